Source: an optimization exercise on an open RTL-to-GDS flow (aim: small area and a short achievable clock period). Production flows keep margins and buffers that such runs may drop. At most, simulation tests tie the RTL to the original design; equivalence was not proved. Order is by start time. A run may have started before the one above it ended, and the first run may already hold edits. Some runs may be left out. An edit can pass the tests and still lose a function that they never use. Function not checked in runs 2, 3, 6, 8, 13, 19, 20 and 23: the RTL went through the layout flow alone. No activity file was given, so power comes from the tool's default toggle rates.

<file path="run.sh">
#!/bin/bash
# synth_recipe.tcl (not shown) runs the flow's synth.tcl, then flattens the netlist and writes it again
# the make line also repeats each setting of config.mk as NAME=value (left out here)
make -C /OpenROAD-flow-scripts/flow DESIGN_CONFIG=/design/flow/config.mk WORK_HOME=/design/flow/orfs CLKGATE_MAP_FILE= SYNTH_SCRIPT=/design/flow/synth_recipe.tcl finish
</file>
<file path="config.mk">
export PLATFORM = sky130hd
export DESIGN_NAME = mult8_reg
export DESIGN_NICKNAME = mult8_reg
export VERILOG_FILES = /design/flow/design.v
export SDC_FILE = /design/flow/constraint.sdc
export NUM_CORES = 4
export LEC_CHECK = 0
export CAP_MARGIN = 20
export CORE_MARGIN = 2
export CORE_UTILIZATION = 40
export SLEW_MARGIN = 20
</file>
<file path="constraint.sdc">
create_clock -name core_clock -period 7.0 [get_ports {clk}]
set_input_delay 1.4000 -clock core_clock [delete_from_list [all_inputs] [get_ports {clk}]]
set_output_delay 1.4000 -clock core_clock [all_outputs]
set_load 0.01 [all_outputs]
</file>
<file path="design.v">
`timescale 1ns / 1ps
module half_adder_beh(
    input x, y,
    output reg s, c
    );
    always @(x, y)
    begin
        s = x ^ y;
        if (x & y)
        begin
            c = 1'b1;
        end 
        else
        begin
            c = 1'b0;
        end
    end
endmodule
`timescale 1ns / 1ps
module fa_structural(
    input x, y, cin,
    output s, cout
    );
    wire s1, a0, a1;
    xor X0 (s1, x, y);
    xor X1 (s , s1, cin);
    and A0 (a0, s1, cin);
    and A1 (a1, x, y);
    or O0 (cout, a0, a1);
endmodule
`timescale 1ns / 1ps
module array_multiplier_8bit(
    input [7:0] a, b,
    output [15:0] z
    );
    wire [55:0] s, c;
    half_adder_beh HA0 (.x(a[1] & b[0]), .y(a[0] & b[1]), .s(s[0]), .c(c[0]));
    half_adder_beh HA1 (.x(a[2] & b[0]), .y(a[1] & b[1]), .s(s[1]), .c(c[1]));
    half_adder_beh HA2 (.x(a[3] & b[0]), .y(a[2] & b[1]), .s(s[2]), .c(c[2]));
    half_adder_beh HA3 (.x(a[4] & b[0]), .y(a[3] & b[1]), .s(s[3]), .c(c[3]));
    half_adder_beh HA4 (.x(a[5] & b[0]), .y(a[4] & b[1]), .s(s[4]), .c(c[4]));
    half_adder_beh HA5 (.x(a[6] & b[0]), .y(a[5] & b[1]), .s(s[5]), .c(c[5]));
    half_adder_beh HA6 (.x(a[7] & b[0]), .y(a[6] & b[1]), .s(s[6]), .c(c[6]));
    half_adder_beh HA7 (.x(s[43]), .y(c[42]), .s(s[49]), .c(c[49]));
    fa_structural FA0 (.x(s[1]), .y(a[0] & b[2]), .cin(c[0]), .s(s[7]), .cout(c[7]));
    fa_structural FA1 (.x(s[2]), .y(a[1] & b[2]), .cin(c[1]), .s(s[8]), .cout(c[8]));
    fa_structural FA2 (.x(s[3]), .y(a[2] & b[2]), .cin(c[2]), .s(s[9]), .cout(c[9]));
    fa_structural FA3 (.x(s[4]), .y(a[3] & b[2]), .cin(c[3]), .s(s[10]), .cout(c[10]));
    fa_structural FA4 (.x(s[5]), .y(a[4] & b[2]), .cin(c[4]), .s(s[11]), .cout(c[11]));
    fa_structural FA5 (.x(s[6]), .y(a[5] & b[2]), .cin(c[5]), .s(s[12]), .cout(c[12]));
    fa_structural FA6 (.x(a[7] & b[1]), .y(a[6] & b[2]), .cin(c[6]), .s(s[13]), .cout(c[13]));
    fa_structural FA7 (.x(s[8]), .y(a[0] & b[3]), .cin(c[7]), .s(s[14]), .cout(c[14]));
    fa_structural FA8 (.x(s[9]), .y(a[1] & b[3]), .cin(c[8]), .s(s[15]), .cout(c[15]));
    fa_structural FA9 (.x(s[10]), .y(a[2] & b[3]), .cin(c[9]), .s(s[16]), .cout(c[16]));
    fa_structural FA10 (.x(s[11]), .y(a[3] & b[3]), .cin(c[10]), .s(s[17]), .cout(c[17]));
    fa_structural FA11 (.x(s[12]), .y(a[4] & b[3]), .cin(c[11]), .s(s[18]), .cout(c[18]));
    fa_structural FA12 (.x(s[13]), .y(a[5] & b[3]), .cin(c[12]), .s(s[19]), .cout(c[19]));
    fa_structural FA13 (.x(a[7] & b[2]), .y(a[6] & b[3]), .cin(c[13]), .s(s[20]), .cout(c[20]));
    fa_structural FA14 (.x(s[15]), .y(a[0] & b[4]), .cin(c[14]), .s(s[21]), .cout(c[21]));
    fa_structural FA15 (.x(s[16]), .y(a[1] & b[4]), .cin(c[15]), .s(s[22]), .cout(c[22]));
    fa_structural FA16 (.x(s[17]), .y(a[2] & b[4]), .cin(c[16]), .s(s[23]), .cout(c[23]));
    fa_structural FA17 (.x(s[18]), .y(a[3] & b[4]), .cin(c[17]), .s(s[24]), .cout(c[24]));
    fa_structural FA18 (.x(s[19]), .y(a[4] & b[4]), .cin(c[18]), .s(s[25]), .cout(c[25]));
    fa_structural FA19 (.x(s[20]), .y(a[5] & b[4]), .cin(c[19]), .s(s[26]), .cout(c[26]));
    fa_structural FA20 (.x(a[7] & b[3]), .y(a[6] & b[4]), .cin(c[20]), .s(s[27]), .cout(c[27]));
    fa_structural FA21 (.x(s[22]), .y(a[0] & b[5]), .cin(c[21]), .s(s[28]), .cout(c[28]));
    fa_structural FA22 (.x(s[23]), .y(a[1] & b[5]), .cin(c[22]), .s(s[29]), .cout(c[29]));
    fa_structural FA23 (.x(s[24]), .y(a[2] & b[5]), .cin(c[23]), .s(s[30]), .cout(c[30]));
    fa_structural FA24 (.x(s[25]), .y(a[3] & b[5]), .cin(c[24]), .s(s[31]), .cout(c[31]));
    fa_structural FA25 (.x(s[26]), .y(a[4] & b[5]), .cin(c[25]), .s(s[32]), .cout(c[32]));
    fa_structural FA26 (.x(s[27]), .y(a[5] & b[5]), .cin(c[26]), .s(s[33]), .cout(c[33]));
    fa_structural FA27 (.x(a[7] & b[4]), .y(a[6] & b[5]), .cin(c[27]), .s(s[34]), .cout(c[34]));
    fa_structural FA28 (.x(s[29]), .y(a[0] & b[6]), .cin(c[28]), .s(s[35]), .cout(c[35]));
    fa_structural FA29 (.x(s[30]), .y(a[1] & b[6]), .cin(c[29]), .s(s[36]), .cout(c[36]));
    fa_structural FA30 (.x(s[31]), .y(a[2] & b[6]), .cin(c[30]), .s(s[37]), .cout(c[37]));
    fa_structural FA31 (.x(s[32]), .y(a[3] & b[6]), .cin(c[31]), .s(s[38]), .cout(c[38]));
    fa_structural FA32 (.x(s[33]), .y(a[4] & b[6]), .cin(c[32]), .s(s[39]), .cout(c[39]));
    fa_structural FA33 (.x(s[34]), .y(a[5] & b[6]), .cin(c[33]), .s(s[40]), .cout(c[40]));
    fa_structural FA34 (.x(a[7] & b[5]), .y(a[6] & b[6]), .cin(c[34]), .s(s[41]), .cout(c[41]));
    fa_structural FA35 (.x(s[36]), .y(a[0] & b[7]), .cin(c[35]), .s(s[42]), .cout(c[42]));
    fa_structural FA36 (.x(s[37]), .y(a[1] & b[7]), .cin(c[36]), .s(s[43]), .cout(c[43]));
    fa_structural FA37 (.x(s[38]), .y(a[2] & b[7]), .cin(c[37]), .s(s[44]), .cout(c[44]));
    fa_structural FA38 (.x(s[39]), .y(a[3] & b[7]), .cin(c[38]), .s(s[45]), .cout(c[45]));
    fa_structural FA39 (.x(s[40]), .y(a[4] & b[7]), .cin(c[39]), .s(s[46]), .cout(c[46]));
    fa_structural FA40 (.x(s[41]), .y(a[5] & b[7]), .cin(c[40]), .s(s[47]), .cout(c[47]));
    fa_structural FA41 (.x(a[7] & b[6]), .y(a[6] & b[7]), .cin(c[41]), .s(s[48]), .cout(c[48]));
    fa_structural FA42 (.x(s[44]), .y(c[49]), .cin(c[43]), .s(s[50]), .cout(c[50]));
    fa_structural FA43 (.x(s[45]), .y(c[50]), .cin(c[44]), .s(s[51]), .cout(c[51]));
    fa_structural FA44 (.x(s[46]), .y(c[51]), .cin(c[45]), .s(s[52]), .cout(c[52]));
    fa_structural FA45 (.x(s[47]), .y(c[52]), .cin(c[46]), .s(s[53]), .cout(c[53]));
    fa_structural FA46 (.x(s[48]), .y(c[53]), .cin(c[47]), .s(s[54]), .cout(c[54]));
    fa_structural FA47 (.x(a[7] & b[7]), .y(c[54]), .cin(c[48]), .s(s[55]), .cout(c[55]));
    assign z[0] = a[0] & b[0];
    assign z[1] = s[0];
    assign z[2] = s[7];
    assign z[3] = s[14];
    assign z[4] = s[21];
    assign z[5] = s[28];
    assign z[6] = s[35];
    assign z[7] = s[42];
    assign z[8] = s[49];
    assign z[9] = s[50];
    assign z[10] = s[51];
    assign z[11] = s[52];
    assign z[12] = s[53];
    assign z[13] = s[54];
    assign z[14] = s[55];
    assign z[15] = c[55];
endmodule
`timescale 1ns / 1ps
module mult8_reg(
    input clk,
    input [7:0] a, b,
    output reg [15:0] z
    );
    reg [7:0] a_q, b_q;
    wire [15:0] p;
    array_multiplier_8bit MUL (.a(a_q), .b(b_q), .z(p));
    always @(posedge clk) begin
        a_q <= a;
        b_q <= b;
        z <= p;
    end
endmodule
</file>
==> results of run 1 <==
[layout make-up]
class / instances / area share (%)
clock buffers: 6 / 2.64
flip-flops and latches: 32 / 23.4
inverters: 49 / 6.69
multi-input cells: 120 / 51.6
clock inverters: 1 / 0.182
well taps: 72 / 3.28
repair buffers: 34 / 12.2
[cells by family (layout without fill, tap and decap cells)]
kind of cell	Yosys count	in the layout	synth area share (%)
fa+ha+maj	56	56	47.6
flops	32	32	28.7
buf+inv	49	90	8.24
simple gates	64	64	15.5
[per-layer routing]
layer	global-route usage, %	wire, µm	up-vias
li1	-	-	643
met1	15.6	1290	678
met2	23.9	1640	25
met3	4.02	144	6
met4	3.68	43	0
met5	0	0	-
[cells in the mapped netlist, drive strengths merged]
master and number:
and2 42, dfxtp 32, fa 48, ha 8
inv 49, nand2 22
[flip-flops by register name (all words and copies together), names as in the netlist]
signal,cells
a_q,8
b_q,8
z,16
[worst paths after layout]
kind,start,end,slack [ns]
setup / recovery,b_q[0],z[14],0.36
hold / removal,b_q[0],z[0],0.54
setup reg to reg,b_q[0],z[14],0.36
hold reg to reg,b_q[0],z[0],0.54
[report_power, final]
group | switching, mW | leakage [nW] | internal, mW
combinational | 0.181 | 0.945 | 0.199
clock | 0.0627 | 0.0410 | 0.0674
sequential | 0.0167 | 0.270 | 0.232
[timing repair]
action | 4_1_cts | 5_1_grt
hold endpoints to repair | 0 | 0
hold buffers | 0 | 0
gates resized for setup | 0 | 7
endpoints found under the setup margin | 0 | 1
[worst register-to-register path: cells and delay by family, from the launching register on]
| family | cells | cell delay [ns] |
|---|---|---|
| adders and majority gates | 14 | 5.64 |
| buffers and inverters | 6 | 0.35 |
| DFF | 1 | 0.35 |
| and+or+nand+nor | 1 | 0.17 |
[stage by stage]
stage	instances	util [%]	setup WS, ns	cell area [µm²]	hold WS (ns)
6_report	314	50.5	0.359	2750	0.541
5_1_grt	314	50.5	0.0112	2750	0.576
4_1_cts	314	50.3	0.0388	2730	0.588
3_5_place_dp	307	48.8	0.0679	2660	0.577
3_3_place_gp	307	48.8	0.185	2660	0.567
2_1_floorplan	201	-	0.308	2230	0.508
==> impl_metrics.toml, run 1 <==
[run_status]
status = "timing/DRC/antenna clean"

[layout]
regArea_um2 = 643
syn2layout_area_growth_pct = 23.2
mostFrequentLayoutCell = "inv_1"
final_cell_mix = "49 x inv_1, 43 x fa_1, 42 x and2_1"
fillCellCount = 503
multi_input_area_um2 = 1420
drive_gt1_share_pct = 6.20
diodes = 0
final_nets = 315

[floorplanning]
die-area_um2 = 6190
start_util_pct = 41.0
die_w_um = 78.7
io-pin-count = 33
rows = 27
core_um2 = 5440
die_height_um = 78.7

[pwr]
power.leakage_nw = 1.26
power_density_nw_per_um2 = 276
vdd_ir_drop_max_v = 0.000156
finalPower_mw = 0.759

[timing]
final.setup_skew_ns = 0.00397
rsz0062_at_grt = "no"
slew_headroom_pct = 81.6
tns_ns = 0
max_freq_ghz = 0.151
fin_crit_ns = 6.64
worst_slew_pin_slew_ns = 0.276
finalMaxSlewViolations = 0
post-route-period-util_pct = 94.9
final_hold_viol_count = 0
setup_viol = 0

[detailed_routing]
wl_um = 3120
vias = 1352
routedWlPerCell_um = 9.94
antenna_left = 0
dr.first_iter.drc_count = 19
viasPerCell = 4.31
drc = 0
dr.pass1.iters = 2

[clock_tree]
root_buffer = "clkbuf_8"
h-tree-depth = 2
cts_buffer_depth = 2
clock-sinks = 32
cts_setup_buffers = 0
cts.clk_slew.worst_paths_ns = 0.06
clk_latency_ns = 0.28
cts_tree = "done"
cts_buffers = 5

[worst_setup_path]
crit_path_max_fanout = 8
worst_r2r_path_depth = 21
cp.arrival_ns = 6.80
worst-path-stages = 21
crit_type = "register to register"
worstPathCellList = "and2_1 > ha_1 > inv_1 > fa_1 > inv_1 > fa_1 > fa_2 > fa_1 > fa_1 > inv_1 > fa_1 > inv_1 > ha_1 > inv_1 > fa_2 > fa_2 > fa_2 > fa_2 > fa_1 > inv_1 > fa_1"
cp_slowest_cell = "fa_1"
cp-start-kind = "register"
required_ns = 7.15
cpMostUsedCell = "fa_1"
endpoint_kind = "register"
crit_buf_inv = 6
crit_family = "adder cells"
max_stage_delay_ns = 0.54

[synthesis]
yosys_warnings = 2
syn_area_um2 = 2230
synth_top_cells_by_area = "fa_1 43%, dfxtp_1 29%, and2_1 12%"
yosysTopAreaCellShare_pct = 43.1
avgSynthCellArea_um2 = 11.1
yosysTopAreaCell = "fa_1"
yosysUniqueCellTypes = 6
ys_seq_area_share_pct = 28.7
synthesis.nets = 274
netlist_instances = 201
synth-seq-cells = 32

[min_path]
worst_hold_path_type = "register to register"
min_path_cells = 1

[grt]
grt_pass1_wl_um = 6460
grt_pass1_vias = 1553
grt_max_degree = 10
grtUsageTotal_pct = 13.4
antenna_found_initial = 0
gr-total-overflow = 0

[placement]
gp_congestion = 0.764
io_buffers = 32
hpwlAfterDp_um = 2680

[job]
maxCapViolations = 0
==> inputs of run 2 (changes only) <==
--- a/design.v
+++ b/design.v
@@ -115,10 +115,8 @@
     );
     reg [7:0] a_q, b_q;
-    wire [15:0] p;
-    array_multiplier_8bit MUL (.a(a_q), .b(b_q), .z(p));
     always @(posedge clk) begin
         a_q <= a;
         b_q <= b;
-        z <= p;
+        z <= a_q * b_q;
     end
 endmodule
--- a/config.mk
+++ b/config.mk
@@ -9,3 +9,4 @@
 export CORE_MARGIN = 2
 export CORE_UTILIZATION = 40
+export SETUP_SLACK_MARGIN = 4
 export SLEW_MARGIN = 20
==> run 2 against run 1 <==
Worst hold slack better by 0.016 ns. Total power up 46%. Register-to-register slack better by 2.8 ns. Clock power up 12%. Final cell count up 30%. Wire length up 59%. Setup slack better by 2.8 ns. Synthesized area up 23%. First-iteration DRC count rose to 2.6 times the previous value. Non-clock buffer count up 12. Largest cell class unchanged. Largest power group unchanged. Highest routed layer unchanged.
==> impl_metrics.toml, run 2 <==
[clock_tree]
clk_latency_ns = 0.29
hold_buffers = 0
cts_buffers = 5
root_buffer = "clkbuf_8"
clock-sinks = 32
cts_buffer_depth = 2
h-tree-depth = 2
cts_tree = "done"
cts.clk_slew.worst_paths_ns = 0.07

[timing]
tns_ns = 0
finalMaxSlewViolations = 0
final.setup_skew_ns = 0.00564
slew_headroom_pct = 71.7
setup_viol = 0
max_freq_ghz = 0.261
rsz0062_at_grt = "yes"
final_hold_viol_count = 0
worst_slew_pin_slew_ns = 0.418
fin_crit_ns = 3.83
post-route-period-util_pct = 54.7

[grt]
grt_max_degree = 12
grt_pass1_vias = 1951
gr-total-overflow = 0
antenna_found_initial = 0
grtUsageTotal_pct = 14.7
grt_pass1_wl_um = 8640

[pwr]
power.leakage_nw = 1.69
vdd_ir_drop_max_v = 0.000129
power_density_nw_per_um2 = 310

[synthesis]
synth_edf_count = 0
synth-seq-cells = 32
yosysMostFrequentCell = "inv_1"
yosysTopAreaCellShare_pct = 26.2
syn_area_um2 = 2750
netlist_instances = 275
synthTopCellsByCount = "49 x inv_1, 47 x and2_1, 36 x fa_1, 36 x ha_1, 32 x dfxtp_1"
async_flop_share_pct = 0
yosysTopAreaCell = "fa_1"
synth-main-ff-cell = "dfxtp_1"
avgSynthCellArea_um2 = 9.99
synthesis.nets = 364
synth_top_cells_by_area = "fa_1 26%, dfxtp_1 23%, ha_1 16%"
ys_seq_area_share_pct = 23.3
yosys_warnings = 1
yosysUniqueCellTypes = 29

[worst_setup_path]
worstPathCellList = "and2_4 > fa_1 > inv_1 > fa_1 > inv_1 > fa_1 > inv_1 > fa_1 > inv_2 > ha_4 > and2_4 > a221oi_4 > nand2_1 > buf_4 > xor2_1"
crit_type = "register to register"
cpMostUsedCell = "fa_1"
crit_family = "adder cells"
crit_path_max_fanout = 7
cp_slowest_cell = "fa_1"
max_stage_delay_ns = 0.53
crit_buf_inv = 5
required_ns = 7.18
cp.arrival_ns = 4.01
cp-start-kind = "register"
endpoint_kind = "register"

[layout]
fillCellCount = 599
top_register = "z"
drive_gt1_share_pct = 21.6
largest_register_ffs = 16
final_nets = 417
final_cell_mix = "43 x and2_1, 42 x inv_1, 34 x fa_1"
diodes = 0
syn2layout_area_growth_pct = 30.5
reg.largest.list = "z (16), a_q (8), b_q (8)"
mostFrequentLayoutCell = "and2_1"
fin_cells = 409

[floorplanning]
die_w_um = 86.9
die-area_um2 = 7550
start_util_pct = 40.9
io-pin-count = 33
rows = 30
core_um2 = 6720
die_height_um = 86.9

[job]
maxCapViolations = 0

[placement]
hpwlAfterDp_um = 3920
gp_congestion = 0.860
io_buffers = 32
placed_cells = 387

[detailed_routing]
antenna_left = 0
dr.first_iter.drc_count = 49
vias = 1946
wl_um = 4970
drc = 0
viasPerCell = 4.76
routedWlPerCell_um = 12.2
dr.pass1.iters = 4

[run_status]
status = "timing/DRC/antenna clean"

[min_path]
worst_hold_path_type = "register to register"
## run 2: cell types whose count changed after synthesis, moves of 5 or more
cell     before  now
and2_1       42   47
fa_1         48   36
ha_1          8   36
nor2_1        0    6
xnor2_1       0    7
a21oi_1       0    5
## run 2: metal layers
metal / routed length, µm / global-route usage (%)
met5: 0 / 0
met4: 92 / 5.54
met3: 111 / 2.46
met2: 2460 / 25.0
met1: 2310 / 18.6
## run 2: path summary, 6_finish.rpt
check	endpoint	start	depth (start not counted)	slack (ns)
hold / removal	z[0]	a_q[0]	1	0.56
hold reg to reg	z[0]	a_q[0]	1	0.56
setup reg to reg	z[9]	b_q[4]	15	3.17
setup / recovery	z[9]	b_q[4]	15	3.17
## run 2: logic make-up after synthesis
logic type	count (synthesis)	share of synthesized area [%]
flops	32	23.3
xor+xnor	11	3.51
fa+ha+maj	72	42.6
simple gates	88	17.6
buf+inv	49	6.69
compound gates	23	6.24
## run 2: through the flow
step / util [%] / instance area (µm²) / power [mW] / hold WS [ns] / setup WS (ns)
2_1_floorplan: - / 2830 / 0.703 / 0.500 / 3.36
3_3_place_gp: 48.3 / 3250 / 0.862 / 0.583 / 3.13
3_5_place_dp: 48.3 / 3250 / 0.869 / 0.580 / 3.07
4_1_cts: 52.6 / 3530 / 1.10 / 0.555 / 3.20
5_1_grt: 53.4 / 3590 / 1.21 / 0.571 / 3.06
6_report: 53.4 / 3590 / 1.11 / 0.557 / 3.17
## run 2: layout make-up
type	instances	area, µm²	area share (%)
multi-input combinational	194	2090	58.3
tap	80	100	2.79
inverter	49	184	5.13
sequential	32	682	19.0
clock inverter	3	18.8	0.523
clock buffer	5	68.8	1.92
timing repair buffer	46	440	12.3
## run 2: timing repair
item	4_1_cts	5_1_grt
buffers inserted	11	3
setup endpoints to repair	10	10
resized for setup	35	8
pin swaps	22	4
## run 2: worst register-to-register path: stages (launching register included)
cell,delay [ns]
dfxtp_4,0.37
and2_4,0.17
fa_1,0.53
inv_1,0.05
fa_1,0.47
inv_1,0.05
fa_1,0.47
inv_1,0.05
fa_1,0.48
inv_2,0.04
ha_4,0.22
and2_4,0.15
a221oi_4,0.26
nand2_1,0.13
buf_4,0.16
xor2_1,0.13
## run 2: where the power goes
part,switching (mW),internal [mW],total [mW],leakage (nW)
Combinational,0.327,0.393,0.721,1.37
Sequential,0.0177,0.229,0.246,0.273
Clock,0.0758,0.0692,0.145,0.0479
==> inputs of run 3 (changes only) <==
--- a/config.mk
+++ b/config.mk
@@ -9,4 +9,4 @@
 export CORE_MARGIN = 2
 export CORE_UTILIZATION = 40
-export SETUP_SLACK_MARGIN = 4
+export SETUP_SLACK_MARGIN = 5
 export SLEW_MARGIN = 20
==> run 3 against run 2 <==
Maximum frequency up 0.42%. Sequential share of layout area down 0.11 points. Global-route usage up 0.96 points. Clock skew down 0.0010 ns. Die area unchanged. Critical path type unchanged. Critical endpoint is now z[15].
==> impl_metrics.toml, run 3 <==
[run_status]
status = "timing/DRC/antenna clean"

[timing]
max_freq_ghz = 0.262
slew_headroom_pct = 66.9
setup_viol = 0
rsz0062_at_grt = "yes"
fin_crit_ns = 3.81
final_hold_viol_count = 0
post-route-period-util_pct = 54.5
finalMaxSlewViolations = 0
worst_slew_pin_slew_ns = 0.491
final.setup_skew_ns = 0.00464
tns_ns = 0

[worst_setup_path]
crit_type = "register to register"
required_ns = 7.23
cp.arrival_ns = 4.04
worst_r2r_path_depth = 15
endpoint_kind = "register"
rr_startpoint = "a_q[3]"
crit_path_max_fanout = 6
reg2reg_slack_ns = 3.19
cp-start-kind = "register"
rr_endpoint = "z[15]"

[layout]
top_register = "z"
largest_register_ffs = 16
diodes = 0
final_cell_area_um2 = 3660
final_nets = 425
fillCellCount = 608
regArea_um2 = 692
multi_input_area_um2 = 2140
syn2layout_area_growth_pct = 33.2
reg.largest.list = "z (16), a_q (8), b_q (8)"
final_cell_mix = "39 x and2_1, 39 x inv_1, 33 x fa_1"
drive_gt1_share_pct = 32.6

[grt]
antenna_found_initial = 0
grt_pass1_wl_um = 9160
grt_pass1_vias = 2011
grt_max_degree = 13
grtUsageTotal_pct = 15.6
gr-total-overflow = 0

[floorplanning]
die-area_um2 = 7550
core_um2 = 6720
start_util_pct = 40.9
die_w_um = 86.9
die_height_um = 86.9
io-pin-count = 33
rows = 30

[synthesis]
ys_seq_area_share_pct = 23.3
synth-main-ff-cell = "dfxtp_1"
synth-seq-cells = 32
yosysTopAreaCell = "fa_1"
async_flop_share_pct = 0
synth_edf_count = 0
netlist_instances = 275
syn_area_um2 = 2750
yosys_warnings = 1
yosysMostFrequentCell = "inv_1"
yosysUniqueCellTypes = 29
yosysTopAreaCellShare_pct = 26.2
avgSynthCellArea_um2 = 9.99
synth_top_cells_by_area = "fa_1 26%, dfxtp_1 23%, ha_1 16%"
synthesis.nets = 364
synthTopCellsByCount = "49 x inv_1, 47 x and2_1, 36 x fa_1, 36 x ha_1, 32 x dfxtp_1"

[pwr]
power.leakage_nw = 1.75
power_density_nw_per_um2 = 300
vdd_ir_drop_max_v = 0.000147

[detailed_routing]
routedWlPerCell_um = 13.1
antenna_left = 0
dr.first_iter.drc_count = 41
wl_um = 5450
dr.pass1.iters = 4
vias = 2003
drc = 0
viasPerCell = 4.80

[min_path]
min_path_cells = 1
worst_hold_path_type = "register to register"
worstHoldStart = "b_q[0]"
min_to = "z[0]"

[clock_tree]
cts_buffers = 5
hold_buffers = 0
clk_latency_ns = 0.30
cts_buffer_depth = 2
cts_tree = "done"
cts.clk_slew.worst_paths_ns = 0.08
root_buffer = "clkbuf_8"
clock-sinks = 32
h-tree-depth = 2

[placement]
io_buffers = 32
gp_congestion = 0.783
hpwlAfterDp_um = 4090
place_area_um2 = 3270

[job]
maxCapViolations = 0
[run 3: worst max path at each step]
stage | from | cells after the start | endpoint | slack (ns)
after global placement | b_q[7] | 12 | z[15] | 3.18
after detailed placement | b_q[7] | 12 | z[15] | 3.13
after floorplan | b_q[4] | 15 | z[11] | 3.36
after CTS | a_q[3] | 15 | z[15] | 3.19
after global routing | a_q[3] | 15 | z[15] | 3.02
final | a_q[3] | 15 | z[15] | 3.19
[run 3: critical path, cell delays in order, from the launching register on]
cell and delay [ns]:
dfxtp_4 0.37, and2_4 0.16, fa_1 0.53, inv_1 0.05
fa_1 0.47, inv_1 0.05, fa_1 0.48, inv_1 0.05
fa_1 0.48, inv_2 0.05, ha_4 0.21, and2_4 0.14
a221oi_4 0.26, nand3_2 0.13, and3_1 0.19, a211oi_2 0.13
[run 3: per-layer routing]
layer	share of wire, %	track usage, %	routed length, µm
met1	45	20.6	2450
met4	1.4	4.69	74
met3	2.5	3.32	135
met2	51	25.8	2790
met5	0	0	0
[run 3: power by group]
| group | internal, mW | switching (mW) | leakage [nW] | total [mW] |
|---|---|---|---|---|
| sequential | 0.229 | 0.0162 | 0.274 | 0.245 |
| combinational | 0.368 | 0.332 | 1.44 | 0.699 |
| clock | 0.0705 | 0.0832 | 0.0404 | 0.154 |
| total | 0.667 | 0.431 | 1.75 | 1.10 |
[run 3: kinds of logic (layout without fill, tap and decap cells)]
kind of cell    Yosys count  in the layout  synth area share [%]
buf+inv                  49            111                  6.69
xor+xnor                 11             11                  3.51
flops                    32             32                  23.3
compound gates           23             23                  6.24
fa+ha+maj                72             72                  42.6
simple gates             88             88                  17.6
[run 3: cell type report]
type / count / area share, %
multi-input combinational: 194 / 58.6
sequential: 32 / 18.9
timing repair buffer: 54 / 12.2
inverter: 49 / 5.03
tap: 80 / 2.74
clock buffer: 5 / 1.88
clock inverter: 3 / 0.650
[run 3: repair_timing]
item	4_1_cts	5_1_grt
gates resized for setup	92	25
buffers inserted	14	8
hold endpoints to repair	0	0
setup endpoints to repair	29	29
pin swaps	25	20
[run 3: metrics by stage]
step | util (%) | std cells | setup WS, ns | total power, mW | hold WS, ns
final | 54.5 | 417 | 3.19 | 1.10 | 0.539
after global routing | 54.5 | 417 | 3.02 | 1.20 | 0.568
after CTS | 51.9 | 409 | 3.19 | 1.06 | 0.543
after detailed placement | 48.7 | 387 | 3.13 | 0.869 | 0.531
after global placement | 48.7 | 387 | 3.18 | 0.861 | 0.539
after floorplan | - | 275 | 3.36 | 0.704 | 0.471
==> inputs of run 4 (changes only) <==
--- a/design.v
+++ b/design.v
@@ -114,9 +114,94 @@
     output reg [15:0] z
     );
-    reg [7:0] a_q, b_q;
+    reg [7:0] a_q;
+    reg [9:1] a3_q;
+    reg [3:0] s1_q, s2_q, s3_q;
+    wire [9:0] a3 = {2'b00, a} + {1'b0, a, 1'b0};
+    integer k;
     always @(posedge clk) begin
         a_q <= a;
-        b_q <= b;
-        z <= a_q * b_q;
+        a3_q <= a3[9:1];
+        for (k = 0; k < 4; k = k + 1) begin
+            s1_q[k] <= b[2*k] & ~b[2*k+1];
+            s2_q[k] <= ~b[2*k] & b[2*k+1];
+            s3_q[k] <= b[2*k] & b[2*k+1];
+        end
     end
-endmodule
+    wire r0_0, r0_1, r0_2, r0_3, r0_4, r0_5, r0_6, r0_7, r0_8, r0_9, r1_0, r1_1, r1_2, r1_3, r1_4, r1_5, r1_6, r1_7, r1_8, r1_9, r2_0, r2_1, r2_2, r2_3, r2_4, r2_5, r2_6, r2_7, r2_8, r2_9, r3_0, r3_1, r3_2, r3_3, r3_4, r3_5, r3_6, r3_7, r3_8, r3_9, hs0, hc0, fs0, fc0, fs1, fc1, hs1, hc1, fs2, fc2, fs3, fc3, fs4, fc4, fs5, fc5, fs6, fc6, fs7, fc7, fs8, fc8, hs2, hc2, fs9, fc9, hs3, hc3, fs10, fc10, hs4, hc4;
+    assign r0_0 = (s1_q[0] & a_q[0]) | (s3_q[0] & a_q[0]);
+    assign r0_1 = (s1_q[0] & a_q[1]) | (s2_q[0] & a_q[0]) | (s3_q[0] & a3_q[1]);
+    assign r0_2 = (s1_q[0] & a_q[2]) | (s2_q[0] & a_q[1]) | (s3_q[0] & a3_q[2]);
+    assign r0_3 = (s1_q[0] & a_q[3]) | (s2_q[0] & a_q[2]) | (s3_q[0] & a3_q[3]);
+    assign r0_4 = (s1_q[0] & a_q[4]) | (s2_q[0] & a_q[3]) | (s3_q[0] & a3_q[4]);
+    assign r0_5 = (s1_q[0] & a_q[5]) | (s2_q[0] & a_q[4]) | (s3_q[0] & a3_q[5]);
+    assign r0_6 = (s1_q[0] & a_q[6]) | (s2_q[0] & a_q[5]) | (s3_q[0] & a3_q[6]);
+    assign r0_7 = (s1_q[0] & a_q[7]) | (s2_q[0] & a_q[6]) | (s3_q[0] & a3_q[7]);
+    assign r0_8 = (s2_q[0] & a_q[7]) | (s3_q[0] & a3_q[8]);
+    assign r0_9 = (s3_q[0] & a3_q[9]);
+    assign r1_0 = (s1_q[1] & a_q[0]) | (s3_q[1] & a_q[0]);
+    assign r1_1 = (s1_q[1] & a_q[1]) | (s2_q[1] & a_q[0]) | (s3_q[1] & a3_q[1]);
+    assign r1_2 = (s1_q[1] & a_q[2]) | (s2_q[1] & a_q[1]) | (s3_q[1] & a3_q[2]);
+    assign r1_3 = (s1_q[1] & a_q[3]) | (s2_q[1] & a_q[2]) | (s3_q[1] & a3_q[3]);
+    assign r1_4 = (s1_q[1] & a_q[4]) | (s2_q[1] & a_q[3]) | (s3_q[1] & a3_q[4]);
+    assign r1_5 = (s1_q[1] & a_q[5]) | (s2_q[1] & a_q[4]) | (s3_q[1] & a3_q[5]);
+    assign r1_6 = (s1_q[1] & a_q[6]) | (s2_q[1] & a_q[5]) | (s3_q[1] & a3_q[6]);
+    assign r1_7 = (s1_q[1] & a_q[7]) | (s2_q[1] & a_q[6]) | (s3_q[1] & a3_q[7]);
+    assign r1_8 = (s2_q[1] & a_q[7]) | (s3_q[1] & a3_q[8]);
+    assign r1_9 = (s3_q[1] & a3_q[9]);
+    assign r2_0 = (s1_q[2] & a_q[0]) | (s3_q[2] & a_q[0]);
+    assign r2_1 = (s1_q[2] & a_q[1]) | (s2_q[2] & a_q[0]) | (s3_q[2] & a3_q[1]);
+    assign r2_2 = (s1_q[2] & a_q[2]) | (s2_q[2] & a_q[1]) | (s3_q[2] & a3_q[2]);
+    assign r2_3 = (s1_q[2] & a_q[3]) | (s2_q[2] & a_q[2]) | (s3_q[2] & a3_q[3]);
+    assign r2_4 = (s1_q[2] & a_q[4]) | (s2_q[2] & a_q[3]) | (s3_q[2] & a3_q[4]);
+    assign r2_5 = (s1_q[2] & a_q[5]) | (s2_q[2] & a_q[4]) | (s3_q[2] & a3_q[5]);
+    assign r2_6 = (s1_q[2] & a_q[6]) | (s2_q[2] & a_q[5]) | (s3_q[2] & a3_q[6]);
+    assign r2_7 = (s1_q[2] & a_q[7]) | (s2_q[2] & a_q[6]) | (s3_q[2] & a3_q[7]);
+    assign r2_8 = (s2_q[2] & a_q[7]) | (s3_q[2] & a3_q[8]);
+    assign r2_9 = (s3_q[2] & a3_q[9]);
+    assign r3_0 = (s1_q[3] & a_q[0]) | (s3_q[3] & a_q[0]);
+    assign r3_1 = (s1_q[3] & a_q[1]) | (s2_q[3] & a_q[0]) | (s3_q[3] & a3_q[1]);
+    assign r3_2 = (s1_q[3] & a_q[2]) | (s2_q[3] & a_q[1]) | (s3_q[3] & a3_q[2]);
+    assign r3_3 = (s1_q[3] & a_q[3]) | (s2_q[3] & a_q[2]) | (s3_q[3] & a3_q[3]);
+    assign r3_4 = (s1_q[3] & a_q[4]) | (s2_q[3] & a_q[3]) | (s3_q[3] & a3_q[4]);
+    assign r3_5 = (s1_q[3] & a_q[5]) | (s2_q[3] & a_q[4]) | (s3_q[3] & a3_q[5]);
+    assign r3_6 = (s1_q[3] & a_q[6]) | (s2_q[3] & a_q[5]) | (s3_q[3] & a3_q[6]);
+    assign r3_7 = (s1_q[3] & a_q[7]) | (s2_q[3] & a_q[6]) | (s3_q[3] & a3_q[7]);
+    assign r3_8 = (s2_q[3] & a_q[7]) | (s3_q[3] & a3_q[8]);
+    assign r3_9 = (s3_q[3] & a3_q[9]);
+    assign hs0 = r0_4 ^ r1_2;
+    assign hc0 = r0_4 & r1_2;
+    assign fs0 = r0_5 ^ r1_3 ^ r2_1;
+    assign fc0 = (r0_5 & r1_3) | (r2_1 & (r0_5 ^ r1_3));
+    assign fs1 = r0_6 ^ r1_4 ^ r2_2;
+    assign fc1 = (r0_6 & r1_4) | (r2_2 & (r0_6 ^ r1_4));
+    assign hs1 = r3_0 ^ fc0;
+    assign hc1 = r3_0 & fc0;
+    assign fs2 = r0_7 ^ r1_5 ^ r2_3;
+    assign fc2 = (r0_7 & r1_5) | (r2_3 & (r0_7 ^ r1_5));
+    assign fs3 = r3_1 ^ fc1 ^ fs2;
+    assign fc3 = (r3_1 & fc1) | (fs2 & (r3_1 ^ fc1));
+    assign fs4 = r0_8 ^ r1_6 ^ r2_4;
+    assign fc4 = (r0_8 & r1_6) | (r2_4 & (r0_8 ^ r1_6));
+    assign fs5 = r3_2 ^ fc2 ^ fs4;
+    assign fc5 = (r3_2 & fc2) | (fs4 & (r3_2 ^ fc2));
+    assign fs6 = r0_9 ^ r1_7 ^ r2_5;
+    assign fc6 = (r0_9 & r1_7) | (r2_5 & (r0_9 ^ r1_7));
+    assign fs7 = r3_3 ^ fc4 ^ fs6;
+    assign fc7 = (r3_3 & fc4) | (fs6 & (r3_3 ^ fc4));
+    assign fs8 = r1_8 ^ r2_6 ^ r3_4;
+    assign fc8 = (r1_8 & r2_6) | (r3_4 & (r1_8 ^ r2_6));
+    assign hs2 = fc6 ^ fs8;
+    assign hc2 = fc6 & fs8;
+    assign fs9 = r1_9 ^ r2_7 ^ r3_5;
+    assign fc9 = (r1_9 & r2_7) | (r3_5 & (r1_9 ^ r2_7));
+    assign hs3 = fc8 ^ fs9;
+    assign hc3 = fc8 & fs9;
+    assign fs10 = r2_8 ^ r3_6 ^ fc9;
+    assign fc10 = (r2_8 & r3_6) | (fc9 & (r2_8 ^ r3_6));
+    assign hs4 = r2_9 ^ r3_7;
+    assign hc4 = r2_9 & r3_7;
+    wire [15:0] row0 = {r3_9, r3_8, hs4, hc3, hc2, hs2, fc5, fc3, hc1, fs1, hc0, r2_0, r0_3, r0_2, r0_1, r0_0};
+    wire [15:0] row1 = {1'b0, hc4, fc10, fs10, hs3, fc7, fs7, fs5, fs3, hs1, fs0, hs0, r1_1, r1_0, 1'b0, 1'b0};
+    always @(posedge clk)
+        z <= row0 + row1;
+endmodule
--- a/config.mk
+++ b/config.mk
@@ -9,4 +9,4 @@
 export CORE_MARGIN = 2
 export CORE_UTILIZATION = 40
-export SETUP_SLACK_MARGIN = 5
+export SETUP_SLACK_MARGIN = 4.9
 export SLEW_MARGIN = 20
==> run 4 against run 3 <==
Still clean on timing, DRC and antenna. Sequential share of layout area rose by 7.1 points. Clock-buffer cell count rose by 1. Flip-flop and latch count rose by 13. Clock skew rose by 0.0047 ns. Die area rose by 0.26%. Critical endpoint is now z[10]. Highest routed layer unchanged.
==> impl_metrics.toml, run 4 <==
[run_status]
status = "timing/DRC/antenna clean"

[clock_tree]
cts_tree = "done"
hold_buffers = 0
clk_latency_ns = 0.30
clock-sinks = 45
cts_buffers = 5
root_buffer = "clkbuf_8"
h-tree-depth = 2
cts_buffer_depth = 2
cts.clk_slew.worst_paths_ns = 0.08

[layout]
top_register = "z"
mostFrequentLayoutCell = "inv_1"
drive_gt1_share_pct = 30.2
final_nets = 387
diodes = 0
largest_register_ffs = 16
syn2layout_area_growth_pct = 31.6
final_cell_mix = "42 x inv_1, 28 x a222oi_1, 27 x dfxtp_1"
reg.largest.list = "z (16), a3_q (9), a_q (8)"
utilization_pct = 53.9

[placement]
gp_congestion = 0.817
io_buffers = 32
hpwlAfterDp_um = 4240
dp_slack_ns = 3.42

[synthesis]
synth_edf_count = 0
synth-seq-cells = 45
synth_compound_area_share_pct = 22.0
synth_top_family_by_area = "compound AO/OA/AOI/OAI gates"
yosysMostFrequentCell = "dfxtp_1"
async_flop_share_pct = 0
yosysUniqueCellTypes = 35
synth_mux_area_share_pct = 0.363
synth-main-ff-cell = "dfxtp_1"
synthTopCellsByCount = "45 x dfxtp_1, 44 x inv_1, 28 x a222oi_1, 27 x ha_1, 20 x clkbuf_1"
avgSynthCellArea_um2 = 9.40
synthXorXnorAreaFrac_pct = 4.77
syn_area_um2 = 2760
yosysTopAreaCellShare_pct = 32.7
yosys_warnings = 1
synthesis.nets = 350
yosys.area_share.simple_pct = 9.58
synth_fa_ha_area_share_pct = 21.7
netlist_instances = 293
ys_seq_area_share_pct = 32.7
yosysTopAreaCell = "dfxtp_1"
synth_top_cells_by_area = "dfxtp_1 33%, ha_1 12%, a222oi_1 10%"

[detailed_routing]
antenna_left = 0
drc = 0
viasPerCell = 5.59
wl_um = 6050
dr.first_iter.drc_count = 271
routedWlPerCell_um = 14.7
vias = 2296
dr.pass1.iters = 14

[pwr]
vdd_ir_drop_max_v = 0.0000956
power.leakage_nw = 1.62
power_density_nw_per_um2 = 290

[timing]
setup_viol = 0
rsz0062_at_grt = "yes"
tns_ns = 0
finalMaxSlewViolations = 0
worst_slew_pin_slew_ns = 0.600
fin_crit_ns = 3.16
final_hold_viol_count = 0
fin_ws_ns = 3.84
post-route-period-util_pct = 45.1
slew_headroom_pct = 60.0
max_freq_ghz = 0.317
final.setup_skew_ns = 0.00936

[worst_setup_path]
crit_path_max_fanout = 6
crit_type = "register to register"
cp-start-kind = "register"
required_ns = 7.23
endpoint_kind = "register"
cp.arrival_ns = 3.39

[grt]
antenna_found_initial = 0
grt_pass1_wl_um = 9900
grt_max_degree = 15
grt_pass1_vias = 2218
gr-total-overflow = 0
grtUsageTotal_pct = 16.3

[floorplanning]
rows = 30
die_w_um = 87.0
start_util_pct = 41.0
die_height_um = 87.0
core_um2 = 6720
io-pin-count = 33
die-area_um2 = 7570

[min_path]
worst_hold_path_type = "register to register"

[job]
maxCapViolations = 0
-- run 4: cell count changes after synthesis, moves of 5 or more --
cell      previous run  this run
nand2_1             23         6
xnor2_1              7        13
inv_1               49        44
ha_1                36        27
fa_1                36        13
and2_1              47         6
nor2_1               6        11
a222oi_1             0        28
nor2b_1              2        11
clkbuf_1             0        20
dfxtp_1             32        45
a21oi_1              5        12
o21ai_0              1        11
-- run 4: where the power goes --
group          internal (mW)  leakage, nW  total (mW)  switching, mW
Combinational          0.260         1.18       0.516          0.256
Clock                  0.107       0.0554       0.195         0.0881
Sequential             0.310        0.383       0.341         0.0308
-- run 4: routing by layer --
| metal | wire (µm) | part of all wire (%) | GRT usage (%) | up-vias |
|---|---|---|---|---|
| met1 | 2650 | 44 | 20.5 | 1060 |
| met3 | 395 | 6.5 | 2.84 | 14 |
| li1 | - | - | - | 1121 |
| met5 | 0 | 0 | 0 | - |
| met2 | 2890 | 48 | 26.8 | 101 |
| met4 | 115 | 1.9 | 7.81 | 0 |
-- run 4: path summary, 6_finish.rpt --
path / depth (start not counted) / slack (ns) / start / to
max: 11 / 3.84 / s3_q[0] / z[10]
min: 1 / 0.55 / s1_q[0] / z[0]
max reg2reg: 11 / 3.84 / s3_q[0] / z[10]
min reg2reg: 1 / 0.55 / s1_q[0] / z[0]
-- run 4: area by class of cell --
cell class              instances  area, µm²
clock buffers                   6       72.6
clock inverters                 2       38.8
fillers                       589       3090
inverters                      44        165
multi-input cells             183       1910
flip-flops and latches         45        941
well taps                      80        100
repair buffers                 51        400
-- run 4: logic make-up after synthesis --
logic type | Yosys count
adders and majority gates | 40
xor gates and xnor gates | 15
and+or+nand+nor | 49
muxes | 1
AOI/OAI and AO/OA | 78
DFF | 45
buffers and inverters | 65
-- run 4: worst max-delay path, stage by stage, from the launching register on --
cell	delay [ns]
dfxtp_4	0.37
a222oi_1	0.36
inv_1	0.14
fa_1	0.58
fa_1	0.46
ha_4	0.30
o211ai_1	0.10
a21oi_2	0.20
buf_4	0.15
o21ai_0	0.09
a21oi_1	0.20
xor2_1	0.15
-- run 4: what timing repair did --
item,in CTS,in global routing
cloned,0,0
pin swaps,32,18
buffers inserted,13,6
resized for setup,128,25
setup endpoints to repair,34,33
-- run 4: through the flow --
stage               std cells  power, mW  hold slack [ns]  area (µm²)
global route              411       1.12            0.579        3620
CTS                       405       1.02            0.558        3480
detailed placement        384      0.783            0.548        3210
finish                    411       1.05            0.555        3620
floorplan                 293      0.647            0.481        2890
global placement          384      0.782            0.554        3210
==> inputs of run 5 (changes only) <==
--- a/config.mk
+++ b/config.mk
@@ -9,4 +9,4 @@
 export CORE_MARGIN = 2
 export CORE_UTILIZATION = 40
-export SETUP_SLACK_MARGIN = 4.9
+export SETUP_SLACK_MARGIN = 4.5
 export SLEW_MARGIN = 20
==> run 5 against run 4 <==
Still clean on timing, DRC and antenna. Total power rose by 3.2%. Via count up 2.6%. Wire length down 0.30%. Synthesized area stayed put. Sequential share of layout area down 0.75 points. Utilization rose by 0.95 points. Flip-flop and latch count is the same. Sequential power about the same.
==> impl_metrics.toml, run 5 <==
[run_status]
status = "timing/DRC/antenna clean"

[detailed_routing]
dr.first_iter.drc_count = 230
viasPerCell = 5.66
dr.pass1.iters = 9
vias = 2355
routedWlPerCell_um = 14.5
drc = 0
wl_um = 6030
antenna_left = 0

[worst_setup_path]
cp-endpoint = "z[12]"
rr_endpoint = "z[12]"
crit_type = "register to register"
cp.arrival_ns = 3.30
cp_slowest_cell = "fa_1"
crit_path_max_fanout = 5
cp-start-kind = "register"
worstPathCellList = "a222oi_1 > inv_1 > fa_1 > fa_1 > ha_4 > a21o_1 > nor4_2 > o21bai_1 > xor2_1"
crit_start = "s2_q[2]"
cpMostUsedCell = "fa_1"
reg2reg_slack_ns = 3.89
worst_r2r_path_depth = 9
rr_startpoint = "s2_q[2]"
required_ns = 7.19
endpoint_kind = "register"
max_stage_delay_ns = 0.56

[grt]
antenna_found_initial = 0
top_usage_layer = "met2"
grt_max_degree = 15
met2_usage_pct = 28.0
use_met1_pct = 20.6
grt_pass1_vias = 2259
gr-total-overflow = 0
grt_pass1_wl_um = 10100
grtUsageTotal_pct = 16.8
use_met3_pct = 3.32

[synthesis]
ys_seq_area_share_pct = 32.7
synth-seq-cells = 45
yosysUniqueCellTypes = 35
synth_edf_count = 0
syn_area_um2 = 2760
yosysTopAreaCell = "dfxtp_1"
synthesis.nets = 350
synth-main-ff-cell = "dfxtp_1"
netlist_instances = 293
yosysTopAreaCellShare_pct = 32.7
async_flop_share_pct = 0
avgSynthCellArea_um2 = 9.40
yosys_warnings = 1
synthTopCellsByCount = "45 x dfxtp_1, 44 x inv_1, 28 x a222oi_1, 27 x ha_1, 20 x clkbuf_1"
yosysMostFrequentCell = "dfxtp_1"
synth_top_cells_by_area = "dfxtp_1 33%, ha_1 12%, a222oi_1 10%"

[placement]
gp_congestion = 0.817
hpwlAfterDp_um = 4190
io_buffers = 32
place_area_um2 = 3190
dp_slack_ns = 3.44

[clock_tree]
hold_buffers = 0
clock-sinks = 45
cts_buffer_depth = 2
cts.clk_slew.worst_paths_ns = 0.08
root_buffer = "clkbuf_8"
clk_latency_ns = 0.30
cts_tree = "done"
h-tree-depth = 2
cts_buffers = 5

[timing]
tns_ns = 0
post-route-period-util_pct = 44.4
slew_headroom_pct = 60.5
final.setup_skew_ns = 0.00755
final_hold_viol_count = 0
finalMaxSlewViolations = 0
fin_ws_ns = 3.89
fin_crit_ns = 3.11
setup_viol = 0
max_freq_ghz = 0.322
rsz0062_at_grt = "yes"
worst_slew_pin_slew_ns = 0.593

[pwr]
p_switching_mw = 0.384
clkPwrFrac_pct = 18.1
vdd_ir_drop_max_v = 0.0000872
swShare_pct = 35.3
seqPwrFrac_pct = 31.3
internal_power_mw = 0.703
power.leakage_nw = 1.65
power_density_nw_per_um2 = 294
power_frac_comb_pct = 50.6

[layout]
mostFrequentLayoutCell = "inv_1"
drive_gt1_share_pct = 26.2
diodes = 0
reg.largest.list = "z (16), a3_q (9), a_q (8)"
final_cell_mix = "41 x inv_1, 32 x dfxtp_1, 28 x a222oi_1"
top_register = "z"
final_cell_area_um2 = 3690
largest_register_ffs = 16
syn2layout_area_growth_pct = 33.9
fillCellCount = 613
final_nets = 392

[min_path]
worstHoldStart = "a3_q[9]"
worst_hold_path_type = "register to register"

[floorplanning]
core_um2 = 6720
die-area_um2 = 7570
die_height_um = 87.0
start_util_pct = 41.0
rows = 30
io-pin-count = 33
die_w_um = 87.0

[job]
maxCapViolations = 0
[run 5: cell counts after synthesis]
No cell type changed its count.
[run 5: how the worst min path moves through the flow]
stage | end | cells past startpoint
2_1_floorplan | z[1] | 2
3_3_place_gp | z[1] | 2
3_5_place_dp | z[0] | 1
4_1_cts | z[0] | 1
5_1_grt | z[0] | 1
6_report | z[15] | 2
[run 5: worst max-delay path, delay by kind of cell (launching register included)]
kind                       cells  cell delay (ns)
and+or+nand+nor                1             0.37
buffers and inverters          1             0.11
adders and majority gates      3             1.28
xor gates and xnor gates       1             0.15
DFF                            1             0.37
AOI/OAI and AO/OA              3             0.71
[run 5: metrics by stage]
| step | instances | hold slack (ns) | utilization, % | total power, mW |
|---|---|---|---|---|
| floorplan | 293 | 0.481 | - | 0.641 |
| global placement | 384 | 0.554 | 47.5 | 0.776 |
| detailed placement | 384 | 0.557 | 47.5 | 0.776 |
| CTS | 410 | 0.561 | 53.3 | 1.04 |
| global route | 416 | 0.586 | 54.9 | 1.17 |
| finish | 416 | 0.570 | 54.9 | 1.09 |
[run 5: metal layers]
layer | vias to the layer above | wire length (µm)
met3 | 15 | 406
met5 | - | 0
met4 | 0 | 144
li1 | 1127 | -
met2 | 126 | 2890
met1 | 1087 | 2590
[run 5: cell families (layout without fill, tap and decap cells)]
kind of cell               count (synthesis)  in the layout  synth area share, %
DFF                                       45             45                 32.7
adders and majority gates                 40             40                 21.7
buffers and inverters                     65            108                 8.86
xor gates and xnor gates                  15             15                 4.77
and+or+nand+nor                           49             49                 9.58
AOI/OAI and AO/OA                         78             78                 22.0
muxes                                      1              1                0.363
[run 5: layout make-up]
class / count / area [µm²] / area share (%)
Clock buffer: 6 / 72.6 / 1.97
Clock inverter: 2 / 38.8 / 1.05
Inverter: 44 / 165 / 4.48
Multi-Input combinational cell: 183 / 1890 / 51.2
Sequential cell: 45 / 930 / 25.2
Tap cell: 80 / 100 / 2.71
Timing Repair Buffer: 56 / 493 / 13.4
[run 5: power groups by stage]
stage,sequential [mW],clock [mW],combinational [mW]
2_1_floorplan,0.352,0,0.290
3_3_place_gp,0.348,0,0.428
3_5_place_dp,0.348,0,0.429
4_1_cts,0.339,0.203,0.501
5_1_grt,0.344,0.213,0.610
6_report,0.340,0.197,0.550
[run 5: what timing repair did]
action | CTS | global route
buffers inserted | 18 | 6
resized for setup | 80 | 22
pin swaps | 25 | 21
endpoints found under the setup margin | 33 | 13
==> inputs of run 6 (changes only) <==
--- a/design.v
+++ b/design.v
@@ -116,92 +116,277 @@
     reg [7:0] a_q;
     reg [9:1] a3_q;
-    reg [3:0] s1_q, s2_q, s3_q;
-    wire [9:0] a3 = {2'b00, a} + {1'b0, a, 1'b0};
-    integer k;
+    reg [2:0] sel1_q, sel2_q, sel3_q, sel4_q;
+    reg [1:0] neg_q;
+    wire [3:0] dg0 = {b[2], b[1], b[0], 1'b0};
+    wire [3:0] dg1 = {b[5], b[4], b[3], b[2]};
+    wire [3:0] dg2 = {1'b0, b[7], b[6], b[5]};
+    function [4:0] booth;
+        input [3:0] d;
+        case (d)
+            4'b0000: booth = 5'b0_0000;
+            4'b0001: booth = 5'b0_0001;
+            4'b0010: booth = 5'b0_0001;
+            4'b0011: booth = 5'b0_0010;
+            4'b0100: booth = 5'b0_0010;
+            4'b0101: booth = 5'b0_0100;
+            4'b0110: booth = 5'b0_0100;
+            4'b0111: booth = 5'b0_1000;
+            4'b1000: booth = 5'b1_1000;
+            4'b1001: booth = 5'b1_0100;
+            4'b1010: booth = 5'b1_0100;
+            4'b1011: booth = 5'b1_0010;
+            4'b1100: booth = 5'b1_0010;
+            4'b1101: booth = 5'b1_0001;
+            4'b1110: booth = 5'b1_0001;
+            default: booth = 5'b0_0000;
+        endcase
+    endfunction
+    wire [4:0] bd0 = booth(dg0);
+    wire [4:0] bd1 = booth(dg1);
+    wire [4:0] bd2 = booth(dg2);
+    wire t3_g1;
+    wire t3_p1;
+    wire t3_g2;
+    wire t3_p2;
+    wire t3_g3;
+    wire t3_p3;
+    wire t3_g4;
+    wire t3_p4;
+    wire t3_g5;
+    wire t3_p5;
+    wire t3_g6;
+    wire t3_p6;
+    wire t3_g7;
+    wire t3_p7;
+    wire t3_G1_1;
+    wire t3_P1_1;
+    wire t3_G1_3;
+    wire t3_P1_3;
+    wire t3_G1_5;
+    wire t3_P1_5;
+    wire t3_G1_7;
+    wire t3_P1_7;
+    wire t3_G1_9;
+    wire t3_P1_9;
+    wire t3_G2_2;
+    wire t3_P2_2;
+    wire t3_G2_3;
+    wire t3_P2_3;
+    wire t3_G2_6;
+    wire t3_P2_6;
+    wire t3_G2_7;
+    wire t3_P2_7;
+    wire t3_G4_4;
+    wire t3_P4_4;
+    wire t3_G4_5;
+    wire t3_P4_5;
+    wire t3_G4_6;
+    wire t3_P4_6;
+    wire t3_G4_7;
+    wire t3_P4_7;
+    wire t3_G8_8;
+    wire t3_P8_8;
+    wire t3_G8_9;
+    wire t3_P8_9;
+    wire t3_t1;
+    wire t3_s1;
+    wire t3_t2;
+    wire t3_s2;
+    wire t3_t3;
+    wire t3_s3;
+    wire t3_t4;
+    wire t3_s4;
+    wire t3_t5;
+    wire t3_s5;
+    wire t3_t6;
+    wire t3_s6;
+    wire t3_t7;
+    wire t3_s7;
+    wire t3_s8;
+    wire r0_0;
+    wire r0_1;
+    wire r0_2;
+    wire r0_3;
+    wire r0_4;
+    wire r0_5;
+    wire r0_6;
+    wire r0_7;
+    wire r0_8;
+    wire r0_9;
+    wire r1_0;
+    wire r1_1;
+    wire r1_2;
+    wire r1_3;
+    wire r1_4;
+    wire r1_5;
+    wire r1_6;
+    wire r1_7;
+    wire r1_8;
+    wire r1_9;
+    wire r2_0;
+    wire r2_1;
+    wire r2_2;
+    wire r2_3;
+    wire r2_4;
+    wire r2_5;
+    wire r2_6;
+    wire r2_7;
+    wire r2_8;
+    wire r2_9;
+    wire e13;
+    wire e14;
+    wire hs0;
+    wire hc0;
+    wire hs1;
+    wire hc1;
+    wire hs2;
+    wire hc2;
+    wire fs0;
+    wire fc0;
+    wire fs1;
+    wire fc1;
+    wire fs2;
+    wire fc2;
+    wire fs3;
+    wire fc3;
+    wire fs4;
+    wire fc4;
+    wire fs5;
+    wire fc5;
+    wire fs6;
+    wire fc6;
+    wire hs3;
+    wire hc3;
+    wire hs4;
+    wire hc4;
+    wire hs5;
+    wire hc5;
+    wire [15:0] psum;
+    assign t3_g1 = a[1] & a[0];
+    assign t3_p1 = a[1] | a[0];
+    assign t3_g2 = a[2] & a[1];
+    assign t3_p2 = a[2] | a[1];
+    assign t3_g3 = a[3] & a[2];
+    assign t3_p3 = a[3] | a[2];
+    assign t3_g4 = a[4] & a[3];
+    assign t3_p4 = a[4] | a[3];
+    assign t3_g5 = a[5] & a[4];
+    assign t3_p5 = a[5] | a[4];
+    assign t3_g6 = a[6] & a[5];
+    assign t3_p6 = a[6] | a[5];
+    assign t3_g7 = a[7] & a[6];
+    assign t3_p7 = a[7] | a[6];
+    assign t3_G1_1 = t3_g1 | (t3_p1 & 1'b0);
+    assign t3_P1_1 = t3_p1 & a[0];
+    assign t3_G1_3 = t3_g3 | (t3_p3 & t3_g2);
+    assign t3_P1_3 = t3_p3 & t3_p2;
+    assign t3_G1_5 = t3_g5 | (t3_p5 & t3_g4);
+    assign t3_P1_5 = t3_p5 & t3_p4;
+    assign t3_G1_7 = t3_g7 | (t3_p7 & t3_g6);
+    assign t3_P1_7 = t3_p7 & t3_p6;
+    assign t3_G1_9 = 1'b0 | (1'b0 & 1'b0);
+    assign t3_P1_9 = 1'b0 & a[7];
+    assign t3_G2_2 = t3_g2 | (t3_p2 & t3_G1_1);
+    assign t3_P2_2 = t3_p2 & t3_P1_1;
+    assign t3_G2_3 = t3_G1_3 | (t3_P1_3 & t3_G1_1);
+    assign t3_P2_3 = t3_P1_3 & t3_P1_1;
+    assign t3_G2_6 = t3_g6 | (t3_p6 & t3_G1_5);
+    assign t3_P2_6 = t3_p6 & t3_P1_5;
+    assign t3_G2_7 = t3_G1_7 | (t3_P1_7 & t3_G1_5);
+    assign t3_P2_7 = t3_P1_7 & t3_P1_5;
+    assign t3_G4_4 = t3_g4 | (t3_p4 & t3_G2_3);
+    assign t3_P4_4 = t3_p4 & t3_P2_3;
+    assign t3_G4_5 = t3_G1_5 | (t3_P1_5 & t3_G2_3);
+    assign t3_P4_5 = t3_P1_5 & t3_P2_3;
+    assign t3_G4_6 = t3_G2_6 | (t3_P2_6 & t3_G2_3);
+    assign t3_P4_6 = t3_P2_6 & t3_P2_3;
+    assign t3_G4_7 = t3_G2_7 | (t3_P2_7 & t3_G2_3);
+    assign t3_P4_7 = t3_P2_7 & t3_P2_3;
+    assign t3_G8_8 = 1'b0 | (a[7] & t3_G4_7);
+    assign t3_P8_8 = a[7] & t3_P4_7;
+    assign t3_G8_9 = t3_G1_9 | (t3_P1_9 & t3_G4_7);
+    assign t3_P8_9 = t3_P1_9 & t3_P4_7;
+    assign t3_t1 = a[0] ^ 1'b0;
+    assign t3_s1 = a[1] ^ t3_t1;
+    assign t3_t2 = a[1] ^ t3_G1_1;
+    assign t3_s2 = a[2] ^ t3_t2;
+    assign t3_t3 = a[2] ^ t3_G2_2;
+    assign t3_s3 = a[3] ^ t3_t3;
+    assign t3_t4 = a[3] ^ t3_G2_3;
+    assign t3_s4 = a[4] ^ t3_t4;
+    assign t3_t5 = a[4] ^ t3_G4_4;
+    assign t3_s5 = a[5] ^ t3_t5;
+    assign t3_t6 = a[5] ^ t3_G4_5;
+    assign t3_s6 = a[6] ^ t3_t6;
+    assign t3_t7 = a[6] ^ t3_G4_6;
+    assign t3_s7 = a[7] ^ t3_t7;
+    assign t3_s8 = a[7] ^ t3_G4_7;
+    assign r0_0 = ((sel1_q[0] & a_q[0]) | (sel3_q[0] & a_q[0])) ^ neg_q[0];
+    assign r0_1 = ((sel1_q[0] & a_q[1]) | (sel2_q[0] & a_q[0]) | (sel3_q[0] & a3_q[1])) ^ neg_q[0];
+    assign r0_2 = ((sel1_q[0] & a_q[2]) | (sel2_q[0] & a_q[1]) | (sel3_q[0] & a3_q[2]) | (sel4_q[0] & a_q[0])) ^ neg_q[0];
+    assign r0_3 = ((sel1_q[0] & a_q[3]) | (sel2_q[0] & a_q[2]) | (sel3_q[0] & a3_q[3]) | (sel4_q[0] & a_q[1])) ^ neg_q[0];
+    assign r0_4 = ((sel1_q[0] & a_q[4]) | (sel2_q[0] & a_q[3]) | (sel3_q[0] & a3_q[4]) | (sel4_q[0] & a_q[2])) ^ neg_q[0];
+    assign r0_5 = ((sel1_q[0] & a_q[5]) | (sel2_q[0] & a_q[4]) | (sel3_q[0] & a3_q[5]) | (sel4_q[0] & a_q[3])) ^ neg_q[0];
+    assign r0_6 = ((sel1_q[0] & a_q[6]) | (sel2_q[0] & a_q[5]) | (sel3_q[0] & a3_q[6]) | (sel4_q[0] & a_q[4])) ^ neg_q[0];
+    assign r0_7 = ((sel1_q[0] & a_q[7]) | (sel2_q[0] & a_q[6]) | (sel3_q[0] & a3_q[7]) | (sel4_q[0] & a_q[5])) ^ neg_q[0];
+    assign r0_8 = ((sel2_q[0] & a_q[7]) | (sel3_q[0] & a3_q[8]) | (sel4_q[0] & a_q[6])) ^ neg_q[0];
+    assign r0_9 = ((sel3_q[0] & a3_q[9]) | (sel4_q[0] & a_q[7])) ^ neg_q[0];
+    assign r1_0 = ((sel1_q[1] & a_q[0]) | (sel3_q[1] & a_q[0])) ^ neg_q[1];
+    assign r1_1 = ((sel1_q[1] & a_q[1]) | (sel2_q[1] & a_q[0]) | (sel3_q[1] & a3_q[1])) ^ neg_q[1];
+    assign r1_2 = ((sel1_q[1] & a_q[2]) | (sel2_q[1] & a_q[1]) | (sel3_q[1] & a3_q[2]) | (sel4_q[1] & a_q[0])) ^ neg_q[1];
+    assign r1_3 = ((sel1_q[1] & a_q[3]) | (sel2_q[1] & a_q[2]) | (sel3_q[1] & a3_q[3]) | (sel4_q[1] & a_q[1])) ^ neg_q[1];
+    assign r1_4 = ((sel1_q[1] & a_q[4]) | (sel2_q[1] & a_q[3]) | (sel3_q[1] & a3_q[4]) | (sel4_q[1] & a_q[2])) ^ neg_q[1];
+    assign r1_5 = ((sel1_q[1] & a_q[5]) | (sel2_q[1] & a_q[4]) | (sel3_q[1] & a3_q[5]) | (sel4_q[1] & a_q[3])) ^ neg_q[1];
+    assign r1_6 = ((sel1_q[1] & a_q[6]) | (sel2_q[1] & a_q[5]) | (sel3_q[1] & a3_q[6]) | (sel4_q[1] & a_q[4])) ^ neg_q[1];
+    assign r1_7 = ((sel1_q[1] & a_q[7]) | (sel2_q[1] & a_q[6]) | (sel3_q[1] & a3_q[7]) | (sel4_q[1] & a_q[5])) ^ neg_q[1];
+    assign r1_8 = ((sel2_q[1] & a_q[7]) | (sel3_q[1] & a3_q[8]) | (sel4_q[1] & a_q[6])) ^ neg_q[1];
+    assign r1_9 = ((sel3_q[1] & a3_q[9]) | (sel4_q[1] & a_q[7])) ^ neg_q[1];
+    assign r2_0 = (sel1_q[2] & a_q[0]) | (sel3_q[2] & a_q[0]);
+    assign r2_1 = (sel1_q[2] & a_q[1]) | (sel2_q[2] & a_q[0]) | (sel3_q[2] & a3_q[1]);
+    assign r2_2 = (sel1_q[2] & a_q[2]) | (sel2_q[2] & a_q[1]) | (sel3_q[2] & a3_q[2]) | (sel4_q[2] & a_q[0]);
+    assign r2_3 = (sel1_q[2] & a_q[3]) | (sel2_q[2] & a_q[2]) | (sel3_q[2] & a3_q[3]) | (sel4_q[2] & a_q[1]);
+    assign r2_4 = (sel1_q[2] & a_q[4]) | (sel2_q[2] & a_q[3]) | (sel3_q[2] & a3_q[4]) | (sel4_q[2] & a_q[2]);
+    assign r2_5 = (sel1_q[2] & a_q[5]) | (sel2_q[2] & a_q[4]) | (sel3_q[2] & a3_q[5]) | (sel4_q[2] & a_q[3]);
+    assign r2_6 = (sel1_q[2] & a_q[6]) | (sel2_q[2] & a_q[5]) | (sel3_q[2] & a3_q[6]) | (sel4_q[2] & a_q[4]);
+    assign r2_7 = (sel1_q[2] & a_q[7]) | (sel2_q[2] & a_q[6]) | (sel3_q[2] & a3_q[7]) | (sel4_q[2] & a_q[5]);
+    assign r2_8 = (sel2_q[2] & a_q[7]) | (sel3_q[2] & a3_q[8]) | (sel4_q[2] & a_q[6]);
+    assign r2_9 = (sel3_q[2] & a3_q[9]) | (sel4_q[2] & a_q[7]);
+    assign e13 = neg_q[0] ^ neg_q[1];
+    assign e14 = neg_q[0] | neg_q[1];
+    assign hs0 = neg_q[1] ^ r0_3;
+    assign hc0 = neg_q[1] & r0_3;
+    assign hs1 = r0_4 ^ r1_1;
+    assign hc1 = r0_4 & r1_1;
+    assign hs2 = r0_5 ^ r1_2;
+    assign hc2 = r0_5 & r1_2;
+    assign fs0 = r0_6 ^ r1_3 ^ r2_0;
+    assign fc0 = (r0_6 & r1_3) | (r2_0 & (r0_6 ^ r1_3));
+    assign fs1 = r0_7 ^ r1_4 ^ r2_1;
+    assign fc1 = (r0_7 & r1_4) | (r2_1 & (r0_7 ^ r1_4));
+    assign fs2 = r0_8 ^ r1_5 ^ r2_2;
+    assign fc2 = (r0_8 & r1_5) | (r2_2 & (r0_8 ^ r1_5));
+    assign fs3 = r0_9 ^ r1_6 ^ r2_3;
+    assign fc3 = (r0_9 & r1_6) | (r2_3 & (r0_9 ^ r1_6));
+    assign fs4 = neg_q[0] ^ r1_7 ^ r2_4;
+    assign fc4 = (neg_q[0] & r1_7) | (r2_4 & (neg_q[0] ^ r1_7));
+    assign fs5 = neg_q[0] ^ r1_8 ^ r2_5;
+    assign fc5 = (neg_q[0] & r1_8) | (r2_5 & (neg_q[0] ^ r1_8));
+    assign fs6 = neg_q[0] ^ r1_9 ^ r2_6;
+    assign fc6 = (neg_q[0] & r1_9) | (r2_6 & (neg_q[0] ^ r1_9));
+    assign hs3 = e13 ^ r2_7;
+    assign hc3 = e13 & r2_7;
+    assign hs4 = e14 ^ r2_8;
+    assign hc4 = e14 & r2_8;
+    assign hs5 = e14 ^ r2_9;
+    assign hc5 = e14 & r2_9;
+    assign psum = {hc4, hc3, hs3, fc5, fc4, fc3, fc2, fc1, fc0, hc2, hc1, hc0, r1_0, r0_2, r0_1, neg_q[0]} + {hs5, hs4, fc6, fs6, fs5, fs4, fs3, fs2, fs1, fs0, hs2, hs1, hs0, 1'b0, 1'b0, r0_0};
     always @(posedge clk) begin
         a_q <= a;
-        a3_q <= a3[9:1];
-        for (k = 0; k < 4; k = k + 1) begin
-            s1_q[k] <= b[2*k] & ~b[2*k+1];
-            s2_q[k] <= ~b[2*k] & b[2*k+1];
-            s3_q[k] <= b[2*k] & b[2*k+1];
-        end
+        a3_q <= {t3_G8_8, t3_s8, t3_s7, t3_s6, t3_s5, t3_s4, t3_s3, t3_s2, t3_s1};
+        {sel4_q[0], sel3_q[0], sel2_q[0], sel1_q[0]} <= bd0[3:0];
+        {sel4_q[1], sel3_q[1], sel2_q[1], sel1_q[1]} <= bd1[3:0];
+        {sel4_q[2], sel3_q[2], sel2_q[2], sel1_q[2]} <= bd2[3:0];
+        neg_q <= {bd1[4], bd0[4]};
+        z <= {psum[15], psum[14], psum[13], psum[12], psum[11], psum[10], psum[9], psum[8], psum[7], psum[6], psum[5], psum[4], psum[3], psum[2], psum[1], psum[0]};
     end
-    wire r0_0, r0_1, r0_2, r0_3, r0_4, r0_5, r0_6, r0_7, r0_8, r0_9, r1_0, r1_1, r1_2, r1_3, r1_4, r1_5, r1_6, r1_7, r1_8, r1_9, r2_0, r2_1, r2_2, r2_3, r2_4, r2_5, r2_6, r2_7, r2_8, r2_9, r3_0, r3_1, r3_2, r3_3, r3_4, r3_5, r3_6, r3_7, r3_8, r3_9, hs0, hc0, fs0, fc0, fs1, fc1, hs1, hc1, fs2, fc2, fs3, fc3, fs4, fc4, fs5, fc5, fs6, fc6, fs7, fc7, fs8, fc8, hs2, hc2, fs9, fc9, hs3, hc3, fs10, fc10, hs4, hc4;
-    assign r0_0 = (s1_q[0] & a_q[0]) | (s3_q[0] & a_q[0]);
-    assign r0_1 = (s1_q[0] & a_q[1]) | (s2_q[0] & a_q[0]) | (s3_q[0] & a3_q[1]);
-    assign r0_2 = (s1_q[0] & a_q[2]) | (s2_q[0] & a_q[1]) | (s3_q[0] & a3_q[2]);
-    assign r0_3 = (s1_q[0] & a_q[3]) | (s2_q[0] & a_q[2]) | (s3_q[0] & a3_q[3]);
-    assign r0_4 = (s1_q[0] & a_q[4]) | (s2_q[0] & a_q[3]) | (s3_q[0] & a3_q[4]);
-    assign r0_5 = (s1_q[0] & a_q[5]) | (s2_q[0] & a_q[4]) | (s3_q[0] & a3_q[5]);
-    assign r0_6 = (s1_q[0] & a_q[6]) | (s2_q[0] & a_q[5]) | (s3_q[0] & a3_q[6]);
-    assign r0_7 = (s1_q[0] & a_q[7]) | (s2_q[0] & a_q[6]) | (s3_q[0] & a3_q[7]);
-    assign r0_8 = (s2_q[0] & a_q[7]) | (s3_q[0] & a3_q[8]);
-    assign r0_9 = (s3_q[0] & a3_q[9]);
-    assign r1_0 = (s1_q[1] & a_q[0]) | (s3_q[1] & a_q[0]);
-    assign r1_1 = (s1_q[1] & a_q[1]) | (s2_q[1] & a_q[0]) | (s3_q[1] & a3_q[1]);
-    assign r1_2 = (s1_q[1] & a_q[2]) | (s2_q[1] & a_q[1]) | (s3_q[1] & a3_q[2]);
-    assign r1_3 = (s1_q[1] & a_q[3]) | (s2_q[1] & a_q[2]) | (s3_q[1] & a3_q[3]);
-    assign r1_4 = (s1_q[1] & a_q[4]) | (s2_q[1] & a_q[3]) | (s3_q[1] & a3_q[4]);
-    assign r1_5 = (s1_q[1] & a_q[5]) | (s2_q[1] & a_q[4]) | (s3_q[1] & a3_q[5]);
-    assign r1_6 = (s1_q[1] & a_q[6]) | (s2_q[1] & a_q[5]) | (s3_q[1] & a3_q[6]);
-    assign r1_7 = (s1_q[1] & a_q[7]) | (s2_q[1] & a_q[6]) | (s3_q[1] & a3_q[7]);
-    assign r1_8 = (s2_q[1] & a_q[7]) | (s3_q[1] & a3_q[8]);
-    assign r1_9 = (s3_q[1] & a3_q[9]);
-    assign r2_0 = (s1_q[2] & a_q[0]) | (s3_q[2] & a_q[0]);
-    assign r2_1 = (s1_q[2] & a_q[1]) | (s2_q[2] & a_q[0]) | (s3_q[2] & a3_q[1]);
-    assign r2_2 = (s1_q[2] & a_q[2]) | (s2_q[2] & a_q[1]) | (s3_q[2] & a3_q[2]);
-    assign r2_3 = (s1_q[2] & a_q[3]) | (s2_q[2] & a_q[2]) | (s3_q[2] & a3_q[3]);
-    assign r2_4 = (s1_q[2] & a_q[4]) | (s2_q[2] & a_q[3]) | (s3_q[2] & a3_q[4]);
-    assign r2_5 = (s1_q[2] & a_q[5]) | (s2_q[2] & a_q[4]) | (s3_q[2] & a3_q[5]);
-    assign r2_6 = (s1_q[2] & a_q[6]) | (s2_q[2] & a_q[5]) | (s3_q[2] & a3_q[6]);
-    assign r2_7 = (s1_q[2] & a_q[7]) | (s2_q[2] & a_q[6]) | (s3_q[2] & a3_q[7]);
-    assign r2_8 = (s2_q[2] & a_q[7]) | (s3_q[2] & a3_q[8]);
-    assign r2_9 = (s3_q[2] & a3_q[9]);
-    assign r3_0 = (s1_q[3] & a_q[0]) | (s3_q[3] & a_q[0]);
-    assign r3_1 = (s1_q[3] & a_q[1]) | (s2_q[3] & a_q[0]) | (s3_q[3] & a3_q[1]);
-    assign r3_2 = (s1_q[3] & a_q[2]) | (s2_q[3] & a_q[1]) | (s3_q[3] & a3_q[2]);
-    assign r3_3 = (s1_q[3] & a_q[3]) | (s2_q[3] & a_q[2]) | (s3_q[3] & a3_q[3]);
-    assign r3_4 = (s1_q[3] & a_q[4]) | (s2_q[3] & a_q[3]) | (s3_q[3] & a3_q[4]);
-    assign r3_5 = (s1_q[3] & a_q[5]) | (s2_q[3] & a_q[4]) | (s3_q[3] & a3_q[5]);
-    assign r3_6 = (s1_q[3] & a_q[6]) | (s2_q[3] & a_q[5]) | (s3_q[3] & a3_q[6]);
-    assign r3_7 = (s1_q[3] & a_q[7]) | (s2_q[3] & a_q[6]) | (s3_q[3] & a3_q[7]);
-    assign r3_8 = (s2_q[3] & a_q[7]) | (s3_q[3] & a3_q[8]);
-    assign r3_9 = (s3_q[3] & a3_q[9]);
-    assign hs0 = r0_4 ^ r1_2;
-    assign hc0 = r0_4 & r1_2;
-    assign fs0 = r0_5 ^ r1_3 ^ r2_1;
-    assign fc0 = (r0_5 & r1_3) | (r2_1 & (r0_5 ^ r1_3));
-    assign fs1 = r0_6 ^ r1_4 ^ r2_2;
-    assign fc1 = (r0_6 & r1_4) | (r2_2 & (r0_6 ^ r1_4));
-    assign hs1 = r3_0 ^ fc0;
-    assign hc1 = r3_0 & fc0;
-    assign fs2 = r0_7 ^ r1_5 ^ r2_3;
-    assign fc2 = (r0_7 & r1_5) | (r2_3 & (r0_7 ^ r1_5));
-    assign fs3 = r3_1 ^ fc1 ^ fs2;
-    assign fc3 = (r3_1 & fc1) | (fs2 & (r3_1 ^ fc1));
-    assign fs4 = r0_8 ^ r1_6 ^ r2_4;
-    assign fc4 = (r0_8 & r1_6) | (r2_4 & (r0_8 ^ r1_6));
-    assign fs5 = r3_2 ^ fc2 ^ fs4;
-    assign fc5 = (r3_2 & fc2) | (fs4 & (r3_2 ^ fc2));
-    assign fs6 = r0_9 ^ r1_7 ^ r2_5;
-    assign fc6 = (r0_9 & r1_7) | (r2_5 & (r0_9 ^ r1_7));
-    assign fs7 = r3_3 ^ fc4 ^ fs6;
-    assign fc7 = (r3_3 & fc4) | (fs6 & (r3_3 ^ fc4));
-    assign fs8 = r1_8 ^ r2_6 ^ r3_4;
-    assign fc8 = (r1_8 & r2_6) | (r3_4 & (r1_8 ^ r2_6));
-    assign hs2 = fc6 ^ fs8;
-    assign hc2 = fc6 & fs8;
-    assign fs9 = r1_9 ^ r2_7 ^ r3_5;
-    assign fc9 = (r1_9 & r2_7) | (r3_5 & (r1_9 ^ r2_7));
-    assign hs3 = fc8 ^ fs9;
-    assign hc3 = fc8 & fs9;
-    assign fs10 = r2_8 ^ r3_6 ^ fc9;
-    assign fc10 = (r2_8 & r3_6) | (fc9 & (r2_8 ^ r3_6));
-    assign hs4 = r2_9 ^ r3_7;
-    assign hc4 = r2_9 & r3_7;
-    wire [15:0] row0 = {r3_9, r3_8, hs4, hc3, hc2, hs2, fc5, fc3, hc1, fs1, hc0, r2_0, r0_3, r0_2, r0_1, r0_0};
-    wire [15:0] row1 = {1'b0, hc4, fc10, fs10, hs3, fc7, fs7, fs5, fs3, hs1, fs0, hs0, r1_1, r1_0, 1'b0, 1'b0};
-    always @(posedge clk)
-        z <= row0 + row1;
 endmodule
--- a/config.mk
+++ b/config.mk
@@ -9,4 +9,3 @@
 export CORE_MARGIN = 2
 export CORE_UTILIZATION = 40
-export SETUP_SLACK_MARGIN = 4.5
 export SLEW_MARGIN = 20
==> run 6 against run 5 <==
Clock-buffer cell count decreased by 1. Maximum frequency down 16%. Critical path depth rose by 2. Synthesized cell count increased by 18%. Worst hold slack gained 0.10 ns. Flip-flop and latch count increased by 2. Via count up 9.8%. Clock skew up 0.00056 ns. Design area shrank 1.8%. Non-clock buffer count down 24.
==> impl_metrics.toml, run 6 <==
[run_status]
status = "timing/DRC/antenna clean"

[grt]
grt_pass1_vias = 2372
antenna_found_initial = 0
grt_max_degree = 17
grt_pass1_wl_um = 11000
gr-total-overflow = 0
grtUsageTotal_pct = 15.6

[worst_setup_path]
endpoint_kind = "register"
crit_type = "register to register"
required_ns = 7.23
cp.arrival_ns = 3.92
crit_path_max_fanout = 10
cp-start-kind = "register"

[clock_tree]
cts.clk_slew.worst_paths_ns = 0.09
clock-sinks = 47
hold_buffers = 0
root_buffer = "clkbuf_8"
cts_tree = "done"
cts_buffers = 5
cts_buffer_depth = 2
clk_latency_ns = 0.31
cts_setup_buffers = 0
ctsResizeCount = 0
h-tree-depth = 2

[floorplanning]
rows = 32
die-area_um2 = 8710
die_w_um = 93.3
core_um2 = 7730
start_util_pct = 41.3
die_height_um = 93.3
io-pin-count = 33

[layout]
top_register = "z"
final_cell_mix = "47 x dfxtp_1, 34 x inv_1, 32 x clkdlybuf4s50_1"
final_nets = 417
largest_register_ffs = 16
syn2layout_area_growth_pct = 13.5
mostFrequentLayoutCell = "dfxtp_1"
reg.largest.list = "z (16), a3_q (9), a_q (8)"
drive_gt1_share_pct = 4.93
final_cell_area_um2 = 3620
diodes = 0

[detailed_routing]
drc = 0
vias = 2586
dr.pass1.iters = 5
wl_um = 6440
antenna_left = 0
routedWlPerCell_um = 13.8
viasPerCell = 5.54
dr.first_iter.drc_count = 178

[synthesis]
avgSynthCellArea_um2 = 9.20
synth-seq-cells = 47
synthesis.nets = 400
synth-main-ff-cell = "dfxtp_1"
synth_edf_count = 0
yosysMostFrequentCell = "dfxtp_1"
ys_seq_area_share_pct = 29.5
yosysTopAreaCell = "dfxtp_1"
syn_area_um2 = 3190
netlist_instances = 347
yosysTopAreaCellShare_pct = 29.5
async_flop_share_pct = 0
yosys_warnings = 1
synthTopCellsByCount = "47 x dfxtp_1, 34 x inv_1, 29 x xnor2_1, 28 x ha_1, 20 x a21oi_1"
yosysUniqueCellTypes = 53
synth_top_cells_by_area = "dfxtp_1 29%, ha_1 11%, xnor2_1 8.0%"

[timing]
fin_crit_ns = 3.69
tns_ns = 0
setup_viol = 0
post-route-period-util_pct = 52.7
finalMaxSlewViolations = 0
slew_headroom_pct = 45.9
max_freq_ghz = 0.271
worst_slew_pin_slew_ns = 0.801
fin_hold_ws_ns = 0.673
final.setup_skew_ns = 0.00810
final_hold_viol_count = 0
rsz0062_at_grt = "no"

[pwr]
power_density_nw_per_um2 = 317
power.leakage_nw = 1.53
vdd_ir_drop_max_v = 0.0000991

[placement]
hpwlAfterDp_um = 5100
place_area_um2 = 3530
gp_congestion = 0.895
io_buffers = 32

[job]
maxCapViolations = 0

[min_path]
worst_hold_path_type = "register to register"
[run 6: kinds of logic after synthesis]
kind of cell | Yosys count | synth area share (%)
multiplexers | 7 | 2.43
XOR/XNOR | 37 | 10.2
AND/OR/NAND/NOR | 58 | 9.64
AO/OA/AOI/OAI | 104 | 24.7
buffers and inverters | 58 | 7.64
adder cells (fa/ha/maj) | 36 | 16.0
flip-flops | 47 | 29.5
[run 6: metrics by stage]
stage	power [mW]	worst slack [ns]	instances	utilization, %
floorplan	0.804	3.75	347	-
global placement	0.975	3.60	459	45.7
detailed placement	0.984	3.48	459	45.7
CTS	1.16	3.46	467	46.9
global route	1.25	3.10	467	46.9
finish	1.15	3.31	467	46.9
[run 6: where the power goes]
part           leakage (nW)  total (mW)  switching (mW)  internal (mW)
clock network        0.0489       0.171          0.0985         0.0724
registers             0.395       0.369          0.0381          0.331
logic                  1.09       0.609           0.305          0.304
total                  1.53        1.15           0.442          0.707
[run 6: per-layer routing]
layer	up-vias	wire length, µm	share of wire (%)	GRT usage [%]
li1	1301	-	-	-
met1	1184	2950	46	20.0
met2	91	3000	47	26.5
met3	10	395	6.1	2.82
met4	0	92	1.4	4.78
met5	-	0	0	0
[run 6: worst paths after layout]
kind	from	endpoint	slack, ns	cells past startpoint
setup / recovery	sel3_q[1]	z[14]	3.31	11
hold / removal	neg_q[0]	z[0]	0.67	1
setup reg to reg	sel3_q[1]	z[14]	3.31	11
hold reg to reg	neg_q[0]	z[0]	0.67	1
[run 6: cell type report]
cell class / count / area, µm²
sequential: 47 / 941
tap: 102 / 128
clock inverter: 3 / 22.5
fill: 755 / 4110
timing repair buffer: 32 / 320
inverter: 36 / 135
clock buffer: 5 / 68.8
multi-input combinational: 242 / 2010
[run 6: worst max-delay path, stage by stage, from the launching register on]
cell      delay [ns]
dfxtp_1         0.42
a22o_1          0.24
a221oi_1        0.32
xnor2_1         0.14
fa_1            0.51
inv_1           0.04
ha_1            0.36
and4_1          0.32
nand2_1         0.08
nor4b_1         0.67
o21ai_0         0.27
a211oi_1        0.24
==> inputs of run 7 (changes only) <==
==> design.v: back to that of run 4 <==
==> run 7 against run 6 <==
Still clean. Flip-flop and latch count is 2 lower. Design area is 11% lower. Sequential power is 7.0% lower. Clock skew is 0.0035 ns lower. Via count is 17% lower.
==> impl_metrics.toml, run 7 <==
[floorplanning]
start_util_pct = 41.0
core_um2 = 6720
io-pin-count = 33
rows = 30
die-area_um2 = 7570
die_w_um = 87.0
die_height_um = 87.0

[placement]
gp_congestion = 0.783
io_buffers = 32
dp_slack_ns = 3.46
hpwlAfterDp_um = 4210

[timing]
finalMaxSlewViolations = 0
tns_ns = 0
final_hold_viol_count = 0
post-route-period-util_pct = 49.6
final.setup_skew_ns = 0.00456
rsz0062_at_grt = "no"
max_freq_ghz = 0.288
setup_viol = 0
fin_ws_ns = 3.53
worst_slew_pin_slew_ns = 0.543
fin_crit_ns = 3.47
slew_headroom_pct = 63.5

[detailed_routing]
dr.first_iter.drc_count = 274
dr.pass1.iters = 7
vias = 2154
drc = 0
routedWlPerCell_um = 13.9
wl_um = 5460
viasPerCell = 5.49
antenna_left = 0

[layout]
final_nets = 368
final_cell_mix = "45 x dfxtp_1, 44 x inv_1, 32 x clkdlybuf4s50_1"
fillCellCount = 631
top_register = "z"
reg.largest.list = "z (16), a3_q (9), a_q (8)"
syn2layout_area_growth_pct = 16.6
drive_gt1_share_pct = 2.56
diodes = 0
largest_register_ffs = 16
mostFrequentLayoutCell = "dfxtp_1"

[clock_tree]
root_buffer = "clkbuf_8"
h-tree-depth = 2
hold_buffers = 0
cts_setup_buffers = 0
cts_buffer_depth = 2
cts_tree = "done"
cts.clk_slew.worst_paths_ns = 0.09
ctsResizeCount = 0
clk_latency_ns = 0.30
cts_buffers = 5
clock-sinks = 45

[synthesis]
syn_area_um2 = 2760
yosys_warnings = 1
yosysTopAreaCellShare_pct = 32.7
synth-seq-cells = 45
synthesis.nets = 350
yosysMostFrequentCell = "dfxtp_1"
synth-main-ff-cell = "dfxtp_1"
yosysUniqueCellTypes = 35
async_flop_share_pct = 0
ys_seq_area_share_pct = 32.7
netlist_instances = 293
avgSynthCellArea_um2 = 9.40
synth_top_cells_by_area = "dfxtp_1 33%, ha_1 12%, a222oi_1 10%"
synth_edf_count = 0
yosysTopAreaCell = "dfxtp_1"
synthTopCellsByCount = "45 x dfxtp_1, 44 x inv_1, 28 x a222oi_1, 27 x ha_1, 20 x clkbuf_1"

[grt]
grt_pass1_vias = 1990
grt_pass1_wl_um = 9110
antenna_found_initial = 0
gr-total-overflow = 0
grtUsageTotal_pct = 15.2
grt_max_degree = 17

[worst_setup_path]
cp-start-kind = "register"
cp.arrival_ns = 3.67
required_ns = 7.19
crit_path_max_fanout = 10
crit_type = "register to register"
endpoint_kind = "register"

[pwr]
power.leakage_nw = 1.46
power_density_nw_per_um2 = 294
vdd_ir_drop_max_v = 0.000123

[min_path]
worst_hold_path_type = "register to register"

[job]
maxCapViolations = 0

[run_status]
status = "timing/DRC/antenna clean"
[run 7: cell count changes after synthesis, sizes merged, moves of 7 or more]
| cell | change |
|---|---|
| inv | +8 |
| a221oi | -15 |
| clkbuf | +7 |
| a21oi | -8 |
| buf | -8 |
| nor2b | +8 |
| xnor2 | -16 |
| a222oi | +22 |
| a22o | -15 |
[run 7: routing by layer]
metal / global-route usage [%] / part of all wire, % / up-vias
met5: 0 / 0 / -
met4: 8.24 / 1.7 / 0
met3: 2.94 / 7.9 / 7
met2: 23.7 / 44 / 102
met1: 19.9 / 46 / 964
li1: - / - / 1081
[run 7: report_power, final]
group / internal [mW] / switching [mW]
Sequential: 0.310 / 0.0335
Clock: 0.109 / 0.0964
Combinational: 0.200 / 0.195
[run 7: through the flow]
stage                     utilization, %  cell area [µm²]  cells  total power [mW]  hold slack, ns
final                               47.8             3210    392             0.944           0.579
after floorplan                        -             2760    293             0.610           0.481
after global routing                47.8             3210    392              1.01           0.601
after detailed placement            46.1             3100    384             0.743           0.561
after global placement              46.1             3100    384             0.742           0.562
after CTS                           47.8             3210    392             0.950           0.576
[run 7: worst max-delay path, stage by stage (launching register included)]
cell      delay (ns)
dfxtp_1         0.42
a222oi_1        0.47
inv_1           0.12
fa_1            0.56
fa_1            0.41
ha_1            0.37
o211ai_1        0.11
a21oi_1         0.09
nor4_1          0.49
o21bai_1        0.16
xor2_1          0.16
[run 7: final cells by class]
class	instances	area [µm²]	area share [%]
multi-input cells	183	1610	50.1
flip-flops and latches	45	901	28.0
clock buffers	5	68.8	2.14
clock inverters	3	47.5	1.48
well taps	80	100	3.12
repair buffers	32	320	9.97
inverters	44	165	5.14
[run 7: cell families (layout without fill, tap and decap cells)]
logic type | Yosys count | after routing | synth area share (%)
compound gates | 78 | 78 | 22.0
xor+xnor | 15 | 15 | 4.77
fa+ha+maj | 40 | 40 | 21.7
buf+inv | 65 | 84 | 8.86
flops | 45 | 45 | 32.7
mux | 1 | 1 | 0.363
simple gates | 49 | 49 | 9.58
[run 7: worst paths after layout]
path              startpoint     to  slack [ns]  depth (start not counted)
setup / recovery     s3_q[0]  z[12]        3.53                         10
hold / removal       a3_q[9]  z[15]        0.58                          2
setup reg to reg     s3_q[0]  z[12]        3.53                         10
hold reg to reg      a3_q[9]  z[15]        0.58                          2
==> inputs of run 8 (changes only) <==
--- a/design.v
+++ b/design.v
@@ -114,94 +114,613 @@
     output reg [15:0] z
     );
-    reg [7:0] a_q;
-    reg [9:1] a3_q;
-    reg [3:0] s1_q, s2_q, s3_q;
-    wire [9:0] a3 = {2'b00, a} + {1'b0, a, 1'b0};
-    integer k;
+    reg [7:0] a_q, b_q;
+    wire pp0_0;
+    wire pp0_1;
+    wire pp0_2;
+    wire pp0_3;
+    wire pp0_4;
+    wire pp0_5;
+    wire pp0_6;
+    wire pp0_7;
+    wire pp1_0;
+    wire pp1_1;
+    wire pp1_2;
+    wire pp1_3;
+    wire pp1_4;
+    wire pp1_5;
+    wire pp1_6;
+    wire pp1_7;
+    wire pp2_0;
+    wire pp2_1;
+    wire pp2_2;
+    wire pp2_3;
+    wire pp2_4;
+    wire pp2_5;
+    wire pp2_6;
+    wire pp2_7;
+    wire pp3_0;
+    wire pp3_1;
+    wire pp3_2;
+    wire pp3_3;
+    wire pp3_4;
+    wire pp3_5;
+    wire pp3_6;
+    wire pp3_7;
+    wire pp4_0;
+    wire pp4_1;
+    wire pp4_2;
+    wire pp4_3;
+    wire pp4_4;
+    wire pp4_5;
+    wire pp4_6;
+    wire pp4_7;
+    wire pp5_0;
+    wire pp5_1;
+    wire pp5_2;
+    wire pp5_3;
+    wire pp5_4;
+    wire pp5_5;
+    wire pp5_6;
+    wire pp5_7;
+    wire pp6_0;
+    wire pp6_1;
+    wire pp6_2;
+    wire pp6_3;
+    wire pp6_4;
+    wire pp6_5;
+    wire pp6_6;
+    wire pp6_7;
+    wire pp7_0;
+    wire pp7_1;
+    wire pp7_2;
+    wire pp7_3;
+    wire pp7_4;
+    wire pp7_5;
+    wire pp7_6;
+    wire pp7_7;
+    wire hs0;
+    wire hc0;
+    wire fs0;
+    wire fc0;
+    wire hs1;
+    wire hc1;
+    wire fs1;
+    wire fc1;
+    wire fs2;
+    wire fc2;
+    wire hs2;
+    wire hc2;
+    wire fs3;
+    wire fc3;
+    wire fs4;
+    wire fc4;
+    wire fs5;
+    wire fc5;
+    wire hs3;
+    wire hc3;
+    wire fs6;
+    wire fc6;
+    wire fs7;
+    wire fc7;
+    wire fs8;
+    wire fc8;
+    wire fs9;
+    wire fc9;
+    wire hs4;
+    wire hc4;
+    wire fs10;
+    wire fc10;
+    wire fs11;
+    wire fc11;
+    wire fs12;
+    wire fc12;
+    wire fs13;
+    wire fc13;
+    wire fs14;
+    wire fc14;
+    wire hs5;
+    wire hc5;
+    wire fs15;
+    wire fc15;
+    wire fs16;
+    wire fc16;
+    wire fs17;
+    wire fc17;
+    wire fs18;
+    wire fc18;
+    wire fs19;
+    wire fc19;
+    wire hs6;
+    wire hc6;
+    wire fs20;
+    wire fc20;
+    wire fs21;
+    wire fc21;
+    wire fs22;
+    wire fc22;
+    wire fs23;
+    wire fc23;
+    wire fs24;
+    wire fc24;
+    wire fs25;
+    wire fc25;
+    wire fs26;
+    wire fc26;
+    wire fs27;
+    wire fc27;
+    wire fs28;
+    wire fc28;
+    wire fs29;
+    wire fc29;
+    wire fs30;
+    wire fc30;
+    wire fs31;
+    wire fc31;
+    wire fs32;
+    wire fc32;
+    wire fs33;
+    wire fc33;
+    wire fs34;
+    wire fc34;
+    wire f_g1;
+    wire f_p1;
+    wire f_g2;
+    wire f_p2;
+    wire f_g3;
+    wire f_p3;
+    wire f_g4;
+    wire f_p4;
+    wire f_g5;
+    wire f_p5;
+    wire f_g6;
+    wire f_p6;
+    wire f_g7;
+    wire f_p7;
+    wire f_g8;
+    wire f_p8;
+    wire f_g9;
+    wire f_p9;
+    wire f_g10;
+    wire f_p10;
+    wire f_g11;
+    wire f_p11;
+    wire f_g12;
+    wire f_p12;
+    wire f_g13;
+    wire f_p13;
+    wire f_g14;
+    wire f_p14;
+    wire f_G1_1;
+    wire f_P1_1;
+    wire f_G1_2;
+    wire f_P1_2;
+    wire f_G1_3;
+    wire f_P1_3;
+    wire f_G1_4;
+    wire f_P1_4;
+    wire f_G1_5;
+    wire f_P1_5;
+    wire f_G1_6;
+    wire f_P1_6;
+    wire f_G1_7;
+    wire f_P1_7;
+    wire f_G1_8;
+    wire f_P1_8;
+    wire f_G1_9;
+    wire f_P1_9;
+    wire f_G1_10;
+    wire f_P1_10;
+    wire f_G1_11;
+    wire f_P1_11;
+    wire f_G1_12;
+    wire f_P1_12;
+    wire f_G1_13;
+    wire f_P1_13;
+    wire f_G1_14;
+    wire f_P1_14;
+    wire f_G1_15;
+    wire f_P1_15;
+    wire f_G2_2;
+    wire f_P2_2;
+    wire f_G2_3;
+    wire f_P2_3;
+    wire f_G2_4;
+    wire f_P2_4;
+    wire f_G2_5;
+    wire f_P2_5;
+    wire f_G2_6;
+    wire f_P2_6;
+    wire f_G2_7;
+    wire f_P2_7;
+    wire f_G2_8;
+    wire f_P2_8;
+    wire f_G2_9;
+    wire f_P2_9;
+    wire f_G2_10;
+    wire f_P2_10;
+    wire f_G2_11;
+    wire f_P2_11;
+    wire f_G2_12;
+    wire f_P2_12;
+    wire f_G2_13;
+    wire f_P2_13;
+    wire f_G2_14;
+    wire f_P2_14;
+    wire f_G2_15;
+    wire f_P2_15;
+    wire f_G4_4;
+    wire f_P4_4;
+    wire f_G4_5;
+    wire f_P4_5;
+    wire f_G4_6;
+    wire f_P4_6;
+    wire f_G4_7;
+    wire f_P4_7;
+    wire f_G4_8;
+    wire f_P4_8;
+    wire f_G4_9;
+    wire f_P4_9;
+    wire f_G4_10;
+    wire f_P4_10;
+    wire f_G4_11;
+    wire f_P4_11;
+    wire f_G4_12;
+    wire f_P4_12;
+    wire f_G4_13;
+    wire f_P4_13;
+    wire f_G4_14;
+    wire f_P4_14;
+    wire f_G4_15;
+    wire f_P4_15;
+    wire f_G8_8;
+    wire f_P8_8;
+    wire f_G8_9;
+    wire f_P8_9;
+    wire f_G8_10;
+    wire f_P8_10;
+    wire f_G8_11;
+    wire f_P8_11;
+    wire f_G8_12;
+    wire f_P8_12;
+    wire f_G8_13;
+    wire f_P8_13;
+    wire f_G8_14;
+    wire f_P8_14;
+    wire f_G8_15;
+    wire f_P8_15;
+    wire f_t1;
+    wire f_s1;
+    wire f_t2;
+    wire f_s2;
+    wire f_t3;
+    wire f_s3;
+    wire f_t4;
+    wire f_s4;
+    wire f_t5;
+    wire f_s5;
+    wire f_t6;
+    wire f_s6;
+    wire f_t7;
+    wire f_s7;
+    wire f_t8;
+    wire f_s8;
+    wire f_t9;
+    wire f_s9;
+    wire f_t10;
+    wire f_s10;
+    wire f_t11;
+    wire f_s11;
+    wire f_t12;
+    wire f_s12;
+    wire f_t13;
+    wire f_s13;
+    wire f_t14;
+    wire f_s14;
+    assign pp0_0 = a_q[0] & b_q[0];
+    assign pp0_1 = a_q[0] & b_q[1];
+    assign pp0_2 = a_q[0] & b_q[2];
+    assign pp0_3 = a_q[0] & b_q[3];
+    assign pp0_4 = a_q[0] & b_q[4];
+    assign pp0_5 = a_q[0] & b_q[5];
+    assign pp0_6 = a_q[0] & b_q[6];
+    assign pp0_7 = a_q[0] & b_q[7];
+    assign pp1_0 = a_q[1] & b_q[0];
+    assign pp1_1 = a_q[1] & b_q[1];
+    assign pp1_2 = a_q[1] & b_q[2];
+    assign pp1_3 = a_q[1] & b_q[3];
+    assign pp1_4 = a_q[1] & b_q[4];
+    assign pp1_5 = a_q[1] & b_q[5];
+    assign pp1_6 = a_q[1] & b_q[6];
+    assign pp1_7 = a_q[1] & b_q[7];
+    assign pp2_0 = a_q[2] & b_q[0];
+    assign pp2_1 = a_q[2] & b_q[1];
+    assign pp2_2 = a_q[2] & b_q[2];
+    assign pp2_3 = a_q[2] & b_q[3];
+    assign pp2_4 = a_q[2] & b_q[4];
+    assign pp2_5 = a_q[2] & b_q[5];
+    assign pp2_6 = a_q[2] & b_q[6];
+    assign pp2_7 = a_q[2] & b_q[7];
+    assign pp3_0 = a_q[3] & b_q[0];
+    assign pp3_1 = a_q[3] & b_q[1];
+    assign pp3_2 = a_q[3] & b_q[2];
+    assign pp3_3 = a_q[3] & b_q[3];
+    assign pp3_4 = a_q[3] & b_q[4];
+    assign pp3_5 = a_q[3] & b_q[5];
+    assign pp3_6 = a_q[3] & b_q[6];
+    assign pp3_7 = a_q[3] & b_q[7];
+    assign pp4_0 = a_q[4] & b_q[0];
+    assign pp4_1 = a_q[4] & b_q[1];
+    assign pp4_2 = a_q[4] & b_q[2];
+    assign pp4_3 = a_q[4] & b_q[3];
+    assign pp4_4 = a_q[4] & b_q[4];
+    assign pp4_5 = a_q[4] & b_q[5];
+    assign pp4_6 = a_q[4] & b_q[6];
+    assign pp4_7 = a_q[4] & b_q[7];
+    assign pp5_0 = a_q[5] & b_q[0];
+    assign pp5_1 = a_q[5] & b_q[1];
+    assign pp5_2 = a_q[5] & b_q[2];
+    assign pp5_3 = a_q[5] & b_q[3];
+    assign pp5_4 = a_q[5] & b_q[4];
+    assign pp5_5 = a_q[5] & b_q[5];
+    assign pp5_6 = a_q[5] & b_q[6];
+    assign pp5_7 = a_q[5] & b_q[7];
+    assign pp6_0 = a_q[6] & b_q[0];
+    assign pp6_1 = a_q[6] & b_q[1];
+    assign pp6_2 = a_q[6] & b_q[2];
+    assign pp6_3 = a_q[6] & b_q[3];
+    assign pp6_4 = a_q[6] & b_q[4];
+    assign pp6_5 = a_q[6] & b_q[5];
+    assign pp6_6 = a_q[6] & b_q[6];
+    assign pp6_7 = a_q[6] & b_q[7];
+    assign pp7_0 = a_q[7] & b_q[0];
+    assign pp7_1 = a_q[7] & b_q[1];
+    assign pp7_2 = a_q[7] & b_q[2];
+    assign pp7_3 = a_q[7] & b_q[3];
+    assign pp7_4 = a_q[7] & b_q[4];
+    assign pp7_5 = a_q[7] & b_q[5];
+    assign pp7_6 = a_q[7] & b_q[6];
+    assign pp7_7 = a_q[7] & b_q[7];
+    assign hs0 = pp0_2 ^ pp1_1;
+    assign hc0 = pp0_2 & pp1_1;
+    assign fs0 = pp0_3 ^ pp1_2 ^ pp2_1;
+    assign fc0 = (pp0_3 & pp1_2) | (pp2_1 & (pp0_3 ^ pp1_2));
+    assign hs1 = pp3_0 ^ hc0;
+    assign hc1 = pp3_0 & hc0;
+    assign fs1 = pp0_4 ^ pp1_3 ^ pp2_2;
+    assign fc1 = (pp0_4 & pp1_3) | (pp2_2 & (pp0_4 ^ pp1_3));
+    assign fs2 = pp3_1 ^ pp4_0 ^ fc0;
+    assign fc2 = (pp3_1 & pp4_0) | (fc0 & (pp3_1 ^ pp4_0));
+    assign hs2 = hc1 ^ fs1;
+    assign hc2 = hc1 & fs1;
+    assign fs3 = pp0_5 ^ pp1_4 ^ pp2_3;
+    assign fc3 = (pp0_5 & pp1_4) | (pp2_3 & (pp0_5 ^ pp1_4));
+    assign fs4 = pp3_2 ^ pp4_1 ^ pp5_0;
+    assign fc4 = (pp3_2 & pp4_1) | (pp5_0 & (pp3_2 ^ pp4_1));
+    assign fs5 = fc1 ^ fs3 ^ fs4;
+    assign fc5 = (fc1 & fs3) | (fs4 & (fc1 ^ fs3));
+    assign hs3 = hc2 ^ fc2;
+    assign hc3 = hc2 & fc2;
+    assign fs6 = pp0_6 ^ pp1_5 ^ pp2_4;
+    assign fc6 = (pp0_6 & pp1_5) | (pp2_4 & (pp0_6 ^ pp1_5));
+    assign fs7 = pp3_3 ^ pp4_2 ^ pp5_1;
+    assign fc7 = (pp3_3 & pp4_2) | (pp5_1 & (pp3_3 ^ pp4_2));
+    assign fs8 = pp6_0 ^ fc3 ^ fc4;
+    assign fc8 = (pp6_0 & fc3) | (fc4 & (pp6_0 ^ fc3));
+    assign fs9 = fs6 ^ fs7 ^ fc5;
+    assign fc9 = (fs6 & fs7) | (fc5 & (fs6 ^ fs7));
+    assign hs4 = fs8 ^ hc3;
+    assign hc4 = fs8 & hc3;
+    assign fs10 = pp0_7 ^ pp1_6 ^ pp2_5;
+    assign fc10 = (pp0_7 & pp1_6) | (pp2_5 & (pp0_7 ^ pp1_6));
+    assign fs11 = pp3_4 ^ pp4_3 ^ pp5_2;
+    assign fc11 = (pp3_4 & pp4_3) | (pp5_2 & (pp3_4 ^ pp4_3));
+    assign fs12 = pp6_1 ^ pp7_0 ^ fc6;
+    assign fc12 = (pp6_1 & pp7_0) | (fc6 & (pp6_1 ^ pp7_0));
+    assign fs13 = fc7 ^ fs10 ^ fs11;
+    assign fc13 = (fc7 & fs10) | (fs11 & (fc7 ^ fs10));
+    assign fs14 = fc8 ^ fs12 ^ fs13;
+    assign fc14 = (fc8 & fs12) | (fs13 & (fc8 ^ fs12));
+    assign hs5 = hc4 ^ fc9;
+    assign hc5 = hc4 & fc9;
+    assign fs15 = pp1_7 ^ pp2_6 ^ pp3_5;
+    assign fc15 = (pp1_7 & pp2_6) | (pp3_5 & (pp1_7 ^ pp2_6));
+    assign fs16 = pp4_4 ^ pp5_3 ^ pp6_2;
+    assign fc16 = (pp4_4 & pp5_3) | (pp6_2 & (pp4_4 ^ pp5_3));
+    assign fs17 = pp7_1 ^ fc10 ^ fc11;
+    assign fc17 = (pp7_1 & fc10) | (fc11 & (pp7_1 ^ fc10));
+    assign fs18 = fs15 ^ fs16 ^ fc12;
+    assign fc18 = (fs15 & fs16) | (fc12 & (fs15 ^ fs16));
+    assign fs19 = fc13 ^ fs17 ^ fs18;
+    assign fc19 = (fc13 & fs17) | (fs18 & (fc13 ^ fs17));
+    assign hs6 = fc14 ^ hc5;
+    assign hc6 = fc14 & hc5;
+    assign fs20 = pp2_7 ^ pp3_6 ^ pp4_5;
+    assign fc20 = (pp2_7 & pp3_6) | (pp4_5 & (pp2_7 ^ pp3_6));
+    assign fs21 = pp5_4 ^ pp6_3 ^ pp7_2;
+    assign fc21 = (pp5_4 & pp6_3) | (pp7_2 & (pp5_4 ^ pp6_3));
+    assign fs22 = fc15 ^ fc16 ^ fs20;
+    assign fc22 = (fc15 & fc16) | (fs20 & (fc15 ^ fc16));
+    assign fs23 = fs21 ^ fc17 ^ fs22;
+    assign fc23 = (fs21 & fc17) | (fs22 & (fs21 ^ fc17));
+    assign fs24 = fc18 ^ fs23 ^ fc19;
+    assign fc24 = (fc18 & fs23) | (fc19 & (fc18 ^ fs23));
+    assign fs25 = pp3_7 ^ pp4_6 ^ pp5_5;
+    assign fc25 = (pp3_7 & pp4_6) | (pp5_5 & (pp3_7 ^ pp4_6));
+    assign fs26 = pp6_4 ^ pp7_3 ^ fc20;
+    assign fc26 = (pp6_4 & pp7_3) | (fc20 & (pp6_4 ^ pp7_3));
+    assign fs27 = fc21 ^ fs25 ^ fc22;
+    assign fc27 = (fc21 & fs25) | (fc22 & (fc21 ^ fs25));
+    assign fs28 = fs26 ^ fs27 ^ fc23;
+    assign fc28 = (fs26 & fs27) | (fc23 & (fs26 ^ fs27));
+    assign fs29 = pp4_7 ^ pp5_6 ^ pp6_5;
+    assign fc29 = (pp4_7 & pp5_6) | (pp6_5 & (pp4_7 ^ pp5_6));
+    assign fs30 = pp7_4 ^ fc25 ^ fs29;
+    assign fc30 = (pp7_4 & fc25) | (fs29 & (pp7_4 ^ fc25));
+    assign fs31 = fc26 ^ fs30 ^ fc27;
+    assign fc31 = (fc26 & fs30) | (fc27 & (fc26 ^ fs30));
+    assign fs32 = pp5_7 ^ pp6_6 ^ pp7_5;
+    assign fc32 = (pp5_7 & pp6_6) | (pp7_5 & (pp5_7 ^ pp6_6));
+    assign fs33 = fc29 ^ fs32 ^ fc30;
+    assign fc33 = (fc29 & fs32) | (fc30 & (fc29 ^ fs32));
+    assign fs34 = pp6_7 ^ pp7_6 ^ fc32;
+    assign fc34 = (pp6_7 & pp7_6) | (fc32 & (pp6_7 ^ pp7_6));
+    assign f_g1 = pp0_1 & pp1_0;
+    assign f_p1 = pp0_1 | pp1_0;
+    assign f_g2 = pp2_0 & hs0;
+    assign f_p2 = pp2_0 | hs0;
+    assign f_g3 = fs0 & hs1;
+    assign f_p3 = fs0 | hs1;
+    assign f_g4 = hs2 & fs2;
+    assign f_p4 = hs2 | fs2;
+    assign f_g5 = fs5 & hs3;
+    assign f_p5 = fs5 | hs3;
+    assign f_g6 = hs4 & fs9;
+    assign f_p6 = hs4 | fs9;
+    assign f_g7 = fs14 & hs5;
+    assign f_p7 = fs14 | hs5;
+    assign f_g8 = fs19 & hs6;
+    assign f_p8 = fs19 | hs6;
+    assign f_g9 = hc6 & fs24;
+    assign f_p9 = hc6 | fs24;
+    assign f_g10 = fs28 & fc24;
+    assign f_p10 = fs28 | fc24;
+    assign f_g11 = fs31 & fc28;
+    assign f_p11 = fs31 | fc28;
+    assign f_g12 = fs33 & fc31;
+    assign f_p12 = fs33 | fc31;
+    assign f_g13 = fs34 & fc33;
+    assign f_p13 = fs34 | fc33;
+    assign f_g14 = pp7_7 & fc34;
+    assign f_p14 = pp7_7 | fc34;
+    assign f_G1_1 = f_g1 | (f_p1 & 1'b0);
+    assign f_P1_1 = f_p1 & pp0_0;
+    assign f_G1_2 = f_g2 | (f_p2 & f_g1);
+    assign f_P1_2 = f_p2 & f_p1;
+    assign f_G1_3 = f_g3 | (f_p3 & f_g2);
+    assign f_P1_3 = f_p3 & f_p2;
+    assign f_G1_4 = f_g4 | (f_p4 & f_g3);
+    assign f_P1_4 = f_p4 & f_p3;
+    assign f_G1_5 = f_g5 | (f_p5 & f_g4);
+    assign f_P1_5 = f_p5 & f_p4;
+    assign f_G1_6 = f_g6 | (f_p6 & f_g5);
+    assign f_P1_6 = f_p6 & f_p5;
+    assign f_G1_7 = f_g7 | (f_p7 & f_g6);
+    assign f_P1_7 = f_p7 & f_p6;
+    assign f_G1_8 = f_g8 | (f_p8 & f_g7);
+    assign f_P1_8 = f_p8 & f_p7;
+    assign f_G1_9 = f_g9 | (f_p9 & f_g8);
+    assign f_P1_9 = f_p9 & f_p8;
+    assign f_G1_10 = f_g10 | (f_p10 & f_g9);
+    assign f_P1_10 = f_p10 & f_p9;
+    assign f_G1_11 = f_g11 | (f_p11 & f_g10);
+    assign f_P1_11 = f_p11 & f_p10;
+    assign f_G1_12 = f_g12 | (f_p12 & f_g11);
+    assign f_P1_12 = f_p12 & f_p11;
+    assign f_G1_13 = f_g13 | (f_p13 & f_g12);
+    assign f_P1_13 = f_p13 & f_p12;
+    assign f_G1_14 = f_g14 | (f_p14 & f_g13);
+    assign f_P1_14 = f_p14 & f_p13;
+    assign f_G1_15 = 1'b0 | (1'b0 & f_g14);
+    assign f_P1_15 = 1'b0 & f_p14;
+    assign f_G2_2 = f_G1_2 | (f_P1_2 & 1'b0);
+    assign f_P2_2 = f_P1_2 & pp0_0;
+    assign f_G2_3 = f_G1_3 | (f_P1_3 & f_G1_1);
+    assign f_P2_3 = f_P1_3 & f_P1_1;
+    assign f_G2_4 = f_G1_4 | (f_P1_4 & f_G1_2);
+    assign f_P2_4 = f_P1_4 & f_P1_2;
+    assign f_G2_5 = f_G1_5 | (f_P1_5 & f_G1_3);
+    assign f_P2_5 = f_P1_5 & f_P1_3;
+    assign f_G2_6 = f_G1_6 | (f_P1_6 & f_G1_4);
+    assign f_P2_6 = f_P1_6 & f_P1_4;
+    assign f_G2_7 = f_G1_7 | (f_P1_7 & f_G1_5);
+    assign f_P2_7 = f_P1_7 & f_P1_5;
+    assign f_G2_8 = f_G1_8 | (f_P1_8 & f_G1_6);
+    assign f_P2_8 = f_P1_8 & f_P1_6;
+    assign f_G2_9 = f_G1_9 | (f_P1_9 & f_G1_7);
+    assign f_P2_9 = f_P1_9 & f_P1_7;
+    assign f_G2_10 = f_G1_10 | (f_P1_10 & f_G1_8);
+    assign f_P2_10 = f_P1_10 & f_P1_8;
+    assign f_G2_11 = f_G1_11 | (f_P1_11 & f_G1_9);
+    assign f_P2_11 = f_P1_11 & f_P1_9;
+    assign f_G2_12 = f_G1_12 | (f_P1_12 & f_G1_10);
+    assign f_P2_12 = f_P1_12 & f_P1_10;
+    assign f_G2_13 = f_G1_13 | (f_P1_13 & f_G1_11);
+    assign f_P2_13 = f_P1_13 & f_P1_11;
+    assign f_G2_14 = f_G1_14 | (f_P1_14 & f_G1_12);
+    assign f_P2_14 = f_P1_14 & f_P1_12;
+    assign f_G2_15 = f_G1_15 | (f_P1_15 & f_G1_13);
+    assign f_P2_15 = f_P1_15 & f_P1_13;
+    assign f_G4_4 = f_G2_4 | (f_P2_4 & 1'b0);
+    assign f_P4_4 = f_P2_4 & pp0_0;
+    assign f_G4_5 = f_G2_5 | (f_P2_5 & f_G1_1);
+    assign f_P4_5 = f_P2_5 & f_P1_1;
+    assign f_G4_6 = f_G2_6 | (f_P2_6 & f_G2_2);
+    assign f_P4_6 = f_P2_6 & f_P2_2;
+    assign f_G4_7 = f_G2_7 | (f_P2_7 & f_G2_3);
+    assign f_P4_7 = f_P2_7 & f_P2_3;
+    assign f_G4_8 = f_G2_8 | (f_P2_8 & f_G2_4);
+    assign f_P4_8 = f_P2_8 & f_P2_4;
+    assign f_G4_9 = f_G2_9 | (f_P2_9 & f_G2_5);
+    assign f_P4_9 = f_P2_9 & f_P2_5;
+    assign f_G4_10 = f_G2_10 | (f_P2_10 & f_G2_6);
+    assign f_P4_10 = f_P2_10 & f_P2_6;
+    assign f_G4_11 = f_G2_11 | (f_P2_11 & f_G2_7);
+    assign f_P4_11 = f_P2_11 & f_P2_7;
+    assign f_G4_12 = f_G2_12 | (f_P2_12 & f_G2_8);
+    assign f_P4_12 = f_P2_12 & f_P2_8;
+    assign f_G4_13 = f_G2_13 | (f_P2_13 & f_G2_9);
+    assign f_P4_13 = f_P2_13 & f_P2_9;
+    assign f_G4_14 = f_G2_14 | (f_P2_14 & f_G2_10);
+    assign f_P4_14 = f_P2_14 & f_P2_10;
+    assign f_G4_15 = f_G2_15 | (f_P2_15 & f_G2_11);
+    assign f_P4_15 = f_P2_15 & f_P2_11;
+    assign f_G8_8 = f_G4_8 | (f_P4_8 & 1'b0);
+    assign f_P8_8 = f_P4_8 & pp0_0;
+    assign f_G8_9 = f_G4_9 | (f_P4_9 & f_G1_1);
+    assign f_P8_9 = f_P4_9 & f_P1_1;
+    assign f_G8_10 = f_G4_10 | (f_P4_10 & f_G2_2);
+    assign f_P8_10 = f_P4_10 & f_P2_2;
+    assign f_G8_11 = f_G4_11 | (f_P4_11 & f_G2_3);
+    assign f_P8_11 = f_P4_11 & f_P2_3;
+    assign f_G8_12 = f_G4_12 | (f_P4_12 & f_G4_4);
+    assign f_P8_12 = f_P4_12 & f_P4_4;
+    assign f_G8_13 = f_G4_13 | (f_P4_13 & f_G4_5);
+    assign f_P8_13 = f_P4_13 & f_P4_5;
+    assign f_G8_14 = f_G4_14 | (f_P4_14 & f_G4_6);
+    assign f_P8_14 = f_P4_14 & f_P4_6;
+    assign f_G8_15 = f_G4_15 | (f_P4_15 & f_G4_7);
+    assign f_P8_15 = f_P4_15 & f_P4_7;
+    assign f_t1 = pp1_0 ^ 1'b0;
+    assign f_s1 = pp0_1 ^ f_t1;
+    assign f_t2 = hs0 ^ f_G1_1;
+    assign f_s2 = pp2_0 ^ f_t2;
+    assign f_t3 = hs1 ^ f_G2_2;
+    assign f_s3 = fs0 ^ f_t3;
+    assign f_t4 = fs2 ^ f_G2_3;
+    assign f_s4 = hs2 ^ f_t4;
+    assign f_t5 = hs3 ^ f_G4_4;
+    assign f_s5 = fs5 ^ f_t5;
+    assign f_t6 = fs9 ^ f_G4_5;
+    assign f_s6 = hs4 ^ f_t6;
+    assign f_t7 = hs5 ^ f_G4_6;
+    assign f_s7 = fs14 ^ f_t7;
+    assign f_t8 = hs6 ^ f_G4_7;
+    assign f_s8 = fs19 ^ f_t8;
+    assign f_t9 = fs24 ^ f_G8_8;
+    assign f_s9 = hc6 ^ f_t9;
+    assign f_t10 = fc24 ^ f_G8_9;
+    assign f_s10 = fs28 ^ f_t10;
+    assign f_t11 = fc28 ^ f_G8_10;
+    assign f_s11 = fs31 ^ f_t11;
+    assign f_t12 = fc31 ^ f_G8_11;
+    assign f_s12 = fs33 ^ f_t12;
+    assign f_t13 = fc33 ^ f_G8_12;
+    assign f_s13 = fs34 ^ f_t13;
+    assign f_t14 = fc34 ^ f_G8_13;
+    assign f_s14 = pp7_7 ^ f_t14;
     always @(posedge clk) begin
         a_q <= a;
-        a3_q <= a3[9:1];
-        for (k = 0; k < 4; k = k + 1) begin
-            s1_q[k] <= b[2*k] & ~b[2*k+1];
-            s2_q[k] <= ~b[2*k] & b[2*k+1];
-            s3_q[k] <= b[2*k] & b[2*k+1];
-        end
+        b_q <= b;
+        z <= {f_G8_14, f_s14, f_s13, f_s12, f_s11, f_s10, f_s9, f_s8, f_s7, f_s6, f_s5, f_s4, f_s3, f_s2, f_s1, pp0_0};
     end
-    wire r0_0, r0_1, r0_2, r0_3, r0_4, r0_5, r0_6, r0_7, r0_8, r0_9, r1_0, r1_1, r1_2, r1_3, r1_4, r1_5, r1_6, r1_7, r1_8, r1_9, r2_0, r2_1, r2_2, r2_3, r2_4, r2_5, r2_6, r2_7, r2_8, r2_9, r3_0, r3_1, r3_2, r3_3, r3_4, r3_5, r3_6, r3_7, r3_8, r3_9, hs0, hc0, fs0, fc0, fs1, fc1, hs1, hc1, fs2, fc2, fs3, fc3, fs4, fc4, fs5, fc5, fs6, fc6, fs7, fc7, fs8, fc8, hs2, hc2, fs9, fc9, hs3, hc3, fs10, fc10, hs4, hc4;
-    assign r0_0 = (s1_q[0] & a_q[0]) | (s3_q[0] & a_q[0]);
-    assign r0_1 = (s1_q[0] & a_q[1]) | (s2_q[0] & a_q[0]) | (s3_q[0] & a3_q[1]);
-    assign r0_2 = (s1_q[0] & a_q[2]) | (s2_q[0] & a_q[1]) | (s3_q[0] & a3_q[2]);
-    assign r0_3 = (s1_q[0] & a_q[3]) | (s2_q[0] & a_q[2]) | (s3_q[0] & a3_q[3]);
-    assign r0_4 = (s1_q[0] & a_q[4]) | (s2_q[0] & a_q[3]) | (s3_q[0] & a3_q[4]);
-    assign r0_5 = (s1_q[0] & a_q[5]) | (s2_q[0] & a_q[4]) | (s3_q[0] & a3_q[5]);
-    assign r0_6 = (s1_q[0] & a_q[6]) | (s2_q[0] & a_q[5]) | (s3_q[0] & a3_q[6]);
-    assign r0_7 = (s1_q[0] & a_q[7]) | (s2_q[0] & a_q[6]) | (s3_q[0] & a3_q[7]);
-    assign r0_8 = (s2_q[0] & a_q[7]) | (s3_q[0] & a3_q[8]);
-    assign r0_9 = (s3_q[0] & a3_q[9]);
-    assign r1_0 = (s1_q[1] & a_q[0]) | (s3_q[1] & a_q[0]);
-    assign r1_1 = (s1_q[1] & a_q[1]) | (s2_q[1] & a_q[0]) | (s3_q[1] & a3_q[1]);
-    assign r1_2 = (s1_q[1] & a_q[2]) | (s2_q[1] & a_q[1]) | (s3_q[1] & a3_q[2]);
-    assign r1_3 = (s1_q[1] & a_q[3]) | (s2_q[1] & a_q[2]) | (s3_q[1] & a3_q[3]);
-    assign r1_4 = (s1_q[1] & a_q[4]) | (s2_q[1] & a_q[3]) | (s3_q[1] & a3_q[4]);
-    assign r1_5 = (s1_q[1] & a_q[5]) | (s2_q[1] & a_q[4]) | (s3_q[1] & a3_q[5]);
-    assign r1_6 = (s1_q[1] & a_q[6]) | (s2_q[1] & a_q[5]) | (s3_q[1] & a3_q[6]);
-    assign r1_7 = (s1_q[1] & a_q[7]) | (s2_q[1] & a_q[6]) | (s3_q[1] & a3_q[7]);
-    assign r1_8 = (s2_q[1] & a_q[7]) | (s3_q[1] & a3_q[8]);
-    assign r1_9 = (s3_q[1] & a3_q[9]);
-    assign r2_0 = (s1_q[2] & a_q[0]) | (s3_q[2] & a_q[0]);
-    assign r2_1 = (s1_q[2] & a_q[1]) | (s2_q[2] & a_q[0]) | (s3_q[2] & a3_q[1]);
-    assign r2_2 = (s1_q[2] & a_q[2]) | (s2_q[2] & a_q[1]) | (s3_q[2] & a3_q[2]);
-    assign r2_3 = (s1_q[2] & a_q[3]) | (s2_q[2] & a_q[2]) | (s3_q[2] & a3_q[3]);
-    assign r2_4 = (s1_q[2] & a_q[4]) | (s2_q[2] & a_q[3]) | (s3_q[2] & a3_q[4]);
-    assign r2_5 = (s1_q[2] & a_q[5]) | (s2_q[2] & a_q[4]) | (s3_q[2] & a3_q[5]);
-    assign r2_6 = (s1_q[2] & a_q[6]) | (s2_q[2] & a_q[5]) | (s3_q[2] & a3_q[6]);
-    assign r2_7 = (s1_q[2] & a_q[7]) | (s2_q[2] & a_q[6]) | (s3_q[2] & a3_q[7]);
-    assign r2_8 = (s2_q[2] & a_q[7]) | (s3_q[2] & a3_q[8]);
-    assign r2_9 = (s3_q[2] & a3_q[9]);
-    assign r3_0 = (s1_q[3] & a_q[0]) | (s3_q[3] & a_q[0]);
-    assign r3_1 = (s1_q[3] & a_q[1]) | (s2_q[3] & a_q[0]) | (s3_q[3] & a3_q[1]);
-    assign r3_2 = (s1_q[3] & a_q[2]) | (s2_q[3] & a_q[1]) | (s3_q[3] & a3_q[2]);
-    assign r3_3 = (s1_q[3] & a_q[3]) | (s2_q[3] & a_q[2]) | (s3_q[3] & a3_q[3]);
-    assign r3_4 = (s1_q[3] & a_q[4]) | (s2_q[3] & a_q[3]) | (s3_q[3] & a3_q[4]);
-    assign r3_5 = (s1_q[3] & a_q[5]) | (s2_q[3] & a_q[4]) | (s3_q[3] & a3_q[5]);
-    assign r3_6 = (s1_q[3] & a_q[6]) | (s2_q[3] & a_q[5]) | (s3_q[3] & a3_q[6]);
-    assign r3_7 = (s1_q[3] & a_q[7]) | (s2_q[3] & a_q[6]) | (s3_q[3] & a3_q[7]);
-    assign r3_8 = (s2_q[3] & a_q[7]) | (s3_q[3] & a3_q[8]);
-    assign r3_9 = (s3_q[3] & a3_q[9]);
-    assign hs0 = r0_4 ^ r1_2;
-    assign hc0 = r0_4 & r1_2;
-    assign fs0 = r0_5 ^ r1_3 ^ r2_1;
-    assign fc0 = (r0_5 & r1_3) | (r2_1 & (r0_5 ^ r1_3));
-    assign fs1 = r0_6 ^ r1_4 ^ r2_2;
-    assign fc1 = (r0_6 & r1_4) | (r2_2 & (r0_6 ^ r1_4));
-    assign hs1 = r3_0 ^ fc0;
-    assign hc1 = r3_0 & fc0;
-    assign fs2 = r0_7 ^ r1_5 ^ r2_3;
-    assign fc2 = (r0_7 & r1_5) | (r2_3 & (r0_7 ^ r1_5));
-    assign fs3 = r3_1 ^ fc1 ^ fs2;
-    assign fc3 = (r3_1 & fc1) | (fs2 & (r3_1 ^ fc1));
-    assign fs4 = r0_8 ^ r1_6 ^ r2_4;
-    assign fc4 = (r0_8 & r1_6) | (r2_4 & (r0_8 ^ r1_6));
-    assign fs5 = r3_2 ^ fc2 ^ fs4;
-    assign fc5 = (r3_2 & fc2) | (fs4 & (r3_2 ^ fc2));
-    assign fs6 = r0_9 ^ r1_7 ^ r2_5;
-    assign fc6 = (r0_9 & r1_7) | (r2_5 & (r0_9 ^ r1_7));
-    assign fs7 = r3_3 ^ fc4 ^ fs6;
-    assign fc7 = (r3_3 & fc4) | (fs6 & (r3_3 ^ fc4));
-    assign fs8 = r1_8 ^ r2_6 ^ r3_4;
-    assign fc8 = (r1_8 & r2_6) | (r3_4 & (r1_8 ^ r2_6));
-    assign hs2 = fc6 ^ fs8;
-    assign hc2 = fc6 & fs8;
-    assign fs9 = r1_9 ^ r2_7 ^ r3_5;
-    assign fc9 = (r1_9 & r2_7) | (r3_5 & (r1_9 ^ r2_7));
-    assign hs3 = fc8 ^ fs9;
-    assign hc3 = fc8 & fs9;
-    assign fs10 = r2_8 ^ r3_6 ^ fc9;
-    assign fc10 = (r2_8 & r3_6) | (fc9 & (r2_8 ^ r3_6));
-    assign hs4 = r2_9 ^ r3_7;
-    assign hc4 = r2_9 & r3_7;
-    wire [15:0] row0 = {r3_9, r3_8, hs4, hc3, hc2, hs2, fc5, fc3, hc1, fs1, hc0, r2_0, r0_3, r0_2, r0_1, r0_0};
-    wire [15:0] row1 = {1'b0, hc4, fc10, fs10, hs3, fc7, fs7, fs5, fs3, hs1, fs0, hs0, r1_1, r1_0, 1'b0, 1'b0};
-    always @(posedge clk)
-        z <= row0 + row1;
 endmodule
==> run 8 against run 7 <==
Final cell count is 2.0% lower. Setup slack worse by 0.48 ns. Synthesized area is 6.2% lower. First-iteration DRC count is 79% lower. Design area is 3.9% lower. Global-route usage is 0.36 points lower. Critical endpoint is now z[14]. Largest cell class unchanged. Highest routed layer unchanged.
==> impl_metrics.toml, run 8 <==
[worst_setup_path]
cp-start-kind = "register"
cp.arrival_ns = 4.13
worstPathCellList = "and2_1 > fa_1 > fa_1 > fa_1 > fa_1 > nor2b_1 > maj3_1 > maj3_1 > o21ai_1 > o211ai_1 > xnor2_1"
crit_path_max_fanout = 8
reg2reg_slack_ns = 3.05
endpoint_kind = "register"
crit_type = "register to register"
cpMostUsedCell = "fa_1"
required_ns = 7.18
max_stage_delay_ns = 0.53
cp_slowest_cell = "fa_1"

[floorplanning]
start_util_pct = 40.9
rows = 29
die-area_um2 = 7120
core_um2 = 6310
die_height_um = 84.4
die_w_um = 84.4
io-pin-count = 33

[detailed_routing]
viasPerCell = 4.82
dr.pass1.iters = 4
vias = 1849
wl_um = 4880
antenna_left = 0
dr.first_iter.drc_count = 58
drc = 0
routedWlPerCell_um = 12.7

[synthesis]
netlist_instances = 269
synth-main-ff-cell = "dfxtp_1"
synth-seq-cells = 32
yosysUniqueCellTypes = 34
yosysTopAreaCell = "fa_1"
synthesis.nets = 330
yosysTopAreaCellShare_pct = 27.9
syn_area_um2 = 2580
ys_seq_area_share_pct = 24.8
avgSynthCellArea_um2 = 9.61
yosys_warnings = 1
synth_top_cells_by_area = "fa_1 28%, dfxtp_1 25%, and2_1 8.5%"
yosysMostFrequentCell = "nand2_1"
async_flop_share_pct = 0
synth_edf_count = 0
synthTopCellsByCount = "40 x nand2_1, 36 x fa_1, 35 x and2_1, 32 x dfxtp_1, 30 x inv_1"

[clock_tree]
cts_setup_buffers = 0
cts_buffer_depth = 2
hold_buffers = 0
cts_buffers = 5
cts.clk_slew.worst_paths_ns = 0.08
clk_latency_ns = 0.29
clock-sinks = 32
ctsResizeCount = 0
cts_tree = "done"
h-tree-depth = 2
root_buffer = "clkbuf_8"

[placement]
io_buffers = 32
gp_congestion = 0.858
hpwlAfterDp_um = 3870

[pwr]
vdd_ir_drop_max_v = 0.000184
power.leakage_nw = 1.34
power_frac_comb_pct = 56.8
finalPower_mw = 0.915
p_switching_mw = 0.360
clkPwrFrac_pct = 16.2
seqPwrFrac_pct = 27.0
internal_power_mw = 0.555
power_density_nw_per_um2 = 296
swShare_pct = 39.3

[timing]
post-route-period-util_pct = 56.4
final_hold_viol_count = 0
final.setup_skew_ns = 0.00577
rsz0062_at_grt = "no"
slew_headroom_pct = 73.4
setup_viol = 0
fin_crit_ns = 3.95
worst_slew_pin_slew_ns = 0.398
tns_ns = 0
max_freq_ghz = 0.253
finalMaxSlewViolations = 0

[job]
maxCapViolations = 0

[run_status]
status = "timing/DRC/antenna clean"

[grt]
gr-total-overflow = 0
grtUsageTotal_pct = 14.9
grt_max_degree = 13
antenna_found_initial = 0
grt_pass1_wl_um = 8660
grt_pass1_vias = 1883

[layout]
mostFrequentLayoutCell = "nand2_1"
reg.largest.list = "z (16), a_q (8), b_q (8)"
diodes = 0
top_register = "z"
syn2layout_area_growth_pct = 19.4
final_cell_mix = "40 x nand2_1, 36 x fa_1, 35 x and2_1"
final_nets = 367
largest_register_ffs = 16
fillCellCount = 627
utilization_pct = 48.9
drive_gt1_share_pct = 5.54

[min_path]
worst_hold_path_type = "register to register"
[run 8: cell count changes in the layout (fill, tap and decap cells not counted), moves of 7 or more]
cell and change:
nand2_1 +34, fa_1 +23, dfxtp_1 -13, a21oi_1 -7, ha_1 -19, inv_1 -14, maj3_1 +8, o21ai_0 -8
and2_1 +29, a222oi_1 -28
[run 8: layer usage]
layer	vias to the layer above	GRT usage (%)	wire, µm
met5	-	0	0
met4	0	3.90	59
met3	5	2.95	157
met2	43	24.2	2210
met1	872	20.5	2450
li1	929	-	-
[run 8: path summary, 6_finish.rpt]
path / cells past startpoint / to / startpoint
max: 11 / z[14] / a_q[4]
min: 1 / z[0] / a_q[0]
max reg2reg: 11 / z[14] / a_q[4]
min reg2reg: 1 / z[0] / a_q[0]
[run 8: cell type report]
class                           count  area [µm²]  area share [%]
Clock buffer                        5        68.8            2.23
Clock inverter                      3        23.8           0.770
Inverter                           30         113            3.65
Sequential cell                    32         641            20.8
Multi-Input combinational cell    205        1820            59.1
Timing Repair Buffer               32         320            10.4
Tap cell                           77        96.3            3.12
[run 8: power groups by stage]
stage | logic (mW) | clock network (mW) | registers [mW]
after global routing | 0.584 | 0.164 | 0.251
final | 0.519 | 0.148 | 0.247
after detailed placement | 0.518 | 0 | 0.252
after global placement | 0.518 | 0 | 0.251
after CTS | 0.522 | 0.156 | 0.248
after floorplan | 0.354 | 0 | 0.268
[run 8: kinds of logic (layout without fill, tap and decap cells)]
group | after synthesis | after routing | synth area share (%)
buffers and inverters | 32 | 70 | 4.65
XOR/XNOR | 21 | 21 | 7.11
AND/OR/NAND/NOR | 101 | 101 | 19.4
flip-flops | 32 | 32 | 24.8
adder cells (fa/ha/maj) | 55 | 55 | 36.2
AO/OA/AOI/OAI | 28 | 28 | 7.89
[run 8: through the flow]
step | hold slack (ns) | setup WS [ns] | instance area, µm² | std cells
after floorplan | 0.512 | 3.32 | 2580 | 269
after global placement | 0.550 | 3.07 | 2990 | 376
after detailed placement | 0.563 | 3.03 | 2990 | 376
after CTS | 0.584 | 3.02 | 3090 | 384
after global routing | 0.598 | 2.79 | 3090 | 384
final | 0.580 | 3.05 | 3090 | 384
[run 8: critical path, delay by kind of cell (launching register included)]
kind / cells / cell delay, ns
AO/OA/AOI/OAI: 2 / 0.24
flip-flops: 1 / 0.51
adder cells (fa/ha/maj): 6 / 2.58
AND/OR/NAND/NOR: 2 / 0.38
XOR/XNOR: 1 / 0.14
==> inputs of run 9 (changes only) <==
==> design.v: back to that of run 4 <==
==> flow/run.sh (new file) <==
#!/bin/bash
# Own layout flow: the standard ORFS flow (standard.sh) with one change in
# synthesis: Yosys's extract_fa step is skipped and ABC maps the logic with a
# delay-targeted script (flow/abc.script) instead of ORFS's abc_speed script.
# Everything else (register names, flatten, rename, floorplan ... finish) is the
# standard flow. Each tool writes its full log under orfs/logs/ as in ORFS;
# this script's own output goes to flow_run.log.
set -euo pipefail
W=$PWD
exec > >(tee -a "$W/flow_run.log") 2>&1

python3 - "$W" <<'PY'
import sys, pathlib
w = pathlib.Path(sys.argv[1])
import os
src = pathlib.Path(os.environ["FLOW_HOME"]) / "scripts" / "synth.tcl"
s = src.read_text()
pre = "source $::env(SCRIPTS_DIR)/synth_preamble.tcl\n"
fa = "  extract_fa {*}[dont_use_extract_fa_args]\n"
assert s.count(pre) == 1 and s.count(fa) == 1, "synth.tcl changed"
s = s.replace(pre, pre + (
    "set abc_args [list -script %s {*}$lib_args {*}$lib_dont_use_args"
    " -constr $::env(OBJECTS_DIR)/abc.constr]\n" % (w / "flow" / "abc.script")))
s = s.replace(fa, "")
(w / "flow_synth_core.tcl").write_text(s)
b = (w / "synth_recipe.tcl").read_text()
line = "source $::env(SCRIPTS_DIR)/synth.tcl"
assert b.count(line) == 1, "synth_recipe.tcl changed"
(w / "flow_synth.tcl").write_text(b.replace(line, "source %s" % (w / "flow_synth_core.tcl")))
t = (w / "standard.sh").read_text()
old = "SYNTH_SCRIPT=%s" % (w / "synth_recipe.tcl")
assert t.count(old) == 1, "standard.sh changed"
(w / "flow_standard.sh").write_text(t.replace(old, "SYNTH_SCRIPT=%s" % (w / "flow_synth.tcl")))
PY

bash "$W/flow_standard.sh" finish > "$W/flow_make.log" 2>&1 || { tail -40 "$W/flow_make.log"; exit 1; }
tail -5 "$W/flow_make.log"
test -s "$W/out/final.def"
==> flow/abc.script (new file) <==
strash
dch -f
map -D 2000
topo
buffer -p
upsize 2000
dnsize 2000
stime -p
==> standard.sh (new file) <==
#!/bin/bash
# synth_recipe.tcl (not shown) runs the flow's synth.tcl, then flattens the netlist and writes it again
# the make line also repeats each setting of config.mk as NAME=value (left out here)
make -C /OpenROAD-flow-scripts/flow DESIGN_CONFIG=/design/flow/config.mk WORK_HOME=/design/flow/orfs CLKGATE_MAP_FILE= SYNTH_SCRIPT=/design/flow/synth_recipe.tcl "${@:-finish}"
removed: run.sh
==> run 9 against run 8 <==
Still clean. Clock power is 59% higher. Via count up 28%. Die area up 4.3%. Critical path depth fell by 1. Worst hold slack improved by 0.022 ns. Combinational power decreased by 27%. Clock skew is 0.0052 ns higher. First-iteration DRC count is 120% higher. Final cell count is 24% higher. Global-route usage grew 2.0 points. Sequential share of layout area up 7.1 points. Critical endpoint is now a3_q[9].
==> impl_metrics.toml, run 9 <==
[min_path]
worst_hold_path_type = "register to register"
min_path_cells = 2
worstHoldStart = "a3_q[1]"
min_to = "z[1]"

[synthesis]
yosysUniqueCellTypes = 43
yosysTopAreaCellShare_pct = 33.3
synthesis.nets = 378
synth-main-ff-cell = "dfxtp_1"
ys_seq_area_share_pct = 33.3
async_flop_share_pct = 0
netlist_instances = 361
yosysTopAreaCell = "dfxtp_1"
synth_edf_count = 0
syn_area_um2 = 2700
avgSynthCellArea_um2 = 7.49
synth-seq-cells = 45
yosys_warnings = 1
synth_top_cells_by_area = "dfxtp_1 33%, nand2_1 8.1%, xor2_1 7.5%"
synthTopCellsByCount = "58 x nand2_1, 49 x nor2_1, 45 x dfxtp_1, 41 x inv_1, 24 x a22oi_1"
yosysMostFrequentCell = "nand2_1"

[clock_tree]
clk_latency_ns = 0.31
cts_buffer_depth = 2
cts_buffers = 5
cts.clk_slew.worst_paths_ns = 0.09
ctsResizeCount = 0
clock-sinks = 45
hold_buffers = 0
h-tree-depth = 2
root_buffer = "clkbuf_8"
cts_tree = "done"
cts_setup_buffers = 0

[worst_setup_path]
rr_startpoint = "s3_q[0]"
cp-start-kind = "input pin"
cpMostUsedCell = "nor2_1"
max_stage_delay_ns = 0.54
crit_path_max_fanout = 5
rr_endpoint = "z[14]"
endpoint_kind = "register"
worstPathCellList = "clkdlybuf4s50_1 > inv_1 > nor2_1 > nor2_1 > a21oi_1 > nor2_1 > nor2_1 > nor2_1 > nor3_1 > a21oi_1"
worst_r2r_path_depth = 17
required_ns = 7.18
reg2reg_slack_ns = 4.36
cp.arrival_ns = 3.12
cp_slowest_cell = "clkdlybuf4s50_1"
crit_type = "input pin to register"

[placement]
hpwlAfterDp_um = 4680
gp_congestion = 0.928
placed_cells = 468
io_buffers = 32

[layout]
top_register = "z"
reg.largest.list = "z (16), a3_q (9), a_q (8)"
final_cell_mix = "58 x nand2_1, 49 x nor2_1, 45 x dfxtp_1"
fin_cells = 476
mostFrequentLayoutCell = "nand2_1"
diodes = 0
largest_register_ffs = 16
final_nets = 415
syn2layout_area_growth_pct = 19.7
drive_gt1_share_pct = 11.0

[detailed_routing]
wl_um = 5790
dr.pass1.iters = 4
drc = 0
viasPerCell = 4.97
vias = 2367
antenna_left = 0
dr.first_iter.drc_count = 127
routedWlPerCell_um = 12.2

[floorplanning]
die_height_um = 86.2
die-area_um2 = 7430
io-pin-count = 33
core_um2 = 6460
rows = 29
start_util_pct = 41.8
die_w_um = 86.2

[grt]
grtUsageTotal_pct = 16.8
gr-total-overflow = 0
antenna_found_initial = 0
grt_pass1_wl_um = 10000
grt_pass1_vias = 2178
grt_max_degree = 16

[timing]
setup_viol = 0
slew_headroom_pct = 64.7
tns_ns = 0
worst_slew_pin_slew_ns = 0.524
rsz0062_at_grt = "no"
post-route-period-util_pct = 42.0
final_hold_viol_count = 0
final.setup_skew_ns = 0.0110
finalMaxSlewViolations = 0
fin_crit_ns = 2.94
max_freq_ghz = 0.340

[pwr]
seqPwrFrac_pct = 35.4
power_density_nw_per_um2 = 293
vdd_ir_drop_max_v = 0.0000940
power_frac_comb_pct = 39.8
swShare_pct = 33.6
clkPwrFrac_pct = 24.9
power.leakage_nw = 1.45
p_switching_mw = 0.318
internal_power_mw = 0.629

[job]
maxCapViolations = 0

[run_status]
status = "timing/DRC/antenna clean"
[run 9: cell count changes in the layout (fill, tap and decap cells not counted), sizes merged, moves of 20 or more]
cell   before  now
fa         36    0
nor2       12   52
a22oi       1   24
nand2      40   65
inv        30   50
and2       35    1
[run 9: area by class of cell]
type                    instances  area [µm²]
fillers                       669        3220
multi-input cells             265        1600
flip-flops and latches         45         901
repair buffers                 32         320
inverters                      49         184
well taps                      77        96.3
clock buffers                   5        68.8
clock inverters                 3        68.8
[run 9: through the flow]
step | util [%] | worst slack [ns] | hold WS [ns] | area (µm²) | power [mW]
final | 50.1 | 4.06 | 0.602 | 3230 | 0.947
after global routing | 50.1 | 3.79 | 0.628 | 3230 | 1.01
after CTS | 50.1 | 4.05 | 0.593 | 3230 | 0.956
after detailed placement | 47.9 | 3.74 | 0.587 | 3100 | 0.720
after global placement | 47.9 | 3.82 | 0.585 | 3100 | 0.713
after floorplan | - | 4.49 | 0.493 | 2700 | 0.601
[run 9: cells by family after synthesis]
group	share of synthesized area, %
AO/OA/AOI/OAI	21.0
XOR/XNOR	14.8
adder cells (fa/ha/maj)	1.62
buffers and inverters	7.64
flip-flops	33.3
AND/OR/NAND/NOR	21.7
[run 9: worst max path at each step]
| stage | slack, ns | end | start |
|---|---|---|---|
| after CTS | 4.05 | a3_q[9] | a[2] |
| final | 4.06 | a3_q[9] | a[2] |
| after detailed placement | 3.74 | a3_q[9] | a[2] |
| after global routing | 3.79 | a3_q[8] | a[2] |
| after global placement | 3.82 | a3_q[9] | a[2] |
| after floorplan | 4.49 | a3_q[9] | a[3] |
[run 9: worst max-delay path, delay by kind of cell]
| kind | cells | cell delay, ns |
|---|---|---|
| AO/OA/AOI/OAI | 2 | 0.33 |
| buffers and inverters | 2 | 0.62 |
| AND/OR/NAND/NOR | 6 | 0.77 |
[run 9: power by group through the flow]
stage	Sequential (mW)	Clock (mW)	Combinational (mW)
after detailed placement	0.341	0	0.378
after global placement	0.340	0	0.373
after floorplan	0.351	0	0.250
after global routing	0.340	0.251	0.420
after CTS	0.335	0.242	0.380
final	0.335	0.236	0.377
[run 9: per-layer routing]
metal  up-vias  global-route usage [%]  wire, µm
li1       1253                       -         -
met1      1035                    22.0      2690
met2        71                    28.0      2670
met3         8                    2.86       313
met4         0                    5.97       108
met5         -                       0         0
==> inputs of run 10 (changes only) <==
--- a/flow/run.sh
+++ b/flow/run.sh
@@ -4,5 +4,5 @@
 # delay-targeted script (flow/abc.script) instead of ORFS's abc_speed script.
 # Everything else (register names, flatten, rename, floorplan ... finish) is the
-# standard flow. Each tool writes its full log under orfs/logs/ as in ORFS;
+# standard flow, except that the port buffers are buf_4 cells. Each tool writes its full log under orfs/logs/ as in ORFS;
 # this script's own output goes to flow_run.log.
 set -euo pipefail
@@ -34,5 +34,5 @@
 PY
 
-bash "$W/flow_standard.sh" finish > "$W/flow_make.log" 2>&1 || { tail -40 "$W/flow_make.log"; exit 1; }
+bash "$W/flow_standard.sh" BUFFER_PORTS_ARGS="-buffer_cell sky130_fd_sc_hd__buf_4" finish > "$W/flow_make.log" 2>&1 || { tail -40 "$W/flow_make.log"; exit 1; }
 tail -5 "$W/flow_make.log"
 test -s "$W/out/final.def"
--- a/config.mk
+++ b/config.mk
@@ -9,3 +9,4 @@
 export CORE_MARGIN = 2
 export CORE_UTILIZATION = 40
+export SETUP_SLACK_MARGIN = 4.7
 export SLEW_MARGIN = 20
==> run 10 against run 9 <==
Still clean. Non-clock buffer count up 24. Maximum frequency rose by 20%. Clock skew fell by 0.0030 ns. Wire length grew 8.9%. Via count increased by 8.4%. Synthesized area unchanged. Flip-flop and latch count unchanged. Total power increased by 2.1%. Design area rose by 13%. Register-to-register slack better by 0.18 ns. Largest cell class unchanged.
==> impl_metrics.toml, run 10 <==
[run_status]
status = "timing/DRC/antenna clean"

[floorplanning]
die-area_um2 = 7430
die_height_um = 86.2
core_um2 = 6460
io-pin-count = 33
start_util_pct = 41.8
die_w_um = 86.2
rows = 29

[worst_setup_path]
required_ns = 7.24
cpMostUsedCell = "o21ai_2"
cp.arrival_ns = 2.70
worst_r2r_path_depth = 14
cp-start-kind = "register"
crit_path_max_fanout = 4
reg2reg_slack_ns = 4.54
cp_slowest_cell = "dfxtp_4"
max_stage_delay_ns = 0.38
worstPathCellList = "a22oi_2 > o21ai_2 > maj3_2 > xnor2_2 > xor2_2 > nor2_4 > inv_1 > nand2_1 > inv_2 > nand2_2 > o21ai_4 > a31oi_4 > o21ai_2 > xnor2_1"
crit_type = "register to register"
endpoint_kind = "register"

[clock_tree]
hold_buffers = 0
root_buffer = "clkbuf_8"
cts_buffer_depth = 2
cts_buffers = 5
clk_latency_ns = 0.31
cts.clk_slew.worst_paths_ns = 0.09
cts_tree = "done"
clock-sinks = 45
h-tree-depth = 2

[synthesis]
netlist_instances = 361
synth-main-ff-cell = "dfxtp_1"
syn_area_um2 = 2700
yosys_warnings = 1
avgSynthCellArea_um2 = 7.49
yosysUniqueCellTypes = 43
yosysMostFrequentCell = "nand2_1"
async_flop_share_pct = 0
synth_top_cells_by_area = "dfxtp_1 33%, nand2_1 8.1%, xor2_1 7.5%"
synth-seq-cells = 45
synthesis.nets = 378
yosysTopAreaCellShare_pct = 33.3
yosysTopAreaCell = "dfxtp_1"
ys_seq_area_share_pct = 33.3
synthTopCellsByCount = "58 x nand2_1, 49 x nor2_1, 45 x dfxtp_1, 41 x inv_1, 24 x a22oi_1"
synth_edf_count = 0

[pwr]
swShare_pct = 38.2
seqPwrFrac_pct = 34.8
power.leakage_nw = 1.65
power_density_nw_per_um2 = 265
clkPwrFrac_pct = 18.0
power_frac_comb_pct = 47.2
finalPower_mw = 0.967
vdd_ir_drop_max_v = 0.000122
p_switching_mw = 0.369
internal_power_mw = 0.598

[detailed_routing]
routedWlPerCell_um = 12.6
vias = 2565
wl_um = 6300
viasPerCell = 5.13
antenna_left = 0
dr.first_iter.drc_count = 137
drc = 0
dr.pass1.iters = 5

[timing]
tns_ns = 0
final_hold_viol_count = 0
post-route-period-util_pct = 35.1
final.setup_skew_ns = 0.00791
worst_slew_pin_slew_ns = 0.534
slew_headroom_pct = 64.0
fin_crit_ns = 2.46
finalMaxSlewViolations = 0
max_freq_ghz = 0.407
rsz0062_at_grt = "yes"
setup_viol = 0

[grt]
grt_pass1_vias = 2265
grt_max_degree = 18
grtUsageTotal_pct = 16.9
antenna_found_initial = 0
gr-total-overflow = 0
grt_pass1_wl_um = 10100

[layout]
final_nets = 439
fillCellCount = 587
largest_register_ffs = 16
diodes = 0
drive_gt1_share_pct = 39.0
top_register = "z"
reg.largest.list = "z (16), a3_q (9), a_q (8)"
mostFrequentLayoutCell = "buf_4"
syn2layout_area_growth_pct = 35.2
final_cell_mix = "53 x buf_4, 48 x nand2_1, 40 x nor2_1"
fin_cells = 500

[min_path]
worst_hold_path_type = "register to register"
min_path_cells = 2

[placement]
gp_congestion = 0.903
io_buffers = 32
hpwlAfterDp_um = 4520
placed_cells = 468

[job]
maxCapViolations = 0
run 10: final timing paths:
check | endpoint | from
worst max-delay path | z[13] | a_q[6]
worst min register to register | z[0] | s1_q[0]
worst min-delay path | z[0] | s1_q[0]
worst max register to register | z[13] | a_q[6]
run 10: cell families (layout without fill, tap and decap cells):
group	after synthesis	in the layout	synth area share (%)
xor+xnor	43	43	14.8
fa+ha+maj	4	4	1.62
compound gates	81	81	21.0
simple gates	137	137	21.7
flops	45	45	33.3
buf+inv	51	113	7.64
run 10: final cells by class:
cell class	count	area, µm²	share of cell area, %
clock buffer	5	68.8	1.88
clock inverter	3	28.8	0.788
inverter	49	204	5.58
multi-input combinational	265	1870	51.2
sequential	45	940	25.7
tap	77	96.3	2.64
timing repair buffer	56	444	12.2
run 10: power by group through the flow:
stage	sequential [mW]	combinational, mW	clock [mW]
after floorplan	0.351	0.252	0
after global placement	0.340	0.359	0
after detailed placement	0.340	0.362	0
after CTS	0.335	0.400	0.182
after global routing	0.341	0.500	0.193
final	0.337	0.457	0.174
run 10: layer usage:
layer | up-vias | track usage (%) | wire [µm] | part of all wire (%)
met5 | - | 0 | 0 | 0
met4 | 0 | 7.39 | 225 | 3.6
met3 | 25 | 3.62 | 331 | 5.3
met2 | 99 | 28.0 | 3030 | 48
met1 | 1141 | 21.1 | 2720 | 43
li1 | 1300 | - | - | -
run 10: critical path, delay by kind of cell, from the launching register on:
kind / cells / cell delay, ns
AO/OA/AOI/OAI: 5 / 0.80
XOR/XNOR: 3 / 0.53
adder cells (fa/ha/maj): 1 / 0.35
buffers and inverters: 2 / 0.14
flip-flops: 1 / 0.38
AND/OR/NAND/NOR: 3 / 0.20
run 10: through the flow:
stage	worst slack [ns]	instance area [µm²]	util, %	hold slack, ns
2_1_floorplan	4.58	2740	-	0.493
3_3_place_gp	4.34	3050	47.2	0.589
3_5_place_dp	4.29	3050	47.2	0.585
4_1_cts	4.60	3400	52.7	0.599
5_1_grt	4.40	3650	56.6	0.632
6_report	4.54	3650	56.6	0.611
run 10: repair_timing:
item                       CTS  global route
pin swaps                   22            32
buffers inserted            16             8
resized for setup           47            46
setup endpoints to repair    9            11
==> inputs of run 11 (changes only) <==
--- a/config.mk
+++ b/config.mk
@@ -9,4 +9,3 @@
 export CORE_MARGIN = 2
 export CORE_UTILIZATION = 40
-export SETUP_SLACK_MARGIN = 4.7
 export SLEW_MARGIN = 20
==> run 11 against run 10 <==
Sequential share of layout area grew 3.2 points. Wire length shrank 7.9%. First-iteration DRC count shrank 19%. Maximum frequency shrank 5.2%. Clock-buffer cell count is the same. Critical path depth grew 3. Sequential power is essentially flat. Utilization shrank 8.3 points. Final cell count shrank 4.8%. Critical path type unchanged.
==> impl_metrics.toml, run 11 <==
[grt]
grt_max_degree = 18
grtUsageTotal_pct = 17.0
grt_pass1_wl_um = 10200
grt_pass1_vias = 2264
gr-total-overflow = 0
antenna_found_initial = 0

[layout]
mostFrequentLayoutCell = "nand2_1"
utilization_pct = 48.2
final_cell_area_um2 = 3110
diodes = 0
reg.largest.list = "z (16), a3_q (9), a_q (8)"
drive_gt1_share_pct = 19.0
final_cell_mix = "58 x nand2_1, 49 x nor2_1, 45 x dfxtp_1"
final_nets = 415
top_register = "z"
syn2layout_area_growth_pct = 15.2
largest_register_ffs = 16

[synthesis]
yosys_warnings = 1
yosysTopAreaCellShare_pct = 33.3
avgSynthCellArea_um2 = 7.49
synthTopCellsByCount = "58 x nand2_1, 49 x nor2_1, 45 x dfxtp_1, 41 x inv_1, 24 x a22oi_1"
yosysTopAreaCell = "dfxtp_1"
synthXorXnorAreaFrac_pct = 14.8
async_flop_share_pct = 0
synth_fa_ha_area_share_pct = 1.62
synth_top_cells_by_area = "dfxtp_1 33%, nand2_1 8.1%, xor2_1 7.5%"
synthesis.nets = 378
synth_edf_count = 0
synth_compound_area_share_pct = 21.0
netlist_instances = 361
yosys.area_share.simple_pct = 21.7
synth-seq-cells = 45
synth_mux_area_share_pct = 0
syn_area_um2 = 2700
synth-main-ff-cell = "dfxtp_1"
yosysUniqueCellTypes = 43
synth_top_family_by_area = "simple AND/OR/NAND/NOR gates"
ys_seq_area_share_pct = 33.3
yosysMostFrequentCell = "nand2_1"

[floorplanning]
die-area_um2 = 7430
io-pin-count = 33
start_util_pct = 41.8
rows = 29
die_height_um = 86.2
die_w_um = 86.2
core_um2 = 6460

[detailed_routing]
routedWlPerCell_um = 12.2
dr.first_iter.drc_count = 111
dr.pass1.iters = 4
drc = 0
vias = 2410
wl_um = 5800
antenna_left = 0
viasPerCell = 5.06

[run_status]
status = "timing/DRC/antenna clean"

[clock_tree]
hold_buffers = 0
cts_setup_buffers = 0
clock-sinks = 45
root_buffer = "clkbuf_8"
cts.clk_slew.worst_paths_ns = 0.10
clk_latency_ns = 0.31
cts_buffer_depth = 2
cts_tree = "done"
cts_buffers = 5
h-tree-depth = 2
ctsResizeCount = 0

[timing]
finalMaxSlewViolations = 0
post-route-period-util_pct = 37.0
setup_viol = 0
fin_ws_ns = 4.41
rsz0062_at_grt = "no"
final.setup_skew_ns = 0.0101
final_hold_viol_count = 0
worst_slew_pin_slew_ns = 0.509
fin_crit_ns = 2.59
slew_headroom_pct = 65.7
max_freq_ghz = 0.386
tns_ns = 0

[worst_setup_path]
rr_startpoint = "s3_q[0]"
worst_r2r_path_depth = 17
required_ns = 7.25
cp-endpoint = "z[14]"
crit_path_max_fanout = 9
endpoint_kind = "register"
rr_endpoint = "z[14]"
reg2reg_slack_ns = 4.41
cp.arrival_ns = 2.84
crit_type = "register to register"
crit_start = "s3_q[0]"
cp-start-kind = "register"

[pwr]
vdd_ir_drop_max_v = 0.000105
power_density_nw_per_um2 = 280
power.leakage_nw = 1.46

[placement]
dp_slack_ns = 4.23
hpwlAfterDp_um = 4680
place_area_um2 = 3020
gp_congestion = 0.892
io_buffers = 32

[job]
maxCapViolations = 0

[min_path]
worst_hold_path_type = "register to register"
-- run 11: cell types whose count changed in the layout (fill, tap and decap cells not counted), moves of 7 or more --
cell	change
a22oi_2	-8
a22oi_1	+8
nor2_1	+9
dfxtp_4	-8
dfxtp_2	-7
nand2_1	+10
dfxtp_1	+15
buf_4	-21
-- run 11: cell families (layout without fill, tap and decap cells) --
logic type,Yosys count,after routing
adders and majority gates,4,4
buffers and inverters,51,89
xor gates and xnor gates,43,43
DFF,45,45
AOI/OAI and AO/OA,81,81
and+or+nand+nor,137,137
-- run 11: where the power goes --
| group | switching, mW | total, mW | internal [mW] |
|---|---|---|---|
| combinational | 0.197 | 0.359 | 0.162 |
| sequential | 0.0288 | 0.335 | 0.306 |
| clock | 0.104 | 0.179 | 0.0755 |
| total | 0.329 | 0.873 | 0.544 |
-- run 11: worst min-delay path by stage --
stage	from	endpoint	depth (start not counted)
final	a_q[0]	z[0]	2
after global routing	s1_q[0]	z[0]	2
after floorplan	a3_q[1]	z[1]	2
after detailed placement	s1_q[0]	z[0]	2
after CTS	s1_q[0]	z[0]	2
after global placement	s1_q[0]	z[0]	2
-- run 11: layout make-up --
| type | instances | area [µm²] |
|---|---|---|
| clock inverters | 3 | 28.8 |
| repair buffers | 32 | 240 |
| fillers | 676 | 3340 |
| clock buffers | 5 | 68.8 |
| flip-flops and latches | 45 | 901 |
| multi-input cells | 265 | 1600 |
| well taps | 77 | 96.3 |
| inverters | 49 | 184 |
-- run 11: stage by stage --
stage / hold slack, ns / power [mW] / instances
6_report: 0.600 / 0.873 / 476
5_1_grt: 0.649 / 0.939 / 476
4_1_cts: 0.595 / 0.880 / 476
3_5_place_dp: 0.578 / 0.703 / 468
3_3_place_gp: 0.591 / 0.696 / 468
2_1_floorplan: 0.493 / 0.601 / 361
-- run 11: metal layers --
layer | share of wire [%] | vias to the layer above | global-route usage, %
met5 | 0 | - | 0
met4 | 2.5 | 0 | 6.11
met3 | 5.3 | 17 | 3.33
met2 | 46 | 76 | 28.1
met1 | 46 | 1061 | 22.1
li1 | - | 1256 | -
-- run 11: critical path: stages (launching register included) --
cell and delay, ns:
dfxtp_1 0.54, inv_2 0.09, o21ai_1 0.26, nand2_1 0.17
and3_1 0.22, nor2_2 0.11, a21o_1 0.16, nand2_1 0.07
nand2_2 0.07, nand2_1 0.06, nand2_2 0.09, nand2_1 0.06
nand2_1 0.09, nand3_1 0.09, nand2_2 0.10, nand3_1 0.09
a21oi_2 0.14, xor2_1 0.14
==> inputs of run 12 (changes only) <==
--- a/config.mk
+++ b/config.mk
@@ -8,4 +8,4 @@
 export CAP_MARGIN = 20
 export CORE_MARGIN = 2
-export CORE_UTILIZATION = 40
+export CORE_UTILIZATION = 65
 export SLEW_MARGIN = 20
==> run 12 against run 11 <==
Setup slack lost 0.037 ns. Highest routed layer unchanged. Still clean on timing, DRC and antenna. Clock-buffer cell count grew 1. Global-route usage grew 10 points. Critical endpoint is now z[15]. Synthesized cell count is the same.
==> impl_metrics.toml, run 12 <==
[worst_setup_path]
cp-start-kind = "register"
worst-path-stages = 14
required_ns = 7.19
worst_r2r_path_depth = 14
crit_path_max_fanout = 11
crit_type = "register to register"
endpoint_kind = "register"
reg2reg_slack_ns = 4.37
crit_start = "s3_q[1]"
crit_buf_inv = 2
worstPathCellList = "a22oi_1 > o21ai_1 > maj3_2 > xnor2_2 > o21a_1 > nor2_1 > inv_1 > nand2_1 > inv_2 > nand2_2 > o21ai_4 > a31oi_4 > o21ai_2 > xor2_1"
max_stage_delay_ns = 0.44
cp-endpoint = "z[15]"
cp.arrival_ns = 2.82
rr_startpoint = "s3_q[1]"
crit_family = "compound AO/OA/AOI/OAI gates"
cp_slowest_cell = "dfxtp_1"
rr_endpoint = "z[15]"

[clock_tree]
cts_tree = "done"
cts_setup_buffers = 0
clock-sinks = 45
cts_buffer_depth = 2
cts.clk_slew.worst_paths_ns = 0.08
clk_latency_ns = 0.30
h-tree-depth = 2
cts_buffers = 5
root_buffer = "clkbuf_8"
ctsResizeCount = 0
hold_buffers = 0

[layout]
final_nets = 415
largest_register_ffs = 16
reg.largest.list = "z (16), a3_q (9), a_q (8)"
mostFrequentLayoutCell = "nand2_1"
final_cell_mix = "58 x nand2_1, 49 x nor2_1, 45 x dfxtp_1"
top_register = "z"
diodes = 0
syn2layout_area_growth_pct = 14.5
drive_gt1_share_pct = 18.8

[synthesis]
yosysTopAreaCellShare_pct = 33.3
synth_top_cells_by_area = "dfxtp_1 33%, nand2_1 8.1%, xor2_1 7.5%"
synth-main-ff-cell = "dfxtp_1"
yosysUniqueCellTypes = 43
synthTopCellsByCount = "58 x nand2_1, 49 x nor2_1, 45 x dfxtp_1, 41 x inv_1, 24 x a22oi_1"
synth-seq-cells = 45
synthesis.nets = 378
yosys_warnings = 1
ys_seq_area_share_pct = 33.3
yosysMostFrequentCell = "nand2_1"
async_flop_share_pct = 0
netlist_instances = 361
syn_area_um2 = 2700
synth_edf_count = 0
yosysTopAreaCell = "dfxtp_1"
avgSynthCellArea_um2 = 7.49

[detailed_routing]
drc = 0
dr.first_iter.drc_count = 156
routedWlPerCell_um = 12.9
dr.pass1.iters = 5
vias = 2451
antenna_left = 0
viasPerCell = 5.46
met2_length_um = 2820
routedLengthMet1_um = 2540
top_layer_used = "met4"
met3_length_um = 331
wl_um = 5790

[grt]
gr-total-overflow = 0
grtUsageTotal_pct = 27.5
grt_max_degree = 15
grt_pass1_vias = 2196
antenna_found_initial = 0
grt_pass1_wl_um = 9560

[placement]
gp_congestion = 0.969
hpwlAfterDp_um = 4650
dp_slack_ns = 4.19
io_buffers = 32

[job]
maxCapViolations = 0

[timing]
final.setup_skew_ns = 0.00298
post-route-period-util_pct = 37.5
fin_crit_ns = 2.63
slew_headroom_pct = 67.3
worst_slew_pin_slew_ns = 0.486
tns_ns = 0
setup_viol = 0
final_hold_viol_count = 0
rsz0062_at_grt = "no"
finalMaxSlewViolations = 0
fin_ws_ns = 4.37
max_freq_ghz = 0.380

[min_path]
worst_hold_path_type = "register to register"

[floorplanning]
die_height_um = 68.5
core_um2 = 4000
rows = 23
die_w_um = 68.5
start_util_pct = 67.6
io-pin-count = 33
die-area_um2 = 4690

[pwr]
power_density_nw_per_um2 = 289
power.leakage_nw = 1.46
vdd_ir_drop_max_v = 0.000155

[run_status]
status = "timing/DRC/antenna clean"
-- run 12: power by group --
part	total [mW]	switching, mW	internal [mW]
combinational	0.363	0.201	0.162
sequential	0.337	0.0303	0.306
clock	0.195	0.0875	0.107
total	0.895	0.319	0.576
-- run 12: kinds of logic after synthesis --
logic type,Yosys count,synth area share (%)
AND/OR/NAND/NOR,137,21.7
AO/OA/AOI/OAI,81,21.0
buffers and inverters,51,7.64
flip-flops,45,33.3
XOR/XNOR,43,14.8
adder cells (fa/ha/maj),4,1.62
-- run 12: worst reg2reg max path, cell delays in order (launching register included) --
cell	delay [ns]
dfxtp_1	0.44
a22oi_1	0.21
o21ai_1	0.14
maj3_2	0.37
xnor2_2	0.15
o21a_1	0.20
nor2_1	0.20
inv_1	0.08
nand2_1	0.09
inv_2	0.06
nand2_2	0.07
o21ai_4	0.07
a31oi_4	0.22
o21ai_2	0.08
xor2_1	0.15
-- run 12: worst min-delay path by stage --
stage	startpoint	end	slack (ns)	cells after the start
4_1_cts	a3_q[1]	z[1]	0.58	2
5_1_grt	s1_q[0]	z[0]	0.62	2
2_1_floorplan	a3_q[1]	z[1]	0.49	2
3_3_place_gp	a3_q[1]	z[1]	0.56	2
6_report	a3_q[1]	z[1]	0.59	2
3_5_place_dp	a3_q[1]	z[1]	0.56	2
-- run 12: layout make-up --
type,instances,area (µm²)
inverter,49,184
tap,50,62.6
multi-input combinational,265,1600
sequential,45,901
clock buffer,6,72.6
clock inverter,2,38.8
timing repair buffer,32,240
fill,307,906
-- run 12: per-layer routing --
layer / GRT usage [%] / up-vias
met5: 0 / -
met4: 9.50 / 0
met3: 5.43 / 12
met2: 47.1 / 82
met1: 34.0 / 1098
li1: - / 1259
-- run 12: stage by stage --
stage,instances,utilization (%),hold slack (ns),total power [mW],cell area (µm²)
after global placement,441,74.6,0.556,0.692,2980
after CTS,449,77.4,0.580,0.899,3090
after global routing,449,77.4,0.618,0.959,3090
after detailed placement,441,74.6,0.564,0.707,2980
after floorplan,361,-,0.493,0.601,2700
final,449,77.4,0.589,0.895,3090
==> inputs of run 13 (changes only) <==
--- a/design.v
+++ b/design.v
@@ -116,92 +116,280 @@
     reg [7:0] a_q;
     reg [9:1] a3_q;
-    reg [3:0] s1_q, s2_q, s3_q;
-    wire [9:0] a3 = {2'b00, a} + {1'b0, a, 1'b0};
-    integer k;
+    reg [2:0] sel1_q, sel2_q, sel3_q, sel4_q;
+    reg [1:0] neg_q;
+    wire [3:0] dg0 = {b[2], b[1], b[0], 1'b0};
+    wire [3:0] dg1 = {b[5], b[4], b[3], b[2]};
+    wire [3:0] dg2 = {1'b0, b[7], b[6], b[5]};
+    function [4:0] booth;
+        input [3:0] d;
+        case (d)
+            4'b0000: booth = 5'b0_0000;
+            4'b0001: booth = 5'b0_0001;
+            4'b0010: booth = 5'b0_0001;
+            4'b0011: booth = 5'b0_0010;
+            4'b0100: booth = 5'b0_0010;
+            4'b0101: booth = 5'b0_0100;
+            4'b0110: booth = 5'b0_0100;
+            4'b0111: booth = 5'b0_1000;
+            4'b1000: booth = 5'b1_1000;
+            4'b1001: booth = 5'b1_0100;
+            4'b1010: booth = 5'b1_0100;
+            4'b1011: booth = 5'b1_0010;
+            4'b1100: booth = 5'b1_0010;
+            4'b1101: booth = 5'b1_0001;
+            4'b1110: booth = 5'b1_0001;
+            default: booth = 5'b0_0000;
+        endcase
+    endfunction
+    wire [4:0] bd0 = booth(dg0);
+    wire [4:0] bd1 = booth(dg1);
+    wire [4:0] bd2 = booth(dg2);
+    wire t3_g1, t3_p1, t3_g2, t3_p2, t3_g3, t3_p3, t3_g4, t3_p4, t3_g5, t3_p5, t3_g6, t3_p6, t3_g7, t3_p7, t3_G1_1, t3_P1_1, t3_G1_3, t3_P1_3, t3_G1_5, t3_P1_5, t3_G1_7, t3_P1_7, t3_G1_9, t3_P1_9, t3_G2_2, t3_P2_2, t3_G2_3, t3_P2_3, t3_G2_6, t3_P2_6, t3_G2_7, t3_P2_7, t3_G4_4, t3_P4_4, t3_G4_5, t3_P4_5, t3_G4_6, t3_P4_6, t3_G4_7, t3_P4_7, t3_G8_8, t3_P8_8, t3_G8_9, t3_P8_9, t3_t1, t3_s1, t3_t2, t3_s2, t3_t3, t3_s3, t3_t4, t3_s4, t3_t5, t3_s5, t3_t6, t3_s6, t3_t7, t3_s7, t3_s8, r0_0, r0_1, r0_2, r0_3, r0_4, r0_5, r0_6, r0_7, r0_8, r0_9, r1_0, r1_1, r1_2, r1_3, r1_4, r1_5, r1_6, r1_7, r1_8, r1_9, r2_0, r2_1, r2_2, r2_3, r2_4, r2_5, r2_6, r2_7, r2_8, r2_9, e13, e14, hs0, hc0, hs1, hc1, hs2, hc2, fs0, fc0, fs1, fc1, fs2, fc2, fs3, fc3, fs4, fc4, fs5, fc5, fs6, fc6, hs3, hc3, hs4, hc4, hs5, hc5, f_g0, f_p0, f_g3, f_p3, f_g4, f_p4, f_g5, f_p5, f_g6, f_p6, f_g7, f_p7, f_g8, f_p8, f_g9, f_p9, f_g10, f_p10, f_g11, f_p11, f_g12, f_p12, f_g13, f_p13, f_g14, f_p14, f_g15, f_p15, f_G1_1, f_P1_1, f_G1_3, f_P1_3, f_G1_5, f_P1_5, f_G1_7, f_P1_7, f_G1_9, f_P1_9, f_G1_11, f_P1_11, f_G1_13, f_P1_13, f_G1_15, f_P1_15, f_G2_2, f_P2_2, f_G2_3, f_P2_3, f_G2_6, f_P2_6, f_G2_7, f_P2_7, f_G2_10, f_P2_10, f_G2_11, f_P2_11, f_G2_14, f_P2_14, f_G2_15, f_P2_15, f_G4_4, f_P4_4, f_G4_5, f_P4_5, f_G4_6, f_P4_6, f_G4_7, f_P4_7, f_G4_12, f_P4_12, f_G4_13, f_P4_13, f_G4_14, f_P4_14, f_G4_15, f_P4_15, f_G8_8, f_P8_8, f_G8_9, f_P8_9, f_G8_10, f_P8_10, f_G8_11, f_P8_11, f_G8_12, f_P8_12, f_G8_13, f_P8_13, f_G8_14, f_P8_14, f_G8_15, f_P8_15, f_s0, f_s1, f_s2, f_t3, f_s3, f_t4, f_s4, f_t5, f_s5, f_t6, f_s6, f_t7, f_s7, f_t8, f_s8, f_t9, f_s9, f_t10, f_s10, f_t11, f_s11, f_t12, f_s12, f_t13, f_s13, f_t14, f_s14, f_t15, f_s15;
+    assign t3_g1 = a[1] & a[0];
+    assign t3_p1 = a[1] | a[0];
+    assign t3_g2 = a[2] & a[1];
+    assign t3_p2 = a[2] | a[1];
+    assign t3_g3 = a[3] & a[2];
+    assign t3_p3 = a[3] | a[2];
+    assign t3_g4 = a[4] & a[3];
+    assign t3_p4 = a[4] | a[3];
+    assign t3_g5 = a[5] & a[4];
+    assign t3_p5 = a[5] | a[4];
+    assign t3_g6 = a[6] & a[5];
+    assign t3_p6 = a[6] | a[5];
+    assign t3_g7 = a[7] & a[6];
+    assign t3_p7 = a[7] | a[6];
+    assign t3_G1_1 = t3_g1 | (t3_p1 & 1'b0);
+    assign t3_P1_1 = t3_p1 & a[0];
+    assign t3_G1_3 = t3_g3 | (t3_p3 & t3_g2);
+    assign t3_P1_3 = t3_p3 & t3_p2;
+    assign t3_G1_5 = t3_g5 | (t3_p5 & t3_g4);
+    assign t3_P1_5 = t3_p5 & t3_p4;
+    assign t3_G1_7 = t3_g7 | (t3_p7 & t3_g6);
+    assign t3_P1_7 = t3_p7 & t3_p6;
+    assign t3_G1_9 = 1'b0 | (1'b0 & 1'b0);
+    assign t3_P1_9 = 1'b0 & a[7];
+    assign t3_G2_2 = t3_g2 | (t3_p2 & t3_G1_1);
+    assign t3_P2_2 = t3_p2 & t3_P1_1;
+    assign t3_G2_3 = t3_G1_3 | (t3_P1_3 & t3_G1_1);
+    assign t3_P2_3 = t3_P1_3 & t3_P1_1;
+    assign t3_G2_6 = t3_g6 | (t3_p6 & t3_G1_5);
+    assign t3_P2_6 = t3_p6 & t3_P1_5;
+    assign t3_G2_7 = t3_G1_7 | (t3_P1_7 & t3_G1_5);
+    assign t3_P2_7 = t3_P1_7 & t3_P1_5;
+    assign t3_G4_4 = t3_g4 | (t3_p4 & t3_G2_3);
+    assign t3_P4_4 = t3_p4 & t3_P2_3;
+    assign t3_G4_5 = t3_G1_5 | (t3_P1_5 & t3_G2_3);
+    assign t3_P4_5 = t3_P1_5 & t3_P2_3;
+    assign t3_G4_6 = t3_G2_6 | (t3_P2_6 & t3_G2_3);
+    assign t3_P4_6 = t3_P2_6 & t3_P2_3;
+    assign t3_G4_7 = t3_G2_7 | (t3_P2_7 & t3_G2_3);
+    assign t3_P4_7 = t3_P2_7 & t3_P2_3;
+    assign t3_G8_8 = 1'b0 | (a[7] & t3_G4_7);
+    assign t3_P8_8 = a[7] & t3_P4_7;
+    assign t3_G8_9 = t3_G1_9 | (t3_P1_9 & t3_G4_7);
+    assign t3_P8_9 = t3_P1_9 & t3_P4_7;
+    assign t3_t1 = a[0] ^ 1'b0;
+    assign t3_s1 = a[1] ^ t3_t1;
+    assign t3_t2 = a[1] ^ t3_G1_1;
+    assign t3_s2 = a[2] ^ t3_t2;
+    assign t3_t3 = a[2] ^ t3_G2_2;
+    assign t3_s3 = a[3] ^ t3_t3;
+    assign t3_t4 = a[3] ^ t3_G2_3;
+    assign t3_s4 = a[4] ^ t3_t4;
+    assign t3_t5 = a[4] ^ t3_G4_4;
+    assign t3_s5 = a[5] ^ t3_t5;
+    assign t3_t6 = a[5] ^ t3_G4_5;
+    assign t3_s6 = a[6] ^ t3_t6;
+    assign t3_t7 = a[6] ^ t3_G4_6;
+    assign t3_s7 = a[7] ^ t3_t7;
+    assign t3_s8 = a[7] ^ t3_G4_7;
+    assign r0_0 = ((sel1_q[0] & a_q[0]) | (sel3_q[0] & a_q[0])) ^ neg_q[0];
+    assign r0_1 = ((sel1_q[0] & a_q[1]) | (sel2_q[0] & a_q[0]) | (sel3_q[0] & a3_q[1])) ^ neg_q[0];
+    assign r0_2 = ((sel1_q[0] & a_q[2]) | (sel2_q[0] & a_q[1]) | (sel3_q[0] & a3_q[2]) | (sel4_q[0] & a_q[0])) ^ neg_q[0];
+    assign r0_3 = ((sel1_q[0] & a_q[3]) | (sel2_q[0] & a_q[2]) | (sel3_q[0] & a3_q[3]) | (sel4_q[0] & a_q[1])) ^ neg_q[0];
+    assign r0_4 = ((sel1_q[0] & a_q[4]) | (sel2_q[0] & a_q[3]) | (sel3_q[0] & a3_q[4]) | (sel4_q[0] & a_q[2])) ^ neg_q[0];
+    assign r0_5 = ((sel1_q[0] & a_q[5]) | (sel2_q[0] & a_q[4]) | (sel3_q[0] & a3_q[5]) | (sel4_q[0] & a_q[3])) ^ neg_q[0];
+    assign r0_6 = ((sel1_q[0] & a_q[6]) | (sel2_q[0] & a_q[5]) | (sel3_q[0] & a3_q[6]) | (sel4_q[0] & a_q[4])) ^ neg_q[0];
+    assign r0_7 = ((sel1_q[0] & a_q[7]) | (sel2_q[0] & a_q[6]) | (sel3_q[0] & a3_q[7]) | (sel4_q[0] & a_q[5])) ^ neg_q[0];
+    assign r0_8 = ((sel2_q[0] & a_q[7]) | (sel3_q[0] & a3_q[8]) | (sel4_q[0] & a_q[6])) ^ neg_q[0];
+    assign r0_9 = ((sel3_q[0] & a3_q[9]) | (sel4_q[0] & a_q[7])) ^ neg_q[0];
+    assign r1_0 = ((sel1_q[1] & a_q[0]) | (sel3_q[1] & a_q[0])) ^ neg_q[1];
+    assign r1_1 = ((sel1_q[1] & a_q[1]) | (sel2_q[1] & a_q[0]) | (sel3_q[1] & a3_q[1])) ^ neg_q[1];
+    assign r1_2 = ((sel1_q[1] & a_q[2]) | (sel2_q[1] & a_q[1]) | (sel3_q[1] & a3_q[2]) | (sel4_q[1] & a_q[0])) ^ neg_q[1];
+    assign r1_3 = ((sel1_q[1] & a_q[3]) | (sel2_q[1] & a_q[2]) | (sel3_q[1] & a3_q[3]) | (sel4_q[1] & a_q[1])) ^ neg_q[1];
+    assign r1_4 = ((sel1_q[1] & a_q[4]) | (sel2_q[1] & a_q[3]) | (sel3_q[1] & a3_q[4]) | (sel4_q[1] & a_q[2])) ^ neg_q[1];
+    assign r1_5 = ((sel1_q[1] & a_q[5]) | (sel2_q[1] & a_q[4]) | (sel3_q[1] & a3_q[5]) | (sel4_q[1] & a_q[3])) ^ neg_q[1];
+    assign r1_6 = ((sel1_q[1] & a_q[6]) | (sel2_q[1] & a_q[5]) | (sel3_q[1] & a3_q[6]) | (sel4_q[1] & a_q[4])) ^ neg_q[1];
+    assign r1_7 = ((sel1_q[1] & a_q[7]) | (sel2_q[1] & a_q[6]) | (sel3_q[1] & a3_q[7]) | (sel4_q[1] & a_q[5])) ^ neg_q[1];
+    assign r1_8 = ((sel2_q[1] & a_q[7]) | (sel3_q[1] & a3_q[8]) | (sel4_q[1] & a_q[6])) ^ neg_q[1];
+    assign r1_9 = ((sel3_q[1] & a3_q[9]) | (sel4_q[1] & a_q[7])) ^ neg_q[1];
+    assign r2_0 = (sel1_q[2] & a_q[0]) | (sel3_q[2] & a_q[0]);
+    assign r2_1 = (sel1_q[2] & a_q[1]) | (sel2_q[2] & a_q[0]) | (sel3_q[2] & a3_q[1]);
+    assign r2_2 = (sel1_q[2] & a_q[2]) | (sel2_q[2] & a_q[1]) | (sel3_q[2] & a3_q[2]) | (sel4_q[2] & a_q[0]);
+    assign r2_3 = (sel1_q[2] & a_q[3]) | (sel2_q[2] & a_q[2]) | (sel3_q[2] & a3_q[3]) | (sel4_q[2] & a_q[1]);
+    assign r2_4 = (sel1_q[2] & a_q[4]) | (sel2_q[2] & a_q[3]) | (sel3_q[2] & a3_q[4]) | (sel4_q[2] & a_q[2]);
+    assign r2_5 = (sel1_q[2] & a_q[5]) | (sel2_q[2] & a_q[4]) | (sel3_q[2] & a3_q[5]) | (sel4_q[2] & a_q[3]);
+    assign r2_6 = (sel1_q[2] & a_q[6]) | (sel2_q[2] & a_q[5]) | (sel3_q[2] & a3_q[6]) | (sel4_q[2] & a_q[4]);
+    assign r2_7 = (sel1_q[2] & a_q[7]) | (sel2_q[2] & a_q[6]) | (sel3_q[2] & a3_q[7]) | (sel4_q[2] & a_q[5]);
+    assign r2_8 = (sel2_q[2] & a_q[7]) | (sel3_q[2] & a3_q[8]) | (sel4_q[2] & a_q[6]);
+    assign r2_9 = (sel3_q[2] & a3_q[9]) | (sel4_q[2] & a_q[7]);
+    assign e13 = neg_q[0] ^ neg_q[1];
+    assign e14 = neg_q[0] | neg_q[1];
+    assign hs0 = neg_q[1] ^ r0_3;
+    assign hc0 = neg_q[1] & r0_3;
+    assign hs1 = r0_4 ^ r1_1;
+    assign hc1 = r0_4 & r1_1;
+    assign hs2 = r0_5 ^ r1_2;
+    assign hc2 = r0_5 & r1_2;
+    assign fs0 = r0_6 ^ r1_3 ^ r2_0;
+    assign fc0 = (r0_6 & r1_3) | (r2_0 & (r0_6 ^ r1_3));
+    assign fs1 = r0_7 ^ r1_4 ^ r2_1;
+    assign fc1 = (r0_7 & r1_4) | (r2_1 & (r0_7 ^ r1_4));
+    assign fs2 = r0_8 ^ r1_5 ^ r2_2;
+    assign fc2 = (r0_8 & r1_5) | (r2_2 & (r0_8 ^ r1_5));
+    assign fs3 = r0_9 ^ r1_6 ^ r2_3;
+    assign fc3 = (r0_9 & r1_6) | (r2_3 & (r0_9 ^ r1_6));
+    assign fs4 = neg_q[0] ^ r1_7 ^ r2_4;
+    assign fc4 = (neg_q[0] & r1_7) | (r2_4 & (neg_q[0] ^ r1_7));
+    assign fs5 = neg_q[0] ^ r1_8 ^ r2_5;
+    assign fc5 = (neg_q[0] & r1_8) | (r2_5 & (neg_q[0] ^ r1_8));
+    assign fs6 = neg_q[0] ^ r1_9 ^ r2_6;
+    assign fc6 = (neg_q[0] & r1_9) | (r2_6 & (neg_q[0] ^ r1_9));
+    assign hs3 = e13 ^ r2_7;
+    assign hc3 = e13 & r2_7;
+    assign hs4 = e14 ^ r2_8;
+    assign hc4 = e14 & r2_8;
+    assign hs5 = e14 ^ r2_9;
+    assign hc5 = e14 & r2_9;
+    assign f_g0 = neg_q[0] & r0_0;
+    assign f_p0 = neg_q[0] | r0_0;
+    assign f_g3 = r1_0 & hs0;
+    assign f_p3 = r1_0 | hs0;
+    assign f_g4 = hc0 & hs1;
+    assign f_p4 = hc0 | hs1;
+    assign f_g5 = hc1 & hs2;
+    assign f_p5 = hc1 | hs2;
+    assign f_g6 = hc2 & fs0;
+    assign f_p6 = hc2 | fs0;
+    assign f_g7 = fc0 & fs1;
+    assign f_p7 = fc0 | fs1;
+    assign f_g8 = fc1 & fs2;
+    assign f_p8 = fc1 | fs2;
+    assign f_g9 = fc2 & fs3;
+    assign f_p9 = fc2 | fs3;
+    assign f_g10 = fc3 & fs4;
+    assign f_p10 = fc3 | fs4;
+    assign f_g11 = fc4 & fs5;
+    assign f_p11 = fc4 | fs5;
+    assign f_g12 = fc5 & fs6;
+    assign f_p12 = fc5 | fs6;
+    assign f_g13 = hs3 & fc6;
+    assign f_p13 = hs3 | fc6;
+    assign f_g14 = hc3 & hs4;
+    assign f_p14 = hc3 | hs4;
+    assign f_g15 = hc4 & hs5;
+    assign f_p15 = hc4 | hs5;
+    assign f_G1_1 = 1'b0 | (r0_1 & f_g0);
+    assign f_P1_1 = r0_1 & f_p0;
+    assign f_G1_3 = f_g3 | (f_p3 & 1'b0);
+    assign f_P1_3 = f_p3 & r0_2;
+    assign f_G1_5 = f_g5 | (f_p5 & f_g4);
+    assign f_P1_5 = f_p5 & f_p4;
+    assign f_G1_7 = f_g7 | (f_p7 & f_g6);
+    assign f_P1_7 = f_p7 & f_p6;
+    assign f_G1_9 = f_g9 | (f_p9 & f_g8);
+    assign f_P1_9 = f_p9 & f_p8;
+    assign f_G1_11 = f_g11 | (f_p11 & f_g10);
+    assign f_P1_11 = f_p11 & f_p10;
+    assign f_G1_13 = f_g13 | (f_p13 & f_g12);
+    assign f_P1_13 = f_p13 & f_p12;
+    assign f_G1_15 = f_g15 | (f_p15 & f_g14);
+    assign f_P1_15 = f_p15 & f_p14;
+    assign f_G2_2 = 1'b0 | (r0_2 & f_G1_1);
+    assign f_P2_2 = r0_2 & f_P1_1;
+    assign f_G2_3 = f_G1_3 | (f_P1_3 & f_G1_1);
+    assign f_P2_3 = f_P1_3 & f_P1_1;
+    assign f_G2_6 = f_g6 | (f_p6 & f_G1_5);
+    assign f_P2_6 = f_p6 & f_P1_5;
+    assign f_G2_7 = f_G1_7 | (f_P1_7 & f_G1_5);
+    assign f_P2_7 = f_P1_7 & f_P1_5;
+    assign f_G2_10 = f_g10 | (f_p10 & f_G1_9);
+    assign f_P2_10 = f_p10 & f_P1_9;
+    assign f_G2_11 = f_G1_11 | (f_P1_11 & f_G1_9);
+    assign f_P2_11 = f_P1_11 & f_P1_9;
+    assign f_G2_14 = f_g14 | (f_p14 & f_G1_13);
+    assign f_P2_14 = f_p14 & f_P1_13;
+    assign f_G2_15 = f_G1_15 | (f_P1_15 & f_G1_13);
+    assign f_P2_15 = f_P1_15 & f_P1_13;
+    assign f_G4_4 = f_g4 | (f_p4 & f_G2_3);
+    assign f_P4_4 = f_p4 & f_P2_3;
+    assign f_G4_5 = f_G1_5 | (f_P1_5 & f_G2_3);
+    assign f_P4_5 = f_P1_5 & f_P2_3;
+    assign f_G4_6 = f_G2_6 | (f_P2_6 & f_G2_3);
+    assign f_P4_6 = f_P2_6 & f_P2_3;
+    assign f_G4_7 = f_G2_7 | (f_P2_7 & f_G2_3);
+    assign f_P4_7 = f_P2_7 & f_P2_3;
+    assign f_G4_12 = f_g12 | (f_p12 & f_G2_11);
+    assign f_P4_12 = f_p12 & f_P2_11;
+    assign f_G4_13 = f_G1_13 | (f_P1_13 & f_G2_11);
+    assign f_P4_13 = f_P1_13 & f_P2_11;
+    assign f_G4_14 = f_G2_14 | (f_P2_14 & f_G2_11);
+    assign f_P4_14 = f_P2_14 & f_P2_11;
+    assign f_G4_15 = f_G2_15 | (f_P2_15 & f_G2_11);
+    assign f_P4_15 = f_P2_15 & f_P2_11;
+    assign f_G8_8 = f_g8 | (f_p8 & f_G4_7);
+    assign f_P8_8 = f_p8 & f_P4_7;
+    assign f_G8_9 = f_G1_9 | (f_P1_9 & f_G4_7);
+    assign f_P8_9 = f_P1_9 & f_P4_7;
+    assign f_G8_10 = f_G2_10 | (f_P2_10 & f_G4_7);
+    assign f_P8_10 = f_P2_10 & f_P4_7;
+    assign f_G8_11 = f_G2_11 | (f_P2_11 & f_G4_7);
+    assign f_P8_11 = f_P2_11 & f_P4_7;
+    assign f_G8_12 = f_G4_12 | (f_P4_12 & f_G4_7);
+    assign f_P8_12 = f_P4_12 & f_P4_7;
+    assign f_G8_13 = f_G4_13 | (f_P4_13 & f_G4_7);
+    assign f_P8_13 = f_P4_13 & f_P4_7;
+    assign f_G8_14 = f_G4_14 | (f_P4_14 & f_G4_7);
+    assign f_P8_14 = f_P4_14 & f_P4_7;
+    assign f_G8_15 = f_G4_15 | (f_P4_15 & f_G4_7);
+    assign f_P8_15 = f_P4_15 & f_P4_7;
+    assign f_s0 = neg_q[0] ^ r0_0;
+    assign f_s1 = r0_1 ^ f_g0;
+    assign f_s2 = r0_2 ^ f_G1_1;
+    assign f_t3 = hs0 ^ f_G2_2;
+    assign f_s3 = r1_0 ^ f_t3;
+    assign f_t4 = hs1 ^ f_G2_3;
+    assign f_s4 = hc0 ^ f_t4;
+    assign f_t5 = hs2 ^ f_G4_4;
+    assign f_s5 = hc1 ^ f_t5;
+    assign f_t6 = fs0 ^ f_G4_5;
+    assign f_s6 = hc2 ^ f_t6;
+    assign f_t7 = fs1 ^ f_G4_6;
+    assign f_s7 = fc0 ^ f_t7;
+    assign f_t8 = fs2 ^ f_G4_7;
+    assign f_s8 = fc1 ^ f_t8;
+    assign f_t9 = fs3 ^ f_G8_8;
+    assign f_s9 = fc2 ^ f_t9;
+    assign f_t10 = fs4 ^ f_G8_9;
+    assign f_s10 = fc3 ^ f_t10;
+    assign f_t11 = fs5 ^ f_G8_10;
+    assign f_s11 = fc4 ^ f_t11;
+    assign f_t12 = fs6 ^ f_G8_11;
+    assign f_s12 = fc5 ^ f_t12;
+    assign f_t13 = fc6 ^ f_G8_12;
+    assign f_s13 = hs3 ^ f_t13;
+    assign f_t14 = hs4 ^ f_G8_13;
+    assign f_s14 = hc3 ^ f_t14;
+    assign f_t15 = hs5 ^ f_G8_14;
+    assign f_s15 = hc4 ^ f_t15;
     always @(posedge clk) begin
         a_q <= a;
-        a3_q <= a3[9:1];
-        for (k = 0; k < 4; k = k + 1) begin
-            s1_q[k] <= b[2*k] & ~b[2*k+1];
-            s2_q[k] <= ~b[2*k] & b[2*k+1];
-            s3_q[k] <= b[2*k] & b[2*k+1];
-        end
+        a3_q <= {t3_G8_8, t3_s8, t3_s7, t3_s6, t3_s5, t3_s4, t3_s3, t3_s2, t3_s1};
+        {sel4_q[0], sel3_q[0], sel2_q[0], sel1_q[0]} <= bd0[3:0];
+        {sel4_q[1], sel3_q[1], sel2_q[1], sel1_q[1]} <= bd1[3:0];
+        {sel4_q[2], sel3_q[2], sel2_q[2], sel1_q[2]} <= bd2[3:0];
+        neg_q <= {bd1[4], bd0[4]};
+        z <= {f_s15, f_s14, f_s13, f_s12, f_s11, f_s10, f_s9, f_s8, f_s7, f_s6, f_s5, f_s4, f_s3, f_s2, f_s1, f_s0};
     end
-    wire r0_0, r0_1, r0_2, r0_3, r0_4, r0_5, r0_6, r0_7, r0_8, r0_9, r1_0, r1_1, r1_2, r1_3, r1_4, r1_5, r1_6, r1_7, r1_8, r1_9, r2_0, r2_1, r2_2, r2_3, r2_4, r2_5, r2_6, r2_7, r2_8, r2_9, r3_0, r3_1, r3_2, r3_3, r3_4, r3_5, r3_6, r3_7, r3_8, r3_9, hs0, hc0, fs0, fc0, fs1, fc1, hs1, hc1, fs2, fc2, fs3, fc3, fs4, fc4, fs5, fc5, fs6, fc6, fs7, fc7, fs8, fc8, hs2, hc2, fs9, fc9, hs3, hc3, fs10, fc10, hs4, hc4;
-    assign r0_0 = (s1_q[0] & a_q[0]) | (s3_q[0] & a_q[0]);
-    assign r0_1 = (s1_q[0] & a_q[1]) | (s2_q[0] & a_q[0]) | (s3_q[0] & a3_q[1]);
-    assign r0_2 = (s1_q[0] & a_q[2]) | (s2_q[0] & a_q[1]) | (s3_q[0] & a3_q[2]);
-    assign r0_3 = (s1_q[0] & a_q[3]) | (s2_q[0] & a_q[2]) | (s3_q[0] & a3_q[3]);
-    assign r0_4 = (s1_q[0] & a_q[4]) | (s2_q[0] & a_q[3]) | (s3_q[0] & a3_q[4]);
-    assign r0_5 = (s1_q[0] & a_q[5]) | (s2_q[0] & a_q[4]) | (s3_q[0] & a3_q[5]);
-    assign r0_6 = (s1_q[0] & a_q[6]) | (s2_q[0] & a_q[5]) | (s3_q[0] & a3_q[6]);
-    assign r0_7 = (s1_q[0] & a_q[7]) | (s2_q[0] & a_q[6]) | (s3_q[0] & a3_q[7]);
-    assign r0_8 = (s2_q[0] & a_q[7]) | (s3_q[0] & a3_q[8]);
-    assign r0_9 = (s3_q[0] & a3_q[9]);
-    assign r1_0 = (s1_q[1] & a_q[0]) | (s3_q[1] & a_q[0]);
-    assign r1_1 = (s1_q[1] & a_q[1]) | (s2_q[1] & a_q[0]) | (s3_q[1] & a3_q[1]);
-    assign r1_2 = (s1_q[1] & a_q[2]) | (s2_q[1] & a_q[1]) | (s3_q[1] & a3_q[2]);
-    assign r1_3 = (s1_q[1] & a_q[3]) | (s2_q[1] & a_q[2]) | (s3_q[1] & a3_q[3]);
-    assign r1_4 = (s1_q[1] & a_q[4]) | (s2_q[1] & a_q[3]) | (s3_q[1] & a3_q[4]);
-    assign r1_5 = (s1_q[1] & a_q[5]) | (s2_q[1] & a_q[4]) | (s3_q[1] & a3_q[5]);
-    assign r1_6 = (s1_q[1] & a_q[6]) | (s2_q[1] & a_q[5]) | (s3_q[1] & a3_q[6]);
-    assign r1_7 = (s1_q[1] & a_q[7]) | (s2_q[1] & a_q[6]) | (s3_q[1] & a3_q[7]);
-    assign r1_8 = (s2_q[1] & a_q[7]) | (s3_q[1] & a3_q[8]);
-    assign r1_9 = (s3_q[1] & a3_q[9]);
-    assign r2_0 = (s1_q[2] & a_q[0]) | (s3_q[2] & a_q[0]);
-    assign r2_1 = (s1_q[2] & a_q[1]) | (s2_q[2] & a_q[0]) | (s3_q[2] & a3_q[1]);
-    assign r2_2 = (s1_q[2] & a_q[2]) | (s2_q[2] & a_q[1]) | (s3_q[2] & a3_q[2]);
-    assign r2_3 = (s1_q[2] & a_q[3]) | (s2_q[2] & a_q[2]) | (s3_q[2] & a3_q[3]);
-    assign r2_4 = (s1_q[2] & a_q[4]) | (s2_q[2] & a_q[3]) | (s3_q[2] & a3_q[4]);
-    assign r2_5 = (s1_q[2] & a_q[5]) | (s2_q[2] & a_q[4]) | (s3_q[2] & a3_q[5]);
-    assign r2_6 = (s1_q[2] & a_q[6]) | (s2_q[2] & a_q[5]) | (s3_q[2] & a3_q[6]);
-    assign r2_7 = (s1_q[2] & a_q[7]) | (s2_q[2] & a_q[6]) | (s3_q[2] & a3_q[7]);
-    assign r2_8 = (s2_q[2] & a_q[7]) | (s3_q[2] & a3_q[8]);
-    assign r2_9 = (s3_q[2] & a3_q[9]);
-    assign r3_0 = (s1_q[3] & a_q[0]) | (s3_q[3] & a_q[0]);
-    assign r3_1 = (s1_q[3] & a_q[1]) | (s2_q[3] & a_q[0]) | (s3_q[3] & a3_q[1]);
-    assign r3_2 = (s1_q[3] & a_q[2]) | (s2_q[3] & a_q[1]) | (s3_q[3] & a3_q[2]);
-    assign r3_3 = (s1_q[3] & a_q[3]) | (s2_q[3] & a_q[2]) | (s3_q[3] & a3_q[3]);
-    assign r3_4 = (s1_q[3] & a_q[4]) | (s2_q[3] & a_q[3]) | (s3_q[3] & a3_q[4]);
-    assign r3_5 = (s1_q[3] & a_q[5]) | (s2_q[3] & a_q[4]) | (s3_q[3] & a3_q[5]);
-    assign r3_6 = (s1_q[3] & a_q[6]) | (s2_q[3] & a_q[5]) | (s3_q[3] & a3_q[6]);
-    assign r3_7 = (s1_q[3] & a_q[7]) | (s2_q[3] & a_q[6]) | (s3_q[3] & a3_q[7]);
-    assign r3_8 = (s2_q[3] & a_q[7]) | (s3_q[3] & a3_q[8]);
-    assign r3_9 = (s3_q[3] & a3_q[9]);
-    assign hs0 = r0_4 ^ r1_2;
-    assign hc0 = r0_4 & r1_2;
-    assign fs0 = r0_5 ^ r1_3 ^ r2_1;
-    assign fc0 = (r0_5 & r1_3) | (r2_1 & (r0_5 ^ r1_3));
-    assign fs1 = r0_6 ^ r1_4 ^ r2_2;
-    assign fc1 = (r0_6 & r1_4) | (r2_2 & (r0_6 ^ r1_4));
-    assign hs1 = r3_0 ^ fc0;
-    assign hc1 = r3_0 & fc0;
-    assign fs2 = r0_7 ^ r1_5 ^ r2_3;
-    assign fc2 = (r0_7 & r1_5) | (r2_3 & (r0_7 ^ r1_5));
-    assign fs3 = r3_1 ^ fc1 ^ fs2;
-    assign fc3 = (r3_1 & fc1) | (fs2 & (r3_1 ^ fc1));
-    assign fs4 = r0_8 ^ r1_6 ^ r2_4;
-    assign fc4 = (r0_8 & r1_6) | (r2_4 & (r0_8 ^ r1_6));
-    assign fs5 = r3_2 ^ fc2 ^ fs4;
-    assign fc5 = (r3_2 & fc2) | (fs4 & (r3_2 ^ fc2));
-    assign fs6 = r0_9 ^ r1_7 ^ r2_5;
-    assign fc6 = (r0_9 & r1_7) | (r2_5 & (r0_9 ^ r1_7));
-    assign fs7 = r3_3 ^ fc4 ^ fs6;
-    assign fc7 = (r3_3 & fc4) | (fs6 & (r3_3 ^ fc4));
-    assign fs8 = r1_8 ^ r2_6 ^ r3_4;
-    assign fc8 = (r1_8 & r2_6) | (r3_4 & (r1_8 ^ r2_6));
-    assign hs2 = fc6 ^ fs8;
-    assign hc2 = fc6 & fs8;
-    assign fs9 = r1_9 ^ r2_7 ^ r3_5;
-    assign fc9 = (r1_9 & r2_7) | (r3_5 & (r1_9 ^ r2_7));
-    assign hs3 = fc8 ^ fs9;
-    assign hc3 = fc8 & fs9;
-    assign fs10 = r2_8 ^ r3_6 ^ fc9;
-    assign fc10 = (r2_8 & r3_6) | (fc9 & (r2_8 ^ r3_6));
-    assign hs4 = r2_9 ^ r3_7;
-    assign hc4 = r2_9 & r3_7;
-    wire [15:0] row0 = {r3_9, r3_8, hs4, hc3, hc2, hs2, fc5, fc3, hc1, fs1, hc0, r2_0, r0_3, r0_2, r0_1, r0_0};
-    wire [15:0] row1 = {1'b0, hc4, fc10, fs10, hs3, fc7, fs7, fs5, fs3, hs1, fs0, hs0, r1_1, r1_0, 1'b0, 1'b0};
-    always @(posedge clk)
-        z <= row0 + row1;
 endmodule
--- a/config.mk
+++ b/config.mk
@@ -8,4 +8,4 @@
 export CAP_MARGIN = 20
 export CORE_MARGIN = 2
-export CORE_UTILIZATION = 65
+export CORE_UTILIZATION = 40
 export SLEW_MARGIN = 20
==> run 13 against run 12 <==
Non-clock buffer count unchanged. Largest cell class unchanged. Utilization decreased by 30 points. Clock power decreased by about 10%. Critical path type unchanged. Synthesized area increased by 5.7%.
==> impl_metrics.toml, run 13 <==
[run_status]
status = "timing/DRC/antenna clean"

[min_path]
worst_hold_path_type = "register to register"

[layout]
diodes = 0
syn2layout_area_growth_pct = 14.9
utilization_pct = 47.8
multi_input_area_um2 = 1670
top_register = "z"
largest_register_ffs = 16
final_cell_area_um2 = 3280
fin_cells = 540
final_nets = 460
drive_gt1_share_pct = 14.6
final_cell_mix = "80 x nand2_1, 52 x nor2_1, 48 x inv_1"
fillCellCount = 708
reg.largest.list = "z (16), a3_q (9), a_q (8)"
regArea_um2 = 941
mostFrequentLayoutCell = "nand2_1"

[clock_tree]
cts.clk_slew.worst_paths_ns = 0.10
cts_setup_buffers = 0
cts_buffer_depth = 2
clk_latency_ns = 0.31
ctsResizeCount = 0
h-tree-depth = 2
clock-sinks = 47
cts_tree = "done"
root_buffer = "clkbuf_8"
cts_buffers = 5
hold_buffers = 0

[detailed_routing]
drc = 0
routedWlPerCell_um = 11.3
antenna_left = 0
dr.first_iter.drc_count = 186
vias = 2598
wl_um = 6080
viasPerCell = 4.81
dr.pass1.iters = 5

[synthesis]
yosys_warnings = 1
synth-main-ff-cell = "dfxtp_1"
synthTopCellsByCount = "80 x nand2_1, 52 x nor2_1, 48 x inv_1, 47 x dfxtp_1, 35 x xor2_1"
syn_area_um2 = 2860
async_flop_share_pct = 0
yosysMostFrequentCell = "nand2_1"
netlist_instances = 408
yosysTopAreaCellShare_pct = 32.9
synth_top_cells_by_area = "dfxtp_1 33%, xor2_1 11%, nand2_1 11%"
synth-seq-cells = 47
yosysUniqueCellTypes = 39
ys_seq_area_share_pct = 32.9
avgSynthCellArea_um2 = 7.00
synthesis.nets = 425
synth_edf_count = 0
yosysTopAreaCell = "dfxtp_1"

[pwr]
finalPower_mw = 0.936
internal_power_mw = 0.587
power_density_nw_per_um2 = 285
clkPwrFrac_pct = 18.7
p_switching_mw = 0.349
power_frac_comb_pct = 43.5
seqPwrFrac_pct = 37.7
power.leakage_nw = 1.58
vdd_ir_drop_max_v = 0.000152
swShare_pct = 37.3

[timing]
post-route-period-util_pct = 36.0
max_freq_ghz = 0.396
finalMaxSlewViolations = 0
final.setup_skew_ns = 0.00886
rsz0062_at_grt = "no"
tns_ns = 0
fin_crit_ns = 2.52
worst_slew_pin_slew_ns = 0.629
final_hold_viol_count = 0
slew_headroom_pct = 58.1
setup_viol = 0

[placement]
place_area_um2 = 3190
hpwlAfterDp_um = 4960
gp_congestion = 0.959
placed_cells = 532
io_buffers = 32

[floorplanning]
die_w_um = 88.5
die_height_um = 88.5
die-area_um2 = 7830
rows = 30
io-pin-count = 33
start_util_pct = 41.6
core_um2 = 6870

[worst_setup_path]
endpoint_kind = "register"
crit_type = "register to register"
cp.arrival_ns = 2.73
cp-start-kind = "register"
required_ns = 7.20
crit_path_max_fanout = 5

[grt]
antenna_found_initial = 0
grtUsageTotal_pct = 16.9
gr-total-overflow = 0
grt_pass1_wl_um = 10500
grt_max_degree = 18
grt_pass1_vias = 2311

[job]
maxCapViolations = 0
run 13: cell types whose count changed in the layout (fill, tap and decap cells not counted), sizes merged, moves of 8 or more:
cell and change:
a22oi -12, inv +11, nand2 +20, nor3 +8
o21ai +10, xnor2 -12, xor2 +12
run 13: worst paths after layout:
kind                                start    end  slack [ns]  cells past startpoint
worst max-delay path            sel2_q[0]  z[14]        4.48                     16
worst min-delay path             neg_q[0]   z[1]        0.63                      2
worst max register to register  sel2_q[0]  z[14]        4.48                     16
worst min register to register   neg_q[0]   z[1]        0.63                      2
run 13: layout make-up:
| type | instances | share of cell area [%] |
|---|---|---|
| Clock buffer | 5 | 2.10 |
| Inverter | 58 | 6.63 |
| Multi-Input combinational cell | 299 | 50.8 |
| Sequential cell | 47 | 28.7 |
| Timing Repair Buffer | 32 | 7.32 |
| Tap cell | 96 | 3.66 |
| Clock inverter | 3 | 0.839 |
run 13: metal layers:
layer / track usage (%) / vias up / wire (µm) / share of wire (%)
met3: 3.26 / 10 / 306 / 5.0
met2: 27.7 / 63 / 2720 / 45
met1: 22.3 / 1129 / 2940 / 48
met4: 6.06 / 0 / 115 / 1.9
li1: - / 1396 / - / -
met5: 0 / - / 0 / 0
run 13: cell families after synthesis:
logic type             count (synthesis)  share of synthesized area, %
AO/OA/AOI/OAI                         88                          20.2
XOR/XNOR                              43                          13.2
buffers and inverters                 62                          8.72
flip-flops                            47                          32.9
AND/OR/NAND/NOR                      168                          24.9
run 13: power by group through the flow:
stage                     combinational, mW  clock, mW  sequential (mW)
after detailed placement              0.410          0            0.359
after CTS                             0.411      0.181            0.353
after floorplan                       0.278          0            0.375
after global placement                0.406          0            0.360
final                                 0.407      0.175            0.353
after global routing                  0.466      0.192            0.360
run 13: stage by stage:
stage	setup WS, ns	hold slack (ns)
global placement	4.49	0.629
floorplan	4.69	0.551
detailed placement	4.44	0.621
finish	4.48	0.627
CTS	4.49	0.635
global route	4.22	0.676
run 13: worst max-delay path: stages (launching register included):
cell,delay [ns]
dfxtp_1,0.37
inv_1,0.15
o22ai_1,0.10
a21oi_1,0.13
nand2_1,0.09
xor2_1,0.16
or2_4,0.28
a21boi_1,0.17
inv_1,0.07
nand2_1,0.06
nand2_1,0.06
a21oi_2,0.19
o211a_4,0.25
o21ai_4,0.08
nand2_2,0.06
nand2_1,0.05
xor2_1,0.14
==> inputs of run 14 (changes only) <==
==> design.v: back to that of run 4 <==
--- a/flow/run.sh
+++ b/flow/run.sh
@@ -4,5 +4,6 @@
 # delay-targeted script (flow/abc.script) instead of ORFS's abc_speed script.
 # Everything else (register names, flatten, rename, floorplan ... finish) is the
-# standard flow, except that the port buffers are buf_4 cells. Each tool writes its full log under orfs/logs/ as in ORFS;
+# standard flow, except that the port buffers are $PORT_BUF cells and heavily
+# loaded registers are upsized after global placement (flow/post_gp.tcl). Each tool writes its full log under orfs/logs/ as in ORFS;
 # this script's own output goes to flow_run.log.
 set -euo pipefail
@@ -34,5 +35,6 @@
 PY
 
-bash "$W/flow_standard.sh" BUFFER_PORTS_ARGS="-buffer_cell sky130_fd_sc_hd__buf_4" finish > "$W/flow_make.log" 2>&1 || { tail -40 "$W/flow_make.log"; exit 1; }
+source "$W/flow/knobs.sh"
+bash "$W/flow_standard.sh" BUFFER_PORTS_ARGS="-buffer_cell $PORT_BUF" POST_GLOBAL_PLACE_TCL="$W/flow/post_gp.tcl" finish > "$W/flow_make.log" 2>&1 || { tail -40 "$W/flow_make.log"; exit 1; }
 tail -5 "$W/flow_make.log"
 test -s "$W/out/final.def"
==> flow/knobs.sh (new file) <==
PORT_BUF=sky130_fd_sc_hd__buf_2
export FLOW_FF_BIG=sky130_fd_sc_hd__dfxtp_4 FLOW_FF_FANOUT=4
==> flow/post_gp.tcl (new file) <==
# Upsize registers whose output drives many loads (drive strength only; the
# register cell type stays dfxtp).
set db [ord::get_db]
set big [$db findMaster $::env(FLOW_FF_BIG)]
set n 0
foreach inst [[ord::get_db_block] getInsts] {
  if {[[$inst getMaster] getName] ne "sky130_fd_sc_hd__dfxtp_1"} { continue }
  set q [$inst findITerm Q]
  set net [$q getNet]
  if {$net eq "NULL"} { continue }
  if {[llength [$net getITerms]] > $::env(FLOW_FF_FANOUT)} {
    $inst swapMaster $big
    incr n
  }
}
puts "post_gp: upsized $n registers to $::env(FLOW_FF_BIG)"
==> run 14 against run 13 <==
Still clean on timing, DRC and antenna. Clock-buffer cell count is the same. Clock skew decreased by 0.00068 ns. Design area fell by 4.5%. Synthesized area is 5.4% lower. Sequential share of layout area grew 3.3 points. Sequential power down 6.2%. First-iteration DRC count fell by 18%. Synthesized cell count fell by 12%. Combinational power fell by 17%. Largest power group unchanged.
==> impl_metrics.toml, run 14 <==
[run_status]
status = "timing/DRC/antenna clean"

[placement]
io_buffers = 32
dp_slack_ns = 4.21
place_area_um2 = 3040
hpwlAfterDp_um = 4540

[synthesis]
ys_seq_area_share_pct = 33.3
synth_top_cells_by_area = "dfxtp_1 33%, nand2_1 8.1%, xor2_1 7.5%"
yosysTopAreaCellShare_pct = 33.3
synth-main-ff-cell = "dfxtp_1"
yosysUniqueCellTypes = 43
synth-seq-cells = 45
syn_area_um2 = 2700
avgSynthCellArea_um2 = 7.49
synthesis.nets = 378
synthTopCellsByCount = "58 x nand2_1, 49 x nor2_1, 45 x dfxtp_1, 41 x inv_1, 24 x a22oi_1"
yosys_warnings = 1
async_flop_share_pct = 0
synth_edf_count = 0
netlist_instances = 361
yosysMostFrequentCell = "nand2_1"
yosysTopAreaCell = "dfxtp_1"

[clock_tree]
clock-sinks = 45
cts_buffer_depth = 2
h-tree-depth = 2
cts.clk_slew.worst_paths_ns = 0.10
cts_buffers = 5
cts_setup_buffers = 0
root_buffer = "clkbuf_8"
cts_tree = "done"
ctsResizeCount = 0
clk_latency_ns = 0.31
hold_buffers = 0

[detailed_routing]
antenna_left = 0
dr.pass1.iters = 4
drc = 0
viasPerCell = 4.92
routedWlPerCell_um = 11.7
vias = 2344
wl_um = 5550
dr.first_iter.drc_count = 152

[timing]
post-route-period-util_pct = 36.0
fin_crit_ns = 2.52
fin_ws_ns = 4.48
final_hold_viol_count = 0
rsz0062_at_grt = "no"
fin_hold_ws_ns = 0.547
max_freq_ghz = 0.397
worst_slew_pin_slew_ns = 0.481
finalMaxSlewViolations = 0
final.setup_skew_ns = 0.00819
tns_ns = 0
setup_viol = 0
slew_headroom_pct = 67.6

[worst_setup_path]
reg2reg_slack_ns = 4.48
rr_endpoint = "z[14]"
endpoint_kind = "register"
crit_type = "register to register"
rr_startpoint = "s2_q[0]"
crit_path_max_fanout = 6
worst_r2r_path_depth = 17
cp.arrival_ns = 2.71
required_ns = 7.19
cp-start-kind = "register"

[layout]
largest_register_ffs = 16
reg.largest.list = "z (16), a3_q (9), a_q (8)"
syn2layout_area_growth_pct = 16.0
drive_gt1_share_pct = 25.8
diodes = 0
mostFrequentLayoutCell = "nand2_1"
final_nets = 415
final_cell_area_um2 = 3140
top_register = "z"
final_cell_mix = "58 x nand2_1, 49 x nor2_1, 41 x inv_1"

[min_path]
worst_hold_path_type = "register to register"
min_path_cells = 2
worstHoldStart = "a3_q[1]"
min_to = "z[1]"

[pwr]
power_density_nw_per_um2 = 269
power.leakage_nw = 1.45
power_frac_comb_pct = 40.0
p_switching_mw = 0.320
internal_power_mw = 0.522
seqPwrFrac_pct = 39.3
swShare_pct = 38.0
vdd_ir_drop_max_v = 0.000118
clkPwrFrac_pct = 20.7

[grt]
grtUsageTotal_pct = 16.6
grt_max_degree = 18
grt_pass1_vias = 2254
grt_pass1_wl_um = 9920
antenna_found_initial = 0
gr-total-overflow = 0

[floorplanning]
start_util_pct = 41.8
core_um2 = 6460
die_w_um = 86.2
io-pin-count = 33
die_height_um = 86.2
rows = 29
die-area_um2 = 7430

[job]
maxCapViolations = 0
==> run 14: cell types whose count changed after synthesis, sizes merged, moves of 9 or more <==
cell / change
nand2: -20
xor2: -12
xnor2: +12
a22oi: +12
inv: -9
o21ai: -10
==> run 14: how the worst max path moves through the flow <==
stage | slack (ns) | to | start
2_1_floorplan | 4.49 | a3_q[9] | a[3]
3_3_place_gp | 4.26 | a3_q[9] | a[2]
3_5_place_dp | 4.21 | a3_q[9] | a[3]
4_1_cts | 4.47 | z[14] | s2_q[0]
5_1_grt | 4.17 | z[12] | s2_q[0]
6_report | 4.48 | z[14] | s2_q[0]
==> run 14: layout make-up <==
type | instances | area [µm²]
clock inverters | 3 | 28.8
multi-input cells | 265 | 1600
fillers | 647 | 3320
well taps | 77 | 96.3
inverters | 49 | 184
flip-flops and latches | 45 | 1000
clock buffers | 5 | 68.8
repair buffers | 32 | 160
==> run 14: cell families after synthesis <==
| logic type | share of synthesized area, % |
|---|---|
| AOI/OAI and AO/OA | 21.0 |
| xor gates and xnor gates | 14.8 |
| adders and majority gates | 1.62 |
| buffers and inverters | 7.64 |
| DFF | 33.3 |
| and+or+nand+nor | 21.7 |
==> run 14: critical path, stage by stage, from the launching register on <==
cell and delay (ns):
dfxtp_4 0.38, inv_1 0.08, nor2_1 0.05, a221oi_1 0.37, nor2_1 0.13, maj3_2 0.33
a21o_1 0.19, nand2_1 0.08, nand2_2 0.06, nand2_1 0.07, nand2_2 0.07, nand2_1 0.06
nand2_1 0.07, nand3_1 0.10, nand2_2 0.07, nand3_1 0.09, a21oi_2 0.06, xor2_1 0.13
==> run 14: per-layer routing <==
| layer | vias up | global-route usage (%) | routed length (µm) |
|---|---|---|---|
| met3 | 12 | 3.24 | 315 |
| met5 | - | 0 | 0 |
| li1 | 1256 | - | - |
| met1 | 997 | 21.6 | 2530 |
| met2 | 79 | 26.8 | 2570 |
| met4 | 0 | 7.39 | 143 |
==> run 14: metrics by stage <==
stage	total power [mW]	utilization (%)	cells
floorplan	0.601	-	361
global placement	0.675	45.5	468
detailed placement	0.677	47.0	468
CTS	0.854	48.5	476
global route	0.911	48.5	476
finish	0.843	48.5	476
==> run 14: power by group through the flow <==
stage | Sequential [mW] | Combinational (mW) | Clock (mW)
detailed placement | 0.336 | 0.341 | 0
floorplan | 0.351 | 0.250 | 0
CTS | 0.330 | 0.342 | 0.183
global placement | 0.339 | 0.336 | 0
global route | 0.337 | 0.383 | 0.192
finish | 0.331 | 0.337 | 0.175
==> inputs of run 15 (changes only) <==
==> flow/knobs.sh (replaced) <==
PORT_BUF=sky130_fd_sc_hd__buf_4
export FLOW_FF_BIG=sky130_fd_sc_hd__dfxtp_2 FLOW_FF_FANOUT=4
export FLOW_RT_MARGIN=4.8 FLOW_RT_TNS=10 FLOW_RT_SEQ="sizeup,swap,buffer"
--- a/flow/post_gp.tcl
+++ b/flow/post_gp.tcl
@@ -15,2 +15,11 @@
 }
 puts "post_gp: upsized $n registers to $::env(FLOW_FF_BIG)"
+
+# Optional: upsize gates on the worst paths only (no buffers), towards a
+# tighter internal target than the design's clock.
+if {[info exists ::env(FLOW_RT_MARGIN)] && $::env(FLOW_RT_MARGIN) > 0} {
+  estimate_parasitics -placement
+  repair_timing -setup -setup_margin $::env(FLOW_RT_MARGIN) -repair_tns $::env(FLOW_RT_TNS) \
+    -sequence $::env(FLOW_RT_SEQ) -skip_last_gasp
+  report_worst_slack
+}
==> run 15 against run 14 <==
Still clean. Die area unchanged. Clock skew is 0.0032 ns higher. Combinational power rose by 8.6%. Utilization up 2.0 points. Synthesized cell count unchanged. Sequential share of layout area shrank 3.4 points. First-iteration DRC count is 14% lower. Critical endpoint is now z[12].
==> impl_metrics.toml, run 15 <==
[layout]
fillCellCount = 645
top_register = "z"
syn2layout_area_growth_pct = 20.9
largest_register_ffs = 16
multi_input_area_um2 = 1630
final_cell_area_um2 = 3270
mostFrequentLayoutCell = "nand2_1"
final_nets = 419
diodes = 0
reg.largest.list = "z (16), a3_q (9), a_q (8)"
utilization_pct = 50.6
regArea_um2 = 935
final_cell_mix = "57 x nand2_1, 44 x nor2_1, 39 x inv_1"
drive_gt1_share_pct = 29.0

[synthesis]
synthTopCellsByCount = "58 x nand2_1, 49 x nor2_1, 45 x dfxtp_1, 41 x inv_1, 24 x a22oi_1"
synthesis.nets = 378
async_flop_share_pct = 0
synth-main-ff-cell = "dfxtp_1"
yosysMostFrequentCell = "nand2_1"
netlist_instances = 361
yosysTopAreaCell = "dfxtp_1"
synth-seq-cells = 45
synth_edf_count = 0
synth_top_cells_by_area = "dfxtp_1 33%, nand2_1 8.1%, xor2_1 7.5%"
yosysTopAreaCellShare_pct = 33.3
avgSynthCellArea_um2 = 7.49
yosysUniqueCellTypes = 43
yosys_warnings = 1
syn_area_um2 = 2700
ys_seq_area_share_pct = 33.3

[pwr]
power_density_nw_per_um2 = 288
vdd_ir_drop_max_v = 0.0000957
power.leakage_nw = 1.50

[timing]
final.setup_skew_ns = 0.0114
fin_crit_ns = 2.49
slew_headroom_pct = 67.0
fin_hold_ws_ns = 0.549
post-route-period-util_pct = 35.6
finalMaxSlewViolations = 0
final_hold_viol_count = 0
setup_viol = 0
fin_ws_ns = 4.51
rsz0062_at_grt = "no"
worst_slew_pin_slew_ns = 0.490
tns_ns = 0
max_freq_ghz = 0.401

[worst_setup_path]
cp_slowest_cell = "dfxtp_2"
reg2reg_slack_ns = 4.51
required_ns = 7.24
cp.arrival_ns = 2.73
max_stage_delay_ns = 0.37
cp-start-kind = "register"
crit_path_max_fanout = 6
endpoint_kind = "register"
worstPathCellList = "inv_1 > nor2_1 > a221oi_1 > nor2_1 > maj3_2 > a21o_1 > nand2_1 > nand2_2 > nand2_1 > nand2_2 > nand2_1 > nand2_1 > nand3_1 > nand2_2 > a31oi_1 > xor2_1"
crit_family = "simple AND/OR/NAND/NOR gates"
worst_r2r_path_depth = 16
crit_buf_inv = 1
cpMostUsedCell = "nand2_1"
crit_type = "register to register"
worst-path-stages = 16

[placement]
place_area_um2 = 3130
io_buffers = 32
dp_slack_ns = 4.34
hpwlAfterDp_um = 4820

[min_path]
min_path_cells = 2
worst_hold_path_type = "register to register"

[detailed_routing]
routedWlPerCell_um = 12.4
dr.first_iter.drc_count = 131
vias = 2434
antenna_left = 0
drc = 0
wl_um = 5950
viasPerCell = 5.07
dr.pass1.iters = 4

[grt]
antenna_found_initial = 0
top_usage_layer = "met2"
grtUsageTotal_pct = 17.0
grt_pass1_vias = 2302
grt_pass1_wl_um = 10200
met2_usage_pct = 28.9
use_met3_pct = 3.43
grt_max_degree = 16
use_met1_pct = 21.6
gr-total-overflow = 0

[floorplanning]
die-area_um2 = 7430
core_um2 = 6460
io-pin-count = 33
start_util_pct = 41.8
die_w_um = 86.2
rows = 29
die_height_um = 86.2

[clock_tree]
cts_buffers = 5
cts_setup_buffers = 0
hold_buffers = 0
root_buffer = "clkbuf_8"
cts_tree = "done"
cts_buffer_depth = 2
ctsResizeCount = 0
cts.clk_slew.worst_paths_ns = 0.10
clock-sinks = 45
clk_latency_ns = 0.31
h-tree-depth = 2

[run_status]
status = "timing/DRC/antenna clean"

[job]
maxCapViolations = 0
[run 15: cell counts after synthesis]
Identical to the previous run, type by type.
[run 15: metal layers]
metal  up-vias  part of all wire (%)
met5         -                     0
met3        11                   5.8
met4         0                   2.1
met1      1082                    46
met2        80                    46
li1       1261                     -
[run 15: stage by stage]
step	cells	power, mW
floorplan	361	0.601
global placement	468	0.696
detailed placement	472	0.713
CTS	480	0.949
global route	480	1.01
finish	480	0.942
[run 15: cell families after synthesis]
| kind of cell | share of synthesized area [%] |
|---|---|
| AND/OR/NAND/NOR | 21.7 |
| flip-flops | 33.3 |
| buffers and inverters | 7.64 |
| AO/OA/AOI/OAI | 21.0 |
| XOR/XNOR | 14.8 |
| adder cells (fa/ha/maj) | 1.62 |
[run 15: power breakdown]
part           switching (mW)  internal [mW]  total [mW]
clock                  0.0942          0.144       0.238
combinational           0.200          0.166       0.366
sequential             0.0291          0.309       0.338
total                   0.323          0.619       0.942
[run 15: worst paths after layout]
kind,startpoint,end
max,s2_q[0],z[12]
min,a3_q[1],z[1]
max reg2reg,s2_q[0],z[12]
min reg2reg,a3_q[1],z[1]
[run 15: worst min-delay path, cell delays in order, from the launching register on]
cell and delay, ns:
dfxtp_2 0.37, a22oi_1 0.07, o21ai_0 0.08
[run 15: cell type report]
cell class	instances	area share [%]
inverters	49	5.78
clock buffers	5	2.11
flip-flops and latches	45	28.6
multi-input cells	265	49.9
repair buffers	36	8.50
clock inverters	3	2.11
well taps	77	2.95
==> inputs of run 16 (changes only) <==
==> flow/knobs.sh (replaced) <==
PORT_BUF=sky130_fd_sc_hd__buf_4
export FLOW_FF_BIG=sky130_fd_sc_hd__dfxtp_2 FLOW_FF_FANOUT=4
export FLOW_RT_MARGIN=4.8 FLOW_RT_TNS=0 FLOW_RT_SEQ="sizeup,swap"
==> run 16 against run 15 <==
Total power is 0.51% lower. Global-route usage increased by 0.10 points. Synthesized cell count is the same. Design area fell by 1.9%. Highest routed layer unchanged. Worst hold slack got worse by 0.010 ns. Non-clock buffer count is 4 lower. Clock-buffer cell count unchanged. Setup slack got worse by 0.030 ns. Still clean.
==> impl_metrics.toml, run 16 <==
[layout]
regArea_um2 = 935
reg.largest.list = "z (16), a3_q (9), a_q (8)"
final_cell_mix = "58 x nand2_1, 46 x nor2_1, 41 x inv_1"
drive_gt1_share_pct = 27.1
fillCellCount = 651
syn2layout_area_growth_pct = 18.6
final_cell_area_um2 = 3200
multi_input_area_um2 = 1610
final_nets = 415
fin_cells = 476
largest_register_ffs = 16
mostFrequentLayoutCell = "nand2_1"
diodes = 0
top_register = "z"

[placement]
hpwlAfterDp_um = 4740
placed_cells = 468
io_buffers = 32
place_area_um2 = 3070

[synthesis]
yosys_warnings = 1
async_flop_share_pct = 0
yosysTopAreaCellShare_pct = 33.3
yosysMostFrequentCell = "nand2_1"
yosysTopAreaCell = "dfxtp_1"
synth-seq-cells = 45
avgSynthCellArea_um2 = 7.49
yosysUniqueCellTypes = 43
ys_seq_area_share_pct = 33.3
synth_edf_count = 0
synth-main-ff-cell = "dfxtp_1"
synthesis.nets = 378
syn_area_um2 = 2700
synthTopCellsByCount = "58 x nand2_1, 49 x nor2_1, 45 x dfxtp_1, 41 x inv_1, 24 x a22oi_1"
synth_top_cells_by_area = "dfxtp_1 33%, nand2_1 8.1%, xor2_1 7.5%"
netlist_instances = 361

[worst_setup_path]
crit_path_max_fanout = 5
max_stage_delay_ns = 0.35
endpoint_kind = "register"
required_ns = 7.20
cp-start-kind = "register"
crit_type = "register to register"
cpMostUsedCell = "nand2_2"
reg2reg_slack_ns = 4.48
cp_slowest_cell = "dfxtp_2"
worst_r2r_path_depth = 16
cp.arrival_ns = 2.72
rr_endpoint = "z[15]"
worstPathCellList = "inv_1 > nor2_1 > a221oi_2 > a21o_2 > nand2_2 > o21ai_2 > xnor2_1 > o21a_1 > or2_4 > nand2_1 > inv_2 > nand2_2 > nand2_2 > a31oi_4 > o21ai_2 > xor2_1"
rr_startpoint = "a_q[5]"

[clock_tree]
ctsResizeCount = 0
h-tree-depth = 2
cts_setup_buffers = 0
clk_latency_ns = 0.31
clock-sinks = 45
cts_buffer_depth = 2
hold_buffers = 0
root_buffer = "clkbuf_8"
cts_tree = "done"
cts.clk_slew.worst_paths_ns = 0.10
cts_buffers = 5

[grt]
grt_pass1_vias = 2292
grtUsageTotal_pct = 17.1
grt_pass1_wl_um = 10200
antenna_found_initial = 0
grt_max_degree = 16
gr-total-overflow = 0

[timing]
worst_slew_pin_slew_ns = 0.511
post-route-period-util_pct = 36.0
final_hold_viol_count = 0
slew_headroom_pct = 65.6
final.setup_skew_ns = 0.0146
finalMaxSlewViolations = 0
fin_crit_ns = 2.52
setup_viol = 0
rsz0062_at_grt = "no"
tns_ns = 0
max_freq_ghz = 0.396

[floorplanning]
die-area_um2 = 7430
rows = 29
die_height_um = 86.2
core_um2 = 6460
die_w_um = 86.2
start_util_pct = 41.8
io-pin-count = 33

[pwr]
swShare_pct = 34.3
power_density_nw_per_um2 = 293
clkPwrFrac_pct = 25.5
power_frac_comb_pct = 38.5
internal_power_mw = 0.616
p_switching_mw = 0.322
power.leakage_nw = 1.48
seqPwrFrac_pct = 36.0
vdd_ir_drop_max_v = 0.000108
finalPower_mw = 0.937

[detailed_routing]
routedWlPerCell_um = 12.3
drc = 0
viasPerCell = 5.06
dr.first_iter.drc_count = 113
antenna_left = 0
wl_um = 5880
dr.pass1.iters = 4
vias = 2410

[min_path]
worstHoldStart = "a3_q[1]"
min_path_cells = 2
min_to = "z[1]"
worst_hold_path_type = "register to register"

[job]
maxCapViolations = 0

[run_status]
status = "timing/DRC/antenna clean"
## run 16: area by class of cell
cell class / instances / area share (%)
Multi-Input combinational cell: 265 / 50.3
Sequential cell: 45 / 29.2
Timing Repair Buffer: 32 / 7.50
Inverter: 49 / 5.74
Tap cell: 77 / 3.01
Clock buffer: 5 / 2.15
Clock inverter: 3 / 2.15
## run 16: how the worst max path moves through the flow
stage	startpoint	end	slack [ns]	cells after the start
global placement	a[3]	a3_q[9]	4.28	10
CTS	s2_q[0]	z[12]	4.48	16
detailed placement	a[1]	a3_q[8]	4.37	10
floorplan	a[3]	a3_q[9]	4.49	9
finish	a_q[5]	z[15]	4.48	16
global route	a_q[5]	z[15]	4.23	16
## run 16: per-layer routing
| metal | part of all wire (%) | vias to the layer above | GRT usage (%) |
|---|---|---|---|
| met5 | 0 | - | 0 |
| met4 | 2.0 | 0 | 6.39 |
| met3 | 5.1 | 9 | 2.95 |
| met2 | 47 | 79 | 28.1 |
| met1 | 46 | 1067 | 22.5 |
| li1 | - | 1255 | - |
## run 16: logic make-up (layout without fill, tap and decap cells)
logic type | after synthesis | in the layout | synth area share, %
AND/OR/NAND/NOR | 137 | 137 | 21.7
flip-flops | 45 | 45 | 33.3
AO/OA/AOI/OAI | 81 | 81 | 21.0
XOR/XNOR | 43 | 43 | 14.8
buffers and inverters | 51 | 89 | 7.64
adder cells (fa/ha/maj) | 4 | 4 | 1.62
## run 16: metrics by stage
stage          utilization [%]  hold WS [ns]  worst slack (ns)
2_1_floorplan                -         0.493              4.49
3_3_place_gp              46.7         0.591              4.28
3_5_place_dp              47.5         0.537              4.37
4_1_cts                   49.6         0.544              4.48
5_1_grt                   49.6         0.577              4.23
6_report                  49.6         0.539              4.48
## run 16: power groups by stage
stage / registers, mW / logic, mW / clock network (mW)
floorplan: 0.351 / 0.250 / 0
global placement: 0.341 / 0.356 / 0
detailed placement: 0.344 / 0.364 / 0
CTS: 0.338 / 0.364 / 0.243
global route: 0.343 / 0.407 / 0.254
finish: 0.338 / 0.361 / 0.239
## run 16: worst max-delay path, delay by kind of cell, from the launching register on
family                 cells  cell delay, ns
buffers and inverters      2            0.19
AO/OA/AOI/OAI              6            1.07
flip-flops                 1            0.35
AND/OR/NAND/NOR            6            0.56
XOR/XNOR                   2            0.23
==> inputs of run 17 (changes only) <==
==> flow/knobs.sh (replaced) <==
PORT_BUF=sky130_fd_sc_hd__buf_4
export FLOW_FF_BIG=sky130_fd_sc_hd__dfxtp_2 FLOW_FF_FANOUT=4
--- a/flow/post_gp.tcl
+++ b/flow/post_gp.tcl
@@ -15,11 +15,2 @@
 }
 puts "post_gp: upsized $n registers to $::env(FLOW_FF_BIG)"
-
-# Optional: upsize gates on the worst paths only (no buffers), towards a
-# tighter internal target than the design's clock.
-if {[info exists ::env(FLOW_RT_MARGIN)] && $::env(FLOW_RT_MARGIN) > 0} {
-  estimate_parasitics -placement
-  repair_timing -setup -setup_margin $::env(FLOW_RT_MARGIN) -repair_tns $::env(FLOW_RT_TNS) \
-    -sequence $::env(FLOW_RT_SEQ) -skip_last_gasp
-  report_worst_slack
-}
==> run 17 against run 16 <==
Still clean. Synthesized cell count did not move. Maximum frequency rose by 1.8%. Critical path depth did not move. Design area fell by 1.8%. Combinational power barely moved. Clock power fell by 26%. Via count rose by 0.58%. Die area did not move. Clock-buffer cell count did not move. Global-route usage fell by 0.28 points. Critical path type unchanged.
==> impl_metrics.toml, run 17 <==
[clock_tree]
cts.clk_slew.worst_paths_ns = 0.10
cts_setup_buffers = 0
hold_buffers = 0
cts_tree = "done"
clk_latency_ns = 0.31
cts_buffer_depth = 2
clock-sinks = 45
ctsResizeCount = 0
h-tree-depth = 2
root_buffer = "clkbuf_8"
cts_buffers = 5

[worst_setup_path]
worst_r2r_path_depth = 16
max_stage_delay_ns = 0.35
endpoint_kind = "register"
cp-start-kind = "register"
required_ns = 7.20
rr_endpoint = "z[15]"
crit_path_max_fanout = 5
cp.arrival_ns = 2.68
cp_slowest_cell = "dfxtp_2"
cpMostUsedCell = "nand2_2"
crit_type = "register to register"
reg2reg_slack_ns = 4.52
worstPathCellList = "inv_1 > nor2_1 > a221oi_2 > a21o_2 > nand2_2 > o21ai_2 > xnor2_1 > o21a_1 > or2_4 > nand2_1 > inv_2 > nand2_2 > nand2_2 > a31oi_4 > o21ai_2 > xor2_1"
rr_startpoint = "a_q[5]"

[grt]
grt_pass1_vias = 2294
grt_pass1_wl_um = 10100
grtUsageTotal_pct = 16.8
antenna_found_initial = 0
gr-total-overflow = 0
grt_max_degree = 18

[synthesis]
yosysTopAreaCell = "dfxtp_1"
synth_edf_count = 0
synth_top_cells_by_area = "dfxtp_1 33%, nand2_1 8.1%, xor2_1 7.5%"
ys_seq_area_share_pct = 33.3
netlist_instances = 361
avgSynthCellArea_um2 = 7.49
synthesis.nets = 378
syn_area_um2 = 2700
yosysMostFrequentCell = "nand2_1"
async_flop_share_pct = 0
yosysTopAreaCellShare_pct = 33.3
yosysUniqueCellTypes = 43
synthTopCellsByCount = "58 x nand2_1, 49 x nor2_1, 45 x dfxtp_1, 41 x inv_1, 24 x a22oi_1"
synth-main-ff-cell = "dfxtp_1"
yosys_warnings = 1
synth-seq-cells = 45

[job]
maxCapViolations = 0

[detailed_routing]
wl_um = 5780
antenna_left = 0
routedWlPerCell_um = 12.1
vias = 2424
drc = 0
viasPerCell = 5.09
dr.first_iter.drc_count = 155
dr.pass1.iters = 4

[floorplanning]
die_height_um = 86.2
start_util_pct = 41.8
die_w_um = 86.2
io-pin-count = 33
core_um2 = 6460
rows = 29
die-area_um2 = 7430

[layout]
largest_register_ffs = 16
utilization_pct = 48.7
drive_gt1_share_pct = 25.8
final_nets = 415
top_register = "z"
syn2layout_area_growth_pct = 16.5
mostFrequentLayoutCell = "nand2_1"
final_cell_mix = "58 x nand2_1, 49 x nor2_1, 41 x inv_1"
reg.largest.list = "z (16), a3_q (9), a_q (8)"
diodes = 0
fin_cells = 476
final_cell_area_um2 = 3150

[placement]
io_buffers = 32
hpwlAfterDp_um = 4650
placed_cells = 468
dp_slack_ns = 4.22
place_area_um2 = 3050

[min_path]
min_to = "z[1]"
worstHoldStart = "a3_q[1]"
min_path_cells = 2
worst_hold_path_type = "register to register"

[pwr]
swShare_pct = 37.5
seqPwrFrac_pct = 38.6
clkPwrFrac_pct = 20.3
p_switching_mw = 0.328
power_density_nw_per_um2 = 278
finalPower_mw = 0.874
vdd_ir_drop_max_v = 0.0000939
internal_power_mw = 0.547
power_frac_comb_pct = 41.1
power.leakage_nw = 1.46

[timing]
max_freq_ghz = 0.404
finalMaxSlewViolations = 0
final.setup_skew_ns = 0.0109
rsz0062_at_grt = "no"
worst_slew_pin_slew_ns = 0.485
fin_crit_ns = 2.48
setup_viol = 0
slew_headroom_pct = 67.3
fin_ws_ns = 4.52
final_hold_viol_count = 0
tns_ns = 0
post-route-period-util_pct = 35.4
fin_hold_ws_ns = 0.549

[run_status]
status = "timing/DRC/antenna clean"
## run 17: cell count changes in the layout (fill, tap and decap cells not counted)
cell / change
a21oi_2: -1
a21oi_1: +1
nor3_2: -1
inv_8: +1
inv_6: +1
nor3_1: +1
bufinv_16: -2
nor2_2: -3
nor2_1: +3
## run 17: area by class of cell
cell class	count	area (µm²)
inverters	49	184
clock buffers	5	68.8
fillers	640	3310
clock inverters	3	28.8
repair buffers	32	240
well taps	77	96.3
multi-input cells	265	1600
flip-flops and latches	45	935
## run 17: routing by layer
metal	vias up	track usage [%]	share of wire [%]
met3	15	3.05	5.5
met1	1073	21.9	47
li1	1251	-	-
met5	-	0	0
met2	85	28.0	45
met4	0	5.97	2.7
## run 17: how the worst max path moves through the flow
stage	end	slack [ns]	from	cells after the start
detailed placement	a3_q[9]	4.22	a[3]	10
floorplan	a3_q[9]	4.49	a[3]	9
CTS	z[12]	4.51	s2_q[0]	16
finish	z[15]	4.52	a_q[5]	16
global placement	a3_q[9]	4.28	a[3]	10
global route	z[15]	4.23	a_q[5]	16
## run 17: power groups by stage
| stage | Sequential [mW] | Combinational (mW) | Clock (mW) |
|---|---|---|---|
| after global routing | 0.343 | 0.405 | 0.194 |
| after global placement | 0.341 | 0.356 | 0 |
| final | 0.337 | 0.359 | 0.178 |
| after floorplan | 0.351 | 0.250 | 0 |
| after CTS | 0.337 | 0.362 | 0.182 |
| after detailed placement | 0.344 | 0.361 | 0 |
## run 17: worst max-delay path, delay by kind of cell, from the launching register on
kind            cells  cell delay [ns]
simple gates        6             0.55
flops               1             0.35
xor+xnor            2             0.23
compound gates      6             1.05
buf+inv             2             0.19
## run 17: kinds of logic (layout without fill, tap and decap cells)
logic type / after synthesis / count (layout) / share of synthesized area [%]
flops: 45 / 45 / 33.3
xor+xnor: 43 / 43 / 14.8
buf+inv: 51 / 89 / 7.64
fa+ha+maj: 4 / 4 / 1.62
simple gates: 137 / 137 / 21.7
compound gates: 81 / 81 / 21.0
==> inputs of run 18 (changes only) <==
==> flow/knobs.sh (replaced) <==
PORT_BUF=sky130_fd_sc_hd__buf_4
export FLOW_FF_BIG=sky130_fd_sc_hd__dfxtp_2 FLOW_FF_FANOUT=4
export FLOW_SMALL_PORTS="^z" FLOW_SMALL_BUF=sky130_fd_sc_hd__buf_1
--- a/flow/post_gp.tcl
+++ b/flow/post_gp.tcl
@@ -15,2 +15,30 @@
 }
 puts "post_gp: upsized $n registers to $::env(FLOW_FF_BIG)"
+
+# Port buffers on ports whose name matches FLOW_SMALL_PORTS get FLOW_SMALL_BUF.
+if {[info exists ::env(FLOW_SMALL_PORTS)] && $::env(FLOW_SMALL_PORTS) ne ""} {
+  set small [[ord::get_db] findMaster $::env(FLOW_SMALL_BUF)]
+  set n 0
+  foreach bterm [[ord::get_db_block] getBTerms] {
+    if {![regexp $::env(FLOW_SMALL_PORTS) [$bterm getName]]} { continue }
+    set net [$bterm getNet]
+    if {$net eq "NULL"} { continue }
+    foreach it [$net getITerms] {
+      set inst [$it getInst]
+      if {[string match "sky130_fd_sc_hd__buf_*" [[$inst getMaster] getName]]} {
+        $inst swapMaster $small
+        incr n
+      }
+    }
+  }
+  puts "post_gp: $n port buffers set to $::env(FLOW_SMALL_BUF)"
+}
+
+# Optional: upsize gates on the worst paths only (no buffers), towards a
+# tighter internal target than the design's clock.
+if {[info exists ::env(FLOW_RT_MARGIN)] && $::env(FLOW_RT_MARGIN) > 0} {
+  estimate_parasitics -placement
+  repair_timing -setup -setup_margin $::env(FLOW_RT_MARGIN) -repair_tns $::env(FLOW_RT_TNS) \
+    -sequence $::env(FLOW_RT_SEQ) -skip_last_gasp
+  report_worst_slack
+}
==> run 18 against run 17 <==
Flip-flop and latch count unchanged. Sequential share of layout area up 0.39 points. Design area down 1.3%. Synthesized cell count stayed put. Via count is 2.2% lower. Largest power group is now registers. Non-clock buffer count unchanged. Critical path depth unchanged. Setup slack got worse by 0.076 ns. Wire length up 0.93%. Worst hold slack got worse by 0.015 ns.
==> impl_metrics.toml, run 18 <==
[run_status]
status = "timing/DRC/antenna clean"

[floorplanning]
start_util_pct = 41.8
die_w_um = 86.2
rows = 29
core_um2 = 6460
die-area_um2 = 7430
die_height_um = 86.2
io-pin-count = 33

[timing]
finalMaxSlewViolations = 0
fin_crit_ns = 2.55
fin_ws_ns = 4.45
setup_viol = 0
final_hold_viol_count = 0
max_freq_ghz = 0.392
rsz0062_at_grt = "no"
worst_slew_pin_slew_ns = 0.517
final.setup_skew_ns = 0.0215
tns_ns = 0
post-route-period-util_pct = 36.5
slew_headroom_pct = 65.1

[grt]
grtUsageTotal_pct = 17.6
gr-total-overflow = 0
grt_max_degree = 17
grt_pass1_wl_um = 10500
grt_pass1_vias = 2268
antenna_found_initial = 0

[synthesis]
synth_edf_count = 0
synth_top_cells_by_area = "dfxtp_1 33%, nand2_1 8.1%, xor2_1 7.5%"
synthTopCellsByCount = "58 x nand2_1, 49 x nor2_1, 45 x dfxtp_1, 41 x inv_1, 24 x a22oi_1"
yosys_warnings = 1
yosysMostFrequentCell = "nand2_1"
synthesis.nets = 378
syn_area_um2 = 2700
yosysUniqueCellTypes = 43
synth-main-ff-cell = "dfxtp_1"
yosysTopAreaCellShare_pct = 33.3
async_flop_share_pct = 0
yosysTopAreaCell = "dfxtp_1"
netlist_instances = 361
synth-seq-cells = 45
ys_seq_area_share_pct = 33.3
avgSynthCellArea_um2 = 7.49

[clock_tree]
cts_setup_buffers = 0
clock-sinks = 45
cts_tree = "done"
cts_buffer_depth = 2
clk_latency_ns = 0.32
root_buffer = "clkbuf_8"
h-tree-depth = 2
cts.clk_slew.worst_paths_ns = 0.11
cts_buffers = 5
hold_buffers = 0
ctsResizeCount = 0

[worst_setup_path]
crit_family = "simple AND/OR/NAND/NOR gates"
cp_slowest_cell = "dfxtp_2"
crit_type = "register to register"
crit_buf_inv = 1
cpMostUsedCell = "nand2_1"
cp-start-kind = "register"
crit_path_max_fanout = 6
cp.arrival_ns = 2.78
required_ns = 7.23
max_stage_delay_ns = 0.37
endpoint_kind = "register"
worstPathCellList = "inv_1 > nor2_1 > a221oi_1 > nor2_1 > maj3_2 > a21o_1 > nand2_1 > nand2_2 > nand2_1 > nand2_2 > nand2_1 > nand2_1 > nand3_1 > nand2_2 > a31oi_1 > xor2_1"

[layout]
final_nets = 415
final_cell_mix = "58 x nand2_1, 49 x nor2_1, 41 x inv_1"
reg.largest.list = "z (16), a3_q (9), a_q (8)"
largest_register_ffs = 16
diodes = 0
syn2layout_area_growth_pct = 15.0
drive_gt1_share_pct = 21.8
top_register = "z"
fillCellCount = 637
mostFrequentLayoutCell = "nand2_1"

[pwr]
power_frac_comb_pct = 38.0
p_switching_mw = 0.321
clkPwrFrac_pct = 23.5
vdd_ir_drop_max_v = 0.000121
seqPwrFrac_pct = 38.5
swShare_pct = 36.7
power_density_nw_per_um2 = 282
internal_power_mw = 0.554
power.leakage_nw = 1.41

[detailed_routing]
dr.pass1.iters = 5
antenna_left = 0
routedWlPerCell_um = 12.3
drc = 0
wl_um = 5830
dr.first_iter.drc_count = 147
vias = 2370
viasPerCell = 4.98

[min_path]
worst_hold_path_type = "register to register"

[placement]
hpwlAfterDp_um = 4710
dp_slack_ns = 4.20
io_buffers = 32

[job]
maxCapViolations = 0
run 18: power by group through the flow:
stage	clock (mW)	sequential, mW	combinational [mW]
after global routing	0.223	0.342	0.381
final	0.206	0.337	0.332
after global placement	0	0.341	0.356
after floorplan	0	0.351	0.250
after detailed placement	0	0.343	0.336
after CTS	0.213	0.336	0.336
run 18: cell type report:
cell class,count,area (µm²),area share (%)
Multi-Input combinational cell,265,1600,51.3
Timing Repair Buffer,32,180,5.80
Tap cell,77,96.3,3.10
Sequential cell,45,935,30.1
Clock inverter,3,47.5,1.53
Inverter,49,184,5.92
Clock buffer,5,68.8,2.22
run 18: worst register-to-register path, cell delays in order, from the launching register on:
cell,delay (ns)
dfxtp_2,0.37
inv_1,0.09
nor2_1,0.05
a221oi_1,0.36
nor2_1,0.14
maj3_2,0.34
a21o_1,0.19
nand2_1,0.08
nand2_2,0.06
nand2_1,0.07
nand2_2,0.08
nand2_1,0.06
nand2_1,0.07
nand3_1,0.10
nand2_2,0.07
a31oi_1,0.18
xor2_1,0.16
run 18: routing by layer:
metal  up-vias  global-route usage [%]  wire length [µm]
met4         0                    6.68               150
met2        67                    27.9              2680
li1       1258                       -                 -
met1      1030                    23.5              2710
met3        15                    3.81               297
met5         -                       0                 0
run 18: cell families (layout without fill, tap and decap cells):
family / count (synthesis) / in the layout / share of synthesized area [%]
AND/OR/NAND/NOR: 137 / 137 / 21.7
XOR/XNOR: 43 / 43 / 14.8
buffers and inverters: 51 / 89 / 7.64
AO/OA/AOI/OAI: 81 / 81 / 21.0
flip-flops: 45 / 45 / 33.3
adder cells (fa/ha/maj): 4 / 4 / 1.62
run 18: per-stage QoR:
step           instances  hold WS [ns]  power, mW  util (%)  area [µm²]
2_1_floorplan        361         0.493      0.601         -        2700
3_3_place_gp         468         0.591      0.696      46.7        3020
3_5_place_dp         468         0.522      0.678      46.3        2990
4_1_cts              476         0.531      0.886      48.1        3110
5_1_grt              476         0.578      0.945      48.1        3110
6_report             476         0.534      0.875      48.1        3110
run 18: final timing paths:
path / startpoint / end / slack, ns / cells past startpoint
max: s2_q[0] / z[12] / 4.45 / 16
min: a3_q[1] / z[1] / 0.53 / 2
max reg2reg: s2_q[0] / z[12] / 4.45 / 16
min reg2reg: a3_q[1] / z[1] / 0.53 / 2
==> inputs of run 19 (changes only) <==
==> design.v: back to that of run 13 <==
==> flow/knobs.sh (replaced) <==
PORT_BUF=sky130_fd_sc_hd__buf_4
export FLOW_FF_BIG=sky130_fd_sc_hd__dfxtp_2 FLOW_FF_FANOUT=4
==> flow/post_gp.tcl (replaced) <==
# Upsize registers whose output drives many loads (drive strength only; the
# register cell type stays dfxtp).
set db [ord::get_db]
set big [$db findMaster $::env(FLOW_FF_BIG)]
set n 0
foreach inst [[ord::get_db_block] getInsts] {
  if {[[$inst getMaster] getName] ne "sky130_fd_sc_hd__dfxtp_1"} { continue }
  set q [$inst findITerm Q]
  set net [$q getNet]
  if {$net eq "NULL"} { continue }
  if {[llength [$net getITerms]] > $::env(FLOW_FF_FANOUT)} {
    $inst swapMaster $big
    incr n
  }
}
puts "post_gp: upsized $n registers to $::env(FLOW_FF_BIG)"
==> run 19 against run 18 <==
Still clean. Synthesized cell count up 13%. Sequential power up 5%. Via count up 7.5%. Total power up 7.0%. Design area up 6.2%. Worst hold slack better by 0.038 ns. Clock skew down 0.016 ns. Register-to-register slack better by 0.08 ns. Largest cell class unchanged. Largest power group is now combinational logic. Highest routed layer unchanged.
==> impl_metrics.toml, run 19 <==
[run_status]
status = "timing/DRC/antenna clean"

[pwr]
power.leakage_nw = 1.58
vdd_ir_drop_max_v = 0.000136
power_density_nw_per_um2 = 284

[synthesis]
synth-main-ff-cell = "dfxtp_1"
netlist_instances = 408
yosys_warnings = 1
syn_area_um2 = 2860
synth-seq-cells = 47
async_flop_share_pct = 0
yosysTopAreaCellShare_pct = 32.9
ys_seq_area_share_pct = 32.9
synthesis.nets = 425
avgSynthCellArea_um2 = 7.00
synth_top_cells_by_area = "dfxtp_1 33%, xor2_1 11%, nand2_1 11%"
yosysMostFrequentCell = "nand2_1"
synthTopCellsByCount = "80 x nand2_1, 52 x nor2_1, 48 x inv_1, 47 x dfxtp_1, 35 x xor2_1"
synth_edf_count = 0
yosysTopAreaCell = "dfxtp_1"
yosysUniqueCellTypes = 39

[clock_tree]
h-tree-depth = 2
cts_buffers = 5
hold_buffers = 0
clock-sinks = 47
root_buffer = "clkbuf_8"
cts_tree = "done"
cts.clk_slew.worst_paths_ns = 0.10
clk_latency_ns = 0.31
cts_buffer_depth = 2
cts_setup_buffers = 0
ctsResizeCount = 0

[worst_setup_path]
reg2reg_slack_ns = 4.53
max_stage_delay_ns = 0.32
required_ns = 7.21
rr_startpoint = "a_q[4]"
worst_r2r_path_depth = 16
worstPathCellList = "inv_1 > o22ai_1 > a21oi_1 > nand2_1 > xor2_1 > or2_4 > a21boi_1 > inv_1 > nand2_1 > nand2_1 > a21oi_2 > o211a_4 > o21ai_4 > nand2_2 > nand2_1 > xor2_1"
cpMostUsedCell = "nand2_1"
endpoint_kind = "register"
crit_type = "register to register"
crit_start = "a_q[4]"
cp-endpoint = "z[14]"
cp-start-kind = "register"
crit_path_max_fanout = 8
cp_slowest_cell = "dfxtp_1"
worst-path-stages = 16
cp.arrival_ns = 2.69
rr_endpoint = "z[14]"
crit_family = "compound AO/OA/AOI/OAI gates"
crit_buf_inv = 2

[detailed_routing]
antenna_left = 0
dr.first_iter.drc_count = 145
drc = 0
viasPerCell = 4.72
wl_um = 6140
vias = 2547
routedWlPerCell_um = 11.4
dr.pass1.iters = 4

[floorplanning]
die_w_um = 88.5
rows = 30
die-area_um2 = 7830
io-pin-count = 33
die_height_um = 88.5
core_um2 = 6870
start_util_pct = 41.6

[layout]
utilization_pct = 48.1
mostFrequentLayoutCell = "nand2_1"
fin_cells = 540
syn2layout_area_growth_pct = 15.5
final_cell_mix = "80 x nand2_1, 52 x nor2_1, 48 x inv_1"
drive_gt1_share_pct = 18.0
final_nets = 460
largest_register_ffs = 16
top_register = "z"
reg.largest.list = "z (16), a3_q (9), a_q (8)"
diodes = 0
final_cell_area_um2 = 3300

[placement]
place_area_um2 = 3200
placed_cells = 532
io_buffers = 32
hpwlAfterDp_um = 5020

[grt]
antenna_found_initial = 0
grt_pass1_wl_um = 10600
gr-total-overflow = 0
grtUsageTotal_pct = 17.2
grt_max_degree = 18
grt_pass1_vias = 2289

[timing]
slew_headroom_pct = 59.2
rsz0062_at_grt = "no"
final.setup_skew_ns = 0.00546
fin_crit_ns = 2.47
finalMaxSlewViolations = 0
worst_slew_pin_slew_ns = 0.606
fin_hold_ws_ns = 0.572
final_hold_viol_count = 0
post-route-period-util_pct = 35.3
max_freq_ghz = 0.404
setup_viol = 0
tns_ns = 0

[job]
maxCapViolations = 0

[min_path]
worst_hold_path_type = "register to register"
==> run 19: metrics by stage <==
step	setup WS, ns	total power [mW]
2_1_floorplan	4.69	0.653
3_3_place_gp	4.49	0.766
3_5_place_dp	4.43	0.771
4_1_cts	4.52	0.945
5_1_grt	4.28	1.02
6_report	4.53	0.936
==> run 19: power by group <==
group,total [mW],switching [mW],internal (mW)
Clock,0.174,0.0999,0.0740
Combinational,0.408,0.222,0.186
Sequential,0.354,0.0266,0.328
Total,0.936,0.348,0.588
==> run 19: cells by family after synthesis <==
family,count (synthesis),synth area share [%]
AOI/OAI and AO/OA,88,20.2
xor gates and xnor gates,43,13.2
buffers and inverters,62,8.72
DFF,47,32.9
and+or+nand+nor,168,24.9
==> run 19: tightest hold or removal path, cell delays in order (launching register included) <==
cell,delay [ns]
dfxtp_2,0.38
nand2_1,0.09
xnor2_1,0.06
==> run 19: worst min-delay path by stage <==
stage | start | end | slack [ns] | cells after the start
after floorplan | a_q[0] | z[0] | 0.55 | 2
after global placement | neg_q[0] | z[1] | 0.63 | 2
after detailed placement | neg_q[0] | z[1] | 0.56 | 2
after CTS | neg_q[0] | z[1] | 0.58 | 2
after global routing | neg_q[0] | z[1] | 0.59 | 2
final | neg_q[0] | z[1] | 0.57 | 2
==> run 19: layout make-up <==
type	instances	area, µm²
clock buffers	5	68.8
clock inverters	3	27.5
fillers	702	3570
inverters	58	218
multi-input cells	299	1670
flip-flops and latches	47	960
well taps	96	120
repair buffers	32	240
==> run 19: metal layers <==
layer  vias up  global-route usage, %  wire (µm)
li1       1387                      -          -
met1      1085                   22.9       3040
met2        68                   28.3       2730
met3         7                   3.08        290
met4         0                   5.10         82
met5         -                      0          0
==> inputs of run 20 (changes only) <==
==> design.v (replaced) <==
`timescale 1ns / 1ps
module half_adder_beh(
    input x, y,
    output reg s, c
    );
    always @(x, y)
    begin
        s = x ^ y;
        if (x & y)
        begin
            c = 1'b1;
        end 
        else
        begin
            c = 1'b0;
        end
    end
endmodule
`timescale 1ns / 1ps
module fa_structural(
    input x, y, cin,
    output s, cout
    );
    wire s1, a0, a1;
    xor X0 (s1, x, y);
    xor X1 (s , s1, cin);
    and A0 (a0, s1, cin);
    and A1 (a1, x, y);
    or O0 (cout, a0, a1);
endmodule
`timescale 1ns / 1ps
module array_multiplier_8bit(
    input [7:0] a, b,
    output [15:0] z
    );
    wire [55:0] s, c;
    half_adder_beh HA0 (.x(a[1] & b[0]), .y(a[0] & b[1]), .s(s[0]), .c(c[0]));
    half_adder_beh HA1 (.x(a[2] & b[0]), .y(a[1] & b[1]), .s(s[1]), .c(c[1]));
    half_adder_beh HA2 (.x(a[3] & b[0]), .y(a[2] & b[1]), .s(s[2]), .c(c[2]));
    half_adder_beh HA3 (.x(a[4] & b[0]), .y(a[3] & b[1]), .s(s[3]), .c(c[3]));
    half_adder_beh HA4 (.x(a[5] & b[0]), .y(a[4] & b[1]), .s(s[4]), .c(c[4]));
    half_adder_beh HA5 (.x(a[6] & b[0]), .y(a[5] & b[1]), .s(s[5]), .c(c[5]));
    half_adder_beh HA6 (.x(a[7] & b[0]), .y(a[6] & b[1]), .s(s[6]), .c(c[6]));
    half_adder_beh HA7 (.x(s[43]), .y(c[42]), .s(s[49]), .c(c[49]));
    fa_structural FA0 (.x(s[1]), .y(a[0] & b[2]), .cin(c[0]), .s(s[7]), .cout(c[7]));
    fa_structural FA1 (.x(s[2]), .y(a[1] & b[2]), .cin(c[1]), .s(s[8]), .cout(c[8]));
    fa_structural FA2 (.x(s[3]), .y(a[2] & b[2]), .cin(c[2]), .s(s[9]), .cout(c[9]));
    fa_structural FA3 (.x(s[4]), .y(a[3] & b[2]), .cin(c[3]), .s(s[10]), .cout(c[10]));
    fa_structural FA4 (.x(s[5]), .y(a[4] & b[2]), .cin(c[4]), .s(s[11]), .cout(c[11]));
    fa_structural FA5 (.x(s[6]), .y(a[5] & b[2]), .cin(c[5]), .s(s[12]), .cout(c[12]));
    fa_structural FA6 (.x(a[7] & b[1]), .y(a[6] & b[2]), .cin(c[6]), .s(s[13]), .cout(c[13]));
    fa_structural FA7 (.x(s[8]), .y(a[0] & b[3]), .cin(c[7]), .s(s[14]), .cout(c[14]));
    fa_structural FA8 (.x(s[9]), .y(a[1] & b[3]), .cin(c[8]), .s(s[15]), .cout(c[15]));
    fa_structural FA9 (.x(s[10]), .y(a[2] & b[3]), .cin(c[9]), .s(s[16]), .cout(c[16]));
    fa_structural FA10 (.x(s[11]), .y(a[3] & b[3]), .cin(c[10]), .s(s[17]), .cout(c[17]));
    fa_structural FA11 (.x(s[12]), .y(a[4] & b[3]), .cin(c[11]), .s(s[18]), .cout(c[18]));
    fa_structural FA12 (.x(s[13]), .y(a[5] & b[3]), .cin(c[12]), .s(s[19]), .cout(c[19]));
    fa_structural FA13 (.x(a[7] & b[2]), .y(a[6] & b[3]), .cin(c[13]), .s(s[20]), .cout(c[20]));
    fa_structural FA14 (.x(s[15]), .y(a[0] & b[4]), .cin(c[14]), .s(s[21]), .cout(c[21]));
    fa_structural FA15 (.x(s[16]), .y(a[1] & b[4]), .cin(c[15]), .s(s[22]), .cout(c[22]));
    fa_structural FA16 (.x(s[17]), .y(a[2] & b[4]), .cin(c[16]), .s(s[23]), .cout(c[23]));
    fa_structural FA17 (.x(s[18]), .y(a[3] & b[4]), .cin(c[17]), .s(s[24]), .cout(c[24]));
    fa_structural FA18 (.x(s[19]), .y(a[4] & b[4]), .cin(c[18]), .s(s[25]), .cout(c[25]));
    fa_structural FA19 (.x(s[20]), .y(a[5] & b[4]), .cin(c[19]), .s(s[26]), .cout(c[26]));
    fa_structural FA20 (.x(a[7] & b[3]), .y(a[6] & b[4]), .cin(c[20]), .s(s[27]), .cout(c[27]));
    fa_structural FA21 (.x(s[22]), .y(a[0] & b[5]), .cin(c[21]), .s(s[28]), .cout(c[28]));
    fa_structural FA22 (.x(s[23]), .y(a[1] & b[5]), .cin(c[22]), .s(s[29]), .cout(c[29]));
    fa_structural FA23 (.x(s[24]), .y(a[2] & b[5]), .cin(c[23]), .s(s[30]), .cout(c[30]));
    fa_structural FA24 (.x(s[25]), .y(a[3] & b[5]), .cin(c[24]), .s(s[31]), .cout(c[31]));
    fa_structural FA25 (.x(s[26]), .y(a[4] & b[5]), .cin(c[25]), .s(s[32]), .cout(c[32]));
    fa_structural FA26 (.x(s[27]), .y(a[5] & b[5]), .cin(c[26]), .s(s[33]), .cout(c[33]));
    fa_structural FA27 (.x(a[7] & b[4]), .y(a[6] & b[5]), .cin(c[27]), .s(s[34]), .cout(c[34]));
    fa_structural FA28 (.x(s[29]), .y(a[0] & b[6]), .cin(c[28]), .s(s[35]), .cout(c[35]));
    fa_structural FA29 (.x(s[30]), .y(a[1] & b[6]), .cin(c[29]), .s(s[36]), .cout(c[36]));
    fa_structural FA30 (.x(s[31]), .y(a[2] & b[6]), .cin(c[30]), .s(s[37]), .cout(c[37]));
    fa_structural FA31 (.x(s[32]), .y(a[3] & b[6]), .cin(c[31]), .s(s[38]), .cout(c[38]));
    fa_structural FA32 (.x(s[33]), .y(a[4] & b[6]), .cin(c[32]), .s(s[39]), .cout(c[39]));
    fa_structural FA33 (.x(s[34]), .y(a[5] & b[6]), .cin(c[33]), .s(s[40]), .cout(c[40]));
    fa_structural FA34 (.x(a[7] & b[5]), .y(a[6] & b[6]), .cin(c[34]), .s(s[41]), .cout(c[41]));
    fa_structural FA35 (.x(s[36]), .y(a[0] & b[7]), .cin(c[35]), .s(s[42]), .cout(c[42]));
    fa_structural FA36 (.x(s[37]), .y(a[1] & b[7]), .cin(c[36]), .s(s[43]), .cout(c[43]));
    fa_structural FA37 (.x(s[38]), .y(a[2] & b[7]), .cin(c[37]), .s(s[44]), .cout(c[44]));
    fa_structural FA38 (.x(s[39]), .y(a[3] & b[7]), .cin(c[38]), .s(s[45]), .cout(c[45]));
    fa_structural FA39 (.x(s[40]), .y(a[4] & b[7]), .cin(c[39]), .s(s[46]), .cout(c[46]));
    fa_structural FA40 (.x(s[41]), .y(a[5] & b[7]), .cin(c[40]), .s(s[47]), .cout(c[47]));
    fa_structural FA41 (.x(a[7] & b[6]), .y(a[6] & b[7]), .cin(c[41]), .s(s[48]), .cout(c[48]));
    fa_structural FA42 (.x(s[44]), .y(c[49]), .cin(c[43]), .s(s[50]), .cout(c[50]));
    fa_structural FA43 (.x(s[45]), .y(c[50]), .cin(c[44]), .s(s[51]), .cout(c[51]));
    fa_structural FA44 (.x(s[46]), .y(c[51]), .cin(c[45]), .s(s[52]), .cout(c[52]));
    fa_structural FA45 (.x(s[47]), .y(c[52]), .cin(c[46]), .s(s[53]), .cout(c[53]));
    fa_structural FA46 (.x(s[48]), .y(c[53]), .cin(c[47]), .s(s[54]), .cout(c[54]));
    fa_structural FA47 (.x(a[7] & b[7]), .y(c[54]), .cin(c[48]), .s(s[55]), .cout(c[55]));
    assign z[0] = a[0] & b[0];
    assign z[1] = s[0];
    assign z[2] = s[7];
    assign z[3] = s[14];
    assign z[4] = s[21];
    assign z[5] = s[28];
    assign z[6] = s[35];
    assign z[7] = s[42];
    assign z[8] = s[49];
    assign z[9] = s[50];
    assign z[10] = s[51];
    assign z[11] = s[52];
    assign z[12] = s[53];
    assign z[13] = s[54];
    assign z[14] = s[55];
    assign z[15] = c[55];
endmodule
`timescale 1ns / 1ps
module mult8_reg(
    input clk,
    input [7:0] a, b,
    output reg [15:0] z
    );
    reg [7:0] a_q;
    reg [9:1] a3_q;
    reg [7:0] b_q;
    wire [3:0] s1_q, s2_q, s3_q;
    genvar gk;
    generate for (gk = 0; gk < 4; gk = gk + 1) begin : dec
        assign s1_q[gk] = b_q[2*gk] & ~b_q[2*gk+1];
        assign s2_q[gk] = ~b_q[2*gk] & b_q[2*gk+1];
        assign s3_q[gk] = b_q[2*gk] & b_q[2*gk+1];
    end endgenerate
    wire [9:0] a3 = {2'b00, a} + {1'b0, a, 1'b0};
    integer k;
    always @(posedge clk) begin
        a_q <= a;
        a3_q <= a3[9:1];
        b_q <= b;
    end
    wire r0_0, r0_1, r0_2, r0_3, r0_4, r0_5, r0_6, r0_7, r0_8, r0_9, r1_0, r1_1, r1_2, r1_3, r1_4, r1_5, r1_6, r1_7, r1_8, r1_9, r2_0, r2_1, r2_2, r2_3, r2_4, r2_5, r2_6, r2_7, r2_8, r2_9, r3_0, r3_1, r3_2, r3_3, r3_4, r3_5, r3_6, r3_7, r3_8, r3_9, hs0, hc0, fs0, fc0, fs1, fc1, hs1, hc1, fs2, fc2, fs3, fc3, fs4, fc4, fs5, fc5, fs6, fc6, fs7, fc7, fs8, fc8, hs2, hc2, fs9, fc9, hs3, hc3, fs10, fc10, hs4, hc4;
    assign r0_0 = (s1_q[0] & a_q[0]) | (s3_q[0] & a_q[0]);
    assign r0_1 = (s1_q[0] & a_q[1]) | (s2_q[0] & a_q[0]) | (s3_q[0] & a3_q[1]);
    assign r0_2 = (s1_q[0] & a_q[2]) | (s2_q[0] & a_q[1]) | (s3_q[0] & a3_q[2]);
    assign r0_3 = (s1_q[0] & a_q[3]) | (s2_q[0] & a_q[2]) | (s3_q[0] & a3_q[3]);
    assign r0_4 = (s1_q[0] & a_q[4]) | (s2_q[0] & a_q[3]) | (s3_q[0] & a3_q[4]);
    assign r0_5 = (s1_q[0] & a_q[5]) | (s2_q[0] & a_q[4]) | (s3_q[0] & a3_q[5]);
    assign r0_6 = (s1_q[0] & a_q[6]) | (s2_q[0] & a_q[5]) | (s3_q[0] & a3_q[6]);
    assign r0_7 = (s1_q[0] & a_q[7]) | (s2_q[0] & a_q[6]) | (s3_q[0] & a3_q[7]);
    assign r0_8 = (s2_q[0] & a_q[7]) | (s3_q[0] & a3_q[8]);
    assign r0_9 = (s3_q[0] & a3_q[9]);
    assign r1_0 = (s1_q[1] & a_q[0]) | (s3_q[1] & a_q[0]);
    assign r1_1 = (s1_q[1] & a_q[1]) | (s2_q[1] & a_q[0]) | (s3_q[1] & a3_q[1]);
    assign r1_2 = (s1_q[1] & a_q[2]) | (s2_q[1] & a_q[1]) | (s3_q[1] & a3_q[2]);
    assign r1_3 = (s1_q[1] & a_q[3]) | (s2_q[1] & a_q[2]) | (s3_q[1] & a3_q[3]);
    assign r1_4 = (s1_q[1] & a_q[4]) | (s2_q[1] & a_q[3]) | (s3_q[1] & a3_q[4]);
    assign r1_5 = (s1_q[1] & a_q[5]) | (s2_q[1] & a_q[4]) | (s3_q[1] & a3_q[5]);
    assign r1_6 = (s1_q[1] & a_q[6]) | (s2_q[1] & a_q[5]) | (s3_q[1] & a3_q[6]);
    assign r1_7 = (s1_q[1] & a_q[7]) | (s2_q[1] & a_q[6]) | (s3_q[1] & a3_q[7]);
    assign r1_8 = (s2_q[1] & a_q[7]) | (s3_q[1] & a3_q[8]);
    assign r1_9 = (s3_q[1] & a3_q[9]);
    assign r2_0 = (s1_q[2] & a_q[0]) | (s3_q[2] & a_q[0]);
    assign r2_1 = (s1_q[2] & a_q[1]) | (s2_q[2] & a_q[0]) | (s3_q[2] & a3_q[1]);
    assign r2_2 = (s1_q[2] & a_q[2]) | (s2_q[2] & a_q[1]) | (s3_q[2] & a3_q[2]);
    assign r2_3 = (s1_q[2] & a_q[3]) | (s2_q[2] & a_q[2]) | (s3_q[2] & a3_q[3]);
    assign r2_4 = (s1_q[2] & a_q[4]) | (s2_q[2] & a_q[3]) | (s3_q[2] & a3_q[4]);
    assign r2_5 = (s1_q[2] & a_q[5]) | (s2_q[2] & a_q[4]) | (s3_q[2] & a3_q[5]);
    assign r2_6 = (s1_q[2] & a_q[6]) | (s2_q[2] & a_q[5]) | (s3_q[2] & a3_q[6]);
    assign r2_7 = (s1_q[2] & a_q[7]) | (s2_q[2] & a_q[6]) | (s3_q[2] & a3_q[7]);
    assign r2_8 = (s2_q[2] & a_q[7]) | (s3_q[2] & a3_q[8]);
    assign r2_9 = (s3_q[2] & a3_q[9]);
    assign r3_0 = (s1_q[3] & a_q[0]) | (s3_q[3] & a_q[0]);
    assign r3_1 = (s1_q[3] & a_q[1]) | (s2_q[3] & a_q[0]) | (s3_q[3] & a3_q[1]);
    assign r3_2 = (s1_q[3] & a_q[2]) | (s2_q[3] & a_q[1]) | (s3_q[3] & a3_q[2]);
    assign r3_3 = (s1_q[3] & a_q[3]) | (s2_q[3] & a_q[2]) | (s3_q[3] & a3_q[3]);
    assign r3_4 = (s1_q[3] & a_q[4]) | (s2_q[3] & a_q[3]) | (s3_q[3] & a3_q[4]);
    assign r3_5 = (s1_q[3] & a_q[5]) | (s2_q[3] & a_q[4]) | (s3_q[3] & a3_q[5]);
    assign r3_6 = (s1_q[3] & a_q[6]) | (s2_q[3] & a_q[5]) | (s3_q[3] & a3_q[6]);
    assign r3_7 = (s1_q[3] & a_q[7]) | (s2_q[3] & a_q[6]) | (s3_q[3] & a3_q[7]);
    assign r3_8 = (s2_q[3] & a_q[7]) | (s3_q[3] & a3_q[8]);
    assign r3_9 = (s3_q[3] & a3_q[9]);
    assign hs0 = r0_4 ^ r1_2;
    assign hc0 = r0_4 & r1_2;
    assign fs0 = r0_5 ^ r1_3 ^ r2_1;
    assign fc0 = (r0_5 & r1_3) | (r2_1 & (r0_5 ^ r1_3));
    assign fs1 = r0_6 ^ r1_4 ^ r2_2;
    assign fc1 = (r0_6 & r1_4) | (r2_2 & (r0_6 ^ r1_4));
    assign hs1 = r3_0 ^ fc0;
    assign hc1 = r3_0 & fc0;
    assign fs2 = r0_7 ^ r1_5 ^ r2_3;
    assign fc2 = (r0_7 & r1_5) | (r2_3 & (r0_7 ^ r1_5));
    assign fs3 = r3_1 ^ fc1 ^ fs2;
    assign fc3 = (r3_1 & fc1) | (fs2 & (r3_1 ^ fc1));
    assign fs4 = r0_8 ^ r1_6 ^ r2_4;
    assign fc4 = (r0_8 & r1_6) | (r2_4 & (r0_8 ^ r1_6));
    assign fs5 = r3_2 ^ fc2 ^ fs4;
    assign fc5 = (r3_2 & fc2) | (fs4 & (r3_2 ^ fc2));
    assign fs6 = r0_9 ^ r1_7 ^ r2_5;
    assign fc6 = (r0_9 & r1_7) | (r2_5 & (r0_9 ^ r1_7));
    assign fs7 = r3_3 ^ fc4 ^ fs6;
    assign fc7 = (r3_3 & fc4) | (fs6 & (r3_3 ^ fc4));
    assign fs8 = r1_8 ^ r2_6 ^ r3_4;
    assign fc8 = (r1_8 & r2_6) | (r3_4 & (r1_8 ^ r2_6));
    assign hs2 = fc6 ^ fs8;
    assign hc2 = fc6 & fs8;
    assign fs9 = r1_9 ^ r2_7 ^ r3_5;
    assign fc9 = (r1_9 & r2_7) | (r3_5 & (r1_9 ^ r2_7));
    assign hs3 = fc8 ^ fs9;
    assign hc3 = fc8 & fs9;
    assign fs10 = r2_8 ^ r3_6 ^ fc9;
    assign fc10 = (r2_8 & r3_6) | (fc9 & (r2_8 ^ r3_6));
    assign hs4 = r2_9 ^ r3_7;
    assign hc4 = r2_9 & r3_7;
    wire f_g2;
    wire f_p2;
    wire f_g3;
    wire f_p3;
    wire f_g4;
    wire f_p4;
    wire f_g5;
    wire f_p5;
    wire f_g6;
    wire f_p6;
    wire f_g7;
    wire f_p7;
    wire f_g8;
    wire f_p8;
    wire f_g9;
    wire f_p9;
    wire f_g10;
    wire f_p10;
    wire f_g11;
    wire f_p11;
    wire f_g12;
    wire f_p12;
    wire f_g13;
    wire f_p13;
    wire f_g14;
    wire f_p14;
    wire f_G1_1;
    wire f_P1_1;
    wire f_G1_3;
    wire f_P1_3;
    wire f_G1_5;
    wire f_P1_5;
    wire f_G1_7;
    wire f_P1_7;
    wire f_G1_9;
    wire f_P1_9;
    wire f_G1_11;
    wire f_P1_11;
    wire f_G1_13;
    wire f_P1_13;
    wire f_G1_15;
    wire f_P1_15;
    wire f_G2_2;
    wire f_P2_2;
    wire f_G2_3;
    wire f_P2_3;
    wire f_G2_6;
    wire f_P2_6;
    wire f_G2_7;
    wire f_P2_7;
    wire f_G2_10;
    wire f_P2_10;
    wire f_G2_11;
    wire f_P2_11;
    wire f_G2_14;
    wire f_P2_14;
    wire f_G2_15;
    wire f_P2_15;
    wire f_G4_4;
    wire f_P4_4;
    wire f_G4_5;
    wire f_P4_5;
    wire f_G4_6;
    wire f_P4_6;
    wire f_G4_7;
    wire f_P4_7;
    wire f_G4_12;
    wire f_P4_12;
    wire f_G4_13;
    wire f_P4_13;
    wire f_G4_14;
    wire f_P4_14;
    wire f_G4_15;
    wire f_P4_15;
    wire f_G8_8;
    wire f_P8_8;
    wire f_G8_9;
    wire f_P8_9;
    wire f_G8_10;
    wire f_P8_10;
    wire f_G8_11;
    wire f_P8_11;
    wire f_G8_12;
    wire f_P8_12;
    wire f_G8_13;
    wire f_P8_13;
    wire f_G8_14;
    wire f_P8_14;
    wire f_G8_15;
    wire f_P8_15;
    wire f_s1;
    wire f_t2;
    wire f_s2;
    wire f_t3;
    wire f_s3;
    wire f_t4;
    wire f_s4;
    wire f_t5;
    wire f_s5;
    wire f_t6;
    wire f_s6;
    wire f_t7;
    wire f_s7;
    wire f_t8;
    wire f_s8;
    wire f_t9;
    wire f_s9;
    wire f_t10;
    wire f_s10;
    wire f_t11;
    wire f_s11;
    wire f_t12;
    wire f_s12;
    wire f_t13;
    wire f_s13;
    wire f_t14;
    wire f_s14;
    wire f_s15;
    assign f_g2 = r0_2 & r1_0;
    assign f_p2 = r0_2 | r1_0;
    assign f_g3 = r0_3 & r1_1;
    assign f_p3 = r0_3 | r1_1;
    assign f_g4 = r2_0 & hs0;
    assign f_p4 = r2_0 | hs0;
    assign f_g5 = hc0 & fs0;
    assign f_p5 = hc0 | fs0;
    assign f_g6 = fs1 & hs1;
    assign f_p6 = fs1 | hs1;
    assign f_g7 = hc1 & fs3;
    assign f_p7 = hc1 | fs3;
    assign f_g8 = fc3 & fs5;
    assign f_p8 = fc3 | fs5;
    assign f_g9 = fc5 & fs7;
    assign f_p9 = fc5 | fs7;
    assign f_g10 = hs2 & fc7;
    assign f_p10 = hs2 | fc7;
    assign f_g11 = hc2 & hs3;
    assign f_p11 = hc2 | hs3;
    assign f_g12 = hc3 & fs10;
    assign f_p12 = hc3 | fs10;
    assign f_g13 = hs4 & fc10;
    assign f_p13 = hs4 | fc10;
    assign f_g14 = r3_8 & hc4;
    assign f_p14 = r3_8 | hc4;
    assign f_G1_1 = 1'b0 | (r0_1 & 1'b0);
    assign f_P1_1 = r0_1 & r0_0;
    assign f_G1_3 = f_g3 | (f_p3 & f_g2);
    assign f_P1_3 = f_p3 & f_p2;
    assign f_G1_5 = f_g5 | (f_p5 & f_g4);
    assign f_P1_5 = f_p5 & f_p4;
    assign f_G1_7 = f_g7 | (f_p7 & f_g6);
    assign f_P1_7 = f_p7 & f_p6;
    assign f_G1_9 = f_g9 | (f_p9 & f_g8);
    assign f_P1_9 = f_p9 & f_p8;
    assign f_G1_11 = f_g11 | (f_p11 & f_g10);
    assign f_P1_11 = f_p11 & f_p10;
    assign f_G1_13 = f_g13 | (f_p13 & f_g12);
    assign f_P1_13 = f_p13 & f_p12;
    assign f_G1_15 = 1'b0 | (r3_9 & f_g14);
    assign f_P1_15 = r3_9 & f_p14;
    assign f_G2_2 = f_g2 | (f_p2 & f_G1_1);
    assign f_P2_2 = f_p2 & f_P1_1;
    assign f_G2_3 = f_G1_3 | (f_P1_3 & f_G1_1);
    assign f_P2_3 = f_P1_3 & f_P1_1;
    assign f_G2_6 = f_g6 | (f_p6 & f_G1_5);
    assign f_P2_6 = f_p6 & f_P1_5;
    assign f_G2_7 = f_G1_7 | (f_P1_7 & f_G1_5);
    assign f_P2_7 = f_P1_7 & f_P1_5;
    assign f_G2_10 = f_g10 | (f_p10 & f_G1_9);
    assign f_P2_10 = f_p10 & f_P1_9;
    assign f_G2_11 = f_G1_11 | (f_P1_11 & f_G1_9);
    assign f_P2_11 = f_P1_11 & f_P1_9;
    assign f_G2_14 = f_g14 | (f_p14 & f_G1_13);
    assign f_P2_14 = f_p14 & f_P1_13;
    assign f_G2_15 = f_G1_15 | (f_P1_15 & f_G1_13);
    assign f_P2_15 = f_P1_15 & f_P1_13;
    assign f_G4_4 = f_g4 | (f_p4 & f_G2_3);
    assign f_P4_4 = f_p4 & f_P2_3;
    assign f_G4_5 = f_G1_5 | (f_P1_5 & f_G2_3);
    assign f_P4_5 = f_P1_5 & f_P2_3;
    assign f_G4_6 = f_G2_6 | (f_P2_6 & f_G2_3);
    assign f_P4_6 = f_P2_6 & f_P2_3;
    assign f_G4_7 = f_G2_7 | (f_P2_7 & f_G2_3);
    assign f_P4_7 = f_P2_7 & f_P2_3;
    assign f_G4_12 = f_g12 | (f_p12 & f_G2_11);
    assign f_P4_12 = f_p12 & f_P2_11;
    assign f_G4_13 = f_G1_13 | (f_P1_13 & f_G2_11);
    assign f_P4_13 = f_P1_13 & f_P2_11;
    assign f_G4_14 = f_G2_14 | (f_P2_14 & f_G2_11);
    assign f_P4_14 = f_P2_14 & f_P2_11;
    assign f_G4_15 = f_G2_15 | (f_P2_15 & f_G2_11);
    assign f_P4_15 = f_P2_15 & f_P2_11;
    assign f_G8_8 = f_g8 | (f_p8 & f_G4_7);
    assign f_P8_8 = f_p8 & f_P4_7;
    assign f_G8_9 = f_G1_9 | (f_P1_9 & f_G4_7);
    assign f_P8_9 = f_P1_9 & f_P4_7;
    assign f_G8_10 = f_G2_10 | (f_P2_10 & f_G4_7);
    assign f_P8_10 = f_P2_10 & f_P4_7;
    assign f_G8_11 = f_G2_11 | (f_P2_11 & f_G4_7);
    assign f_P8_11 = f_P2_11 & f_P4_7;
    assign f_G8_12 = f_G4_12 | (f_P4_12 & f_G4_7);
    assign f_P8_12 = f_P4_12 & f_P4_7;
    assign f_G8_13 = f_G4_13 | (f_P4_13 & f_G4_7);
    assign f_P8_13 = f_P4_13 & f_P4_7;
    assign f_G8_14 = f_G4_14 | (f_P4_14 & f_G4_7);
    assign f_P8_14 = f_P4_14 & f_P4_7;
    assign f_G8_15 = f_G4_15 | (f_P4_15 & f_G4_7);
    assign f_P8_15 = f_P4_15 & f_P4_7;
    assign f_s1 = r0_1 ^ 1'b0;
    assign f_t2 = r1_0 ^ f_G1_1;
    assign f_s2 = r0_2 ^ f_t2;
    assign f_t3 = r1_1 ^ f_G2_2;
    assign f_s3 = r0_3 ^ f_t3;
    assign f_t4 = hs0 ^ f_G2_3;
    assign f_s4 = r2_0 ^ f_t4;
    assign f_t5 = fs0 ^ f_G4_4;
    assign f_s5 = hc0 ^ f_t5;
    assign f_t6 = hs1 ^ f_G4_5;
    assign f_s6 = fs1 ^ f_t6;
    assign f_t7 = fs3 ^ f_G4_6;
    assign f_s7 = hc1 ^ f_t7;
    assign f_t8 = fs5 ^ f_G4_7;
    assign f_s8 = fc3 ^ f_t8;
    assign f_t9 = fs7 ^ f_G8_8;
    assign f_s9 = fc5 ^ f_t9;
    assign f_t10 = fc7 ^ f_G8_9;
    assign f_s10 = hs2 ^ f_t10;
    assign f_t11 = hs3 ^ f_G8_10;
    assign f_s11 = hc2 ^ f_t11;
    assign f_t12 = fs10 ^ f_G8_11;
    assign f_s12 = hc3 ^ f_t12;
    assign f_t13 = fc10 ^ f_G8_12;
    assign f_s13 = hs4 ^ f_t13;
    assign f_t14 = hc4 ^ f_G8_13;
    assign f_s14 = r3_8 ^ f_t14;
    assign f_s15 = r3_9 ^ f_G8_14;
    always @(posedge clk)
        z <= {f_s15, f_s14, f_s13, f_s12, f_s11, f_s10, f_s9, f_s8, f_s7, f_s6, f_s5, f_s4, f_s3, f_s2, f_s1, r0_0};
endmodule
==> run 20 against run 19 <==
Critical endpoint is now z[15]. Design area decreased by 8.6%. Utilization about the same. First-iteration DRC count decreased by 39%. Sequential power decreased by 15%. Setup slack got worse by 0.27 ns. Highest routed layer unchanged. Register-to-register slack got worse by 0.27 ns. Final cell count decreased by 8.9%. Maximum frequency decreased by 9.8%. Largest cell class unchanged. Clock skew increased by 0.0030 ns.
==> impl_metrics.toml, run 20 <==
[run_status]
status = "timing/DRC/antenna clean"

[detailed_routing]
dr.pass1.iters = 4
antenna_left = 0
viasPerCell = 4.95
drc = 0
wl_um = 5570
dr.first_iter.drc_count = 89
routedWlPerCell_um = 11.3
vias = 2436

[layout]
final_nets = 431
top_register = "z"
diodes = 0
largest_register_ffs = 16
utilization_pct = 48.1
reg.largest.list = "z (16), a3_q (9)"
final_cell_mix = "85 x nand2_1, 63 x nor2_1, 49 x inv_1"
drive_gt1_share_pct = 16.4
syn2layout_area_growth_pct = 18.2
mostFrequentLayoutCell = "nand2_1"

[clock_tree]
root_buffer = "clkbuf_8"
cts_buffer_depth = 2
ctsResizeCount = 0
clock-sinks = 41
h-tree-depth = 2
hold_buffers = 0
cts_buffers = 5
clk_latency_ns = 0.30
cts_tree = "done"
cts.clk_slew.worst_paths_ns = 0.08
cts_setup_buffers = 0

[floorplanning]
die-area_um2 = 7040
start_util_pct = 40.7
die_w_um = 83.9
io-pin-count = 33
rows = 29
core_um2 = 6280
die_height_um = 83.9

[synthesis]
avgSynthCellArea_um2 = 6.81
async_flop_share_pct = 0
yosysMostFrequentCell = "nand2_1"
syn_area_um2 = 2550
yosysUniqueCellTypes = 38
synth-main-ff-cell = "dfxtp_1"
yosys_warnings = 1
netlist_instances = 375
synthTopCellsByCount = "85 x nand2_1, 63 x nor2_1, 49 x inv_1, 41 x dfxtp_1, 19 x xor2_1"
yosysTopAreaCellShare_pct = 32.2
synthesis.nets = 392
synth_edf_count = 0
synth-seq-cells = 41
synth_top_cells_by_area = "dfxtp_1 32%, nand2_1 13%, nor2_1 9.3%"
ys_seq_area_share_pct = 32.2
yosysTopAreaCell = "dfxtp_1"

[worst_setup_path]
crit_type = "register to register"
cp-start-kind = "register"
cp.arrival_ns = 2.97
crit_path_max_fanout = 7
rr_startpoint = "b_q[3]"
crit_family = "simple AND/OR/NAND/NOR gates"
crit_buf_inv = 0
cpMostUsedCell = "nand2_1"
required_ns = 7.23
cp_slowest_cell = "nor4_1"
reg2reg_slack_ns = 4.26
max_stage_delay_ns = 0.55
worstPathCellList = "nand2_1 > nor2_1 > a221oi_1 > nor2_1 > nor4_1 > a21boi_2 > nand2_1 > nand2_1 > nand2_1 > nand2_1 > nand2_2 > a21oi_2 > o31ai_2 > xor2_1"
endpoint_kind = "register"
worst_r2r_path_depth = 14
rr_endpoint = "z[15]"

[grt]
antenna_found_initial = 0
grt_pass1_wl_um = 9850
grtUsageTotal_pct = 16.8
gr-total-overflow = 0
grt_max_degree = 15
grt_pass1_vias = 2236

[timing]
max_freq_ghz = 0.365
final_hold_viol_count = 0
final.setup_skew_ns = 0.00851
slew_headroom_pct = 58.4
finalMaxSlewViolations = 0
fin_crit_ns = 2.74
post-route-period-util_pct = 39.2
rsz0062_at_grt = "no"
setup_viol = 0
tns_ns = 0
worst_slew_pin_slew_ns = 0.618

[min_path]
worstHoldStart = "b_q[0]"
min_to = "z[0]"
worst_hold_path_type = "register to register"
min_path_cells = 2

[pwr]
swShare_pct = 34.5
power_frac_comb_pct = 39.4
power_density_nw_per_um2 = 270
internal_power_mw = 0.535
power.leakage_nw = 1.52
finalPower_mw = 0.816
p_switching_mw = 0.281
vdd_ir_drop_max_v = 0.000139
clkPwrFrac_pct = 23.5
seqPwrFrac_pct = 37.0

[placement]
io_buffers = 32
hpwlAfterDp_um = 4530

[job]
maxCapViolations = 0
## run 20: area by class of cell
| type | count | area (µm²) |
|---|---|---|
| Clock buffer | 5 | 68.8 |
| Clock inverter | 3 | 46.3 |
| Timing Repair Buffer | 32 | 240 |
| Tap cell | 77 | 96.3 |
| Multi-Input combinational cell | 284 | 1540 |
| Inverter | 50 | 188 |
| Fill cell | 657 | 3260 |
| Sequential cell | 41 | 835 |
## run 20: how the worst max path moves through the flow
stage | from | endpoint | slack [ns] | cells past startpoint
6_report | b_q[3] | z[15] | 4.26 | 14
5_1_grt | b_q[0] | z[15] | 3.89 | 15
4_1_cts | b_q[3] | z[15] | 4.22 | 14
3_5_place_dp | a[1] | a3_q[7] | 4.10 | 10
3_3_place_gp | a[1] | a3_q[7] | 4.16 | 10
2_1_floorplan | a[1] | a3_q[7] | 4.39 | 9
## run 20: layer usage
| layer | global-route usage (%) | up-vias | share of wire [%] |
|---|---|---|---|
| met5 | 0 | - | 0 |
| met4 | 5.72 | 0 | 1.6 |
| met2 | 27.6 | 78 | 46 |
| met1 | 22.0 | 1049 | 47 |
| li1 | - | 1302 | - |
| met3 | 3.36 | 7 | 5.5 |
## run 20: cell families (layout without fill, tap and decap cells)
family	Yosys count	count (layout)	share of synthesized area, %
buffers and inverters	50	90	7.35
XOR/XNOR	33	33	11.3
adder cells (fa/ha/maj)	1	1	0.392
AO/OA/AOI/OAI	72	72	19.6
flip-flops	41	41	32.2
AND/OR/NAND/NOR	178	178	29.2
## run 20: per-stage QoR
stage	hold slack, ns	setup WS (ns)	cells	cell area [µm²]
2_1_floorplan	0.483	4.39	375	2550
3_3_place_gp	0.507	4.16	484	2890
3_5_place_dp	0.509	4.10	484	2900
4_1_cts	0.523	4.22	492	3020
5_1_grt	0.576	3.89	492	3020
6_report	0.514	4.26	492	3020
## run 20: power groups by stage
stage | sequential, mW | clock (mW) | combinational, mW
final | 0.302 | 0.192 | 0.322
after detailed placement | 0.308 | 0 | 0.324
after floorplan | 0.321 | 0 | 0.214
after CTS | 0.303 | 0.201 | 0.324
after global placement | 0.306 | 0 | 0.319
after global routing | 0.308 | 0.209 | 0.362
## run 20: worst reg2reg max path, cell delays in order (launching register included)
cell and delay, ns:
dfxtp_2 0.34, nand2_1 0.24, nor2_1 0.09, a221oi_1 0.29, nor2_1 0.15, nor4_1 0.55
a21boi_2 0.12, nand2_1 0.11, nand2_1 0.06, nand2_1 0.09, nand2_1 0.07, nand2_2 0.11
a21oi_2 0.10, o31ai_2 0.20, xor2_1 0.15
==> inputs of run 21 (changes only) <==
==> design.v: back to that of run 4 <==
==> flow/abc.script (replaced) <==
strash
dch -f
map -D 1800
topo
buffer -p
upsize 1800
dnsize 1800
stime -p
==> run 21 against run 20 <==
Design area increased by 10%. Flip-flop and latch count increased by 4. Global-route usage increased by 1.5 points. Wire length increased by 21%. Register-to-register slack improved by 0.04 ns. Clock skew increased by 0.0034 ns. Utilization increased by 0.23 points. Clock-buffer cell count increased by 1. Non-clock buffer count unchanged. Die area increased by 11%. Final cell count increased by 10%. Highest routed layer unchanged.
==> impl_metrics.toml, run 21 <==
[run_status]
status = "timing/DRC/antenna clean"

[clock_tree]
cts.clk_slew.worst_paths_ns = 0.10
clock-sinks = 45
cts_tree = "done"
hold_buffers = 0
root_buffer = "clkbuf_8"
cts_buffers = 5
ctsResizeCount = 0
h-tree-depth = 2
clk_latency_ns = 0.30
cts_buffer_depth = 2
cts_setup_buffers = 0

[timing]
post-route-period-util_pct = 38.6
tns_ns = 0
worst_slew_pin_slew_ns = 0.466
fin_crit_ns = 2.70
finalMaxSlewViolations = 0
slew_headroom_pct = 68.6
rsz0062_at_grt = "no"
final_hold_viol_count = 0
final.setup_skew_ns = 0.0119
max_freq_ghz = 0.370
setup_viol = 0

[pwr]
power.leakage_nw = 1.55
power_density_nw_per_um2 = 275
vdd_ir_drop_max_v = 0.0000969

[synthesis]
synthTopCellsByCount = "79 x nand2_1, 59 x nor2_1, 50 x inv_1, 45 x dfxtp_1"
synthesis.nets = 424
yosysUniqueCellTypes = 43
async_flop_share_pct = 0
netlist_instances = 407
yosys_warnings = 1
synth-main-ff-cell = "dfxtp_1"
yosysTopAreaCellShare_pct = 31.5
synth_edf_count = 0
synth_top_cells_by_area = "dfxtp_1 32%, nand2_1 10%, nor2_1 7.8%"
yosysMostFrequentCell = "nand2_1"
synth-seq-cells = 45
ys_seq_area_share_pct = 31.5
syn_area_um2 = 2860
yosysTopAreaCell = "dfxtp_1"
avgSynthCellArea_um2 = 7.02

[worst_setup_path]
rr_endpoint = "z[14]"
worst_r2r_path_depth = 17
cp-start-kind = "register"
crit_type = "register to register"
reg2reg_slack_ns = 4.30
crit_path_max_fanout = 6
rr_startpoint = "a_q[6]"
cp.arrival_ns = 2.94
required_ns = 7.24
endpoint_kind = "register"

[grt]
antenna_found_initial = 0
grt_pass1_wl_um = 11300
grtUsageTotal_pct = 18.3
grt_max_degree = 15
grt_pass1_vias = 2503
gr-total-overflow = 0

[layout]
drive_gt1_share_pct = 21.8
final_nets = 461
final_cell_mix = "79 x nand2_1, 59 x nor2_1, 50 x inv_1"
largest_register_ffs = 16
reg.largest.list = "z (16), a3_q (9), a_q (8)"
utilization_pct = 48.3
syn2layout_area_growth_pct = 16.2
mostFrequentLayoutCell = "nand2_1"
diodes = 0
top_register = "z"

[min_path]
worst_hold_path_type = "register to register"
worstHoldStart = "a3_q[1]"
min_to = "z[1]"
min_path_cells = 2

[detailed_routing]
antenna_left = 0
viasPerCell = 4.92
vias = 2663
routedWlPerCell_um = 12.5
dr.first_iter.drc_count = 120
wl_um = 6760
drc = 0
dr.pass1.iters = 4

[floorplanning]
core_um2 = 6870
rows = 30
io-pin-count = 33
die_height_um = 88.5
die_w_um = 88.5
start_util_pct = 41.6
die-area_um2 = 7830

[job]
maxCapViolations = 0

[placement]
hpwlAfterDp_um = 5500
io_buffers = 32
==> run 21: stage by stage <==
step / power, mW / setup WS [ns] / area, µm² / instances / hold slack [ns]
5_1_grt: 0.985 / 4.13 / 3320 / 541 / 0.589
4_1_cts: 0.920 / 4.31 / 3320 / 541 / 0.551
6_report: 0.914 / 4.30 / 3320 / 541 / 0.550
3_5_place_dp: 0.755 / 4.18 / 3230 / 533 / 0.536
2_1_floorplan: 0.636 / 4.49 / 2860 / 407 / 0.495
3_3_place_gp: 0.748 / 4.25 / 3200 / 533 / 0.579
==> run 21: how the worst max path moves through the flow <==
stage | startpoint | slack (ns) | to
after floorplan | a[3] | 4.49 | a3_q[9]
after global placement | a[3] | 4.25 | a3_q[9]
after detailed placement | a[3] | 4.18 | a3_q[7]
after CTS | a_q[6] | 4.31 | z[14]
after global routing | a_q[6] | 4.13 | z[14]
final | a_q[6] | 4.30 | z[14]
==> run 21: critical path, stage by stage (launching register included) <==
cell	delay [ns]
dfxtp_2	0.35
inv_1	0.12
nor2_1	0.06
a221oi_1	0.37
o21ai_0	0.25
nand2_1	0.13
xor2_1	0.18
or2_1	0.14
nand2_1	0.06
nand2_1	0.09
inv_1	0.06
nor2_1	0.14
nand4_1	0.16
inv_1	0.12
nand4_1	0.16
o211ai_1	0.13
nand2_1	0.07
nand2_1	0.05
==> run 21: final cells by class <==
type	count	area, µm²
inverters	54	203
fillers	722	3550
well taps	96	120
flip-flops and latches	45	933
clock buffers	6	72.6
multi-input cells	306	1730
repair buffers	32	240
clock inverters	2	15.0
==> run 21: kinds of logic (layout without fill, tap and decap cells) <==
logic type | count (synthesis) | in the layout | synth area share (%)
compound gates | 88 | 88 | 20.3
xor+xnor | 36 | 36 | 11.6
fa+ha+maj | 3 | 3 | 1.10
buf+inv | 56 | 94 | 7.75
flops | 45 | 45 | 31.5
simple gates | 179 | 179 | 27.7
==> run 21: per-layer routing <==
| layer | track usage (%) | up-vias | share of wire [%] |
|---|---|---|---|
| li1 | - | 1408 | - |
| met1 | 22.8 | 1173 | 45 |
| met2 | 32.3 | 71 | 49 |
| met3 | 3.26 | 11 | 3.9 |
| met4 | 5.37 | 0 | 1.6 |
| met5 | 0 | - | 0 |
==> run 21: where the power goes <==
group / switching, mW / internal (mW)
combinational: 0.240 / 0.172
sequential: 0.0293 / 0.308
clock: 0.0934 / 0.0705
total: 0.363 / 0.551
==> inputs of run 22 (changes only) <==
==> flow/abc.script (replaced) <==
strash
dch -f
map -D 2300
topo
buffer -p
upsize 2300
dnsize 2300
stime -p
==> run 22 against run 21 <==
Clock power rose by 23%. Synthesized area shrank 6.2%. Synthesized cell count down 11%. Sequential power hardly changed. Clock skew decreased by 0.00069 ns. Total power decreased by 2.9%. Via count shrank 9.7%. Worst hold slack got worse by 0.012 ns. Critical endpoint is now z[15]. Clock-buffer cell count fell by 1. Flip-flop and latch count unchanged. Critical path type unchanged. Non-clock buffer count is the same.
==> impl_metrics.toml, run 22 <==
[run_status]
status = "timing/DRC/antenna clean"

[worst_setup_path]
rr_startpoint = "s2_q[1]"
worst_r2r_path_depth = 17
cp_slowest_cell = "dfxtp_1"
max_stage_delay_ns = 0.40
crit_path_max_fanout = 6
crit_type = "register to register"
worstPathCellList = "inv_1 > o21ai_0 > inv_1 > or2_4 > and3_4 > nor2_2 > a21o_2 > nand2_1 > o21ai_2 > nand2_2 > nand2_2 > nand2_1 > o221ai_2 > a31oi_2 > nor4_2 > nor3_2 > xor2_1"
required_ns = 7.19
endpoint_kind = "register"
cp.arrival_ns = 2.96
reg2reg_slack_ns = 4.24
rr_endpoint = "z[15]"
cp-start-kind = "register"

[synthesis]
yosysMostFrequentCell = "nor2_1"
ys_seq_area_share_pct = 33.6
synth-main-ff-cell = "dfxtp_1"
yosysTopAreaCell = "dfxtp_1"
yosysTopAreaCellShare_pct = 33.6
syn_area_um2 = 2680
netlist_instances = 363
yosysUniqueCellTypes = 40
yosys_warnings = 1
synthTopCellsByCount = "58 x nor2_1, 54 x inv_1, 50 x nand2_1, 45 x dfxtp_1, 27 x xor2_1"
synth_top_cells_by_area = "dfxtp_1 34%, xor2_1 8.8%, nor2_1 8.1%"
avgSynthCellArea_um2 = 7.38
async_flop_share_pct = 0
synth-seq-cells = 45
synthesis.nets = 380
synth_edf_count = 0

[min_path]
worstHoldStart = "a3_q[9]"
worst_hold_path_type = "register to register"
min_path_cells = 2
min_to = "z[15]"

[timing]
tns_ns = 0
slew_headroom_pct = 68.8
setup_viol = 0
final.setup_skew_ns = 0.0112
final_hold_viol_count = 0
max_freq_ghz = 0.362
finalMaxSlewViolations = 0
fin_crit_ns = 2.76
rsz0062_at_grt = "no"
worst_slew_pin_slew_ns = 0.468
post-route-period-util_pct = 39.5

[clock_tree]
hold_buffers = 0
root_buffer = "clkbuf_8"
h-tree-depth = 2
ctsResizeCount = 0
cts_buffer_depth = 2
clk_latency_ns = 0.31
cts_buffers = 5
cts.clk_slew.worst_paths_ns = 0.09
clock-sinks = 45
cts_tree = "done"
cts_setup_buffers = 0

[grt]
grt_pass1_vias = 2176
grtUsageTotal_pct = 16.9
grt_pass1_wl_um = 9890
grt_max_degree = 16
gr-total-overflow = 0
antenna_found_initial = 0

[detailed_routing]
drc = 0
viasPerCell = 5.02
routedWlPerCell_um = 12.4
vias = 2404
dr.pass1.iters = 8
antenna_left = 0
dr.first_iter.drc_count = 225
wl_um = 5950

[layout]
drive_gt1_share_pct = 23.9
diodes = 0
final_nets = 418
largest_register_ffs = 16
fillCellCount = 646
final_cell_area_um2 = 3150
final_cell_mix = "58 x nor2_1, 54 x inv_1, 50 x nand2_1"
top_register = "z"
syn2layout_area_growth_pct = 17.6
reg.largest.list = "z (16), a3_q (9), a_q (8)"
mostFrequentLayoutCell = "nor2_1"

[floorplanning]
core_um2 = 6420
die_height_um = 85.9
start_util_pct = 41.7
rows = 29
io-pin-count = 33
die-area_um2 = 7370
die_w_um = 85.9

[placement]
place_area_um2 = 3040
hpwlAfterDp_um = 4690
io_buffers = 32

[pwr]
seqPwrFrac_pct = 37.9
internal_power_mw = 0.572
power_density_nw_per_um2 = 282
clkPwrFrac_pct = 22.6
swShare_pct = 35.5
p_switching_mw = 0.315
power.leakage_nw = 1.47
power_frac_comb_pct = 39.4
vdd_ir_drop_max_v = 0.0000910

[job]
maxCapViolations = 0
## run 22: cell type report
cell class	instances	area (µm²)	share of cell area (%)
Tap cell	77	96.3	3.06
Timing Repair Buffer	32	240	7.63
Clock inverter	3	46.3	1.47
Clock buffer	5	68.8	2.18
Sequential cell	45	931	29.5
Multi-Input combinational cell	257	1540	49.0
Inverter	60	225	7.15
## run 22: worst max-delay path by stage
stage                        from       to  slack (ns)  cells after the start
after floorplan              a[3]  a3_q[9]        4.49                      9
after global placement       a[3]  a3_q[9]        4.19                     10
after detailed placement     a[3]  a3_q[9]        4.14                     10
after CTS                 s2_q[1]    z[15]        4.23                     17
after global routing      s2_q[1]    z[15]        3.95                     17
final                     s2_q[1]    z[15]        4.24                     17
## run 22: layer usage
layer | vias to the layer above | share of wire, % | global-route usage (%)
li1 | 1253 | - | -
met1 | 1012 | 46 | 21.9
met2 | 115 | 43 | 27.1
met3 | 24 | 7.1 | 3.75
met4 | 0 | 3.4 | 6.93
met5 | - | 0 | 0
## run 22: critical path, delay by kind of cell, from the launching register on
kind	cells	cell delay (ns)
buf+inv	2	0.23
compound gates	5	0.80
xor+xnor	1	0.14
simple gates	9	1.08
flops	1	0.40
## run 22: power groups by stage
stage	clock network, mW	registers (mW)	logic (mW)
global route	0.215	0.341	0.394
finish	0.201	0.337	0.350
detailed placement	0	0.342	0.351
floorplan	0	0.351	0.238
global placement	0	0.340	0.348
CTS	0.207	0.336	0.352
## run 22: through the flow
step           instances  power [mW]  utilization, %  hold WS (ns)  worst slack (ns)
2_1_floorplan        363       0.589               -         0.478              4.49
5_1_grt              479       0.950            49.1         0.566              3.95
3_3_place_gp         471       0.688            46.8         0.535              4.19
3_5_place_dp         471       0.693            47.3         0.528              4.14
4_1_cts              479       0.895            49.1         0.534              4.23
6_report             479       0.887            49.1         0.538              4.24
## run 22: cells by family after synthesis
kind of cell / share of synthesized area (%)
and+or+nand+nor: 20.8
AOI/OAI and AO/OA: 21.2
buffers and inverters: 8.82
DFF: 33.6
xor gates and xnor gates: 14.3
adders and majority gates: 1.21
==> inputs of run 23 (changes only) <==
==> design.v: back to that of run 13 <==
==> flow/abc.script (replaced) <==
strash
&get -n
&st
&if -g -K 6
&synch2
&if -g -K 6
&synch2
&put
strash
dch -f
map -D 2000
topo
buffer -p
upsize 2000
dnsize 2000
stime -p
==> run 23 against run 22 <==
Synthesized area is 7.3% higher. Sequential power is 6.8% higher. Flip-flop and latch count is 2 higher. Still clean on timing, DRC and antenna. Clock-buffer cell count is 2 higher. Sequential share of layout area is 0.52 points lower.
==> impl_metrics.toml, run 23 <==
[run_status]
status = "timing/DRC/antenna clean"

[detailed_routing]
vias = 2515
dr.first_iter.drc_count = 74
drc = 0
dr.pass1.iters = 4
routedWlPerCell_um = 12.9
antenna_left = 0
viasPerCell = 4.86
wl_um = 6690

[grt]
gr-total-overflow = 0
top_usage_layer = "met2"
met2_usage_pct = 29.6
grtUsageTotal_pct = 18.4
grt_pass1_wl_um = 11200
use_met3_pct = 3.54
antenna_found_initial = 0
grt_pass1_vias = 2394
use_met1_pct = 23.9
grt_max_degree = 15

[clock_tree]
clock-sinks = 47
ctsResizeCount = 0
cts_buffer_depth = 2
hold_buffers = 0
h-tree-depth = 2
cts_tree = "done"
cts_setup_buffers = 0
cts_buffers = 5
cts.clk_slew.worst_paths_ns = 0.09
root_buffer = "clkbuf_8"
clk_latency_ns = 0.30

[synthesis]
async_flop_share_pct = 0
synthXorXnorAreaFrac_pct = 16.7
yosysUniqueCellTypes = 44
ys_seq_area_share_pct = 32.7
synthTopCellsByCount = "68 x nand2_1, 50 x inv_1, 47 x dfxtp_1, 47 x nor2_1, 37 x xor2_1"
avgSynthCellArea_um2 = 7.47
yosysMostFrequentCell = "nand2_1"
synth_compound_area_share_pct = 19.7
synth_fa_ha_area_share_pct = 0.391
yosysTopAreaCellShare_pct = 32.7
synth-main-ff-cell = "dfxtp_1"
yosys_warnings = 1
synth_edf_count = 0
yosys.area_share.simple_pct = 22.0
netlist_instances = 385
syn_area_um2 = 2880
yosysTopAreaCell = "dfxtp_1"
synth_mux_area_share_pct = 0
synth_top_family_by_area = "simple AND/OR/NAND/NOR gates"
synth_top_cells_by_area = "dfxtp_1 33%, xor2_1 11%, nand2_1 8.9%"
synthesis.nets = 402
synth-seq-cells = 47

[timing]
slew_headroom_pct = 59.1
post-route-period-util_pct = 36.1
worst_slew_pin_slew_ns = 0.613
final_hold_viol_count = 0
max_freq_ghz = 0.395
fin_ws_ns = 4.47
fin_crit_ns = 2.53
rsz0062_at_grt = "no"
tns_ns = 0
final.setup_skew_ns = 0.00629
setup_viol = 0
finalMaxSlewViolations = 0

[worst_setup_path]
worstPathCellList = "inv_1 > o22ai_1 > a221oi_1 > nand3_1 > nand2_1 > nand2_1 > nor2_1 > nand2_1 > nand2_2 > nand3_2 > nand3_4 > nand2_1 > nor2_2 > o31ai_2 > xor2_1"
required_ns = 7.18
max_stage_delay_ns = 0.40
cpMostUsedCell = "nand2_1"
endpoint_kind = "register"
rr_startpoint = "a_q[2]"
crit_start = "a_q[2]"
crit_path_max_fanout = 6
cp-start-kind = "register"
crit_type = "register to register"
cp_slowest_cell = "a221oi_1"
cp.arrival_ns = 2.71

[floorplanning]
die_w_um = 88.8
core_um2 = 6870
start_util_pct = 41.9
die_height_um = 88.8
io-pin-count = 33
die-area_um2 = 7890
rows = 30

[pwr]
power_frac_comb_pct = 45.2
power_density_nw_per_um2 = 290
vdd_ir_drop_max_v = 0.0000905
seqPwrFrac_pct = 37.2
clkPwrFrac_pct = 17.6
power.leakage_nw = 1.55
p_switching_mw = 0.360
swShare_pct = 37.2
internal_power_mw = 0.607
finalPower_mw = 0.967

[layout]
fillCellCount = 704
syn2layout_area_growth_pct = 15.8
reg.largest.list = "z (16), a3_q (9), a_q (8)"
top_register = "z"
drive_gt1_share_pct = 23.0
mostFrequentLayoutCell = "nand2_1"
diodes = 0
largest_register_ffs = 16
final_nets = 438
final_cell_area_um2 = 3330
final_cell_mix = "68 x nand2_1, 50 x inv_1, 47 x nor2_1"

[min_path]
worstHoldStart = "neg_q[0]"
worst_hold_path_type = "register to register"

[placement]
place_area_um2 = 3240
io_buffers = 32
dp_slack_ns = 4.49
hpwlAfterDp_um = 5530

[job]
maxCapViolations = 0
==> run 23: cell count changes in the layout (fill, tap and decap cells not counted), sizes merged, moves of 5 or more <==
cell / delta
a21oi: +5
a22oi: -11
nand2: +19
nor2: -10
o21ai: -14
o22ai: +10
xor2: +11
==> run 23: power groups by stage <==
stage | logic (mW) | clock network (mW) | registers, mW
2_1_floorplan | 0.305 | 0 | 0.377
3_3_place_gp | 0.437 | 0 | 0.366
3_5_place_dp | 0.441 | 0 | 0.366
4_1_cts | 0.442 | 0.178 | 0.360
5_1_grt | 0.494 | 0.190 | 0.368
6_report | 0.437 | 0.170 | 0.360
==> run 23: logic make-up (layout without fill, tap and decap cells) <==
| group | count (synthesis) | after routing |
|---|---|---|
| buffers and inverters | 61 | 98 |
| AO/OA/AOI/OAI | 77 | 77 |
| XOR/XNOR | 53 | 53 |
| AND/OR/NAND/NOR | 146 | 146 |
| flip-flops | 47 | 47 |
| adder cells (fa/ha/maj) | 1 | 1 |
==> run 23: cell type report <==
class / count / area, µm² / area share, %
Clock buffer: 7 / 86.3 / 2.59
Timing Repair Buffer: 32 / 240 / 7.21
Inverter: 58 / 220 / 6.61
Tap cell: 96 / 120 / 3.60
Sequential cell: 47 / 967 / 29.0
Clock inverter: 1 / 8.76 / 0.263
Multi-Input combinational cell: 277 / 1690 / 50.7
==> run 23: worst paths after layout <==
check,cells after the start,to,slack [ns]
min,2,z[1],0.61
max,15,z[11],4.47
max reg2reg,15,z[11],4.47
min reg2reg,2,z[1],0.61
==> run 23: per-stage QoR <==
| step | utilization (%) | hold WS [ns] | std cells |
|---|---|---|---|
| finish | 48.5 | 0.610 | 518 |
| global route | 48.5 | 0.632 | 518 |
| CTS | 48.5 | 0.596 | 518 |
| detailed placement | 47.1 | 0.583 | 510 |
| global placement | 46.7 | 0.637 | 510 |
| floorplan | - | 0.533 | 385 |
==> run 23: layer usage <==
metal  vias to the layer above  part of all wire, %
met5                         -                    0
met2                        97                   47
met4                         0                  3.1
met3                        15                  5.7
met1                      1080                   45
li1                       1323                    -
==> run 23: worst max-delay path, delay by kind of cell, from the launching register on <==
| kind | cells | cell delay (ns) |
|---|---|---|
| AO/OA/AOI/OAI | 3 | 0.58 |
| XOR/XNOR | 1 | 0.14 |
| buffers and inverters | 1 | 0.17 |
| flip-flops | 1 | 0.36 |
| AND/OR/NAND/NOR | 10 | 1.18 |
==> inputs of run 24 (changes only) <==
==> design.v: back to that of run 4 <==
==> flow/abc.script (replaced) <==
strash
balance
rewrite
refactor
balance
rewrite -z
balance
strash
dch -f
map -D 2000
topo
buffer -p
upsize 2000
dnsize 2000
stime -p
==> run 24 against run 23 <==
Clock-buffer cell count fell by 1. Final cell count down 7.3%. Flip-flop and latch count decreased by 2. Design area is 6.2% lower. Critical path type unchanged. Combinational power is 17% lower. Highest routed layer unchanged.
==> impl_metrics.toml, run 24 <==
[timing]
max_freq_ghz = 0.390
final_hold_viol_count = 0
tns_ns = 0
final.setup_skew_ns = 0.0142
fin_ws_ns = 4.44
fin_crit_ns = 2.56
post-route-period-util_pct = 36.6
finalMaxSlewViolations = 0
setup_viol = 0
rsz0062_at_grt = "no"
worst_slew_pin_slew_ns = 0.519
slew_headroom_pct = 65.4

[floorplanning]
rows = 29
start_util_pct = 41.7
die_w_um = 85.9
die-area_um2 = 7370
die_height_um = 85.9
io-pin-count = 33
core_um2 = 6420

[detailed_routing]
antenna_left = 0
wl_um = 5840
dr.pass1.iters = 7
drc = 0
viasPerCell = 5.03
routedWlPerCell_um = 12.2
dr.first_iter.drc_count = 151
vias = 2416

[layout]
fillCellCount = 663
fin_cells = 480
regArea_um2 = 932
multi_input_area_um2 = 1590
utilization_pct = 48.6
mostFrequentLayoutCell = "nand2_1"
drive_gt1_share_pct = 22.6
final_nets = 419
largest_register_ffs = 16
reg.largest.list = "z (16), a3_q (9), a_q (8)"
syn2layout_area_growth_pct = 16.6
diodes = 0
final_cell_mix = "69 x nand2_1, 45 x nor2_1, 44 x inv_1"
top_register = "z"

[worst_setup_path]
endpoint_kind = "register"
crit_type = "register to register"
crit_path_max_fanout = 6
cp.arrival_ns = 2.76
required_ns = 7.19
cp-start-kind = "register"
rr_startpoint = "s3_q[2]"
crit_start = "s3_q[2]"

[clock_tree]
cts_buffers = 5
cts_buffer_depth = 2
clock-sinks = 45
root_buffer = "clkbuf_8"
clk_latency_ns = 0.31
ctsResizeCount = 0
cts_setup_buffers = 0
h-tree-depth = 2
cts_tree = "done"
hold_buffers = 0
cts.clk_slew.worst_paths_ns = 0.08

[pwr]
vdd_ir_drop_max_v = 0.0000849
power.leakage_nw = 1.44
power_density_nw_per_um2 = 276
finalPower_mw = 0.864

[synthesis]
syn_area_um2 = 2680
synth_top_cells_by_area = "dfxtp_1 34%, nand2_1 9.7%, xor2_1 7.5%"
synth-seq-cells = 45
netlist_instances = 364
yosysTopAreaCell = "dfxtp_1"
async_flop_share_pct = 0
yosys_warnings = 1
yosysUniqueCellTypes = 37
synth_edf_count = 0
yosysMostFrequentCell = "nand2_1"
synth-main-ff-cell = "dfxtp_1"
yosysTopAreaCellShare_pct = 33.6
ys_seq_area_share_pct = 33.6
synthTopCellsByCount = "69 x nand2_1, 45 x dfxtp_1, 45 x nor2_1, 44 x inv_1, 26 x a22oi_1"
avgSynthCellArea_um2 = 7.36
synthesis.nets = 381

[grt]
gr-total-overflow = 0
grt_max_degree = 15
grtUsageTotal_pct = 16.9
antenna_found_initial = 0
grt_pass1_vias = 2227
grt_pass1_wl_um = 9940

[placement]
io_buffers = 32
dp_slack_ns = 4.11
placed_cells = 472
hpwlAfterDp_um = 4670

[job]
maxCapViolations = 0

[min_path]
worst_hold_path_type = "register to register"
worstHoldStart = "a3_q[1]"

[run_status]
status = "timing/DRC/antenna clean"
run 24: worst max-delay path, stage by stage (launching register included):
cell	delay [ns]
dfxtp_2	0.36
inv_1	0.18
nor2_1	0.06
a221oi_1	0.43
o21ai_2	0.14
xnor2_1	0.18
or2_1	0.16
nand2_1	0.08
or2_1	0.25
nand2_1	0.11
nor2_1	0.05
nand2_1	0.07
nand3_2	0.11
nand3_1	0.09
nand2_1	0.06
xnor2_1	0.12
run 24: report_power, final:
group	internal [mW]	switching (mW)	leakage (nW)
combinational	0.162	0.198	1.02
sequential	0.309	0.0290	0.381
clock	0.0705	0.0947	0.0374
run 24: layout make-up:
class,instances,share of cell area [%]
timing repair buffer,32,7.69
tap,77,3.08
sequential,45,29.8
clock buffer,6,2.32
multi-input combinational,271,50.9
clock inverter,2,0.481
inverter,47,5.65
run 24: cells by family after synthesis:
group / Yosys count / synth area share (%)
flip-flops: 45 / 33.6
AND/OR/NAND/NOR: 141 / 22.7
XOR/XNOR: 44 / 14.4
buffers and inverters: 48 / 7.00
AO/OA/AOI/OAI: 83 / 21.1
adder cells (fa/ha/maj): 3 / 1.17
run 24: final timing paths:
| check | slack (ns) | end | cells past startpoint |
|---|---|---|---|
| max | 4.44 | z[14] | 15 |
| max reg2reg | 4.44 | z[14] | 15 |
| min | 0.53 | z[1] | 2 |
| min reg2reg | 0.53 | z[1] | 2 |
run 24: through the flow:
stage	hold slack [ns]	instance area (µm²)
final	0.532	3120
after global routing	0.568	3120
after CTS	0.531	3120
after detailed placement	0.509	3040
after global placement	0.530	3010
after floorplan	0.466	2680
run 24: layer usage:
layer	GRT usage (%)	part of all wire, %	up-vias
li1	-	-	1269
met1	21.8	47	1045
met2	27.6	43	82
met3	3.66	5.9	20
met4	6.78	3.5	0
met5	0	0	-
==> inputs of run 25 (changes only) <==
==> flow/abc.script (replaced) <==
strash
dch -f
map -D 2000
topo
buffer -p
upsize 2000
dnsize 2000
stime -p
==> flow/knobs.sh (replaced) <==
PORT_BUF=sky130_fd_sc_hd__buf_4
export FLOW_FF_BIG=sky130_fd_sc_hd__dfxtp_2 FLOW_FF_FANOUT=4
export FLOW_FF_HUGE=sky130_fd_sc_hd__dfxtp_4 FLOW_FF_HUGE_FANOUT=8
--- a/flow/post_gp.tcl
+++ b/flow/post_gp.tcl
@@ -9,5 +9,9 @@
   set net [$q getNet]
   if {$net eq "NULL"} { continue }
-  if {[llength [$net getITerms]] > $::env(FLOW_FF_FANOUT)} {
+  set fo [llength [$net getITerms]]
+  if {[info exists ::env(FLOW_FF_HUGE_FANOUT)] && $fo > $::env(FLOW_FF_HUGE_FANOUT)} {
+    $inst swapMaster [$db findMaster $::env(FLOW_FF_HUGE)]
+    incr n
+  } elseif {$fo > $::env(FLOW_FF_FANOUT)} {
     $inst swapMaster $big
     incr n
==> run 25 against run 24 <==
First-iteration DRC count rose by 6.0%. Largest power group unchanged. Register-to-register slack improved by 0.07 ns. Setup slack improved by 0.074 ns. Worst hold slack improved by 0.011 ns. Clock-buffer cell count fell by 1. Non-clock buffer count did not move. Wire length fell by 0.58%. Via count fell by 0.41%. Global-route usage barely moved. Critical path depth rose by 1. Design area rose by 2.4%.
==> impl_metrics.toml, run 25 <==
[floorplanning]
core_um2 = 6460
die_height_um = 86.2
io-pin-count = 33
die_w_um = 86.2
rows = 29
die-area_um2 = 7430
start_util_pct = 41.8

[detailed_routing]
viasPerCell = 5.05
drc = 0
wl_um = 5810
routedWlPerCell_um = 12.2
dr.pass1.iters = 5
vias = 2406
antenna_left = 0
dr.first_iter.drc_count = 160

[worst_setup_path]
crit_type = "register to register"
required_ns = 7.19
crit_path_max_fanout = 5
endpoint_kind = "register"
cp-start-kind = "register"
cp.arrival_ns = 2.68

[synthesis]
yosysUniqueCellTypes = 43
yosysMostFrequentCell = "nand2_1"
synth-main-ff-cell = "dfxtp_1"
avgSynthCellArea_um2 = 7.49
yosysTopAreaCellShare_pct = 33.3
yosysTopAreaCell = "dfxtp_1"
synth_top_cells_by_area = "dfxtp_1 33%, nand2_1 8.1%, xor2_1 7.5%"
netlist_instances = 361
synth-seq-cells = 45
syn_area_um2 = 2700
synth_edf_count = 0
synthesis.nets = 378
async_flop_share_pct = 0
ys_seq_area_share_pct = 33.3
synthTopCellsByCount = "58 x nand2_1, 49 x nor2_1, 45 x dfxtp_1, 41 x inv_1, 24 x a22oi_1"
yosys_warnings = 1

[layout]
utilization_pct = 49.5
largest_register_ffs = 16
top_register = "z"
final_nets = 415
mostFrequentLayoutCell = "nand2_1"
final_cell_mix = "58 x nand2_1, 49 x nor2_1, 41 x inv_1"
syn2layout_area_growth_pct = 18.3
drive_gt1_share_pct = 25.8
diodes = 0
reg.largest.list = "z (16), a3_q (9), a_q (8)"

[grt]
grt_pass1_vias = 2280
grtUsageTotal_pct = 16.9
grt_pass1_wl_um = 10200
gr-total-overflow = 0
antenna_found_initial = 0
grt_max_degree = 16

[timing]
post-route-period-util_pct = 35.5
final.setup_skew_ns = 0.0122
final_hold_viol_count = 0
setup_viol = 0
max_freq_ghz = 0.402
fin_crit_ns = 2.49
tns_ns = 0
slew_headroom_pct = 65.8
finalMaxSlewViolations = 0
rsz0062_at_grt = "no"
worst_slew_pin_slew_ns = 0.507

[clock_tree]
cts_tree = "done"
clk_latency_ns = 0.30
hold_buffers = 0
ctsResizeCount = 0
cts.clk_slew.worst_paths_ns = 0.09
cts_buffers = 5
cts_buffer_depth = 2
root_buffer = "clkbuf_8"
clock-sinks = 45
h-tree-depth = 2
cts_setup_buffers = 0

[min_path]
worst_hold_path_type = "register to register"

[pwr]
vdd_ir_drop_max_v = 0.0000945
power_density_nw_per_um2 = 292
finalPower_mw = 0.933
power.leakage_nw = 1.48

[placement]
hpwlAfterDp_um = 4690
io_buffers = 32

[job]
maxCapViolations = 0

[run_status]
status = "timing/DRC/antenna clean"
-- run 25: cell types whose count changed in the layout (fill, tap and decap cells not counted), sizes merged, moves of 3 or more --
| cell | change |
|---|---|
| inv | +3 |
| a22oi | -3 |
| o21ai | -9 |
| a21boi | +3 |
| a31oi | +4 |
| a21o | +3 |
| nor2 | +5 |
| nand2 | -8 |
-- run 25: area by class of cell --
type / count / area (µm²)
Tap cell: 77 / 96.3
Fill cell: 644 / 3260
Multi-Input combinational cell: 265 / 1600
Clock buffer: 5 / 68.8
Timing Repair Buffer: 32 / 240
Clock inverter: 3 / 68.8
Inverter: 49 / 184
Sequential cell: 45 / 945
-- run 25: per-stage QoR --
stage | std cells | setup WS [ns] | cell area [µm²] | hold WS, ns
6_report | 476 | 4.51 | 3200 | 0.543
5_1_grt | 476 | 4.26 | 3200 | 0.590
4_1_cts | 476 | 4.49 | 3200 | 0.543
3_5_place_dp | 468 | 4.22 | 3060 | 0.535
3_3_place_gp | 468 | 4.28 | 3020 | 0.591
2_1_floorplan | 361 | 4.49 | 2700 | 0.493
-- run 25: path summary, 6_finish.rpt --
check	slack, ns	start	cells past startpoint	endpoint
worst min register to register	0.54	a3_q[1]	2	z[1]
worst max register to register	4.51	a_q[5]	16	z[15]
worst max-delay path	4.51	a_q[5]	16	z[15]
worst min-delay path	0.54	a3_q[1]	2	z[1]
-- run 25: report_power, final --
part | switching [mW] | internal (mW) | leakage (nW)
combinational | 0.197 | 0.162 | 1.03
clock | 0.0934 | 0.144 | 0.0687
sequential | 0.0289 | 0.308 | 0.383
total | 0.319 | 0.614 | 1.48
-- run 25: worst max-delay path: stages (launching register included) --
cell	delay [ns]
dfxtp_2	0.35
inv_1	0.12
nor2_1	0.07
a221oi_2	0.25
a21o_2	0.17
nand2_2	0.06
o21ai_2	0.14
xnor2_1	0.10
o21a_1	0.21
or2_4	0.24
nand2_1	0.07
inv_2	0.07
nand2_2	0.06
nand2_2	0.05
a31oi_4	0.21
o21ai_2	0.08
xor2_1	0.13
-- run 25: layer usage --
| metal | global-route usage [%] | vias to the layer above | share of wire, % | routed length, µm |
|---|---|---|---|---|
| li1 | - | 1251 | - | - |
| met1 | 22.1 | 1064 | 46 | 2650 |
| met2 | 28.2 | 83 | 47 | 2710 |
| met3 | 2.95 | 8 | 6.1 | 353 |
| met4 | 5.97 | 0 | 1.7 | 96 |
| met5 | 0 | - | 0 | 0 |
-- run 25: logic make-up after synthesis --
family	share of synthesized area [%]
AND/OR/NAND/NOR	21.7
AO/OA/AOI/OAI	21.0
buffers and inverters	7.64
flip-flops	33.3
XOR/XNOR	14.8
adder cells (fa/ha/maj)	1.62

static timing again, ports no longer ideal:
The results above use ideal ports. As a check the final layouts listed here were re-extracted and re-timed, cells and wires unchanged. Step 1 assumes that a clkbuf_16 drives the clock port and a buf_2 every other input. Step 2, shift: input delay + t, output delay - t, t = (earliest + latest rising clock arrival at the registers) / 2. This alone moves slack from input paths to output paths. Three values: ideal, step 1, step 2; two values: the first two.
run	shift t [ns]	setup WS [ns]	pins driven straight from the clock port
run 1	0.303	0.359 / 0.359 / 0.359	1
run 2	0.317	3.172 / 3.172 / 3.172	1
run 3	0.323	3.188 / 3.188 / 3.188	1
run 4	0.326	3.842 / 3.842 / 3.842	1
run 5	0.328	3.892 / 3.892 / 3.892	1
run 6	0.332	3.308 / 3.308 / 3.308	1
run 7	0.332	3.527 / 3.527 / 3.472	1
run 8	0.315	3.049 / 3.049 / 3.049	1
run 9	0.336	4.060 / 4.071 / 3.736	1
run 10	0.333	4.545 / 4.545 / 4.371	1
run 11	0.339	4.409 / 4.409 / 4.211	1
run 12	0.325	4.372 / 4.372 / 4.176	1
run 13	0.334	4.477 / 4.477 / 4.442	1
run 14	0.337	4.478 / 4.478 / 4.213	1
run 15	0.335	4.507 / 4.507 / 4.303	1
run 16	0.336	4.477 / 4.477 / 4.353	1
run 17	0.336	4.522 / 4.522 / 4.220	1
run 18	0.338	4.446 / 4.446 / 4.184	1
run 19	0.337	4.526 / 4.526 / 4.439	1
run 20	0.323	4.258 / 4.258 / 4.105	1
run 21	0.324	4.301 / 4.301 / 4.200	1
run 22	0.334	4.237 / 4.237 / 4.158	1
run 23	0.322	4.470 / 4.470 / 4.470	1
run 24	0.335	4.438 / 4.438 / 4.127	1
run 25	0.326	4.512 / 4.512 / 4.195	1
After both steps setup and hold are still met in every run listed. The setup slack of run 9, which loses most, moves by +0.011 ns with the drivers and by -0.324 ns with both steps.
